Background: an optimization exercise with open tools, aiming at small area and a short achievable clock period. Do not read the settings as production practice. Where RTL was checked, it was by simulation tests only, not by an equivalence proof against the original. Order is by start time. A run may have started before the one above it ended, and the first run may already hold edits. The series may have gaps, and a smaller design here may also do less where the tests do not look. Function not checked in runs 2 to 16, 29, 30, 41 to 44, 55 to 57, 60, 61, 67 to 73, 75, 77, 80 to 83, 86 to 89, 93, 94, 102, 103 and 108 to 111: the RTL went through the layout flow alone. The clock port is modelled as an ideal driver; clocking choices that lean on that would not hold on a real chip.

[flow/design.v]
module prng (
    input logic [31:0] seed,
    output logic [31:0] rand_num,
    input logic clk,
    input logic rst
);
    logic [31:0] state;
    parameter int unsigned A = 1103515245;
    parameter int unsigned C = 12345;
    parameter int unsigned M = 2 ** 31;
    always_ff @(posedge clk) begin
        if (rst) begin
            state <= seed;
        end else begin
            state <= (A * state + C) % M;
        end
        rand_num <= state;
    end
endmodule
[flow/config.mk]
export PLATFORM = sky130hd
export DESIGN_NAME = prng
export DESIGN_NICKNAME = prng
export VERILOG_FILES = /design/flow/design.v
export SDC_FILE = /design/flow/constraint.sdc
export NUM_CORES = 4
export LEC_CHECK = 0
export CAP_MARGIN = 20
export CORE_MARGIN = 2
export CORE_UTILIZATION = 40
export SLEW_MARGIN = 20
[flow/run.sh]
#!/bin/bash
# synth_recipe.tcl (not shown) runs the flow's synth.tcl, then flattens the netlist and writes it again
# the make line also repeats each setting of config.mk as NAME=value (left out here)
make -C /OpenROAD-flow-scripts/flow DESIGN_CONFIG=/design/flow/config.mk WORK_HOME=/design/flow/orfs CLKGATE_MAP_FILE= SYNTH_SCRIPT=/design/flow/synth_recipe.tcl finish
[flow/constraint.sdc]
create_clock -name core_clock -period 7.0 [get_ports {clk}]
set_input_delay 1.4000 -clock core_clock [delete_from_list [all_inputs] [get_ports {clk}]]
set_output_delay 1.4000 -clock core_clock [all_outputs]
set_load 0.01 [all_outputs]
==> results of run 1 <==
[through the flow]
step                utilization (%)  instance area, um2  std cells
CTS                            46.9               11900       1492
detailed placement             45.6               11500       1476
global placement               45.6               11500       1476
global route                   47.0               11900       1492
finish                         47.0               11900       1492
floorplan                         -               10300       1065
[worst max-delay path, stage by stage, from the launching register on]
cell and delay [ns]:
dfxtp_1 0.48, ha_1 0.31, xor2_1 0.19, ha_1 0.20, a21oi_1 0.28, fa_1 0.47
fa_1 0.49, inv_1 0.05, fa_1 0.49, inv_1 0.06, fa_1 0.54, inv_1 0.05
fa_1 0.47, inv_1 0.05, fa_1 0.47, inv_1 0.06, ha_1 0.36, nand4_1 0.18
nor2_1 0.21, nand3_1 0.11, a211o_1 0.27, a211oi_2 0.33, o31ai_2 0.13, xnor2_1 0.13
mux2_4 0.25
[synthesized netlist by cell type (2+ instances only)]
library cell    n
a21o_1          7
nand4_1         3
o21bai_1        2
a21oi_2         2
inv_1         386
o21ai_1         2
nor2_1         14
nand2b_1        5
o211ai_2        2
nand2_1        38
or3_1           2
o21a_1          3
o21ai_0        34
a21oi_1        16
a211o_1         2
nor3_1          2
xor2_1         18
clkbuf_1        6
nor3b_1         2
ha_1          195
a211oi_1        4
a31oi_1         2
nand3_1         3
a21boi_0        2
and3_1          2
fa_1          178
dfxtp_1        64
xnor2_1        39
nor4b_1         2
mux2_2          4
and2_1          5
[layout make-up]
class | count | area [um2] | share of cell area, %
Sequential cell | 64 | 1280 | 10.8
Timing Repair Buffer | 87 | 811 | 6.84
Tap cell | 330 | 413 | 3.48
Clock buffer | 14 | 274 | 2.31
Multi-Input combinational cell | 609 | 7570 | 63.8
Inverter | 386 | 1450 | 12.2
Clock inverter | 2 | 60.1 | 0.506
[final timing paths]
check / start / to / slack (ns)
min: state[31] / rand_num[31] / 0.33
min reg2reg: state[31] / rand_num[31] / 0.33
max reg2reg: state[6] / state[29] / 0.23
max: state[6] / state[29] / 0.23
[what timing repair did]
item,CTS,global route
endpoints found under the setup margin,0,2
hold buffers,0,0
resized for setup,0,1
[sequential cells by signal (all words and copies together) (netlist names)]
signal    cells
rand_num     32
state        32
[cell families after synthesis]
group | after synthesis | share of synthesized area [%]
buffers and inverters | 392 | 14.3
and+or+nand+nor | 84 | 3.92
AOI/OAI and AO/OA | 90 | 5.82
adders and majority gates | 373 | 58.2
muxes | 5 | 0.582
xor gates and xnor gates | 57 | 4.84
DFF | 64 | 12.4
[metal layers]
| layer | up-vias | wire (um) | global-route usage [%] |
|---|---|---|---|
| li1 | 3339 | - | - |
| met1 | 3392 | 12000 | 29.6 |
| met2 | 159 | 12100 | 33.8 |
| met3 | 40 | 1380 | 3.82 |
| met4 | 0 | 864 | 7.55 |
| met5 | - | 0 | 0 |
==> run_results.csv, run 1 <==
group,metric,value,unit
setup_path,crit_required,7.23,ns
clock_tree,insertion_delay,0.35,ns
routing,drc_errors,0,
die,pin_count,66,
timing,fin_crit_sh,96.6,%
routing,vias,6930,
hold_path,hold_path_class,"flip-flop to flip-flop",
setup_path,rr_worst_depth,24,
routing,drtIter0Drc,416,
die,fp.dieW,165,um
clock_tree,clk_pin_slew,0.06,ns
synthesis,postSynthAreaPerCell,9.69,um2
synthesis,yosysWarnings,1,
timing,hold_violations,0,
final_layout,antenna_cells,0,
synthesis,ys_types,50,
global_route,gr-usage-all-layers,21.4,%
routing,wl,26400,um
run,cap_violations,0,
timing,whs,0.332,ns
setup_path,start_kind,"flip-flop",
clock_tree,root_buffer,"clkbuf_16",
final_layout,final_cell_mix,"inv_1 (386), ha_1 (195), fa_1 (178)",
clock_tree,cts_max_path_buffers,2,
run_status,status,"timing/DRC/antenna clean",
synthesis,yosys.area.top_type,"fa_1",
setup_path,path_class,"flip-flop to flip-flop",
setup_path,crit_path_end_kind,"flip-flop",
synthesis,syn_inst,1065,
routing,wl_per_cell,17.7,um
placed_design,gp_congestion,0.961,
die,die_h,165,um
timing,slew_viol_final,0,
global_route,antenna_found_initial,0,
global_route,grt_pass1_wl,42200,um
final_layout,final_net_count,1564,
final_layout,drive_gt1_share,4.82,%
placed_design,post-place-ws,0.191,ns
die,dieArea,27100,um2
placed_design,dp.final_hpwl,23800,um
final_layout,fillers,2449,
synthesis,synth_top_area_share,34.5,%
timing,maxSlewHeadroom,49.2,%
setup_path,crit_fanout,7,
timing,fin_crit,6.77,ns
global_route,gr-total-overflow,0,
clock_tree,htreeDepth,3,
clock_tree,cts_tree,"done",
die,start_util,40.9,%
global_route,grt_pass1_vias,7645,
synthesis,async_flop_share,0,%
hold_path,min_path_cells,0,
routing,ant_nets,0,
final_layout,areaGrowthSynthToFinish,14.9,%
timing,clock_skew,0.0112,ns
clock_tree,cts_sinks,64,
timing,worst_pin_slew,0.754,ns
synthesis,yosys-top-cells-area,"fa_1 (35%), ha_1 (24%), inv_1 (14%)",
final_layout,layout_commonest_cell,"inv_1",
die,rows,58,
timing,setup_tns,0,ns
synthesis,netlist_area,10300,um2
die,core-area,25300,um2
synthesis,seq_area_frac_synth,12.4,%
timing,finalSetupViolCount,0,
timing,max_freq,0.148,GHz
clock_tree,cts_setup_buffers,0,
synthesis,synthFlopType,"dfxtp_1",
routing,avgViaCountPerCell,4.64,
synthesis,synth_edf_count,0,
global_route,grt_max_degree,33,
timing,worst_slack,0.235,ns
routing,first_pass_iters,4,
synthesis,syn_nets,1472,
clock_tree,cts_buffers,9,
synthesis,ys_ff_latch,64,
setup_path,arrival,7.00,ns
placed_design,io_buffers,65,
Power of run 1 is left out: the tool's default activity adds up to more than one toggle a clock period on the data nets, which glitch-free logic cannot reach.
--- run 2: outline of the changes from run 1 ---
flow/design.v: 19 -> 683 lines; modules unchanged: 0
  prng: edited, 19 -> 683 lines, shown in part
==> module prng, changes in run 2, first 101 of 683 lines <==
@@ -5,14 +5,678 @@
     input logic rst
 );
     logic [31:0] state;
-    parameter int unsigned A = 1103515245;
-    parameter int unsigned C = 12345;
-    parameter int unsigned M = 2 ** 31;
+    wire [30:0] x = state[30:0];
+    wire [30:0] xn = ~state[30:0];
+    wire [30:0] nxt;
+    wire s1;
+    wire c2;
+    wire s3;
+    wire c4;
+    wire s5;
+    wire c6;
+    wire s7;
+    wire c8;
+    wire s9;
+    wire c10;
+    wire s11;
+    wire c12;
+    wire s13;
+    wire c14;
+    wire s15;
+    wire c16;
+    wire s17;
+    wire c18;
+    wire s19;
+    wire c20;
+    wire s21;
+    wire c22;
+    wire s23;
+    wire c24;
+    wire s25;
+    wire c26;
+    wire s27;
+    wire c28;
+    wire s29;
+    wire c30;
+    wire s31;
+    wire c32;
+    wire s33;
+    wire c34;
+    wire s35;
+    wire c36;
+    wire s37;
+    wire c38;
+    wire s39;
+    wire c40;
+    wire s41;
+    wire c42;
+    wire s43;
+    wire c44;
+    wire s45;
+    wire c46;
+    wire s47;
+    wire c48;
+    wire s49;
+    wire c50;
+    wire s51;
+    wire c52;
+    wire s53;
+    wire c54;
+    wire s55;
+    wire c56;
+    wire s57;
+    wire c58;
+    wire s59;
+    wire c60;
+    wire s61;
+    wire c62;
+    wire s63;
+    wire c64;
+    wire s65;
+    wire c66;
+    wire s67;
+    wire c68;
+    wire s69;
+    wire c70;
+    wire s71;
+    wire c72;
+    wire s73;
+    wire c74;
+    wire s75;
+    wire c76;
+    wire s77;
+    wire c78;
+    wire s79;
+    wire c80;
+    wire s81;
+    wire c82;
+    wire s83;
+    wire c84;
+    wire s85;
+    wire c86;
+    wire s87;
+    wire c88;
+    wire s89;
+    wire c90;
+    wire s91;
==> run 2 against run 1 <==
Compared with the run above:
- fmax is 9.6% higher
- count of clock-buffer cells in the layout is 5 lower
- via count is 31% lower
- flip-flop and latch count stayed put
- die area is 34% lower
- critical endpoint is now state[30]
==> run_results.csv, run 2 <==
group,metric,value,unit
routing,wl,18400,um
setup_path,rrSetupSlack,0.83,ns
synthesis,ys_types,60,
global_route,gr-total-overflow,0,
routing,drc_errors,0,
hold_path,min_path_cells,0,
placed_design,io_buffers,65,
routing,wl_per_cell,19.3,um
die,core-area,16500,um2
synthesis,synth_edf_count,0,
final_layout,buf_share,8.89,%
setup_path,r2r_end,"state[30]",
final_layout,multi_input_area,4810,um2
synthesis,netlist_area,6720,um2
clock_tree,cts_setup_buffers,0,
die,rows,47,
die,pin_count,66,
hold_path,min_to,"rand_num[31]",
synthesis,syn_nets,859,
timing,finalSetupViolCount,0,
final_layout,clock_buffers,9,
synthesis,yosys.area.top_type,"fa_1",
timing,setup_tns,0,ns
run_status,status,"timing/DRC/antenna clean",
timing,clock_skew,0.00783,ns
global_route,grt_pass1_wl,29600,um
routing,vias,4788,
final_layout,fillers,1530,
global_route,grt_max_degree,60,
final_layout,largestRegisters,"rand_num: 32 flops, state: 32 flops",
setup_path,cp_common_cell,"fa_1",
final_layout,antenna_cells,0,
final_layout,fin_cells,952,
die,dieArea,17900,um2
-- run 2: changes by cell type after synthesis, moves of 8 or more --
| cell | change |
|---|---|
| fa_1 | -42 |
| ha_1 | -160 |
| inv_1 | -231 |
| nor2_1 | +8 |
| xnor2_1 | -11 |
-- run 2: worst reg2reg max path, stage by stage, from the launching register on --
cell     delay [ns]
dfxtp_1        0.68
inv_1          0.29
fa_1           0.45
fa_1           0.42
fa_1           0.43
fa_1           0.40
fa_1           0.39
fa_1           0.39
fa_1           0.37
inv_1          0.07
fa_1           0.42
ha_1           0.39
a21o_1         0.19
a311o_1        0.34
o221a_2        0.28
a31oi_1        0.21
xnor2_1        0.08
mux2_2         0.26
-- run 2: worst max path at each step --
stage,start,endpoint,slack [ns],cells past startpoint
3_5_place_dp,state[4],state[30],0.80,17
4_1_cts,state[4],state[30],0.80,17
5_1_grt,state[4],state[30],0.53,17
6_report,state[4],state[30],0.83,17
2_1_floorplan,state[9],state[30],1.27,17
3_3_place_gp,state[4],state[30],0.92,17
Power of run 2 is left out for the same reason.
--- run 3: outline of the changes from run 2 ---
flow/design.v: 683 -> 556 lines; modules unchanged: 0
  prng: edited, 683 -> 546 lines, not shown
  fa: new, 10 lines
==> module fa as of run 3 <==
module fa (
    input  logic a,
    input  logic b,
    input  logic c,
    output logic s,
    output logic co
);
    assign s = a ^ b ^ c;
    assign co = (a & b) | (a & c) | (b & c);
endmodule
--- a/flow/config.mk
+++ b/flow/config.mk
@@ -9,3 +9,4 @@
 export CORE_MARGIN = 2
 export CORE_UTILIZATION = 40
 export SLEW_MARGIN = 20
+export SYNTH_HIERARCHICAL = 1
==> run 3 against run 2 <==
Compared with the run above:
- hold slack lost 0.0035 ns
- fmax grew 0.60%
- register-to-register slack gained 0.04 ns
- global-route usage down 2.2 points
- count of clock-buffer cells in the layout unchanged
- core utilization grew 0.70 points
- highest routed layer unchanged
==> run_results.csv, run 3 <==
group,metric,value,unit
run_status,status,"timing/DRC/antenna clean",
synthesis,synthAdderAreaFrac,51.3,%
synthesis,ys_types,50,
die,pin_count,66,
final_layout,multi_input_gates,398,
setup_path,arrival,6.35,ns
hold_path,min_to,"rand_num[31]",
placed_design,dp_cells,771,
setup_path,critical-path-top-delay-family,"adder cells",
timing,whs,0.324,ns
global_route,grt_pass1_wl,24400,um
final_layout,antenna_cells,0,
final_layout,final_util,48.7,%
setup_path,max_stage_delay,0.87,ns
clock_tree,cts_hold_buf,0,
synthesis,yosys-top-cells-area,"fa_1 (45%), dfxtp_1 (21%), ha_1 (6.5%)",
placed_design,post-place-ws,0.865,ns
timing,max_freq,0.163,GHz
timing,clock_skew,0.00840,ns
timing,finalSetupViolCount,0,
clock_tree,cts_tree,"done",
synthesis,syn_nets,719,
die,fp.dieW,128,um
clock_tree,cts_buffers,9,
setup_path,cp_common_cell,"fa_1",
synthesis,synth_mux_area_share,0.551,%
timing,fin_crit,6.14,ns
run,cap_violations,0,
routing,vias,4162,
final_layout,clkCellAreaFrac,4.03,%
final_layout,areaGrowthSynthToFinish,19.9,%
die,rows,45,
synthesis,yosysWarnings,7,
synthesis,synthFlopType,"dfxtp_1",
## run 3: cell count changes in the layout (fill, tap and decap cells not counted), moves of 4 or more
cell / before / now
inv_1: 155 / 46
nor2_1: 22 / 13
nand4_1: 0 / 4
o21ai_0: 35 / 31
o21ai_1: 2 / 10
nand3_1: 10 / 3
xnor2_1: 28 / 36
a31oi_1: 9 / 1
## run 3: per-layer routing
metal  vias to the layer above  wire length [um]  part of all wire (%)  track usage [%]
met5                         -                 0                     0                0
met4                         0               374                   2.4             6.92
met3                        27               701                   4.6             4.09
met2                       103              7970                    52             35.3
met1                      2171              6310                    41             25.5
li1                       1861                 -                     -                -
## run 3: worst max-delay path by stage
stage                     startpoint   endpoint  cells after the start
final                       state[8]  state[29]                     17
after global routing        state[8]  state[29]                     17
after CTS                  state[13]  state[30]                     17
after detailed placement   state[13]  state[30]                     17
after global placement     state[14]  state[30]                     16
after floorplan             state[0]  state[30]                     17
Power of run 3 is left out for the same reason.
==> run 4: too many edits to list; what changed since run 3 <==
flow/design.v: 556 -> 556 lines; modules unchanged: 1
  prng: edited, 546 -> 546 lines, shown in part
==> module prng as of run 4, first 111 of 546 lines <==
module prng (
    input logic [31:0] seed,
    output logic [31:0] rand_num,
    input logic clk,
    input logic rst
);
    logic [31:0] state;
    wire [30:0] x = state[30:0];
    wire [30:0] xn = ~state[30:0];
    wire [30:0] nxt;
    wire s1;
    wire c2;
    wire s3;
    wire c4;
    wire s5;
    wire c6;
    wire s7;
    wire c8;
    wire s9;
    wire c10;
    wire s11;
    wire c12;
    wire s13;
    wire c14;
    wire s15;
    wire c16;
    wire s17;
    wire c18;
    wire s19;
    wire c20;
    wire s21;
    wire c22;
    wire s23;
    wire c24;
    wire s25;
    wire c26;
    wire s27;
    wire c28;
    wire s29;
    wire c30;
    wire s31;
    wire c32;
    wire s33;
    wire c34;
    wire s35;
    wire c36;
    wire s37;
    wire c38;
    wire s39;
    wire c40;
    wire s41;
    wire c42;
    wire s43;
    wire c44;
    wire s45;
    wire c46;
    wire s47;
    wire c48;
    wire s49;
    wire c50;
    wire s51;
    wire c52;
    wire s53;
    wire c54;
    wire s55;
    wire c56;
    wire s57;
    wire c58;
    wire s59;
    wire c60;
    wire s61;
    wire c62;
    wire s63;
    wire c64;
    wire s65;
    wire c66;
    wire s67;
    wire c68;
    wire s69;
    wire c70;
    wire s71;
    wire c72;
    wire s73;
    wire c74;
    wire s75;
    wire c76;
    wire s77;
    wire c78;
    wire s79;
    wire c80;
    wire s81;
    wire c82;
    wire s83;
    wire c84;
    wire s85;
    wire c86;
    wire s87;
    wire c88;
    wire s89;
    wire c90;
    wire s91;
    wire c92;
    wire s93;
    wire c94;
    wire s95;
    wire c96;
    wire s97;
    wire c98;
    wire s99;
    wire c100;
    wire s101;
==> run 4 against run 3 <==
Compared with the run above:
- global-route usage barely moved
- setup slack gained 0.79 ns
- still clean on timing, DRC and antenna
- cell count increased by 5.5%
- highest routed layer unchanged
- critical path type unchanged
- register-to-register slack better by 0.79 ns
- non-clock buffer count is 9 lower
- core utilization fell by 0.19 points
- design area rose by 0.36%
- first-iteration DRC count grew 44%
- area after synthesis is 1.8% higher
- count of clock-buffer cells in the layout up 4
==> run_results.csv, run 4 <==
group,metric,value,unit
clock_tree,cts_buffers,9,
global_route,met1_usage,27.6,%
setup_path,worst_path_max_delay_cell,"dfxtp_1",
routing,first_pass_iters,4,
synthesis,postSynthAreaPerCell,11.0,um2
global_route,gr-usage-all-layers,20.4,%
global_route,grt_max_degree,66,
die,core-area,15200,um2
setup_path,crit_path_end_kind,"flip-flop",
final_layout,fin_cells,830,
clock_tree,cts_sinks,64,
clock_tree,insertion_delay,0.34,ns
synthesis,synth_xor_area_share,6.03,%
routing,avgViaCountPerCell,4.99,
final_layout,final_area,7380,um2
run,cap_violations,0,
clock_tree,cts_setup_buffers,0,
timing,maxSlewHeadroom,49.6,%
placed_design,post-place-ws,1.70,ns
final_layout,largestRegisters,"rand_num: 32 flops, state: 32 flops",
final_layout,multi_input_area,4530,um2
final_layout,antenna_cells,0,
die,rows,45,
synthesis,yosys-top-cells-count,"fa_1 (137), inv_1 (108), dfxtp_1 (64), nand2_1 (37), ha_1 (32)",
run_status,status,"timing/DRC/antenna clean",
routing,wl_per_cell,18.6,um
clock_tree,cts_max_path_buffers,2,
final_layout,areaGrowthSynthToFinish,18.2,%
setup_path,path_class,"flip-flop to flip-flop",
final_layout,seq_area,1280,um2
synthesis,async_flop_share,0,%
global_route,use_met3,4.74,%
global_route,grt_pass1_wl,24800,um
die,fp.dieW,129,um
==> run 4: cell types whose count changed after synthesis, moves of 6 or more <==
cell     before  now
o21ai_1      10    1
a21o_1       10    4
inv_1        46  108
nand3_1       3    9
xnor2_1      36   29
==> run 4: path summary, 6_finish.rpt <==
path | start | to | slack (ns) | cells after the start
hold / removal | state[31] | rand_num[31] | 0.33 | 0
setup reg to reg | state[5] | state[30] | 1.65 | 15
hold reg to reg | state[31] | rand_num[31] | 0.33 | 0
setup / recovery | state[5] | state[30] | 1.65 | 15
==> run 4: layout make-up <==
cell class                 count  share of cell area [%]
tap                          188                    3.19
sequential                    64                    17.4
timing repair buffer          66                    8.85
inverter                     108                    5.49
clock inverter                 2                   0.203
clock buffer                  13                    3.53
multi-input combinational    389                    61.4
==> run 4: Yosys stat by module (local to each module, per instance) <==
| module | flip-flops and latches | area, um2 | cells | copies in the design |
|---|---|---|---|---|
| fa | 0 | 20.0 | 1 | 137 |
| prng | 64 | 3500 | 431 | 1 |
Power of run 4 is left out for the same reason.
==> run 5, diff against run 4 <==
--- a/flow/config.mk
+++ b/flow/config.mk
@@ -8,5 +8,6 @@
 export CAP_MARGIN = 20
 export CORE_MARGIN = 2
 export CORE_UTILIZATION = 40
+export SETUP_SLACK_MARGIN = 2.5
 export SLEW_MARGIN = 20
 export SYNTH_HIERARCHICAL = 1
==> run 5 against run 4 <==
Compared with the run above:
- count of clock-buffer cells in the layout shrank 2
- core utilization grew 4.4 points
- cell count grew 5.3%
- global-route usage grew 1.3 points
- register-to-register slack gained 0.79 ns
- critical path type unchanged
- first-iteration DRC count shrank 17%
- clock skew grew 0.0016 ns
- setup slack gained 0.79 ns
- design area grew 9.1%
- die area is the same
- hold slack gained 0.00063 ns
- critical path depth grew 1
==> run_results.csv, run 5 <==
group,metric,value,unit
timing,maxSlewHeadroom,58.5,%
routing,first_pass_iters,4,
synthesis,synth_xor_area_share,6.03,%
clock_tree,cts_hold_buf,0,
synthesis,ys_types,48,
setup_path,arrival,4.77,ns
setup_path,regToRegStartpoint,"state[10]",
clock_tree,cts_buffers,9,
setup_path,cp_common_cell,"fa_1",
final_layout,clock_buffers,11,
run_status,status,"timing/DRC/antenna clean",
final_layout,fin_cells,874,
timing,clock_skew,0.00674,ns
synthesis,synth_mux_area_share,0.701,%
timing,finalSetupViolCount,0,
placed_design,dp.final_hpwl,12800,um
setup_path,crit_fanout,4,
die,start_util,41.1,%
setup_path,path_depth,16,
final_layout,inverters_excl_clock,108,
timing,hold_violations,0,
final_layout,largestRegisters,"rand_num: 32 flops, state: 32 flops",
synthesis,async_flop_share,0,%
timing,fin_crit,4.56,ns
die,core-area,15200,um2
setup_path,worst_path_max_delay_cell,"fa_1",
placed_design,post-place-ws,1.69,ns
placed_design,placedInstanceArea,7110,um2
final_layout,seq_area,1360,um2
synthesis,synth.most_common_cell,"fa_1",
final_layout,nNonClkBuffers,109,
synthesis,netlist_area,6240,um2
setup_path,crit_required,7.21,ns
routing,wl_per_cell,19.1,um
## run 5: cell counts after synthesis
No cell type changed its count.
## run 5: what timing repair did
item	CTS	global route
buffers inserted	18	25
resized for setup	52	43
pin swaps	7	15
endpoints found under the setup margin	11	7
## run 5: metal layers
metal  routed length (um)  GRT usage [%]  share of wire, %  vias up
li1                     -              -                 -     2017
met1                 7490           29.9                45     2191
met2                 7890           34.5                47      116
met3                  758           3.83               4.5       36
met4                  531           7.99               3.2        0
met5                    0              0                 0        -
## run 5: final timing paths
path	end	slack (ns)
min reg2reg	rand_num[31]	0.33
max reg2reg	state[30]	2.44
max	state[30]	2.44
min	rand_num[31]	0.33
## run 5: cell families after synthesis
group,Yosys count
muxes,4
buffers and inverters,115
and+or+nand+nor,91
xor gates and xnor gates,43
DFF,64
AOI/OAI and AO/OA,82
adders and majority gates,169
## run 5: modules after synthesis (local to each module, per instance)
module  flip-flops and latches  times used  cells inside  cell area, um2
prng                        64           1           431            3500
fa                           0         137             1            20.0
Power of run 5 is left out for the same reason.
--- run 6: outline of the changes from run 5 ---
flow/design.v: 556 -> 806 lines; modules unchanged: 1
  prng: edited, 546 -> 796 lines, shown in part
==> module prng, changes in run 6, first 45 of 259 lines <==
@@ -534,7 +534,257 @@
     assign rb[29] = s289;
     assign ra[30] = s300;
     assign rb[30] = 1'b0;
-    assign nxt = ra + rb;
+    wire [30:0] g0 = ra & rb;
+    wire [30:0] p0 = ra ^ rb;
+    wire gg1 = g0[1] | (p0[1] & g0[0]);
+    wire gg2 = g0[2] | (p0[2] & g0[1]);
+    wire pp2 = p0[2] & p0[1];
+    wire gg3 = g0[3] | (p0[3] & g0[2]);
+    wire pp3 = p0[3] & p0[2];
+    wire gg4 = g0[4] | (p0[4] & g0[3]);
+    wire pp4 = p0[4] & p0[3];
+    wire gg5 = g0[5] | (p0[5] & g0[4]);
+    wire pp5 = p0[5] & p0[4];
+    wire gg6 = g0[6] | (p0[6] & g0[5]);
+    wire pp6 = p0[6] & p0[5];
+    wire gg7 = g0[7] | (p0[7] & g0[6]);
+    wire pp7 = p0[7] & p0[6];
+    wire gg8 = g0[8] | (p0[8] & g0[7]);
+    wire pp8 = p0[8] & p0[7];
+    wire gg9 = g0[9] | (p0[9] & g0[8]);
+    wire pp9 = p0[9] & p0[8];
+    wire gg10 = g0[10] | (p0[10] & g0[9]);
+    wire pp10 = p0[10] & p0[9];
+    wire gg11 = g0[11] | (p0[11] & g0[10]);
+    wire pp11 = p0[11] & p0[10];
+    wire gg12 = g0[12] | (p0[12] & g0[11]);
+    wire pp12 = p0[12] & p0[11];
+    wire gg13 = g0[13] | (p0[13] & g0[12]);
+    wire pp13 = p0[13] & p0[12];
+    wire gg14 = g0[14] | (p0[14] & g0[13]);
+    wire pp14 = p0[14] & p0[13];
+    wire gg15 = g0[15] | (p0[15] & g0[14]);
+    wire pp15 = p0[15] & p0[14];
+    wire gg16 = g0[16] | (p0[16] & g0[15]);
+    wire pp16 = p0[16] & p0[15];
+    wire gg17 = g0[17] | (p0[17] & g0[16]);
+    wire pp17 = p0[17] & p0[16];
+    wire gg18 = g0[18] | (p0[18] & g0[17]);
+    wire pp18 = p0[18] & p0[17];
+    wire gg19 = g0[19] | (p0[19] & g0[18]);
+    wire pp19 = p0[19] & p0[18];
+    wire gg20 = g0[20] | (p0[20] & g0[19]);
==> run 6 against run 5 <==
Compared with the run above:
- synthesized cell count increased by 0.53%
- clock skew about the same
- wire length increased by 9.1%
- critical path depth decreased by 2
- fmax increased by 3.4%
- largest cell class unchanged
==> run_results.csv, run 6 <==
group,metric,value,unit
final_layout,seq_area,1380,um2
synthesis,async_flop_share,0,%
synthesis,netlist_area,6310,um2
routing,drtIter0Drc,287,
synthesis,seq_area_frac_synth,20.3,%
final_layout,seq_share,16.7,%
timing,max_freq,0.227,GHz
synthesis,syn_inst,571,
clock_tree,root_buffer,"clkbuf_16",
timing,setup_tns,0,ns
final_layout,clkCellAreaFrac,3.61,%
final_layout,dominant_cells,"multi-input gates",
clock_tree,cts_setup_buffers,31,
routing,first_pass_iters,5,
run_status,status,"timing/DRC/antenna clean",
global_route,grt_pass1_wl,28200,um
routing,wl_per_cell,20.2,um
clock_tree,cts_tree,"done",
placed_design,dp.final_hpwl,13700,um
setup_path,r2r_end,"state[30]",
final_layout,layout_commonest_cell,"fa_1",
die,start_util,41.2,%
synthesis,postSynthAreaPerCell,11.0,um2
run,cap_violations,0,
synthesis,synth.most_common_cell,"fa_1",
clock_tree,cts_buffers,9,
die,n_tap_cell,211,
final_layout,inverters_excl_clock,110,
final_layout,multi_input_gates,388,
final_layout,multi_input_area_share,58.7,%
setup_path,critical-path-top-delay-family,"adder cells",
clock_tree,htreeDepth,3,
global_route,met1_usage,31.3,%
synthesis,ys_ff_latch,64,
[run 6: changes by cell type in the layout (fill, tap and decap cells not counted), moves of 5 or more]
cell and delta:
fa_1 -22, fa_2 +22, a21o_1 +6, xor2_1 -6
dfxtp_1 -5, nand3_1 -5, o21ai_0 -5
[run 6: metal layers]
layer | wire length (um) | share of wire [%]
met5 | 0 | 0
met3 | 1010 | 5.6
met1 | 8010 | 44
met4 | 601 | 3.3
met2 | 8560 | 47
[run 6: kinds of logic (layout without fill, tap and decap cells)]
logic type	after synthesis	after routing	synth area share, %
adders and majority gates	169	169	49.8
DFF	64	64	20.3
buffers and inverters	119	237	7.10
muxes	4	4	0.714
xor gates and xnor gates	40	40	5.56
and+or+nand+nor	86	86	6.75
AOI/OAI and AO/OA	89	89	9.72
[run 6: metrics by stage]
stage	instances	setup slack [ns]	utilization, %
floorplan	571	2.55	-
global placement	839	1.60	47.0
detailed placement	839	1.58	47.0
CTS	886	2.47	51.9
global route	900	2.41	53.7
finish	900	2.59	53.7
Power of run 6 is left out for the same reason.
## Run 7: large edit since run 6, in outline
flow/design.v: 806 -> 708 lines; modules unchanged: 1
  prng: edited, 796 -> 698 lines, not shown
==> run 7 against run 6 <==
Compared with the run above:
- synthesized cell count down 6.5%
- design area down 1.8%
- largest cell class unchanged
- sequential share of layout area up 0.33 points
- critical path depth down 1
- still clean on timing, DRC and antenna
- hold slack better by 0.0056 ns
==> run_results.csv, run 7 <==
group,metric,value,unit
timing,finalSetupViolCount,0,
hold_path,min_to,"rand_num[31]",
setup_path,arrival,4.82,ns
routing,first_pass_iters,4,
run_status,status,"timing/DRC/antenna clean",
setup_path,crit_required,7.27,ns
synthesis,synth_top_area_share,45.5,%
timing,hold_violations,0,
synthesis,netlist_area,6150,um2
setup_path,max_stage_delay,0.62,ns
global_route,top_usage_layer,"met2",
timing,max_freq,0.220,GHz
synthesis,synth.most_common_cell,"fa_1",
die,core-area,15100,um2
global_route,gr-usage-all-layers,21.8,%
routing,drtIter0Drc,177,
placed_design,placedInstanceArea,7100,um2
timing,setup_tns,0,ns
setup_path,crit_path_end_kind,"flip-flop",
die,fp.dieW,128,um
placed_design,dp.final_hpwl,12600,um
die,start_util,40.6,%
placed_design,io_buffers,65,
synthesis,async_flop_share,0,%
clock_tree,htreeDepth,3,
routing,wl_per_cell,19.2,um
timing,maxSlewHeadroom,60.7,%
global_route,use_met3,5.30,%
setup_path,rr_worst_depth,13,
final_layout,final_area,8080,um2
synthesis,synth_mux_area_share,1.28,%
synthesis,synth_xor_area_share,4.98,%
synthesis,synth_compound_area_share,7.64,%
final_layout,largestRegisters,"rand_num: 32 flops, state: 32 flops",
run 7: final cells by class:
class / instances / area [um2]
flip-flops and latches: 64 / 1380
clock buffers: 9 / 225
multi-input cells: 356 / 4670
inverters: 107 / 433
well taps: 188 / 235
clock inverters: 7 / 46.3
fillers: 1280 / 7070
repair buffers: 119 / 1090
run 7: per-stage QoR:
| step | setup WS [ns] | hold WS, ns |
|---|---|---|
| after detailed placement | 1.94 | 0.315 |
| after global routing | 2.36 | 0.343 |
| after floorplan | 2.50 | 0.310 |
| after CTS | 2.42 | 0.334 |
| after global placement | 2.01 | 0.316 |
| final | 2.45 | 0.331 |
run 7: repair_timing:
action,in CTS,in global routing
setup buffers,37,16
endpoints found under the hold margin,0,0
pin swaps,19,12
resized for setup,59,32
endpoints found under the setup margin,14,16
run 7: worst max path at each step:
stage,start,endpoint,slack [ns]
floorplan,state[12],state[30],2.50
global placement,state[0],state[30],2.01
detailed placement,state[0],state[30],1.94
CTS,state[20],state[30],2.42
global route,state[20],state[30],2.36
finish,state[21],state[30],2.45
Power of run 7 is left out for the same reason.
--- run 8: outline of the changes from run 7 ---
flow/design.v: 708 -> 662 lines; modules unchanged: 1
  prng: edited, 698 -> 652 lines, shown in part
==> module prng, changes in run 8, first 46 of 202 lines <==
@@ -565,128 +565,82 @@
     wire pp14 = p0[27] & p0[26];
     wire gg15 = g0[29] | (p0[29] & g0[28]);
     wire pp15 = p0[29] & p0[28];
-    wire gg16 = g0[2] | (p0[2] & gg1);
-    wire gg17 = gg2 | (pp2 & gg1);
-    wire gg18 = g0[6] | (p0[6] & gg3);
-    wire pp18 = p0[6] & pp3;
-    wire gg19 = gg4 | (pp4 & gg3);
-    wire pp19 = pp4 & pp3;
-    wire gg20 = g0[10] | (p0[10] & gg5);
-    wire pp20 = p0[10] & pp5;
-    wire gg21 = gg6 | (pp6 & gg5);
-    wire pp21 = pp6 & pp5;
-    wire gg22 = g0[14] | (p0[14] & gg7);
-    wire pp22 = p0[14] & pp7;
-    wire gg23 = gg8 | (pp8 & gg7);
-    wire pp23 = pp8 & pp7;
-    wire gg24 = g0[18] | (p0[18] & gg9);
-    wire pp24 = p0[18] & pp9;
-    wire gg25 = gg10 | (pp10 & gg9);
-    wire pp25 = pp10 & pp9;
-    wire gg26 = g0[22] | (p0[22] & gg11);
-    wire pp26 = p0[22] & pp11;
-    wire gg27 = gg12 | (pp12 & gg11);
-    wire pp27 = pp12 & pp11;
-    wire gg28 = g0[26] | (p0[26] & gg13);
-    wire pp28 = p0[26] & pp13;
-    wire gg29 = gg14 | (pp14 & gg13);
-    wire pp29 = pp14 & pp13;
-    wire gg30 = g0[30] | (p0[30] & gg15);
-    wire pp30 = p0[30] & pp15;
-    wire gg31 = g0[4] | (p0[4] & gg17);
-    wire gg32 = gg3 | (pp3 & gg17);
-    wire gg33 = gg18 | (pp18 & gg17);
-    wire gg34 = gg19 | (pp19 & gg17);
-    wire gg35 = g0[12] | (p0[12] & gg21);
-    wire pp35 = p0[12] & pp21;
-    wire gg36 = gg7 | (pp7 & gg21);
-    wire pp36 = pp7 & pp21;
-    wire gg37 = gg22 | (pp22 & gg21);
-    wire pp37 = pp22 & pp21;
-    wire gg38 = gg23 | (pp23 & gg21);
-    wire pp38 = pp23 & pp21;
-    wire gg39 = g0[20] | (p0[20] & gg25);
-    wire pp39 = p0[20] & pp25;
==> run 8 against run 7 <==
Compared with the run above:
- still clean
- critical path depth up 1
- first-iteration DRC count down 19%
- non-clock buffer count up 1
- die area down 0.17%
==> run_results.csv, run 8 <==
group,metric,value,unit
final_layout,multi_input_gates,327,
synthesis,synthFlopType,"dfxtp_1",
synthesis,synth_mux_area_share,2.02,%
routing,vias,4066,
clock_tree,htreeDepth,3,
global_route,gr-usage-all-layers,22.5,%
run,cap_violations,0,
hold_path,hold_path_class,"flip-flop to flip-flop",
synthesis,yosys-top-cells-count,"fa_1 (149), inv_1 (109), dfxtp_1 (64), ha_1 (34)",
clock_tree,cts_hold_buf,0,
timing,setup_tns,0,ns
synthesis,syn_nets,723,
global_route,grt_pass1_vias,4656,
routing,drtIter0Drc,144,
setup_path,critical-path-top-delay-family,"adder cells",
global_route,use_met3,6.09,%
timing,worst_pin_slew,0.950,ns
die,core-area,15100,um2
timing,fin_crit,4.73,ns
clock_tree,insertion_delay,0.34,ns
clock_tree,cts_sinks,64,
synthesis,synth.most_common_cell,"fa_1",
routing,wl,16600,um
setup_path,crit_fanout,4,
setup_path,path_cells,"buf_6, fa_2, fa_2, fa_2, fa_1, fa_2, fa_2, nand2_2, or3_1, o221ai_2, nand2b_4, a31o_4, fa_1, mux2_2",
die,start_util,40.7,%
global_route,gr-total-overflow,0,
global_route,grt_pass1_wl,26400,um
timing,finalSetupViolCount,0,
clock_tree,cts_buffers,9,
run_status,status,"timing/DRC/antenna clean",
routing,ant_nets,0,
synthesis,syn_inst,506,
final_layout,fin_cells,824,
final_layout,drive_gt1_share,29.1,%
global_route,top_usage_layer,"met2",
synthesis,yosys.area.top_type,"fa_1",
setup_path,arrival,4.96,ns
synthesis,synth_edf_count,0,
setup_path,crit_path_end_kind,"flip-flop",
routing,avgViaCountPerCell,4.93,
die,fp.dieW,128,um
clock_tree,root_buffer,"clkbuf_16",
placed_design,post-place-ws,1.90,ns
final_layout,inverters_excl_clock,109,
synthesis,async_flop_share,0,%
routing,wl_met2,7880,um
die,die_h,128,um
global_route,grt.met2_usage,36.0,%
[run 8: cell types whose count changed after synthesis, sizes merged, moves of 3 or more]
| cell | change |
|---|---|
| xnor2 | -3 |
| o21ai | +3 |
| nor3b | -3 |
| fa | +9 |
| nor2 | -3 |
| nand2 | -7 |
| a211oi | -4 |
| a21boi | -3 |
| mux2 | +4 |
| nand3 | -3 |
| o31ai | -4 |
| nor3 | -5 |
[run 8: stage by stage]
step           hold WS [ns]  instance area (um2)
2_1_floorplan         0.310                 6220
4_1_cts               0.328                 7920
3_5_place_dp          0.315                 7070
3_3_place_gp          0.314                 7070
5_1_grt               0.343                 8200
6_report              0.325                 8200
[run 8: final timing paths]
kind | startpoint | to | slack [ns] | depth (start not counted)
setup / recovery | state[7] | state[28] | 2.27 | 14
hold / removal | state[31] | rand_num[31] | 0.32 | 0
setup reg to reg | state[7] | state[28] | 2.27 | 14
hold reg to reg | state[31] | rand_num[31] | 0.32 | 0
Power of run 8 is left out for the same reason.
==> run 9, diff against run 8 <==
==> flow/design.v: back to that of run 4 <==
--- a/flow/config.mk
+++ b/flow/config.mk
@@ -5,6 +5,7 @@
 export SDC_FILE = /design/flow/constraint.sdc
 export NUM_CORES = 4
 export LEC_CHECK = 0
+export ABC_CLOCK_PERIOD_IN_PS = 2000
 export CAP_MARGIN = 20
 export CORE_MARGIN = 2
 export CORE_UTILIZATION = 40
==> run 9 against run 8 <==
Compared with the run above:
- die area increased by 1.6%
- critical path depth increased by 2
- via count increased by 7.2%
- setup slack improved by 0.17 ns
- flip-flop and latch count unchanged
- clock skew increased by 0.00097 ns
- critical path type unchanged
- area after synthesis increased by 1.6%
- still clean on timing, DRC and antenna
- synthesized cell count increased by 12%
- design area decreased by 1.8%
- hold slack improved by 0.0016 ns
- core utilization decreased by 1.4 points
==> run_results.csv, run 9 <==
group,metric,value,unit
synthesis,synth_top_area_share,43.9,%
setup_path,crit_start,"state[10]",
synthesis,yosys-top-cells-area,"fa_1 (44%), dfxtp_1 (21%), inv_1 (6.5%)",
placed_design,placedInstanceArea,7110,um2
die,die_h,129,um
placed_design,dp.final_hpwl,12800,um
synthesis,synthFlopType,"dfxtp_1",
setup_path,crit_end,"state[30]",
global_route,grt_pass1_vias,4732,
setup_path,path_cells,"clkinvlp_4, buf_4, fa_1, fa_1, fa_1, inv_1, fa_2, ha_4, or2_4, o22a_4, o311a_4, a211oi_4, a21oi_2, a311oi_2, xnor2_1, o21ai_1",
setup_path,r2r_end,"state[30]",
final_layout,final_area,8050,um2
final_layout,seq_area,1360,um2
routing,vias,4360,
synthesis,netlist_area,6240,um2
setup_path,max_stage_delay,0.47,ns
routing,first_pass_iters,4,
global_route,gr-usage-all-layers,21.7,%
routing,ant_nets,0,
run_status,status,"timing/DRC/antenna clean",
die,n_tap_cell,188,
setup_path,rr_worst_depth,16,
global_route,gr-total-overflow,0,
synthesis,postSynthAreaPerCell,11.0,um2
final_layout,nNonClkBuffers,109,
setup_path,regToRegStartpoint,"state[10]",
final_layout,multi_input_gates,389,
timing,fin_crit_sh,65.2,%
synthesis,seq_area_frac_synth,20.5,%
timing,max_freq,0.219,GHz
routing,avgViaCountPerCell,4.99,
clock_tree,htreeDepth,3,
hold_path,holdCritStartpoint,"state[31]",
routing,top_layer_used,"met4",
-- run 9: cell types whose count changed after synthesis, sizes merged, moves of 4 or more --
| cell | before | now |
|---|---|---|
| a21oi | 8 | 17 |
| fa | 149 | 137 |
| mux2 | 11 | 3 |
| nand2 | 24 | 37 |
| nand3 | 3 | 9 |
| nor2 | 2 | 13 |
| nor3 | 1 | 7 |
| o21ai | 22 | 32 |
| xnor2 | 25 | 29 |
| xor2 | 7 | 14 |
-- run 9: kinds of logic (layout without fill, tap and decap cells) --
logic type | Yosys count | count (layout) | share of synthesized area (%)
adders and majority gates | 169 | 169 | 50.3
xor gates and xnor gates | 43 | 43 | 6.03
DFF | 64 | 64 | 20.5
AOI/OAI and AO/OA | 82 | 82 | 8.32
and+or+nand+nor | 91 | 91 | 7.17
muxes | 4 | 4 | 0.701
buffers and inverters | 115 | 233 | 6.91
-- run 9: what timing repair did --
action	4_1_cts	5_1_grt
buffers inserted	18	25
setup endpoints to repair	11	7
pin swaps	7	15
gates resized for setup	52	43
Power of run 9 is left out for the same reason.
==> run 10, diff against run 9 <==
==> flow/design.v: back to that of run 6 <==
==> flow/config.mk (replaced) <==
export PLATFORM = sky130hd
export DESIGN_NAME = prng
export DESIGN_NICKNAME = prng
export VERILOG_FILES = /design/flow/design.v
export SDC_FILE = /design/flow/constraint.sdc
export NUM_CORES = 4
export LEC_CHECK = 0
export CAP_MARGIN = 20
export CORE_MARGIN = 2
export CORE_UTILIZATION = 60
export SETUP_SLACK_MARGIN = 2.5
export SLEW_MARGIN = 20
export SYNTH_HIERARCHICAL = 1
==> run 10 against run 9 <==
Compared with the run above:
- still clean
- non-clock buffer count up 1
- count of clock-buffer cells in the layout up 2
- setup slack better by 0.070 ns
- wire length up 3.1%
- flip-flop and latch count unchanged
- design area down 0.73%
- core utilization up 25 points
- sequential share of layout area up 0.30 points
- clock skew up 0.0041 ns
- critical path type unchanged
- critical endpoint unchanged
- highest routed layer unchanged
==> run_results.csv, run 10 <==
group,metric,value,unit
run_status,status,"timing/DRC/antenna clean",
setup_path,r2r_end,"state[30]",
setup_path,arrival,4.73,ns
setup_path,crit_path_end_kind,"flip-flop",
routing,wl,17200,um
placed_design,post-place-ws,1.68,ns
routing,vias,4560,
synthesis,yosys-top-cells-count,"fa_1 (137), inv_1 (110), dfxtp_1 (64), nand2_1 (36)",
hold_path,holdCritStartpoint,"state[31]",
clock_tree,cts_setup_buffers,26,
global_route,grt_pass1_vias,4886,
synthesis,postSynthAreaPerCell,11.0,um2
global_route,met1_usage,43.1,%
hold_path,min_to,"rand_num[31]",
die,core-area,10300,um2
synthesis,synth_top_family_by_area,"adder cells",
timing,finalSetupViolCount,0,
timing,hold_violations,0,
placed_design,placedInstanceArea,7090,um2
global_route,grt_pass1_wl,26600,um
global_route,gr-total-overflow,0,
placed_design,io_buffers,65,
clock_tree,clk_pin_slew,0.07,ns
timing,max_freq,0.223,GHz
timing,clock_skew,0.0109,ns
synthesis,synthSimpleGateAreaFrac,6.75,%
placed_design,gp_congestion,1.03,
routing,avgViaCountPerCell,5.54,
synthesis,ys_types,51,
setup_path,worst_path_max_delay_cell,"fa_2",
die,die_h,107,um
synthesis,synth_top_area_share,43.5,%
routing,top_layer_used,"met4",
synthesis,synth.most_common_cell,"fa_1",
==> run 10: changes by cell type after synthesis, moves of 3 or more <==
cell	delta
nor2_1	-3
nand3_1	-3
xnor2_1	+3
and3_1	-3
xor2_1	-6
a21o_1	+6
a211oi_1	+3
a21o_2	+3
and2_1	+4
o21ai_0	-6
==> run 10: final cells by class <==
class / instances / area [um2] / share of cell area (%)
tap: 136 / 170 / 2.13
inverter: 110 / 443 / 5.54
clock inverter: 2 / 12.5 / 0.157
timing repair buffer: 110 / 996 / 12.5
multi-input combinational: 388 / 4820 / 60.3
sequential: 64 / 1380 / 17.2
clock buffer: 13 / 179 / 2.24
==> run 10: worst max-delay path: cells and delay by family, from the launching register on <==
kind | cells | cell delay, ns
adder cells (fa/ha/maj) | 6 | 2.57
flip-flops | 1 | 0.37
buffers and inverters | 2 | 0.13
AO/OA/AOI/OAI | 6 | 1.11
XOR/XNOR | 1 | 0.17
Power of run 10 is left out for the same reason.
==> run 11, diff against run 10 <==
--- a/flow/config.mk
+++ b/flow/config.mk
@@ -8,6 +8,6 @@
 export CAP_MARGIN = 20
 export CORE_MARGIN = 2
 export CORE_UTILIZATION = 60
-export SETUP_SLACK_MARGIN = 2.5
+export SETUP_SLACK_MARGIN = 3.5
 export SLEW_MARGIN = 20
 export SYNTH_HIERARCHICAL = 1
==> run 11 against run 10 <==
Compared with the run above:
- non-clock buffer count increased by 37
- design area rose by 9.1%
- setup slack better by 0.19 ns
- flip-flop and latch count unchanged
- sequential share of layout area is 1.4 points lower
- critical endpoint is now state[26]
- critical path depth down 1
- register-to-register slack better by 0.19 ns
- core utilization increased by 7.1 points
- global-route usage grew 2.1 points
- wire length increased by 15%
==> run_results.csv, run 11 <==
group,metric,value,unit
final_layout,final_net_count,923,
die,dieArea,11300,um2
setup_path,start_kind,"flip-flop",
synthesis,yosys-top-cells-count,"fa_1 (137), inv_1 (110), dfxtp_1 (64), nand2_1 (36)",
global_route,grt_max_degree,56,
die,die_h,107,um
clock_tree,cts_sinks,64,
synthesis,synthFlopType,"dfxtp_1",
synthesis,synth_top_area_share,43.5,%
clock_tree,cts_buffers,9,
timing,maxSlewHeadroom,41.3,%
final_layout,final_cell_mix,"inv_1 (90), fa_1 (90), buf_4 (65)",
routing,avgViaCountPerCell,5.83,
placed_design,post-place-ws,2.44,ns
global_route,use_met3,13.3,%
routing,first_pass_iters,5,
synthesis,synth_mux_area_share,0.714,%
timing,worst_pin_slew,0.880,ns
clock_tree,cts_hold_buf,0,
clock_tree,clk_pin_slew,0.08,ns
timing,finalSetupViolCount,0,
synthesis,yosysWarnings,7,
synthesis,synth_top_family_by_area,"adder cells",
clock_tree,root_buffer,"clkbuf_8",
placed_design,placedInstanceArea,7380,um2
timing,clock_skew,0.0124,ns
synthesis,synth_xor_area_share,5.56,%
run_status,status,"timing/DRC/antenna clean",
setup_path,arrival,4.54,ns
final_layout,final_area,8720,um2
synthesis,synthAdderAreaFrac,49.8,%
timing,fin_crit_sh,61.4,%
global_route,grt_pass1_vias,5112,
routing,wl,19800,um
-- run 11: cell counts after synthesis --
Identical to the previous run, type by type.
-- run 11: path summary, 6_finish.rpt --
kind	to	startpoint	cells past startpoint
max	state[26]	state[13]	14
min	rand_num[31]	state[31]	0
max reg2reg	state[26]	state[13]	14
min reg2reg	rand_num[31]	state[31]	0
-- run 11: per-module statistics from Yosys, one instance, submodules excluded --
module / copies in the design / flip-flops and latches / cell area (um2) / cells
prng: 1 / 64 / 3560 / 434
fa: 137 / 0 / 20.0 / 1
-- run 11: area by class of cell --
type                            instances  area [um2]  area share [%]
Sequential cell                        64        1380            15.8
Multi-Input combinational cell        388        5110            58.6
Clock buffer                           10         128            1.46
Clock inverter                          6        83.8           0.961
Inverter                              110         437            5.01
Tap cell                              136         170            1.95
Timing Repair Buffer                  147        1410            16.2
-- run 11: layer usage --
layer	vias up	part of all wire, %
li1	2104	-
met5	-	0
met1	2514	37
met4	0	3.4
met3	63	12
met2	335	47
Power of run 11 is left out for the same reason.
==> run 12, diff against run 11 <==
--- a/flow/config.mk
+++ b/flow/config.mk
@@ -7,7 +7,7 @@
 export LEC_CHECK = 0
 export CAP_MARGIN = 20
 export CORE_MARGIN = 2
-export CORE_UTILIZATION = 60
-export SETUP_SLACK_MARGIN = 3.5
+export CORE_UTILIZATION = 40
+export SETUP_SLACK_MARGIN = 1.5
 export SLEW_MARGIN = 20
 export SYNTH_HIERARCHICAL = 1
==> run 12 against run 11 <==
Compared with the run above:
- still clean on timing, DRC and antenna
- setup slack lost 0.96 ns
- design area shrank 14%
- wire length shrank 15%
- clock skew shrank 0.0047 ns
- non-clock buffer count shrank 80
- sequential share of layout area grew 1.2 points
- synthesized cell count is the same
- die area grew 48%
- critical endpoint unchanged
- largest cell class unchanged
==> run_results.csv, run 12 <==
group,metric,value,unit
run_status,status,"timing/DRC/antenna clean",
final_layout,fillers,1412,
timing,fin_crit_sh,75.0,%
routing,ant_nets,0,
die,dieArea,16800,um2
placed_design,dp.final_hpwl,13600,um
clock_tree,cts_tree,"done",
clock_tree,root_buffer,"clkbuf_16",
final_layout,final_area,7520,um2
die,die_h,130,um
timing,fin_crit,5.25,ns
setup_path,crit_start,"state[11]",
synthesis,synth_compound_area_share,9.72,%
timing,worst_pin_slew,0.755,ns
setup_path,max_stage_delay,0.73,ns
run,cap_violations,0,
synthesis,ys_types,51,
placed_design,post-place-ws,1.74,ns
routing,wl_per_cell,19.7,um
die,core-area,15300,um2
routing,vias,4263,
setup_path,critical-path-top-delay-family,"adder cells",
clock_tree,cts_buffers,9,
global_route,gr-total-overflow,0,
clock_tree,post_cts_resized,0,
global_route,met1_usage,30.5,%
clock_tree,cts_setup_buffers,0,
synthesis,synth_mux_area_share,0.714,%
setup_path,crit_path_end_kind,"flip-flop",
synthesis,yosys.area.top_type,"fa_1",
routing,first_pass_iters,4,
setup_path,crit_required,7.24,ns
die,start_util,41.2,%
global_route,top_usage_layer,"met2",
run 12: cell counts after synthesis:
No cell type changed its count.
run 12: final cells by class:
type                       instances  area share (%)
multi-input combinational        388            60.9
sequential                        64            17.1
timing repair buffer              67            8.79
inverter                         110            5.49
tap                              211            3.51
clock buffer                       9            3.00
clock inverter                     7            1.26
run 12: path summary, 6_finish.rpt:
path	end	slack, ns	cells past startpoint
min	rand_num[31]	0.33	0
max reg2reg	state[26]	1.75	14
max	state[26]	1.75	14
min reg2reg	rand_num[31]	0.33	0
run 12: per-stage QoR:
step | utilization, % | hold slack [ns] | instances
2_1_floorplan | - | 0.310 | 571
3_3_place_gp | 47.0 | 0.314 | 840
3_5_place_dp | 47.0 | 0.312 | 840
4_1_cts | 49.1 | 0.326 | 856
5_1_grt | 49.1 | 0.335 | 856
6_report | 49.1 | 0.326 | 856
run 12: modules after synthesis, one instance, submodules excluded:
module / flops+latches / area [um2] / times used
fa: 0 / 20.0 / 137
prng: 64 / 3560 / 1
Power of run 12 is left out for the same reason.
==> run 13, diff against run 12 <==
==> flow/flow/run.sh (new file) <==
#!/bin/bash
# Standard layout, but with the smallest buffer on each port.
cp standard.sh standard_copy.txt
export BUFFER_PORTS_ARGS="-buffer_cell sky130_fd_sc_hd__buf_1"
bash standard.sh > standard.log 2>&1
==> flow/standard.sh (new file) <==
#!/bin/bash
# synth_recipe.tcl (not shown) runs the flow's synth.tcl, then flattens the netlist and writes it again
# the make line also repeats each setting of config.mk as NAME=value (left out here)
make -C /OpenROAD-flow-scripts/flow DESIGN_CONFIG=/design/flow/config.mk WORK_HOME=/design/flow/orfs CLKGATE_MAP_FILE= SYNTH_SCRIPT=/design/flow/synth_recipe.tcl "${@:-finish}"
--- a/flow/config.mk
+++ b/flow/config.mk
@@ -7,7 +7,7 @@
 export LEC_CHECK = 0
 export CAP_MARGIN = 20
 export CORE_MARGIN = 2
-export CORE_UTILIZATION = 40
-export SETUP_SLACK_MARGIN = 1.5
+export CORE_UTILIZATION = 60
+export SETUP_SLACK_MARGIN = 2.5
 export SLEW_MARGIN = 20
 export SYNTH_HIERARCHICAL = 1
removed: flow/run.sh
==> run 13 against run 12 <==
Compared with the run above:
- fmax grew 18%
- first-iteration DRC count increased by 18%
- critical path type unchanged
- clock skew is 0.0047 ns higher
- synthesized cell count stayed put
- non-clock buffer count rose by 47
- design area increased by 2.5%
- hold slack gained 0.012 ns
- core utilization grew 26 points
==> run_results.csv, run 13 <==
group,metric,value,unit
hold_path,hold_path_class,"flip-flop to flip-flop",
timing,max_freq,0.225,GHz
placed_design,io_buffers,65,
placed_design,dp_cells,763,
clock_tree,root_buffer,"clkbuf_8",
setup_path,crit_end,"state[30]",
timing,worst_slack,2.55,ns
routing,ant_nets,0,
timing,setup_tns,0,ns
synthesis,netlist_area,6310,um2
placed_design,post-place-ws,1.70,ns
synthesis,synth_xor_area_share,5.56,%
die,core-area,10300,um2
final_layout,final_area,7700,um2
placed_design,gp_congestion,0.939,
timing,whs,0.338,ns
setup_path,crit_required,7.23,ns
die,rows,37,
final_layout,layout_commonest_cell,"fa_1",
global_route,antenna_found_initial,0,
synthesis,synthAdderAreaFrac,49.8,%
final_layout,fin_cells,826,
synthesis,yosys-top-cells-area,"fa_1 (43%), dfxtp_1 (20%), inv_1 (6.5%)",
clock_tree,cts_buffers,9,
clock_tree,cts_max_path_buffers,2,
hold_path,min_to,"rand_num[31]",
routing,wl_per_cell,21.1,um
synthesis,ys_types,51,
global_route,use_met3,7.54,%
routing,wl,17400,um
run_status,status,"timing/DRC/antenna clean",
hold_path,min_path_cells,0,
final_layout,final_net_count,890,
synthesis,synth_compound_area_share,9.72,%
==> run 13: cell types whose count changed in the layout (fill, tap and decap cells not counted), moves of 10 or more <==
cell	previous run	this run
dfxtp_1	62	37
clkdlybuf4s50_1	64	0
buf_4	2	45
fa_2	0	23
dfxtp_4	0	25
clkbuf_8	0	12
buf_1	0	64
ha_1	32	22
inv_1	110	97
fa_1	137	114
==> run 13: critical path: stages, from the launching register on <==
cell and delay (ns):
dfxtp_4 0.37, clkinvlp_4 0.12, fa_1 0.46, fa_2 0.40
fa_2 0.34, fa_1 0.47, fa_1 0.41, fa_2 0.37
ha_4 0.19, a21o_1 0.21, a21oi_2 0.21, and2_1 0.17
o31ai_2 0.07, a31oi_2 0.28, xnor2_1 0.16, o21ai_1 0.07
==> run 13: final cells by class <==
class	instances	area, um2
clock buffers	14	173
flip-flops and latches	64	1380
fillers	727	2570
inverters	110	445
repair buffers	114	646
multi-input cells	388	4890
well taps	136	170
Power of run 13 is left out for the same reason.
--- run 14: outline of the changes from run 13 ---
flow/design.v: 806 -> 806 lines; modules unchanged: 1
  prng: edited, 796 -> 796 lines, shown in part
==> module prng, changes in run 14, first 25 of 106 lines <==
@@ -368,15 +368,15 @@
     fa u_s101 (.a(x[11]), .b(~x[9]), .c(x[6]), .s(s101), .co(c102));
     fa u_s103 (.a(~x[4]), .b(x[1]), .c(c88), .s(s103), .co(c104));
     fa u_s105 (.a(c90), .b(~c92), .c(s99), .s(s105), .co(c106));
-    fa u_s107 (.a(~s101), .b(c94), .c(s103), .s(s107), .co(c108));
+    fa u_s107 (.a(~s101), .b(s103), .c(c94), .s(s107), .co(c108));
     fa u_s109 (.a(s105), .b(~c96), .c(s107), .s(s109), .co(c110));
     fa u_s111 (.a(~x[19]), .b(x[17]), .c(x[15]), .s(s111), .co(c112));
     fa u_s113 (.a(x[12]), .b(~x[10]), .c(x[7]), .s(s113), .co(c114));
     fa u_s115 (.a(x[5]), .b(~x[2]), .c(x[0]), .s(s115), .co(c116));
     fa u_s117 (.a(c100), .b(~c102), .c(s111), .s(s117), .co(c118));
     fa u_s119 (.a(s113), .b(s115), .c(~c104), .s(s119), .co(c120));
-    fa u_s121 (.a(c106), .b(s117), .c(c108), .s(s121), .co(c122));
-    fa u_s123 (.a(~s119), .b(c110), .c(s121), .s(s123), .co(c124));
+    fa u_s121 (.a(c106), .b(s117), .c(~s119), .s(s121), .co(c122));
+    fa u_s123 (.a(c108), .b(s121), .c(c110), .s(s123), .co(c124));
     fa u_s125 (.a(~x[20]), .b(x[18]), .c(x[16]), .s(s125), .co(c126));
     fa u_s127 (.a(x[13]), .b(~x[11]), .c(x[8]), .s(s127), .co(c128));
     fa u_s129 (.a(x[6]), .b(~x[3]), .c(x[1]), .s(s129), .co(c130));
@@ -390,7 +390,7 @@
     fa u_s145 (.a(~c126), .b(c128), .c(c130), .s(s145), .co(c146));
     fa u_s147 (.a(~s139), .b(s141), .c(s143), .s(s147), .co(c148));
     fa u_s149 (.a(c132), .b(c134), .c(s145), .s(s149), .co(c150));
-    fa u_s151 (.a(s147), .b(c136), .c(s149), .s(s151), .co(c152));
+    fa u_s151 (.a(s147), .b(s149), .c(c136), .s(s151), .co(c152));
==> run 14 against run 13 <==
Compared with the run above:
- core utilization fell by 3.3 points
- cell count rose by 4.2%
- setup slack got worse by 0.033 ns
- critical path type unchanged
- via count rose by 6.1%
- non-clock buffer count fell by 6
- flip-flop and latch count did not move
==> run_results.csv, run 14 <==
group,metric,value,unit
routing,wl,18800,um
synthesis,synthFlopType,"dfxtp_1",
clock_tree,cts_setup_buffers,23,
setup_path,path_class,"flip-flop to flip-flop",
die,dieArea,11700,um2
global_route,top_usage_layer,"met2",
routing,dr_wl_met3,1860,um
setup_path,arrival,4.71,ns
synthesis,yosys-top-cells-area,"fa_1 (42%), dfxtp_1 (20%), inv_1 (6.3%)",
clock_tree,cts_buffers,9,
synthesis,synth_top_area_share,42.1,%
final_layout,nNonClkBuffers,108,
clock_tree,cts_sinks,64,
timing,setup_tns,0,ns
synthesis,synth_edf_count,0,
global_route,grt_pass1_wl,28500,um
final_layout,clkCellAreaFrac,2.46,%
global_route,grt_max_degree,61,
global_route,gr-usage-all-layers,34.8,%
setup_path,start_kind,"flip-flop",
synthesis,synth_top_family_by_area,"adder cells",
final_layout,buf_share,7.41,%
setup_path,path_cells,"inv_2, fa_2, fa_1, fa_2, fa_1, inv_1, fa_2, fa_2, ha_4, o21a_1, o21a_1, o21ai_2, nor2_1, a211o_2, xnor2_2, o21ai_0",
clock_tree,cts_tree,"done",
routing,top_layer_used,"met4",
clock_tree,htreeDepth,3,
die,die_h,108,um
run_status,status,"timing/DRC/antenna clean",
clock_tree,insertion_delay,0.37,ns
synthesis,synthSimpleGateAreaFrac,8.13,%
die,rows,38,
setup_path,crit_required,7.22,ns
routing,wl_per_cell,21.8,um
global_route,met1_usage,47.1,%
## run 14: cell count changes in the layout (fill, tap and decap cells not counted), moves of 7 or more
cell	before	now
xor2_1	8	15
fa_2	23	11
nor2_1	10	21
fa_1	114	126
a21oi_1	11	18
## run 14: final timing paths
check	startpoint	endpoint	slack, ns	cells past startpoint
setup / recovery	state[15]	state[30]	2.51	16
hold reg to reg	state[31]	rand_num[31]	0.33	0
setup reg to reg	state[15]	state[30]	2.51	16
hold / removal	state[31]	rand_num[31]	0.33	0
## run 14: through the flow
step | utilization [%] | hold WS, ns | cell area [um2] | worst slack, ns | std cells
2_1_floorplan | - | 0.310 | 6520 | 2.51 | 605
4_1_cts | 69.3 | 0.331 | 7420 | 2.49 | 841
3_5_place_dp | 64.6 | 0.315 | 6910 | 1.75 | 802
5_1_grt | 71.6 | 0.347 | 7660 | 2.36 | 860
3_3_place_gp | 64.6 | 0.316 | 6910 | 1.81 | 802
6_report | 71.6 | 0.329 | 7660 | 2.51 | 861
Power of run 14 is left out for the same reason.
## Run 15: large edit since run 14, in outline
flow/design.v: 806 -> 806 lines; modules unchanged: 1
  prng: edited, 796 -> 796 lines, not shown
==> run 15 against run 14 <==
Compared with the run above:
- fmax rose by 0.37%
- global-route usage hardly changed
- wire length is 0.98% higher
- still clean on timing, DRC and antenna
- design area is 1.3% higher
- flip-flop and latch count unchanged
- highest routed layer unchanged
==> run_results.csv, run 15 <==
group,metric,value,unit
die,rows,38,
die,dieArea,11800,um2
die,fp.dieW,109,um
final_layout,final_util,72.3,%
clock_tree,insertion_delay,0.37,ns
setup_path,critPathBufInv,2,
setup_path,crit_fanout,4,
placed_design,post-place-ws,1.88,ns
synthesis,async_flop_share,0,%
run_status,status,"timing/DRC/antenna clean",
setup_path,critical-path-top-delay-family,"adder cells",
synthesis,postSynthAreaPerCell,10.5,um2
final_layout,seq_area,1360,um2
synthesis,yosysWarnings,7,
clock_tree,cts_buffers,9,
global_route,antenna_found_initial,0,
final_layout,fillers,756,
synthesis,ys_types,54,
synthesis,seq_area_frac_synth,19.5,%
timing,maxSlewHeadroom,59.2,%
timing,worst_slack,2.53,ns
synthesis,synth_xor_area_share,4.54,%
clock_tree,cts_max_path_buffers,2,
placed_design,dp_cells,814,
timing,clock_skew,0.00980,ns
timing,fin_crit,4.47,ns
setup_path,crit_required,7.28,ns
hold_path,hold_path_class,"flip-flop to flip-flop",
final_layout,final_cell_mix,"fa_1 (121), inv_1 (95), buf_1 (64)",
timing,fin_crit_sh,63.9,%
routing,wl_met2,8520,um
setup_path,path_cells,"buf_4, fa_1, fa_1, fa_2, inv_1, fa_1, fa_2, ha_4, a21oi_4, nor2_1, a21oi_2, o221ai_2, nor2b_1, o31a_1, o31ai_1",
final_layout,layout_commonest_cell,"fa_1",
final_layout,areaGrowthSynthToFinish,18.5,%
-- run 15: area by class of cell --
type / instances / area share (%)
Multi-Input combinational cell: 439 / 64.3
Sequential cell: 64 / 17.5
Timing Repair Buffer: 106 / 7.60
Inverter: 105 / 5.46
Tap cell: 140 / 2.26
Clock buffer: 9 / 1.59
Clock inverter: 7 / 1.32
-- run 15: worst paths after layout --
check                           cells after the start      endpoint  slack (ns)       from
worst max register to register                     15     state[27]        2.53  state[16]
worst max-delay path                               15     state[27]        2.53  state[16]
worst min register to register                      0  rand_num[31]        0.33  state[31]
worst min-delay path                                0  rand_num[31]        0.33  state[31]
-- run 15: kinds of logic (layout without fill, tap and decap cells) --
family | after synthesis | count (layout)
adder cells (fa/ha/maj) | 169 | 169
AND/OR/NAND/NOR | 127 | 127
buffers and inverters | 119 | 227
AO/OA/AOI/OAI | 107 | 107
flip-flops | 64 | 64
XOR/XNOR | 34 | 34
multiplexers | 2 | 2
Power of run 15 is left out for the same reason.
==> run 16: too many edits to list; what changed since run 15 <==
flow/design.v: 806 -> 661 lines; modules unchanged: 1
  prng: edited, 796 -> 651 lines, shown in part
==> module prng as of run 16, first 44 of 651 lines <==
module prng (
    input logic [31:0] seed,
    output logic [31:0] rand_num,
    input logic clk,
    input logic rst
);
    logic [31:0] state;
    wire [30:0] x = state[30:0];
    wire [30:0] xn = ~state[30:0];
    wire [30:0] nxt;
    wire s0; wire c0;
    assign s0 = 1'b1 ^ x[2] ^ xn[0];
    assign c0 = (1'b1 & x[2]) | (1'b1 & xn[0]) | (x[2] & xn[0]);
    wire s1; wire c1;
    assign s1 = 1'b1 ^ x[3] ^ xn[1];
    assign c1 = (1'b1 & x[3]) | (1'b1 & xn[1]) | (x[3] & xn[1]);
    wire s2; wire c2;
    fa u2 (.a(x[4]), .b(xn[2]), .c(xn[0]), .s(s2), .co(c2));
    wire s3; wire c3;
    fa u3 (.a(x[5]), .b(xn[3]), .c(xn[1]), .s(s3), .co(c3));
    wire s4; wire c4;
    assign s4 = 1'b1 ^ x[6] ^ xn[4];
    assign c4 = (1'b1 & x[6]) | (1'b1 & xn[4]) | (x[6] & xn[4]);
    wire s5; wire c5;
    fa u5 (.a(xn[2]), .b(c3), .c(s4), .s(s5), .co(c5));
    wire s6; wire c6;
    fa u6 (.a(x[7]), .b(xn[5]), .c(xn[3]), .s(s6), .co(c6));
    wire s7; wire c7;
    fa u7 (.a(x[0]), .b(c4), .c(s6), .s(s7), .co(c7));
    wire s8; wire c8;
    fa u8 (.a(x[8]), .b(xn[6]), .c(xn[4]), .s(s8), .co(c8));
    wire s9; wire c9;
    fa u9 (.a(x[1]), .b(c6), .c(s8), .s(s9), .co(c9));
    wire s10; wire c10;
    assign s10 = 1'b1 ^ x[9] ^ xn[7];
    assign c10 = (1'b1 & x[9]) | (1'b1 & xn[7]) | (x[9] & xn[7]);
    wire s11; wire c11;
    fa u11 (.a(xn[5]), .b(x[2]), .c(xn[0]), .s(s11), .co(c11));
    wire s12; wire c12;
    fa u12 (.a(c8), .b(s10), .c(s11), .s(s12), .co(c12));
    wire s13; wire c13;
    fa u13 (.a(x[10]), .b(xn[8]), .c(xn[6]), .s(s13), .co(c13));
    wire s14; wire c14;
    fa u14 (.a(x[3]), .b(xn[1]), .c(c10), .s(s14), .co(c14));
==> run 16 against run 15 <==
Compared with the run above:
- core utilization up 1.9 points
- first-iteration DRC count fell by 20%
- non-clock buffer count rose by 25
- flip-flop and latch count is the same
- critical path depth down 2
- global-route usage shrank 1.8 points
- register-to-register slack got worse by 0.03 ns
- critical endpoint is now state[29]
==> run_results.csv, run 16 <==
group,metric,value,unit
run_status,status,"timing/DRC/antenna clean",
placed_design,post-place-ws,1.82,ns
synthesis,synthAdderAreaFrac,50.7,%
setup_path,path_cells,"clkinvlp_4, fa_2, fa_1, fa_2, fa_1, fa_1, fa_1, ha_4, nand2_2, nor3b_2, a31oi_1, or4_1, nand3_1",
setup_path,start_kind,"flip-flop",
placed_design,dp.final_hpwl,13600,um
final_layout,layout_commonest_cell,"fa_1",
global_route,gr-usage-all-layers,33.0,%
clock_tree,htreeDepth,3,
timing,worst_pin_slew,0.593,ns
die,start_util,60.9,%
final_layout,fin_cells,803,
synthesis,synthSimpleGateAreaFrac,8.31,%
die,n_tap_cell,136,
die,pin_count,66,
setup_path,path_depth,13,
timing,whs,0.342,ns
final_layout,multi_input_area_share,64.0,%
timing,setup_tns,0,ns
setup_path,crit_fanout,5,
setup_path,worst_path_max_delay_cell,"or4_1",
global_route,grt_pass1_wl,26000,um
hold_path,min_path_cells,0,
synthesis,netlist_area,6200,um2
timing,max_freq,0.222,GHz
synthesis,yosys-top-cells-area,"fa_1 (44%), dfxtp_1 (21%), ha_1 (6.5%)",
clock_tree,cts_tree,"done",
global_route,grt_max_degree,65,
final_layout,buf_share,9.81,%
timing,finalSetupViolCount,0,
timing,fin_crit,4.50,ns
synthesis,async_flop_share,0,%
setup_path,arrival,4.79,ns
hold_path,min_to,"rand_num[31]",
## run 16: changes by cell type after synthesis, moves of 8 or more
| cell | delta |
|---|---|
| nor2_1 | -9 |
| a21oi_1 | -10 |
| o21a_1 | -8 |
| inv_1 | -56 |
| clkbuf_1 | -9 |
| nor3_1 | -8 |
## run 16: routing by layer
| layer | GRT usage, % | routed length (um) | share of wire [%] |
|---|---|---|---|
| met3 | 9.59 | 1520 | 8.7 |
| met1 | 48.2 | 7450 | 43 |
| met5 | 0 | 0 | 0 |
| met4 | 10.8 | 468 | 2.7 |
| met2 | 48.0 | 8010 | 46 |
## run 16: what timing repair did
action / in CTS / in global routing
pin swaps: 1 / 5
buffers inserted: 24 / 41
gates resized for setup: 55 / 34
endpoints found under the setup margin: 14 / 9
## run 16: modules after synthesis (local to each module, per instance)
| module | flip-flops and latches | cells inside | times used | cell area (um2) |
|---|---|---|---|---|
| prng | 64 | 392 | 1 | 3460 |
| fa | 0 | 1 | 137 | 20.0 |
Power of run 16 is left out for the same reason.
## Run 17: large edit since run 16, in outline
flow/design.v: 661 -> 563 lines; modules unchanged: 1
  prng: edited, 651 -> 553 lines, not shown
==> run 17 against run 16 <==
Compared with the run above:
- still clean
- non-clock buffer count shrank 10
- cell count shrank 6.1%
- sequential share of layout area grew 0.36 points
- first-iteration DRC count shrank 9.4%
- area after synthesis shrank 2.2%
- clock skew is essentially flat
- wire length shrank 5.6%
- setup slack gained 0.086 ns
- register-to-register slack gained 0.09 ns
==> run_results.csv, run 17 <==
group,metric,value,unit
timing,clock_skew,0.0186,ns
synthesis,seq_area_frac_synth,21.1,%
die,core-area,9820,um2
final_layout,largestRegisters,"rand_num: 32 flops, state: 32 flops",
final_layout,layout_commonest_cell,"fa_1",
final_layout,antenna_cells,0,
global_route,antenna_found_initial,0,
run_status,status,"timing/DRC/antenna clean",
setup_path,path_class,"flip-flop to flip-flop",
clock_tree,root_buffer,"clkbuf_8",
synthesis,yosys.area.top_type,"fa_1",
die,pin_count,66,
setup_path,crit_required,7.26,ns
setup_path,crit_start,"state[11]",
setup_path,crit_path_end_kind,"flip-flop",
timing,setup_tns,0,ns
placed_design,io_buffers,65,
setup_path,crit_fanout,7,
synthesis,ys_ff_latch,64,
global_route,grt_pass1_vias,4479,
timing,fin_crit_sh,63.1,%
routing,vias,4319,
setup_path,rrSetupSlack,2.59,ns
timing,maxSlewHeadroom,54.6,%
setup_path,r2r_end,"state[25]",
synthesis,postSynthAreaPerCell,12.3,um2
die,fp.dieW,105,um
placed_design,dp.final_hpwl,12500,um
setup_path,cp_common_cell,"fa_1",
clock_tree,cts_max_path_buffers,2,
synthesis,syn_nets,700,
global_route,gr-total-overflow,0,
final_layout,final_area,7480,um2
final_layout,fillers,681,
-- run 17: final cells by class --
| class | instances | area [um2] | share of cell area [%] |
|---|---|---|---|
| timing repair buffer | 121 | 691 | 9.24 |
| sequential | 64 | 1370 | 18.3 |
| clock inverter | 7 | 72.6 | 0.970 |
| clock buffer | 9 | 124 | 1.66 |
| multi-input combinational | 359 | 4780 | 64.0 |
| tap | 133 | 166 | 2.23 |
| inverter | 61 | 275 | 3.68 |
-- run 17: metal layers --
| metal | vias up | global-route usage [%] | routed length (um) |
|---|---|---|---|
| met5 | - | 0 | 0 |
| met4 | 0 | 7.71 | 376 |
| met3 | 30 | 10.3 | 1710 |
| met2 | 225 | 47.4 | 7530 |
| met1 | 2187 | 46.8 | 6860 |
| li1 | 1877 | - | - |
-- run 17: timing repair --
item                       CTS  global route
setup endpoints to repair   12            10
buffers inserted            27            28
pin swaps                    3            24
hold buffers                 0             0
gates resized for setup     64            51
Power of run 17 is left out for the same reason.
--- run 18: outline of the changes from run 17 ---
flow/design.v: 563 -> 559 lines; modules unchanged: 1
  prng: edited, 553 -> 549 lines, not shown
==> run 18 against run 17 <==
Compared with the run above:
- hold slack lost 0.0033 ns
- largest cell class unchanged
- clock skew shrank 0.012 ns
- fmax shrank 0.50%
- global-route usage shrank 1.6 points
- critical endpoint is now state[29]
- wire length shrank 3.2%
- register-to-register slack lost 0.02 ns
- via count shrank 1.9%
- critical path type unchanged
- cell count grew 0.53%
- critical path depth is the same
==> run_results.csv, run 18 <==
group,metric,value,unit
die,dieArea,10600,um2
synthesis,ys_ff_latch,64,
setup_path,start_kind,"flip-flop",
global_route,use_met3,8.88,%
timing,clock_skew,0.00661,ns
setup_path,rr_worst_depth,12,
clock_tree,cts_buffers,9,
run_status,status,"timing/DRC/antenna clean",
placed_design,post-place-ws,1.94,ns
synthesis,synthFlopType,"dfxtp_1",
clock_tree,insertion_delay,0.36,ns
final_layout,drive_gt1_share,28.3,%
setup_path,crit_path_end_kind,"flip-flop",
hold_path,min_to,"rand_num[31]",
final_layout,final_util,76.8,%
clock_tree,root_buffer,"clkbuf_8",
placed_design,gp_congestion,0.966,
synthesis,synth_compound_area_share,9.33,%
die,fp.dieW,103,um
clock_tree,clk_pin_slew,0.07,ns
timing,whs,0.332,ns
routing,met1Wirelength,6480,um
final_layout,final_area,7400,um2
die,pin_count,66,
setup_path,cp_common_cell,"fa_1",
final_layout,layout_commonest_cell,"fa_1",
synthesis,synth_edf_count,0,
synthesis,synth.most_common_cell,"fa_1",
setup_path,path_cells,"clkinvlp_4, buf_4, fa_1, fa_1, fa_1, fa_1, fa_1, ha_1, and3_1, o211a_1, o21a_1, o31ai_1",
global_route,grt_pass1_wl,22500,um
timing,hold_violations,0,
global_route,met1_usage,44.0,%
synthesis,synth_top_family_by_area,"adder cells",
clock_tree,cts_max_path_buffers,2,
run 18: changes by cell type in the layout (fill, tap and decap cells not counted), moves of 7 or more:
cell	previous run	this run
nor3_1	1	8
inv_1	42	28
nor2_1	9	2
fa_2	31	3
buf_4	54	85
fa_1	109	134
run 18: layout make-up:
class | instances | area, um2
Inverter | 48 | 248
Timing Repair Buffer | 150 | 883
Fill cell | 629 | 2240
Clock buffer | 14 | 173
Sequential cell | 64 | 1360
Multi-Input combinational cell | 347 | 4510
Tap cell | 133 | 166
Clock inverter | 2 | 60.1
run 18: worst max path at each step:
stage,slack (ns),startpoint,end,cells past startpoint
floorplan,2.72,state[11],state[30],13
global placement,1.97,state[0],state[18],17
detailed placement,1.94,state[0],state[18],17
CTS,2.47,state[6],state[18],17
global route,2.46,state[7],state[29],12
finish,2.56,state[7],state[29],12
run 18: modules after synthesis (local to each module, per instance):
module	times used	cell area, um2	cells
fa	137	20.0	1
prng	1	3130	329
Power of run 18 is left out for the same reason.
==> run 19, diff against run 18 <==
--- a/flow/config.mk
+++ b/flow/config.mk
@@ -8,6 +8,6 @@
 export CAP_MARGIN = 20
 export CORE_MARGIN = 2
 export CORE_UTILIZATION = 60
-export SETUP_SLACK_MARGIN = 2.5
+export SETUP_SLACK_MARGIN = 3.0
 export SLEW_MARGIN = 20
 export SYNTH_HIERARCHICAL = 1
==> run 19 against run 18 <==
Compared with the run above:
- still clean
- setup slack improved by 0.20 ns
- register-to-register slack improved by 0.20 ns
- flip-flop and latch count did not move
- wire length fell by 1.3%
- cell count decreased by 4.2%
- via count fell by 4.2%
- synthesized cell count unchanged
- count of clock-buffer cells in the layout is 1 lower
- critical endpoint is now state[28]
==> run_results.csv, run 19 <==
group,metric,value,unit
die,start_util,60.9,%
routing,drc_errors,0,
global_route,use_met3,11.2,%
clock_tree,root_buffer,"clkbuf_8",
setup_path,max_stage_delay,0.54,ns
synthesis,yosys-top-cells-area,"fa_1 (47%), dfxtp_1 (22%), ha_1 (7.5%)",
final_layout,fillers,654,
timing,worst_pin_slew,0.551,ns
die,die_h,103,um
clock_tree,cts_hold_buf,0,
die,rows,36,
setup_path,path_cells,"clkinvlp_4, ha_4, inv_1, fa_2, fa_1, fa_2, ha_4, nand2_2, nor3_2, o211ai_1, buf_4, a211oi_2, buf_4, o2111ai_1, nor3b_1, o31ai_1",
global_route,gr-total-overflow,0,
timing,finalSetupViolCount,0,
setup_path,crit_required,7.26,ns
clock_tree,cts_sinks,64,
timing,max_freq,0.236,GHz
routing,wl,15700,um
synthesis,yosys-top-cells-count,"fa_1 (137), dfxtp_1 (64), inv_1 (48), ha_1 (35), nand2_1 (29)",
global_route,grt.met2_usage,49.2,%
global_route,grt_max_degree,62,
run_status,status,"timing/DRC/antenna clean",
synthesis,postSynthAreaPerCell,12.6,um2
synthesis,synth_edf_count,0,
clock_tree,cts_tree,"done",
timing,maxSlewHeadroom,63.3,%
die,fp.dieW,103,um
synthesis,synthAdderAreaFrac,54.1,%
synthesis,seq_area_frac_synth,21.8,%
clock_tree,insertion_delay,0.36,ns
setup_path,crit_path_end_kind,"flip-flop",
synthesis,synth_top_family_by_area,"adder cells",
run,cap_violations,0,
timing,setup_tns,0,ns
run 19: area by class of cell:
class                   count  area (um2)  area share (%)
clock buffers              13         159            2.17
clock inverters             1        5.00          0.0682
inverters                  48         210            2.86
multi-input cells         347        4730            64.5
flip-flops and latches     64        1370            18.7
well taps                 133         166            2.27
repair buffers            120         694            9.46
run 19: per-stage QoR:
| step | instances | instance area, um2 |
|---|---|---|
| 2_1_floorplan | 466 | 5910 |
| 3_3_place_gp | 658 | 6300 |
| 3_5_place_dp | 658 | 6300 |
| 4_1_cts | 717 | 7160 |
| 5_1_grt | 726 | 7340 |
| 6_report | 726 | 7340 |
run 19: final timing paths:
path                   from           end  cells past startpoint
setup / recovery  state[10]     state[28]                     16
hold reg to reg   state[31]  rand_num[31]                      0
setup reg to reg  state[10]     state[28]                     16
hold / removal    state[31]  rand_num[31]                      0
run 19: repair_timing:
item | in CTS | in global routing
setup endpoints to repair | 16 | 13
setup buffers | 45 | 9
pin swaps | 22 | 15
gates resized for setup | 91 | 18
Power of run 19 is left out for the same reason.
==> run 20, diff against run 19 <==
--- a/flow/config.mk
+++ b/flow/config.mk
@@ -8,6 +8,6 @@
 export CAP_MARGIN = 20
 export CORE_MARGIN = 2
 export CORE_UTILIZATION = 60
-export SETUP_SLACK_MARGIN = 3.0
+export SETUP_SLACK_MARGIN = 2.0
 export SLEW_MARGIN = 20
 export SYNTH_HIERARCHICAL = 1
==> run 20 against run 19 <==
Compared with the run above:
- still clean on timing, DRC and antenna
- hold slack got worse by 0.016 ns
- first-iteration DRC count rose by 6.3%
- register-to-register slack got worse by 0.50 ns
- design area is 11% lower
- fmax down 10%
==> run_results.csv, run 20 <==
group,metric,value,unit
run_status,status,"timing/DRC/antenna clean",
timing,hold_violations,0,
routing,met1Wirelength,5940,um
clock_tree,htreeDepth,3,
routing,drc_errors,0,
routing,vias,3745,
synthesis,yosys-top-cells-count,"fa_1 (137), dfxtp_1 (64), inv_1 (48), ha_1 (35), nand2_1 (29)",
routing,dr_wl_met3,1340,um
setup_path,critPathBufInv,1,
synthesis,synth.most_common_cell,"fa_1",
synthesis,ys_ff_latch,64,
global_route,antenna_found_initial,0,
setup_path,path_class,"flip-flop to flip-flop",
routing,wl_per_cell,20.5,um
setup_path,crit_fanout,11,
synthesis,synthAdderAreaFrac,54.1,%
global_route,top_usage_layer,"met1",
hold_path,min_to,"rand_num[31]",
final_layout,largestRegisters,"rand_num: 32 flops, state: 32 flops",
setup_path,r2r_end,"state[18]",
synthesis,syn_nets,672,
clock_tree,cts_hold_buf,0,
setup_path,cp_common_cell,"fa_1",
die,fp.dieW,103,um
final_layout,antenna_cells,0,
final_layout,final_net_count,741,
final_layout,dominant_cells,"multi-input gates",
routing,wl_met2,6000,um
die,n_tap_cell,133,
timing,max_freq,0.211,GHz
timing,maxSlewHeadroom,31.5,%
synthesis,postSynthAreaPerCell,12.6,um2
setup_path,path_depth,17,
final_layout,layout_commonest_cell,"fa_1",
setup_path,critical-path-top-delay-family,"adder cells",
final_layout,final_cell_mix,"fa_1 (137), buf_1 (64), dfxtp_1 (49)",
placed_design,gp_congestion,0.966,
final_layout,multi_input_area,4380,um2
clock_tree,cts_tree,"done",
synthesis,synthSimpleGateAreaFrac,4.90,%
global_route,grt_pass1_vias,3889,
synthesis,synth_xor_area_share,5.47,%
final_layout,seq_cell_count,64,
die,pin_count,66,
synthesis,synth_compound_area_share,9.33,%
clock_tree,cts_setup_buffers,0,
setup_path,crit_required,7.21,ns
die,start_util,60.9,%
placed_design,dp.final_hpwl,11400,um
-- run 20: cell counts after synthesis --
No cell type changed its count.
-- run 20: per-module statistics from Yosys, one instance, submodules excluded --
module | area [um2] | copies in the design | flops+latches | cells inside
prng | 3130 | 1 | 64 | 329
fa | 20.0 | 137 | 0 | 1
-- run 20: how the worst max path moves through the flow --
stage          slack [ns]       from   endpoint
5_1_grt              2.01  state[14]  state[23]
6_report             2.26   state[0]  state[18]
3_5_place_dp         1.94   state[0]  state[18]
2_1_floorplan        2.72  state[11]  state[30]
3_3_place_gp         1.97   state[0]  state[18]
4_1_cts              2.07   state[5]  state[23]
-- run 20: stage by stage --
step                setup slack, ns  hold WS [ns]  cell area [um2]  instances
floorplan                      2.72         0.310             5870        466
global placement               1.97         0.317             6260        657
detailed placement             1.94         0.318             6260        657
CTS                            2.07         0.334             6490        673
global route                   2.01         0.338             6510        673
finish                         2.26         0.332             6510        673
Power of run 20 is left out for the same reason.
==> run 21, diff against run 20 <==
--- a/flow/config.mk
+++ b/flow/config.mk
@@ -8,6 +8,7 @@
 export CAP_MARGIN = 20
 export CORE_MARGIN = 2
 export CORE_UTILIZATION = 60
-export SETUP_SLACK_MARGIN = 2.0
+export PLACE_DENSITY = 0.8
+export SETUP_SLACK_MARGIN = 2.5
 export SLEW_MARGIN = 20
 export SYNTH_HIERARCHICAL = 1
==> run 21 against run 20 <==
Compared with the run above:
- design area rose by 14%
- register-to-register slack improved by 0.25 ns
- non-clock buffer count rose by 82
- count of clock-buffer cells in the layout fell by 5
- largest cell class unchanged
- clock skew rose by 0.0060 ns
- hold slack improved by 0.0045 ns
- cell count rose by 12%
- critical path type unchanged
- wire length rose by 27%
- die area did not move
==> run_results.csv, run 21 <==
group,metric,value,unit
routing,wl,17600,um
setup_path,critPathBufInv,4,
hold_path,min_path_cells,0,
global_route,use_met3,8.68,%
routing,wl_met2,8430,um
synthesis,synthFlopType,"dfxtp_1",
final_layout,drive_gt1_share,28.5,%
timing,hold_violations,0,
global_route,met1_usage,44.4,%
synthesis,syn_inst,466,
clock_tree,cts_sinks,64,
final_layout,fillers,607,
final_layout,layout_commonest_cell,"fa_1",
timing,finalSetupViolCount,0,
timing,fin_crit,4.49,ns
synthesis,seq_area_frac_synth,21.8,%
die,die_h,103,um
setup_path,crit_start,"state[7]",
routing,met1Wirelength,6400,um
clock_tree,clk_pin_slew,0.09,ns
run,cap_violations,0,
setup_path,r2r_end,"state[30]",
run_status,status,"timing/DRC/antenna clean",
clock_tree,cts_buffers,9,
final_layout,final_cell_mix,"fa_1 (130), buf_4 (82), buf_1 (64)",
setup_path,arrival,4.75,ns
setup_path,rrSetupSlack,2.51,ns
clock_tree,post_cts_resized,46,
global_route,gr-usage-all-layers,31.7,%
setup_path,start_kind,"flip-flop",
routing,top_layer_used,"met4",
final_layout,multi_input_area_share,61.4,%
synthesis,yosysWarnings,7,
placed_design,gp_congestion,0.965,
## run 21: changes by cell type in the layout (fill, tap and decap cells not counted), sizes merged
cell,previous run,this run
clkinv,0,2
buf,65,146
inv,48,34
clkinvlp,0,17
clkbuf,14,10
## run 21: logic make-up after synthesis
| logic type | share of synthesized area, % |
|---|---|
| adder cells (fa/ha/maj) | 54.1 |
| AO/OA/AOI/OAI | 9.33 |
| AND/OR/NAND/NOR | 4.90 |
| buffers and inverters | 3.58 |
| XOR/XNOR | 5.47 |
| multiplexers | 0.767 |
| flip-flops | 21.8 |
## run 21: metrics by stage
| stage | cells | hold WS, ns | instance area, um2 | worst slack [ns] |
|---|---|---|---|---|
| floorplan | 466 | 0.310 | 5870 | 2.72 |
| global placement | 658 | 0.311 | 6260 | 1.92 |
| detailed placement | 658 | 0.319 | 6260 | 1.89 |
| CTS | 695 | 0.340 | 6760 | 2.51 |
| global route | 755 | 0.351 | 7390 | 2.38 |
| finish | 755 | 0.337 | 7390 | 2.51 |
Power of run 21 is left out for the same reason.
==> run 22, diff against run 21 <==
--- a/flow/config.mk
+++ b/flow/config.mk
@@ -7,8 +7,7 @@
 export LEC_CHECK = 0
 export CAP_MARGIN = 20
 export CORE_MARGIN = 2
-export CORE_UTILIZATION = 60
-export PLACE_DENSITY = 0.8
+export CORE_UTILIZATION = 70
 export SETUP_SLACK_MARGIN = 2.5
 export SLEW_MARGIN = 20
 export SYNTH_HIERARCHICAL = 1
==> run 22 against run 21 <==
Compared with the run above:
- still clean
- fmax shrank 4.6%
- global-route usage grew 6.1 points
- hold slack worse by 0.0068 ns
- core utilization is 12 points higher
- synthesized cell count did not move
- register-to-register slack got worse by 0.21 ns
- wire length grew 8.0%
- non-clock buffer count decreased by 11
- cell count decreased by 5.3%
- first-iteration DRC count grew 30%
- flip-flop and latch count is the same
- critical path type unchanged
- largest cell class unchanged
- highest routed layer unchanged
==> run_results.csv, run 22 <==
group,metric,value,unit
global_route,grt_max_degree,62,
setup_path,cp_common_cell,"ha_1",
final_layout,drive_gt1_share,26.6,%
routing,met1Wirelength,6190,um
synthesis,ys_types,45,
setup_path,start_kind,"flip-flop",
routing,first_pass_iters,5,
die,dieArea,9140,um2
global_route,grt_pass1_vias,4260,
timing,finalSetupViolCount,0,
final_layout,final_cell_mix,"fa_1 (132), buf_4 (71), buf_1 (64)",
setup_path,crit_end,"state[18]",
synthesis,yosys.area.top_type,"fa_1",
run_status,status,"timing/DRC/antenna clean",
setup_path,regToRegStartpoint,"state[5]",
synthesis,postSynthAreaPerCell,12.6,um2
synthesis,async_flop_share,0,%
synthesis,seq_area_frac_synth,21.8,%
routing,dr_wl_met3,2470,um
synthesis,yosys-top-cells-count,"fa_1 (137), dfxtp_1 (64), inv_1 (48), ha_1 (35), nand2_1 (29)",
final_layout,fin_cells,715,
routing,avgViaCountPerCell,6.54,
setup_path,path_depth,18,
clock_tree,root_buffer,"clkbuf_8",
hold_path,holdCritStartpoint,"state[31]",
run,cap_violations,0,
timing,slew_viol_final,0,
setup_path,r2r_end,"state[18]",
global_route,gr-usage-all-layers,37.8,%
synthesis,syn_nets,672,
clock_tree,htreeDepth,3,
setup_path,worst_path_max_delay_cell,"dfxtp_4",
timing,max_freq,0.213,GHz
setup_path,rrSetupSlack,2.30,ns
-- run 22: layout make-up --
type	instances	area [um2]	area share (%)
clock buffers	12	155	2.13
clock inverters	3	65.1	0.893
inverters	48	248	3.40
multi-input cells	347	4540	62.4
flip-flops and latches	64	1360	18.7
well taps	105	131	1.80
repair buffers	136	778	10.7
-- run 22: per-module statistics from Yosys (local to each module, per instance) --
module  area [um2]  cells
prng          3130    329
fa            20.0      1
-- run 22: cells by family (layout without fill, tap and decap cells) --
logic type | Yosys count | count (layout) | share of synthesized area, %
compound gates | 81 | 81 | 9.33
buf+inv | 55 | 199 | 3.58
xor+xnor | 33 | 33 | 5.47
flops | 64 | 64 | 21.8
mux | 4 | 4 | 0.767
fa+ha+maj | 172 | 172 | 54.1
simple gates | 57 | 57 | 4.90
-- run 22: timing repair --
action,in CTS,in global routing
setup buffers,18,52
pin swaps,3,12
endpoints found under the setup margin,12,9
resized for setup,52,35
Power of run 22 is left out for the same reason.
==> run 23, diff against run 22 <==
--- a/flow/config.mk
+++ b/flow/config.mk
@@ -7,7 +7,7 @@
 export LEC_CHECK = 0
 export CAP_MARGIN = 20
 export CORE_MARGIN = 2
-export CORE_UTILIZATION = 70
-export SETUP_SLACK_MARGIN = 2.5
+export CORE_UTILIZATION = 60
+export SETUP_SLACK_MARGIN = 1.5
 export SLEW_MARGIN = 20
 export SYNTH_HIERARCHICAL = 1
==> run 23 against run 22 <==
Compared with the run above:
- still clean on timing, DRC and antenna
- die area increased by 16%
- critical path depth shrank 1
- register-to-register slack worse by 0.41 ns
- flip-flop and latch count did not move
- non-clock buffer count fell by 71
- core utilization down 22 points
- setup slack got worse by 0.41 ns
- design area fell by 11%
- count of clock-buffer cells in the layout grew 2
- first-iteration DRC count decreased by 51%
- via count is 20% lower
- hold slack gained 0.0024 ns
- highest routed layer unchanged
==> run_results.csv, run 23 <==
group,metric,value,unit
run_status,status,"timing/DRC/antenna clean",
final_layout,dominant_cells,"multi-input gates",
setup_path,r2r_end,"state[18]",
synthesis,ys_ff_latch,64,
setup_path,rr_worst_depth,17,
routing,first_pass_iters,5,
timing,maxSlewHeadroom,34.8,%
timing,fin_crit,5.11,ns
setup_path,critical-path-top-delay-family,"adder cells",
final_layout,areaGrowthSynthToFinish,10.5,%
clock_tree,clk_pin_slew,0.07,ns
global_route,gr-total-overflow,0,
die,fp.dieW,103,um
setup_path,worst_path_max_delay_cell,"dfxtp_1",
placed_design,placedInstanceArea,6260,um2
routing,wl_per_cell,20.4,um
routing,met1Wirelength,5840,um
global_route,grt_max_degree,62,
synthesis,synth.most_common_cell,"fa_1",
timing,finalSetupViolCount,0,
final_layout,seq_area,1280,um2
setup_path,path_cells,"inv_1, fa_1, fa_1, fa_1, ha_1, nand3_1, nor2b_1, a2bb2oi_2, nand2_1, ha_1, a21o_1, a21o_1, a21oi_1, nor2b_1, nor2_1, xor2_1, o21ai_0",
final_layout,buf_share,3.78,%
placed_design,io_buffers,65,
global_route,met1_usage,43.6,%
final_layout,layout_commonest_cell,"fa_1",
global_route,gr-usage-all-layers,30.0,%
synthesis,async_flop_share,0,%
synthesis,synth_edf_count,0,
routing,drc_errors,0,
die,rows,36,
timing,slew_viol_final,0,
final_layout,multi_input_gates,347,
timing,hold_violations,0,
[run 23: cell counts after synthesis]
No cell type changed its count.
[run 23: worst max path at each step]
stage	to	cells past startpoint	startpoint	slack, ns
global placement	state[18]	17	state[0]	1.97
global route	state[18]	17	state[0]	1.66
finish	state[18]	17	state[0]	1.89
floorplan	state[30]	13	state[11]	2.72
detailed placement	state[18]	17	state[0]	1.94
CTS	state[18]	17	state[0]	1.92
[run 23: cell families (layout without fill, tap and decap cells)]
logic type                 Yosys count  count (layout)  share of synthesized area [%]
DFF                                 64              64                           21.8
and+or+nand+nor                     57              57                           4.90
buffers and inverters               55             129                           3.58
adders and majority gates          172             172                           54.1
xor gates and xnor gates            33              33                           5.47
muxes                                4               4                          0.767
AOI/OAI and AO/OA                   81              81                           9.33
[run 23: modules after synthesis, one instance, submodules excluded]
module  copies in the design  cells  flops+latches
fa                       137      1              0
prng                       1    329             64
Power of run 23 is left out for the same reason.
==> run 24, diff against run 23 <==
--- a/flow/config.mk
+++ b/flow/config.mk
@@ -8,6 +8,5 @@
 export CAP_MARGIN = 20
 export CORE_MARGIN = 2
 export CORE_UTILIZATION = 60
-export SETUP_SLACK_MARGIN = 1.5
 export SLEW_MARGIN = 20
 export SYNTH_HIERARCHICAL = 1
==> run 24 against run 23 <==
Compared with the run above:
- count of clock-buffer cells in the layout did not move
- critical path depth did not move
- cell count unchanged
- non-clock buffer count is the same
- synthesized cell count unchanged
- wire length unchanged
- register-to-register slack hardly changed
- sequential share of layout area is the same
==> run_results.csv, run 24 <==
group,metric,value,unit
placed_design,gp_congestion,0.966,
die,core-area,9640,um2
timing,maxSlewHeadroom,34.8,%
synthesis,seq_area_frac_synth,21.8,%
synthesis,yosysWarnings,7,
synthesis,synth_mux_area_share,0.767,%
run,cap_violations,0,
final_layout,seq_area,1280,um2
timing,hold_violations,0,
setup_path,crit_required,7.21,ns
timing,clock_skew,0.00783,ns
clock_tree,htreeDepth,3,
routing,first_pass_iters,5,
routing,wl,13700,um
run_status,status,"timing/DRC/antenna clean",
timing,setup_tns,0,ns
placed_design,post-place-ws,1.94,ns
clock_tree,clk_pin_slew,0.07,ns
hold_path,min_path_cells,0,
setup_path,start_kind,"flip-flop",
timing,whs,0.332,ns
die,pin_count,66,
timing,slew_viol_final,0,
final_layout,fin_cells,673,
synthesis,syn_nets,672,
global_route,use_met3,8.75,%
routing,ant_nets,0,
synthesis,synth_top_area_share,46.7,%
final_layout,final_area,6490,um2
global_route,top_usage_layer,"met1",
final_layout,final_util,67.3,%
synthesis,synthSimpleGateAreaFrac,4.90,%
global_route,antenna_found_initial,0,
timing,fin_crit_sh,73.1,%
[run 24: cell counts after synthesis]
Identical to the previous run, type by type.
[run 24: path summary, 6_finish.rpt]
check,from,end,slack (ns)
setup / recovery,state[0],state[18],1.89
hold / removal,state[31],rand_num[31],0.33
setup reg to reg,state[0],state[18],1.89
hold reg to reg,state[31],rand_num[31],0.33
[run 24: cell type report]
| class | instances | share of cell area [%] |
|---|---|---|
| sequential | 64 | 19.7 |
| timing repair buffer | 65 | 3.78 |
| inverter | 48 | 2.78 |
| clock inverter | 2 | 0.926 |
| multi-input combinational | 347 | 67.5 |
| tap | 133 | 2.56 |
| clock buffer | 14 | 2.66 |
[run 24: routing by layer]
metal | vias to the layer above | share of wire, %
li1 | 1670 | -
met1 | 1854 | 43
met2 | 185 | 44
met3 | 33 | 9.8
met4 | 0 | 3.2
met5 | - | 0
[run 24: per-module statistics from Yosys, one instance, submodules excluded]
module | cells | copies in the design | cell area, um2 | flops+latches
fa | 1 | 137 | 20.0 | 0
prng | 329 | 1 | 3130 | 64
Power of run 24 is left out for the same reason.
==> run 25, diff against run 24 <==
--- a/flow/config.mk
+++ b/flow/config.mk
@@ -8,5 +8,6 @@
 export CAP_MARGIN = 20
 export CORE_MARGIN = 2
 export CORE_UTILIZATION = 60
+export SETUP_SLACK_MARGIN = 2.8
 export SLEW_MARGIN = 20
 export SYNTH_HIERARCHICAL = 1
==> run 25 against run 24 <==
Compared with the run above:
- non-clock buffer count rose by 76
- cell count rose by 11%
- critical path depth rose by 1
- count of clock-buffer cells in the layout fell by 5
- fmax rose by 16%
- core utilization rose by 11 points
- setup slack improved by 0.71 ns
- critical path type unchanged
==> run_results.csv, run 25 <==
group,metric,value,unit
final_layout,buf_share,11.1,%
setup_path,cp_common_cell,"fa_1",
setup_path,rr_worst_depth,18,
timing,worst_pin_slew,0.576,ns
setup_path,crit_required,7.21,ns
die,rows,36,
final_layout,seq_share,18.1,%
global_route,grt_pass1_wl,24500,um
placed_design,dp.final_hpwl,11500,um
final_layout,multi_input_area,4740,um2
synthesis,ys_types,45,
run_status,status,"timing/DRC/antenna clean",
clock_tree,cts_setup_buffers,59,
clock_tree,cts_sinks,64,
die,n_tap_cell,133,
global_route,antenna_found_initial,0,
timing,fin_crit_sh,62.9,%
clock_tree,cts_buffers,9,
clock_tree,insertion_delay,0.37,ns
setup_path,max_stage_delay,0.54,ns
final_layout,largestRegisters,"rand_num: 32 flops, state: 32 flops",
setup_path,arrival,4.62,ns
die,pin_count,66,
routing,drc_errors,0,
clock_tree,cts_hold_buf,0,
synthesis,syn_inst,466,
final_layout,final_cell_mix,"fa_1 (108), buf_4 (72), buf_1 (64)",
setup_path,regToRegStartpoint,"state[7]",
placed_design,gp_congestion,0.976,
synthesis,synth_edf_count,0,
timing,clock_skew,0.00726,ns
global_route,gr-usage-all-layers,33.6,%
synthesis,yosysWarnings,7,
timing,hold_violations,0,
synthesis,ys_ff_latch,64,
final_layout,layout_commonest_cell,"fa_1",
final_layout,antenna_cells,0,
routing,first_pass_iters,4,
synthesis,synth_mux_area_share,0.767,%
hold_path,hold_path_class,"flip-flop to flip-flop",
final_layout,fillers,611,
die,start_util,60.9,%
setup_path,path_class,"flip-flop to flip-flop",
die,dieArea,10600,um2
timing,setup_tns,0,ns
setup_path,path_depth,18,
timing,finalSetupViolCount,0,
setup_path,rrSetupSlack,2.59,ns
final_layout,nNonClkBuffers,141,
run 25: cell counts after synthesis:
No cell type changed its count.
run 25: layer usage:
| layer | vias up | GRT usage [%] | wire [um] |
|---|---|---|---|
| met1 | 2107 | 43.7 | 6550 |
| met3 | 61 | 10.8 | 1540 |
| met2 | 217 | 51.5 | 8020 |
| met5 | - | 0 | 0 |
| met4 | 0 | 15.8 | 803 |
| li1 | 1827 | - | - |
run 25: path summary, 6_finish.rpt:
kind	end
max	state[18]
min	rand_num[31]
max reg2reg	state[18]
min reg2reg	rand_num[31]
run 25: modules after synthesis, one instance, submodules excluded:
module,copies in the design,flops+latches
fa,137,0
prng,1,64
run 25: per-stage QoR:
step / utilization, % / instance area (um2) / setup WS, ns
final: 78.5 / 7560 / 2.59
after global routing: 78.5 / 7560 / 2.47
after CTS: 75.9 / 7320 / 2.77
after detailed placement: 65.0 / 6270 / 1.86
after global placement: 65.0 / 6270 / 1.87
after floorplan: - / 5880 / 2.80
Power of run 25 is left out for the same reason.
==> run 26, diff against run 25 <==
--- a/flow/config.mk
+++ b/flow/config.mk
@@ -8,6 +8,6 @@
 export CAP_MARGIN = 20
 export CORE_MARGIN = 2
 export CORE_UTILIZATION = 60
-export SETUP_SLACK_MARGIN = 2.8
+export SETUP_SLACK_MARGIN = 2.2
 export SLEW_MARGIN = 20
 export SYNTH_HIERARCHICAL = 1
==> run 26 against run 25 <==
Compared with the run above:
- design area down 12%
- register-to-register slack got worse by 0.21 ns
- critical path type unchanged
- cell count decreased by 8.4%
- clock skew increased by 0.0016 ns
- core utilization shrank 9.4 points
- die area unchanged
==> run_results.csv, run 26 <==
group,metric,value,unit
synthesis,yosysWarnings,7,
clock_tree,clk_pin_slew,0.08,ns
synthesis,synthAdderAreaFrac,54.1,%
final_layout,dominant_cells,"multi-input gates",
final_layout,final_util,69.1,%
placed_design,dp_cells,657,
clock_tree,cts_sinks,64,
final_layout,layout_commonest_cell,"fa_1",
synthesis,yosys.area.top_type,"fa_1",
timing,clock_skew,0.00887,ns
synthesis,synthFlopType,"dfxtp_1",
die,dieArea,10600,um2
global_route,grt_max_degree,62,
timing,worst_pin_slew,0.983,ns
timing,slew_viol_final,0,
final_layout,fin_cells,686,
clock_tree,root_buffer,"clkbuf_8",
final_layout,multi_input_area,4390,um2
routing,met1Wirelength,5880,um
final_layout,final_net_count,754,
die,start_util,60.9,%
setup_path,arrival,4.82,ns
hold_path,hold_path_class,"flip-flop to flip-flop",
routing,wl,14000,um
synthesis,seq_area_frac_synth,21.8,%
synthesis,synth_top_area_share,46.7,%
setup_path,crit_fanout,6,
global_route,gr-total-overflow,0,
synthesis,synth_xor_area_share,5.47,%
die,fp.dieW,103,um
final_layout,seq_share,19.8,%
run_status,status,"timing/DRC/antenna clean",
setup_path,crit_required,7.21,ns
routing,avgViaCountPerCell,5.50,
global_route,gr-usage-all-layers,29.9,%
placed_design,dp.final_hpwl,11400,um
global_route,grt.met2_usage,42.4,%
die,n_tap_cell,133,
synthesis,synth_top_family_by_area,"adder cells",
timing,fin_crit_sh,65.9,%
setup_path,regToRegStartpoint,"state[6]",
global_route,grt_pass1_wl,22100,um
routing,first_pass_iters,4,
global_route,met1_usage,43.6,%
global_route,top_usage_layer,"met1",
setup_path,path_class,"flip-flop to flip-flop",
die,pin_count,66,
routing,dr_wl_met3,1330,um
final_layout,buf_share,5.15,%
==> run 26: critical path: stages, from the launching register on <==
cell and delay [ns]:
dfxtp_2 0.47, inv_1 0.29, fa_1 0.49, fa_1 0.51, fa_1 0.41, ha_1 0.32
a21o_1 0.19, a21oi_1 0.42, nand2_1 0.13, ha_1 0.23, a21o_1 0.18, a21o_1 0.16
a21oi_1 0.21, nor2b_1 0.08, nor2_1 0.11, xor2_1 0.17, o21ai_0 0.08
==> run 26: repair_timing <==
action	in CTS	in global routing
gates resized for setup	8	23
setup buffers	0	13
hold endpoints to repair	0	0
setup endpoints to repair	8	9
==> run 26: Yosys stat by module (local to each module, per instance) <==
module	copies in the design	cells
prng	1	329
fa	137	1
==> run 26: how the worst min path moves through the flow <==
stage,startpoint,depth (start not counted),to
after floorplan,state[31],0,rand_num[31]
after global placement,state[31],0,rand_num[31]
after detailed placement,state[31],0,rand_num[31]
after CTS,state[31],0,rand_num[31]
after global routing,state[31],0,rand_num[31]
final,state[31],0,rand_num[31]
Power of run 26 is left out for the same reason.
==> run 27, diff against run 26 <==
--- a/flow/config.mk
+++ b/flow/config.mk
@@ -7,7 +7,7 @@
 export LEC_CHECK = 0
 export CAP_MARGIN = 20
 export CORE_MARGIN = 2
-export CORE_UTILIZATION = 60
-export SETUP_SLACK_MARGIN = 2.2
+export CORE_UTILIZATION = 50
+export SETUP_SLACK_MARGIN = 2.0
 export SLEW_MARGIN = 20
 export SYNTH_HIERARCHICAL = 1
==> run 27 against run 26 <==
Compared with the run above:
- critical path type unchanged
- cell count rose by 0.44%
- fmax is 4.6% lower
- largest cell class unchanged
- hold slack got worse by 0.00078 ns
==> run_results.csv, run 27 <==
group,metric,value,unit
run_status,status,"timing/DRC/antenna clean",
clock_tree,cts_hold_buf,0,
final_layout,final_net_count,747,
clock_tree,cts_buffers,9,
setup_path,start_kind,"flip-flop",
routing,avgViaCountPerCell,5.32,
routing,drtIter0Drc,206,
placed_design,gp_congestion,0.905,
die,fp.dieW,112,um
synthesis,synth_top_area_share,46.7,%
setup_path,crit_required,7.27,ns
clock_tree,cts_sinks,64,
routing,dr_wl_met3,1060,um
final_layout,fillers,994,
routing,drc_errors,0,
run,cap_violations,0,
synthesis,synth_xor_area_share,5.47,%
global_route,grt_pass1_wl,23200,um
synthesis,yosysWarnings,7,
hold_path,min_path_cells,0,
global_route,gr-total-overflow,0,
synthesis,synthFlopType,"dfxtp_1",
timing,hold_violations,0,
global_route,gr-usage-all-layers,25.0,%
placed_design,io_buffers,65,
hold_path,holdCritStartpoint,"state[31]",
clock_tree,clk_pin_slew,0.06,ns
setup_path,critPathBufInv,1,
clock_tree,cts_tree,"done",
clock_tree,cts_max_path_buffers,2,
die,die_h,112,um
synthesis,synth_compound_area_share,9.33,%
setup_path,critical-path-top-delay-family,"adder cells",
final_layout,drive_gt1_share,9.89,%
[run 27: repair_timing]
| item | CTS | global route |
|---|---|---|
| resized for setup | 3 | 17 |
| endpoints found under the setup margin | 6 | 10 |
| setup buffers | 0 | 5 |
[run 27: area by class of cell]
| type | count | area (um2) | share of cell area [%] |
|---|---|---|---|
| repair buffers | 71 | 290 | 4.35 |
| well taps | 143 | 179 | 2.68 |
| flip-flops and latches | 64 | 1310 | 19.6 |
| clock buffers | 9 | 225 | 3.38 |
| clock inverters | 7 | 96.3 | 1.45 |
| multi-input cells | 347 | 4380 | 65.7 |
| inverters | 48 | 188 | 2.82 |
[run 27: per-stage QoR]
step	area [um2]	hold WS, ns	instances	worst slack, ns	utilization (%)
2_1_floorplan	5870	0.310	466	2.72	-
3_3_place_gp	6280	0.318	668	1.80	55.0
3_5_place_dp	6280	0.313	668	1.81	55.0
4_1_cts	6600	0.332	684	2.04	57.8
5_1_grt	6670	0.340	689	1.98	58.4
6_report	6670	0.331	689	2.17	58.4
Power of run 27 is left out for the same reason.
==> run 28, diff against run 27 <==
--- a/flow/config.mk
+++ b/flow/config.mk
@@ -7,7 +7,7 @@
 export LEC_CHECK = 0
 export CAP_MARGIN = 20
 export CORE_MARGIN = 2
-export CORE_UTILIZATION = 50
-export SETUP_SLACK_MARGIN = 2.0
+export CORE_UTILIZATION = 60
+export SETUP_SLACK_MARGIN = 3.2
 export SLEW_MARGIN = 20
 export SYNTH_HIERARCHICAL = 1
==> run 28 against run 27 <==
Compared with the run above:
- register-to-register slack better by 0.53 ns
- hold slack improved by 0.0023 ns
- global-route usage rose by 7.7 points
- critical endpoint is now state[23]
- fmax grew 12%
- via count grew 12%
- first-iteration DRC count is 5.8% lower
==> run_results.csv, run 28 <==
group,metric,value,unit
final_layout,fin_cells,735,
synthesis,seq_area_frac_synth,21.8,%
routing,vias,4115,
setup_path,start_kind,"flip-flop",
die,rows,36,
synthesis,ys_types,45,
synthesis,synth.most_common_cell,"fa_1",
timing,finalSetupViolCount,0,
timing,setup_tns,0,ns
setup_path,path_class,"flip-flop to flip-flop",
setup_path,critPathBufInv,2,
synthesis,syn_inst,466,
hold_path,holdCritStartpoint,"state[31]",
synthesis,netlist_area,5870,um2
timing,max_freq,0.233,GHz
setup_path,crit_fanout,5,
synthesis,synthFlopType,"dfxtp_1",
global_route,gr-usage-all-layers,32.7,%
clock_tree,cts_tree,"done",
synthesis,postSynthAreaPerCell,12.6,um2
run_status,status,"timing/DRC/antenna clean",
setup_path,crit_required,7.27,ns
routing,drtIter0Drc,194,
setup_path,worst_path_max_delay_cell,"fa_2",
clock_tree,clk_pin_slew,0.08,ns
routing,drc_errors,0,
synthesis,synth_xor_area_share,5.47,%
timing,worst_slack,2.70,ns
setup_path,critical-path-top-delay-family,"adder cells",
routing,wl_per_cell,21.6,um
synthesis,synth_top_area_share,46.7,%
die,pin_count,66,
global_route,antenna_found_initial,0,
final_layout,final_util,78.6,%
die,die_h,103,um
setup_path,crit_start,"state[8]",
global_route,gr-total-overflow,0,
clock_tree,htreeDepth,3,
timing,whs,0.334,ns
die,dieArea,10600,um2
hold_path,hold_path_class,"flip-flop to flip-flop",
synthesis,syn_nets,672,
timing,maxSlewHeadroom,64.2,%
routing,ant_nets,0,
die,core-area,9640,um2
routing,first_pass_iters,4,
synthesis,synth_mux_area_share,0.767,%
final_layout,layout_commonest_cell,"fa_1",
synthesis,synth_compound_area_share,9.33,%
[run 28: cell counts after synthesis]
Identical to the previous run, type by type.
[run 28: timing repair]
item	CTS	global route
gates resized for setup	51	19
hold buffers	0	0
endpoints found under the setup margin	16	14
pin swaps	33	37
buffers inserted	49	12
[run 28: layout make-up]
class                   instances  area, um2  share of cell area, %
clock buffers                  10        149                   1.96
clock inverters                 6        111                   1.47
inverters                      48        218                   2.87
multi-input cells             347       4850                   63.9
flip-flops and latches         64       1370                   18.0
well taps                     133        166                   2.20
repair buffers                127        723                   9.54
[run 28: routing by layer]
layer	global-route usage, %	routed length (um)
met1	44.4	6490
met2	50.2	7700
met3	11.3	1340
met4	10.6	362
met5	0	0
[run 28: path summary, 6_finish.rpt]
path / to / slack [ns] / depth (start not counted)
min reg2reg: rand_num[31] / 0.33 / 0
max reg2reg: state[23] / 2.70 / 14
min: rand_num[31] / 0.33 / 0
max: state[23] / 2.70 / 14
Power of run 28 is left out for the same reason.
## Run 29: large edit since run 28, in outline
flow/design.v: 559 -> 563 lines; modules unchanged: 1
  prng: edited, 549 -> 553 lines, not shown
--- a/flow/config.mk
+++ b/flow/config.mk
@@ -8,6 +8,6 @@
 export CAP_MARGIN = 20
 export CORE_MARGIN = 2
 export CORE_UTILIZATION = 60
-export SETUP_SLACK_MARGIN = 3.2
+export SETUP_SLACK_MARGIN = 2.0
 export SLEW_MARGIN = 20
 export SYNTH_HIERARCHICAL = 1
==> run 29 against run 28 <==
Compared with the run above:
- still clean on timing, DRC and antenna
- register-to-register slack got worse by 0.62 ns
- die area increased by 1.7%
- fmax decreased by 13%
- non-clock buffer count decreased by 34
- cell count decreased by 1.9%
- global-route usage decreased by 2.8 points
- count of clock-buffer cells in the layout increased by 1
- synthesized cell count increased by 4.3%
- setup slack got worse by 0.62 ns
- hold slack got worse by 0.0028 ns
- first-iteration DRC count increased by 12%
- clock skew increased by 0.0025 ns
- critical path type unchanged
- critical endpoint is now state[27]
- largest cell class unchanged
==> run_results.csv, run 29 <==
group,metric,value,unit
clock_tree,cts_tree,"done",
routing,top_layer_used,"met4",
setup_path,path_class,"flip-flop to flip-flop",
clock_tree,htreeDepth,3,
synthesis,synth_mux_area_share,0.754,%
final_layout,drive_gt1_share,15.8,%
global_route,met1_usage,40.8,%
routing,first_pass_iters,4,
run_status,status,"timing/DRC/antenna clean",
placed_design,dp_cells,678,
synthesis,yosys-top-cells-count,"fa_1 (140), dfxtp_1 (64), inv_1 (59), ha_1 (33), xnor2_1 (29)",
synthesis,synth.most_common_cell,"fa_1",
final_layout,areaGrowthSynthToFinish,15.9,%
setup_path,path_cells,"clkinvlp_4, fa_1, fa_1, fa_1, fa_1, fa_1, ha_1, nand3_2, or3_1, o31ai_4, a21oi_2, and4b_1, or3_1",
synthesis,synthFlopType,"dfxtp_1",
setup_path,r2r_end,"state[27]",
final_layout,fin_cells,721,
final_layout,antenna_cells,0,
routing,ant_nets,0,
global_route,use_met3,7.99,%
global_route,top_usage_layer,"met2",
setup_path,critical-path-top-delay-family,"adder cells",
synthesis,syn_nets,693,
final_layout,final_area,6930,um2
global_route,grt.met2_usage,47.8,%
synthesis,synth_edf_count,0,
clock_tree,cts_sinks,64,
global_route,grt_pass1_wl,23600,um
final_layout,final_cell_mix,"fa_1 (140), buf_1 (64), inv_1 (49)",
timing,maxSlewHeadroom,53.7,%
synthesis,syn_inst,486,
clock_tree,root_buffer,"clkbuf_8",
synthesis,synth_xor_area_share,5.28,%
setup_path,crit_fanout,8,
==> run 29: cell families after synthesis <==
| family | after synthesis |
|---|---|
| xor gates and xnor gates | 36 |
| adders and majority gates | 173 |
| and+or+nand+nor | 71 |
| DFF | 64 |
| AOI/OAI and AO/OA | 72 |
| muxes | 4 |
| buffers and inverters | 66 |
==> run 29: worst max path at each step <==
stage                    from        end  slack (ns)  depth (start not counted)
floorplan            state[8]  state[30]        2.25                         14
global placement     state[7]  state[30]        1.64                         14
detailed placement   state[7]  state[30]        1.61                         14
CTS                 state[11]  state[27]        2.01                         13
global route         state[8]  state[27]        1.95                         13
finish               state[8]  state[27]        2.08                         13
==> run 29: layout make-up <==
class	instances	area (um2)	share of cell area, %
inverter	59	259	3.74
clock inverter	5	86.3	1.25
tap	133	166	2.40
clock buffer	11	151	2.18
sequential	64	1340	19.3
multi-input combinational	356	4470	64.6
timing repair buffer	93	455	6.57
Power of run 29 is left out for the same reason.
==> run 30, diff against run 29 <==
--- a/flow/config.mk
+++ b/flow/config.mk
@@ -8,6 +8,6 @@
 export CAP_MARGIN = 20
 export CORE_MARGIN = 2
 export CORE_UTILIZATION = 60
-export SETUP_SLACK_MARGIN = 2.0
+export SETUP_SLACK_MARGIN = 2.2
 export SLEW_MARGIN = 20
 export SYNTH_HIERARCHICAL = 1
==> run 30 against run 29 <==
Compared with the run above:
- hold slack hardly changed
- still clean on timing, DRC and antenna
- synthesized cell count unchanged
- die area unchanged
- area after synthesis unchanged
- first-iteration DRC count fell by 2.3%
- via count is 2.7% higher
- critical path depth unchanged
- setup slack improved by 0.25 ns
- clock skew grew 0.0010 ns
- flip-flop and latch count stayed put
==> run_results.csv, run 30 <==
group,metric,value,unit
setup_path,path_cells,"clkinvlp_4, buf_4, fa_1, fa_1, fa_1, fa_1, fa_2, ha_4, a31o_2, a21o_1, a2111o_1, and3_1, o31ai_2",
placed_design,dp.final_hpwl,12000,um
clock_tree,cts_sinks,64,
routing,ant_nets,0,
setup_path,cp_common_cell,"fa_1",
global_route,grt_pass1_wl,24500,um
run_status,status,"timing/DRC/antenna clean",
final_layout,areaGrowthSynthToFinish,20.8,%
clock_tree,cts_tree,"done",
synthesis,yosys-top-cells-count,"fa_1 (140), dfxtp_1 (64), inv_1 (59), ha_1 (33), xnor2_1 (29)",
final_layout,final_cell_mix,"fa_1 (135), buf_1 (64), buf_4 (48)",
routing,dr_wl_met3,1460,um
die,n_tap_cell,133,
synthesis,yosysWarnings,7,
die,pin_count,66,
synthesis,synth_xor_area_share,5.28,%
die,dieArea,10800,um2
final_layout,multi_input_gates,356,
routing,vias,4116,
global_route,grt.met2_usage,50.3,%
timing,finalSetupViolCount,0,
hold_path,holdCritStartpoint,"state[31]",
routing,drtIter0Drc,212,
clock_tree,root_buffer,"clkbuf_8",
synthesis,syn_nets,693,
synthesis,synthSimpleGateAreaFrac,6.41,%
global_route,grt_max_degree,37,
final_layout,multi_input_area,4540,um2
synthesis,synthFlopType,"dfxtp_1",
final_layout,largestRegisters,"rand_num: 32 flops, state: 32 flops",
clock_tree,insertion_delay,0.36,ns
synthesis,synthAdderAreaFrac,53.8,%
routing,top_layer_used,"met4",
final_layout,dominant_cells,"multi-input gates",
[run 30: through the flow]
| stage | worst slack, ns | hold WS (ns) | area, um2 | utilization, % | std cells |
|---|---|---|---|---|---|
| 2_1_floorplan | 2.25 | 0.310 | 5980 | - | 486 |
| 3_3_place_gp | 1.64 | 0.312 | 6370 | 65.5 | 678 |
| 3_5_place_dp | 1.61 | 0.314 | 6370 | 65.5 | 678 |
| 4_1_cts | 2.15 | 0.332 | 7010 | 72.0 | 726 |
| 5_1_grt | 2.21 | 0.349 | 7220 | 74.2 | 743 |
| 6_report | 2.33 | 0.331 | 7220 | 74.2 | 743 |
[run 30: worst max-delay path by stage]
stage          startpoint         to  slack, ns  cells after the start
3_5_place_dp     state[7]  state[30]       1.61                     14
4_1_cts          state[4]  state[28]       2.15                     13
5_1_grt         state[13]  state[27]       2.21                     13
3_3_place_gp     state[7]  state[30]       1.64                     14
6_report         state[5]  state[30]       2.33                     13
2_1_floorplan    state[8]  state[30]       2.25                     14
Power of run 30 is left out for the same reason.
--- run 31: outline of the changes from run 30 ---
new, not shown: flow/flow/skew.py
new, not shown: flow/flow/skew.tcl
==> flow/design.v: back to that of run 18 <==
==> flow/flow/run.sh (replaced) <==
#!/bin/bash
# Standard layout with two changes: the smallest buffer on each port, and
# useful clock skew between registers after clock tree synthesis (skew.tcl).
export BUFFER_PORTS_ARGS="-buffer_cell sky130_fd_sc_hd__buf_1"
export POST_CTS_TCL="$PWD/flow/skew.tcl"
bash standard.sh > standard.log 2>&1
--- a/flow/config.mk
+++ b/flow/config.mk
@@ -8,6 +8,6 @@
 export CAP_MARGIN = 20
 export CORE_MARGIN = 2
 export CORE_UTILIZATION = 60
-export SETUP_SLACK_MARGIN = 2.2
+export SETUP_SLACK_MARGIN = 2.0
 export SLEW_MARGIN = 20
 export SYNTH_HIERARCHICAL = 1
==> run 31 against run 30 <==
Compared with the run above:
- the flow now stops in 4_1_cts
- synthesized cell count fell by 4.1%
- area after synthesis fell by 1.7%
==> run_results.csv, run 31 <==
group,metric,value,unit
synthesis,ys_ff_latch,64,
die,fp.dieW,103,um
synthesis,yosys.area.top_type,"fa_1",
synthesis,yosys-top-cells-area,"fa_1 (47%), dfxtp_1 (22%), ha_1 (7.5%)",
synthesis,netlist_area,5870,um2
synthesis,async_flop_share,0,%
synthesis,ys_types,45,
die,rows,36,
synthesis,synthFlopType,"dfxtp_1",
die,pin_count,66,
synthesis,yosys-top-cells-count,"fa_1 (137), dfxtp_1 (64), inv_1 (48), ha_1 (35), nand2_1 (29)",
placed_design,gp_congestion,0.966,
die,start_util,60.9,%
placed_design,dp.final_hpwl,11400,um
synthesis,synth_top_area_share,46.7,%
run_status,error_line,"Error: cts.tcl, 90 couldn't open \"skew_paths.txt\": read-only file system",
die,die_h,103,um
clock_tree,cts_sinks,64,
synthesis,syn_nets,672,
synthesis,yosysWarnings,7,
synthesis,postSynthAreaPerCell,12.6,um2
run_status,status,"did not finish",
synthesis,seq_area_frac_synth,21.8,%
placed_design,io_buffers,65,
synthesis,syn_inst,466,
synthesis,synth_edf_count,0,
run_status,lastStage,"4_1_cts",
synthesis,synth.most_common_cell,"fa_1",
-- run 31: logic make-up after synthesis --
| kind of cell | after synthesis | share of synthesized area [%] |
|---|---|---|
| fa+ha+maj | 172 | 54.1 |
| compound gates | 81 | 9.33 |
| flops | 64 | 21.8 |
| simple gates | 57 | 4.90 |
| buf+inv | 55 | 3.58 |
| xor+xnor | 33 | 5.47 |
| mux | 4 | 0.767 |
-- run 31: modules after synthesis, one instance, submodules excluded --
module  cells inside  cell area (um2)  flops+latches  times used
fa                 1             20.0              0         137
prng             329             3130             64           1
-- run 31: worst max-delay path by stage --
stage	depth (start not counted)	slack [ns]	endpoint	from
after floorplan	13	2.72	state[30]	state[11]
after global placement	17	1.97	state[18]	state[0]
after detailed placement	17	1.94	state[18]	state[0]
-- run 31: through the flow --
step	area (um2)	utilization (%)	setup slack (ns)	cells
detailed placement	6260	64.9	1.94	657
floorplan	5870	-	2.72	466
global placement	6260	64.9	1.97	657
==> run 32, diff against run 31 <==
--- a/flow/flow/skew.tcl
+++ b/flow/flow/skew.tcl
@@ -8,7 +8,8 @@
 # the skew. The delays are made by clock buffers put in front of the
 # registers' clock pins.
 
-set skew_dir [file dirname [info script]]
+set skew_dir [file dirname [file normalize [info script]]]
+set work_dir [file dirname $skew_dir]
 set_propagated_clock [all_clocks]
 estimate_parasitics -placement
 
@@ -24,7 +25,7 @@
   }
 }
 
-set f [open skew_paths.txt w]
+set f [open $work_dir/skew_paths.txt w]
 foreach r $regs {
   set n [get_full_name $r]
   set cp [dict get $clkpin $n]
@@ -53,13 +54,13 @@
 close $f
 
 set period [get_property [lindex [all_clocks] 0] period]
-exec python3 $skew_dir/skew.py skew_paths.txt $period > skew_plan.txt
+exec python3 $skew_dir/skew.py $work_dir/skew_paths.txt $period > $work_dir/skew_plan.txt
 puts "skew plan:"
-puts [exec cat skew_plan.txt]
+puts [exec cat $work_dir/skew_plan.txt]
 
 set block [ord::get_db_block]
 set nbuf 0
-foreach line [split [exec cat skew_plan.txt] "\n"] {
+foreach line [split [exec cat $work_dir/skew_plan.txt] "\n"] {
   if { [llength $line] < 3 || [lindex $line 0] != "delay" } { continue }
   set n [lindex $line 1]
   set cells [lrange $line 3 end]
==> run 32 against run 31 <==
Compared with the run above:
- the run again fails in 4_1_cts
- synthesized cell count unchanged
- area after synthesis unchanged
==> run_results.csv, run 32 <==
group,metric,value,unit
synthesis,yosysWarnings,7,
placed_design,dp.final_hpwl,11400,um
die,rows,36,
synthesis,synth.most_common_cell,"fa_1",
placed_design,post-place-ws,1.94,ns
synthesis,syn_inst,466,
synthesis,yosys-top-cells-area,"fa_1 (47%), dfxtp_1 (22%), ha_1 (7.5%)",
run_status,lastStage,"4_1_cts",
clock_tree,cts_sinks,64,
die,start_util,60.9,%
synthesis,seq_area_frac_synth,21.8,%
die,pin_count,66,
synthesis,synthFlopType,"dfxtp_1",
synthesis,yosys-top-cells-count,"fa_1 (137), dfxtp_1 (64), inv_1 (48), ha_1 (35), nand2_1 (29)",
synthesis,yosys.area.top_type,"fa_1",
synthesis,ys_types,45,
die,fp.dieW,103,um
synthesis,netlist_area,5870,um2
synthesis,syn_nets,672,
placed_design,gp_congestion,0.966,
synthesis,synth_top_area_share,46.7,%
die,die_h,103,um
synthesis,async_flop_share,0,%
synthesis,postSynthAreaPerCell,12.6,um2
synthesis,synth_edf_count,0,
synthesis,ys_ff_latch,64,
run_status,error_line,"Error: cts.tcl, 90 invalid command name \"NULL\"",
placed_design,io_buffers,65,
run_status,status,"did not finish",
run 32: cell families after synthesis:
| family | count (synthesis) | synth area share [%] |
|---|---|---|
| AOI/OAI and AO/OA | 81 | 9.33 |
| xor gates and xnor gates | 33 | 5.47 |
| adders and majority gates | 172 | 54.1 |
| buffers and inverters | 55 | 3.58 |
| DFF | 64 | 21.8 |
| muxes | 4 | 0.767 |
| and+or+nand+nor | 57 | 4.90 |
run 32: stage by stage:
step	utilization, %	area (um2)	cells
2_1_floorplan	-	5870	466
3_3_place_gp	64.9	6260	657
3_5_place_dp	64.9	6260	657
run 32: worst max path at each step:
| stage | slack [ns] | depth (start not counted) | start | end |
|---|---|---|---|---|
| 2_1_floorplan | 2.72 | 13 | state[11] | state[30] |
| 3_3_place_gp | 1.97 | 17 | state[0] | state[18] |
| 3_5_place_dp | 1.94 | 17 | state[0] | state[18] |
run 32: per-module statistics from Yosys, one instance, submodules excluded:
module  times used  area [um2]  flops+latches  cells
fa             137        20.0              0      1
prng             1        3130             64    329
==> run 33, diff against run 32 <==
--- a/flow/flow/skew.tcl
+++ b/flow/flow/skew.tcl
@@ -16,8 +16,10 @@
 set regs [all_registers -cells]
 set clkpin [dict create]
 set dpin [dict create]
+set cellof [dict create]
 foreach r $regs {
   set n [get_full_name $r]
+  dict set cellof $n $r
   foreach p [get_pins -of_objects $r] {
     set pn [get_property $p lib_pin_name]
     if { $pn == "CLK" } { dict set clkpin $n $p }
@@ -64,7 +66,7 @@
   if { [llength $line] < 3 || [lindex $line 0] != "delay" } { continue }
   set n [lindex $line 1]
   set cells [lrange $line 3 end]
-  set inst [$block findInst $n]
+  set inst [sta::sta_to_db_inst [dict get $cellof $n]]
   set loc [$inst getLocation]
   foreach cell $cells {
     set p [dict get $clkpin $n]
@@ -74,7 +76,7 @@
         [ord::dbu_to_microns [lindex $loc 1]]] \
       -buffer_name skewbuf_$nbuf -net_name skewnet_$nbuf
     set bnet [$block findNet skewnet_$nbuf]
-    if { $bnet != "NULL" } { $bnet setSigType CLOCK }
+    if { $bnet ne "NULL" && $bnet ne "" } { $bnet setSigType CLOCK }
     incr nbuf
   }
 }
==> run 33 against run 32 <==
Compared with the run above:
- the run now finishes clean
- area after synthesis is the same
- synthesized cell count is the same
==> run_results.csv, run 33 <==
group,metric,value,unit
timing,maxSlewHeadroom,34.8,%
final_layout,fillers,737,
routing,vias,3814,
setup_path,max_stage_delay,0.71,ns
run_status,status,"timing/DRC/antenna clean",
setup_path,path_depth,17,
run,cap_violations,0,
timing,setup_tns,0,ns
synthesis,postSynthAreaPerCell,12.6,um2
synthesis,seq_area_frac_synth,21.8,%
global_route,grt.met2_usage,43.3,%
setup_path,rr_worst_depth,17,
setup_path,arrival,5.16,ns
clock_tree,cts_tree,"done",
routing,drc_errors,0,
placed_design,dp.final_hpwl,11400,um
global_route,use_met3,9.02,%
synthesis,ys_types,45,
final_layout,areaGrowthSynthToFinish,14.3,%
routing,avgViaCountPerCell,5.42,
timing,max_freq,0.227,GHz
clock_tree,insertion_delay,1.42,ns
timing,fin_crit_sh,62.9,%
placed_design,placedInstanceArea,6260,um2
setup_path,critical-path-top-delay-family,"adder cells",
synthesis,syn_inst,466,
timing,hold_violations,0,
final_layout,final_cell_mix,"fa_1 (137), buf_1 (64), dfxtp_1 (63)",
setup_path,crit_required,7.76,ns
synthesis,synth.most_common_cell,"fa_1",
timing,fin_crit,4.40,ns
setup_path,cp_common_cell,"fa_1",
die,rows,36,
clock_tree,clk_pin_slew,0.07,ns
global_route,grt_max_degree,62,
setup_path,r2r_end,"state[18]",
hold_path,min_to,"state[29]",
final_layout,final_net_count,772,
routing,dr_wl_met3,1610,um
placed_design,io_buffers,65,
synthesis,syn_nets,672,
setup_path,crit_end,"state[18]",
final_layout,largestRegisters,"rand_num: 32 flops, state: 32 flops",
routing,top_layer_used,"met4",
synthesis,async_flop_share,0,%
placed_design,gp_congestion,0.966,
routing,wl_met2,6320,um
final_layout,layout_commonest_cell,"fa_1",
timing,slew_viol_final,0,
run 33: Yosys stat by module, one instance, submodules excluded:
| module | flops+latches | times used | cell area, um2 |
|---|---|---|---|
| fa | 0 | 137 | 20.0 |
| prng | 64 | 1 | 3130 |
run 33: tightest hold or removal path, delay by kind of cell:
kind,cells,cell delay (ns)
and+or+nand+nor,1,0.04
buffers and inverters,1,0.06
AOI/OAI and AO/OA,1,0.05
run 33: metrics by stage:
stage / setup WS [ns] / instances
after global routing: 2.37 / 704
final: 2.60 / 704
after detailed placement: 1.94 / 657
after floorplan: 2.72 / 466
after global placement: 1.97 / 657
run 33: cell type report, clock buffers not listed:
type / count / area (um2) / share of cell area [%]
multi-input combinational: 347 / 4380 / 65.3
inverter: 48 / 180 / 2.68
tap: 133 / 166 / 2.48
sequential: 64 / 1280 / 19.1
timing repair buffer: 65 / 245 / 3.65
clock inverter: 2 / 60.1 / 0.895
Power of run 33 is left out for the same reason.
==> run 34, diff against run 33 <==
--- a/flow/config.mk
+++ b/flow/config.mk
@@ -8,6 +8,6 @@
 export CAP_MARGIN = 20
 export CORE_MARGIN = 2
 export CORE_UTILIZATION = 60
-export SETUP_SLACK_MARGIN = 2.0
+export SETUP_SLACK_MARGIN = 2.6
 export SLEW_MARGIN = 20
 export SYNTH_HIERARCHICAL = 1
==> run 34 against run 33 <==
Compared with the run above:
- global-route usage increased by 1.5 points
- critical endpoint is now state[17]
- core utilization increased by 3.8 points
- sequential share of layout area increased by 0.079 points
- flip-flop and latch count unchanged
- hold slack got worse by 0.060 ns
- cell count increased by 3.7%
- highest routed layer unchanged
- wire length increased by 5.2%
- synthesized cell count unchanged
- area after synthesis unchanged
- setup slack improved by 0.33 ns
- design area increased by 5.5%
- still clean
- via count increased by 4.5%
==> run_results.csv, run 34 <==
group,metric,value,unit
placed_design,io_buffers,65,
die,dieArea,10600,um2
timing,hold_violations,0,
synthesis,syn_nets,672,
global_route,top_usage_layer,"met2",
timing,slew_viol_final,0,
clock_tree,cts_tree,"done",
setup_path,rrSetupSlack,2.93,ns
global_route,grt.met2_usage,45.9,%
placed_design,placedInstanceArea,6260,um2
run_status,status,"timing/DRC/antenna clean",
timing,finalSetupViolCount,0,
setup_path,max_stage_delay,0.51,ns
setup_path,worst_path_max_delay_cell,"fa_1",
synthesis,postSynthAreaPerCell,12.6,um2
synthesis,synth_compound_area_share,9.33,%
run,cap_violations,0,
setup_path,r2r_end,"state[17]",
synthesis,synth_top_family_by_area,"adder cells",
global_route,grt_pass1_wl,23600,um
timing,worst_slack,2.93,ns
routing,wl,14700,um
clock_tree,clk_pin_slew,0.07,ns
timing,fin_crit_sh,58.1,%
routing,wl_met2,6670,um
setup_path,rr_worst_depth,15,
synthesis,synth_top_area_share,46.7,%
timing,maxSlewHeadroom,33.5,%
final_layout,antenna_cells,0,
routing,vias,3987,
routing,first_pass_iters,4,
die,pin_count,66,
routing,met1Wirelength,6020,um
timing,whs,0.127,ns
[run 34: changes by cell type in the layout (fill, tap and decap cells not counted), moves of 7 or more]
| cell | delta |
|---|---|
| dfxtp_1 | -25 |
| clkinvlp_4 | +12 |
| dfxtp_2 | +7 |
| inv_1 | -14 |
| buf_4 | +29 |
| dfxtp_4 | +18 |
[run 34: cell families (layout without fill, tap and decap cells)]
| family | Yosys count | count (layout) |
|---|---|---|
| mux | 4 | 4 |
| flops | 64 | 64 |
| xor+xnor | 33 | 33 |
| buf+inv | 55 | 186 |
| fa+ha+maj | 172 | 172 |
| simple gates | 57 | 57 |
| compound gates | 81 | 81 |
[run 34: area by class of cell, clock buffers not listed]
type | count | area [um2] | share of cell area (%)
flip-flops and latches | 64 | 1360 | 19.2
clock inverters | 2 | 60.1 | 0.848
multi-input cells | 347 | 4440 | 62.7
inverters | 48 | 225 | 3.18
repair buffers | 94 | 463 | 6.53
well taps | 133 | 166 | 2.35
Power of run 34 is left out for the same reason.
==> run 35, diff against run 34 <==
--- a/flow/config.mk
+++ b/flow/config.mk
@@ -8,6 +8,6 @@
 export CAP_MARGIN = 20
 export CORE_MARGIN = 2
 export CORE_UTILIZATION = 60
-export SETUP_SLACK_MARGIN = 2.6
+export SETUP_SLACK_MARGIN = 2.3
 export SLEW_MARGIN = 20
 export SYNTH_HIERARCHICAL = 1
==> run 35 against run 34 <==
Compared with the run above:
- area after synthesis unchanged
- synthesized cell count unchanged
- largest cell class unchanged
- flip-flop and latch count unchanged
- design area decreased by 4.8%
- critical path depth unchanged
- clock skew about the same
- hold slack improved by 0.025 ns
- register-to-register slack got worse by 0.098 ns
- core utilization decreased by 3.5 points
- still clean on timing, DRC and antenna
- wire length decreased by 4.3%
- cell count decreased by 3.2%
==> run_results.csv, run 35 <==
group,metric,value,unit
run_status,status,"timing/DRC/antenna clean",
placed_design,io_buffers,65,
routing,met1Wirelength,5910,um
placed_design,dp.final_hpwl,11400,um
timing,max_freq,0.240,GHz
routing,drc_errors,0,
synthesis,synthAdderAreaFrac,54.1,%
final_layout,fin_cells,707,
final_layout,fillers,734,
run,cap_violations,0,
synthesis,seq_area_frac_synth,21.8,%
final_layout,antenna_cells,0,
final_layout,seq_area,1300,um2
timing,whs,0.152,ns
final_layout,final_util,70.0,%
placed_design,post-place-ws,1.94,ns
synthesis,synth_top_area_share,46.7,%
die,fp.dieW,103,um
timing,clock_skew,1.20,ns
synthesis,postSynthAreaPerCell,12.6,um2
final_layout,layout_commonest_cell,"fa_1",
synthesis,async_flop_share,0,%
final_layout,areaGrowthSynthToFinish,14.8,%
placed_design,placedInstanceArea,6260,um2
setup_path,crit_end,"state[17]",
routing,wl,14100,um
synthesis,netlist_area,5870,um2
global_route,gr-usage-all-layers,30.6,%
timing,slew_viol_final,0,
timing,finalSetupViolCount,0,
final_layout,drive_gt1_share,7.32,%
global_route,top_usage_layer,"met2",
synthesis,yosys.area.top_type,"fa_1",
routing,top_layer_used,"met4",
[run 35: cell counts after synthesis]
Identical to the previous run, type by type.
[run 35: worst max-delay path, cell delays in order (launching register included)]
cell	delay [ns]
dfxtp_2	0.64
inv_1	0.30
fa_1	0.51
fa_1	0.39
fa_1	0.46
ha_1	0.34
nand3_1	0.15
nor2b_1	0.07
a2bb2oi_2	0.34
nand2_1	0.12
ha_1	0.23
a21o_1	0.18
a21o_1	0.16
a21oi_1	0.22
xor2_1	0.17
o21ai_0	0.08
[run 35: cell type report, clock buffers not listed]
| class | count | area share (%) |
|---|---|---|
| Sequential cell | 64 | 19.3 |
| Multi-Input combinational cell | 347 | 65.0 |
| Timing Repair Buffer | 65 | 3.64 |
| Tap cell | 133 | 2.47 |
| Clock inverter | 2 | 0.890 |
| Inverter | 48 | 2.67 |
[run 35: per-module statistics from Yosys, one instance, submodules excluded]
| module | cell area (um2) | copies in the design | cells inside |
|---|---|---|---|
| fa | 20.0 | 137 | 1 |
| prng | 3130 | 1 | 329 |
Power of run 35 is left out for the same reason.
==> run 36, diff against run 35 <==
--- a/flow/config.mk
+++ b/flow/config.mk
@@ -8,6 +8,5 @@
 export CAP_MARGIN = 20
 export CORE_MARGIN = 2
 export CORE_UTILIZATION = 60
-export SETUP_SLACK_MARGIN = 2.3
 export SLEW_MARGIN = 20
 export SYNTH_HIERARCHICAL = 1
==> run 36 against run 35 <==
Compared with the run above:
- global-route usage fell by 0.17 points
- synthesized cell count did not move
- via count rose by 0.65%
- fmax fell by 6.9%
- first-iteration DRC count rose by 15%
- wire length fell by 0.53%
- critical path type unchanged
- critical endpoint is now state[23]
- highest routed layer unchanged
==> run_results.csv, run 36 <==
group,metric,value,unit
routing,avgViaCountPerCell,5.50,
clock_tree,insertion_delay,1.42,ns
hold_path,hold_path_class,"input port to flip-flop",
setup_path,crit_fanout,5,
synthesis,synth_mux_area_share,0.767,%
final_layout,drive_gt1_share,4.75,%
routing,wl,14000,um
setup_path,crit_path_end_kind,"flip-flop",
global_route,gr-usage-all-layers,30.5,%
global_route,met1_usage,43.5,%
final_layout,seq_area,1280,um2
timing,fin_crit_sh,63.9,%
synthesis,ys_types,45,
routing,drc_errors,0,
die,dieArea,10600,um2
synthesis,seq_area_frac_synth,21.8,%
setup_path,start_kind,"flip-flop",
global_route,use_met3,9.02,%
placed_design,dp.final_hpwl,11400,um
final_layout,multi_input_area_share,65.4,%
final_layout,final_cell_mix,"fa_1 (137), buf_1 (64), dfxtp_1 (64)",
synthesis,yosys-top-cells-area,"fa_1 (47%), dfxtp_1 (22%), ha_1 (7.5%)",
run_status,status,"timing/DRC/antenna clean",
final_layout,layout_commonest_cell,"fa_1",
global_route,antenna_found_initial,0,
setup_path,path_class,"flip-flop to flip-flop",
placed_design,io_buffers,65,
timing,clock_skew,1.07,ns
synthesis,yosys.area.top_type,"fa_1",
synthesis,synth_top_area_share,46.7,%
global_route,grt_pass1_wl,22600,um
synthesis,synth_edf_count,0,
routing,top_layer_used,"met4",
synthesis,postSynthAreaPerCell,12.6,um2
==> run 36: cell counts after synthesis <==
Identical to the previous run, type by type.
==> run 36: worst paths after layout <==
path / start / to / slack, ns / cells past startpoint
worst max-delay path: state[18] / state[23] / 2.53 / 11
worst min-delay path: seed[29] / state[29] / 0.18 / 3
worst max register to register: state[18] / state[23] / 2.53 / 11
worst min register to register: state[31] / rand_num[31] / 0.33 / 0
==> run 36: stage by stage <==
stage | setup slack (ns) | hold WS (ns)
floorplan | 2.72 | 0.310
global placement | 1.97 | 0.317
detailed placement | 1.94 | 0.318
global route | 2.32 | 0.171
finish | 2.53 | 0.184
==> run 36: worst max-delay path, cell delays in order (launching register included) <==
cell	delay (ns)
dfxtp_1	0.62
inv_1	0.25
fa_1	0.61
fa_1	0.45
fa_1	0.56
fa_1	0.44
ha_1	0.32
o211ai_1	0.15
a21oi_1	0.11
o31a_1	0.31
o21a_1	0.19
o31ai_1	0.30
Power of run 36 is left out for the same reason.
==> run 37, diff against run 36 <==
--- a/flow/config.mk
+++ b/flow/config.mk
@@ -8,5 +8,6 @@
 export CAP_MARGIN = 20
 export CORE_MARGIN = 2
 export CORE_UTILIZATION = 60
+export SETUP_SLACK_MARGIN = 3.3
 export SLEW_MARGIN = 20
 export SYNTH_HIERARCHICAL = 1
==> run 37 against run 36 <==
Compared with the run above:
- still clean
- clock skew is 0.086 ns higher
- via count is 14% higher
- synthesized cell count stayed put
- largest cell class unchanged
==> run_results.csv, run 37 <==
group,metric,value,unit
run_status,status,"timing/DRC/antenna clean",
synthesis,ys_types,45,
placed_design,io_buffers,65,
global_route,gr-usage-all-layers,34.9,%
setup_path,crit_path_end_kind,"flip-flop",
global_route,top_usage_layer,"met2",
hold_path,hold_path_class,"input port to flip-flop",
synthesis,synth_top_family_by_area,"adder cells",
synthesis,synth_edf_count,0,
final_layout,fin_cells,781,
clock_tree,clk_pin_slew,0.06,ns
final_layout,final_net_count,849,
global_route,grt_max_degree,59,
die,start_util,60.9,%
routing,drc_errors,0,
synthesis,synthSimpleGateAreaFrac,4.90,%
synthesis,yosys.area.top_type,"fa_1",
die,rows,36,
global_route,grt_pass1_wl,25700,um
synthesis,async_flop_share,0,%
final_layout,largestRegisters,"rand_num: 32 flops, state: 32 flops",
clock_tree,insertion_delay,1.51,ns
synthesis,seq_area_frac_synth,21.8,%
final_layout,multi_input_area_share,61.3,%
synthesis,syn_inst,466,
timing,clock_skew,1.16,ns
setup_path,crit_fanout,5,
timing,slew_viol_final,0,
final_layout,seq_area,1380,um2
setup_path,arrival,4.83,ns
global_route,met1_usage,45.2,%
synthesis,synthAdderAreaFrac,54.1,%
synthesis,synth.most_common_cell,"fa_1",
final_layout,multi_input_gates,347,
timing,worst_pin_slew,0.575,ns
final_layout,fillers,582,
timing,hold_violations,0,
routing,first_pass_iters,5,
synthesis,netlist_area,5870,um2
synthesis,yosys-top-cells-area,"fa_1 (47%), dfxtp_1 (22%), ha_1 (7.5%)",
clock_tree,cts_tree,"done",
synthesis,synthFlopType,"dfxtp_1",
placed_design,post-place-ws,2.34,ns
final_layout,inverters_excl_clock,48,
timing,max_freq,0.260,GHz
routing,avgViaCountPerCell,5.65,
final_layout,layout_commonest_cell,"fa_1",
final_layout,final_util,82.2,%
synthesis,ys_ff_latch,64,
-- run 37: path summary, 6_finish.rpt --
check	startpoint	end	slack, ns	depth (start not counted)
setup / recovery	state[21]	state[26]	3.15	13
hold / removal	seed[29]	state[29]	0.19	3
setup reg to reg	state[21]	state[26]	3.15	13
hold reg to reg	state[31]	rand_num[31]	0.34	0
-- run 37: worst max-delay path, cell delays in order (launching register included) --
cell      delay [ns]
dfxtp_4         0.42
inv_2           0.08
fa_1            0.58
fa_2            0.48
fa_1            0.60
fa_1            0.47
ha_4            0.30
nand4_1         0.15
a211oi_2        0.24
buf_4           0.17
buf_4           0.11
o21a_1          0.16
xnor2_1         0.12
o21ai_1         0.08
-- run 37: per-layer routing --
| metal | vias up | wire length [um] |
|---|---|---|
| li1 | 1892 | - |
| met2 | 256 | 8370 |
| met3 | 51 | 1570 |
| met5 | - | 0 |
| met1 | 2215 | 6720 |
| met4 | 0 | 628 |
Power of run 37 is left out for the same reason.
==> run 38, diff against run 37 <==
--- a/flow/config.mk
+++ b/flow/config.mk
@@ -8,6 +8,6 @@
 export CAP_MARGIN = 20
 export CORE_MARGIN = 2
 export CORE_UTILIZATION = 60
-export SETUP_SLACK_MARGIN = 3.3
+export SETUP_SLACK_MARGIN = 3.6
 export SLEW_MARGIN = 20
 export SYNTH_HIERARCHICAL = 1
==> run 38 against run 37 <==
Compared with the run above:
- via count is 4.8% lower
- die area unchanged
- wire length down 6.0%
- global-route usage shrank 2.0 points
- setup slack improved by 0.078 ns
- hold slack got worse by 0.020 ns
- synthesized cell count is the same
- cell count down 2.4%
==> run_results.csv, run 38 <==
group,metric,value,unit
timing,worst_slack,3.23,ns
global_route,top_usage_layer,"met2",
timing,whs,0.172,ns
synthesis,ys_ff_latch,64,
synthesis,postSynthAreaPerCell,12.6,um2
synthesis,ys_types,45,
synthesis,synth_top_family_by_area,"adder cells",
global_route,gr-usage-all-layers,32.9,%
timing,finalSetupViolCount,0,
placed_design,dp_cells,658,
final_layout,dominant_cells,"multi-input gates",
final_layout,layout_commonest_cell,"fa_1",
run_status,status,"timing/DRC/antenna clean",
final_layout,largestRegisters,"rand_num: 32 flops, state: 32 flops",
timing,setup_tns,0,ns
routing,drtIter0Drc,251,
synthesis,synth_compound_area_share,9.33,%
synthesis,yosys-top-cells-count,"fa_1 (137), dfxtp_1 (64), inv_1 (48), ha_1 (35), nand2_1 (29)",
final_layout,final_area,7720,um2
timing,maxSlewHeadroom,61.7,%
final_layout,fin_cells,762,
synthesis,synth_edf_count,0,
setup_path,path_class,"flip-flop to flip-flop",
routing,wl_met2,7780,um
global_route,antenna_found_initial,1,
routing,ant_nets,0,
timing,max_freq,0.265,GHz
placed_design,dp.final_hpwl,12300,um
hold_path,min_path_cells,3,
die,core-area,9640,um2
setup_path,crit_fanout,4,
final_layout,final_util,80.0,%
final_layout,seq_cell_count,64,
timing,clock_skew,1.16,ns
timing,slew_viol_final,0,
synthesis,synth_top_area_share,46.7,%
routing,vias,4202,
final_layout,multi_input_area_share,62.2,%
global_route,gr-total-overflow,0,
hold_path,hold_path_class,"input port to flip-flop",
routing,wl_per_cell,21.3,um
routing,wl,16300,um
synthesis,yosysWarnings,7,
setup_path,r2r_end,"state[18]",
hold_path,min_to,"state[29]",
hold_path,holdCritStartpoint,"seed[29]",
timing,hold_violations,0,
synthesis,seq_area_frac_synth,21.8,%
die,fp.dieW,103,um
run 38: how the worst max path moves through the flow:
stage          startpoint        end  slack, ns
3_5_place_dp    state[13]  state[30]       2.73
2_1_floorplan   state[23]  state[30]       3.12
3_3_place_gp     state[3]  state[29]       2.69
5_1_grt          state[7]  state[18]       3.05
6_report         state[7]  state[18]       3.23
run 38: critical path: stages, from the launching register on:
cell and delay [ns]:
dfxtp_4 0.40, inv_8 0.05, fa_2 0.38, fa_1 0.50
fa_1 0.62, ha_4 0.25, buf_4 0.14, a21oi_4 0.21
nand2_2 0.11, ha_4 0.17, a21o_1 0.15, a21o_1 0.16
a21oi_2 0.15, nor2b_1 0.06, nor2_1 0.13, xor2_1 0.18
o21ai_1 0.07
run 38: kinds of logic (layout without fill, tap and decap cells):
logic type      Yosys count  count (layout)
buf+inv                  55             217
mux                       4               4
simple gates             57              57
flops                    64              64
other cells               0               1
xor+xnor                 33              33
compound gates           81              81
fa+ha+maj               172             172
Power of run 38 is left out for the same reason.
==> run 39, diff against run 38 <==
--- a/flow/flow/skew.py
+++ b/flow/flow/skew.py
@@ -15,7 +15,7 @@
 """
 import sys
 
-DMAX = 1.2
+DMAX = 1.8
 HOLD_MARGIN = 0.2
 # cells and the delay each adds in front of one register's clock pin (ns)
 CELLS = [
--- a/flow/config.mk
+++ b/flow/config.mk
@@ -8,6 +8,6 @@
 export CAP_MARGIN = 20
 export CORE_MARGIN = 2
 export CORE_UTILIZATION = 60
-export SETUP_SLACK_MARGIN = 3.6
+export SETUP_SLACK_MARGIN = 2.3
 export SLEW_MARGIN = 20
 export SYNTH_HIERARCHICAL = 1
==> run 39 against run 38 <==
Compared with the run above:
- clock skew rose by 0.033 ns
- cell count fell by 7.2%
- global-route usage decreased by 2.2 points
- wire length fell by 14%
- hold slack worse by 0.020 ns
- register-to-register slack worse by 0.39 ns
- core utilization is 10 points lower
- fmax decreased by 9.4%
- first-iteration DRC count is 27% lower
- largest cell class unchanged
==> run_results.csv, run 39 <==
group,metric,value,unit
timing,worst_slack,2.83,ns
final_layout,multi_input_area_share,65.0,%
die,fp.dieW,103,um
routing,drc_errors,0,
timing,finalSetupViolCount,0,
clock_tree,cts_tree,"done",
setup_path,rr_worst_depth,15,
synthesis,ys_ff_latch,64,
timing,fin_crit,4.17,ns
timing,maxSlewHeadroom,34.3,%
placed_design,dp.final_hpwl,11400,um
placed_design,gp_congestion,0.966,
clock_tree,cts_sinks,64,
final_layout,antenna_cells,0,
timing,slew_viol_final,0,
setup_path,path_cells,"inv_1, fa_1, fa_1, fa_1, ha_1, nand3_1, nor2b_1, a2bb2oi_2, nand2_1, ha_1, a21o_1, a21o_1, a21oi_1, xor2_1, o21ai_0",
setup_path,cp_common_cell,"fa_1",
global_route,gr-total-overflow,0,
synthesis,seq_area_frac_synth,21.8,%
run_status,status,"timing/DRC/antenna clean",
placed_design,io_buffers,65,
die,core-area,9640,um2
setup_path,rrSetupSlack,2.83,ns
routing,ant_nets,0,
final_layout,layout_commonest_cell,"fa_1",
final_layout,fin_cells,707,
final_layout,seq_share,19.3,%
global_route,grt_pass1_vias,4194,
synthesis,yosys-top-cells-area,"fa_1 (47%), dfxtp_1 (22%), ha_1 (7.5%)",
synthesis,synth.most_common_cell,"fa_1",
die,n_tap_cell,133,
final_layout,final_util,70.0,%
final_layout,dominant_cells,"multi-input gates",
hold_path,min_path_cells,7,
run 39: critical path: cells and delay by family, from the launching register on:
family / cells / cell delay [ns]
AO/OA/AOI/OAI: 5 / 0.98
adder cells (fa/ha/maj): 5 / 1.93
AND/OR/NAND/NOR: 3 / 0.34
buffers and inverters: 1 / 0.30
flip-flops: 1 / 0.64
XOR/XNOR: 1 / 0.17
run 39: logic make-up (layout without fill, tap and decap cells):
kind of cell,Yosys count,after routing,share of synthesized area (%)
AND/OR/NAND/NOR,57,57,4.90
AO/OA/AOI/OAI,81,81,9.33
flip-flops,64,64,21.8
buffers and inverters,55,163,3.58
XOR/XNOR,33,33,5.47
adder cells (fa/ha/maj),172,172,54.1
multiplexers,4,4,0.767
run 39: layer usage:
metal | vias to the layer above | GRT usage, % | wire (um)
met3 | 33 | 11.0 | 1430
met2 | 182 | 43.2 | 6350
met4 | 0 | 13.5 | 369
met1 | 1881 | 43.1 | 5910
li1 | 1738 | - | -
met5 | - | 0 | 0
Power of run 39 is left out for the same reason.
==> run 40, diff against run 39 <==
--- a/flow/config.mk
+++ b/flow/config.mk
@@ -8,6 +8,6 @@
 export CAP_MARGIN = 20
 export CORE_MARGIN = 2
 export CORE_UTILIZATION = 60
-export SETUP_SLACK_MARGIN = 2.3
+export SETUP_SLACK_MARGIN = 3.0
 export SLEW_MARGIN = 20
 export SYNTH_HIERARCHICAL = 1
==> run 40 against run 39 <==
Compared with the run above:
- fmax grew 9.5%
- flip-flop and latch count did not move
- die area is the same
- design area up 9.2%
- critical path depth fell by 1
- hold slack improved by 0.017 ns
- area after synthesis is the same
- global-route usage grew 3.1 points
- register-to-register slack improved by 0.36 ns
- via count grew 6.5%
- largest cell class unchanged
==> run_results.csv, run 40 <==
group,metric,value,unit
setup_path,path_cells,"inv_2, ha_4, inv_1, fa_1, fa_1, fa_2, ha_4, nand2_2, o21ai_2, buf_4, o21ai_0, a21oi_1, xnor2_1, o21ai_0",
synthesis,synth_top_area_share,46.7,%
clock_tree,clk_pin_slew,0.06,ns
final_layout,fillers,656,
setup_path,rrSetupSlack,3.19,ns
synthesis,syn_inst,466,
timing,worst_pin_slew,0.546,ns
placed_design,gp_congestion,0.960,
routing,avgViaCountPerCell,5.45,
timing,setup_tns,0,ns
timing,max_freq,0.263,GHz
routing,wl_per_cell,20.8,um
timing,hold_violations,0,
timing,slew_viol_final,0,
setup_path,worst_path_max_delay_cell,"fa_1",
routing,dr_wl_met3,1530,um
placed_design,io_buffers,65,
setup_path,crit_start,"state[17]",
setup_path,critical-path-top-delay-family,"adder cells",
synthesis,yosys-top-cells-count,"fa_1 (137), dfxtp_1 (64), inv_1 (48), ha_1 (35), nand2_1 (29)",
routing,drtIter0Drc,164,
global_route,grt.met2_usage,49.8,%
clock_tree,cts_tree,"done",
global_route,grt_pass1_vias,4497,
final_layout,layout_commonest_cell,"fa_1",
routing,vias,4084,
die,die_h,103,um
routing,top_layer_used,"met5",
final_layout,drive_gt1_share,26.3,%
run_status,status,"timing/DRC/antenna clean",
final_layout,final_area,7370,um2
routing,ant_nets,0,
hold_path,min_path_cells,3,
global_route,grt_max_degree,62,
## run 40: metrics by stage
stage | cells | hold slack [ns] | utilization [%]
final | 750 | 0.169 | 76.5
after global routing | 750 | 0.149 | 76.5
after detailed placement | 658 | 0.348 | 65.4
after global placement | 658 | 0.316 | 65.4
after floorplan | 466 | 0.310 | -
## run 40: area by class of cell, clock buffers not listed
| class | count | area (um2) | share of cell area (%) |
|---|---|---|---|
| clock inverters | 1 | 5.00 | 0.0679 |
| inverters | 48 | 210 | 2.85 |
| flip-flops and latches | 64 | 1370 | 18.6 |
| repair buffers | 111 | 619 | 8.40 |
| well taps | 133 | 166 | 2.26 |
| multi-input cells | 347 | 4640 | 62.9 |
## run 40: tightest hold or removal path, cell delays in order
cell and delay, ns:
buf_1 0.08, o211ai_2 0.08, nor3_2 0.09
## run 40: modules after synthesis, one instance, submodules excluded
module,cells inside,times used,flops+latches
fa,1,137,0
prng,329,1,64
Power of run 40 is left out for the same reason.
==> run 41, diff against run 40 <==
--- a/flow/design.v
+++ b/flow/design.v
@@ -5,8 +5,9 @@
     input logic rst
 );
     logic [31:0] state;
+    logic [30:0] state_n;
     wire [30:0] x = state[30:0];
-    wire [30:0] xn = ~state[30:0];
+    wire [30:0] xn = state_n;
     wire [30:0] nxt;
     wire s0; wire c0;
     assign s0 = 1'b1 ^ x[2] ^ xn[0];
@@ -309,7 +310,7 @@
     wire s145;
     assign s145 = x[30] ^ x[23] ^ x[18];
     wire s146;
-    assign s146 = x[28] ^ x[26] ^ x[21];
+    assign s146 = xn[28] ^ xn[26] ^ xn[21];
     wire s147;
     assign s147 = x[16] ^ x[11] ^ x[5];
     wire s148;
@@ -317,7 +318,7 @@
     wire s149;
     assign s149 = c136 ^ c137 ^ c138;
     wire s150;
-    assign s150 = s145 ^ ~s146 ^ s147;
+    assign s150 = s145 ^ s146 ^ s147;
     wire s151;
     assign s151 = s148 ^ c139 ^ c140;
     wire s152;
@@ -541,8 +542,10 @@
     always_ff @(posedge clk) begin
         if (rst) begin
             state <= seed;
+            state_n <= ~seed[30:0];
         end else begin
             state <= {1'b0, nxt};
+            state_n <= ~nxt[30:0];
         end
         rand_num <= state;
     end
--- a/flow/flow/skew.py
+++ b/flow/flow/skew.py
@@ -15,7 +15,7 @@
 """
 import sys
 
-DMAX = 1.8
+DMAX = 1.2
 HOLD_MARGIN = 0.2
 # cells and the delay each adds in front of one register's clock pin (ns)
 CELLS = [
--- a/flow/config.mk
+++ b/flow/config.mk
@@ -8,6 +8,6 @@
 export CAP_MARGIN = 20
 export CORE_MARGIN = 2
 export CORE_UTILIZATION = 60
-export SETUP_SLACK_MARGIN = 3.0
+export SETUP_SLACK_MARGIN = 2.3
 export SLEW_MARGIN = 20
 export SYNTH_HIERARCHICAL = 1
==> run 41 against run 40 <==
Compared with the run above:
- still clean on timing, DRC and antenna
- area after synthesis is 13% higher
- core utilization down 4.5 points
- wire length rose by 9.6%
- synthesized cell count is 11% higher
- sequential share of layout area rose by 5.8 points
- fmax shrank 9.5%
- global-route usage fell by 0.77 points
- via count is 4.1% higher
- hold slack worse by 0.031 ns
==> run_results.csv, run 41 <==
group,metric,value,unit
run_status,status,"timing/DRC/antenna clean",
synthesis,yosysWarnings,7,
synthesis,synth_edf_count,0,
setup_path,regToRegStartpoint,"state_n[4]",
timing,hold_violations,0,
synthesis,yosys-top-cells-count,"fa_1 (137), dfxtp_1 (93), inv_1 (53), ha_1 (35), xnor2_1 (32)",
clock_tree,insertion_delay,1.45,ns
placed_design,io_buffers,65,
clock_tree,clk_pin_slew,0.10,ns
setup_path,crit_path_end_kind,"flip-flop",
global_route,gr-total-overflow,0,
setup_path,worst_path_max_delay_cell,"dfxtp_1",
setup_path,crit_end,"state[17]",
setup_path,path_depth,17,
setup_path,max_stage_delay,0.62,ns
setup_path,rrSetupSlack,2.79,ns
global_route,gr-usage-all-layers,33.0,%
setup_path,critPathBufInv,1,
synthesis,yosys.area.top_type,"fa_1",
final_layout,drive_gt1_share,8.97,%
routing,wl_per_cell,21.4,um
routing,drc_errors,0,
synthesis,syn_nets,721,
synthesis,postSynthAreaPerCell,12.8,um2
final_layout,inverters_excl_clock,54,
final_layout,seq_share,24.4,%
timing,worst_pin_slew,0.867,ns
timing,max_freq,0.238,GHz
final_layout,fillers,800,
clock_tree,cts_tree,"done",
clock_tree,cts_sinks,93,
synthesis,synthAdderAreaFrac,48.1,%
die,fp.dieW,109,um
timing,fin_crit,4.21,ns
run 41: changes by cell type after synthesis, sizes merged, moves of 4 or more:
cell    before  now
o21ai       20    7
mux2i        0   12
xnor2       25   32
o211ai       4    0
a21oi       16   20
clkbuf       6    2
dfxtp       64   93
o31ai       10    2
nor2         2   13
inv         48   53
nor3        11    7
run 41: worst register-to-register path: stages, from the launching register on:
cell	delay (ns)
dfxtp_1	0.62
fa_1	0.51
fa_1	0.48
ha_1	0.37
a21o_1	0.19
a21oi_1	0.32
a21boi_0	0.29
nand3_1	0.16
nand2_1	0.07
ha_1	0.21
nand2_1	0.10
nand2_1	0.06
a21o_1	0.18
a21oi_1	0.24
xor2_1	0.27
nor2_1	0.07
a21oi_1	0.18
inv_1	0.05
run 41: routing by layer:
layer | up-vias | global-route usage [%] | wire length (um)
met4 | 0 | 15.0 | 509
met3 | 35 | 10.9 | 1310
met5 | - | 0 | 0
li1 | 1939 | - | -
met2 | 150 | 49.3 | 8070
met1 | 2127 | 43.8 | 7180
Power of run 41 is left out for the same reason.
==> run 42, diff against run 41 <==
--- a/flow/config.mk
+++ b/flow/config.mk
@@ -8,6 +8,6 @@
 export CAP_MARGIN = 20
 export CORE_MARGIN = 2
 export CORE_UTILIZATION = 60
-export SETUP_SLACK_MARGIN = 2.3
+export SETUP_SLACK_MARGIN = 3.0
 export SLEW_MARGIN = 20
 export SYNTH_HIERARCHICAL = 1
==> run 42 against run 41 <==
Compared with the run above:
- still clean on timing, DRC and antenna
- design area grew 5.1%
- wire length is 2.9% higher
- register-to-register slack improved by 0.25 ns
- setup slack better by 0.25 ns
- via count grew 3.9%
- first-iteration DRC count is 40% higher
- synthesized cell count unchanged
- cell count rose by 1.9%
==> run_results.csv, run 42 <==
group,metric,value,unit
timing,max_freq,0.253,GHz
synthesis,syn_nets,721,
timing,clock_skew,1.06,ns
setup_path,max_stage_delay,0.58,ns
synthesis,seq_area_frac_synth,28.1,%
synthesis,postSynthAreaPerCell,12.8,um2
setup_path,r2r_end,"state_n[18]",
setup_path,crit_start,"state_n[3]",
setup_path,worst_path_max_delay_cell,"fa_1",
timing,worst_pin_slew,0.907,ns
synthesis,synth.most_common_cell,"fa_1",
synthesis,synth_edf_count,0,
placed_design,gp_congestion,0.874,
global_route,grt.met2_usage,52.7,%
final_layout,final_net_count,874,
routing,drc_errors,0,
setup_path,crit_fanout,3,
timing,fin_crit_sh,56.5,%
hold_path,min_to,"state[30]",
final_layout,seq_area,1930,um2
hold_path,hold_path_class,"input port to flip-flop",
hold_path,min_path_cells,3,
die,dieArea,11900,um2
global_route,use_met3,9.50,%
timing,slew_viol_final,0,
die,fp.dieW,109,um
routing,dr_wl_met3,1510,um
hold_path,holdCritStartpoint,"seed[30]",
routing,first_pass_iters,4,
run_status,status,"timing/DRC/antenna clean",
routing,ant_nets,0,
routing,wl,17600,um
timing,maxSlewHeadroom,39.2,%
final_layout,drive_gt1_share,22.7,%
final_layout,areaGrowthSynthToFinish,23.4,%
die,core-area,10800,um2
clock_tree,insertion_delay,1.45,ns
die,rows,38,
final_layout,final_cell_mix,"fa_1 (119), buf_1 (64), dfxtp_1 (60)",
routing,wl_met2,8870,um
timing,finalSetupViolCount,0,
synthesis,ys_types,44,
die,n_tap_cell,140,
routing,avgViaCountPerCell,5.43,
global_route,grt_pass1_vias,4966,
setup_path,critical-path-top-delay-family,"adder cells",
timing,hold_violations,0,
final_layout,layout_commonest_cell,"fa_1",
setup_path,start_kind,"flip-flop",
[run 42: through the flow]
step | instance area [um2] | setup slack (ns) | utilization [%] | hold WS (ns) | instances
after floorplan | 6700 | 2.66 | - | 0.310 | 515
after global placement | 7110 | 2.34 | 65.9 | 0.314 | 715
after detailed placement | 7110 | 2.28 | 65.9 | 0.327 | 715
after global routing | 8160 | 2.93 | 75.6 | 0.135 | 813
final | 8160 | 3.04 | 75.6 | 0.150 | 813
[run 42: worst max path at each step]
stage,slack [ns],cells past startpoint,end
after floorplan,2.66,14,state[28]
after global routing,2.93,20,state_n[18]
after global placement,2.34,13,state[28]
after detailed placement,2.28,13,state[28]
final,3.04,20,state_n[18]
[run 42: cell families after synthesis]
group	Yosys count	synth area share [%]
muxes	16	2.50
and+or+nand+nor	71	5.33
adders and majority gates	172	48.1
DFF	93	28.1
buffers and inverters	60	3.40
xor gates and xnor gates	40	5.30
AOI/OAI and AO/OA	63	7.24
Power of run 42 is left out for the same reason.
==> run 43, diff against run 42 <==
--- a/flow/design.v
+++ b/flow/design.v
@@ -5,9 +5,9 @@
     input logic rst
 );
     logic [31:0] state;
-    logic [30:0] state_n;
+    logic [15:0] state_n;
     wire [30:0] x = state[30:0];
-    wire [30:0] xn = state_n;
+    wire [30:0] xn = {~state[30:16], state_n};
     wire [30:0] nxt;
     wire s0; wire c0;
     assign s0 = 1'b1 ^ x[2] ^ xn[0];
@@ -542,10 +542,10 @@
     always_ff @(posedge clk) begin
         if (rst) begin
             state <= seed;
-            state_n <= ~seed[30:0];
+            state_n <= ~seed[15:0];
         end else begin
             state <= {1'b0, nxt};
-            state_n <= ~nxt[30:0];
+            state_n <= ~nxt[15:0];
         end
         rand_num <= state;
     end
--- a/flow/config.mk
+++ b/flow/config.mk
@@ -8,6 +8,6 @@
 export CAP_MARGIN = 20
 export CORE_MARGIN = 2
 export CORE_UTILIZATION = 60
-export SETUP_SLACK_MARGIN = 3.0
+export SETUP_SLACK_MARGIN = 2.3
 export SLEW_MARGIN = 20
 export SYNTH_HIERARCHICAL = 1
==> run 43 against run 42 <==
Compared with the run above:
- synthesized cell count down 1.6%
- core utilization down 6.2 points
- flip-flop and latch count down 13
- clock skew up 0.20 ns
- critical path type unchanged
- cell count down 8.2%
- critical path depth down 5
==> run_results.csv, run 43 <==
group,metric,value,unit
run_status,status,"timing/DRC/antenna clean",
final_layout,final_util,69.4,%
routing,dr_wl_met3,1350,um
global_route,gr-usage-all-layers,31.4,%
synthesis,syn_nets,713,
setup_path,start_kind,"flip-flop",
timing,hold_violations,0,
die,dieArea,11500,um2
placed_design,dp_cells,702,
placed_design,placedInstanceArea,6770,um2
run,cap_violations,0,
synthesis,netlist_area,6370,um2
setup_path,crit_fanout,5,
final_layout,multi_input_area_share,63.2,%
synthesis,synth_top_family_by_area,"adder cells",
global_route,gr-total-overflow,0,
setup_path,path_cells,"fa_1, fa_1, fa_1, ha_1, a21o_1, a21oi_1, o21ai_0, ha_1, a21oi_1, o21bai_1, a21oi_1, nor2b_1, nor2_1, xor2_1, o21ai_0",
global_route,antenna_found_initial,0,
global_route,grt_max_degree,38,
die,core-area,10300,um2
final_layout,layout_commonest_cell,"fa_1",
final_layout,final_cell_mix,"fa_1 (137), buf_1 (64), inv_1 (62), dfxtp_1 (62), ha_1 (34)",
clock_tree,cts_tree,"done",
final_layout,dominant_cells,"multi-input gates",
timing,slew_viol_final,0,
synthesis,ys_types,50,
synthesis,postSynthAreaPerCell,12.6,um2
synthesis,syn_inst,507,
setup_path,critical-path-top-delay-family,"adder cells",
final_layout,areaGrowthSynthToFinish,12.5,%
final_layout,final_area,7170,um2
die,die_h,107,um
synthesis,synthFlopType,"dfxtp_1",
final_layout,fin_cells,746,
[run 43: changes by cell type in the layout (fill, tap and decap cells not counted), moves of 6 or more]
cell,previous run,this run
fa_1,119,137
a21oi_2,6,0
buf_4,25,1
ha_1,23,34
dfxtp_4,11,1
nand3_1,2,9
buf_6,6,0
a21oi_1,14,20
inv_1,52,62
fa_2,18,0
ha_4,10,1
clkbuf_1,35,16
[run 43: path summary, 6_finish.rpt]
kind,start,end,cells past startpoint
max,state_n[5],state[18],15
min,state[16],state[30],5
max reg2reg,state_n[5],state[18],15
min reg2reg,state[16],state[30],5
[run 43: worst register-to-register path, delay by kind of cell, from the launching register on]
kind                       cells  cell delay [ns]
AOI/OAI and AO/OA              7             1.20
DFF                            1             0.67
xor gates and xnor gates       1             0.17
and+or+nand+nor                2             0.21
adders and majority gates      5             1.91
[run 43: routing by layer]
metal  vias up  global-route usage [%]
met5         -                       0
met4         0                    11.3
met3        32                    10.0
met2       154                    47.1
met1      2066                    43.4
li1       1850                       -
Power of run 43 is left out for the same reason.
==> run 44, diff against run 43 <==
--- a/flow/config.mk
+++ b/flow/config.mk
@@ -8,6 +8,6 @@
 export CAP_MARGIN = 20
 export CORE_MARGIN = 2
 export CORE_UTILIZATION = 60
-export SETUP_SLACK_MARGIN = 2.3
+export SETUP_SLACK_MARGIN = 3.0
 export SLEW_MARGIN = 20
 export SYNTH_HIERARCHICAL = 1
==> run 44 against run 43 <==
Compared with the run above:
- area after synthesis unchanged
- setup slack improved by 0.10 ns
- still clean on timing, DRC and antenna
- critical path depth unchanged
- via count increased by 2.0%
- hold slack improved by 0.093 ns
- synthesized cell count unchanged
- critical path type unchanged
- clock skew decreased by 0.12 ns
- cell count increased by 1.5%
- fmax increased by 2.6%
==> run_results.csv, run 44 <==
group,metric,value,unit
final_layout,final_area,7520,um2
setup_path,r2r_end,"state[26]",
timing,max_freq,0.251,GHz
placed_design,dp_cells,702,
die,fp.dieW,107,um
synthesis,ys_ff_latch,80,
global_route,gr-total-overflow,0,
die,rows,37,
run,cap_violations,0,
final_layout,antenna_cells,0,
synthesis,yosysWarnings,7,
setup_path,start_kind,"flip-flop",
die,core-area,10300,um2
synthesis,synth_top_family_by_area,"adder cells",
placed_design,gp_congestion,0.924,
synthesis,synth.most_common_cell,"fa_1",
timing,worst_slack,3.02,ns
synthesis,seq_area_frac_synth,25.1,%
die,start_util,61.7,%
die,dieArea,11500,um2
run_status,status,"timing/DRC/antenna clean",
hold_path,min_to,"state[30]",
global_route,grt_pass1_vias,4561,
setup_path,critical-path-top-delay-family,"adder cells",
synthesis,syn_nets,713,
final_layout,largestRegisters,"rand_num: 32 flops, state: 32 flops, state_n: 16 flops",
final_layout,areaGrowthSynthToFinish,18.0,%
hold_path,holdCritStartpoint,"state_n[8]",
setup_path,cp_common_cell,"fa_1",
synthesis,synthAdderAreaFrac,49.9,%
setup_path,regToRegStartpoint,"state[5]",
global_route,gr-usage-all-layers,31.4,%
setup_path,crit_path_end_kind,"flip-flop",
setup_path,max_stage_delay,0.56,ns
-- run 44: layer usage --
layer	part of all wire (%)	global-route usage, %	vias up
li1	-	-	1878
met1	43	45.1	2110
met2	47	48.0	165
met3	7.3	6.57	29
met4	2.3	10.8	0
met5	0	0	-
-- run 44: kinds of logic after synthesis --
logic type,Yosys count
buf+inv,69
xor+xnor,33
mux,10
fa+ha+maj,172
flops,80
compound gates,72
simple gates,71
-- run 44: area by class of cell, clock buffers not listed --
| cell class | count | area [um2] | share of cell area (%) |
|---|---|---|---|
| inverters | 62 | 238 | 3.16 |
| multi-input cells | 358 | 4680 | 62.3 |
| clock inverters | 7 | 58.8 | 0.782 |
| well taps | 136 | 170 | 2.26 |
| repair buffers | 83 | 404 | 5.38 |
| flip-flops and latches | 80 | 1690 | 22.5 |
-- run 44: modules after synthesis (local to each module, per instance) --
module	flops+latches	area (um2)	cells inside	times used
fa	0	20.0	1	137
prng	80	3630	370	1
Power of run 44 is left out for the same reason.
==> run 45, diff against run 44 <==
--- a/flow/design.v
+++ b/flow/design.v
@@ -5,9 +5,8 @@
     input logic rst
 );
     logic [31:0] state;
-    logic [15:0] state_n;
     wire [30:0] x = state[30:0];
-    wire [30:0] xn = {~state[30:16], state_n};
+    wire [30:0] xn = ~state[30:0];
     wire [30:0] nxt;
     wire s0; wire c0;
     assign s0 = 1'b1 ^ x[2] ^ xn[0];
@@ -310,7 +309,7 @@
     wire s145;
     assign s145 = x[30] ^ x[23] ^ x[18];
     wire s146;
-    assign s146 = xn[28] ^ xn[26] ^ xn[21];
+    assign s146 = x[28] ^ x[26] ^ x[21];
     wire s147;
     assign s147 = x[16] ^ x[11] ^ x[5];
     wire s148;
@@ -318,7 +317,7 @@
     wire s149;
     assign s149 = c136 ^ c137 ^ c138;
     wire s150;
-    assign s150 = s145 ^ s146 ^ s147;
+    assign s150 = s145 ^ ~s146 ^ s147;
     wire s151;
     assign s151 = s148 ^ c139 ^ c140;
     wire s152;
@@ -542,10 +541,8 @@
     always_ff @(posedge clk) begin
         if (rst) begin
             state <= seed;
-            state_n <= ~seed[15:0];
         end else begin
             state <= {1'b0, nxt};
-            state_n <= ~nxt[15:0];
         end
         rand_num <= state;
     end
==> run 45 against run 44 <==
Compared with the run above:
- critical endpoint is now state[20]
- fmax increased by 4.7%
- flip-flop and latch count decreased by 16
- design area decreased by 2.0%
- largest cell class unchanged
==> run_results.csv, run 45 <==
group,metric,value,unit
timing,worst_slack,3.19,ns
global_route,met1_usage,45.6,%
setup_path,critical-path-top-delay-family,"adder cells",
clock_tree,insertion_delay,1.52,ns
timing,fin_crit,3.81,ns
clock_tree,cts_tree,"done",
setup_path,r2r_end,"state[20]",
final_layout,dominant_cells,"multi-input gates",
timing,worst_pin_slew,0.546,ns
global_route,gr-total-overflow,0,
setup_path,crit_required,7.30,ns
final_layout,antenna_cells,0,
final_layout,final_area,7370,um2
final_layout,areaGrowthSynthToFinish,25.5,%
global_route,use_met3,11.9,%
routing,wl_met2,7220,um
synthesis,yosysWarnings,7,
die,core-area,9640,um2
routing,top_layer_used,"met5",
final_layout,final_net_count,820,
global_route,antenna_found_initial,0,
final_layout,seq_share,18.6,%
final_layout,drive_gt1_share,26.3,%
setup_path,crit_path_end_kind,"flip-flop",
routing,met1Wirelength,6310,um
synthesis,synth_top_area_share,46.7,%
synthesis,async_flop_share,0,%
die,dieArea,10600,um2
synthesis,synthFlopType,"dfxtp_1",
hold_path,min_to,"state[30]",
run_status,status,"timing/DRC/antenna clean",
timing,setup_tns,0,ns
global_route,gr-usage-all-layers,33.7,%
final_layout,seq_cell_count,64,
synthesis,yosys.area.top_type,"fa_1",
final_layout,seq_area,1370,um2
routing,ant_nets,0,
placed_design,post-place-ws,2.30,ns
synthesis,syn_nets,672,
final_layout,multi_input_gates,347,
final_layout,multi_input_area_share,62.9,%
final_layout,multi_input_area,4640,um2
placed_design,dp.final_hpwl,11800,um
clock_tree,clk_pin_slew,0.06,ns
placed_design,gp_congestion,0.960,
run,cap_violations,0,
hold_path,holdCritStartpoint,"seed[30]",
routing,drc_errors,0,
placed_design,dp_cells,658,
## run 45: cell types whose count changed after synthesis, sizes merged, moves of 4 or more
cell,before,now
a21oi,20,16
nand2,23,29
mux2i,8,0
o21ai,6,20
inv,62,48
nand3,9,2
nor2,15,2
nor3,5,11
dfxtp,80,64
## run 45: worst max path at each step
stage / startpoint / slack, ns / end
final: state[17] / 3.19 / state[20]
after global routing: state[17] / 3.01 / state[20]
after detailed placement: state[9] / 2.30 / state[17]
after global placement: state[9] / 2.31 / state[17]
after floorplan: state[6] / 2.97 / state[30]
## run 45: cells by family (layout without fill, tap and decap cells)
group | count (synthesis) | count (layout) | share of synthesized area, %
fa+ha+maj | 172 | 172 | 54.1
compound gates | 81 | 81 | 9.33
flops | 64 | 64 | 21.8
simple gates | 57 | 57 | 4.90
buf+inv | 55 | 206 | 3.58
xor+xnor | 33 | 33 | 5.47
mux | 4 | 4 | 0.767
Power of run 45 is left out for the same reason.
==> run 46, diff against run 45 <==
--- a/flow/flow/run.sh
+++ b/flow/flow/run.sh
@@ -3,4 +3,5 @@
 # useful clock skew between registers after clock tree synthesis (skew.tcl).
 export BUFFER_PORTS_ARGS="-buffer_cell sky130_fd_sc_hd__buf_1"
 export POST_CTS_TCL="$PWD/flow/skew.tcl"
+export RECOVER_POWER=100
 bash standard.sh > standard.log 2>&1
==> run 46 against run 45 <==
Compared with the run above:
- now fails the layout checks on capacitance limit, slew limit
- hold slack got worse by 0.0072 ns
- wire length increased by 0.32%
- register-to-register slack got worse by 1.1 ns
- synthesized cell count unchanged
- largest cell class unchanged
==> run_results.csv, run 46 <==
group,metric,value,unit
run_status,status,"finished with violations",
run_status,so.violations,"capacitance limit, slew limit",
timing,worst_slack,2.06,ns
final_layout,largestRegisters,"rand_num: 32 flops, state: 32 flops",
synthesis,synth_compound_area_share,9.33,%
synthesis,postSynthAreaPerCell,12.6,um2
synthesis,yosysWarnings,7,
synthesis,syn_inst,466,
setup_path,worst_path_max_delay_cell,"fa_1",
setup_path,crit_path_end_kind,"flip-flop",
synthesis,netlist_area,5870,um2
timing,finalSetupViolCount,0,
routing,drc_errors,0,
final_layout,final_net_count,820,
final_layout,final_area,7210,um2
synthesis,syn_nets,672,
timing,maxSlewHeadroom,-55.8,%
global_route,gr-usage-all-layers,33.7,%
hold_path,hold_path_class,"input port to flip-flop",
synthesis,yosys-top-cells-area,"fa_1 (47%), dfxtp_1 (22%), ha_1 (7.5%)",
placed_design,gp_congestion,0.960,
synthesis,synthFlopType,"dfxtp_1",
routing,first_pass_iters,4,
die,start_util,60.9,%
synthesis,seq_area_frac_synth,21.8,%
timing,slew_viol_final,62,
synthesis,async_flop_share,0,%
synthesis,synthSimpleGateAreaFrac,4.90,%
run,cap_violations,1,
global_route,grt_pass1_wl,24600,um
die,pin_count,66,
placed_design,io_buffers,65,
routing,avgViaCountPerCell,5.39,
global_route,grt_max_degree,62,
[run 46: worst paths after layout]
check	end	slack, ns	cells after the start	start
max	state[17]	2.06	15	state[6]
min	state[30]	0.16	3	seed[30]
max reg2reg	state[17]	2.06	15	state[6]
min reg2reg	state[30]	0.34	7	state[0]
[run 46: per-layer routing]
layer	up-vias	share of wire, %	routed length (um)	global-route usage, %
met4	0	2.7	419	14.4
met5	-	0	0	2.40
li1	1838	-	-	-
met3	32	11	1730	11.9
met1	1972	40	6200	45.6
met2	203	46	7260	49.8
[run 46: area by class of cell, clock buffers not listed]
type | count | area [um2] | share of cell area [%]
repair buffers | 111 | 578 | 8.01
flip-flops and latches | 64 | 1300 | 18.1
multi-input cells | 347 | 4590 | 63.6
clock inverters | 1 | 5.00 | 0.0694
well taps | 133 | 166 | 2.31
inverters | 48 | 209 | 2.90
[run 46: modules after synthesis (local to each module, per instance)]
module  area [um2]  cells inside  times used  flip-flops and latches
prng          3130           329           1                      64
fa            20.0             1         137                       0
Power of run 46 is left out for the same reason.
--- run 47: outline of the changes from run 46 ---
new, not shown: flow/flow/skew_core.tcl
removed: flow/flow/skew.tcl
==> flow/flow/run.sh (replaced) <==
#!/bin/bash
# Standard layout with two changes: the smallest buffer on each port, and
# useful clock skew between registers, planned and inserted after clock tree
# synthesis and again after global routing's timing repair (skew_*.tcl).
export BUFFER_PORTS_ARGS="-buffer_cell sky130_fd_sc_hd__buf_1"
export POST_CTS_TCL="$PWD/flow/skew_cts.tcl"
export POST_GLOBAL_ROUTE_TCL="$PWD/flow/skew_grt.tcl"
bash standard.sh > standard.log 2>&1
==> flow/flow/skew_cts.tcl (new file) <==
# After clock tree synthesis: plan and insert useful skew (see skew_core.tcl).
set skew_dir [file dirname [file normalize [info script]]]
set work_dir [file dirname $skew_dir]
set skew_para -placement
set skew_tag cts
source $skew_dir/skew_core.tcl
==> flow/flow/skew_grt.tcl (new file) <==
# After global routing and its timing repair: plan and insert more useful
# skew on the repaired design, then route the changed nets again.
set skew_dir [file dirname [file normalize [info script]]]
set work_dir [file dirname $skew_dir]
set skew_para -global_routing
set skew_tag grt
global_route -start_incremental
source $skew_dir/skew_core.tcl
global_route -end_incremental
estimate_parasitics -global_routing
report_worst_slack -max
report_worst_slack -min
==> run 47 against run 46 <==
Compared with the run above:
- the run now finishes clean
- die area is the same
- area after synthesis is the same
- hold slack gained 0.0072 ns
- cell count is the same
- largest cell class unchanged
==> run_results.csv, run 47 <==
group,metric,value,unit
run_status,status,"timing/DRC/antenna clean",
die,start_util,60.9,%
clock_tree,cts_tree,"done",
routing,top_layer_used,"met5",
synthesis,yosys-top-cells-area,"fa_1 (47%), dfxtp_1 (22%), ha_1 (7.5%)",
synthesis,synthAdderAreaFrac,54.1,%
timing,maxSlewHeadroom,63.6,%
timing,hold_violations,0,
final_layout,layout_commonest_cell,"fa_1",
clock_tree,clk_pin_slew,0.06,ns
final_layout,multi_input_area_share,62.9,%
synthesis,seq_area_frac_synth,21.8,%
final_layout,seq_cell_count,64,
global_route,gr-total-overflow,0,
clock_tree,cts_sinks,64,
synthesis,synth_edf_count,0,
routing,drc_errors,0,
timing,finalSetupViolCount,0,
global_route,antenna_found_initial,0,
synthesis,syn_nets,672,
die,pin_count,66,
die,fp.dieW,103,um
global_route,top_usage_layer,"met2",
die,rows,36,
timing,setup_tns,0,ns
synthesis,ys_types,45,
setup_path,crit_path_end_kind,"flip-flop",
die,die_h,103,um
final_layout,multi_input_gates,347,
synthesis,ys_ff_latch,64,
synthesis,synthSimpleGateAreaFrac,4.90,%
routing,ant_nets,0,
placed_design,dp.final_hpwl,11800,um
routing,vias,4084,
timing,worst_pin_slew,0.546,ns
placed_design,io_buffers,65,
timing,clock_skew,1.17,ns
setup_path,crit_required,7.30,ns
final_layout,fin_cells,750,
routing,first_pass_iters,5,
placed_design,post-place-ws,2.30,ns
placed_design,dp_cells,658,
final_layout,drive_gt1_share,26.3,%
die,n_tap_cell,133,
synthesis,synthFlopType,"dfxtp_1",
global_route,met1_usage,45.6,%
routing,wl_met2,7220,um
run,cap_violations,0,
final_layout,final_util,76.5,%
-- run 47: cell types whose count changed in the layout (fill, tap and decap cells not counted), moves of 2 or more --
cell and change:
clkbuf_1 -11, o21ai_1 +2, buf_4 +13, dfxtp_1 -18, o21ai_0 -3, dfxtp_4 +17
a21oi_1 -2, clkbuf_4 -2, a21oi_2 +2
-- run 47: critical path, cell delays in order, from the launching register on --
cell and delay [ns]:
dfxtp_4 0.36, inv_2 0.14, ha_4 0.15, inv_1 0.05, fa_1 0.48, fa_1 0.56
fa_2 0.47, ha_4 0.30, nand2_2 0.07, o21ai_2 0.24, buf_4 0.17, o21ai_0 0.09
a21oi_1 0.22, xnor2_1 0.15, o21ai_0 0.08
-- run 47: final timing paths --
path                            slack, ns         to  cells after the start       from
worst max-delay path                 3.19  state[20]                     14  state[17]
worst min-delay path                 0.17  state[30]                      3   seed[30]
worst max register to register       3.19  state[20]                     14  state[17]
worst min register to register       0.28  state[30]                      7   state[0]
Power of run 47 is left out for the same reason.
==> run 48, diff against run 47 <==
--- a/flow/config.mk
+++ b/flow/config.mk
@@ -8,6 +8,6 @@
 export CAP_MARGIN = 20
 export CORE_MARGIN = 2
 export CORE_UTILIZATION = 60
-export SETUP_SLACK_MARGIN = 3.0
+export SETUP_SLACK_MARGIN = 2.3
 export SLEW_MARGIN = 20
 export SYNTH_HIERARCHICAL = 1
==> run 48 against run 47 <==
Compared with the run above:
- flip-flop and latch count unchanged
- clock skew up 0.025 ns
- core utilization down 6.5 points
- area after synthesis unchanged
- sequential share of layout area up 0.70 points
- setup slack worse by 0.36 ns
- critical path depth up 1
==> run_results.csv, run 48 <==
group,metric,value,unit
synthesis,async_flop_share,0,%
final_layout,final_area,6750,um2
setup_path,rrSetupSlack,2.83,ns
setup_path,start_kind,"flip-flop",
routing,ant_nets,0,
setup_path,crit_required,7.54,ns
routing,drtIter0Drc,184,
setup_path,path_class,"flip-flop to flip-flop",
timing,maxSlewHeadroom,34.3,%
global_route,grt_max_degree,62,
synthesis,yosys-top-cells-area,"fa_1 (47%), dfxtp_1 (22%), ha_1 (7.5%)",
synthesis,synth.most_common_cell,"fa_1",
timing,max_freq,0.240,GHz
placed_design,gp_congestion,0.966,
routing,drc_errors,0,
setup_path,regToRegStartpoint,"state[0]",
hold_path,min_path_cells,7,
global_route,grt_pass1_vias,4194,
synthesis,syn_inst,466,
setup_path,path_cells,"inv_1, fa_1, fa_1, fa_1, ha_1, nand3_1, nor2b_1, a2bb2oi_2, nand2_1, ha_1, a21o_1, a21o_1, a21oi_1, xor2_1, o21ai_0",
synthesis,yosysWarnings,7,
timing,fin_crit,4.17,ns
routing,vias,3834,
die,core-area,9640,um2
setup_path,critical-path-top-delay-family,"adder cells",
setup_path,cp_common_cell,"fa_1",
synthesis,ys_types,45,
synthesis,seq_area_frac_synth,21.8,%
global_route,met1_usage,43.1,%
timing,worst_slack,2.83,ns
global_route,gr-total-overflow,0,
final_layout,drive_gt1_share,7.32,%
run_status,status,"timing/DRC/antenna clean",
placed_design,dp_cells,657,
run 48: cell counts after synthesis:
No cell type changed its count.
run 48: final cells by class, clock buffers not listed:
type / instances / share of cell area [%]
Tap cell: 133 / 2.47
Timing Repair Buffer: 65 / 3.64
Inverter: 48 / 2.67
Multi-Input combinational cell: 347 / 65.0
Clock inverter: 2 / 0.890
Sequential cell: 64 / 19.3
run 48: final timing paths:
path,end
max,state[17]
max reg2reg,state[17]
min,state[30]
min reg2reg,state[30]
run 48: cells by family (layout without fill, tap and decap cells):
group | count (synthesis) | in the layout | share of synthesized area (%)
xor gates and xnor gates | 33 | 33 | 5.47
AOI/OAI and AO/OA | 81 | 81 | 9.33
DFF | 64 | 64 | 21.8
adders and majority gates | 172 | 172 | 54.1
and+or+nand+nor | 57 | 57 | 4.90
buffers and inverters | 55 | 163 | 3.58
muxes | 4 | 4 | 0.767
run 48: per-layer routing:
metal	vias to the layer above	part of all wire, %
met4	0	2.6
met3	33	10
met2	182	45
li1	1738	-
met5	-	0
met1	1881	42
Power of run 48 is left out for the same reason.
==> run 49, diff against run 48 <==
--- a/flow/flow/skew.py
+++ b/flow/flow/skew.py
@@ -57,7 +57,7 @@
     for r in regs:
         ub = DMAX
         if r in inhold:
-            ub = min(ub, inhold[r] - HOLD_MARGIN)
+            ub = min(ub, max(0.0, inhold[r] - HOLD_MARGIN))
         if r in outp:
             ub = min(ub, T - (period - outp[r]))
         if ub < 0:
@@ -75,7 +75,7 @@
         if s == e:
             continue
         # D[e] - D[s] <= sl - margin
-        edges.append((idx[e], idx[s], -(sl - HOLD_MARGIN)))
+        edges.append((idx[e], idx[s], -max(0.0, sl - HOLD_MARGIN)))
     for e, sl in inp.items():
         if period - sl > T:
             return None
@@ -94,7 +94,8 @@
     return None
 
 
-t0 = max(period - sl for sl in setup.values())
+t0 = max([period - sl for sl in setup.values()] + [period - sl for sl in inp.values()]
+         + [period - sl for sl in outp.values()])
 lo, hi = 0.0, t0
 if solve(hi) is None:
     print(f'# no skew plan (T0 {t0:.3f})')
--- a/flow/config.mk
+++ b/flow/config.mk
@@ -8,6 +8,6 @@
 export CAP_MARGIN = 20
 export CORE_MARGIN = 2
 export CORE_UTILIZATION = 60
-export SETUP_SLACK_MARGIN = 2.3
+export SETUP_SLACK_MARGIN = 3.0
 export SLEW_MARGIN = 20
 export SYNTH_HIERARCHICAL = 1
==> run 49 against run 48 <==
Compared with the run above:
- design area rose by 9.2%
- synthesized cell count is the same
- setup slack better by 0.36 ns
- core utilization rose by 6.5 points
- sequential share of layout area shrank 0.70 points
- via count rose by 6.5%
- critical endpoint is now state[20]
- wire length is 11% higher
- area after synthesis did not move
- first-iteration DRC count shrank 11%
- clock skew down 0.025 ns
- critical path type unchanged
- global-route usage is 3.1 points higher
==> run_results.csv, run 49 <==
group,metric,value,unit
routing,wl,15600,um
synthesis,synth_mux_area_share,0.767,%
routing,avgViaCountPerCell,5.45,
synthesis,yosysWarnings,7,
global_route,grt_pass1_wl,24600,um
synthesis,postSynthAreaPerCell,12.6,um2
setup_path,start_kind,"flip-flop",
global_route,grt.met2_usage,49.8,%
routing,dr_wl_met3,1530,um
routing,drc_errors,0,
setup_path,crit_path_end_kind,"flip-flop",
global_route,gr-usage-all-layers,33.7,%
timing,finalSetupViolCount,0,
hold_path,min_path_cells,3,
final_layout,largestRegisters,"rand_num: 32 flops, state: 32 flops",
synthesis,seq_area_frac_synth,21.8,%
setup_path,path_depth,14,
timing,clock_skew,1.17,ns
synthesis,synth_top_family_by_area,"adder cells",
run_status,status,"timing/DRC/antenna clean",
clock_tree,insertion_delay,1.52,ns
global_route,met1_usage,45.6,%
synthesis,syn_nets,672,
synthesis,yosys-top-cells-area,"fa_1 (47%), dfxtp_1 (22%), ha_1 (7.5%)",
setup_path,path_cells,"inv_2, ha_4, inv_1, fa_1, fa_1, fa_2, ha_4, nand2_2, o21ai_2, buf_4, o21ai_0, a21oi_1, xnor2_1, o21ai_0",
clock_tree,cts_tree,"done",
setup_path,crit_start,"state[17]",
setup_path,crit_required,7.30,ns
synthesis,syn_inst,466,
routing,ant_nets,0,
setup_path,critPathBufInv,3,
timing,setup_tns,0,ns
routing,first_pass_iters,5,
placed_design,dp.final_hpwl,11800,um
run 49: changes by cell type in the layout (fill, tap and decap cells not counted), moves of 11 or more:
cell / change
buf_4: +43
dfxtp_2: -14
dfxtp_4: +23
fa_1: -23
fa_2: +23
ha_1: -11
inv_1: -19
run 49: per-module statistics from Yosys (local to each module, per instance):
module / times used / flops+latches / area, um2 / cells
fa: 137 / 0 / 20.0 / 1
prng: 1 / 64 / 3130 / 329
run 49: stage by stage:
step	hold slack [ns]	worst slack (ns)	instances	cell area, um2
after global placement	0.316	2.31	658	6300
after floorplan	0.310	2.97	466	5910
final	0.169	3.19	750	7370
after detailed placement	0.348	2.30	658	6300
run 49: layout make-up, clock buffers not listed:
class	count	share of cell area, %
Multi-Input combinational cell	347	62.9
Sequential cell	64	18.6
Timing Repair Buffer	111	8.40
Inverter	48	2.85
Tap cell	133	2.26
Clock inverter	1	0.0679
Power of run 49 is left out for the same reason.
==> run 50, diff against run 49 <==
--- a/flow/config.mk
+++ b/flow/config.mk
@@ -8,6 +8,6 @@
 export CAP_MARGIN = 20
 export CORE_MARGIN = 2
 export CORE_UTILIZATION = 60
-export SETUP_SLACK_MARGIN = 3.0
+export SETUP_SLACK_MARGIN = 2.6
 export SLEW_MARGIN = 20
 export SYNTH_HIERARCHICAL = 1
==> run 50 against run 49 <==
Compared with the run above:
- flip-flop and latch count unchanged
- register-to-register slack worse by 0.28 ns
- via count is 1.9% lower
- still clean
- design area decreased by 3.5%
- critical path depth shrank 1
- synthesized cell count did not move
- clock skew grew 0.027 ns
- critical path type unchanged
- wire length down 5.7%
- fmax is 6.9% lower
- core utilization is 2.6 points lower
==> run_results.csv, run 50 <==
group,metric,value,unit
run_status,status,"timing/DRC/antenna clean",
synthesis,synth_top_area_share,46.7,%
global_route,grt.met2_usage,45.9,%
routing,vias,4007,
routing,wl_per_cell,19.9,um
final_layout,layout_commonest_cell,"fa_1",
routing,met1Wirelength,5900,um
setup_path,crit_end,"state[26]",
die,fp.dieW,103,um
placed_design,post-place-ws,1.94,ns
global_route,grt_max_degree,62,
die,core-area,9640,um2
placed_design,placedInstanceArea,6260,um2
setup_path,regToRegStartpoint,"state[18]",
timing,clock_skew,1.20,ns
synthesis,ys_types,45,
setup_path,rr_worst_depth,13,
die,dieArea,10600,um2
routing,drc_errors,0,
setup_path,path_cells,"clkinvlp_4, fa_1, fa_1, fa_1, fa_1, fa_1, ha_4, nand4_1, a211oi_4, buf_4, o21a_1, xnor2_1, o21ai_1",
placed_design,gp_congestion,0.966,
final_layout,areaGrowthSynthToFinish,21.1,%
global_route,grt_pass1_vias,4304,
routing,avgViaCountPerCell,5.43,
final_layout,drive_gt1_share,16.9,%
timing,whs,0.121,ns
clock_tree,cts_sinks,64,
timing,worst_pin_slew,0.984,ns
die,start_util,60.9,%
synthesis,yosysWarnings,7,
routing,dr_wl_met3,1490,um
synthesis,yosys.area.top_type,"fa_1",
final_layout,final_util,73.8,%
synthesis,yosys-top-cells-count,"fa_1 (137), dfxtp_1 (64), inv_1 (48), ha_1 (35), nand2_1 (29)",
run 50: changes by cell type in the layout (fill, tap and decap cells not counted), moves of 6 or more:
cell,previous run,this run
inv_2,9,2
fa_1,114,137
fa_2,23,0
dfxtp_2,1,8
ha_4,9,2
ha_1,24,33
clkinvlp_4,4,12
buf_4,43,29
inv_4,6,0
run 50: worst min path at each step:
stage / to / startpoint / slack (ns)
3_3_place_gp: rand_num[31] / state[31] / 0.32
3_5_place_dp: rand_num[31] / state[31] / 0.32
6_report: state[30] / state[0] / 0.12
2_1_floorplan: rand_num[31] / state[31] / 0.31
run 50: cell type report, clock buffers not listed:
cell class / instances / area, um2
clock inverter: 2 / 60.1
fill: 688 / 2520
inverter: 48 / 225
multi-input combinational: 347 / 4440
sequential: 64 / 1360
tap: 133 / 166
timing repair buffer: 94 / 463
run 50: Yosys stat by module, one instance, submodules excluded:
module | cells inside | flip-flops and latches | copies in the design | area (um2)
fa | 1 | 0 | 137 | 20.0
prng | 329 | 64 | 1 | 3130
Power of run 50 is left out for the same reason.
==> run 51, diff against run 50 <==
==> flow/flow/run.sh (replaced) <==
#!/bin/bash
# Standard layout with two changes: the smallest buffer on each port, and
# useful clock skew between registers after clock tree synthesis (skew.tcl).
export BUFFER_PORTS_ARGS="-buffer_cell sky130_fd_sc_hd__buf_1"
export POST_CTS_TCL="$PWD/flow/skew.tcl"
export SKIP_CTS_REPAIR_TIMING=1
bash standard.sh > standard.log 2>&1
==> flow/flow/skew.tcl: back to that of run 33 <==
removed: flow/flow/skew_core.tcl
removed: flow/flow/skew_cts.tcl
removed: flow/flow/skew_grt.tcl
==> run 51 against run 50 <==
Compared with the run above:
- flip-flop and latch count unchanged
- setup slack got worse by 0.15 ns
- register-to-register slack got worse by 0.15 ns
- cell count decreased by 4.7%
- wire length decreased by 4.8%
- die area is the same
- hold slack gained 0.069 ns
- first-iteration DRC count increased by 9.5%
- largest cell class unchanged
==> run_results.csv, run 51 <==
group,metric,value,unit
run_status,status,"timing/DRC/antenna clean",
synthesis,ys_types,45,
timing,hold_violations,0,
timing,whs,0.190,ns
routing,wl_met2,6220,um
routing,avgViaCountPerCell,5.47,
final_layout,antenna_cells,0,
synthesis,syn_nets,672,
final_layout,final_util,69.9,%
timing,setup_tns,0,ns
routing,dr_wl_met3,1220,um
synthesis,yosys-top-cells-count,"fa_1 (137), dfxtp_1 (64), inv_1 (48), ha_1 (35), nand2_1 (29)",
synthesis,netlist_area,5870,um2
timing,finalSetupViolCount,0,
setup_path,rrSetupSlack,2.76,ns
global_route,met1_usage,43.5,%
synthesis,synth_edf_count,0,
routing,wl_per_cell,19.9,um
synthesis,syn_inst,466,
timing,clock_skew,1.07,ns
synthesis,postSynthAreaPerCell,12.6,um2
synthesis,synth_top_area_share,46.7,%
setup_path,rr_worst_depth,12,
global_route,grt_pass1_wl,22600,um
synthesis,ys_ff_latch,64,
final_layout,layout_commonest_cell,"fa_1",
setup_path,start_kind,"flip-flop",
timing,maxSlewHeadroom,34.8,%
routing,met1Wirelength,6080,um
timing,worst_slack,2.76,ns
global_route,grt.met2_usage,43.2,%
final_layout,fin_cells,703,
die,rows,36,
synthesis,yosysWarnings,7,
synthesis,synthAdderAreaFrac,54.1,%
clock_tree,insertion_delay,1.41,ns
placed_design,gp_congestion,0.966,
placed_design,dp.final_hpwl,11400,um
setup_path,arrival,5.54,ns
die,dieArea,10600,um2
setup_path,crit_start,"state[27]",
hold_path,holdCritStartpoint,"seed[29]",
placed_design,io_buffers,65,
global_route,use_met3,9.02,%
global_route,gr-usage-all-layers,30.5,%
routing,drtIter0Drc,184,
global_route,gr-total-overflow,0,
synthesis,seq_area_frac_synth,21.8,%
setup_path,crit_path_end_kind,"flip-flop",
-- run 51: cell counts after synthesis --
No cell type changed its count.
-- run 51: layout make-up, clock buffers not listed --
cell class | instances | area share, %
multi-input combinational | 347 | 65.1
sequential | 64 | 19.3
timing repair buffer | 66 | 3.75
inverter | 48 | 2.68
tap | 133 | 2.47
clock inverter | 2 | 0.892
-- run 51: critical path: stages (launching register included) --
cell and delay, ns:
dfxtp_1 0.35, fa_1 0.57, fa_1 0.43, fa_1 0.40, fa_1 0.42, fa_1 0.41
xor2_1 0.16, xnor2_1 0.20, xnor2_1 0.15, xnor3_2 0.47, or4_1 0.43, o211ai_2 0.08
nor3_2 0.04
-- run 51: worst max path at each step --
stage | to | slack [ns] | depth (start not counted)
after floorplan | state[30] | 2.72 | 13
after global placement | state[18] | 1.97 | 17
after detailed placement | state[18] | 1.94 | 17
after global routing | state[20] | 2.57 | 12
final | state[30] | 2.76 | 12
Power of run 51 is left out for the same reason.
==> run 52, diff against run 51 <==
--- a/flow/config.mk
+++ b/flow/config.mk
@@ -8,6 +8,6 @@
 export CAP_MARGIN = 20
 export CORE_MARGIN = 2
 export CORE_UTILIZATION = 60
-export SETUP_SLACK_MARGIN = 2.6
+export SETUP_SLACK_MARGIN = 3.0
 export SLEW_MARGIN = 20
 export SYNTH_HIERARCHICAL = 1
==> run 52 against run 51 <==
Compared with the run above:
- global-route usage up 0.10 points
- cell count is 2.7% higher
- synthesized cell count unchanged
- fmax increased by 5.8%
- critical path depth stayed put
- wire length rose by 4.0%
- register-to-register slack better by 0.23 ns
- critical endpoint is now state[25]
==> run_results.csv, run 52 <==
group,metric,value,unit
setup_path,worst_path_max_delay_cell,"fa_1",
timing,max_freq,0.249,GHz
setup_path,crit_fanout,5,
clock_tree,clk_pin_slew,0.06,ns
synthesis,ys_types,45,
hold_path,hold_path_class,"input port to flip-flop",
synthesis,synthAdderAreaFrac,54.1,%
synthesis,yosys-top-cells-area,"fa_1 (47%), dfxtp_1 (22%), ha_1 (7.5%)",
final_layout,antenna_cells,0,
routing,top_layer_used,"met4",
global_route,gr-usage-all-layers,30.6,%
global_route,grt.met2_usage,43.9,%
synthesis,yosys.area.top_type,"fa_1",
run_status,status,"timing/DRC/antenna clean",
synthesis,synth_xor_area_share,5.47,%
run,cap_violations,0,
global_route,antenna_found_initial,0,
clock_tree,insertion_delay,1.49,ns
global_route,gr-total-overflow,0,
final_layout,dominant_cells,"multi-input gates",
die,fp.dieW,103,um
routing,ant_nets,0,
synthesis,synthFlopType,"dfxtp_1",
timing,slew_viol_final,0,
setup_path,crit_required,8.00,ns
global_route,grt_pass1_wl,22500,um
clock_tree,cts_sinks,64,
setup_path,path_cells,"clkinvlp_4, fa_2, fa_2, fa_2, fa_1, fa_1, ha_4, nand4_1, a211oi_4, buf_4, nor3_1, o31ai_1",
die,pin_count,66,
routing,vias,3923,
final_layout,final_cell_mix,"fa_1 (131), buf_1 (64), dfxtp_1 (40)",
routing,first_pass_iters,5,
global_route,top_usage_layer,"met2",
final_layout,largestRegisters,"rand_num: 32 flops, state: 32 flops",
## run 52: changes by cell type in the layout (fill, tap and decap cells not counted), moves of 5 or more
| cell | change |
|---|---|
| fa_2 | +6 |
| dfxtp_4 | +7 |
| fa_1 | -6 |
| inv_1 | -15 |
| clkbuf_1 | +5 |
| buf_4 | +13 |
| inv_2 | +13 |
| dfxtp_1 | -10 |
## run 52: stage by stage
stage | std cells | hold slack (ns) | cell area [um2] | utilization, %
2_1_floorplan | 466 | 0.310 | 5910 | -
3_3_place_gp | 658 | 0.316 | 6300 | 65.4
3_5_place_dp | 658 | 0.348 | 6300 | 65.4
5_1_grt | 722 | 0.166 | 6980 | 72.4
6_report | 722 | 0.180 | 6980 | 72.4
## run 52: worst min-delay path: cells and delay by family
| family | cells | cell delay (ns) |
|---|---|---|
| buf+inv | 1 | 0.06 |
| simple gates | 1 | 0.06 |
| compound gates | 1 | 0.06 |
Power of run 52 is left out for the same reason.
==> run 53, diff against run 52 <==
--- a/flow/config.mk
+++ b/flow/config.mk
@@ -8,6 +8,6 @@
 export CAP_MARGIN = 20
 export CORE_MARGIN = 2
 export CORE_UTILIZATION = 60
-export SETUP_SLACK_MARGIN = 3.0
+export SETUP_SLACK_MARGIN = 3.4
 export SLEW_MARGIN = 20
 export SYNTH_HIERARCHICAL = 1
==> run 53 against run 52 <==
Compared with the run above:
- die area unchanged
- register-to-register slack gained 0.24 ns
- clock skew up 0.018 ns
- core utilization rose by 6.2 points
- flip-flop and latch count stayed put
- wire length is 8.6% higher
- fmax grew 6.4%
- area after synthesis stayed put
- critical path depth stayed put
- cell count is 4.8% higher
==> run_results.csv, run 53 <==
group,metric,value,unit
final_layout,fin_cells,757,
global_route,met1_usage,43.0,%
final_layout,drive_gt1_share,30.8,%
placed_design,dp_cells,658,
synthesis,synthFlopType,"dfxtp_1",
synthesis,syn_inst,466,
run_status,status,"timing/DRC/antenna clean",
synthesis,yosys-top-cells-count,"fa_1 (137), dfxtp_1 (64), inv_1 (48), ha_1 (35), nand2_1 (29)",
routing,ant_nets,0,
setup_path,crit_fanout,4,
timing,clock_skew,1.16,ns
routing,met1Wirelength,6270,um
timing,worst_slack,3.23,ns
global_route,gr-total-overflow,0,
timing,fin_crit,3.77,ns
die,die_h,103,um
timing,hold_violations,0,
placed_design,dp.final_hpwl,12400,um
timing,maxSlewHeadroom,63.7,%
setup_path,crit_path_end_kind,"flip-flop",
final_layout,layout_commonest_cell,"fa_1",
synthesis,seq_area_frac_synth,21.8,%
final_layout,final_cell_mix,"fa_1 (111), buf_1 (64), buf_4 (54)",
die,fp.dieW,103,um
die,rows,36,
routing,wl_per_cell,20.9,um
synthesis,async_flop_share,0,%
hold_path,hold_path_class,"input port to flip-flop",
routing,avgViaCountPerCell,5.47,
synthesis,postSynthAreaPerCell,12.6,um2
global_route,antenna_found_initial,0,
synthesis,synth_mux_area_share,0.767,%
global_route,top_usage_layer,"met2",
final_layout,areaGrowthSynthToFinish,29.0,%
run 53: cell counts after synthesis:
No cell type changed its count.
run 53: worst paths after layout:
path | cells after the start | from | to | slack (ns)
setup / recovery | 12 | state[15] | state[22] | 3.23
hold / removal | 3 | seed[30] | state[30] | 0.17
setup reg to reg | 12 | state[15] | state[22] | 3.23
hold reg to reg | 7 | state[0] | state[30] | 0.26
run 53: critical path, stage by stage, from the launching register on:
cell,delay (ns)
dfxtp_4,0.42
inv_6,0.06
fa_2,0.39
fa_1,0.55
fa_2,0.46
fa_2,0.58
ha_4,0.22
a21oi_4,0.16
o21ai_4,0.10
nor3b_4,0.31
a21oi_2,0.13
o31a_1,0.30
o31ai_1,0.26
run 53: final cells by class, clock buffers not listed:
| cell class | count | area, um2 |
|---|---|---|
| Timing Repair Buffer | 120 | 671 |
| Tap cell | 133 | 166 |
| Sequential cell | 64 | 1370 |
| Multi-Input combinational cell | 347 | 4760 |
| Clock inverter | 6 | 66.3 |
| Fill cell | 623 | 2060 |
| Inverter | 48 | 220 |
Power of run 53 is left out for the same reason.
==> run 54, diff against run 53 <==
--- a/flow/config.mk
+++ b/flow/config.mk
@@ -8,6 +8,6 @@
 export CAP_MARGIN = 20
 export CORE_MARGIN = 2
 export CORE_UTILIZATION = 60
-export SETUP_SLACK_MARGIN = 3.4
+export SETUP_SLACK_MARGIN = 3.8
 export SLEW_MARGIN = 20
 export SYNTH_HIERARCHICAL = 1
==> run 54 against run 53 <==
Compared with the run above:
- via count increased by 0.75%
- sequential share of layout area shrank 0.13 points
- highest routed layer unchanged
- cell count increased by 0.13%
- wire length is 4.0% higher
- critical path depth fell by 2
- synthesized cell count is the same
- setup slack worse by 0.014 ns
- critical path type unchanged
- first-iteration DRC count down 34%
- clock skew down 0.0067 ns
==> run_results.csv, run 54 <==
group,metric,value,unit
die,rows,36,
setup_path,path_depth,10,
setup_path,rr_worst_depth,10,
final_layout,final_cell_mix,"fa_1 (107), buf_1 (64), buf_4 (48)",
routing,drtIter0Drc,168,
synthesis,synth_top_area_share,46.7,%
timing,whs,0.185,ns
routing,vias,4173,
final_layout,areaGrowthSynthToFinish,29.7,%
global_route,gr-usage-all-layers,32.7,%
global_route,grt_pass1_vias,4356,
placed_design,gp_congestion,0.994,
placed_design,post-place-ws,2.71,ns
synthesis,ys_types,45,
die,die_h,103,um
die,core-area,9640,um2
timing,fin_crit_sh,54.1,%
timing,slew_viol_final,0,
routing,drc_errors,0,
setup_path,critPathBufInv,0,
setup_path,critical-path-top-delay-family,"adder cells",
synthesis,syn_nets,672,
timing,setup_tns,0,ns
global_route,grt_max_degree,62,
clock_tree,insertion_delay,1.52,ns
final_layout,fin_cells,758,
setup_path,cp_common_cell,"fa_1",
die,dieArea,10600,um2
final_layout,multi_input_area,4790,um2
final_layout,multi_input_area_share,62.9,%
final_layout,final_util,79.0,%
final_layout,final_area,7620,um2
die,fp.dieW,103,um
synthesis,synth.most_common_cell,"fa_1",
synthesis,yosys.area.top_type,"fa_1",
timing,hold_violations,0,
clock_tree,cts_tree,"done",
final_layout,layout_commonest_cell,"fa_1",
synthesis,yosysWarnings,7,
final_layout,fillers,593,
die,start_util,60.9,%
hold_path,min_path_cells,3,
final_layout,largestRegisters,"rand_num: 32 flops, state: 32 flops",
routing,ant_nets,0,
run_status,status,"timing/DRC/antenna clean",
final_layout,seq_cell_count,64,
setup_path,worst_path_max_delay_cell,"fa_1",
final_layout,seq_share,17.9,%
routing,wl,16400,um
[run 54: cell count changes in the layout (fill, tap and decap cells not counted), sizes merged]
cell / change
inv: -2
buf: -7
dlygate4sd1: +5
bufinv: -1
clkinv: -1
clkinvlp: -1
clkdlybuf4s50: +1
clkbuf: +7
[run 54: path summary, 6_finish.rpt]
check | start | to | slack, ns
setup / recovery | state[23] | state[26] | 3.22
hold / removal | seed[29] | state[29] | 0.18
hold reg to reg | state[13] | state[30] | 0.19
setup reg to reg | state[23] | state[26] | 3.22
[run 54: logic make-up after synthesis]
family | synth area share (%)
and+or+nand+nor | 4.90
buffers and inverters | 3.58
AOI/OAI and AO/OA | 9.33
DFF | 21.8
adders and majority gates | 54.1
xor gates and xnor gates | 5.47
muxes | 0.767
[run 54: per-layer routing]
metal  global-route usage, %  up-vias  part of all wire [%]
met4                    13.3        0                   3.0
met2                    49.6      177                    49
met1                    42.1     2120                    39
met5                       0        -                     0
li1                        -     1845                     -
met3                    13.6       31                   8.3
Power of run 54 is left out for the same reason.
==> run 55: too many edits to list; what changed since run 54 <==
flow/design.v: 559 -> 517 lines; modules unchanged: 1
  prng: edited, 549 -> 507 lines, not shown
--- a/flow/config.mk
+++ b/flow/config.mk
@@ -8,6 +8,6 @@
 export CAP_MARGIN = 20
 export CORE_MARGIN = 2
 export CORE_UTILIZATION = 60
-export SETUP_SLACK_MARGIN = 3.8
+export SETUP_SLACK_MARGIN = 3.0
 export SLEW_MARGIN = 20
 export SYNTH_HIERARCHICAL = 1
==> run 55 against run 54 <==
Compared with the run above:
- clock skew shrank 0.088 ns
- critical endpoint is now state[30]
- flip-flop and latch count stayed put
- wire length down 9.9%
- highest routed layer unchanged
- fmax fell by 7.1%
- via count fell by 4.0%
- first-iteration DRC count up 17%
- design area shrank 1.3%
- setup slack worse by 0.29 ns
==> run_results.csv, run 55 <==
group,metric,value,unit
placed_design,io_buffers,65,
setup_path,rr_worst_depth,11,
final_layout,seq_area,1360,um2
hold_path,min_path_cells,2,
synthesis,seq_area_frac_synth,21.6,%
final_layout,multi_input_area_share,62.2,%
placed_design,post-place-ws,2.09,ns
setup_path,path_class,"flip-flop to flip-flop",
routing,avgViaCountPerCell,5.30,
die,rows,36,
timing,hold_violations,0,
placed_design,placedInstanceArea,6540,um2
synthesis,yosys.area.top_type,"fa_1",
synthesis,synth_edf_count,0,
routing,ant_nets,0,
setup_path,crit_required,8.15,ns
setup_path,path_depth,11,
timing,worst_slack,2.92,ns
synthesis,syn_nets,677,
global_route,gr-total-overflow,0,
hold_path,holdCritStartpoint,"seed[28]",
timing,clock_skew,1.07,ns
setup_path,arrival,5.23,ns
synthesis,ys_ff_latch,64,
routing,first_pass_iters,5,
setup_path,regToRegStartpoint,"state[28]",
timing,fin_crit_sh,58.2,%
timing,setup_tns,0,ns
die,start_util,61.2,%
final_layout,final_area,7520,um2
timing,maxSlewHeadroom,62.4,%
global_route,gr-usage-all-layers,30.7,%
run_status,status,"timing/DRC/antenna clean",
synthesis,syn_inst,460,
-- run 55: cell count changes in the layout (fill, tap and decap cells not counted), moves of 4 or more --
cell / change
a21oi_1: -5
a21oi_2: -4
buf_4: +8
clkdlybuf4s50_1: -4
fa_1: +10
ha_1: +7
ha_4: -7
inv_1: +12
inv_4: -5
mux2_2: +4
nor3_1: -7
o21a_1: -6
o21ai_0: +7
o31ai_1: -9
-- run 55: cell families after synthesis --
group	Yosys count	synth area share, %
AOI/OAI and AO/OA	55	5.97
xor gates and xnor gates	33	5.11
adders and majority gates	183	57.5
buffers and inverters	65	4.11
DFF	64	21.6
muxes	9	1.71
and+or+nand+nor	51	4.01
-- run 55: per-layer routing --
metal / wire length (um) / GRT usage (%) / vias up
met5: 0 / 0 / -
met4: 327 / 9.62 / 0
met3: 1080 / 8.40 / 23
met2: 7310 / 47.7 / 150
met1: 6060 / 42.7 / 2049
li1: - / - / 1783
Power of run 55 is left out for the same reason.
--- run 56: outline of the changes from run 55 ---
flow/design.v: 517 -> 661 lines; modules unchanged: 1
  prng: edited, 507 -> 651 lines, shown in part
==> module prng, changes in run 56, first 45 of 356 lines <==
@@ -392,110 +392,254 @@
     wire [30:0] g0 = ra & rb;
     wire [30:0] p0 = ra ^ rb;
     wire gg1 = g0[1] | (p0[1] & g0[0]);
-    wire gg2 = g0[3] | (p0[3] & g0[2]);
-    wire pp2 = p0[3] & p0[2];
-    wire gg3 = g0[5] | (p0[5] & g0[4]);
-    wire pp3 = p0[5] & p0[4];
-    wire gg4 = g0[7] | (p0[7] & g0[6]);
-    wire pp4 = p0[7] & p0[6];
-    wire gg5 = g0[9] | (p0[9] & g0[8]);
-    wire pp5 = p0[9] & p0[8];
-    wire gg6 = g0[11] | (p0[11] & g0[10]);
-    wire pp6 = p0[11] & p0[10];
-    wire gg7 = g0[13] | (p0[13] & g0[12]);
-    wire pp7 = p0[13] & p0[12];
-    wire gg8 = g0[15] | (p0[15] & g0[14]);
-    wire pp8 = p0[15] & p0[14];
-    wire gg9 = g0[17] | (p0[17] & g0[16]);
-    wire pp9 = p0[17] & p0[16];
-    wire gg10 = g0[19] | (p0[19] & g0[18]);
-    wire pp10 = p0[19] & p0[18];
-    wire gg11 = g0[21] | (p0[21] & g0[20]);
-    wire pp11 = p0[21] & p0[20];
-    wire gg12 = g0[23] | (p0[23] & g0[22]);
-    wire pp12 = p0[23] & p0[22];
-    wire gg13 = g0[25] | (p0[25] & g0[24]);
-    wire pp13 = p0[25] & p0[24];
-    wire gg14 = g0[27] | (p0[27] & g0[26]);
-    wire pp14 = p0[27] & p0[26];
-    wire gg15 = g0[29] | (p0[29] & g0[28]);
-    wire pp15 = p0[29] & p0[28];
-    wire gg16 = gg2 | (pp2 & gg1);
-    wire gg17 = gg4 | (pp4 & gg3);
-    wire pp17 = pp4 & pp3;
-    wire gg18 = gg6 | (pp6 & gg5);
-    wire pp18 = pp6 & pp5;
-    wire gg19 = gg8 | (pp8 & gg7);
-    wire pp19 = pp8 & pp7;
-    wire gg20 = gg10 | (pp10 & gg9);
-    wire pp20 = pp10 & pp9;
-    wire gg21 = gg12 | (pp12 & gg11);
-    wire pp21 = pp12 & pp11;
-    wire gg22 = gg14 | (pp14 & gg13);
-    wire pp22 = pp14 & pp13;
==> run 56 against run 55 <==
Compared with the run above:
- still clean
- first-iteration DRC count rose by 84%
- clock skew up 0.14 ns
- register-to-register slack improved by 0.16 ns
- setup slack better by 0.16 ns
- largest cell class unchanged
- highest routed layer unchanged
==> run_results.csv, run 56 <==
group,metric,value,unit
run_status,status,"timing/DRC/antenna clean",
timing,maxSlewHeadroom,53.3,%
setup_path,path_class,"flip-flop to flip-flop",
final_layout,final_net_count,834,
setup_path,worst_path_max_delay_cell,"fa_1",
timing,fin_crit_sh,55.9,%
setup_path,crit_required,8.40,ns
hold_path,holdCritStartpoint,"seed[29]",
routing,met1Wirelength,7160,um
timing,clock_skew,1.21,ns
synthesis,netlist_area,6200,um2
final_layout,final_area,7270,um2
synthesis,synth_edf_count,0,
die,start_util,60.9,%
die,die_h,106,um
setup_path,path_depth,11,
hold_path,min_path_cells,3,
die,fp.dieW,106,um
global_route,grt.met2_usage,48.6,%
synthesis,yosys-top-cells-area,"fa_1 (44%), dfxtp_1 (21%), ha_1 (6.5%)",
clock_tree,clk_pin_slew,0.06,ns
die,dieArea,11200,um2
setup_path,rr_worst_depth,11,
run,cap_violations,0,
hold_path,hold_path_class,"input port to flip-flop",
routing,first_pass_iters,5,
placed_design,gp_congestion,1.00,
global_route,top_usage_layer,"met2",
synthesis,syn_nets,732,
routing,wl_per_cell,21.6,um
setup_path,rrSetupSlack,3.09,ns
setup_path,cp_common_cell,"fa_1",
final_layout,largestRegisters,"rand_num: 32 flops, state: 32 flops",
clock_tree,insertion_delay,1.56,ns
[run 56: final cells by class, clock buffers not listed]
class,count,area share (%)
inverters,49,2.68
clock inverters,6,0.998
multi-input cells,407,66.0
repair buffers,70,3.89
well taps,136,2.34
flip-flops and latches,64,18.6
[run 56: through the flow]
stage / utilization (%) / worst slack [ns] / hold slack [ns] / std cells
global route: 71.4 / 2.97 / 0.117 / 772
floorplan: - / 2.79 / 0.310 / 529
finish: 71.4 / 3.09 / 0.0964 / 772
detailed placement: 65.8 / 2.32 / 0.316 / 722
global placement: 65.8 / 2.29 / 0.313 / 722
[run 56: kinds of logic after synthesis]
group	count (synthesis)	share of synthesized area, %
XOR/XNOR	42	5.93
adder cells (fa/ha/maj)	169	50.7
buffers and inverters	58	4.07
AND/OR/NAND/NOR	100	8.31
flip-flops	64	20.7
multiplexers	3	0.545
AO/OA/AOI/OAI	93	9.82
[run 56: modules after synthesis, one instance, submodules excluded]
module | cell area, um2 | times used | cells | flops+latches
fa | 20.0 | 137 | 1 | 0
prng | 3460 | 1 | 392 | 64
Power of run 56 is left out for the same reason.
==> run 57, diff against run 56 <==
==> flow/design.v: back to that of run 55 <==
==> flow/flow/run.sh (replaced) <==
#!/bin/bash
# Standard layout with two changes: the smallest buffer on each port, and
# useful clock skew between registers after clock tree synthesis (skew.tcl).
export BUFFER_PORTS_ARGS="-buffer_cell sky130_fd_sc_hd__buf_1"
export POST_CTS_TCL="$PWD/flow/skew.tcl"
bash standard.sh > standard.log 2>&1
==> run 57 against run 56 <==
Compared with the run above:
- still clean
- register-to-register slack worse by 0.11 ns
- hold slack better by 0.083 ns
- die area shrank 4.3%
- flip-flop and latch count did not move
- via count decreased by 5.9%
- design area is 6.2% higher
- setup slack got worse by 0.11 ns
==> run_results.csv, run 57 <==
group,metric,value,unit
run_status,status,"timing/DRC/antenna clean",
timing,fin_crit,4.02,ns
synthesis,synthFlopType,"dfxtp_1",
global_route,grt_pass1_wl,24000,um
timing,slew_viol_final,0,
setup_path,rr_worst_depth,16,
synthesis,synth_edf_count,0,
die,fp.dieW,103,um
timing,worst_slack,2.98,ns
clock_tree,insertion_delay,1.44,ns
routing,wl,15700,um
global_route,met1_usage,43.5,%
synthesis,syn_inst,460,
timing,finalSetupViolCount,0,
setup_path,worst_path_max_delay_cell,"fa_2",
synthesis,netlist_area,5930,um2
setup_path,crit_required,7.74,ns
routing,drtIter0Drc,225,
setup_path,arrival,4.76,ns
setup_path,max_stage_delay,0.53,ns
synthesis,ys_ff_latch,64,
timing,maxSlewHeadroom,62.4,%
global_route,grt_max_degree,33,
global_route,use_met3,10.0,%
synthesis,async_flop_share,0,%
timing,clock_skew,1.07,ns
routing,drc_errors,0,
clock_tree,clk_pin_slew,0.06,ns
setup_path,regToRegStartpoint,"state[22]",
final_layout,largestRegisters,"rand_num: 32 flops, state: 32 flops",
routing,first_pass_iters,4,
clock_tree,cts_sinks,64,
hold_path,min_to,"state[28]",
routing,ant_nets,0,
synthesis,yosys-top-cells-area,"fa_1 (50%), dfxtp_1 (22%), ha_1 (7.2%)",
die,rows,36,
setup_path,critical-path-top-delay-family,"adder cells",
routing,avgViaCountPerCell,5.41,
die,pin_count,66,
die,die_h,103,um
hold_path,min_path_cells,2,
timing,setup_tns,0,ns
placed_design,placedInstanceArea,6540,um2
hold_path,hold_path_class,"input port to flip-flop",
final_layout,drive_gt1_share,34.2,%
global_route,gr-usage-all-layers,32.7,%
global_route,top_usage_layer,"met2",
die,core-area,9680,um2
placed_design,dp_cells,653,
run 57: changes by cell type in the layout (fill, tap and decap cells not counted), moves of 11 or more:
cell | before | now
a21oi_1 | 14 | 2
buf_4 | 5 | 60
fa_1 | 125 | 102
nor2_1 | 13 | 2
fa_2 | 12 | 47
nand2_1 | 43 | 24
run 57: logic make-up (layout without fill, tap and decap cells):
logic type                 after synthesis  in the layout  share of synthesized area (%)
adders and majority gates              183            183                           57.5
buffers and inverters                   65            236                           4.11
DFF                                     64             64                           21.6
AOI/OAI and AO/OA                       55             55                           5.97
and+or+nand+nor                         51             51                           4.01
xor gates and xnor gates                33             33                           5.11
muxes                                    9              9                           1.71
run 57: per-layer routing:
metal  routed length [um]  vias up
li1                     -     1797
met2                 7720      186
met4                  496        0
met1                 6010     2112
met3                 1490       41
met5                    0        -
run 57: final cells by class, clock buffers not listed:
class                   instances  area, um2
fillers                       621       1960
multi-input cells             331       4740
flip-flops and latches         64       1380
well taps                     133        166
inverters                      59        260
repair buffers                130        787
clock inverters                 7       62.6
Power of run 57 is left out for the same reason.
==> run 58, diff against run 57 <==
==> flow/design.v: back to that of run 18 <==
--- a/flow/flow/run.sh
+++ b/flow/flow/run.sh
@@ -3,4 +3,5 @@
 # useful clock skew between registers after clock tree synthesis (skew.tcl).
 export BUFFER_PORTS_ARGS="-buffer_cell sky130_fd_sc_hd__buf_1"
 export POST_CTS_TCL="$PWD/flow/skew.tcl"
+export SKIP_CTS_REPAIR_TIMING=1
 bash standard.sh > standard.log 2>&1
--- a/flow/config.mk
+++ b/flow/config.mk
@@ -7,7 +7,7 @@
 export LEC_CHECK = 0
 export CAP_MARGIN = 20
 export CORE_MARGIN = 2
-export CORE_UTILIZATION = 60
+export CORE_UTILIZATION = 50
 export SETUP_SLACK_MARGIN = 3.0
 export SLEW_MARGIN = 20
 export SYNTH_HIERARCHICAL = 1
==> run 58 against run 57 <==
Compared with the run above:
- design area shrank 8.5%
- fmax up 2.1%
- critical path depth fell by 6
- core utilization down 18 points
- clock skew rose by 0.087 ns
- hold slack got worse by 0.053 ns
- flip-flop and latch count did not move
- setup slack better by 0.084 ns
- register-to-register slack improved by 0.08 ns
- first-iteration DRC count decreased by 14%
==> run_results.csv, run 58 <==
group,metric,value,unit
timing,finalSetupViolCount,0,
synthesis,ys_types,45,
placed_design,dp.final_hpwl,11500,um
final_layout,final_cell_mix,"fa_1 (130), buf_1 (64), dfxtp_1 (39)",
timing,max_freq,0.254,GHz
routing,top_layer_used,"met4",
clock_tree,insertion_delay,1.50,ns
die,rows,39,
routing,wl,14600,um
clock_tree,cts_sinks,64,
setup_path,rr_worst_depth,10,
hold_path,min_to,"state[30]",
die,start_util,51.4,%
global_route,grt_pass1_wl,23400,um
global_route,grt.met2_usage,38.0,%
run_status,status,"timing/DRC/antenna clean",
routing,first_pass_iters,4,
global_route,gr-total-overflow,0,
die,core-area,11400,um2
final_layout,layout_commonest_cell,"fa_1",
final_layout,seq_area,1340,um2
setup_path,arrival,5.21,ns
setup_path,r2r_end,"state[29]",
placed_design,gp_congestion,0.936,
global_route,use_met3,6.05,%
final_layout,largestRegisters,"rand_num: 32 flops, state: 32 flops",
synthesis,syn_nets,672,
synthesis,synth_top_area_share,46.7,%
setup_path,crit_path_end_kind,"flip-flop",
setup_path,path_class,"flip-flop to flip-flop",
final_layout,seq_cell_count,64,
synthesis,ys_ff_latch,64,
synthesis,netlist_area,5870,um2
routing,vias,3830,
==> run 58: how the worst max path moves through the flow <==
stage / end / depth (start not counted)
6_report: state[29] / 10
5_1_grt: state[21] / 11
3_5_place_dp: state[18] / 17
3_3_place_gp: state[18] / 17
2_1_floorplan: state[30] / 13
==> run 58: cells by family after synthesis <==
| kind of cell | synth area share [%] |
|---|---|
| fa+ha+maj | 54.1 |
| compound gates | 9.33 |
| simple gates | 4.90 |
| flops | 21.8 |
| xor+xnor | 5.47 |
| mux | 0.767 |
| buf+inv | 3.58 |
==> run 58: per-module statistics from Yosys, one instance, submodules excluded <==
module  flops+latches  times used  cells
prng               64           1    329
fa                  0         137      1
==> run 58: metrics by stage <==
stage	area (um2)	utilization, %	worst slack [ns]	hold WS [ns]
3_3_place_gp	6310	55.3	2.23	0.313
2_1_floorplan	5910	-	2.97	0.310
5_1_grt	7070	61.9	2.93	0.149
3_5_place_dp	6310	55.3	2.19	0.315
6_report	7070	61.9	3.06	0.126
Power of run 58 is left out for the same reason.
==> run 59, diff against run 58 <==
--- a/flow/config.mk
+++ b/flow/config.mk
@@ -7,7 +7,7 @@
 export LEC_CHECK = 0
 export CAP_MARGIN = 20
 export CORE_MARGIN = 2
-export CORE_UTILIZATION = 50
+export CORE_UTILIZATION = 70
 export SETUP_SLACK_MARGIN = 3.0
 export SLEW_MARGIN = 20
 export SYNTH_HIERARCHICAL = 1
==> run 59 against run 58 <==
Compared with the run above:
- first-iteration DRC count up 93%
- synthesized cell count unchanged
- cell count down 4.0%
- wire length up 28%
- setup slack worse by 0.31 ns
- via count up 19%
- area after synthesis unchanged
- core utilization up 26 points
- critical path type unchanged
==> run_results.csv, run 59 <==
group,metric,value,unit
timing,clock_skew,1.17,ns
synthesis,yosys-top-cells-area,"fa_1 (47%), dfxtp_1 (22%), ha_1 (7.5%)",
placed_design,gp_congestion,0.993,
routing,met1Wirelength,6250,um
synthesis,synthFlopType,"dfxtp_1",
routing,ant_nets,0,
timing,slew_viol_final,0,
synthesis,ys_types,45,
setup_path,crit_start,"state[18]",
setup_path,crit_fanout,4,
setup_path,start_kind,"flip-flop",
synthesis,synth_top_area_share,46.7,%
global_route,grt_pass1_vias,4650,
timing,setup_tns,0,ns
timing,fin_crit,4.25,ns
timing,worst_pin_slew,0.531,ns
die,dieArea,9140,um2
setup_path,critical-path-top-delay-family,"adder cells",
run_status,status,"timing/DRC/antenna clean",
placed_design,io_buffers,65,
routing,dr_wl_met3,2490,um
setup_path,path_depth,15,
global_route,grt_pass1_wl,25400,um
setup_path,crit_required,8.35,ns
final_layout,drive_gt1_share,19.9,%
routing,wl_met2,8800,um
global_route,grt.met2_usage,61.2,%
clock_tree,clk_pin_slew,0.08,ns
timing,finalSetupViolCount,0,
final_layout,largestRegisters,"rand_num: 32 flops, state: 32 flops",
synthesis,syn_nets,672,
setup_path,cp_common_cell,"buf_4",
final_layout,fillers,366,
timing,max_freq,0.235,GHz
-- run 59: cell counts after synthesis --
No cell type changed its count.
-- run 59: layout make-up, clock buffers not listed --
cell class                      count  area (um2)  area share [%]
Multi-Input combinational cell    347        4610            64.4
Sequential cell                    64        1340            18.7
Timing Repair Buffer               83         397            5.55
Inverter                           48         188            2.63
Tap cell                          105         131            1.84
Clock inverter                      3        40.0           0.560
-- run 59: kinds of logic after synthesis --
kind of cell / share of synthesized area, %
AOI/OAI and AO/OA: 9.33
xor gates and xnor gates: 5.47
adders and majority gates: 54.1
buffers and inverters: 3.58
DFF: 21.8
muxes: 0.767
and+or+nand+nor: 4.90
-- run 59: metrics by stage --
stage / instances / cell area (um2) / worst slack, ns / hold slack [ns]
2_1_floorplan: 466 / 5910 / 2.97 / 0.310
3_3_place_gp: 630 / 6270 / 2.16 / 0.317
3_5_place_dp: 630 / 6270 / 2.10 / 0.325
5_1_grt: 702 / 7150 / 2.70 / 0.187
6_report: 702 / 7150 / 2.75 / 0.182
Power of run 59 is left out for the same reason.
==> run 60: too many edits to list; what changed since run 59 <==
flow/design.v: 559 -> 571 lines; modules unchanged: 1
  prng: edited, 549 -> 561 lines, shown in part
==> module prng, changes in run 60, first 37 of 308 lines <==
@@ -392,152 +392,164 @@
     wire [30:0] g0 = ra & rb;
     wire [30:0] p0 = ra ^ rb;
     wire gg1 = g0[1] | (p0[1] & g0[0]);
-    wire gg2 = g0[2] | (p0[2] & gg1);
-    wire gg3 = g0[3] | (p0[3] & g0[2]);
-    wire pp3 = p0[3] & p0[2];
-    wire gg4 = gg3 | (pp3 & gg1);
-    wire gg5 = g0[4] | (p0[4] & g0[3]);
-    wire pp5 = p0[4] & p0[3];
-    wire gg6 = gg5 | (pp5 & gg2);
-    wire gg7 = g0[5] | (p0[5] & g0[4]);
-    wire pp7 = p0[5] & p0[4];
-    wire gg8 = gg7 | (pp7 & g0[3]);
-    wire pp8 = pp7 & p0[3];
-    wire gg9 = gg8 | (pp8 & gg2);
-    wire gg10 = g0[6] | (p0[6] & gg9);
-    wire gg11 = g0[7] | (p0[7] & g0[6]);
-    wire pp11 = p0[7] & p0[6];
-    wire gg12 = gg11 | (pp11 & gg9);
-    wire gg13 = g0[8] | (p0[8] & g0[7]);
-    wire pp13 = p0[8] & p0[7];
-    wire gg14 = gg13 | (pp13 & gg10);
-    wire gg15 = g0[9] | (p0[9] & g0[8]);
-    wire pp15 = p0[9] & p0[8];
-    wire gg16 = gg15 | (pp15 & gg11);
-    wire pp16 = pp15 & pp11;
-    wire gg17 = gg16 | (pp16 & gg9);
-    wire gg18 = g0[10] | (p0[10] & gg15);
-    wire pp18 = p0[10] & pp15;
-    wire gg19 = gg18 | (pp18 & gg12);
-    wire gg20 = g0[11] | (p0[11] & g0[10]);
-    wire pp20 = p0[11] & p0[10];
-    wire gg21 = gg20 | (pp20 & gg17);
-    wire gg22 = g0[12] | (p0[12] & gg20);
-    wire pp22 = p0[12] & pp20;
-    wire gg23 = gg22 | (pp22 & gg17);
--- a/flow/config.mk
+++ b/flow/config.mk
@@ -7,7 +7,7 @@
 export LEC_CHECK = 0
 export CAP_MARGIN = 20
 export CORE_MARGIN = 2
-export CORE_UTILIZATION = 70
+export CORE_UTILIZATION = 50
 export SETUP_SLACK_MARGIN = 3.0
 export SLEW_MARGIN = 20
 export SYNTH_HIERARCHICAL = 1
==> run 60 against run 59 <==
Compared with the run above:
- register-to-register slack improved by 0.34 ns
- core utilization fell by 24 points
- wire length fell by 12%
- critical path depth fell by 3
- clock skew fell by 0.034 ns
- hold slack got worse by 0.048 ns
- largest cell class unchanged
==> run_results.csv, run 60 <==
group,metric,value,unit
global_route,grt_max_degree,62,
synthesis,synth_edf_count,0,
placed_design,placedInstanceArea,6380,um2
timing,clock_skew,1.14,ns
die,dieArea,12600,um2
synthesis,ys_types,44,
setup_path,critical-path-top-delay-family,"adder cells",
hold_path,min_path_cells,6,
clock_tree,clk_pin_slew,0.07,ns
final_layout,final_net_count,813,
routing,met1Wirelength,7420,um
hold_path,holdCritStartpoint,"state[13]",
run_status,status,"timing/DRC/antenna clean",
global_route,gr-usage-all-layers,28.3,%
routing,wl_per_cell,21.8,um
global_route,top_usage_layer,"met1",
global_route,grt.met2_usage,39.4,%
synthesis,synthFlopType,"dfxtp_1",
setup_path,arrival,5.00,ns
global_route,met1_usage,41.1,%
placed_design,io_buffers,65,
timing,fin_crit,3.91,ns
synthesis,syn_inst,476,
routing,top_layer_used,"met4",
final_layout,seq_area,1350,um2
synthesis,postSynthAreaPerCell,12.3,um2
global_route,antenna_found_initial,0,
placed_design,post-place-ws,2.38,ns
synthesis,synth_top_area_share,46.9,%
final_layout,drive_gt1_share,22.3,%
timing,slew_viol_final,0,
clock_tree,cts_tree,"done",
clock_tree,cts_sinks,64,
timing,maxSlewHeadroom,60.4,%
[run 60: cell count changes in the layout (fill, tap and decap cells not counted), moves of 7 or more]
| cell | before | now |
|---|---|---|
| clkbuf_16 | 0 | 9 |
| buf_4 | 16 | 30 |
| clkbuf_8 | 12 | 0 |
| dfxtp_4 | 10 | 17 |
| o21ai_1 | 5 | 12 |
| dfxtp_2 | 15 | 6 |
| nand2_1 | 28 | 37 |
[run 60: cell families after synthesis]
family	Yosys count	synth area share, %
adder cells (fa/ha/maj)	169	53.8
AND/OR/NAND/NOR	79	6.40
AO/OA/AOI/OAI	73	8.71
flip-flops	64	21.9
buffers and inverters	53	3.40
XOR/XNOR	36	5.40
multiplexers	2	0.385
[run 60: area by class of cell, clock buffers not listed]
type,count,share of cell area [%]
multi-input cells,359,62.6
flip-flops and latches,64,18.6
repair buffers,95,6.46
inverters,46,2.63
well taps,143,2.46
clock inverters,7,0.979
[run 60: Yosys stat by module, one instance, submodules excluded]
module  cell area [um2]  cells inside  flops+latches
fa                 20.0             1              0
prng               3100           339             64
Power of run 60 is left out for the same reason.
==> run 61, diff against run 60 <==
==> flow/flow/run.sh (replaced) <==
#!/bin/bash
# Standard layout with two changes: the smallest buffer on each port, and
# useful clock skew between registers after clock tree synthesis (skew.tcl).
export BUFFER_PORTS_ARGS="-buffer_cell sky130_fd_sc_hd__buf_1"
export POST_CTS_TCL="$PWD/flow/skew.tcl"
bash standard.sh > standard.log 2>&1
==> run 61 against run 60 <==
Compared with the run above:
- still clean on timing, DRC and antenna
- design area increased by 2.5%
- sequential share of layout area decreased by 0.30 points
- clock skew decreased by 0.0021 ns
- flip-flop and latch count unchanged
- die area unchanged
- critical path depth increased by 3
- highest routed layer unchanged
- global-route usage increased by 1.7 points
==> run_results.csv, run 61 <==
group,metric,value,unit
setup_path,crit_required,7.47,ns
routing,vias,4128,
setup_path,crit_fanout,3,
synthesis,syn_nets,679,
global_route,grt_pass1_wl,27000,um
final_layout,dominant_cells,"multi-input gates",
synthesis,synth_edf_count,0,
global_route,grt_pass1_vias,4600,
setup_path,worst_path_max_delay_cell,"fa_2",
clock_tree,insertion_delay,1.47,ns
final_layout,final_util,65.4,%
run_status,status,"timing/DRC/antenna clean",
clock_tree,clk_pin_slew,0.06,ns
synthesis,ys_types,44,
timing,maxSlewHeadroom,60.9,%
global_route,gr-total-overflow,0,
timing,fin_crit,3.91,ns
timing,whs,0.161,ns
routing,wl_met2,7570,um
final_layout,fillers,905,
setup_path,regToRegStartpoint,"state[11]",
timing,fin_crit_sh,55.8,%
die,core-area,11400,um2
setup_path,path_cells,"inv_6, buf_12, fa_2, fa_2, fa_2, fa_1, ha_4, nand4_4, or2_4, o22ai_4, o41a_1, o21a_1, nor2_1, xor2_1, o21ai_2",
routing,dr_wl_met3,1730,um
die,rows,39,
setup_path,path_depth,15,
final_layout,seq_cell_count,64,
clock_tree,cts_sinks,64,
placed_design,post-place-ws,2.38,ns
synthesis,yosys.area.top_type,"fa_1",
die,n_tap_cell,143,
synthesis,syn_inst,476,
final_layout,final_area,7470,um2
run 61: cell counts after synthesis:
Identical to the previous run, type by type.
run 61: kinds of logic after synthesis:
family                     count (synthesis)  share of synthesized area [%]
xor gates and xnor gates                  36                           5.40
and+or+nand+nor                           79                           6.40
buffers and inverters                     53                           3.40
adders and majority gates                169                           53.8
AOI/OAI and AO/OA                         73                           8.71
DFF                                       64                           21.9
muxes                                      2                          0.385
run 61: per-module statistics from Yosys, one instance, submodules excluded:
module | times used | cells inside | flops+latches
fa | 137 | 1 | 0
prng | 1 | 339 | 64
run 61: worst min path at each step:
stage / start / endpoint / slack (ns)
floorplan: state[31] / rand_num[31] / 0.31
global route: seed[30] / state[30] / 0.11
finish: seed[30] / state[30] / 0.16
detailed placement: state[31] / rand_num[31] / 0.31
global placement: state[31] / rand_num[31] / 0.31
run 61: metal layers:
layer / up-vias / track usage [%]
met4: 0 / 11.1
met2: 182 / 42.4
met3: 29 / 11.7
li1: 1847 / -
met5: - / 0
met1: 2070 / 42.4
Power of run 61 is left out for the same reason.
==> run 62, diff against run 61 <==
==> flow/design.v: back to that of run 18 <==
--- a/flow/flow/run.sh
+++ b/flow/flow/run.sh
@@ -3,4 +3,5 @@
 # useful clock skew between registers after clock tree synthesis (skew.tcl).
 export BUFFER_PORTS_ARGS="-buffer_cell sky130_fd_sc_hd__buf_1"
 export POST_CTS_TCL="$PWD/flow/skew.tcl"
+export SKIP_CTS_REPAIR_TIMING=1
 bash standard.sh > standard.log 2>&1
--- a/flow/config.mk
+++ b/flow/config.mk
@@ -8,6 +8,7 @@
 export CAP_MARGIN = 20
 export CORE_MARGIN = 2
 export CORE_UTILIZATION = 50
+export CTS_BUF_LIST = sky130_fd_sc_hd__clkbuf_2 sky130_fd_sc_hd__clkbuf_4
 export SETUP_SLACK_MARGIN = 3.0
 export SLEW_MARGIN = 20
 export SYNTH_HIERARCHICAL = 1
==> run 62 against run 61 <==
Compared with the run above:
- design area fell by 7.0%
- register-to-register slack worse by 0.08 ns
- cell count decreased by 5.1%
- die area up 0.49%
- clock skew shrank 0.14 ns
- area after synthesis grew 0.51%
- via count is 6.4% lower
- synthesized cell count down 2.1%
- fmax shrank 2.0%
- global-route usage fell by 4.8 points
- core utilization decreased by 4.6 points
- highest routed layer unchanged
==> run_results.csv, run 62 <==
group,metric,value,unit
run_status,status,"timing/DRC/antenna clean",
die,rows,39,
routing,wl_per_cell,20.1,um
setup_path,path_depth,12,
setup_path,path_class,"flip-flop to flip-flop",
final_layout,final_net_count,786,
die,start_util,51.4,%
routing,dr_wl_met3,945,um
routing,drtIter0Drc,180,
timing,setup_tns,0,ns
hold_path,min_path_cells,3,
synthesis,netlist_area,5870,um2
die,dieArea,12600,um2
placed_design,io_buffers,65,
timing,worst_slack,3.01,ns
setup_path,crit_end,"state[30]",
routing,wl_met2,6990,um
synthesis,synth_top_area_share,46.7,%
global_route,gr-total-overflow,0,
synthesis,seq_area_frac_synth,21.8,%
synthesis,synth_mux_area_share,0.767,%
global_route,met1_usage,35.6,%
timing,max_freq,0.251,GHz
die,core-area,11400,um2
routing,vias,3865,
synthesis,synthAdderAreaFrac,54.1,%
final_layout,largestRegisters,"rand_num: 32 flops, state: 32 flops",
placed_design,dp_cells,668,
final_layout,final_area,6950,um2
die,die_h,112,um
placed_design,dp.final_hpwl,11500,um
setup_path,crit_path_end_kind,"flip-flop",
hold_path,hold_path_class,"input port to flip-flop",
placed_design,placedInstanceArea,6310,um2
## run 62: changes by cell type after synthesis, sizes merged, moves of 3 or more
cell and delta:
nand2 -10, or2 -3, a31oi -3, nand3 -5
o21ai -5, xnor2 -3, nor2 -6, o211ai +4
a21oi +6, a21o +5, ha +3, o21a +3
## run 62: per-module statistics from Yosys (local to each module, per instance)
module	cell area [um2]	copies in the design	cells	flip-flops and latches
prng	3130	1	329	64
fa	20.0	137	1	0
## run 62: layout make-up, clock buffers not listed
cell class	instances	share of cell area, %
Multi-Input combinational cell	347	65.3
Clock inverter	7	0.684
Timing Repair Buffer	80	5.15
Sequential cell	64	19.3
Inverter	48	2.68
Tap cell	143	2.57
## run 62: how the worst min path moves through the flow
stage                     startpoint            to  slack, ns
final                       seed[29]     state[29]       0.15
after floorplan            state[31]  rand_num[31]       0.31
after global placement     state[31]  rand_num[31]       0.31
after detailed placement   state[31]  rand_num[31]       0.31
after global routing        seed[29]     state[29]       0.13
Power of run 62 is left out for the same reason.
==> run 63, diff against run 62 <==
--- a/flow/config.mk
+++ b/flow/config.mk
@@ -8,7 +8,7 @@
 export CAP_MARGIN = 20
 export CORE_MARGIN = 2
 export CORE_UTILIZATION = 50
-export CTS_BUF_LIST = sky130_fd_sc_hd__clkbuf_2 sky130_fd_sc_hd__clkbuf_4
+export CTS_BUF_LIST = sky130_fd_sc_hd__clkbuf_4 sky130_fd_sc_hd__clkbuf_8
 export SETUP_SLACK_MARGIN = 3.0
 export SLEW_MARGIN = 20
 export SYNTH_HIERARCHICAL = 1
==> run 63 against run 62 <==
Compared with the run above:
- sequential share of layout area is 0.20 points lower
- design area is 0.76% higher
- cell count is 0.14% higher
- die area stayed put
- still clean on timing, DRC and antenna
- critical path depth stayed put
- flip-flop and latch count stayed put
- wire length is 0.31% lower
- clock skew is 0.16 ns higher
- highest routed layer unchanged
- area after synthesis stayed put
==> run_results.csv, run 63 <==
group,metric,value,unit
routing,wl,14600,um
timing,clock_skew,1.15,ns
routing,vias,3814,
hold_path,holdCritStartpoint,"state[0]",
clock_tree,clk_pin_slew,0.08,ns
synthesis,synth_xor_area_share,5.47,%
synthesis,yosys-top-cells-count,"fa_1 (137), dfxtp_1 (64), inv_1 (48), ha_1 (35), nand2_1 (29)",
final_layout,final_net_count,787,
routing,top_layer_used,"met4",
setup_path,path_class,"flip-flop to flip-flop",
setup_path,crit_end,"state[25]",
placed_design,io_buffers,65,
setup_path,crit_path_end_kind,"flip-flop",
setup_path,start_kind,"flip-flop",
setup_path,crit_start,"state[18]",
run_status,status,"timing/DRC/antenna clean",
global_route,grt_max_degree,62,
setup_path,rr_worst_depth,12,
setup_path,crit_required,7.99,ns
synthesis,synth_top_family_by_area,"adder cells",
synthesis,ys_types,45,
setup_path,regToRegStartpoint,"state[18]",
die,die_h,112,um
synthesis,synthFlopType,"dfxtp_1",
routing,avgViaCountPerCell,5.23,
clock_tree,cts_sinks,64,
routing,first_pass_iters,4,
setup_path,arrival,4.90,ns
timing,maxSlewHeadroom,61.0,%
placed_design,gp_congestion,0.936,
synthesis,yosys.area.top_type,"fa_1",
synthesis,synth_edf_count,0,
clock_tree,cts_tree,"done",
die,rows,39,
==> run 63: cell count changes in the layout (fill, tap and decap cells not counted), moves of 2 or more <==
cell and delta:
clkbuf_8 +10, dfxtp_2 +3, clkdlybuf4s50_1 +3, a21oi_2 -3, dfxtp_4 -2, clkbuf_1 +3, o31ai_2 +2, clkbuf_4 -9
a21oi_1 +3, buf_4 -5, o31ai_1 -2
==> run 63: final cells by class, clock buffers not listed <==
type | count | area [um2] | share of cell area (%)
sequential | 64 | 1340 | 19.1
multi-input combinational | 347 | 4520 | 64.5
inverter | 48 | 186 | 2.66
clock inverter | 6 | 43.8 | 0.625
tap | 143 | 179 | 2.56
timing repair buffer | 76 | 332 | 4.74
==> run 63: metrics by stage <==
step                worst slack (ns)  utilization (%)  instance area, um2  cells  hold slack [ns]
detailed placement              2.19             55.3                6310    668            0.315
finish                          3.09             61.3                7000    729            0.145
floorplan                       2.97                -                5910    466            0.310
global placement                2.23             55.3                6310    668            0.313
global route                    2.95             61.3                7000    729            0.142
Power of run 63 is left out for the same reason.
--- run 64: outline of the changes from run 63 ---
changed, not shown: flow/flow/skew.tcl
==> flow/flow/run.sh (replaced) <==
#!/bin/bash
# Standard layout with two changes: the smallest buffer on each port, and
# useful clock skew between registers after clock tree synthesis (skew.tcl).
export BUFFER_PORTS_ARGS="-buffer_cell sky130_fd_sc_hd__buf_1"
export POST_CTS_TCL="$PWD/flow/skew.tcl"
bash standard.sh > standard.log 2>&1
--- a/flow/flow/skew.py
+++ b/flow/flow/skew.py
@@ -17,6 +17,7 @@
 
 DMAX = 1.2
 HOLD_MARGIN = 0.2
+LEVEL_COST = 0.15
 # cells and the delay each adds in front of one register's clock pin (ns)
 CELLS = [
     ('sky130_fd_sc_hd__clkbuf_1', 0.09, 3.75),
@@ -111,6 +112,9 @@
 print(f'# period without skew {t0:.3f}, with skew {T:.3f}')
 
 
+CELL_D = {c[0]: c[1] for c in CELLS}
+
+
 def chain(delta):
     # fewest-area chain of cells whose delay is closest to delta
     best = None
@@ -131,8 +135,44 @@
     return out
 
 
-for r in regs:
-    d = D[r]
-    if d < 0.06:
-        continue
-    print('delay', r, f'{d:.3f}', ' '.join(chain(d)))
+# Shared delays: the registers are put on a few levels; level k is reached
+# through a cascade of delay stages, each stage driving the registers of its
+# level and the next stage.
+need = sorted((D[r], r) for r in regs if D[r] >= 0.06)
+if not need:
+    sys.exit(0)
+vals = [v for v, _ in need]
+
+
+def levels_for(k):
+    # 1-D k-means on the wanted delays
+    cent = [vals[int((i + 0.5) * len(vals) / k)] for i in range(k)]
+    for _ in range(50):
+        groups = [[] for _ in cent]
+        for v in vals:
+            groups[min(range(k), key=lambda i: abs(v - cent[i]))].append(v)
+        cent = [sum(g) / len(g) if g else c for g, c in zip(groups, cent)]
+    err = sum(min(abs(v - c) for c in cent) for v in vals)
+    return sorted(cent), err
+
+
+best = None
+for k in range(1, 7):
+    cent, err = levels_for(k)
+    cost = err + LEVEL_COST * k
+    if best is None or cost < best[0]:
+        best = (cost, cent)
+cent = best[1]
+prev = 0.0
+real = 0.0
+DRIVER = ('sky130_fd_sc_hd__clkbuf_4', 0.12)
+for k, c in enumerate(cent, 1):
+    # each stage ends in a stronger buffer that drives its registers
+    rest = c - real - DRIVER[1]
+    cells = chain(rest) if rest > 0.05 else []
+    cells.append(DRIVER[0])
+    real += sum(CELL_D.get(x, DRIVER[1]) for x in cells)
+    print('stage', k, f'{c:.3f}', ' '.join(cells))
+for v, r in need:
+    k = min(range(len(cent)), key=lambda i: abs(v - cent[i])) + 1
+    print('level', r, k, f'{v:.3f}')
==> run 64 against run 63 <==
Compared with the run above:
- die area unchanged
- critical endpoint is now state[21]
- critical path type unchanged
- clock skew up 0.12 ns
- synthesized cell count did not move
- largest cell class unchanged
- fmax up 1.9%
- core utilization up 2.8 points
- hold slack improved by 0.12 ns
- wire length is 5.4% higher
- flip-flop and latch count stayed put
- setup slack improved by 0.073 ns
==> run_results.csv, run 64 <==
group,metric,value,unit
run_status,status,"timing/DRC/antenna clean",
setup_path,start_kind,"flip-flop",
die,core-area,11400,um2
timing,fin_crit_sh,54.8,%
timing,worst_slack,3.16,ns
die,fp.dieW,112,um
global_route,gr-usage-all-layers,27.0,%
timing,hold_violations,0,
routing,wl,15400,um
synthesis,syn_nets,672,
final_layout,dominant_cells,"multi-input gates",
placed_design,post-place-ws,2.19,ns
global_route,gr-total-overflow,0,
final_layout,fin_cells,742,
routing,wl_per_cell,20.8,um
placed_design,dp.final_hpwl,11500,um
routing,drtIter0Drc,199,
final_layout,drive_gt1_share,29.2,%
clock_tree,clk_pin_slew,0.08,ns
routing,dr_wl_met3,1130,um
hold_path,hold_path_class,"flip-flop to flip-flop",
global_route,grt_max_degree,62,
run,cap_violations,0,
timing,clock_skew,1.27,ns
synthesis,async_flop_share,0,%
setup_path,max_stage_delay,0.60,ns
final_layout,seq_share,18.8,%
setup_path,path_cells,"buf_4, fa_1, fa_2, fa_2, ha_4, a21oi_4, o21ai_4, nor3b_4, a21oi_2, buf_4, o21a_1, o31ai_2",
synthesis,seq_area_frac_synth,21.8,%
die,n_tap_cell,143,
setup_path,crit_fanout,4,
global_route,grt.met2_usage,40.4,%
final_layout,antenna_cells,0,
routing,wl_met2,7280,um
## run 64: cell counts after synthesis
No cell type changed its count.
## run 64: final timing paths
| check | slack (ns) | cells past startpoint | start | endpoint |
|---|---|---|---|---|
| setup reg to reg | 3.16 | 12 | state[18] | state[21] |
| setup / recovery | 3.16 | 12 | state[18] | state[21] |
| hold reg to reg | 0.27 | 8 | state[8] | state[30] |
| hold / removal | 0.27 | 8 | state[8] | state[30] |
## run 64: stage by stage
| stage | util, % | hold WS [ns] |
|---|---|---|
| floorplan | - | 0.310 |
| global placement | 55.3 | 0.313 |
| detailed placement | 55.3 | 0.315 |
| global route | 64.1 | 0.230 |
| finish | 64.1 | 0.270 |
## run 64: logic make-up (layout without fill, tap and decap cells)
kind of cell	Yosys count	in the layout	share of synthesized area, %
AND/OR/NAND/NOR	57	57	4.90
multiplexers	4	4	0.767
flip-flops	64	64	21.8
adder cells (fa/ha/maj)	172	172	54.1
buffers and inverters	55	188	3.58
AO/OA/AOI/OAI	81	81	9.33
XOR/XNOR	33	33	5.47
Power of run 64 is left out for the same reason.
==> run 65, diff against run 64 <==
--- a/flow/flow/run.sh
+++ b/flow/flow/run.sh
@@ -3,4 +3,5 @@
 # useful clock skew between registers after clock tree synthesis (skew.tcl).
 export BUFFER_PORTS_ARGS="-buffer_cell sky130_fd_sc_hd__buf_1"
 export POST_CTS_TCL="$PWD/flow/skew.tcl"
+export SKIP_CTS_REPAIR_TIMING=1
 bash standard.sh > standard.log 2>&1
==> run 65 against run 64 <==
Compared with the run above:
- critical path depth is the same
- fmax is 3.1% lower
- setup slack got worse by 0.12 ns
- via count decreased by 5.2%
- cell count fell by 5.3%
- flip-flop and latch count unchanged
==> run_results.csv, run 65 <==
group,metric,value,unit
setup_path,max_stage_delay,0.50,ns
timing,maxSlewHeadroom,61.3,%
final_layout,largestRegisters,"rand_num: 32 flops, state: 32 flops",
routing,wl_per_cell,20.7,um
final_layout,final_area,6840,um2
global_route,met1_usage,36.6,%
final_layout,inverters_excl_clock,48,
die,core-area,11400,um2
die,start_util,51.4,%
global_route,use_met3,6.05,%
synthesis,ys_ff_latch,64,
timing,max_freq,0.252,GHz
routing,vias,3781,
final_layout,final_cell_mix,"fa_1 (123), buf_1 (64), dfxtp_1 (37)",
synthesis,synth_top_area_share,46.7,%
routing,met1Wirelength,6370,um
global_route,grt_pass1_vias,4116,
global_route,grt_max_degree,62,
global_route,antenna_found_initial,0,
synthesis,syn_inst,466,
routing,drtIter0Drc,205,
clock_tree,cts_tree,"done",
die,pin_count,66,
routing,ant_nets,0,
die,rows,39,
routing,dr_wl_met3,1050,um
final_layout,multi_input_area,4550,um2
die,n_tap_cell,143,
placed_design,placedInstanceArea,6310,um2
routing,top_layer_used,"met4",
setup_path,critPathBufInv,0,
final_layout,fin_cells,703,
placed_design,io_buffers,65,
run_status,status,"timing/DRC/antenna clean",
-- run 65: cell families (layout without fill, tap and decap cells) --
logic type | Yosys count | in the layout | synth area share, %
adder cells (fa/ha/maj) | 172 | 172 | 54.1
AO/OA/AOI/OAI | 81 | 81 | 9.33
multiplexers | 4 | 4 | 0.767
buffers and inverters | 55 | 149 | 3.58
AND/OR/NAND/NOR | 57 | 57 | 4.90
XOR/XNOR | 33 | 33 | 5.47
flip-flops | 64 | 64 | 21.8
-- run 65: per-module statistics from Yosys, one instance, submodules excluded --
module | times used | area (um2)
prng | 1 | 3130
fa | 137 | 20.0
-- run 65: worst paths after layout --
kind / start / endpoint / slack [ns] / cells after the start
setup / recovery: state[28] / state[30] / 3.04 / 12
hold / removal: seed[28] / state[28] / 0.11 / 3
setup reg to reg: state[28] / state[30] / 3.04 / 12
hold reg to reg: state[0] / state[30] / 0.19 / 6
Power of run 65 is left out for the same reason.
==> run 66, diff against run 65 <==
--- a/flow/config.mk
+++ b/flow/config.mk
@@ -9,6 +9,6 @@
 export CORE_MARGIN = 2
 export CORE_UTILIZATION = 50
 export CTS_BUF_LIST = sky130_fd_sc_hd__clkbuf_4 sky130_fd_sc_hd__clkbuf_8
-export SETUP_SLACK_MARGIN = 3.0
+export SETUP_SLACK_MARGIN = 3.4
 export SLEW_MARGIN = 20
 export SYNTH_HIERARCHICAL = 1
==> run 66 against run 65 <==
Compared with the run above:
- first-iteration DRC count is 38% higher
- critical path depth is 2 lower
- area after synthesis stayed put
- largest cell class unchanged
- register-to-register slack better by 0.08 ns
- global-route usage is 2.5 points higher
- core utilization is 5.2 points higher
- highest routed layer unchanged
- sequential share of layout area is 1.2 points lower
- via count is 5.4% higher
- hold slack worse by 0.051 ns
==> run_results.csv, run 66 <==
group,metric,value,unit
global_route,antenna_found_initial,1,
setup_path,path_class,"flip-flop to flip-flop",
synthesis,ys_types,45,
run,cap_violations,0,
setup_path,worst_path_max_delay_cell,"fa_1",
routing,wl_met2,7620,um
global_route,gr-total-overflow,0,
synthesis,synth.most_common_cell,"fa_1",
timing,hold_violations,0,
synthesis,synth_top_area_share,46.7,%
routing,vias,3987,
timing,maxSlewHeadroom,57.5,%
synthesis,postSynthAreaPerCell,12.6,um2
routing,top_layer_used,"met4",
setup_path,crit_start,"state[18]",
synthesis,synthAdderAreaFrac,54.1,%
die,fp.dieW,112,um
setup_path,path_depth,10,
timing,clock_skew,1.29,ns
setup_path,r2r_end,"state[21]",
synthesis,synth_compound_area_share,9.33,%
synthesis,synthSimpleGateAreaFrac,4.90,%
setup_path,critPathBufInv,1,
setup_path,arrival,4.10,ns
synthesis,synth_top_family_by_area,"adder cells",
synthesis,synth_xor_area_share,5.47,%
setup_path,max_stage_delay,0.54,ns
die,start_util,51.4,%
placed_design,io_buffers,65,
setup_path,start_kind,"flip-flop",
global_route,grt_max_degree,62,
run_status,status,"timing/DRC/antenna clean",
setup_path,cp_common_cell,"fa_1",
routing,first_pass_iters,4,
## run 66: cell count changes in the layout (fill, tap and decap cells not counted), moves of 3 or more
cell | before | now
buf_4 | 13 | 54
fa_1 | 123 | 108
fa_2 | 14 | 29
dfxtp_2 | 15 | 5
dfxtp_4 | 12 | 22
inv_4 | 0 | 10
ha_1 | 29 | 21
ha_4 | 5 | 12
inv_1 | 33 | 26
a21oi_1 | 14 | 8
a21oi_2 | 2 | 5
a21oi_4 | 0 | 3
inv_2 | 13 | 10
## run 66: routing by layer
| metal | up-vias | global-route usage [%] |
|---|---|---|
| met5 | - | 0 |
| met4 | 0 | 7.48 |
| met3 | 27 | 7.78 |
| met2 | 136 | 41.5 |
| met1 | 2017 | 39.8 |
| li1 | 1807 | - |
## run 66: area by class of cell, clock buffers not listed
class	count	area [um2]	share of cell area, %
Multi-Input combinational cell	347	4750	63.8
Sequential cell	64	1370	18.4
Timing Repair Buffer	120	661	8.89
Inverter	48	215	2.89
Tap cell	143	179	2.41
Clock inverter	6	68.8	0.926
Power of run 66 is left out for the same reason.
## Run 67: large edit since run 66, in outline
flow/design.v: 559 -> 555 lines; modules unchanged: 1
  prng: edited, 549 -> 545 lines, shown in part
==> module prng, changes in run 67, first 28 of 411 lines <==
@@ -91,46 +91,46 @@
     wire s37; wire c37;
     fa u37 (.a(s35), .b(c31), .c(s36), .s(s37), .co(c37));
     wire s38; wire c38;
-    fa u38 (.a(x[16]), .b(x[9]), .c(x[4]), .s(s38), .co(c38));
+    fa u38 (.a(xn[14]), .b(xn[12]), .c(xn[7]), .s(s38), .co(c38));
     wire s39; wire c39;
-    fa u39 (.a(xn[14]), .b(xn[12]), .c(xn[7]), .s(s39), .co(c39));
+    fa u39 (.a(x[9]), .b(x[4]), .c(x[2]), .s(s39), .co(c39));
     wire s40; wire c40;
-    fa u40 (.a(x[2]), .b(c33), .c(c34), .s(s40), .co(c40));
+    fa u40 (.a(x[16]), .b(c33), .c(c34), .s(s40), .co(c40));
     wire s41; wire c41;
     fa u41 (.a(s38), .b(s39), .c(c35), .s(s41), .co(c41));
     wire s42; wire c42;
     fa u42 (.a(s40), .b(c36), .c(s41), .s(s42), .co(c42));
     wire s43; wire c43;
-    assign s43 = 1'b1 ^ x[17] ^ x[10];
-    assign c43 = (1'b1 & x[17]) | (1'b1 & x[10]) | (x[17] & x[10]);
+    assign s43 = 1'b0 ^ x[15] ^ x[13];
+    assign c43 = (1'b0 & x[15]) | (1'b0 & x[13]) | (x[15] & x[13]);
     wire s44; wire c44;
-    fa u44 (.a(xn[15]), .b(xn[13]), .c(xn[8]), .s(s44), .co(c44));
+    fa u44 (.a(x[10]), .b(x[5]), .c(x[3]), .s(s44), .co(c44));
     wire s45; wire c45;
-    fa u45 (.a(x[5]), .b(x[3]), .c(xn[0]), .s(s45), .co(c45));
+    fa u45 (.a(xn[8]), .b(xn[0]), .c(x[17]), .s(s45), .co(c45));
     wire s46; wire c46;
--- a/flow/config.mk
+++ b/flow/config.mk
@@ -9,6 +9,6 @@
 export CORE_MARGIN = 2
 export CORE_UTILIZATION = 50
 export CTS_BUF_LIST = sky130_fd_sc_hd__clkbuf_4 sky130_fd_sc_hd__clkbuf_8
-export SETUP_SLACK_MARGIN = 3.4
+export SETUP_SLACK_MARGIN = 3.0
 export SLEW_MARGIN = 20
 export SYNTH_HIERARCHICAL = 1
==> run 67 against run 66 <==
Compared with the run above:
- wire length down 11%
- critical path depth rose by 2
- flip-flop and latch count stayed put
- via count decreased by 3.9%
- sequential share of layout area grew 1.5 points
- design area shrank 9.8%
- critical path type unchanged
- critical endpoint is now state[19]
==> run_results.csv, run 67 <==
group,metric,value,unit
setup_path,arrival,4.33,ns
routing,first_pass_iters,5,
final_layout,final_util,58.5,%
global_route,met1_usage,35.7,%
hold_path,hold_path_class,"flip-flop to flip-flop",
placed_design,io_buffers,65,
placed_design,placedInstanceArea,6380,um2
setup_path,start_kind,"flip-flop",
clock_tree,cts_tree,"done",
global_route,grt_pass1_vias,4291,
die,die_h,113,um
global_route,antenna_found_initial,0,
setup_path,crit_path_end_kind,"flip-flop",
setup_path,worst_path_max_delay_cell,"fa_1",
setup_path,rr_worst_depth,12,
placed_design,dp_cells,674,
synthesis,yosys-top-cells-area,"fa_1 (47%), dfxtp_1 (22%), ha_1 (7.4%)",
final_layout,layout_commonest_cell,"fa_1",
placed_design,dp.final_hpwl,11600,um
final_layout,fin_cells,705,
final_layout,antenna_cells,0,
routing,drc_errors,0,
synthesis,netlist_area,5890,um2
synthesis,synthFlopType,"dfxtp_1",
final_layout,areaGrowthSynthToFinish,13.9,%
routing,wl_per_cell,20.4,um
global_route,grt.met2_usage,38.5,%
routing,wl,14400,um
global_route,top_usage_layer,"met2",
global_route,use_met3,5.56,%
setup_path,critical-path-top-delay-family,"adder cells",
global_route,grt_max_degree,65,
die,dieArea,12700,um2
run_status,status,"timing/DRC/antenna clean",
run 67: area by class of cell, clock buffers not listed:
class	instances	area, um2
fillers	968	4760
multi-input cells	352	4430
flip-flops and latches	64	1330
repair buffers	71	303
inverters	49	196
well taps	143	179
clock inverters	2	37.5
run 67: Yosys stat by module (local to each module, per instance):
module,times used,cell area (um2),flops+latches,cells
fa,137,20.0,0,1
prng,1,3150,64,335
run 67: how the worst max path moves through the flow:
stage | slack (ns) | end | cells past startpoint | startpoint
after floorplan | 2.99 | state[30] | 10 | state[9]
after global placement | 2.55 | state[30] | 13 | state[1]
after detailed placement | 2.41 | state[30] | 13 | state[1]
after global routing | 3.03 | state[17] | 14 | state[6]
final | 3.15 | state[19] | 12 | state[10]
run 67: cells by family after synthesis:
group	after synthesis	share of synthesized area (%)
adders and majority gates	172	54.0
AOI/OAI and AO/OA	74	8.50
and+or+nand+nor	65	5.38
DFF	64	21.8
buffers and inverters	56	3.87
xor gates and xnor gates	37	5.74
muxes	4	0.765
Power of run 67 is left out for the same reason.
==> run 68: too many edits to list; what changed since run 67 <==
flow/design.v: 555 -> 547 lines; modules unchanged: 1
  prng: edited, 545 -> 537 lines, shown in part
==> module prng, changes in run 68, first 35 of 358 lines <==
@@ -130,13 +130,13 @@
     wire s56; wire c56;
     fa u56 (.a(x[12]), .b(x[7]), .c(x[5]), .s(s56), .co(c56));
     wire s57; wire c57;
-    fa u57 (.a(x[0]), .b(xn[17]), .c(x[19]), .s(s57), .co(c57));
+    fa u57 (.a(x[0]), .b(c49), .c(c50), .s(s57), .co(c57));
     wire s58; wire c58;
-    fa u58 (.a(c49), .b(c50), .c(s55), .s(s58), .co(c58));
+    fa u58 (.a(xn[17]), .b(s55), .c(s56), .s(s58), .co(c58));
     wire s59; wire c59;
-    fa u59 (.a(s56), .b(s57), .c(c51), .s(s59), .co(c59));
+    fa u59 (.a(x[19]), .b(c51), .c(c52), .s(s59), .co(c59));
     wire s60; wire c60;
-    fa u60 (.a(c52), .b(s58), .c(c53), .s(s60), .co(c60));
+    fa u60 (.a(s57), .b(s58), .c(c53), .s(s60), .co(c60));
     wire s61; wire c61;
     fa u61 (.a(s59), .b(c54), .c(s60), .s(s61), .co(c61));
     wire s62; wire c62;
@@ -144,27 +144,27 @@
     wire s63; wire c63;
     fa u63 (.a(xn[11]), .b(xn[3]), .c(x[1]), .s(s63), .co(c63));
     wire s64; wire c64;
-    fa u64 (.a(xn[16]), .b(xn[18]), .c(x[20]), .s(s64), .co(c64));
+    fa u64 (.a(xn[16]), .b(xn[18]), .c(c55), .s(s64), .co(c64));
     wire s65; wire c65;
-    fa u65 (.a(c55), .b(c56), .c(s62), .s(s65), .co(c65));
+    fa u65 (.a(c56), .b(s62), .c(s63), .s(s65), .co(c65));
     wire s66; wire c66;
-    fa u66 (.a(s63), .b(c57), .c(s64), .s(s66), .co(c66));
+    fa u66 (.a(x[20]), .b(c57), .c(c58), .s(s66), .co(c66));
     wire s67; wire c67;
-    fa u67 (.a(c58), .b(s65), .c(s66), .s(s67), .co(c67));
+    fa u67 (.a(s64), .b(s65), .c(c59), .s(s67), .co(c67));
     wire s68; wire c68;
-    fa u68 (.a(c59), .b(s67), .c(c60), .s(s68), .co(c68));
==> run 68 against run 67 <==
Compared with the run above:
- register-to-register slack lost 0.09 ns
- core utilization up 4.5 points
- global-route usage fell by 0.23 points
- cell count is 4.8% higher
- hold slack gained 0.058 ns
- die area down 0.31%
- setup slack got worse by 0.090 ns
- first-iteration DRC count decreased by 36%
- sequential share of layout area decreased by 1.1 points
- synthesized cell count decreased by 1.7%
- largest cell class unchanged
==> run_results.csv, run 68 <==
group,metric,value,unit
final_layout,final_util,63.0,%
routing,avgViaCountPerCell,5.26,
hold_path,min_path_cells,3,
routing,wl_per_cell,19.5,um
synthesis,synthFlopType,"dfxtp_1",
routing,vias,3886,
timing,max_freq,0.254,GHz
die,start_util,51.4,%
setup_path,crit_fanout,7,
global_route,grt_max_degree,62,
run,cap_violations,0,
synthesis,synth_mux_area_share,0.767,%
synthesis,synth_xor_area_share,5.97,%
timing,fin_crit_sh,56.3,%
hold_path,hold_path_class,"input port to flip-flop",
clock_tree,insertion_delay,1.47,ns
setup_path,max_stage_delay,0.54,ns
global_route,antenna_found_initial,0,
routing,ant_nets,0,
synthesis,seq_area_frac_synth,21.8,%
synthesis,synth_top_family_by_area,"adder cells",
final_layout,largestRegisters,"rand_num: 32 flops, state: 32 flops",
final_layout,areaGrowthSynthToFinish,22.5,%
routing,wl,14400,um
timing,finalSetupViolCount,0,
run_status,status,"timing/DRC/antenna clean",
synthesis,synthSimpleGateAreaFrac,5.46,%
setup_path,critical-path-top-delay-family,"adder cells",
setup_path,worst_path_max_delay_cell,"fa_1",
routing,drtIter0Drc,184,
timing,worst_slack,3.06,ns
setup_path,crit_path_end_kind,"flip-flop",
setup_path,path_cells,"buf_4, fa_1, fa_2, fa_1, fa_1, fa_1, ha_4, and4_2, a221o_2, a21oi_4, xor2_1, o21ai_0",
die,rows,39,
run 68: changes by cell type in the layout (fill, tap and decap cells not counted), moves of 6 or more:
cell	change
ha_1	-6
ha_4	+6
fa_1	-13
nor2_1	-7
buf_4	+47
fa_2	+13
run 68: cell type report, clock buffers not listed:
type / instances / area, um2
Clock inverter: 7 / 103
Fill cell: 942 / 4230
Inverter: 48 / 211
Multi-Input combinational cell: 346 / 4570
Sequential cell: 64 / 1350
Tap cell: 143 / 179
Timing Repair Buffer: 113 / 606
run 68: metal layers:
layer	share of wire, %	routed length, um	global-route usage [%]	vias up
met4	1.5	218	7.15	0
met3	7.2	1050	7.40	17
met5	0	0	0	-
met2	45	6550	34.1	120
li1	-	-	-	1788
met1	46	6610	38.2	1961
run 68: path summary, 6_finish.rpt:
check	startpoint	end	slack [ns]
max	state[8]	state[23]	3.06
min reg2reg	state[21]	state[30]	0.22
max reg2reg	state[8]	state[23]	3.06
min	seed[29]	state[29]	0.14
Power of run 68 is left out for the same reason.
==> run 69, diff against run 68 <==
==> flow/design.v: back to that of run 67 <==
--- a/flow/flow/skew.py
+++ b/flow/flow/skew.py
@@ -165,14 +165,16 @@
 cent = best[1]
 prev = 0.0
 real = 0.0
-DRIVER = ('sky130_fd_sc_hd__clkbuf_4', 0.12)
+lev_of = {r: min(range(len(cent)), key=lambda i: abs(v - cent[i])) + 1 for v, r in need}
 for k, c in enumerate(cent, 1):
-    # each stage ends in a stronger buffer that drives its registers
-    rest = c - real - DRIVER[1]
+    # each stage ends in a stronger buffer that drives its registers and the
+    # next stage
+    nload = sum(1 for r in lev_of if lev_of[r] == k) + (1 if k < len(cent) else 0)
+    driver = ('sky130_fd_sc_hd__clkbuf_8', 0.12) if nload > 3 else ('sky130_fd_sc_hd__clkbuf_4', 0.12)
+    rest = c - real - driver[1]
     cells = chain(rest) if rest > 0.05 else []
-    cells.append(DRIVER[0])
-    real += sum(CELL_D.get(x, DRIVER[1]) for x in cells)
+    cells.append(driver[0])
+    real += sum(CELL_D.get(x, driver[1]) for x in cells)
     print('stage', k, f'{c:.3f}', ' '.join(cells))
 for v, r in need:
-    k = min(range(len(cent)), key=lambda i: abs(v - cent[i])) + 1
-    print('level', r, k, f'{v:.3f}')
+    print('level', r, lev_of[r], f'{v:.3f}')
==> run 69 against run 68 <==
Compared with the run above:
- still clean
- sequential share of layout area up 1.1 points
- critical path depth unchanged
- core utilization shrank 4.4 points
- clock skew increased by 0.16 ns
- die area up 0.31%
- area after synthesis increased by 0.32%
- flip-flop and latch count is the same
- via count down 1.9%
- fmax up 2.0%
- first-iteration DRC count grew 44%
- setup slack improved by 0.077 ns
- synthesized cell count is 1.7% higher
- largest cell class unchanged
==> run_results.csv, run 69 <==
group,metric,value,unit
final_layout,final_net_count,761,
timing,finalSetupViolCount,0,
global_route,use_met3,5.56,%
synthesis,synth_edf_count,0,
timing,max_freq,0.259,GHz
synthesis,postSynthAreaPerCell,12.5,um2
clock_tree,insertion_delay,1.63,ns
final_layout,multi_input_area_share,65.9,%
routing,first_pass_iters,4,
routing,drc_errors,0,
synthesis,ys_ff_latch,64,
clock_tree,clk_pin_slew,0.07,ns
synthesis,synth_top_area_share,46.6,%
final_layout,layout_commonest_cell,"fa_1",
die,rows,39,
final_layout,final_area,6710,um2
die,fp.dieW,113,um
hold_path,hold_path_class,"flip-flop to flip-flop",
die,pin_count,66,
global_route,grt_pass1_wl,23400,um
clock_tree,cts_tree,"done",
final_layout,fillers,960,
timing,maxSlewHeadroom,59.1,%
final_layout,final_cell_mix,"fa_1 (135), buf_1 (64), dfxtp_1 (48)",
final_layout,areaGrowthSynthToFinish,14.0,%
synthesis,netlist_area,5890,um2
routing,ant_nets,0,
setup_path,start_kind,"flip-flop",
routing,vias,3812,
placed_design,placedInstanceArea,6380,um2
run,cap_violations,0,
routing,wl,14300,um
synthesis,synthSimpleGateAreaFrac,5.37,%
run_status,status,"timing/DRC/antenna clean",
-- run 69: worst max-delay path, cell delays in order, from the launching register on --
cell     delay [ns]
dfxtp_4        0.45
inv_2          0.12
fa_1           0.41
fa_1           0.39
fa_1           0.55
fa_1           0.43
ha_1           0.35
nand2_1        0.11
or4_4          0.43
o221a_2        0.29
o21ai_1        0.20
xnor2_1        0.14
o21ai_0        0.09
-- run 69: worst paths after layout --
check,end,startpoint,slack (ns),cells after the start
max,state[19],state[8],3.13,12
min,state[30],state[13],0.05,6
max reg2reg,state[19],state[8],3.13,12
min reg2reg,state[30],state[13],0.05,6
-- run 69: logic make-up after synthesis --
group,count (synthesis)
AO/OA/AOI/OAI,74
XOR/XNOR,37
adder cells (fa/ha/maj),172
buffers and inverters,56
flip-flops,64
multiplexers,4
AND/OR/NAND/NOR,65
-- run 69: routing by layer --
metal	wire length, um	vias up
li1	-	1707
met1	6440	1930
met2	6670	152
met3	932	23
met4	272	0
met5	0	-
Power of run 69 is left out for the same reason.
--- run 70: outline of the changes from run 69 ---
flow/design.v: 555 -> 557 lines; modules unchanged: 1
  prng: edited, 545 -> 547 lines, shown in part
==> module prng, changes in run 70, first 34 of 314 lines <==
@@ -144,27 +144,27 @@
     wire s63; wire c63;
     fa u63 (.a(xn[11]), .b(xn[3]), .c(x[1]), .s(s63), .co(c63));
     wire s64; wire c64;
-    fa u64 (.a(xn[16]), .b(xn[18]), .c(x[20]), .s(s64), .co(c64));
+    fa u64 (.a(xn[16]), .b(xn[18]), .c(c55), .s(s64), .co(c64));
     wire s65; wire c65;
-    fa u65 (.a(c55), .b(c56), .c(s62), .s(s65), .co(c65));
+    fa u65 (.a(c56), .b(x[20]), .c(s62), .s(s65), .co(c65));
     wire s66; wire c66;
-    fa u66 (.a(s63), .b(c57), .c(s64), .s(s66), .co(c66));
+    fa u66 (.a(s63), .b(c57), .c(c58), .s(s66), .co(c66));
     wire s67; wire c67;
-    fa u67 (.a(c58), .b(s65), .c(s66), .s(s67), .co(c67));
+    fa u67 (.a(s64), .b(s65), .c(c59), .s(s67), .co(c67));
     wire s68; wire c68;
-    fa u68 (.a(c59), .b(s67), .c(c60), .s(s68), .co(c68));
+    fa u68 (.a(s66), .b(s67), .c(c60), .s(s68), .co(c68));
     wire s69; wire c69;
     fa u69 (.a(x[14]), .b(x[9]), .c(x[7]), .s(s69), .co(c69));
     wire s70; wire c70;
     fa u70 (.a(xn[12]), .b(xn[4]), .c(x[2]), .s(s70), .co(c70));
     wire s71; wire c71;
-    fa u71 (.a(xn[17]), .b(xn[19]), .c(x[21]), .s(s71), .co(c71));
+    fa u71 (.a(xn[17]), .b(xn[19]), .c(c62), .s(s71), .co(c71));
     wire s72; wire c72;
-    fa u72 (.a(c62), .b(c63), .c(s69), .s(s72), .co(c72));
+    fa u72 (.a(c63), .b(s69), .c(s70), .s(s72), .co(c72));
     wire s73; wire c73;
-    fa u73 (.a(s70), .b(c64), .c(s71), .s(s73), .co(c73));
+    fa u73 (.a(x[21]), .b(c64), .c(c65), .s(s73), .co(c73));
     wire s74; wire c74;
-    fa u74 (.a(c65), .b(s72), .c(c66), .s(s74), .co(c74));
+    fa u74 (.a(s71), .b(s72), .c(c66), .s(s74), .co(c74));
==> run 70 against run 69 <==
Compared with the run above:
- first-iteration DRC count grew 13%
- clock skew shrank 0.024 ns
- flip-flop and latch count is the same
- largest cell class unchanged
==> run_results.csv, run 70 <==
group,metric,value,unit
setup_path,max_stage_delay,0.52,ns
synthesis,syn_inst,493,
final_layout,inverters_excl_clock,56,
global_route,use_met3,11.3,%
final_layout,multi_input_gates,366,
synthesis,synthSimpleGateAreaFrac,6.09,%
routing,wl,16900,um
global_route,grt_pass1_wl,26000,um
timing,whs,0.0135,ns
synthesis,ys_ff_latch,64,
final_layout,layout_commonest_cell,"fa_1",
die,pin_count,66,
clock_tree,cts_tree,"done",
setup_path,path_class,"flip-flop to flip-flop",
die,fp.dieW,114,um
routing,met1Wirelength,7330,um
setup_path,path_cells,"inv_2, fa_1, fa_1, fa_1, fa_1, ha_1, a21oi_2, o211ai_1, nor2_1, or4_1, a31oi_1",
synthesis,netlist_area,6040,um2
clock_tree,insertion_delay,1.60,ns
final_layout,final_net_count,787,
final_layout,fin_cells,733,
timing,worst_pin_slew,0.668,ns
routing,top_layer_used,"met4",
routing,dr_wl_met3,1750,um
final_layout,multi_input_area,4680,um2
synthesis,postSynthAreaPerCell,12.2,um2
run_status,status,"timing/DRC/antenna clean",
placed_design,io_buffers,65,
hold_path,hold_path_class,"flip-flop to flip-flop",
routing,avgViaCountPerCell,5.71,
global_route,gr-usage-all-layers,28.4,%
synthesis,synth_compound_area_share,9.74,%
routing,drc_errors,0,
final_layout,final_area,7080,um2
final_layout,seq_cell_count,64,
synthesis,synthAdderAreaFrac,52.7,%
final_layout,dominant_cells,"multi-input gates",
global_route,antenna_found_initial,0,
routing,ant_nets,0,
final_layout,areaGrowthSynthToFinish,17.3,%
die,dieArea,13000,um2
global_route,met1_usage,41.3,%
synthesis,synth_xor_area_share,5.14,%
die,start_util,50.7,%
global_route,gr-total-overflow,0,
routing,drtIter0Drc,299,
final_layout,drive_gt1_share,17.6,%
die,rows,40,
setup_path,cp_common_cell,"fa_1",
==> run 70: cell count changes after synthesis, moves of 3 or more <==
| cell | previous run | this run |
|---|---|---|
| o21ai_0 | 21 | 18 |
| nor3b_1 | 3 | 0 |
| a2111oi_0 | 0 | 3 |
| xnor2_1 | 26 | 18 |
| a2111o_1 | 0 | 3 |
| a211oi_1 | 0 | 7 |
| and4_1 | 0 | 3 |
| inv_1 | 49 | 56 |
| nand3_1 | 4 | 9 |
| xor2_1 | 10 | 7 |
| o21a_1 | 5 | 2 |
| a21oi_1 | 13 | 17 |
==> run 70: worst paths after layout <==
path,start,slack [ns],depth (start not counted),end
hold reg to reg,state[13],0.01,5,state[30]
hold / removal,state[13],0.01,5,state[30]
setup reg to reg,state[4],3.15,11,state[20]
setup / recovery,state[4],3.15,11,state[20]
==> run 70: Yosys stat by module, one instance, submodules excluded <==
module | area, um2 | cells | flops+latches
fa | 20.0 | 1 | 0
prng | 3290 | 356 | 64
Power of run 70 is left out for the same reason.
--- run 71: outline of the changes from run 70 ---
flow/design.v: 557 -> 555 lines; modules unchanged: 1
  prng: edited, 547 -> 545 lines, shown in part
==> module prng, changes in run 71, first 36 of 330 lines <==
@@ -120,9 +120,9 @@
     wire s51; wire c51;
     fa u51 (.a(xn[16]), .b(~c43), .c(c44), .s(s51), .co(c51));
     wire s52; wire c52;
-    fa u52 (.a(x[18]), .b(s49), .c(s50), .s(s52), .co(c52));
+    fa u52 (.a(x[18]), .b(c45), .c(s49), .s(s52), .co(c52));
     wire s53; wire c53;
-    fa u53 (.a(c45), .b(c46), .c(s51), .s(s53), .co(c53));
+    fa u53 (.a(s50), .b(c46), .c(s51), .s(s53), .co(c53));
     wire s54; wire c54;
     fa u54 (.a(s52), .b(c47), .c(s53), .s(s54), .co(c54));
     wire s55; wire c55;
@@ -144,27 +144,27 @@
     wire s63; wire c63;
     fa u63 (.a(xn[11]), .b(xn[3]), .c(x[1]), .s(s63), .co(c63));
     wire s64; wire c64;
-    fa u64 (.a(xn[16]), .b(xn[18]), .c(c55), .s(s64), .co(c64));
+    fa u64 (.a(xn[16]), .b(xn[18]), .c(x[20]), .s(s64), .co(c64));
     wire s65; wire c65;
-    fa u65 (.a(c56), .b(x[20]), .c(s62), .s(s65), .co(c65));
+    fa u65 (.a(c55), .b(c56), .c(s62), .s(s65), .co(c65));
     wire s66; wire c66;
-    fa u66 (.a(s63), .b(c57), .c(c58), .s(s66), .co(c66));
+    fa u66 (.a(s63), .b(c57), .c(s64), .s(s66), .co(c66));
     wire s67; wire c67;
-    fa u67 (.a(s64), .b(s65), .c(c59), .s(s67), .co(c67));
+    fa u67 (.a(c58), .b(s65), .c(s66), .s(s67), .co(c67));
     wire s68; wire c68;
-    fa u68 (.a(s66), .b(s67), .c(c60), .s(s68), .co(c68));
+    fa u68 (.a(c59), .b(s67), .c(c60), .s(s68), .co(c68));
     wire s69; wire c69;
     fa u69 (.a(x[14]), .b(x[9]), .c(x[7]), .s(s69), .co(c69));
     wire s70; wire c70;
     fa u70 (.a(xn[12]), .b(xn[4]), .c(x[2]), .s(s70), .co(c70));
     wire s71; wire c71;
-    fa u71 (.a(xn[17]), .b(xn[19]), .c(c62), .s(s71), .co(c71));
==> run 71 against run 70 <==
Compared with the run above:
- the layout now fails its checks (hold timing)
- cell count shrank 1.6%
- flip-flop and latch count unchanged
- die area down 2.6%
- clock skew fell by 0.14 ns
- register-to-register slack lost 0.04 ns
- core utilization increased by 1.3 points
- global-route usage fell by 3.2 points
- first-iteration DRC count shrank 40%
- area after synthesis shrank 2.7%
- design area shrank 2.0%
- critical path depth increased by 1
- fmax down 1.0%
==> run_results.csv, run 71 <==
group,metric,value,unit
run_status,status,"finished with violations",
run_status,so.violations,"hold timing",
timing,fin_crit,3.89,ns
setup_path,critPathBufInv,1,
routing,drc_errors,0,
die,fp.dieW,112,um
setup_path,start_kind,"flip-flop",
timing,slew_viol_final,0,
die,die_h,112,um
clock_tree,cts_sinks,64,
timing,hold_violations,1,
synthesis,synthAdderAreaFrac,54.2,%
setup_path,worst_path_max_delay_cell,"fa_1",
routing,wl_per_cell,20.2,um
die,pin_count,66,
global_route,grt_pass1_vias,4201,
final_layout,areaGrowthSynthToFinish,18.2,%
final_layout,drive_gt1_share,22.7,%
global_route,grt.met2_usage,40.9,%
placed_design,io_buffers,65,
routing,vias,3812,
synthesis,syn_inst,471,
timing,clock_skew,1.10,ns
synthesis,synth_top_family_by_area,"adder cells",
timing,whs,-0.100,ns
final_layout,final_util,60.8,%
timing,finalSetupViolCount,0,
synthesis,synth_edf_count,0,
synthesis,ys_types,45,
setup_path,crit_path_end_kind,"flip-flop",
global_route,top_usage_layer,"met2",
setup_path,path_cells,"clkinvlp_4, fa_1, fa_1, fa_1, fa_1, ha_4, nor4_4, nand2b_1, nor3_4, a21oi_1, xnor2_1, o21ai_0",
global_route,gr-usage-all-layers,25.1,%
routing,wl_met2,7360,um
[run 71: cell types whose count changed in the layout (fill, tap and decap cells not counted), moves of 7 or more]
cell / previous run / this run
buf_4: 11 / 24
inv_1: 40 / 33
nand2_1: 28 / 36
nor2_1: 12 / 4
o21ai_0: 15 / 23
xnor2_1: 18 / 26
xor2_1: 7 / 14
[run 71: area by class of cell, clock buffers not listed]
cell class | count | area share, %
Inverter | 50 | 2.90
Multi-Input combinational cell | 351 | 65.6
Sequential cell | 64 | 19.3
Clock inverter | 4 | 0.433
Tap cell | 143 | 2.58
Timing Repair Buffer | 89 | 6.13
[run 71: worst paths after layout]
path	from	end	slack, ns	cells after the start
hold / removal	state[0]	state[30]	-0.10	4
setup / recovery	state[18]	state[24]	3.11	12
hold reg to reg	state[0]	state[30]	-0.10	4
setup reg to reg	state[18]	state[24]	3.11	12
[run 71: metrics by stage]
stage                     setup slack (ns)  cells
final                                 3.11    721
after global routing                  2.95    721
after detailed placement              2.25    674
after global placement                2.29    674
after floorplan                       2.98    471
Power of run 71 is left out for the same reason.
## Run 72: large edit since run 71, in outline
flow/design.v: 555 -> 557 lines; modules unchanged: 1
  prng: edited, 545 -> 547 lines, shown in part
==> module prng, changes in run 72, first 34 of 434 lines <==
@@ -60,40 +60,40 @@
     wire s22; wire c22;
     fa u22 (.a(s20), .b(c17), .c(s21), .s(s22), .co(c22));
     wire s23; wire c23;
-    assign s23 = 1'b1 ^ x[13] ^ x[6];
-    assign c23 = (1'b1 & x[13]) | (1'b1 & x[6]) | (x[13] & x[6]);
+    assign s23 = 1'b0 ^ x[11] ^ x[9];
+    assign c23 = (1'b0 & x[11]) | (1'b0 & x[9]) | (x[11] & x[9]);
     wire s24; wire c24;
-    fa u24 (.a(xn[11]), .b(xn[9]), .c(xn[4]), .s(s24), .co(c24));
+    fa u24 (.a(x[6]), .b(xn[4]), .c(x[1]), .s(s24), .co(c24));
     wire s25; wire c25;
-    fa u25 (.a(x[1]), .b(c19), .c(c20), .s(s25), .co(c25));
+    fa u25 (.a(x[13]), .b(c19), .c(c20), .s(s25), .co(c25));
     wire s26; wire c26;
-    fa u26 (.a(s23), .b(s24), .c(c21), .s(s26), .co(c26));
+    fa u26 (.a(~s23), .b(s24), .c(c21), .s(s26), .co(c26));
     wire s27; wire c27;
     fa u27 (.a(s25), .b(c22), .c(s26), .s(s27), .co(c27));
     wire s28; wire c28;
-    fa u28 (.a(x[14]), .b(x[7]), .c(x[2]), .s(s28), .co(c28));
+    fa u28 (.a(xn[12]), .b(xn[10]), .c(xn[5]), .s(s28), .co(c28));
     wire s29; wire c29;
-    fa u29 (.a(xn[12]), .b(xn[10]), .c(xn[5]), .s(s29), .co(c29));
+    fa u29 (.a(x[7]), .b(x[2]), .c(x[0]), .s(s29), .co(c29));
     wire s30; wire c30;
-    fa u30 (.a(x[0]), .b(c23), .c(c24), .s(s30), .co(c30));
+    fa u30 (.a(x[14]), .b(~c23), .c(c24), .s(s30), .co(c30));
     wire s31; wire c31;
     fa u31 (.a(s28), .b(s29), .c(c25), .s(s31), .co(c31));
     wire s32; wire c32;
     fa u32 (.a(s30), .b(c26), .c(s31), .s(s32), .co(c32));
     wire s33; wire c33;
-    fa u33 (.a(x[15]), .b(x[8]), .c(x[3]), .s(s33), .co(c33));
==> run 72 against run 71 <==
Compared with the run above:
- the run now finishes clean
- sequential share of layout area up 0.50 points
- clock skew up 0.080 ns
- core utilization down 2.0 points
- hold slack better by 0.19 ns
- fmax up 1.5%
- register-to-register slack better by 0.06 ns
- critical path depth unchanged
- wire length down 4.1%
- first-iteration DRC count down 11%
- area after synthesis down 0.49%
- die area down 0.47%
- global-route usage down 0.57 points
- critical endpoint is now state[30]
==> run_results.csv, run 72 <==
group,metric,value,unit
setup_path,crit_fanout,4,
run,cap_violations,0,
die,rows,39,
final_layout,areaGrowthSynthToFinish,14.9,%
setup_path,path_cells,"inv_1, fa_1, fa_1, fa_1, fa_1, fa_1, ha_4, a31oi_1, a21boi_4, o211ai_2, xnor2_1, mux2_2",
die,start_util,51.2,%
routing,wl,13900,um
routing,avgViaCountPerCell,5.16,
synthesis,async_flop_share,0,%
routing,drtIter0Drc,160,
synthesis,synth_top_family_by_area,"adder cells",
setup_path,rrSetupSlack,3.17,ns
synthesis,ys_types,37,
hold_path,hold_path_class,"input port to flip-flop",
timing,hold_violations,0,
global_route,grt_max_degree,58,
final_layout,final_cell_mix,"fa_1 (126), buf_1 (64), dfxtp_1 (48)",
run_status,status,"timing/DRC/antenna clean",
global_route,antenna_found_initial,0,
synthesis,syn_nets,676,
placed_design,post-place-ws,2.38,ns
synthesis,seq_area_frac_synth,21.9,%
synthesis,synth_compound_area_share,7.86,%
timing,fin_crit_sh,54.7,%
timing,fin_crit,3.83,ns
synthesis,synth_top_area_share,46.9,%
synthesis,synthSimpleGateAreaFrac,4.24,%
setup_path,crit_required,8.42,ns
setup_path,crit_path_end_kind,"flip-flop",
die,fp.dieW,112,um
synthesis,synth.most_common_cell,"fa_1",
timing,setup_tns,0,ns
routing,first_pass_iters,4,
setup_path,max_stage_delay,0.49,ns
==> run 72: layer usage <==
metal	share of wire (%)	GRT usage (%)	vias to the layer above
li1	-	-	1675
met2	46	37.2	120
met3	7.7	5.67	18
met1	45	35.6	1785
met4	1.7	7.72	0
met5	0	0	-
==> run 72: how the worst max path moves through the flow <==
stage,endpoint,slack [ns],cells after the start
5_1_grt,state[17],2.95,14
6_report,state[30],3.17,12
3_3_place_gp,state[30],2.32,14
3_5_place_dp,state[30],2.38,14
2_1_floorplan,state[30],2.75,14
==> run 72: area by class of cell, clock buffers not listed <==
cell class,instances,area [um2]
sequential,64,1330
fill,975,4700
timing repair buffer,66,253
clock inverter,6,83.8
inverter,53,211
multi-input combinational,347,4460
tap,143,179
==> run 72: worst max-delay path, delay by kind of cell (launching register included) <==
kind,cells,cell delay (ns)
adder cells (fa/ha/maj),6,2.43
AO/OA/AOI/OAI,3,0.54
flip-flops,1,0.49
multiplexers,1,0.25
buffers and inverters,1,0.22
XOR/XNOR,1,0.14
Power of run 72 is left out for the same reason.
==> run 73: too many edits to list; what changed since run 72 <==
flow/design.v: 557 -> 557 lines; modules unchanged: 1
  prng: edited, 547 -> 547 lines, shown in part
==> module prng, changes in run 73, first 34 of 442 lines <==
@@ -60,124 +60,124 @@
     wire s22; wire c22;
     fa u22 (.a(s20), .b(c17), .c(s21), .s(s22), .co(c22));
     wire s23; wire c23;
-    assign s23 = 1'b0 ^ x[11] ^ x[9];
-    assign c23 = (1'b0 & x[11]) | (1'b0 & x[9]) | (x[11] & x[9]);
+    assign s23 = 1'b1 ^ x[13] ^ x[6];
+    assign c23 = (1'b1 & x[13]) | (1'b1 & x[6]) | (x[13] & x[6]);
     wire s24; wire c24;
-    fa u24 (.a(x[6]), .b(xn[4]), .c(x[1]), .s(s24), .co(c24));
+    fa u24 (.a(xn[11]), .b(xn[9]), .c(xn[4]), .s(s24), .co(c24));
     wire s25; wire c25;
-    fa u25 (.a(x[13]), .b(c19), .c(c20), .s(s25), .co(c25));
+    fa u25 (.a(x[1]), .b(c19), .c(c20), .s(s25), .co(c25));
     wire s26; wire c26;
-    fa u26 (.a(~s23), .b(s24), .c(c21), .s(s26), .co(c26));
+    fa u26 (.a(s23), .b(s24), .c(c21), .s(s26), .co(c26));
     wire s27; wire c27;
     fa u27 (.a(s25), .b(c22), .c(s26), .s(s27), .co(c27));
     wire s28; wire c28;
-    fa u28 (.a(xn[12]), .b(xn[10]), .c(xn[5]), .s(s28), .co(c28));
+    fa u28 (.a(x[14]), .b(x[7]), .c(x[2]), .s(s28), .co(c28));
     wire s29; wire c29;
-    fa u29 (.a(x[7]), .b(x[2]), .c(x[0]), .s(s29), .co(c29));
+    fa u29 (.a(xn[12]), .b(xn[10]), .c(xn[5]), .s(s29), .co(c29));
     wire s30; wire c30;
-    fa u30 (.a(x[14]), .b(~c23), .c(c24), .s(s30), .co(c30));
+    fa u30 (.a(x[0]), .b(c23), .c(c24), .s(s30), .co(c30));
     wire s31; wire c31;
     fa u31 (.a(s28), .b(s29), .c(c25), .s(s31), .co(c31));
     wire s32; wire c32;
     fa u32 (.a(s30), .b(c26), .c(s31), .s(s32), .co(c32));
     wire s33; wire c33;
-    fa u33 (.a(x[8]), .b(x[3]), .c(x[1]), .s(s33), .co(c33));
==> run 73 against run 72 <==
Compared with the run above:
- still clean on timing, DRC and antenna
- first-iteration DRC count increased by 38%
- hold slack got worse by 0.023 ns
- die area increased by 0.62%
- flip-flop and latch count unchanged
- global-route usage increased by 0.80 points
- via count increased by 2.1%
- area after synthesis increased by 0.64%
- fmax decreased by 1.7%
- sequential share of layout area decreased by 0.43 points
- design area increased by 2.5%
- critical path depth increased by 1
- highest routed layer unchanged
==> run_results.csv, run 73 <==
group,metric,value,unit
clock_tree,cts_tree,"done",
routing,ant_nets,0,
global_route,top_usage_layer,"met2",
synthesis,postSynthAreaPerCell,12.7,um2
die,rows,39,
run_status,status,"timing/DRC/antenna clean",
setup_path,worst_path_max_delay_cell,"fa_1",
setup_path,rrSetupSlack,3.11,ns
placed_design,io_buffers,65,
synthesis,ys_ff_latch,64,
global_route,met1_usage,36.1,%
synthesis,synth_top_family_by_area,"adder cells",
setup_path,crit_path_end_kind,"flip-flop",
clock_tree,cts_sinks,64,
clock_tree,clk_pin_slew,0.07,ns
setup_path,r2r_end,"state[23]",
synthesis,synth_compound_area_share,8.83,%
global_route,gr-usage-all-layers,25.4,%
run,cap_violations,0,
final_layout,fillers,941,
final_layout,drive_gt1_share,20.3,%
synthesis,ys_types,46,
setup_path,crit_end,"state[23]",
setup_path,crit_required,7.92,ns
synthesis,seq_area_frac_synth,21.8,%
final_layout,final_util,60.0,%
timing,worst_pin_slew,0.551,ns
routing,dr_wl_met3,1160,um
placed_design,gp_congestion,0.908,
synthesis,synth_top_area_share,46.6,%
setup_path,rr_worst_depth,13,
routing,wl_met2,6750,um
placed_design,dp.final_hpwl,11400,um
final_layout,seq_area,1340,um2
run 73: logic make-up after synthesis:
kind of cell | count (synthesis)
muxes | 6
AOI/OAI and AO/OA | 73
and+or+nand+nor | 49
DFF | 64
xor gates and xnor gates | 43
buffers and inverters | 55
adders and majority gates | 172
run 73: layout make-up, clock buffers not listed:
cell class | instances | share of cell area [%]
Timing Repair Buffer | 75 | 4.76
Clock inverter | 5 | 1.18
Tap cell | 143 | 2.60
Antenna cell | 1 | 0.0364
Multi-Input combinational cell | 343 | 66.0
Inverter | 49 | 2.82
Sequential cell | 64 | 19.4
run 73: how the worst min path moves through the flow:
stage,endpoint,depth (start not counted),start,slack [ns]
after floorplan,rand_num[31],0,state[31],0.31
after global placement,rand_num[31],0,state[31],0.31
after detailed placement,rand_num[31],0,state[31],0.31
after global routing,state[30],7,state[11],0.06
final,state[30],7,state[11],0.07
run 73: modules after synthesis (local to each module, per instance):
module,times used,cells inside
prng,1,325
fa,137,1
Power of run 73 is left out for the same reason.
==> run 74: too many edits to list; what changed since run 73 <==
flow/design.v: 557 -> 555 lines; modules unchanged: 1
  prng: edited, 547 -> 545 lines, shown in part
==> module prng, changes in run 74, first 23 of 371 lines <==
@@ -91,46 +91,46 @@
     wire s37; wire c37;
     fa u37 (.a(s35), .b(c31), .c(s36), .s(s37), .co(c37));
     wire s38; wire c38;
-    fa u38 (.a(x[16]), .b(x[9]), .c(x[4]), .s(s38), .co(c38));
+    fa u38 (.a(xn[14]), .b(xn[12]), .c(xn[7]), .s(s38), .co(c38));
     wire s39; wire c39;
-    fa u39 (.a(xn[14]), .b(xn[12]), .c(xn[7]), .s(s39), .co(c39));
+    fa u39 (.a(x[9]), .b(x[4]), .c(x[2]), .s(s39), .co(c39));
     wire s40; wire c40;
-    fa u40 (.a(x[2]), .b(c33), .c(c34), .s(s40), .co(c40));
+    fa u40 (.a(x[16]), .b(c33), .c(c34), .s(s40), .co(c40));
     wire s41; wire c41;
     fa u41 (.a(s38), .b(s39), .c(c35), .s(s41), .co(c41));
     wire s42; wire c42;
     fa u42 (.a(s40), .b(c36), .c(s41), .s(s42), .co(c42));
     wire s43; wire c43;
-    assign s43 = 1'b1 ^ x[17] ^ x[10];
-    assign c43 = (1'b1 & x[17]) | (1'b1 & x[10]) | (x[17] & x[10]);
+    assign s43 = 1'b0 ^ x[15] ^ x[13];
+    assign c43 = (1'b0 & x[15]) | (1'b0 & x[13]) | (x[15] & x[13]);
     wire s44; wire c44;
-    fa u44 (.a(xn[15]), .b(xn[13]), .c(xn[8]), .s(s44), .co(c44));
--- a/flow/flow/skew.py
+++ b/flow/flow/skew.py
@@ -16,7 +16,7 @@
 import sys
 
 DMAX = 1.2
-HOLD_MARGIN = 0.2
+HOLD_MARGIN = 0.3
 LEVEL_COST = 0.15
 # cells and the delay each adds in front of one register's clock pin (ns)
 CELLS = [
--- a/flow/config.mk
+++ b/flow/config.mk
@@ -9,6 +9,7 @@
 export CORE_MARGIN = 2
 export CORE_UTILIZATION = 50
 export CTS_BUF_LIST = sky130_fd_sc_hd__clkbuf_4 sky130_fd_sc_hd__clkbuf_8
+export HOLD_SLACK_MARGIN = 0.15
 export SETUP_SLACK_MARGIN = 3.0
 export SLEW_MARGIN = 20
 export SYNTH_HIERARCHICAL = 1
==> run 74 against run 73 <==
Compared with the run above:
- still clean on timing, DRC and antenna
- flip-flop and latch count unchanged
- fmax increased by 3.3%
- via count grew 0.82%
- hold slack improved by 0.19 ns
- first-iteration DRC count down 3.6%
- clock skew is 0.22 ns lower
- setup slack improved by 0.12 ns
- core utilization is 0.80 points lower
- register-to-register slack improved by 0.12 ns
- global-route usage is essentially flat
- area after synthesis down 0.55%
- critical path depth is the same
- critical path type unchanged
==> run_results.csv, run 74 <==
group,metric,value,unit
run_status,status,"timing/DRC/antenna clean",
final_layout,final_cell_mix,"fa_1 (125), buf_1 (64), dfxtp_1 (45)",
global_route,grt_pass1_vias,4270,
setup_path,crit_fanout,6,
timing,whs,0.258,ns
routing,met1Wirelength,6600,um
synthesis,synth.most_common_cell,"fa_1",
final_layout,final_util,59.2,%
routing,ant_nets,0,
setup_path,critPathBufInv,1,
final_layout,multi_input_area,4460,um2
hold_path,holdCritStartpoint,"seed[30]",
timing,hold_violations,0,
setup_path,rrSetupSlack,3.23,ns
routing,drc_errors,0,
final_layout,final_net_count,760,
routing,wl_per_cell,20.3,um
die,start_util,51.2,%
synthesis,syn_inst,470,
global_route,grt_max_degree,61,
synthesis,synth_xor_area_share,5.84,%
setup_path,path_depth,13,
synthesis,postSynthAreaPerCell,12.4,um2
global_route,gr-usage-all-layers,25.4,%
global_route,grt_pass1_wl,23500,um
die,pin_count,66,
hold_path,hold_path_class,"input port to flip-flop",
setup_path,crit_path_end_kind,"flip-flop",
synthesis,synth_top_family_by_area,"adder cells",
global_route,grt.met2_usage,39.3,%
synthesis,seq_area_frac_synth,21.9,%
timing,fin_crit,3.77,ns
synthesis,synthAdderAreaFrac,54.4,%
global_route,use_met3,5.94,%
## run 74: changes by cell type after synthesis, moves of 3 or more
cell | before | now
nand2_1 | 30 | 33
a21o_1 | 6 | 3
o211ai_1 | 0 | 4
inv_1 | 49 | 53
nor3_1 | 1 | 4
xnor2_1 | 31 | 26
## run 74: cell type report, clock buffers not listed
class / count / share of cell area, %
clock inverters: 6 / 1.20
inverters: 53 / 3.16
multi-input cells: 347 / 65.9
flip-flops and latches: 64 / 19.8
well taps: 143 / 2.65
repair buffers: 70 / 4.25
## run 74: kinds of logic (layout without fill, tap and decap cells)
logic type	Yosys count	in the layout
buffers and inverters	59	148
xor gates and xnor gates	39	39
and+or+nand+nor	60	60
AOI/OAI and AO/OA	72	72
DFF	64	64
muxes	4	4
adders and majority gates	172	172
## run 74: modules after synthesis, one instance, submodules excluded
module / area, um2 / copies in the design / flip-flops and latches
fa: 20.0 / 137 / 0
prng: 3110 / 1 / 64
Power of run 74 is left out for the same reason.
==> run 75, diff against run 74 <==
==> flow/design.v: back to that of run 72 <==
==> run 75 against run 74 <==
Compared with the run above:
- via count is 1.9% lower
- area after synthesis hardly changed
- critical endpoint is now state[24]
- critical path depth stayed put
- largest cell class unchanged
- fmax down 2.4%
- die area hardly changed
- first-iteration DRC count is 9.4% higher
- still clean
- design area fell by 0.15%
==> run_results.csv, run 75 <==
group,metric,value,unit
final_layout,antenna_cells,0,
die,start_util,51.2,%
global_route,grt_pass1_vias,4068,
clock_tree,clk_pin_slew,0.07,ns
timing,slew_viol_final,0,
setup_path,critPathBufInv,0,
synthesis,async_flop_share,0,%
routing,vias,3632,
synthesis,yosys-top-cells-count,"fa_1 (137), dfxtp_1 (64), inv_1 (53), ha_1 (35), nand2_1 (34)",
placed_design,gp_congestion,0.916,
global_route,antenna_found_initial,0,
final_layout,final_area,6750,um2
setup_path,path_class,"flip-flop to flip-flop",
setup_path,worst_path_max_delay_cell,"fa_1",
synthesis,synth_edf_count,0,
final_layout,final_util,59.1,%
final_layout,fillers,973,
clock_tree,cts_sinks,64,
die,rows,39,
die,fp.dieW,112,um
die,die_h,112,um
routing,avgViaCountPerCell,5.18,
setup_path,crit_required,8.07,ns
placed_design,io_buffers,65,
final_layout,layout_commonest_cell,"fa_1",
final_layout,multi_input_area,4460,um2
run_status,status,"timing/DRC/antenna clean",
synthesis,synth_top_area_share,46.9,%
final_layout,final_net_count,759,
die,n_tap_cell,143,
timing,fin_crit,3.86,ns
final_layout,areaGrowthSynthToFinish,15.6,%
timing,setup_tns,0,ns
timing,finalSetupViolCount,0,
[run 75: changes by cell type after synthesis, sizes merged, moves of 3 or more]
cell	change
xnor2	+5
nor3	-4
o31ai	-4
a21o	+3
nand3	+3
o21a	-3
[run 75: logic make-up (layout without fill, tap and decap cells)]
group	Yosys count	after routing	share of synthesized area, %
mux	7	7	1.33
buf+inv	59	147	3.79
simple gates	55	55	4.24
compound gates	70	70	7.86
fa+ha+maj	172	172	54.4
xor+xnor	43	43	6.44
flops	64	64	21.9
[run 75: metal layers]
layer  vias to the layer above  GRT usage (%)  part of all wire [%]
li1                       1684              -                     -
met1                      1830           35.8                    46
met2                       102           37.6                    47
met3                        16           5.78                   6.0
met4                         0           7.48                   1.5
met5                         -              0                     0
[run 75: path summary, 6_finish.rpt]
kind,from,end,slack [ns],depth (start not counted)
worst min-delay path,seed[28],state[28],0.16,3
worst max register to register,state[19],state[24],3.14,13
worst min register to register,state[8],state[30],0.24,7
worst max-delay path,state[19],state[24],3.14,13
Power of run 75 is left out for the same reason.
==> run 76, diff against run 75 <==
==> flow/design.v: back to that of run 74 <==
--- a/flow/flow/skew.py
+++ b/flow/flow/skew.py
@@ -16,7 +16,7 @@
 import sys
 
 DMAX = 1.2
-HOLD_MARGIN = 0.3
+HOLD_MARGIN = 0.2
 LEVEL_COST = 0.15
 # cells and the delay each adds in front of one register's clock pin (ns)
 CELLS = [
--- a/flow/config.mk
+++ b/flow/config.mk
@@ -9,7 +9,6 @@
 export CORE_MARGIN = 2
 export CORE_UTILIZATION = 50
 export CTS_BUF_LIST = sky130_fd_sc_hd__clkbuf_4 sky130_fd_sc_hd__clkbuf_8
-export HOLD_SLACK_MARGIN = 0.15
 export SETUP_SLACK_MARGIN = 3.0
 export SLEW_MARGIN = 20
 export SYNTH_HIERARCHICAL = 1
==> run 76 against run 75 <==
Compared with the run above:
- still clean on timing, DRC and antenna
- clock skew grew 0.059 ns
- design area decreased by 0.17%
- core utilization decreased by 0.099 points
- sequential share of layout area increased by 0.18 points
- hold slack lost 0.086 ns
- flip-flop and latch count unchanged
- cell count decreased by 0.14%
- fmax grew 3.3%
- die area about the same
- first-iteration DRC count shrank 4.7%
- synthesized cell count unchanged
- critical path depth unchanged
==> run_results.csv, run 76 <==
group,metric,value,unit
routing,vias,3675,
final_layout,layout_commonest_cell,"fa_1",
timing,maxSlewHeadroom,61.8,%
die,pin_count,66,
setup_path,crit_fanout,7,
setup_path,path_class,"flip-flop to flip-flop",
clock_tree,cts_sinks,64,
synthesis,synth_top_family_by_area,"adder cells",
global_route,use_met3,5.99,%
synthesis,yosys.area.top_type,"fa_1",
run_status,status,"timing/DRC/antenna clean",
setup_path,crit_path_end_kind,"flip-flop",
hold_path,hold_path_class,"flip-flop to flip-flop",
synthesis,postSynthAreaPerCell,12.4,um2
timing,setup_tns,0,ns
die,start_util,51.2,%
synthesis,seq_area_frac_synth,21.9,%
placed_design,gp_congestion,0.881,
synthesis,async_flop_share,0,%
final_layout,largestRegisters,"rand_num: 32 flops, state: 32 flops",
routing,wl_met2,6600,um
synthesis,ys_ff_latch,64,
synthesis,synth.most_common_cell,"fa_1",
die,rows,39,
die,dieArea,12600,um2
timing,worst_pin_slew,0.573,ns
final_layout,drive_gt1_share,16.2,%
timing,fin_crit_sh,53.4,%
timing,clock_skew,1.19,ns
die,die_h,112,um
routing,wl,14200,um
synthesis,netlist_area,5850,um2
synthesis,syn_inst,470,
setup_path,critical-path-top-delay-family,"adder cells",
## run 76: per-module statistics from Yosys, one instance, submodules excluded
module / flops+latches / area (um2)
fa: 0 / 20.0
prng: 64 / 3110
## run 76: worst paths after layout
check              end  depth (start not counted)
max reg2reg  state[19]                         13
min          state[30]                          6
max          state[19]                         13
min reg2reg  state[30]                          6
## run 76: final cells by class, clock buffers not listed
type | count | area, um2 | area share, %
clock inverters | 6 | 81.3 | 1.21
inverters | 53 | 214 | 3.17
multi-input cells | 347 | 4460 | 66.1
flip-flops and latches | 64 | 1340 | 19.9
well taps | 143 | 179 | 2.65
repair buffers | 67 | 263 | 3.90
## run 76: through the flow
step	hold slack, ns	instances	util (%)	instance area (um2)	setup WS (ns)
2_1_floorplan	0.310	470	-	6030	2.86
5_1_grt	0.0184	700	59.1	6740	3.03
3_5_place_dp	0.329	673	56.4	6440	2.38
3_3_place_gp	0.312	673	56.4	6440	2.50
6_report	0.0699	700	59.1	6740	3.26
Power of run 76 is left out for the same reason.
==> run 77: too many edits to list; what changed since run 76 <==
flow/design.v: 555 -> 557 lines; modules unchanged: 1
  prng: edited, 545 -> 547 lines, shown in part
==> module prng, changes in run 77, first 33 of 278 lines <==
@@ -91,11 +91,11 @@
     wire s37; wire c37;
     fa u37 (.a(s35), .b(c31), .c(s36), .s(s37), .co(c37));
     wire s38; wire c38;
-    fa u38 (.a(xn[14]), .b(xn[12]), .c(xn[7]), .s(s38), .co(c38));
+    fa u38 (.a(x[16]), .b(x[9]), .c(x[4]), .s(s38), .co(c38));
     wire s39; wire c39;
-    fa u39 (.a(x[9]), .b(x[4]), .c(x[2]), .s(s39), .co(c39));
+    fa u39 (.a(xn[14]), .b(xn[12]), .c(xn[7]), .s(s39), .co(c39));
     wire s40; wire c40;
-    fa u40 (.a(x[16]), .b(c33), .c(c34), .s(s40), .co(c40));
+    fa u40 (.a(x[2]), .b(c33), .c(c34), .s(s40), .co(c40));
     wire s41; wire c41;
     fa u41 (.a(s38), .b(s39), .c(c35), .s(s41), .co(c41));
     wire s42; wire c42;
@@ -114,11 +114,11 @@
     wire s48; wire c48;
     fa u48 (.a(s46), .b(c41), .c(s47), .s(s48), .co(c48));
     wire s49; wire c49;
-    fa u49 (.a(xn[14]), .b(xn[9]), .c(xn[1]), .s(s49), .co(c49));
+    fa u49 (.a(xn[16]), .b(xn[14]), .c(xn[9]), .s(s49), .co(c49));
     wire s50; wire c50;
     fa u50 (.a(x[11]), .b(x[6]), .c(x[4]), .s(s50), .co(c50));
     wire s51; wire c51;
-    fa u51 (.a(xn[16]), .b(~c43), .c(c44), .s(s51), .co(c51));
+    fa u51 (.a(xn[1]), .b(~c43), .c(c44), .s(s51), .co(c51));
     wire s52; wire c52;
     fa u52 (.a(x[18]), .b(s49), .c(s50), .s(s52), .co(c52));
     wire s53; wire c53;
@@ -140,11 +140,11 @@
     wire s61; wire c61;
     fa u61 (.a(s59), .b(c54), .c(s60), .s(s61), .co(c61));
     wire s62; wire c62;
--- a/flow/flow/skew.py
+++ b/flow/flow/skew.py
@@ -16,7 +16,7 @@
 import sys
 
 DMAX = 1.2
-HOLD_MARGIN = 0.2
+HOLD_MARGIN = 0.3
 LEVEL_COST = 0.15
 # cells and the delay each adds in front of one register's clock pin (ns)
 CELLS = [
==> run 77 against run 76 <==
Compared with the run above:
- setup slack lost 0.14 ns
- synthesized cell count is the same
- sequential share of layout area shrank 0.11 points
- first-iteration DRC count shrank 3.2%
- wire length is essentially flat
- fmax shrank 3.7%
- critical path type unchanged
==> run_results.csv, run 77 <==
group,metric,value,unit
run_status,status,"timing/DRC/antenna clean",
routing,dr_wl_met3,814,um
final_layout,largestRegisters,"rand_num: 32 flops, state: 32 flops",
routing,met1Wirelength,6610,um
global_route,gr-total-overflow,0,
placed_design,placedInstanceArea,6450,um2
synthesis,netlist_area,5840,um2
die,start_util,51.2,%
synthesis,postSynthAreaPerCell,12.4,um2
setup_path,path_cells,"inv_2, fa_1, fa_1, fa_1, fa_1, ha_1, and2_1, a221o_2, o31ai_2",
synthesis,yosys-top-cells-count,"fa_1 (137), dfxtp_1 (64), inv_1 (53), ha_1 (35), nand2_1 (34)",
placed_design,dp_cells,672,
synthesis,syn_inst,470,
synthesis,synthFlopType,"dfxtp_1",
die,fp.dieW,112,um
global_route,gr-usage-all-layers,25.5,%
clock_tree,clk_pin_slew,0.07,ns
setup_path,crit_start,"state[18]",
clock_tree,cts_sinks,64,
setup_path,crit_fanout,5,
timing,worst_slack,3.12,ns
routing,wl,14200,um
die,core-area,11400,um2
synthesis,ys_ff_latch,64,
final_layout,antenna_cells,0,
placed_design,gp_congestion,0.876,
global_route,use_met3,4.97,%
setup_path,worst_path_max_delay_cell,"fa_1",
final_layout,drive_gt1_share,18.8,%
global_route,grt.met2_usage,38.7,%
timing,maxSlewHeadroom,34.4,%
synthesis,synth_edf_count,0,
synthesis,yosys-top-cells-area,"fa_1 (47%), dfxtp_1 (22%), ha_1 (7.5%)",
setup_path,cp_common_cell,"fa_1",
## run 77: path summary, 6_finish.rpt
check | to | depth (start not counted)
setup reg to reg | state[21] | 9
hold reg to reg | state[30] | 5
hold / removal | state[30] | 5
setup / recovery | state[21] | 9
## run 77: cell type report, clock buffers not listed
class	count	area, um2
clock inverter	5	103
timing repair buffer	69	275
multi-input combinational	347	4490
tap	143	179
sequential	64	1350
fill	970	4590
inverter	53	211
## run 77: cells by family after synthesis
logic type,Yosys count,synth area share [%]
and+or+nand+nor,55,4.24
AOI/OAI and AO/OA,70,7.86
muxes,7,1.33
buffers and inverters,59,3.79
adders and majority gates,172,54.4
DFF,64,21.9
xor gates and xnor gates,43,6.44
## run 77: worst max-delay path: cells and delay by family, from the launching register on
family / cells / cell delay, ns
AOI/OAI and AO/OA: 2 / 0.61
buffers and inverters: 1 / 0.13
adders and majority gates: 5 / 2.15
DFF: 1 / 0.38
and+or+nand+nor: 1 / 0.16
Power of run 77 is left out for the same reason.
==> run 78, diff against run 77 <==
==> flow/design.v: back to that of run 74 <==
--- a/flow/config.mk
+++ b/flow/config.mk
@@ -8,7 +8,7 @@
 export CAP_MARGIN = 20
 export CORE_MARGIN = 2
 export CORE_UTILIZATION = 50
-export CTS_BUF_LIST = sky130_fd_sc_hd__clkbuf_4 sky130_fd_sc_hd__clkbuf_8
+export CTS_BUF_LIST = sky130_fd_sc_hd__clkbuf_2 sky130_fd_sc_hd__clkbuf_4 sky130_fd_sc_hd__clkbuf_8
 export SETUP_SLACK_MARGIN = 3.0
 export SLEW_MARGIN = 20
 export SYNTH_HIERARCHICAL = 1
==> run 78 against run 77 <==
Compared with the run above:
- critical path depth grew 4
- setup slack gained 0.11 ns
- hold slack gained 0.083 ns
- sequential share of layout area grew 0.11 points
- core utilization shrank 0.77 points
- cell count shrank 0.14%
- global-route usage shrank 0.17 points
- critical path type unchanged
- fmax grew 2.9%
- area after synthesis is essentially flat
==> run_results.csv, run 78 <==
group,metric,value,unit
global_route,grt.met2_usage,39.3,%
setup_path,crit_path_end_kind,"flip-flop",
synthesis,synth_edf_count,0,
die,start_util,51.2,%
setup_path,crit_fanout,6,
global_route,gr-total-overflow,0,
placed_design,io_buffers,65,
synthesis,synth_xor_area_share,5.84,%
routing,wl_per_cell,20.4,um
setup_path,crit_required,7.50,ns
timing,maxSlewHeadroom,61.4,%
synthesis,synth_compound_area_share,8.53,%
routing,vias,3677,
synthesis,netlist_area,5850,um2
synthesis,syn_nets,676,
final_layout,fillers,976,
timing,clock_skew,1.10,ns
run_status,status,"timing/DRC/antenna clean",
final_layout,fin_cells,700,
setup_path,cp_common_cell,"fa_1",
placed_design,gp_congestion,0.881,
setup_path,critical-path-top-delay-family,"adder cells",
placed_design,dp.final_hpwl,11400,um
routing,top_layer_used,"met4",
timing,fin_crit_sh,53.9,%
routing,wl,14300,um
clock_tree,cts_tree,"done",
final_layout,final_util,59.1,%
final_layout,drive_gt1_share,16.5,%
routing,ant_nets,0,
setup_path,critPathBufInv,1,
setup_path,rrSetupSlack,3.23,ns
routing,avgViaCountPerCell,5.25,
die,pin_count,66,
## run 78: changes by cell type after synthesis, moves of 3 or more
cell     delta
o31ai_1     +3
o21a_1      +3
a21oi_1     -3
xnor2_1     -5
## run 78: how the worst max path moves through the flow
stage / start / end / slack [ns] / depth (start not counted)
after floorplan: state[14] / state[30] / 2.86 / 13
after global placement: state[6] / state[30] / 2.50 / 14
after detailed placement: state[6] / state[30] / 2.38 / 14
after global routing: state[7] / state[17] / 3.00 / 14
final: state[6] / state[19] / 3.23 / 13
## run 78: final cells by class, clock buffers not listed
cell class	count	share of cell area, %
multi-input combinational	347	66.1
sequential	64	19.9
timing repair buffer	68	3.97
inverter	53	3.17
tap	143	2.65
clock inverter	6	1.21
## run 78: per-module statistics from Yosys, one instance, submodules excluded
| module | flops+latches | copies in the design | cells | area [um2] |
|---|---|---|---|---|
| fa | 0 | 137 | 1 | 20.0 |
| prng | 64 | 1 | 333 | 3110 |
## run 78: worst min-delay path, cell delays in order
cell	delay, ns
buf_1	0.06
nand2_1	0.06
o31ai_2	0.05
Power of run 78 is left out for the same reason.
==> run 79, diff against run 78 <==
--- a/flow/config.mk
+++ b/flow/config.mk
@@ -8,7 +8,9 @@
 export CAP_MARGIN = 20
 export CORE_MARGIN = 2
 export CORE_UTILIZATION = 50
-export CTS_BUF_LIST = sky130_fd_sc_hd__clkbuf_2 sky130_fd_sc_hd__clkbuf_4 sky130_fd_sc_hd__clkbuf_8
+export CTS_BUF_LIST = sky130_fd_sc_hd__clkbuf_4 sky130_fd_sc_hd__clkbuf_8
+export CTS_CLUSTER_DIAMETER = 80
+export CTS_CLUSTER_SIZE = 30
 export SETUP_SLACK_MARGIN = 3.0
 export SLEW_MARGIN = 20
 export SYNTH_HIERARCHICAL = 1
==> run 79 against run 78 <==
Compared with the run above:
- still clean on timing, DRC and antenna
- core utilization did not move
- sequential share of layout area unchanged
- critical path depth stayed put
- clock skew stayed put
- critical path type unchanged
- largest cell class unchanged
==> run_results.csv, run 79 <==
group,metric,value,unit
synthesis,synth_mux_area_share,0.770,%
clock_tree,clk_pin_slew,0.08,ns
synthesis,syn_nets,676,
setup_path,start_kind,"flip-flop",
timing,hold_violations,0,
routing,wl,14300,um
die,pin_count,66,
setup_path,path_depth,13,
setup_path,path_cells,"inv_2, fa_1, fa_1, fa_1, fa_1, ha_1, nand4_1, a211oi_1, nor3_1, o31ai_1, nand2_1, o31ai_1, o21ai_0",
setup_path,arrival,4.27,ns
routing,vias,3677,
setup_path,crit_required,7.50,ns
synthesis,yosys-top-cells-area,"fa_1 (47%), dfxtp_1 (22%), ha_1 (7.5%)",
timing,fin_crit,3.77,ns
run,cap_violations,0,
routing,dr_wl_met3,742,um
routing,drtIter0Drc,218,
timing,worst_pin_slew,0.579,ns
hold_path,holdCritStartpoint,"seed[29]",
setup_path,max_stage_delay,0.52,ns
synthesis,synth.most_common_cell,"fa_1",
final_layout,final_area,6740,um2
synthesis,yosys-top-cells-count,"fa_1 (137), dfxtp_1 (64), inv_1 (53), ha_1 (35), nand2_1 (33)",
placed_design,dp_cells,673,
setup_path,rr_worst_depth,13,
placed_design,post-place-ws,2.38,ns
timing,clock_skew,1.10,ns
routing,top_layer_used,"met4",
routing,met1Wirelength,6690,um
placed_design,placedInstanceArea,6440,um2
synthesis,synthFlopType,"dfxtp_1",
run_status,status,"timing/DRC/antenna clean",
global_route,grt_pass1_vias,4270,
timing,fin_crit_sh,53.9,%
run 79: layout make-up, clock buffers not listed:
type,count,area share (%)
well taps,143,2.65
inverters,53,3.17
flip-flops and latches,64,19.9
multi-input cells,347,66.1
repair buffers,68,3.97
clock inverters,6,1.21
run 79: kinds of logic after synthesis:
| kind of cell | Yosys count |
|---|---|
| multiplexers | 4 |
| AND/OR/NAND/NOR | 60 |
| adder cells (fa/ha/maj) | 172 |
| buffers and inverters | 59 |
| AO/OA/AOI/OAI | 72 |
| flip-flops | 64 |
| XOR/XNOR | 39 |
run 79: per-module statistics from Yosys, one instance, submodules excluded:
| module | cells | copies in the design | cell area (um2) | flops+latches |
|---|---|---|---|---|
| prng | 333 | 1 | 3110 | 64 |
| fa | 1 | 137 | 20.0 | 0 |
run 79: worst register-to-register path, delay by kind of cell, from the launching register on:
family	cells	cell delay, ns
compound gates	4	0.54
fa+ha+maj	5	2.10
buf+inv	1	0.15
flops	1	0.44
simple gates	3	0.67
Power of run 79 is left out for the same reason.
--- run 80: outline of the changes from run 79 ---
flow/design.v: 555 -> 553 lines; modules unchanged: 1
  prng: edited, 545 -> 543 lines, shown in part
==> module prng, changes in run 80, first 29 of 188 lines <==
@@ -134,7 +134,7 @@
     wire s58; wire c58;
     fa u58 (.a(c49), .b(c50), .c(s55), .s(s58), .co(c58));
     wire s59; wire c59;
-    fa u59 (.a(s56), .b(s57), .c(c51), .s(s59), .co(c59));
+    fa u59 (.a(s56), .b(c51), .c(s57), .s(s59), .co(c59));
     wire s60; wire c60;
     fa u60 (.a(c52), .b(s58), .c(c53), .s(s60), .co(c60));
     wire s61; wire c61;
@@ -152,19 +152,19 @@
     wire s67; wire c67;
     fa u67 (.a(c58), .b(s65), .c(c59), .s(s67), .co(c67));
     wire s68; wire c68;
-    fa u68 (.a(s66), .b(s67), .c(c60), .s(s68), .co(c68));
+    fa u68 (.a(s66), .b(c60), .c(s67), .s(s68), .co(c68));
     wire s69; wire c69;
     fa u69 (.a(x[14]), .b(x[9]), .c(x[7]), .s(s69), .co(c69));
     wire s70; wire c70;
     fa u70 (.a(xn[12]), .b(xn[4]), .c(x[2]), .s(s70), .co(c70));
     wire s71; wire c71;
-    fa u71 (.a(xn[17]), .b(xn[19]), .c(x[21]), .s(s71), .co(c71));
+    fa u71 (.a(xn[17]), .b(xn[19]), .c(c62), .s(s71), .co(c71));
     wire s72; wire c72;
-    fa u72 (.a(c62), .b(c63), .c(s69), .s(s72), .co(c72));
+    fa u72 (.a(c63), .b(x[21]), .c(s69), .s(s72), .co(c72));
     wire s73; wire c73;
-    fa u73 (.a(s70), .b(c64), .c(s71), .s(s73), .co(c73));
+    fa u73 (.a(s70), .b(c64), .c(c65), .s(s73), .co(c73));
     wire s74; wire c74;
--- a/flow/config.mk
+++ b/flow/config.mk
@@ -9,8 +9,6 @@
 export CORE_MARGIN = 2
 export CORE_UTILIZATION = 50
 export CTS_BUF_LIST = sky130_fd_sc_hd__clkbuf_4 sky130_fd_sc_hd__clkbuf_8
-export CTS_CLUSTER_DIAMETER = 80
-export CTS_CLUSTER_SIZE = 30
 export SETUP_SLACK_MARGIN = 3.0
 export SLEW_MARGIN = 20
 export SYNTH_HIERARCHICAL = 1
==> run 80 against run 79 <==
Compared with the run above:
- still clean
- fmax is 1.7% lower
- design area is 1.1% higher
- area after synthesis is 0.49% higher
- synthesized cell count is 1.7% higher
- hold slack worse by 0.023 ns
- setup slack worse by 0.065 ns
- register-to-register slack worse by 0.06 ns
- critical path depth is 1 lower
- die area is 0.47% higher
- sequential share of layout area is 0.20 points lower
- flip-flop and latch count stayed put
- global-route usage is 1.7 points higher
==> run_results.csv, run 80 <==
group,metric,value,unit
run_status,status,"timing/DRC/antenna clean",
final_layout,final_area,6820,um2
timing,whs,0.131,ns
final_layout,fillers,960,
synthesis,synth_edf_count,0,
setup_path,crit_path_end_kind,"flip-flop",
placed_design,gp_congestion,0.912,
die,rows,39,
final_layout,multi_input_area,4530,um2
final_layout,final_net_count,764,
final_layout,areaGrowthSynthToFinish,16.0,%
synthesis,netlist_area,5880,um2
setup_path,rrSetupSlack,3.16,ns
clock_tree,insertion_delay,1.47,ns
clock_tree,clk_pin_slew,0.07,ns
routing,vias,3823,
setup_path,worst_path_max_delay_cell,"fa_1",
run,cap_violations,0,
setup_path,path_class,"flip-flop to flip-flop",
synthesis,syn_inst,478,
setup_path,path_depth,12,
timing,hold_violations,0,
final_layout,antenna_cells,0,
hold_path,min_to,"state[29]",
timing,worst_slack,3.16,ns
hold_path,min_path_cells,3,
synthesis,async_flop_share,0,%
timing,max_freq,0.261,GHz
synthesis,syn_nets,684,
synthesis,synthFlopType,"dfxtp_1",
clock_tree,cts_sinks,64,
synthesis,synth.most_common_cell,"fa_1",
final_layout,final_cell_mix,"fa_1 (104), buf_1 (64), dfxtp_1 (46)",
timing,maxSlewHeadroom,59.7,%
-- run 80: layout make-up, clock buffers not listed --
class / count / area share [%]
Timing Repair Buffer: 67 / 3.82
Clock inverter: 7 / 1.41
Multi-Input combinational cell: 354 / 66.4
Sequential cell: 64 / 19.7
Inverter: 54 / 3.28
Tap cell: 143 / 2.62
-- run 80: cells by family (layout without fill, tap and decap cells) --
| family | after synthesis | in the layout | synth area share (%) |
|---|---|---|---|
| xor gates and xnor gates | 35 | 35 | 5.45 |
| adders and majority gates | 172 | 172 | 54.1 |
| DFF | 64 | 64 | 21.8 |
| muxes | 4 | 4 | 0.766 |
| AOI/OAI and AO/OA | 77 | 77 | 8.75 |
| and+or+nand+nor | 66 | 66 | 5.24 |
| buffers and inverters | 60 | 145 | 3.90 |
-- run 80: per-layer routing --
metal / global-route usage, % / vias to the layer above / routed length, um
met2: 40.5 / 113 / 6860
met1: 38.5 / 1948 / 6860
met3: 6.37 / 31 / 894
li1: - / 1731 / -
met5: 0 / - / 0
met4: 11.5 / 0 / 509
Power of run 80 is left out for the same reason.
## Run 81: large edit since run 80, in outline
flow/design.v: 553 -> 545 lines; modules unchanged: 1
  prng: edited, 543 -> 535 lines, shown in part
==> module prng, changes in run 81, first 37 of 432 lines <==
@@ -134,11 +134,11 @@
     wire s58; wire c58;
     fa u58 (.a(c49), .b(c50), .c(s55), .s(s58), .co(c58));
     wire s59; wire c59;
-    fa u59 (.a(s56), .b(c51), .c(s57), .s(s59), .co(c59));
+    fa u59 (.a(s56), .b(s57), .c(c51), .s(s59), .co(c59));
     wire s60; wire c60;
     fa u60 (.a(c52), .b(s58), .c(c53), .s(s60), .co(c60));
     wire s61; wire c61;
-    fa u61 (.a(s59), .b(c54), .c(s60), .s(s61), .co(c61));
+    fa u61 (.a(s59), .b(s60), .c(c54), .s(s61), .co(c61));
     wire s62; wire c62;
     fa u62 (.a(x[13]), .b(x[8]), .c(x[6]), .s(s62), .co(c62));
     wire s63; wire c63;
@@ -150,21 +150,21 @@
     wire s66; wire c66;
     fa u66 (.a(s63), .b(c57), .c(s64), .s(s66), .co(c66));
     wire s67; wire c67;
-    fa u67 (.a(c58), .b(s65), .c(c59), .s(s67), .co(c67));
+    fa u67 (.a(c58), .b(s65), .c(s66), .s(s67), .co(c67));
     wire s68; wire c68;
-    fa u68 (.a(s66), .b(c60), .c(s67), .s(s68), .co(c68));
+    fa u68 (.a(c59), .b(s67), .c(c60), .s(s68), .co(c68));
     wire s69; wire c69;
     fa u69 (.a(x[14]), .b(x[9]), .c(x[7]), .s(s69), .co(c69));
     wire s70; wire c70;
     fa u70 (.a(xn[12]), .b(xn[4]), .c(x[2]), .s(s70), .co(c70));
     wire s71; wire c71;
-    fa u71 (.a(xn[17]), .b(xn[19]), .c(c62), .s(s71), .co(c71));
+    fa u71 (.a(xn[17]), .b(xn[19]), .c(x[21]), .s(s71), .co(c71));
     wire s72; wire c72;
-    fa u72 (.a(c63), .b(x[21]), .c(s69), .s(s72), .co(c72));
+    fa u72 (.a(c62), .b(c63), .c(s69), .s(s72), .co(c72));
     wire s73; wire c73;
-    fa u73 (.a(s70), .b(c64), .c(c65), .s(s73), .co(c73));
+    fa u73 (.a(s70), .b(c64), .c(s71), .s(s73), .co(c73));
     wire s74; wire c74;
==> run 81 against run 80 <==
Compared with the run above:
- still clean on timing, DRC and antenna
- cell count up 4.1%
- global-route usage fell by 2.7 points
- setup slack worse by 0.25 ns
- sequential share of layout area is 0.91 points lower
- fmax shrank 6.0%
- flip-flop and latch count did not move
- via count is essentially flat
- critical endpoint is now state[29]
- highest routed layer is now met5
==> run_results.csv, run 81 <==
group,metric,value,unit
synthesis,synth.most_common_cell,"fa_1",
setup_path,arrival,5.09,ns
die,rows,39,
global_route,gr-total-overflow,0,
final_layout,seq_share,18.8,%
final_layout,fin_cells,735,
setup_path,critPathBufInv,1,
final_layout,final_util,63.2,%
routing,drc_errors,0,
run_status,status,"timing/DRC/antenna clean",
synthesis,yosys.area.top_type,"fa_1",
global_route,grt_pass1_vias,4036,
synthesis,synth_edf_count,0,
clock_tree,clk_pin_slew,0.07,ns
final_layout,multi_input_area,4540,um2
placed_design,dp_cells,659,
final_layout,seq_cell_count,64,
timing,fin_crit,4.08,ns
timing,setup_tns,0,ns
global_route,antenna_found_initial,1,
final_layout,inverters_excl_clock,50,
setup_path,cp_common_cell,"a21o_1",
setup_path,path_class,"flip-flop to flip-flop",
setup_path,path_cells,"inv_8, fa_1, fa_1, ha_4, a21o_1, a31o_4, a21o_1, fa_2, a211oi_4, nor3_4, o21a_1, o21a_1, a41o_1, ha_2, a21o_1, a21o_1, a21oi_2, xnor2_1, o21ai_1",
placed_design,placedInstanceArea,6360,um2
timing,clock_skew,1.08,ns
run,cap_violations,0,
clock_tree,insertion_delay,1.44,ns
placed_design,io_buffers,65,
final_layout,dominant_cells,"multi-input gates",
timing,slew_viol_final,0,
final_layout,final_area,7190,um2
synthesis,seq_area_frac_synth,22.1,%
synthesis,async_flop_share,0,%
[run 81: cell types whose count changed in the layout (fill, tap and decap cells not counted), moves of 4 or more]
cell,previous run,this run
o21ai_1,4,9
ha_4,4,8
fa_2,33,9
nor2_1,8,3
mux2_2,4,8
inv_4,7,1
nand3_1,8,1
a21oi_1,11,7
fa_1,104,129
ha_1,30,26
o21ai_0,24,14
nand2_1,33,27
a21oi_2,1,7
buf_4,2,50
[run 81: path summary, 6_finish.rpt]
path	startpoint	end	slack (ns)	cells after the start
max	state[5]	state[29]	2.92	19
min	state[0]	state[30]	0.13	6
max reg2reg	state[5]	state[29]	2.92	19
min reg2reg	state[0]	state[30]	0.13	6
[run 81: layer usage]
| metal | GRT usage [%] | wire length [um] |
|---|---|---|
| met5 | 0 | 9 |
| met4 | 9.79 | 305 |
| met3 | 5.39 | 705 |
| met2 | 37.2 | 6610 |
| met1 | 34.3 | 6320 |
Power of run 81 is left out for the same reason.
## Run 82: large edit since run 81, in outline
flow/design.v: 545 -> 569 lines; modules unchanged: 1
  prng: edited, 535 -> 559 lines, shown in part
==> module prng, changes in run 82, first 39 of 389 lines <==
@@ -138,7 +138,7 @@
     wire s60; wire c60;
     fa u60 (.a(c52), .b(s58), .c(c53), .s(s60), .co(c60));
     wire s61; wire c61;
-    fa u61 (.a(s59), .b(s60), .c(c54), .s(s61), .co(c61));
+    fa u61 (.a(s59), .b(c54), .c(s60), .s(s61), .co(c61));
     wire s62; wire c62;
     fa u62 (.a(x[13]), .b(x[8]), .c(x[6]), .s(s62), .co(c62));
     wire s63; wire c63;
@@ -150,9 +150,9 @@
     wire s66; wire c66;
     fa u66 (.a(s63), .b(c57), .c(s64), .s(s66), .co(c66));
     wire s67; wire c67;
-    fa u67 (.a(c58), .b(s65), .c(s66), .s(s67), .co(c67));
+    fa u67 (.a(c58), .b(s65), .c(c59), .s(s67), .co(c67));
     wire s68; wire c68;
-    fa u68 (.a(c59), .b(s67), .c(c60), .s(s68), .co(c68));
+    fa u68 (.a(s66), .b(s67), .c(c60), .s(s68), .co(c68));
     wire s69; wire c69;
     fa u69 (.a(x[14]), .b(x[9]), .c(x[7]), .s(s69), .co(c69));
     wire s70; wire c70;
@@ -195,7 +195,7 @@
     wire s88; wire c88;
     fa u88 (.a(s85), .b(x[23]), .c(c78), .s(s88), .co(c88));
     wire s89; wire c89;
-    fa u89 (.a(s86), .b(c79), .c(c80), .s(s89), .co(c89));
+    fa u89 (.a(c79), .b(s86), .c(c80), .s(s89), .co(c89));
     wire s90; wire c90;
     fa u90 (.a(s87), .b(s88), .c(c81), .s(s90), .co(c90));
     wire s91; wire c91;
@@ -205,13 +205,13 @@
     wire s93; wire c93;
     fa u93 (.a(x[12]), .b(x[10]), .c(x[5]), .s(s93), .co(c93));
     wire s94; wire c94;
-    fa u94 (.a(x[17]), .b(xn[20]), .c(xn[22]), .s(s94), .co(c94));
+    fa u94 (.a(x[17]), .b(c84), .c(c85), .s(s94), .co(c94));
     wire s95; wire c95;
-    fa u95 (.a(c84), .b(c85), .c(s92), .s(s95), .co(c95));
+    fa u95 (.a(xn[20]), .b(xn[22]), .c(s92), .s(s95), .co(c95));
==> run 82 against run 81 <==
Compared with the run above:
- synthesized cell count up 7.0%
- core utilization shrank 3.7 points
- critical path depth down 8
- hold slack improved by 0.056 ns
- cell count shrank 2.6%
- setup slack better by 0.18 ns
- fmax is 4.6% higher
- via count rose by 1.2%
- wire length increased by 8.4%
- area after synthesis increased by 3.1%
- register-to-register slack better by 0.18 ns
==> run_results.csv, run 82 <==
group,metric,value,unit
die,core-area,11600,um2
global_route,met1_usage,39.0,%
setup_path,crit_start,"state[17]",
placed_design,post-place-ws,2.43,ns
setup_path,rr_worst_depth,11,
hold_path,holdCritStartpoint,"state[0]",
die,fp.dieW,113,um
clock_tree,cts_tree,"done",
synthesis,netlist_area,5980,um2
synthesis,synth.most_common_cell,"fa_1",
timing,clock_skew,1.08,ns
global_route,grt_pass1_wl,25100,um
final_layout,final_util,59.5,%
setup_path,crit_path_end_kind,"flip-flop",
routing,drtIter0Drc,216,
global_route,gr-total-overflow,0,
global_route,antenna_found_initial,0,
hold_path,hold_path_class,"flip-flop to flip-flop",
setup_path,max_stage_delay,0.50,ns
clock_tree,clk_pin_slew,0.09,ns
timing,worst_slack,3.09,ns
timing,hold_violations,0,
final_layout,largestRegisters,"rand_num: 32 flops, state: 32 flops",
synthesis,yosys-top-cells-count,"fa_1 (137), dfxtp_1 (64), inv_1 (55), nand2_1 (38), ha_1 (33)",
global_route,grt.met2_usage,40.2,%
final_layout,drive_gt1_share,17.6,%
synthesis,syn_inst,488,
final_layout,final_net_count,772,
routing,wl,15100,um
global_route,top_usage_layer,"met2",
run_status,status,"timing/DRC/antenna clean",
global_route,grt_pass1_vias,4372,
placed_design,dp_cells,689,
synthesis,synthFlopType,"dfxtp_1",
## run 82: changes by cell type after synthesis, moves of 3 or more
cell / before / now
a211oi_1: 0 / 4
a211oi_4: 0 / 3
a21o_1: 12 / 1
a21oi_2: 0 / 4
ha_1: 37 / 33
inv_1: 50 / 55
mux2_2: 8 / 2
nand2_1: 29 / 38
nand3_1: 2 / 6
nand4_1: 0 / 4
nor3b_1: 2 / 6
o21ai_1: 1 / 4
or4_1: 0 / 3
## run 82: area by class of cell, clock buffers not listed
type,instances,area [um2]
fillers,985,4690
multi-input cells,361,4570
flip-flops and latches,64,1340
repair buffers,69,275
inverters,55,220
well taps,143,179
clock inverters,7,119
## run 82: kinds of logic (layout without fill, tap and decap cells)
group                    count (synthesis)  after routing  synth area share, %
AND/OR/NAND/NOR                         73             73                 6.23
XOR/XNOR                                38             38                 5.56
buffers and inverters                   63            148                 3.97
AO/OA/AOI/OAI                           78             78                 9.68
flip-flops                              64             64                 21.4
multiplexers                             2              2                0.376
adder cells (fa/ha/maj)                170            170                 52.8
Power of run 82 is left out for the same reason.
--- run 83: outline of the changes from run 82 ---
flow/design.v: 569 -> 535 lines; modules unchanged: 1
  prng: edited, 559 -> 525 lines, shown in part
==> module prng, changes in run 83, first 44 of 253 lines <==
@@ -404,119 +404,85 @@
     wire gg8 = gg7 | (pp7 & g0[3]);
     wire pp8 = pp7 & p0[3];
     wire gg9 = gg8 | (pp8 & gg2);
-    wire gg10 = g0[6] | (p0[6] & gg7);
-    wire pp10 = p0[6] & pp7;
-    wire gg11 = gg10 | (pp10 & gg4);
-    wire gg12 = g0[7] | (p0[7] & g0[6]);
-    wire pp12 = p0[7] & p0[6];
-    wire gg13 = gg12 | (pp12 & gg9);
-    wire gg14 = g0[8] | (p0[8] & g0[7]);
-    wire pp14 = p0[8] & p0[7];
-    wire gg15 = gg14 | (pp14 & gg10);
-    wire pp15 = pp14 & pp10;
-    wire gg16 = gg15 | (pp15 & gg4);
-    wire gg17 = g0[9] | (p0[9] & g0[8]);
-    wire pp17 = p0[9] & p0[8];
-    wire gg18 = gg17 | (pp17 & gg12);
-    wire pp18 = pp17 & pp12;
-    wire gg19 = gg18 | (pp18 & gg9);
-    wire gg20 = g0[10] | (p0[10] & gg17);
-    wire pp20 = p0[10] & pp17;
-    wire gg21 = gg20 | (pp20 & gg13);
-    wire gg22 = g0[11] | (p0[11] & g0[10]);
-    wire pp22 = p0[11] & p0[10];
-    wire gg23 = gg22 | (pp22 & gg19);
-    wire gg24 = g0[12] | (p0[12] & gg22);
-    wire pp24 = p0[12] & pp22;
-    wire gg25 = gg24 | (pp24 & gg19);
-    wire gg26 = g0[12] | (p0[12] & g0[11]);
-    wire pp26 = p0[12] & p0[11];
-    wire gg27 = g0[13] | (p0[13] & gg26);
-    wire pp27 = p0[13] & pp26;
-    wire gg28 = gg27 | (pp27 & gg21);
-    wire gg29 = g0[14] | (p0[14] & g0[13]);
-    wire pp29 = p0[14] & p0[13];
-    wire gg30 = gg29 | (pp29 & gg25);
-    wire gg31 = g0[15] | (p0[15] & g0[14]);
-    wire pp31 = p0[15] & p0[14];
-    wire gg32 = gg31 | (pp31 & g0[13]);
-    wire pp32 = pp31 & p0[13];
-    wire gg33 = gg32 | (pp32 & gg25);
-    wire gg34 = g0[16] | (p0[16] & g0[15]);
-    wire pp34 = p0[16] & p0[15];
==> run 83 against run 82 <==
Compared with the run above:
- still clean on timing, DRC and antenna
- area after synthesis shrank 2.9%
- hold slack gained 0.11 ns
- design area grew 1.4%
- sequential share of layout area shrank 0.26 points
- critical path depth grew 5
- largest cell class unchanged
==> run_results.csv, run 83 <==
group,metric,value,unit
synthesis,synth.most_common_cell,"fa_1",
routing,top_layer_used,"met4",
timing,slew_viol_final,0,
run_status,status,"timing/DRC/antenna clean",
synthesis,yosys.area.top_type,"fa_1",
final_layout,areaGrowthSynthToFinish,20.2,%
timing,setup_tns,0,ns
routing,wl_per_cell,19.8,um
setup_path,crit_path_end_kind,"flip-flop",
timing,maxSlewHeadroom,62.1,%
die,die_h,112,um
synthesis,ys_ff_latch,64,
placed_design,gp_congestion,0.950,
final_layout,multi_input_area_share,64.6,%
setup_path,crit_required,7.97,ns
timing,fin_crit,4.35,ns
final_layout,multi_input_gates,331,
routing,drc_errors,0,
final_layout,inverters_excl_clock,49,
setup_path,critPathBufInv,1,
routing,drtIter0Drc,139,
setup_path,worst_path_max_delay_cell,"fa_1",
final_layout,final_cell_mix,"fa_1 (131), buf_1 (64), dfxtp_1 (47)",
timing,hold_violations,0,
clock_tree,cts_tree,"done",
setup_path,max_stage_delay,0.56,ns
routing,met1Wirelength,6670,um
routing,dr_wl_met3,581,um
timing,max_freq,0.230,GHz
synthesis,yosys-top-cells-count,"fa_1 (138), dfxtp_1 (64), inv_1 (49), ha_1 (37), xnor2_1 (28)",
final_layout,seq_area,1340,um2
global_route,gr-usage-all-layers,24.7,%
synthesis,syn_nets,659,
timing,worst_pin_slew,0.568,ns
-- run 83: path summary, 6_finish.rpt --
| check | start | end | slack [ns] |
|---|---|---|---|
| hold reg to reg | state[0] | state[30] | 0.30 |
| hold / removal | state[0] | state[30] | 0.30 |
| setup reg to reg | state[8] | state[28] | 2.65 |
| setup / recovery | state[8] | state[28] | 2.65 |
-- run 83: logic make-up (layout without fill, tap and decap cells) --
kind of cell | count (synthesis) | after routing | synth area share, %
simple gates | 44 | 44 | 3.66
flops | 64 | 64 | 22.1
compound gates | 67 | 67 | 7.61
buf+inv | 55 | 169 | 3.73
mux | 8 | 8 | 1.55
xor+xnor | 37 | 37 | 5.82
fa+ha+maj | 175 | 175 | 55.6
-- run 83: per-stage QoR --
step	area [um2]	utilization (%)	setup WS (ns)	instances
3_3_place_gp	6380	56.1	1.70	653
5_1_grt	6980	61.4	2.51	707
6_report	6980	61.4	2.65	707
3_5_place_dp	6380	56.1	1.71	653
2_1_floorplan	5980	-	2.16	450
Power of run 83 is left out for the same reason.
==> run 84, diff against run 83 <==
==> flow/design.v: back to that of run 74 <==
--- a/flow/config.mk
+++ b/flow/config.mk
@@ -9,6 +9,6 @@
 export CORE_MARGIN = 2
 export CORE_UTILIZATION = 50
 export CTS_BUF_LIST = sky130_fd_sc_hd__clkbuf_4 sky130_fd_sc_hd__clkbuf_8
-export SETUP_SLACK_MARGIN = 3.0
+export SETUP_SLACK_MARGIN = 3.2
 export SLEW_MARGIN = 20
 export SYNTH_HIERARCHICAL = 1
==> run 84 against run 83 <==
Compared with the run above:
- via count rose by 3.1%
- wire length is 2.3% higher
- clock skew grew 0.23 ns
- largest cell class unchanged
==> run_results.csv, run 84 <==
group,metric,value,unit
run_status,status,"timing/DRC/antenna clean",
placed_design,dp.final_hpwl,11300,um
synthesis,yosysWarnings,7,
final_layout,seq_area,1350,um2
final_layout,dominant_cells,"multi-input gates",
setup_path,start_kind,"flip-flop",
setup_path,crit_path_end_kind,"flip-flop",
synthesis,async_flop_share,0,%
final_layout,final_net_count,778,
final_layout,final_area,6950,um2
routing,drc_errors,0,
synthesis,synth_compound_area_share,8.53,%
global_route,gr-usage-all-layers,25.0,%
routing,top_layer_used,"met4",
final_layout,multi_input_area_share,64.6,%
setup_path,worst_path_max_delay_cell,"fa_1",
synthesis,yosys-top-cells-area,"fa_1 (47%), dfxtp_1 (22%), ha_1 (7.5%)",
die,fp.dieW,112,um
global_route,use_met3,5.94,%
final_layout,seq_cell_count,64,
setup_path,rrSetupSlack,3.32,ns
global_route,grt.met2_usage,37.8,%
routing,drtIter0Drc,213,
routing,met1Wirelength,6700,um
placed_design,gp_congestion,0.955,
final_layout,areaGrowthSynthToFinish,18.7,%
setup_path,crit_required,7.40,ns
synthesis,synthAdderAreaFrac,54.4,%
synthesis,synth_mux_area_share,0.770,%
setup_path,path_class,"flip-flop to flip-flop",
final_layout,seq_share,19.4,%
global_route,gr-total-overflow,0,
global_route,grt_max_degree,61,
clock_tree,cts_tree,"done",
final_layout,multi_input_area,4490,um2
timing,finalSetupViolCount,0,
die,core-area,11400,um2
placed_design,placedInstanceArea,6440,um2
setup_path,critPathBufInv,1,
die,die_h,112,um
final_layout,antenna_cells,0,
final_layout,largestRegisters,"rand_num: 32 flops, state: 32 flops",
synthesis,synth_edf_count,0,
timing,slew_viol_final,0,
synthesis,syn_nets,676,
timing,max_freq,0.272,GHz
final_layout,fillers,972,
final_layout,drive_gt1_share,20.6,%
final_layout,final_cell_mix,"fa_1 (125), buf_1 (64), dfxtp_1 (43)",
-- run 84: cell types whose count changed after synthesis, moves of 3 or more --
| cell | delta |
|---|---|
| o21ai_0 | +4 |
| o31ai_1 | +3 |
| xor2_1 | +5 |
| nand2_1 | +9 |
| o21bai_1 | -4 |
| a21o_1 | -6 |
| mux2_2 | -4 |
| o211ai_1 | +4 |
| inv_1 | +4 |
-- run 84: modules after synthesis (local to each module, per instance) --
module / flip-flops and latches / times used
fa: 0 / 137
prng: 64 / 1
-- run 84: kinds of logic (layout without fill, tap and decap cells) --
logic type / Yosys count / count (layout)
AOI/OAI and AO/OA: 72 / 72
xor gates and xnor gates: 39 / 39
buffers and inverters: 59 / 166
DFF: 64 / 64
muxes: 4 / 4
adders and majority gates: 172 / 172
and+or+nand+nor: 60 / 60
-- run 84: path summary, 6_finish.rpt --
check,cells past startpoint,start,end
max,10,state[17],state[20]
min,3,seed[29],state[29]
max reg2reg,10,state[17],state[20]
min reg2reg,7,state[0],state[30]
Power of run 84 is left out for the same reason.
==> run 85, diff against run 84 <==
--- a/flow/config.mk
+++ b/flow/config.mk
@@ -9,6 +9,6 @@
 export CORE_MARGIN = 2
 export CORE_UTILIZATION = 50
 export CTS_BUF_LIST = sky130_fd_sc_hd__clkbuf_4 sky130_fd_sc_hd__clkbuf_8
-export SETUP_SLACK_MARGIN = 3.2
+export SETUP_SLACK_MARGIN = 2.8
 export SLEW_MARGIN = 20
 export SYNTH_HIERARCHICAL = 1
==> run 85 against run 84 <==
Compared with the run above:
- wire length down 2.1%
- first-iteration DRC count up 17%
- global-route usage down 0.53 points
- clock skew down 0.15 ns
- hold slack better by 0.16 ns
- register-to-register slack worse by 0.25 ns
- fmax down 6.3%
- still clean
- via count down 0.79%
- largest cell class unchanged
==> run_results.csv, run 85 <==
group,metric,value,unit
run_status,status,"timing/DRC/antenna clean",
die,start_util,51.2,%
synthesis,synth_mux_area_share,0.770,%
setup_path,critical-path-top-delay-family,"adder cells",
global_route,grt_max_degree,61,
timing,whs,0.259,ns
placed_design,post-place-ws,2.34,ns
die,fp.dieW,112,um
synthesis,syn_inst,470,
routing,wl,14000,um
final_layout,drive_gt1_share,13.2,%
synthesis,syn_nets,676,
synthesis,synthAdderAreaFrac,54.4,%
die,core-area,11400,um2
global_route,gr-usage-all-layers,24.5,%
setup_path,arrival,4.79,ns
routing,vias,3746,
setup_path,path_class,"flip-flop to flip-flop",
synthesis,synthFlopType,"dfxtp_1",
synthesis,yosys.area.top_type,"fa_1",
final_layout,final_area,6610,um2
setup_path,start_kind,"flip-flop",
routing,drtIter0Drc,250,
synthesis,synth_top_area_share,46.9,%
synthesis,postSynthAreaPerCell,12.4,um2
global_route,grt_pass1_wl,22500,um
timing,slew_viol_final,0,
global_route,gr-total-overflow,0,
clock_tree,clk_pin_slew,0.07,ns
synthesis,yosysWarnings,7,
synthesis,netlist_area,5850,um2
final_layout,largestRegisters,"rand_num: 32 flops, state: 32 flops",
routing,drc_errors,0,
timing,setup_tns,0,ns
setup_path,crit_start,"state[18]",
hold_path,holdCritStartpoint,"seed[28]",
timing,worst_pin_slew,0.556,ns
synthesis,synth_xor_area_share,5.84,%
synthesis,yosys-top-cells-count,"fa_1 (137), dfxtp_1 (64), inv_1 (53), ha_1 (35), nand2_1 (33)",
timing,worst_slack,3.07,ns
routing,first_pass_iters,4,
setup_path,worst_path_max_delay_cell,"dfxtp_1",
die,die_h,112,um
final_layout,fillers,993,
clock_tree,cts_tree,"done",
synthesis,async_flop_share,0,%
global_route,grt_pass1_vias,4109,
placed_design,dp_cells,673,
die,pin_count,66,
## run 85: cell counts after synthesis
No cell type changed its count.
## run 85: routing by layer
metal  track usage [%]  part of all wire, %  wire (um)
met1              34.9                   46       6380
met5                 0                    0          0
met3              5.13                  6.0        838
met4              7.97                  1.9        261
met2              38.2                   47       6510
## run 85: final cells by class, clock buffers not listed
| cell class | instances | area [um2] | share of cell area (%) |
|---|---|---|---|
| Multi-Input combinational cell | 347 | 4400 | 66.6 |
| Sequential cell | 64 | 1330 | 20.1 |
| Timing Repair Buffer | 66 | 253 | 3.82 |
| Inverter | 53 | 201 | 3.05 |
| Tap cell | 143 | 179 | 2.71 |
| Clock inverter | 4 | 45.0 | 0.682 |
## run 85: final timing paths
kind | end | slack (ns) | depth (start not counted)
worst min register to register | state[30] | 0.30 | 6
worst max register to register | state[27] | 3.07 | 12
worst min-delay path | state[28] | 0.26 | 3
worst max-delay path | state[27] | 3.07 | 12
Power of run 85 is left out for the same reason.
--- run 86: outline of the changes from run 85 ---
flow/design.v: 555 -> 537 lines; modules unchanged: 1
  prng: edited, 545 -> 527 lines, not shown
--- a/flow/config.mk
+++ b/flow/config.mk
@@ -9,6 +9,6 @@
 export CORE_MARGIN = 2
 export CORE_UTILIZATION = 50
 export CTS_BUF_LIST = sky130_fd_sc_hd__clkbuf_4 sky130_fd_sc_hd__clkbuf_8
-export SETUP_SLACK_MARGIN = 2.8
+export SETUP_SLACK_MARGIN = 3.0
 export SLEW_MARGIN = 20
 export SYNTH_HIERARCHICAL = 1
==> run 86 against run 85 <==
Compared with the run above:
- fmax rose by 0.33%
- first-iteration DRC count fell by 23%
- sequential share of layout area fell by 0.39 points
- register-to-register slack barely moved
- setup slack improved by 0.013 ns
- flip-flop and latch count did not move
- clock skew rose by 0.12 ns
- core utilization rose by 2.5 points
- wire length rose by 5.2%
- via count fell by 0.85%
- largest cell class unchanged
==> run_results.csv, run 86 <==
group,metric,value,unit
run_status,status,"timing/DRC/antenna clean",
setup_path,crit_path_end_kind,"flip-flop",
synthesis,yosys-top-cells-count,"fa_1 (129), dfxtp_1 (64), inv_1 (62), ha_1 (35), nand2_1 (28)",
setup_path,rrSetupSlack,3.08,ns
hold_path,hold_path_class,"input port to flip-flop",
routing,wl_met2,6870,um
placed_design,io_buffers,65,
synthesis,synth_compound_area_share,9.21,%
clock_tree,cts_sinks,64,
timing,max_freq,0.255,GHz
synthesis,synthAdderAreaFrac,52.8,%
hold_path,min_to,"state[30]",
die,pin_count,66,
placed_design,dp_cells,666,
global_route,top_usage_layer,"met2",
placed_design,placedInstanceArea,6320,um2
die,fp.dieW,111,um
final_layout,final_cell_mix,"fa_1 (117), buf_1 (64), inv_1 (51)",
clock_tree,insertion_delay,1.47,ns
routing,drc_errors,0,
synthesis,synthFlopType,"dfxtp_1",
synthesis,async_flop_share,0,%
setup_path,regToRegStartpoint,"state[17]",
timing,fin_crit_sh,55.9,%
routing,ant_nets,0,
synthesis,syn_nets,662,
hold_path,holdCritStartpoint,"seed[30]",
die,start_util,50.7,%
timing,whs,0.134,ns
setup_path,start_kind,"flip-flop",
routing,drtIter0Drc,192,
die,core-area,11300,um2
setup_path,max_stage_delay,0.54,ns
synthesis,seq_area_frac_synth,22.4,%
[run 86: changes by cell type in the layout (fill, tap and decap cells not counted), sizes merged, moves of 4 or more]
cell / delta
fa: -8
a21oi: +6
nand2: -5
o31ai: -4
nor3: -5
inv: +7
a21o: +6
o211ai: -4
buf: +25
nor3b: +4
[run 86: layout make-up, clock buffers not listed]
type	count	area share (%)
Multi-Input combinational cell	330	63.9
Clock inverter	5	0.736
Tap cell	143	2.63
Timing Repair Buffer	91	6.47
Sequential cell	64	19.7
Inverter	63	3.66
[run 86: worst max path at each step]
stage,slack (ns),end,start
2_1_floorplan,2.82,state[30],state[12]
3_3_place_gp,2.46,state[28],state[0]
3_5_place_dp,2.41,state[29],state[0]
5_1_grt,2.92,state[17],state[5]
6_report,3.08,state[23],state[17]
[run 86: worst min-delay path: stages]
cell and delay [ns]:
buf_1 0.07, nand2_1 0.06, o211ai_2 0.05
Power of run 86 is left out for the same reason.
--- run 87: outline of the changes from run 86 ---
flow/design.v: 537 -> 537 lines; modules unchanged: 1
  prng: edited, 527 -> 527 lines, shown in part
==> module prng, changes in run 87, first 39 of 185 lines <==
@@ -11,7 +11,7 @@
     wire s0; wire c0;
     fa u0 (.a(xn[5]), .b(x[3]), .c(xn[0]), .s(s0), .co(c0));
     wire s1; wire c1;
-    fa u1 (.a(x[6]), .b(xn[4]), .c(x[1]), .s(s1), .co(c1));
+    fa u1 (.a(xn[6]), .b(x[4]), .c(xn[1]), .s(s1), .co(c1));
     wire s2; wire c2;
     fa u2 (.a(x[7]), .b(xn[5]), .c(x[2]), .s(s2), .co(c2));
     wire s3; wire c3;
@@ -101,23 +101,23 @@
     wire s42; wire c42;
     fa u42 (.a(xn[13]), .b(c0), .c(c38), .s(s42), .co(c42));
     wire s43; wire c43;
-    fa u43 (.a(s1), .b(~s41), .c(c39), .s(s43), .co(c43));
+    fa u43 (.a(~s1), .b(~s41), .c(c39), .s(s43), .co(c43));
     wire s44; wire c44;
     fa u44 (.a(~s42), .b(c40), .c(s43), .s(s44), .co(c44));
     wire s45; wire c45;
     fa u45 (.a(x[14]), .b(xn[12]), .c(xn[10]), .s(s45), .co(c45));
     wire s46; wire c46;
-    fa u46 (.a(x[0]), .b(c1), .c(~c41), .s(s46), .co(c46));
+    fa u46 (.a(xn[0]), .b(c1), .c(c41), .s(s46), .co(c46));
     wire s47; wire c47;
     fa u47 (.a(s2), .b(s45), .c(~c42), .s(s47), .co(c47));
     wire s48; wire c48;
-    fa u48 (.a(s46), .b(c43), .c(s47), .s(s48), .co(c48));
+    fa u48 (.a(~s46), .b(c43), .c(s47), .s(s48), .co(c48));
     wire s49; wire c49;
     fa u49 (.a(x[15]), .b(xn[13]), .c(xn[11]), .s(s49), .co(c49));
     wire s50; wire c50;
     fa u50 (.a(x[1]), .b(c2), .c(c45), .s(s50), .co(c50));
     wire s51; wire c51;
-    fa u51 (.a(s3), .b(s49), .c(c46), .s(s51), .co(c51));
+    fa u51 (.a(s3), .b(s49), .c(~c46), .s(s51), .co(c51));
     wire s52; wire c52;
     fa u52 (.a(s50), .b(c47), .c(s51), .s(s52), .co(c52));
     wire s53; wire c53;
@@ -170,9 +170,9 @@
     wire s76; wire c76;
==> run 87 against run 86 <==
Compared with the run above:
- flip-flop and latch count stayed put
- synthesized cell count down 0.22%
- critical path depth shrank 1
- fmax is 1.4% lower
- critical path type unchanged
- critical endpoint is now state[21]
- largest cell class unchanged
- highest routed layer unchanged
==> run_results.csv, run 87 <==
group,metric,value,unit
run_status,status,"timing/DRC/antenna clean",
routing,wl_per_cell,19.8,um
placed_design,dp_cells,665,
global_route,gr-total-overflow,0,
clock_tree,cts_tree,"done",
timing,whs,0.186,ns
global_route,grt_pass1_wl,22700,um
final_layout,fin_cells,706,
routing,met1Wirelength,6270,um
die,pin_count,66,
synthesis,synth_top_family_by_area,"adder cells",
final_layout,final_area,6750,um2
die,die_h,111,um
global_route,grt_max_degree,64,
routing,wl_met2,6240,um
routing,drc_errors,0,
synthesis,seq_area_frac_synth,22.4,%
placed_design,io_buffers,65,
routing,vias,3684,
clock_tree,insertion_delay,1.44,ns
placed_design,gp_congestion,0.987,
final_layout,multi_input_area,4310,um2
placed_design,placedInstanceArea,6250,um2
timing,fin_crit_sh,56.7,%
final_layout,fillers,952,
routing,avgViaCountPerCell,5.22,
synthesis,yosys-top-cells-count,"fa_1 (129), dfxtp_1 (64), inv_1 (63), ha_1 (35), nand2_1 (27)",
setup_path,path_class,"flip-flop to flip-flop",
final_layout,final_net_count,757,
synthesis,yosys.area.top_type,"fa_1",
setup_path,crit_required,7.47,ns
final_layout,multi_input_area_share,63.9,%
die,dieArea,12300,um2
setup_path,crit_start,"state[18]",
==> run 87: worst paths after layout <==
path / depth (start not counted) / slack (ns) / endpoint
max: 10 / 3.03 / state[21]
min: 3 / 0.19 / state[30]
max reg2reg: 10 / 3.03 / state[21]
min reg2reg: 0 / 0.34 / rand_num[31]
==> run 87: Yosys stat by module (local to each module, per instance) <==
module / copies in the design / flops+latches / cells
fa: 129 / 0 / 1
prng: 1 / 64 / 334
==> run 87: worst max-delay path: stages (launching register included) <==
cell and delay, ns:
dfxtp_4 0.40, inv_2 0.07, fa_1 0.56, fa_1 0.43, fa_1 0.52, fa_1 0.47, ha_4 0.31, inv_1 0.06
o31ai_4 0.24, xnor2_1 0.15, o21ai_0 0.09
==> run 87: logic make-up after synthesis <==
| logic type | after synthesis |
|---|---|
| buffers and inverters | 70 |
| adders and majority gates | 164 |
| muxes | 4 |
| xor gates and xnor gates | 39 |
| and+or+nand+nor | 49 |
| DFF | 64 |
| AOI/OAI and AO/OA | 73 |
Power of run 87 is left out for the same reason.
## Run 88: large edit since run 87, in outline
flow/design.v: 537 -> 585 lines; modules unchanged: 1
  prng: edited, 527 -> 575 lines, not shown
==> run 88 against run 87 <==
Compared with the run above:
- synthesized cell count increased by 5.4%
- via count increased by 12%
- register-to-register slack about the same
- highest routed layer unchanged
==> run_results.csv, run 88 <==
group,metric,value,unit
hold_path,holdCritStartpoint,"seed[29]",
timing,slew_viol_final,0,
timing,max_freq,0.253,GHz
setup_path,crit_end,"state[23]",
final_layout,layout_commonest_cell,"fa_1",
routing,vias,4122,
routing,wl,16300,um
setup_path,crit_required,7.39,ns
global_route,grt_pass1_wl,25900,um
routing,first_pass_iters,4,
routing,drc_errors,0,
final_layout,final_cell_mix,"fa_1 (113), buf_1 (64), buf_4 (54)",
final_layout,drive_gt1_share,29.1,%
placed_design,post-place-ws,2.07,ns
final_layout,final_util,64.8,%
setup_path,cp_common_cell,"fa_2",
setup_path,rrSetupSlack,3.04,ns
timing,clock_skew,1.02,ns
die,die_h,113,um
setup_path,crit_fanout,7,
setup_path,crit_start,"state[7]",
setup_path,r2r_end,"state[23]",
die,pin_count,66,
global_route,gr-usage-all-layers,27.9,%
synthesis,synth_edf_count,0,
hold_path,hold_path_class,"input port to flip-flop",
timing,maxSlewHeadroom,58.5,%
synthesis,ys_ff_latch,64,
final_layout,largestRegisters,"rand_num: 32 flops, state: 32 flops",
run_status,status,"timing/DRC/antenna clean",
timing,worst_slack,3.04,ns
global_route,use_met3,9.19,%
setup_path,crit_path_end_kind,"flip-flop",
clock_tree,cts_tree,"done",
[run 88: through the flow]
stage,cells,hold WS (ns)
after floorplan,488,0.310
after global placement,689,0.310
after detailed placement,689,0.325
after global routing,766,0.249
final,766,0.263
[run 88: logic make-up (layout without fill, tap and decap cells)]
family / Yosys count / in the layout
buf+inv: 59 / 194
flops: 64 / 64
mux: 2 / 2
simple gates: 73 / 73
fa+ha+maj: 170 / 170
compound gates: 83 / 83
xor+xnor: 37 / 37
[run 88: cell type report, clock buffers not listed]
| type | count | area [um2] | area share [%] |
|---|---|---|---|
| multi-input combinational | 365 | 4780 | 63.8 |
| sequential | 64 | 1350 | 18.0 |
| timing repair buffer | 121 | 691 | 9.21 |
| inverter | 51 | 213 | 2.84 |
| tap | 143 | 179 | 2.39 |
| clock inverter | 7 | 96.3 | 1.29 |
[run 88: Yosys stat by module (local to each module, per instance)]
module / cells inside / copies in the design / cell area, um2
fa: 1 / 137 / 20.0
prng: 351 / 1 / 3250
Power of run 88 is left out for the same reason.
--- run 89: outline of the changes from run 88 ---
flow/design.v: 585 -> 569 lines; modules unchanged: 1
  prng: edited, 575 -> 559 lines, not shown
==> run 89 against run 88 <==
Compared with the run above:
- still clean
- synthesized cell count decreased by 0.61%
- sequential share of layout area is 1.9 points higher
- die area shrank 0.83%
- via count shrank 8.2%
- largest cell class unchanged
==> run_results.csv, run 89 <==
group,metric,value,unit
synthesis,yosys.area.top_type,"fa_1",
clock_tree,insertion_delay,1.38,ns
synthesis,postSynthAreaPerCell,12.3,um2
setup_path,start_kind,"flip-flop",
final_layout,layout_commonest_cell,"fa_1",
global_route,grt_pass1_vias,4152,
final_layout,seq_area,1350,um2
die,die_h,113,um
timing,setup_tns,0,ns
routing,drc_errors,0,
die,start_util,51.6,%
run,cap_violations,0,
timing,fin_crit_sh,55.0,%
setup_path,path_cells,"inv_2, fa_1, fa_1, fa_1, fa_1, fa_1, ha_4, nand4_1, or3_1, o22ai_2, o211ai_4, nor3b_2, o31ai_1",
routing,wl,14000,um
run_status,status,"timing/DRC/antenna clean",
synthesis,async_flop_share,0,%
global_route,gr-total-overflow,0,
placed_design,post-place-ws,2.12,ns
final_layout,multi_input_area,4500,um2
timing,slew_viol_final,0,
die,pin_count,66,
hold_path,hold_path_class,"input port to flip-flop",
global_route,grt_max_degree,63,
setup_path,critPathBufInv,1,
die,core-area,11500,um2
placed_design,io_buffers,65,
clock_tree,cts_tree,"done",
setup_path,path_class,"flip-flop to flip-flop",
routing,top_layer_used,"met4",
synthesis,synth_top_area_share,46.1,%
setup_path,crit_required,8.06,ns
timing,fin_crit,3.85,ns
clock_tree,clk_pin_slew,0.07,ns
==> run 89: cell types whose count changed in the layout (fill, tap and decap cells not counted), sizes merged, moves of 3 or more <==
cell and delta:
buf -55, inv +9, a21oi -6, clkbuf +5, o211ai +4, a31o -3
and3 -3, nor2 +3
==> run 89: worst paths after layout <==
check | to | slack (ns)
hold / removal | state[28] | 0.26
setup / recovery | state[27] | 3.15
setup reg to reg | state[27] | 3.15
hold reg to reg | rand_num[31] | 0.33
==> run 89: logic make-up after synthesis <==
| logic type | after synthesis | synth area share (%) |
|---|---|---|
| fa+ha+maj | 170 | 53.1 |
| compound gates | 78 | 9.39 |
| simple gates | 69 | 5.49 |
| buf+inv | 66 | 4.51 |
| flops | 64 | 21.6 |
| xor+xnor | 35 | 5.39 |
| mux | 3 | 0.568 |
==> run 89: per-module statistics from Yosys, one instance, submodules excluded <==
module,area (um2),cells inside,copies in the design,flops+latches
fa,20.0,1,137,0
prng,3200,348,1,64
Power of run 89 is left out for the same reason.
==> run 90, diff against run 89 <==
==> flow/design.v: back to that of run 74 <==
--- a/flow/flow/skew.py
+++ b/flow/flow/skew.py
@@ -15,8 +15,8 @@
 """
 import sys
 
-DMAX = 1.2
-HOLD_MARGIN = 0.3
+DMAX = 1.5
+HOLD_MARGIN = 0.0
 LEVEL_COST = 0.15
 # cells and the delay each adds in front of one register's clock pin (ns)
 CELLS = [
--- a/flow/config.mk
+++ b/flow/config.mk
@@ -9,6 +9,7 @@
 export CORE_MARGIN = 2
 export CORE_UTILIZATION = 50
 export CTS_BUF_LIST = sky130_fd_sc_hd__clkbuf_4 sky130_fd_sc_hd__clkbuf_8
+export HOLD_SLACK_MARGIN = 0.1
 export SETUP_SLACK_MARGIN = 3.0
 export SLEW_MARGIN = 20
 export SYNTH_HIERARCHICAL = 1
==> run 90 against run 89 <==
Compared with the run above:
- fmax rose by 2.5%
- synthesized cell count fell by 3.1%
- via count is 1.7% lower
- flip-flop and latch count did not move
- register-to-register slack better by 0.095 ns
- first-iteration DRC count down 18%
- critical path depth unchanged
- highest routed layer unchanged
- cell count fell by 1.3%
- core utilization is 0.57 points higher
- critical endpoint is now state[21]
- hold slack worse by 0.10 ns
- area after synthesis decreased by 1.6%
==> run_results.csv, run 90 <==
group,metric,value,unit
run_status,status,"timing/DRC/antenna clean",
placed_design,io_buffers,65,
synthesis,yosys.area.top_type,"fa_1",
final_layout,areaGrowthSynthToFinish,15.8,%
placed_design,dp_cells,673,
synthesis,syn_nets,676,
die,rows,39,
synthesis,async_flop_share,0,%
die,start_util,51.2,%
setup_path,crit_fanout,7,
setup_path,path_cells,"inv_2, fa_1, fa_1, fa_1, fa_1, ha_1, nand4_1, a211oi_1, nor3_1, o311a_4, nor2_1, xnor2_1, o21ai_0",
global_route,grt.met2_usage,39.0,%
die,core-area,11400,um2
routing,dr_wl_met3,749,um
routing,wl_met2,6610,um
routing,top_layer_used,"met4",
synthesis,ys_ff_latch,64,
global_route,grt_pass1_vias,4289,
setup_path,arrival,4.50,ns
setup_path,crit_required,7.74,ns
final_layout,seq_area,1340,um2
final_layout,final_net_count,760,
synthesis,yosys-top-cells-count,"fa_1 (137), dfxtp_1 (64), inv_1 (53), ha_1 (35), nand2_1 (33)",
clock_tree,cts_tree,"done",
clock_tree,cts_sinks,64,
synthesis,yosys-top-cells-area,"fa_1 (47%), dfxtp_1 (22%), ha_1 (7.5%)",
final_layout,drive_gt1_share,15.9,%
global_route,antenna_found_initial,0,
synthesis,seq_area_frac_synth,21.9,%
hold_path,hold_path_class,"flip-flop to flip-flop",
synthesis,synth_mux_area_share,0.770,%
timing,clock_skew,1.30,ns
timing,fin_crit_sh,53.6,%
synthesis,synth_edf_count,0,
-- run 90: final timing paths --
| check | cells after the start | slack [ns] | to | from |
|---|---|---|---|---|
| setup / recovery | 13 | 3.25 | state[21] | state[13] |
| hold / removal | 8 | 0.16 | state[30] | state[11] |
| setup reg to reg | 13 | 3.25 | state[21] | state[13] |
| hold reg to reg | 8 | 0.16 | state[30] | state[11] |
-- run 90: kinds of logic (layout without fill, tap and decap cells) --
family | after synthesis | after routing
flip-flops | 64 | 64
adder cells (fa/ha/maj) | 172 | 172
buffers and inverters | 59 | 148
AND/OR/NAND/NOR | 60 | 60
AO/OA/AOI/OAI | 72 | 72
multiplexers | 4 | 4
XOR/XNOR | 39 | 39
-- run 90: cell type report, clock buffers not listed --
type / count / share of cell area (%)
multi-input cells: 347 / 65.8
well taps: 143 / 2.64
repair buffers: 70 / 4.32
inverters: 53 / 3.16
flip-flops and latches: 64 / 19.8
clock inverters: 6 / 1.20
Power of run 90 is left out for the same reason.
==> run 91, diff against run 90 <==
--- a/flow/config.mk
+++ b/flow/config.mk
@@ -10,6 +10,6 @@
 export CORE_UTILIZATION = 50
 export CTS_BUF_LIST = sky130_fd_sc_hd__clkbuf_4 sky130_fd_sc_hd__clkbuf_8
 export HOLD_SLACK_MARGIN = 0.1
-export SETUP_SLACK_MARGIN = 3.0
+export SETUP_SLACK_MARGIN = 3.6
 export SLEW_MARGIN = 20
 export SYNTH_HIERARCHICAL = 1
==> run 91 against run 90 <==
Compared with the run above:
- synthesized cell count did not move
- wire length is 7.5% higher
- die area unchanged
- design area rose by 9.3%
- register-to-register slack better by 0.29 ns
==> run_results.csv, run 91 <==
group,metric,value,unit
synthesis,synth_top_area_share,46.9,%
timing,max_freq,0.288,GHz
global_route,grt.met2_usage,39.6,%
routing,wl_per_cell,20.0,um
global_route,grt_pass1_wl,23100,um
final_layout,largestRegisters,"rand_num: 32 flops, state: 32 flops",
final_layout,fillers,920,
routing,avgViaCountPerCell,5.21,
clock_tree,cts_tree,"done",
hold_path,hold_path_class,"flip-flop to flip-flop",
routing,wl,15300,um
placed_design,placedInstanceArea,6470,um2
routing,ant_nets,0,
final_layout,final_cell_mix,"fa_1 (116), buf_1 (64), buf_4 (59)",
global_route,met1_usage,35.9,%
placed_design,io_buffers,65,
synthesis,async_flop_share,0,%
routing,vias,3985,
routing,first_pass_iters,4,
setup_path,crit_start,"state[7]",
run,cap_violations,0,
global_route,use_met3,4.70,%
die,n_tap_cell,143,
timing,maxSlewHeadroom,61.2,%
timing,worst_pin_slew,0.581,ns
die,start_util,51.2,%
global_route,gr-usage-all-layers,25.3,%
synthesis,seq_area_frac_synth,21.9,%
timing,hold_violations,0,
routing,drtIter0Drc,255,
final_layout,multi_input_gates,347,
hold_path,min_path_cells,7,
routing,dr_wl_met3,887,um
timing,worst_slack,3.53,ns
final_layout,seq_cell_count,64,
setup_path,arrival,3.88,ns
setup_path,rr_worst_depth,14,
placed_design,dp.final_hpwl,11600,um
synthesis,syn_nets,676,
synthesis,yosysWarnings,7,
final_layout,multi_input_area,4570,um2
placed_design,post-place-ws,2.40,ns
clock_tree,clk_pin_slew,0.08,ns
placed_design,gp_congestion,0.935,
synthesis,netlist_area,5850,um2
timing,fin_crit_sh,49.5,%
timing,clock_skew,1.36,ns
run_status,status,"timing/DRC/antenna clean",
timing,whs,0.108,ns
## run 91: cell counts after synthesis
Identical to the previous run, type by type.
## run 91: worst max path at each step
stage | endpoint | cells after the start
global route | state[17] | 14
detailed placement | state[30] | 14
global placement | state[30] | 14
finish | state[17] | 14
floorplan | state[30] | 13
## run 91: critical path: stages (launching register included)
cell and delay [ns]:
dfxtp_4 0.41, inv_8 0.05, fa_1 0.47, fa_2 0.36
fa_1 0.49, ha_4 0.32, nand3_2 0.07, o31a_4 0.31
o211ai_1 0.24, ha_2 0.24, a21oi_1 0.07, o21bai_1 0.13
a21oi_1 0.11, xor2_1 0.15, o21ai_1 0.08
## run 91: cell families after synthesis
| group | Yosys count | share of synthesized area, % |
|---|---|---|
| buffers and inverters | 59 | 3.79 |
| adders and majority gates | 172 | 54.4 |
| AOI/OAI and AO/OA | 72 | 8.53 |
| muxes | 4 | 0.770 |
| DFF | 64 | 21.9 |
| and+or+nand+nor | 60 | 4.79 |
| xor gates and xnor gates | 39 | 5.84 |
Power of run 91 is left out for the same reason.
==> run 92, diff against run 91 <==
--- a/flow/config.mk
+++ b/flow/config.mk
@@ -10,6 +10,6 @@
 export CORE_UTILIZATION = 50
 export CTS_BUF_LIST = sky130_fd_sc_hd__clkbuf_4 sky130_fd_sc_hd__clkbuf_8
 export HOLD_SLACK_MARGIN = 0.1
-export SETUP_SLACK_MARGIN = 3.6
+export SETUP_SLACK_MARGIN = 3.3
 export SLEW_MARGIN = 20
 export SYNTH_HIERARCHICAL = 1
==> run 92 against run 91 <==
Compared with the run above:
- cell count is 6.1% lower
- die area stayed put
- clock skew is 0.033 ns lower
- wire length is 6.6% lower
- register-to-register slack worse by 0.10 ns
- flip-flop and latch count stayed put
- largest cell class unchanged
==> run_results.csv, run 92 <==
group,metric,value,unit
run_status,status,"timing/DRC/antenna clean",
setup_path,worst_path_max_delay_cell,"fa_1",
setup_path,path_cells,"inv_4, fa_1, fa_1, fa_1, ha_4, nand3_1, o31a_4, o211ai_1, ha_2, mux2_2",
final_layout,largestRegisters,"rand_num: 32 flops, state: 32 flops",
synthesis,synthFlopType,"dfxtp_1",
final_layout,final_area,6980,um2
setup_path,cp_common_cell,"fa_1",
routing,dr_wl_met3,788,um
setup_path,start_kind,"flip-flop",
routing,avgViaCountPerCell,5.29,
die,core-area,11400,um2
placed_design,io_buffers,65,
synthesis,synth_edf_count,0,
final_layout,final_cell_mix,"fa_1 (125), buf_1 (64), dfxtp_1 (41)",
routing,ant_nets,0,
final_layout,drive_gt1_share,20.0,%
global_route,met1_usage,36.9,%
timing,maxSlewHeadroom,62.5,%
final_layout,final_net_count,776,
setup_path,crit_fanout,5,
timing,worst_pin_slew,0.563,ns
global_route,grt_pass1_vias,4251,
global_route,top_usage_layer,"met2",
global_route,gr-total-overflow,0,
global_route,antenna_found_initial,0,
die,pin_count,66,
global_route,grt_pass1_wl,23300,um
synthesis,yosys-top-cells-area,"fa_1 (47%), dfxtp_1 (22%), ha_1 (7.5%)",
synthesis,syn_inst,470,
die,dieArea,12600,um2
routing,vias,3801,
setup_path,rrSetupSlack,3.43,ns
placed_design,dp.final_hpwl,11300,um
global_route,gr-usage-all-layers,25.3,%
[run 92: worst max-delay path by stage]
stage | endpoint | slack [ns] | cells past startpoint | from
2_1_floorplan | state[30] | 2.86 | 13 | state[14]
6_report | state[13] | 3.43 | 10 | state[7]
5_1_grt | state[21] | 3.30 | 13 | state[12]
3_5_place_dp | state[30] | 2.35 | 14 | state[11]
3_3_place_gp | state[30] | 2.48 | 14 | state[11]
[run 92: logic make-up after synthesis]
kind of cell	Yosys count	synth area share (%)
adders and majority gates	172	54.4
AOI/OAI and AO/OA	72	8.53
DFF	64	21.9
and+or+nand+nor	60	4.79
buffers and inverters	59	3.79
xor gates and xnor gates	39	5.84
muxes	4	0.770
[run 92: cell type report, clock buffers not listed]
class                           instances  area (um2)  area share, %
Tap cell                              143         179           2.56
Clock inverter                          5         101           1.45
Multi-Input combinational cell        347        4490           64.4
Sequential cell                        64        1350           19.4
Timing Repair Buffer                   86         413           5.92
Inverter                               53         219           3.14
Power of run 92 is left out for the same reason.
==> run 93, diff against run 92 <==
==> flow/design.v: back to that of run 67 <==
==> run 93 against run 92 <==
Compared with the run above:
- still clean on timing, DRC and antenna
- first-iteration DRC count shrank 2.7%
- clock skew is 0.062 ns higher
- sequential share of layout area fell by 0.53 points
- wire length is 5.7% higher
- cell count grew 0.70%
- critical path depth is the same
- setup slack improved by 0.017 ns
- core utilization grew 0.98 points
- flip-flop and latch count is the same
- largest cell class unchanged
==> run_results.csv, run 93 <==
group,metric,value,unit
synthesis,async_flop_share,0,%
setup_path,r2r_end,"state[13]",
die,fp.dieW,113,um
die,rows,39,
final_layout,largestRegisters,"rand_num: 32 flops, state: 32 flops",
setup_path,path_class,"flip-flop to flip-flop",
final_layout,fin_cells,723,
routing,drc_errors,0,
routing,avgViaCountPerCell,5.40,
die,dieArea,12700,um2
timing,hold_violations,0,
timing,fin_crit,3.55,ns
setup_path,crit_path_end_kind,"flip-flop",
routing,wl,15100,um
final_layout,final_net_count,781,
timing,maxSlewHeadroom,57.8,%
global_route,antenna_found_initial,0,
routing,vias,3905,
final_layout,final_area,7120,um2
placed_design,io_buffers,65,
global_route,grt_max_degree,65,
placed_design,placedInstanceArea,6630,um2
placed_design,dp.final_hpwl,11900,um
global_route,grt_pass1_wl,24000,um
setup_path,regToRegStartpoint,"state[9]",
final_layout,drive_gt1_share,23.4,%
timing,whs,0.122,ns
setup_path,arrival,3.81,ns
hold_path,min_path_cells,6,
final_layout,final_cell_mix,"fa_1 (114), buf_1 (64), dfxtp_1 (45)",
hold_path,min_to,"state[30]",
placed_design,post-place-ws,2.63,ns
run_status,status,"timing/DRC/antenna clean",
die,core-area,11500,um2
[run 93: layer usage]
| layer | part of all wire (%) | track usage, % |
|---|---|---|
| met2 | 47 | 41.0 |
| met3 | 3.9 | 4.81 |
| met1 | 47 | 38.0 |
| met5 | 0 | 0 |
| met4 | 1.4 | 6.99 |
[run 93: kinds of logic (layout without fill, tap and decap cells)]
kind of cell	Yosys count	after routing	synth area share (%)
multiplexers	4	4	0.765
XOR/XNOR	37	37	5.74
AND/OR/NAND/NOR	65	65	5.38
AO/OA/AOI/OAI	74	74	8.50
adder cells (fa/ha/maj)	172	172	54.0
buffers and inverters	56	164	3.87
flip-flops	64	64	21.8
[run 93: area by class of cell, clock buffers not listed]
cell class	instances	area, um2
clock inverters	4	47.5
flip-flops and latches	64	1340
inverters	49	219
multi-input cells	352	4650
well taps	143	179
fillers	952	4350
repair buffers	89	448
[run 93: modules after synthesis (local to each module, per instance)]
| module | area, um2 | times used |
|---|---|---|
| fa | 20.0 | 137 |
| prng | 3150 | 1 |
Power of run 93 is left out for the same reason.
==> run 94: too many edits to list; what changed since run 93 <==
flow/design.v: 555 -> 557 lines; modules unchanged: 1
  prng: edited, 545 -> 547 lines, shown in part
==> module prng, changes in run 94, first 37 of 276 lines <==
@@ -150,21 +150,21 @@
     wire s66; wire c66;
     fa u66 (.a(s63), .b(c57), .c(s64), .s(s66), .co(c66));
     wire s67; wire c67;
-    fa u67 (.a(c58), .b(s65), .c(s66), .s(s67), .co(c67));
+    fa u67 (.a(c58), .b(s65), .c(c59), .s(s67), .co(c67));
     wire s68; wire c68;
-    fa u68 (.a(c59), .b(s67), .c(c60), .s(s68), .co(c68));
+    fa u68 (.a(s66), .b(s67), .c(c60), .s(s68), .co(c68));
     wire s69; wire c69;
     fa u69 (.a(x[14]), .b(x[9]), .c(x[7]), .s(s69), .co(c69));
     wire s70; wire c70;
     fa u70 (.a(xn[12]), .b(xn[4]), .c(x[2]), .s(s70), .co(c70));
     wire s71; wire c71;
-    fa u71 (.a(xn[17]), .b(xn[19]), .c(x[21]), .s(s71), .co(c71));
+    fa u71 (.a(xn[17]), .b(xn[19]), .c(c62), .s(s71), .co(c71));
     wire s72; wire c72;
-    fa u72 (.a(c62), .b(c63), .c(s69), .s(s72), .co(c72));
+    fa u72 (.a(c63), .b(x[21]), .c(s69), .s(s72), .co(c72));
     wire s73; wire c73;
-    fa u73 (.a(s70), .b(c64), .c(s71), .s(s73), .co(c73));
+    fa u73 (.a(s70), .b(c64), .c(c65), .s(s73), .co(c73));
     wire s74; wire c74;
-    fa u74 (.a(c65), .b(s72), .c(c66), .s(s74), .co(c74));
+    fa u74 (.a(s71), .b(s72), .c(c66), .s(s74), .co(c74));
     wire s75; wire c75;
     fa u75 (.a(s73), .b(c67), .c(s74), .s(s75), .co(c75));
     wire s76; wire c76;
@@ -177,7 +177,7 @@
     wire s79; wire c79;
     fa u79 (.a(xn[20]), .b(c69), .c(c70), .s(s79), .co(c79));
     wire s80; wire c80;
-    fa u80 (.a(x[22]), .b(s76), .c(s77), .s(s80), .co(c80));
+    fa u80 (.a(s76), .b(s77), .c(x[22]), .s(s80), .co(c80));
     wire s81; wire c81;
     fa u81 (.a(s78), .b(c71), .c(c72), .s(s81), .co(c81));
     wire s82; wire c82;
==> run 94 against run 93 <==
Compared with the run above:
- highest routed layer unchanged
- setup slack got worse by 0.011 ns
- fmax fell by 0.31%
- flip-flop and latch count did not move
- synthesized cell count fell by 0.42%
- critical endpoint is now state[15]
- core utilization fell by 0.12 points
- still clean
- wire length fell by 3.8%
- largest cell class unchanged
- register-to-register slack barely moved
- hold slack improved by 0.14 ns
==> run_results.csv, run 94 <==
group,metric,value,unit
routing,top_layer_used,"met4",
final_layout,layout_commonest_cell,"fa_1",
clock_tree,insertion_delay,1.65,ns
synthesis,syn_inst,470,
die,fp.dieW,112,um
timing,whs,0.261,ns
die,start_util,51.2,%
setup_path,critPathBufInv,2,
final_layout,fin_cells,730,
synthesis,synth_top_area_share,46.9,%
synthesis,seq_area_frac_synth,21.9,%
routing,first_pass_iters,4,
setup_path,rr_worst_depth,12,
clock_tree,cts_tree,"done",
synthesis,ys_ff_latch,64,
routing,dr_wl_met3,659,um
die,rows,39,
timing,setup_tns,0,ns
setup_path,max_stage_delay,0.51,ns
synthesis,syn_nets,676,
synthesis,yosysWarnings,7,
placed_design,dp.final_hpwl,11500,um
global_route,use_met3,5.99,%
final_layout,largestRegisters,"rand_num: 32 flops, state: 32 flops",
synthesis,yosys.area.top_type,"fa_1",
run_status,status,"timing/DRC/antenna clean",
synthesis,yosys-top-cells-count,"fa_1 (137), dfxtp_1 (64), inv_1 (53), ha_1 (35), nand2_1 (34)",
setup_path,crit_fanout,5,
final_layout,final_cell_mix,"fa_1 (117), buf_1 (64), dfxtp_1 (42)",
die,core-area,11400,um2
routing,wl_met2,6750,um
placed_design,placedInstanceArea,6530,um2
setup_path,arrival,3.79,ns
synthesis,ys_types,37,
-- run 94: changes by cell type after synthesis, sizes merged, moves of 4 or more --
cell / delta
inv: +4
xnor2: +5
o21ai: +4
nand2: +4
nor2: -4
o21a: -4
-- run 94: logic make-up (layout without fill, tap and decap cells) --
| kind of cell | after synthesis | in the layout | synth area share (%) |
|---|---|---|---|
| fa+ha+maj | 172 | 172 | 54.4 |
| mux | 7 | 7 | 1.33 |
| simple gates | 55 | 55 | 4.24 |
| flops | 64 | 64 | 21.9 |
| compound gates | 70 | 70 | 7.86 |
| buf+inv | 59 | 176 | 3.79 |
| xor+xnor | 43 | 43 | 6.44 |
-- run 94: final cells by class, clock buffers not listed --
class	count	area (um2)
fillers	981	4340
well taps	143	179
flip-flops and latches	64	1350
inverters	53	223
repair buffers	98	508
multi-input cells	347	4540
clock inverters	6	68.8
-- run 94: modules after synthesis, one instance, submodules excluded --
module / cells / flops+latches / copies in the design
prng: 333 / 64 / 1
fa: 1 / 0 / 137
Power of run 94 is left out for the same reason.
==> run 95, diff against run 94 <==
==> flow/design.v: back to that of run 74 <==
==> flow/flow/run.sh (replaced) <==
#!/bin/bash
# Standard layout with two changes: the smallest buffer on each port, and
# useful clock skew between registers after clock tree synthesis (skew.tcl).
# Clock tree synthesis adds no dummy loads.
export BUFFER_PORTS_ARGS="-buffer_cell sky130_fd_sc_hd__buf_1"
export POST_CTS_TCL="$PWD/flow/skew.tcl"
export SKIP_CTS_REPAIR_TIMING=1
# clock tree: no dummy loads for balancing (the skew step sets the arrivals)
export CTS_ARGS="-sink_clustering_enable -repair_clock_nets -dont_use_dummy_load -buf_list {sky130_fd_sc_hd__clkbuf_4 sky130_fd_sc_hd__clkbuf_8}"
bash standard.sh > standard.log 2>&1
--- a/flow/config.mk
+++ b/flow/config.mk
@@ -10,6 +10,6 @@
 export CORE_UTILIZATION = 50
 export CTS_BUF_LIST = sky130_fd_sc_hd__clkbuf_4 sky130_fd_sc_hd__clkbuf_8
 export HOLD_SLACK_MARGIN = 0.1
-export SETUP_SLACK_MARGIN = 3.3
+export SETUP_SLACK_MARGIN = 3.0
 export SLEW_MARGIN = 20
 export SYNTH_HIERARCHICAL = 1
==> run 95 against run 94 <==
Compared with the run above:
- via count shrank 2.8%
- first-iteration DRC count grew 11%
- global-route usage grew 0.19 points
- critical endpoint is now state[19]
- highest routed layer unchanged
==> run_results.csv, run 95 <==
group,metric,value,unit
placed_design,dp_cells,673,
setup_path,crit_path_end_kind,"flip-flop",
final_layout,seq_cell_count,64,
global_route,gr-usage-all-layers,25.3,%
timing,max_freq,0.262,GHz
final_layout,drive_gt1_share,14.8,%
final_layout,fillers,976,
timing,setup_tns,0,ns
final_layout,inverters_excl_clock,53,
synthesis,synthFlopType,"dfxtp_1",
final_layout,dominant_cells,"multi-input gates",
final_layout,final_util,58.5,%
global_route,grt_max_degree,61,
setup_path,regToRegStartpoint,"state[17]",
setup_path,path_class,"flip-flop to flip-flop",
setup_path,path_depth,11,
routing,drtIter0Drc,195,
routing,ant_nets,0,
timing,worst_slack,3.18,ns
timing,whs,0.115,ns
setup_path,rr_worst_depth,11,
final_layout,antenna_cells,0,
synthesis,synth.most_common_cell,"fa_1",
synthesis,syn_inst,470,
timing,slew_viol_final,0,
synthesis,ys_types,42,
global_route,grt_pass1_wl,23400,um
timing,maxSlewHeadroom,61.4,%
synthesis,synthAdderAreaFrac,54.4,%
setup_path,crit_start,"state[17]",
routing,vias,3675,
timing,hold_violations,0,
final_layout,layout_commonest_cell,"fa_1",
global_route,gr-total-overflow,0,
run_status,status,"timing/DRC/antenna clean",
final_layout,final_net_count,761,
die,n_tap_cell,143,
synthesis,synth_top_area_share,46.9,%
setup_path,arrival,4.58,ns
placed_design,io_buffers,65,
run,cap_violations,0,
setup_path,path_cells,"fa_1, fa_1, fa_1, ha_1, nand4_1, a211oi_1, nor3_1, o31ai_1, nand2_1, o31ai_1, o21ai_0",
timing,worst_pin_slew,0.579,ns
final_layout,seq_area,1340,um2
synthesis,yosys-top-cells-area,"fa_1 (47%), dfxtp_1 (22%), ha_1 (7.5%)",
timing,clock_skew,1.34,ns
placed_design,gp_congestion,0.881,
clock_tree,clk_pin_slew,0.07,ns
synthesis,syn_nets,676,
-- run 95: cell types whose count changed after synthesis, moves of 3 or more --
cell | previous run | this run
xnor2_1 | 31 | 26
a21oi_1 | 15 | 12
o21a_1 | 1 | 4
o31ai_1 | 2 | 5
-- run 95: layer usage --
layer	wire length [um]	GRT usage (%)
met5	0	0
met4	233	7.80
met3	785	5.94
met2	6560	38.4
met1	6510	36.6
-- run 95: per-module statistics from Yosys, one instance, submodules excluded --
module / cell area (um2) / copies in the design / flip-flops and latches / cells inside
fa: 20.0 / 137 / 0 / 1
prng: 3110 / 1 / 64 / 333
-- run 95: worst reg2reg max path: stages (launching register included) --
cell and delay, ns:
dfxtp_1 0.58, fa_1 0.56, fa_1 0.55, fa_1 0.42, ha_1 0.35, nand4_1 0.21
a211oi_1 0.09, nor3_1 0.36, o31ai_1 0.16, nand2_1 0.15, o31ai_1 0.09, o21ai_0 0.22
Power of run 95 is left out for the same reason.
==> run 96, diff against run 95 <==
--- a/flow/config.mk
+++ b/flow/config.mk
@@ -10,6 +10,6 @@
 export CORE_UTILIZATION = 50
 export CTS_BUF_LIST = sky130_fd_sc_hd__clkbuf_4 sky130_fd_sc_hd__clkbuf_8
 export HOLD_SLACK_MARGIN = 0.1
-export SETUP_SLACK_MARGIN = 3.0
+export SETUP_SLACK_MARGIN = 3.3
 export SLEW_MARGIN = 20
 export SYNTH_HIERARCHICAL = 1
==> run 96 against run 95 <==
Compared with the run above:
- critical path type unchanged
- design area is 2.5% higher
- wire length down 0.13%
- fmax increased by 7.4%
- global-route usage is 0.37 points lower
- core utilization is 1.5 points higher
- sequential share of layout area is 0.27 points lower
- flip-flop and latch count did not move
- still clean
- largest cell class unchanged
- first-iteration DRC count grew 9.7%
==> run_results.csv, run 96 <==
group,metric,value,unit
routing,vias,3768,
final_layout,final_net_count,776,
die,fp.dieW,112,um
die,start_util,51.2,%
setup_path,critPathBufInv,1,
routing,wl_per_cell,19.8,um
setup_path,crit_end,"state[13]",
setup_path,rr_worst_depth,10,
routing,avgViaCountPerCell,5.30,
synthesis,seq_area_frac_synth,21.9,%
final_layout,largestRegisters,"rand_num: 32 flops, state: 32 flops",
die,core-area,11400,um2
final_layout,final_cell_mix,"fa_1 (125), buf_1 (64), dfxtp_1 (41)",
setup_path,regToRegStartpoint,"state[7]",
global_route,met1_usage,36.5,%
synthesis,postSynthAreaPerCell,12.4,um2
global_route,grt.met2_usage,37.9,%
routing,met1Wirelength,6440,um
run_status,status,"timing/DRC/antenna clean",
timing,worst_pin_slew,0.560,ns
synthesis,synth_top_area_share,46.9,%
hold_path,min_path_cells,8,
hold_path,holdCritStartpoint,"state[13]",
placed_design,gp_congestion,0.868,
routing,drc_errors,0,
clock_tree,cts_sinks,64,
synthesis,netlist_area,5850,um2
placed_design,io_buffers,65,
global_route,antenna_found_initial,0,
synthesis,syn_nets,676,
routing,drtIter0Drc,214,
setup_path,crit_start,"state[7]",
timing,slew_viol_final,0,
synthesis,yosys.area.top_type,"fa_1",
run 96: changes by cell type in the layout (fill, tap and decap cells not counted), moves of 2 or more:
cell and delta:
buf_4 +16, clkbuf_4 -2, dfxtp_1 -6, dfxtp_2 +3, dfxtp_4 +3, ha_1 -2
inv_2 -2, inv_4 +2, nor3_1 -2, nor3_2 +2
run 96: cells by family after synthesis:
logic type,after synthesis,share of synthesized area (%)
adder cells (fa/ha/maj),172,54.4
AO/OA/AOI/OAI,72,8.53
flip-flops,64,21.9
AND/OR/NAND/NOR,60,4.79
buffers and inverters,59,3.79
XOR/XNOR,39,5.84
multiplexers,4,0.770
run 96: layout make-up, clock buffers not listed:
type	count	area (um2)	share of cell area (%)
repair buffers	86	413	6.03
flip-flops and latches	64	1350	19.7
multi-input cells	347	4490	65.6
inverters	53	219	3.20
well taps	143	179	2.61
run 96: Yosys stat by module, one instance, submodules excluded:
| module | flip-flops and latches | area (um2) |
|---|---|---|
| fa | 0 | 20.0 |
| prng | 64 | 3110 |
Power of run 96 is left out for the same reason.
==> run 97, diff against run 96 <==
--- a/flow/flow/run.sh
+++ b/flow/flow/run.sh
@@ -6,5 +6,5 @@
 export POST_CTS_TCL="$PWD/flow/skew.tcl"
 export SKIP_CTS_REPAIR_TIMING=1
 # clock tree: no dummy loads for balancing (the skew step sets the arrivals)
-export CTS_ARGS="-sink_clustering_enable -repair_clock_nets -dont_use_dummy_load -buf_list {sky130_fd_sc_hd__clkbuf_4 sky130_fd_sc_hd__clkbuf_8}"
+export CTS_ARGS="-sink_clustering_enable -repair_clock_nets -dont_use_dummy_load -sink_clustering_size 24 -sink_clustering_max_diameter 120 -buf_list {sky130_fd_sc_hd__clkbuf_4 sky130_fd_sc_hd__clkbuf_8}"
 bash standard.sh > standard.log 2>&1
==> run 97 against run 96 <==
Compared with the run above:
- design area stayed put
- setup slack stayed put
- global-route usage stayed put
- still clean on timing, DRC and antenna
- via count stayed put
- sequential share of layout area stayed put
- highest routed layer unchanged
- critical endpoint unchanged
- flip-flop and latch count stayed put
- core utilization stayed put
- area after synthesis stayed put
- first-iteration DRC count stayed put
- register-to-register slack hardly changed
==> run_results.csv, run 97 <==
group,metric,value,unit
timing,setup_tns,0,ns
global_route,grt_pass1_wl,23000,um
setup_path,path_cells,"inv_4, fa_1, fa_1, fa_1, ha_4, nand3_1, o31a_4, o211ai_1, ha_2, mux2_2",
timing,finalSetupViolCount,0,
synthesis,postSynthAreaPerCell,12.4,um2
global_route,use_met3,4.75,%
setup_path,path_class,"flip-flop to flip-flop",
run_status,status,"timing/DRC/antenna clean",
synthesis,yosys.area.top_type,"fa_1",
clock_tree,cts_sinks,64,
synthesis,async_flop_share,0,%
routing,top_layer_used,"met4",
setup_path,start_kind,"flip-flop",
setup_path,cp_common_cell,"fa_1",
timing,hold_violations,0,
placed_design,dp_cells,673,
setup_path,regToRegStartpoint,"state[7]",
timing,clock_skew,1.32,ns
routing,ant_nets,0,
synthesis,synth_top_area_share,46.9,%
final_layout,antenna_cells,0,
setup_path,worst_path_max_delay_cell,"fa_1",
synthesis,ys_ff_latch,64,
setup_path,arrival,3.80,ns
timing,worst_slack,3.44,ns
synthesis,yosysWarnings,7,
setup_path,crit_path_end_kind,"flip-flop",
routing,drtIter0Drc,214,
hold_path,min_to,"state[30]",
clock_tree,insertion_delay,1.67,ns
run,cap_violations,0,
setup_path,crit_start,"state[7]",
synthesis,ys_types,42,
timing,whs,0.117,ns
-- run 97: cell counts after synthesis --
No cell type changed its count.
-- run 97: cell families (layout without fill, tap and decap cells) --
| logic type | after synthesis | count (layout) | synth area share (%) |
|---|---|---|---|
| AO/OA/AOI/OAI | 72 | 72 | 8.53 |
| adder cells (fa/ha/maj) | 172 | 172 | 54.4 |
| XOR/XNOR | 39 | 39 | 5.84 |
| multiplexers | 4 | 4 | 0.770 |
| flip-flops | 64 | 64 | 21.9 |
| AND/OR/NAND/NOR | 60 | 60 | 4.79 |
| buffers and inverters | 59 | 157 | 3.79 |
-- run 97: cell type report, clock buffers not listed --
class / count / area share (%)
multi-input combinational: 347 / 65.6
timing repair buffer: 86 / 6.03
inverter: 53 / 3.20
tap: 143 / 2.61
sequential: 64 / 19.7
-- run 97: modules after synthesis, one instance, submodules excluded --
module | cells | cell area [um2] | times used | flops+latches
prng | 333 | 3110 | 1 | 64
fa | 1 | 20.0 | 137 | 0
Power of run 97 is left out for the same reason.
==> run 98, diff against run 97 <==
==> flow/flow/run.sh (replaced) <==
#!/bin/bash
# Standard layout with two changes: the smallest buffer on each port, and
# useful clock skew between registers after clock tree synthesis (skew.tcl).
# Clock tree synthesis adds no dummy loads.
export BUFFER_PORTS_ARGS="-buffer_cell sky130_fd_sc_hd__buf_1"
export POST_CTS_TCL="$PWD/flow/skew.tcl"
export SKIP_CTS_REPAIR_TIMING=1
# clock tree: no dummy loads for balancing (the skew step sets the arrivals)
export CTS_ARGS="-sink_clustering_enable -repair_clock_nets -dont_use_dummy_load -buf_list {sky130_fd_sc_hd__clkbuf_4} -root_buf sky130_fd_sc_hd__clkbuf_8"
bash standard.sh > standard.log 2>&1
==> run 98 against run 97 <==
Compared with the run above:
- still clean on timing, DRC and antenna
- area after synthesis unchanged
- synthesized cell count stayed put
- design area did not move
- wire length unchanged
- die area unchanged
- clock skew did not move
- hold slack unchanged
- fmax is the same
- setup slack is the same
==> run_results.csv, run 98 <==
group,metric,value,unit
final_layout,layout_commonest_cell,"fa_1",
placed_design,dp.final_hpwl,11300,um
final_layout,largestRegisters,"rand_num: 32 flops, state: 32 flops",
synthesis,synth_edf_count,0,
run_status,status,"timing/DRC/antenna clean",
synthesis,synth_mux_area_share,0.770,%
clock_tree,cts_sinks,64,
hold_path,holdCritStartpoint,"state[13]",
global_route,use_met3,4.75,%
timing,max_freq,0.281,GHz
setup_path,crit_path_end_kind,"flip-flop",
timing,setup_tns,0,ns
final_layout,antenna_cells,0,
final_layout,fillers,1006,
routing,first_pass_iters,4,
global_route,gr-total-overflow,0,
synthesis,syn_inst,470,
synthesis,synthSimpleGateAreaFrac,4.79,%
clock_tree,clk_pin_slew,0.06,ns
setup_path,crit_start,"state[7]",
placed_design,io_buffers,65,
die,die_h,112,um
timing,slew_viol_final,0,
clock_tree,cts_tree,"done",
hold_path,min_path_cells,8,
global_route,grt.met2_usage,37.9,%
synthesis,ys_ff_latch,64,
synthesis,synth_compound_area_share,8.53,%
timing,worst_pin_slew,0.560,ns
synthesis,synthFlopType,"dfxtp_1",
global_route,grt_pass1_wl,23000,um
timing,fin_crit_sh,50.9,%
hold_path,min_to,"state[30]",
synthesis,async_flop_share,0,%
setup_path,crit_required,7.24,ns
routing,wl_per_cell,19.8,um
clock_tree,insertion_delay,1.67,ns
final_layout,areaGrowthSynthToFinish,17.1,%
placed_design,placedInstanceArea,6440,um2
synthesis,ys_types,42,
synthesis,netlist_area,5850,um2
final_layout,final_net_count,776,
global_route,antenna_found_initial,0,
final_layout,final_cell_mix,"fa_1 (125), buf_1 (64), dfxtp_1 (41)",
timing,hold_violations,0,
timing,whs,0.117,ns
timing,clock_skew,1.32,ns
setup_path,arrival,3.80,ns
timing,finalSetupViolCount,0,
## run 98: cell counts after synthesis
Identical to the previous run, type by type.
## run 98: cell type report, clock buffers not listed
class	count	area, um2	area share (%)
inverters	53	219	3.20
multi-input cells	347	4490	65.6
flip-flops and latches	64	1350	19.7
well taps	143	179	2.61
repair buffers	86	413	6.03
## run 98: modules after synthesis, one instance, submodules excluded
module,cell area (um2),times used
prng,3110,1
fa,20.0,137
## run 98: stage by stage
step | worst slack (ns) | std cells
after floorplan | 2.86 | 470
after detailed placement | 2.35 | 673
after global placement | 2.48 | 673
after global routing | 3.30 | 711
final | 3.44 | 711
## run 98: cell families after synthesis
group / count (synthesis)
AOI/OAI and AO/OA: 72
xor gates and xnor gates: 39
adders and majority gates: 172
buffers and inverters: 59
DFF: 64
muxes: 4
and+or+nand+nor: 60
## run 98: routing by layer
metal	up-vias	part of all wire, %
met2	105	47
met5	-	0
met4	0	1.6
met1	1921	46
li1	1725	-
met3	17	5.7
Power of run 98 is left out for the same reason.
==> run 99, diff against run 98 <==
--- a/flow/flow/run.sh
+++ b/flow/flow/run.sh
@@ -6,5 +6,5 @@
 export POST_CTS_TCL="$PWD/flow/skew.tcl"
 export SKIP_CTS_REPAIR_TIMING=1
 # clock tree: no dummy loads for balancing (the skew step sets the arrivals)
-export CTS_ARGS="-sink_clustering_enable -repair_clock_nets -dont_use_dummy_load -buf_list {sky130_fd_sc_hd__clkbuf_4} -root_buf sky130_fd_sc_hd__clkbuf_8"
+export CTS_ARGS="-sink_clustering_enable -repair_clock_nets -dont_use_dummy_load -buf_list {sky130_fd_sc_hd__clkbuf_2 sky130_fd_sc_hd__clkbuf_4} -root_buf sky130_fd_sc_hd__clkbuf_8"
 bash standard.sh > standard.log 2>&1
==> run 99 against run 98 <==
Compared with the run above:
- design area unchanged
- flip-flop and latch count unchanged
- still clean on timing, DRC and antenna
- via count unchanged
- highest routed layer unchanged
- fmax did not move
- global-route usage unchanged
==> run_results.csv, run 99 <==
group,metric,value,unit
final_layout,fillers,1006,
clock_tree,cts_tree,"done",
hold_path,min_path_cells,8,
setup_path,start_kind,"flip-flop",
clock_tree,clk_pin_slew,0.06,ns
synthesis,synth.most_common_cell,"fa_1",
placed_design,gp_congestion,0.868,
clock_tree,cts_sinks,64,
synthesis,syn_nets,676,
routing,avgViaCountPerCell,5.30,
final_layout,seq_cell_count,64,
synthesis,seq_area_frac_synth,21.9,%
global_route,antenna_found_initial,0,
final_layout,multi_input_gates,347,
die,start_util,51.2,%
timing,max_freq,0.281,GHz
routing,wl,14100,um
setup_path,crit_path_end_kind,"flip-flop",
global_route,use_met3,4.75,%
setup_path,crit_start,"state[7]",
hold_path,holdCritStartpoint,"state[13]",
routing,ant_nets,0,
routing,wl_met2,6600,um
routing,first_pass_iters,4,
final_layout,seq_area,1350,um2
synthesis,yosys-top-cells-area,"fa_1 (47%), dfxtp_1 (22%), ha_1 (7.5%)",
global_route,grt_pass1_vias,4231,
routing,dr_wl_met3,804,um
timing,finalSetupViolCount,0,
final_layout,drive_gt1_share,19.0,%
timing,setup_tns,0,ns
routing,met1Wirelength,6440,um
global_route,gr-usage-all-layers,24.9,%
synthesis,netlist_area,5850,um2
synthesis,yosys.area.top_type,"fa_1",
synthesis,syn_inst,470,
clock_tree,insertion_delay,1.67,ns
run_status,status,"timing/DRC/antenna clean",
routing,vias,3768,
setup_path,crit_end,"state[13]",
timing,slew_viol_final,0,
synthesis,ys_ff_latch,64,
final_layout,final_net_count,776,
die,fp.dieW,112,um
timing,fin_crit,3.56,ns
routing,drtIter0Drc,214,
synthesis,synth_edf_count,0,
setup_path,crit_required,7.24,ns
placed_design,dp.final_hpwl,11300,um
## run 99: logic make-up after synthesis
logic type	Yosys count	share of synthesized area, %
and+or+nand+nor	60	4.79
xor gates and xnor gates	39	5.84
adders and majority gates	172	54.4
muxes	4	0.770
buffers and inverters	59	3.79
DFF	64	21.9
AOI/OAI and AO/OA	72	8.53
## run 99: critical path, stage by stage (launching register included)
cell	delay [ns]
dfxtp_4	0.39
inv_4	0.08
fa_1	0.49
fa_1	0.41
fa_1	0.50
ha_4	0.31
nand3_1	0.07
o31a_4	0.37
o211ai_1	0.23
ha_2	0.33
mux2_2	0.26
## run 99: through the flow
step / instances / setup WS [ns] / area [um2] / utilization, % / hold slack, ns
after global routing: 711 / 3.30 / 6850 / 60.0 / 0.158
after global placement: 673 / 2.48 / 6440 / 56.4 / 0.312
after detailed placement: 673 / 2.35 / 6440 / 56.4 / 0.324
final: 711 / 3.44 / 6850 / 60.0 / 0.117
after floorplan: 470 / 2.86 / 6030 / - / 0.310
Power of run 99 is left out for the same reason.
==> run 100, diff against run 99 <==
--- a/flow/flow/run.sh
+++ b/flow/flow/run.sh
@@ -6,5 +6,5 @@
 export POST_CTS_TCL="$PWD/flow/skew.tcl"
 export SKIP_CTS_REPAIR_TIMING=1
 # clock tree: no dummy loads for balancing (the skew step sets the arrivals)
-export CTS_ARGS="-sink_clustering_enable -repair_clock_nets -dont_use_dummy_load -buf_list {sky130_fd_sc_hd__clkbuf_2 sky130_fd_sc_hd__clkbuf_4} -root_buf sky130_fd_sc_hd__clkbuf_8"
+export CTS_ARGS="-sink_clustering_enable -repair_clock_nets -dont_use_dummy_load -buf_list {sky130_fd_sc_hd__clkbuf_4 sky130_fd_sc_hd__clkbuf_8}"
 bash standard.sh > standard.log 2>&1
--- a/flow/config.mk
+++ b/flow/config.mk
@@ -10,6 +10,6 @@
 export CORE_UTILIZATION = 50
 export CTS_BUF_LIST = sky130_fd_sc_hd__clkbuf_4 sky130_fd_sc_hd__clkbuf_8
 export HOLD_SLACK_MARGIN = 0.1
-export SETUP_SLACK_MARGIN = 3.3
+export SETUP_SLACK_MARGIN = 3.2
 export SLEW_MARGIN = 20
 export SYNTH_HIERARCHICAL = 1
==> run 100 against run 99 <==
Compared with the run above:
- still clean
- synthesized cell count unchanged
- area after synthesis unchanged
- die area unchanged
- clock skew up 0.18 ns
- core utilization down 0.31 points
- cell count down 0.42%
- critical path depth unchanged
- global-route usage up 0.18 points
- flip-flop and latch count unchanged
==> run_results.csv, run 100 <==
group,metric,value,unit
final_layout,fin_cells,708,
setup_path,crit_start,"state[17]",
setup_path,start_kind,"flip-flop",
setup_path,rr_worst_depth,10,
run,cap_violations,0,
final_layout,final_cell_mix,"fa_1 (125), buf_1 (64), dfxtp_1 (43)",
setup_path,critical-path-top-delay-family,"adder cells",
synthesis,yosys-top-cells-count,"fa_1 (137), dfxtp_1 (64), inv_1 (53), ha_1 (35), nand2_1 (33)",
global_route,grt.met2_usage,37.5,%
routing,ant_nets,0,
synthesis,postSynthAreaPerCell,12.4,um2
timing,worst_pin_slew,0.582,ns
final_layout,final_util,59.7,%
setup_path,regToRegStartpoint,"state[17]",
die,rows,39,
timing,setup_tns,0,ns
timing,hold_violations,0,
clock_tree,cts_tree,"done",
global_route,grt_pass1_wl,23200,um
synthesis,synth_edf_count,0,
timing,max_freq,0.273,GHz
run_status,status,"timing/DRC/antenna clean",
timing,clock_skew,1.50,ns
synthesis,netlist_area,5850,um2
global_route,top_usage_layer,"met2",
setup_path,arrival,4.40,ns
routing,wl,14200,um
final_layout,drive_gt1_share,15.9,%
clock_tree,cts_sinks,64,
final_layout,dominant_cells,"multi-input gates",
final_layout,multi_input_gates,347,
setup_path,path_depth,10,
routing,drtIter0Drc,249,
final_layout,inverters_excl_clock,53,
==> run 100: changes by cell type in the layout (fill, tap and decap cells not counted), sizes merged <==
cell | before | now
buf | 81 | 67
dlygate4sd3 | 4 | 13
dlygate4sd1 | 2 | 1
clkbuf | 17 | 20
==> run 100: metal layers <==
layer  vias to the layer above  routed length [um]
li1                       1718                   -
met1                      1889                6500
met2                       112                6490
met3                        21                 940
met4                         0                 301
met5                         -                   0
==> run 100: stage by stage <==
| step | hold slack, ns | setup slack [ns] |
|---|---|---|
| 2_1_floorplan | 0.310 | 2.86 |
| 3_3_place_gp | 0.312 | 2.55 |
| 3_5_place_dp | 0.312 | 2.51 |
| 5_1_grt | 0.139 | 3.11 |
| 6_report | 0.107 | 3.34 |
==> run 100: cells by family after synthesis <==
group,after synthesis,synth area share (%)
multiplexers,4,0.770
AND/OR/NAND/NOR,60,4.79
buffers and inverters,59,3.79
adder cells (fa/ha/maj),172,54.4
XOR/XNOR,39,5.84
AO/OA/AOI/OAI,72,8.53
flip-flops,64,21.9
Power of run 100 is left out for the same reason.
==> run 101, diff against run 100 <==
--- a/flow/config.mk
+++ b/flow/config.mk
@@ -10,6 +10,6 @@
 export CORE_UTILIZATION = 50
 export CTS_BUF_LIST = sky130_fd_sc_hd__clkbuf_4 sky130_fd_sc_hd__clkbuf_8
 export HOLD_SLACK_MARGIN = 0.1
-export SETUP_SLACK_MARGIN = 3.2
+export SETUP_SLACK_MARGIN = 3.5
 export SLEW_MARGIN = 20
 export SYNTH_HIERARCHICAL = 1
==> run 101 against run 100 <==
Compared with the run above:
- largest cell class unchanged
- wire length is 4.7% higher
- critical path depth stayed put
- design area is 3.6% higher
- core utilization is 2.1 points higher
- fmax is 4.4% higher
- critical endpoint is now state[27]
- cell count is 2.5% higher
- via count is 2.9% higher
- clock skew is 0.084 ns lower
==> run_results.csv, run 101 <==
group,metric,value,unit
run_status,status,"timing/DRC/antenna clean",
setup_path,start_kind,"flip-flop",
hold_path,min_to,"state[30]",
timing,max_freq,0.286,GHz
setup_path,cp_common_cell,"fa_2",
die,fp.dieW,112,um
setup_path,crit_required,8.20,ns
synthesis,ys_types,42,
timing,hold_violations,0,
synthesis,seq_area_frac_synth,21.9,%
routing,vias,3848,
setup_path,crit_end,"state[27]",
setup_path,critPathBufInv,1,
final_layout,final_area,7060,um2
setup_path,crit_fanout,4,
timing,whs,0.157,ns
timing,clock_skew,1.41,ns
global_route,antenna_found_initial,0,
synthesis,synth_top_area_share,46.9,%
synthesis,synth_top_family_by_area,"adder cells",
placed_design,gp_congestion,0.947,
final_layout,layout_commonest_cell,"fa_1",
setup_path,crit_start,"state[22]",
global_route,grt_pass1_wl,23500,um
timing,setup_tns,0,ns
die,start_util,51.2,%
placed_design,placedInstanceArea,6470,um2
synthesis,synth_compound_area_share,8.53,%
setup_path,worst_path_max_delay_cell,"fa_1",
final_layout,drive_gt1_share,24.7,%
final_layout,fillers,947,
setup_path,max_stage_delay,0.55,ns
final_layout,inverters_excl_clock,53,
synthesis,synthFlopType,"dfxtp_1",
-- run 101: cell count changes in the layout (fill, tap and decap cells not counted), sizes merged --
cell,before,now
buf,67,94
inv,53,52
clkinvlp,0,1
clkbuf,20,18
dlygate4sd3,13,5
dlygate4sd1,1,2
-- run 101: routing by layer --
layer  track usage, %  share of wire, %  up-vias
met2             38.7                47      124
met1             37.9                45     1946
met4             8.62               2.4        0
met3             4.70               6.0       26
met5                0                 0        -
li1                 -                 -     1752
-- run 101: kinds of logic (layout without fill, tap and decap cells) --
| group | after synthesis | count (layout) |
|---|---|---|
| AO/OA/AOI/OAI | 72 | 72 |
| XOR/XNOR | 39 | 39 |
| adder cells (fa/ha/maj) | 172 | 172 |
| buffers and inverters | 59 | 172 |
| flip-flops | 64 | 64 |
| multiplexers | 4 | 4 |
| AND/OR/NAND/NOR | 60 | 60 |
-- run 101: modules after synthesis (local to each module, per instance) --
module / flops+latches / copies in the design
fa: 0 / 137
prng: 64 / 1
Power of run 101 is left out for the same reason.
==> run 102, diff against run 101 <==
==> flow/design.v: back to that of run 94 <==
--- a/flow/config.mk
+++ b/flow/config.mk
@@ -10,6 +10,6 @@
 export CORE_UTILIZATION = 50
 export CTS_BUF_LIST = sky130_fd_sc_hd__clkbuf_4 sky130_fd_sc_hd__clkbuf_8
 export HOLD_SLACK_MARGIN = 0.1
-export SETUP_SLACK_MARGIN = 3.5
+export SETUP_SLACK_MARGIN = 3.3
 export SLEW_MARGIN = 20
 export SYNTH_HIERARCHICAL = 1
==> run 102 against run 101 <==
Compared with the run above:
- critical path depth shrank 1
- cell count is 0.41% higher
- global-route usage decreased by 0.58 points
- design area hardly changed
- wire length shrank 2.4%
- fmax shrank 2.7%
- setup slack worse by 0.098 ns
- clock skew decreased by 0.12 ns
- synthesized cell count unchanged
==> run_results.csv, run 102 <==
group,metric,value,unit
synthesis,ys_types,37,
synthesis,yosys-top-cells-count,"fa_1 (137), dfxtp_1 (64), inv_1 (53), ha_1 (35), nand2_1 (34)",
final_layout,fillers,977,
placed_design,gp_congestion,0.898,
global_route,top_usage_layer,"met2",
placed_design,dp_cells,673,
routing,dr_wl_met3,572,um
run_status,status,"timing/DRC/antenna clean",
timing,whs,0.304,ns
placed_design,io_buffers,65,
routing,met1Wirelength,7020,um
clock_tree,cts_tree,"done",
setup_path,arrival,4.42,ns
synthesis,syn_nets,676,
routing,drtIter0Drc,187,
timing,max_freq,0.278,GHz
clock_tree,cts_sinks,64,
setup_path,path_cells,"clkinvlp_4, fa_1, fa_1, fa_1, fa_1, ha_1, and2_1, a221o_2, o31ai_1",
final_layout,multi_input_area,4550,um2
timing,maxSlewHeadroom,62.2,%
timing,worst_pin_slew,0.567,ns
synthesis,synth_top_area_share,46.9,%
synthesis,synth_mux_area_share,1.33,%
setup_path,rrSetupSlack,3.40,ns
routing,wl_met2,6690,um
synthesis,yosys-top-cells-area,"fa_1 (47%), dfxtp_1 (22%), ha_1 (7.5%)",
placed_design,placedInstanceArea,6530,um2
global_route,met1_usage,37.2,%
synthesis,synth_compound_area_share,7.86,%
routing,top_layer_used,"met4",
global_route,use_met3,5.83,%
synthesis,synth.most_common_cell,"fa_1",
die,fp.dieW,112,um
synthesis,syn_inst,470,
-- run 102: Yosys stat by module (local to each module, per instance) --
module,cell area [um2],flip-flops and latches,cells inside
fa,20.0,0,1
prng,3100,64,333
-- run 102: path summary, 6_finish.rpt --
kind              from        end  cells after the start
max          state[18]  state[21]                      9
max reg2reg  state[18]  state[21]                      9
min          state[15]  state[30]                      8
min reg2reg  state[15]  state[30]                      8
-- run 102: critical path: cells and delay by family, from the launching register on --
kind                     cells  cell delay, ns
buffers and inverters        1            0.14
AND/OR/NAND/NOR              1            0.17
adder cells (fa/ha/maj)      5            2.13
flip-flops                   1            0.42
AO/OA/AOI/OAI                2            0.65
-- run 102: area by class of cell, clock buffers not listed --
cell class                      count  share of cell area, %
Sequential cell                    64                   19.1
Multi-Input combinational cell    347                   64.5
Inverter                           53                   3.15
Timing Repair Buffer              103                   7.94
Tap cell                          143                   2.53
-- run 102: logic make-up after synthesis --
kind of cell | after synthesis
xor+xnor | 43
mux | 7
fa+ha+maj | 172
simple gates | 55
compound gates | 70
buf+inv | 59
flops | 64
Power of run 102 is left out for the same reason.
==> run 103, diff against run 102 <==
==> flow/design.v: back to that of run 67 <==
==> run 103 against run 102 <==
Compared with the run above:
- still clean on timing, DRC and antenna
- cell count shrank 1.1%
- core utilization down 0.12 points
- area after synthesis rose by 0.77%
- global-route usage up 1.0 points
- hold slack worse by 0.21 ns
- first-iteration DRC count is 18% higher
- wire length up 4.3%
- fmax grew 0.41%
- via count rose by 3.7%
- critical endpoint is now state[16]
- highest routed layer unchanged
==> run_results.csv, run 103 <==
group,metric,value,unit
final_layout,largestRegisters,"rand_num: 32 flops, state: 32 flops",
synthesis,syn_inst,472,
setup_path,critPathBufInv,1,
synthesis,synth_top_family_by_area,"adder cells",
final_layout,areaGrowthSynthToFinish,20.2,%
timing,worst_pin_slew,0.641,ns
setup_path,path_cells,"inv_6, fa_2, fa_2, fa_1, fa_1, ha_4, nand2_4, or4_4, o221a_4, nor2b_1, nor2_1, xor2_1, o21ai_0",
placed_design,gp_congestion,0.941,
routing,drtIter0Drc,221,
synthesis,synthAdderAreaFrac,54.0,%
timing,hold_violations,0,
synthesis,seq_area_frac_synth,21.8,%
hold_path,holdCritStartpoint,"state[11]",
routing,dr_wl_met3,678,um
setup_path,rrSetupSlack,3.41,ns
run_status,status,"timing/DRC/antenna clean",
setup_path,crit_end,"state[16]",
global_route,gr-usage-all-layers,26.0,%
synthesis,synth_mux_area_share,0.765,%
die,dieArea,12700,um2
routing,wl_per_cell,21.0,um
setup_path,worst_path_max_delay_cell,"fa_1",
setup_path,path_class,"flip-flop to flip-flop",
setup_path,regToRegStartpoint,"state[10]",
hold_path,min_path_cells,6,
timing,fin_crit,3.59,ns
global_route,grt.met2_usage,40.4,%
global_route,use_met3,4.75,%
timing,maxSlewHeadroom,57.2,%
routing,vias,3908,
die,fp.dieW,113,um
routing,first_pass_iters,4,
timing,finalSetupViolCount,0,
synthesis,synth_xor_area_share,5.74,%
-- run 103: cell types whose count changed after synthesis, moves of 3 or more --
cell     before  now
nor2_1        6   10
inv_1        53   49
o21ai_0      26   21
o31ai_1       2    5
o21a_1        1    5
nor2b_1       0    3
xnor2_1      31   26
nand2_1      34   30
nor3b_1       0    3
-- run 103: final cells by class, clock buffers not listed --
class                      instances  area (um2)  area share [%]
inverter                          49         219            3.09
multi-input combinational        352        4640            65.6
sequential                        64        1340            19.0
tap                              143         179            2.53
timing repair buffer              94         480            6.79
-- run 103: stage by stage --
step	util, %	cells	hold WS, ns	setup WS, ns	cell area [um2]
final	61.7	721	0.0908	3.41	7080
after global routing	61.7	721	0.102	3.26	7080
after detailed placement	57.8	674	0.319	2.63	6630
after global placement	57.8	674	0.317	2.66	6630
after floorplan	-	472	0.310	3.03	6240
-- run 103: modules after synthesis, one instance, submodules excluded --
module	area, um2	times used	flops+latches	cells
prng	3150	1	64	335
fa	20.0	137	0	1
Power of run 103 is left out for the same reason.
==> run 104, diff against run 103 <==
==> flow/design.v: back to that of run 74 <==
--- a/flow/config.mk
+++ b/flow/config.mk
@@ -7,7 +7,7 @@
 export LEC_CHECK = 0
 export CAP_MARGIN = 20
 export CORE_MARGIN = 2
-export CORE_UTILIZATION = 50
+export CORE_UTILIZATION = 55
 export CTS_BUF_LIST = sky130_fd_sc_hd__clkbuf_4 sky130_fd_sc_hd__clkbuf_8
 export HOLD_SLACK_MARGIN = 0.1
 export SETUP_SLACK_MARGIN = 3.3
==> run 104 against run 103 <==
Compared with the run above:
- die area shrank 9.4%
- first-iteration DRC count down 26%
- critical endpoint is now state[18]
- still clean
- largest cell class unchanged
- core utilization up 4.6 points
- clock skew is 0.0023 ns lower
==> run_results.csv, run 104 <==
group,metric,value,unit
setup_path,max_stage_delay,0.53,ns
global_route,grt_pass1_wl,23300,um
hold_path,hold_path_class,"flip-flop to flip-flop",
synthesis,synthAdderAreaFrac,54.4,%
clock_tree,insertion_delay,1.72,ns
die,dieArea,11500,um2
die,pin_count,66,
routing,first_pass_iters,4,
routing,wl,14400,um
routing,ant_nets,0,
die,fp.dieW,107,um
run_status,status,"timing/DRC/antenna clean",
synthesis,synth_compound_area_share,8.53,%
timing,clock_skew,1.40,ns
setup_path,worst_path_max_delay_cell,"fa_1",
timing,worst_slack,3.42,ns
clock_tree,clk_pin_slew,0.07,ns
clock_tree,cts_sinks,64,
routing,vias,3832,
synthesis,async_flop_share,0,%
routing,wl_per_cell,20.5,um
synthesis,postSynthAreaPerCell,12.4,um2
timing,worst_pin_slew,0.570,ns
global_route,use_met3,5.71,%
timing,slew_viol_final,0,
routing,met1Wirelength,6460,um
timing,maxSlewHeadroom,62.0,%
synthesis,ys_types,42,
routing,wl_met2,6900,um
setup_path,path_class,"flip-flop to flip-flop",
synthesis,yosys-top-cells-area,"fa_1 (47%), dfxtp_1 (22%), ha_1 (7.5%)",
global_route,antenna_found_initial,0,
setup_path,arrival,4.47,ns
synthesis,netlist_area,5850,um2
[run 104: worst paths after layout]
kind / startpoint / endpoint / slack (ns)
worst min register to register: state[11] / state[30] / 0.10
worst max register to register: state[2] / state[18] / 3.42
worst max-delay path: state[2] / state[18] / 3.42
worst min-delay path: state[11] / state[30] / 0.10
[run 104: worst max-delay path: cells and delay by family (launching register included)]
kind | cells | cell delay (ns)
XOR/XNOR | 1 | 0.08
flip-flops | 1 | 0.49
adder cells (fa/ha/maj) | 5 | 1.95
buffers and inverters | 2 | 0.22
AO/OA/AOI/OAI | 7 | 1.36
[run 104: final cells by class, clock buffers not listed]
| class | instances | area (um2) |
|---|---|---|
| multi-input cells | 347 | 4510 |
| fillers | 814 | 3480 |
| flip-flops and latches | 64 | 1350 |
| repair buffers | 85 | 405 |
| inverters | 53 | 214 |
| well taps | 136 | 170 |
[run 104: Yosys stat by module (local to each module, per instance)]
| module | cells inside | copies in the design |
|---|---|---|
| fa | 1 | 137 |
| prng | 333 | 1 |
Power of run 104 is left out for the same reason.
==> run 105, diff against run 104 <==
--- a/flow/config.mk
+++ b/flow/config.mk
@@ -7,7 +7,7 @@
 export LEC_CHECK = 0
 export CAP_MARGIN = 20
 export CORE_MARGIN = 2
-export CORE_UTILIZATION = 55
+export CORE_UTILIZATION = 45
 export CTS_BUF_LIST = sky130_fd_sc_hd__clkbuf_4 sky130_fd_sc_hd__clkbuf_8
 export HOLD_SLACK_MARGIN = 0.1
 export SETUP_SLACK_MARGIN = 3.3
==> run 105 against run 104 <==
Compared with the run above:
- wire length is 2.4% higher
- area after synthesis stayed put
- critical endpoint is now state[20]
- highest routed layer unchanged
- critical path type unchanged
- global-route usage is 4.9 points lower
- clock skew is 0.077 ns lower
- cell count is 5.3% higher
- via count is 1.5% lower
- synthesized cell count stayed put
==> run_results.csv, run 105 <==
group,metric,value,unit
hold_path,min_to,"state[30]",
routing,drc_errors,0,
routing,drtIter0Drc,212,
final_layout,multi_input_area,4480,um2
timing,hold_violations,0,
die,dieArea,13900,um2
clock_tree,clk_pin_slew,0.07,ns
synthesis,synth.most_common_cell,"fa_1",
synthesis,yosys.area.top_type,"fa_1",
timing,worst_slack,3.35,ns
synthesis,yosys-top-cells-area,"fa_1 (47%), dfxtp_1 (22%), ha_1 (7.5%)",
hold_path,min_path_cells,8,
synthesis,yosysWarnings,7,
placed_design,io_buffers,65,
setup_path,path_depth,13,
routing,wl_per_cell,20.0,um
setup_path,crit_start,"state[12]",
setup_path,max_stage_delay,0.52,ns
placed_design,gp_congestion,0.930,
setup_path,rrSetupSlack,3.35,ns
routing,avgViaCountPerCell,5.10,
timing,slew_viol_final,0,
die,rows,41,
timing,maxSlewHeadroom,61.4,%
setup_path,path_class,"flip-flop to flip-flop",
setup_path,arrival,4.16,ns
placed_design,post-place-ws,2.50,ns
setup_path,rr_worst_depth,13,
final_layout,drive_gt1_share,18.3,%
clock_tree,cts_tree,"done",
run_status,status,"timing/DRC/antenna clean",
global_route,gr-usage-all-layers,23.4,%
final_layout,layout_commonest_cell,"fa_1",
setup_path,critPathBufInv,1,
-- run 105: cell counts after synthesis --
No cell type changed its count.
-- run 105: logic make-up (layout without fill, tap and decap cells) --
logic type	Yosys count	in the layout	synth area share, %
compound gates	72	72	8.53
xor+xnor	39	39	5.84
fa+ha+maj	172	172	54.4
buf+inv	59	157	3.79
flops	64	64	21.9
mux	4	4	0.770
simple gates	60	60	4.79
-- run 105: tightest hold or removal path, delay by kind of cell (launching register included) --
kind / cells / cell delay (ns)
AOI/OAI and AO/OA: 1 / 0.10
xor gates and xnor gates: 5 / 0.67
and+or+nand+nor: 2 / 0.20
DFF: 1 / 0.44
-- run 105: final cells by class, clock buffers not listed --
| class | count | share of cell area [%] |
|---|---|---|
| Multi-Input combinational cell | 347 | 65.3 |
| Sequential cell | 64 | 19.7 |
| Timing Repair Buffer | 85 | 5.90 |
| Inverter | 53 | 3.15 |
| Tap cell | 172 | 3.13 |
-- run 105: Yosys stat by module, one instance, submodules excluded --
module / cells inside / area, um2
prng: 333 / 3110
fa: 1 / 20.0
Power of run 105 is left out for the same reason.
==> run 106, diff against run 105 <==
--- a/flow/flow/skew.py
+++ b/flow/flow/skew.py
@@ -17,7 +17,7 @@
 
 DMAX = 1.5
 HOLD_MARGIN = 0.0
-LEVEL_COST = 0.15
+LEVEL_COST = 0.3
 # cells and the delay each adds in front of one register's clock pin (ns)
 CELLS = [
     ('sky130_fd_sc_hd__clkbuf_1', 0.09, 3.75),
--- a/flow/config.mk
+++ b/flow/config.mk
@@ -7,7 +7,7 @@
 export LEC_CHECK = 0
 export CAP_MARGIN = 20
 export CORE_MARGIN = 2
-export CORE_UTILIZATION = 45
+export CORE_UTILIZATION = 50
 export CTS_BUF_LIST = sky130_fd_sc_hd__clkbuf_4 sky130_fd_sc_hd__clkbuf_8
 export HOLD_SLACK_MARGIN = 0.1
 export SETUP_SLACK_MARGIN = 3.3
==> run 106 against run 105 <==
Compared with the run above:
- area after synthesis stayed put
- first-iteration DRC count is 0.94% higher
- via count is 0.16% lower
- highest routed layer unchanged
- cell count is 3.9% lower
- register-to-register slack better by 0.09 ns
- wire length is 4.8% lower
- setup slack better by 0.089 ns
- design area is 0.26% lower
- critical path type unchanged
- synthesized cell count stayed put
==> run_results.csv, run 106 <==
group,metric,value,unit
setup_path,crit_path_end_kind,"flip-flop",
setup_path,critical-path-top-delay-family,"adder cells",
clock_tree,cts_tree,"done",
clock_tree,clk_pin_slew,0.06,ns
placed_design,dp_cells,673,
setup_path,crit_required,7.24,ns
final_layout,drive_gt1_share,19.0,%
setup_path,cp_common_cell,"fa_1",
synthesis,async_flop_share,0,%
routing,ant_nets,0,
synthesis,seq_area_frac_synth,21.9,%
timing,worst_pin_slew,0.560,ns
run_status,status,"timing/DRC/antenna clean",
routing,first_pass_iters,4,
run,cap_violations,0,
placed_design,gp_congestion,0.868,
setup_path,regToRegStartpoint,"state[7]",
synthesis,netlist_area,5850,um2
synthesis,synth.most_common_cell,"fa_1",
synthesis,synth_top_area_share,46.9,%
die,fp.dieW,112,um
routing,drc_errors,0,
routing,drtIter0Drc,214,
synthesis,yosys.area.top_type,"fa_1",
synthesis,syn_nets,676,
synthesis,synth_xor_area_share,5.84,%
timing,whs,0.117,ns
synthesis,synth_compound_area_share,8.53,%
hold_path,min_to,"state[30]",
global_route,grt_pass1_wl,23000,um
timing,fin_crit,3.56,ns
timing,clock_skew,1.32,ns
setup_path,start_kind,"flip-flop",
synthesis,yosys-top-cells-count,"fa_1 (137), dfxtp_1 (64), inv_1 (53), ha_1 (35), nand2_1 (33)",
==> run 106: layer usage <==
| metal | global-route usage (%) | part of all wire, % | vias to the layer above | wire length [um] |
|---|---|---|---|---|
| met1 | 36.5 | 46 | 1921 | 6440 |
| met3 | 4.75 | 5.7 | 17 | 804 |
| met2 | 37.9 | 47 | 105 | 6600 |
| met5 | 0 | 0 | - | 0 |
| li1 | - | - | 1725 | - |
| met4 | 8.29 | 1.6 | 0 | 221 |
==> run 106: stage by stage <==
step / util, % / instance area, um2
finish: 60.0 / 6850
global route: 60.0 / 6850
detailed placement: 56.4 / 6440
global placement: 56.4 / 6440
floorplan: - / 6030
==> run 106: final cells by class, clock buffers not listed <==
cell class                      count  area [um2]
Sequential cell                    64        1350
Tap cell                          143         179
Multi-Input combinational cell    347        4490
Inverter                           53         219
Fill cell                        1006        4570
Timing Repair Buffer               86         413
==> run 106: modules after synthesis (local to each module, per instance) <==
module | flip-flops and latches | area (um2)
prng | 64 | 3110
fa | 0 | 20.0
Power of run 106 is left out for the same reason.
==> run 107, diff against run 106 <==
--- a/flow/flow/skew.py
+++ b/flow/flow/skew.py
@@ -17,7 +17,7 @@
 
 DMAX = 1.5
 HOLD_MARGIN = 0.0
-LEVEL_COST = 0.3
+LEVEL_COST = 0.07
 # cells and the delay each adds in front of one register's clock pin (ns)
 CELLS = [
     ('sky130_fd_sc_hd__clkbuf_1', 0.09, 3.75),
==> run 107 against run 106 <==
Compared with the run above:
- synthesized cell count unchanged
- sequential share of layout area decreased by 0.21 points
- via count increased by 1.2%
- flip-flop and latch count unchanged
- setup slack got worse by 0.053 ns
- largest cell class unchanged
- cell count increased by 1.1%
- fmax decreased by 1.5%
- die area unchanged
==> run_results.csv, run 107 <==
group,metric,value,unit
placed_design,post-place-ws,2.35,ns
setup_path,crit_required,7.24,ns
final_layout,areaGrowthSynthToFinish,17.8,%
placed_design,io_buffers,65,
setup_path,path_class,"flip-flop to flip-flop",
routing,drtIter0Drc,271,
final_layout,final_util,60.3,%
clock_tree,clk_pin_slew,0.06,ns
global_route,antenna_found_initial,0,
setup_path,critical-path-top-delay-family,"adder cells",
timing,fin_crit,3.61,ns
placed_design,dp.final_hpwl,11300,um
setup_path,arrival,3.86,ns
routing,wl_per_cell,19.7,um
synthesis,syn_nets,676,
clock_tree,insertion_delay,1.76,ns
synthesis,ys_ff_latch,64,
synthesis,ys_types,42,
run_status,status,"timing/DRC/antenna clean",
final_layout,final_cell_mix,"fa_1 (125), buf_1 (64), dfxtp_1 (44)",
timing,worst_pin_slew,0.570,ns
setup_path,crit_fanout,5,
synthesis,synth.most_common_cell,"fa_1",
setup_path,worst_path_max_delay_cell,"fa_1",
routing,avgViaCountPerCell,5.30,
global_route,gr-usage-all-layers,24.9,%
placed_design,dp_cells,673,
synthesis,async_flop_share,0,%
run,cap_violations,0,
setup_path,max_stage_delay,0.51,ns
final_layout,final_net_count,784,
die,pin_count,66,
routing,first_pass_iters,5,
global_route,grt_pass1_wl,23000,um
==> run 107: logic make-up after synthesis <==
kind of cell	count (synthesis)	share of synthesized area (%)
buf+inv	59	3.79
fa+ha+maj	172	54.4
compound gates	72	8.53
mux	4	0.770
simple gates	60	4.79
flops	64	21.9
xor+xnor	39	5.84
==> run 107: worst paths after layout <==
check / to / depth (start not counted) / slack (ns) / start
max: state[13] / 10 / 3.39 / state[7]
min: state[30] / 9 / 0.24 / state[15]
max reg2reg: state[13] / 10 / 3.39 / state[7]
min reg2reg: state[30] / 9 / 0.24 / state[15]
==> run 107: layout make-up, clock buffers not listed <==
cell class / count / area [um2]
fillers: 1015 / 4530
repair buffers: 91 / 458
well taps: 143 / 179
flip-flops and latches: 64 / 1350
multi-input cells: 347 / 4490
inverters: 53 / 216
==> run 107: metal layers <==
layer	global-route usage [%]	wire (um)	share of wire, %	up-vias
met2	37.8	6610	47	98
met3	4.75	710	5.0	19
met4	7.97	244	1.7	0
met1	36.8	6580	47	1951
met5	0	0	0	-
li1	-	-	-	1744
Power of run 107 is left out for the same reason.
==> run 108: too many edits to list; what changed since run 107 <==
flow/design.v: 555 -> 557 lines; modules unchanged: 1
  prng: edited, 545 -> 547 lines, shown in part
==> module prng, changes in run 108, first 29 of 412 lines <==
@@ -71,29 +71,29 @@
     wire s27; wire c27;
     fa u27 (.a(s25), .b(c22), .c(s26), .s(s27), .co(c27));
     wire s28; wire c28;
-    fa u28 (.a(x[14]), .b(x[7]), .c(x[2]), .s(s28), .co(c28));
+    fa u28 (.a(xn[12]), .b(xn[10]), .c(xn[5]), .s(s28), .co(c28));
     wire s29; wire c29;
-    fa u29 (.a(xn[12]), .b(xn[10]), .c(xn[5]), .s(s29), .co(c29));
+    fa u29 (.a(x[7]), .b(x[2]), .c(x[0]), .s(s29), .co(c29));
     wire s30; wire c30;
-    fa u30 (.a(x[0]), .b(c23), .c(c24), .s(s30), .co(c30));
+    fa u30 (.a(x[14]), .b(c23), .c(c24), .s(s30), .co(c30));
     wire s31; wire c31;
     fa u31 (.a(s28), .b(s29), .c(c25), .s(s31), .co(c31));
     wire s32; wire c32;
     fa u32 (.a(s30), .b(c26), .c(s31), .s(s32), .co(c32));
     wire s33; wire c33;
-    fa u33 (.a(x[15]), .b(x[8]), .c(x[3]), .s(s33), .co(c33));
+    fa u33 (.a(xn[13]), .b(xn[11]), .c(xn[6]), .s(s33), .co(c33));
     wire s34; wire c34;
-    fa u34 (.a(xn[13]), .b(xn[11]), .c(xn[6]), .s(s34), .co(c34));
+    fa u34 (.a(x[8]), .b(x[3]), .c(x[1]), .s(s34), .co(c34));
     wire s35; wire c35;
-    fa u35 (.a(x[1]), .b(c28), .c(c29), .s(s35), .co(c35));
+    fa u35 (.a(x[15]), .b(c28), .c(c29), .s(s35), .co(c35));
     wire s36; wire c36;
     fa u36 (.a(s33), .b(s34), .c(c30), .s(s36), .co(c36));
     wire s37; wire c37;
     fa u37 (.a(s35), .b(c31), .c(s36), .s(s37), .co(c37));
--- a/flow/flow/skew.py
+++ b/flow/flow/skew.py
@@ -17,7 +17,7 @@
 
 DMAX = 1.5
 HOLD_MARGIN = 0.0
-LEVEL_COST = 0.07
+LEVEL_COST = 0.15
 # cells and the delay each adds in front of one register's clock pin (ns)
 CELLS = [
     ('sky130_fd_sc_hd__clkbuf_1', 0.09, 3.75),
==> run 108 against run 107 <==
Compared with the run above:
- still clean on timing, DRC and antenna
- setup slack got worse by 0.10 ns
- die area increased by 0.44%
- fmax decreased by 2.7%
- critical path type unchanged
- highest routed layer is now met5
==> run_results.csv, run 108 <==
group,metric,value,unit
run_status,status,"timing/DRC/antenna clean",
synthesis,synthFlopType,"dfxtp_1",
timing,finalSetupViolCount,0,
final_layout,final_util,64.7,%
placed_design,placedInstanceArea,6470,um2
die,start_util,51.2,%
setup_path,path_depth,18,
final_layout,largestRegisters,"rand_num: 32 flops, state: 32 flops",
die,pin_count,66,
setup_path,path_cells,"inv_8, fa_1, fa_2, fa_1, ha_4, o21ai_2, nor2_2, a41o_1, a21oi_2, inv_2, ha_4, nand3_2, nand2_1, a21oi_2, nor2b_1, nor2_1, xor2_1, o21ai_1",
timing,whs,0.221,ns
setup_path,regToRegStartpoint,"state[7]",
setup_path,crit_end,"state[18]",
synthesis,async_flop_share,0,%
hold_path,min_path_cells,7,
timing,max_freq,0.269,GHz
global_route,gr-total-overflow,0,
placed_design,io_buffers,65,
setup_path,arrival,4.10,ns
timing,worst_slack,3.29,ns
routing,wl_per_cell,20.8,um
setup_path,start_kind,"flip-flop",
final_layout,layout_commonest_cell,"fa_1",
run,cap_violations,0,
hold_path,hold_path_class,"flip-flop to flip-flop",
hold_path,min_to,"state[30]",
routing,wl,15800,um
synthesis,ys_types,45,
setup_path,crit_path_end_kind,"flip-flop",
die,core-area,11500,um2
final_layout,fin_cells,758,
final_layout,final_net_count,823,
placed_design,dp.final_hpwl,11800,um
synthesis,synth.most_common_cell,"fa_1",
[run 108: kinds of logic (layout without fill, tap and decap cells)]
kind of cell / Yosys count / count (layout) / synth area share, %
AND/OR/NAND/NOR: 70 / 70 / 5.66
buffers and inverters: 52 / 193 / 3.45
XOR/XNOR: 38 / 38 / 6.03
adder cells (fa/ha/maj): 172 / 172 / 54.1
AO/OA/AOI/OAI: 73 / 73 / 7.96
multiplexers: 5 / 5 / 0.958
flip-flops: 64 / 64 / 21.8
[run 108: cell type report, clock buffers not listed]
| type | count | area (um2) |
|---|---|---|
| tap | 143 | 179 |
| fill | 890 | 4050 |
| timing repair buffer | 127 | 726 |
| sequential | 64 | 1350 |
| inverter | 46 | 205 |
| multi-input combinational | 358 | 4740 |
[run 108: per-layer routing]
layer | vias up | global-route usage (%) | routed length (um)
met4 | 2 | 9.19 | 435
li1 | 1838 | - | -
met1 | 2056 | 37.4 | 6810
met2 | 158 | 39.0 | 7430
met3 | 26 | 7.29 | 1090
met5 | - | 2.35 | 34
Power of run 108 is left out for the same reason.
--- run 109: outline of the changes from run 108 ---
flow/design.v: 557 -> 555 lines; modules unchanged: 1
  prng: edited, 547 -> 545 lines, shown in part
==> module prng, changes in run 109, first 37 of 348 lines <==
@@ -71,11 +71,11 @@
     wire s27; wire c27;
     fa u27 (.a(s25), .b(c22), .c(s26), .s(s27), .co(c27));
     wire s28; wire c28;
-    fa u28 (.a(xn[12]), .b(xn[10]), .c(xn[5]), .s(s28), .co(c28));
+    fa u28 (.a(x[14]), .b(x[7]), .c(x[2]), .s(s28), .co(c28));
     wire s29; wire c29;
-    fa u29 (.a(x[7]), .b(x[2]), .c(x[0]), .s(s29), .co(c29));
+    fa u29 (.a(xn[12]), .b(xn[10]), .c(xn[5]), .s(s29), .co(c29));
     wire s30; wire c30;
-    fa u30 (.a(x[14]), .b(c23), .c(c24), .s(s30), .co(c30));
+    fa u30 (.a(x[0]), .b(c23), .c(c24), .s(s30), .co(c30));
     wire s31; wire c31;
     fa u31 (.a(s28), .b(s29), .c(c25), .s(s31), .co(c31));
     wire s32; wire c32;
@@ -91,9 +91,9 @@
     wire s37; wire c37;
     fa u37 (.a(s35), .b(c31), .c(s36), .s(s37), .co(c37));
     wire s38; wire c38;
-    fa u38 (.a(x[9]), .b(x[4]), .c(x[2]), .s(s38), .co(c38));
+    fa u38 (.a(xn[14]), .b(xn[12]), .c(xn[7]), .s(s38), .co(c38));
     wire s39; wire c39;
-    fa u39 (.a(xn[12]), .b(xn[7]), .c(xn[14]), .s(s39), .co(c39));
+    fa u39 (.a(x[9]), .b(x[4]), .c(x[2]), .s(s39), .co(c39));
     wire s40; wire c40;
     fa u40 (.a(x[16]), .b(c33), .c(c34), .s(s40), .co(c40));
     wire s41; wire c41;
@@ -114,9 +114,9 @@
     wire s48; wire c48;
     fa u48 (.a(s46), .b(c41), .c(s47), .s(s48), .co(c48));
     wire s49; wire c49;
-    fa u49 (.a(x[11]), .b(x[6]), .c(x[4]), .s(s49), .co(c49));
+    fa u49 (.a(xn[14]), .b(xn[9]), .c(xn[1]), .s(s49), .co(c49));
     wire s50; wire c50;
-    fa u50 (.a(xn[9]), .b(xn[1]), .c(xn[14]), .s(s50), .co(c50));
+    fa u50 (.a(x[11]), .b(x[6]), .c(x[4]), .s(s50), .co(c50));
     wire s51; wire c51;
==> run 109 against run 108 <==
Compared with the run above:
- setup slack better by 0.12 ns
- fmax is 3.2% higher
- global-route usage is 0.44 points lower
- synthesized cell count is 0.42% lower
- largest cell class unchanged
- flip-flop and latch count stayed put
- register-to-register slack better by 0.12 ns
- core utilization is 4.4 points lower
- die area is 0.72% lower
- wire length is 7.1% lower
- clock skew is 0.050 ns lower
- still clean on timing, DRC and antenna
- area after synthesis is 0.75% lower
==> run_results.csv, run 109 <==
group,metric,value,unit
run_status,status,"timing/DRC/antenna clean",
final_layout,antenna_cells,0,
routing,vias,3776,
setup_path,path_depth,13,
final_layout,dominant_cells,"multi-input gates",
die,n_tap_cell,143,
final_layout,seq_area,1350,um2
die,core-area,11400,um2
synthesis,yosys-top-cells-count,"fa_1 (137), dfxtp_1 (64), inv_1 (52), ha_1 (35), nand2_1 (35)",
setup_path,critical-path-top-delay-family,"adder cells",
synthesis,async_flop_share,0,%
synthesis,synth_xor_area_share,5.71,%
final_layout,multi_input_area_share,65.2,%
global_route,antenna_found_initial,0,
setup_path,crit_path_end_kind,"flip-flop",
final_layout,fillers,982,
die,start_util,51.1,%
clock_tree,cts_tree,"done",
timing,worst_pin_slew,0.551,ns
routing,drc_errors,0,
final_layout,layout_commonest_cell,"fa_1",
timing,finalSetupViolCount,0,
final_layout,largestRegisters,"rand_num: 32 flops, state: 32 flops",
hold_path,hold_path_class,"flip-flop to flip-flop",
setup_path,max_stage_delay,0.54,ns
synthesis,synth_compound_area_share,8.24,%
global_route,gr-usage-all-layers,25.8,%
timing,setup_tns,0,ns
timing,max_freq,0.278,GHz
synthesis,synthAdderAreaFrac,54.5,%
hold_path,min_path_cells,6,
timing,fin_crit,3.60,ns
final_layout,seq_cell_count,64,
final_layout,seq_share,19.6,%
==> run 109: modules after synthesis (local to each module, per instance) <==
module  cells  cell area, um2
prng      335            3090
fa          1            20.0
==> run 109: worst paths after layout <==
| path | startpoint | end | slack, ns |
|---|---|---|---|
| worst min-delay path | state[16] | state[30] | 0.14 |
| worst max-delay path | state[13] | state[21] | 3.40 |
| worst min register to register | state[16] | state[30] | 0.14 |
| worst max register to register | state[13] | state[21] | 3.40 |
==> run 109: per-layer routing <==
| layer | wire length (um) | vias to the layer above | GRT usage [%] | part of all wire, % |
|---|---|---|---|---|
| met4 | 305 | 0 | 7.15 | 2.1 |
| met3 | 1030 | 20 | 8.17 | 7.0 |
| met5 | 0 | - | 0 | 0 |
| li1 | - | 1738 | - | - |
| met1 | 6600 | 1905 | 36.5 | 45 |
| met2 | 6740 | 113 | 39.0 | 46 |
==> run 109: metrics by stage <==
step	area, um2	hold WS (ns)
floorplan	6000	0.310
global placement	6410	0.310
detailed placement	6410	0.315
global route	6890	0.182
finish	6890	0.144
Power of run 109 is left out for the same reason.
## Run 110: large edit since run 109, in outline
flow/design.v: 555 -> 567 lines; modules unchanged: 1
  prng: edited, 545 -> 557 lines, shown in part
==> module prng, changes in run 110, first 29 of 476 lines <==
@@ -81,11 +81,11 @@
     wire s32; wire c32;
     fa u32 (.a(s30), .b(c26), .c(s31), .s(s32), .co(c32));
     wire s33; wire c33;
-    fa u33 (.a(xn[13]), .b(xn[11]), .c(xn[6]), .s(s33), .co(c33));
+    fa u33 (.a(x[15]), .b(x[8]), .c(x[3]), .s(s33), .co(c33));
     wire s34; wire c34;
-    fa u34 (.a(x[8]), .b(x[3]), .c(x[1]), .s(s34), .co(c34));
+    fa u34 (.a(xn[13]), .b(xn[11]), .c(xn[6]), .s(s34), .co(c34));
     wire s35; wire c35;
-    fa u35 (.a(x[15]), .b(c28), .c(c29), .s(s35), .co(c35));
+    fa u35 (.a(x[1]), .b(c28), .c(c29), .s(s35), .co(c35));
     wire s36; wire c36;
     fa u36 (.a(s33), .b(s34), .c(c30), .s(s36), .co(c36));
     wire s37; wire c37;
@@ -101,12 +101,12 @@
     wire s42; wire c42;
     fa u42 (.a(s40), .b(c36), .c(s41), .s(s42), .co(c42));
     wire s43; wire c43;
-    assign s43 = 1'b0 ^ x[13] ^ x[8];
-    assign c43 = (1'b0 & x[13]) | (1'b0 & x[8]) | (x[13] & x[8]);
+    assign s43 = 1'b0 ^ x[15] ^ x[13];
+    assign c43 = (1'b0 & x[15]) | (1'b0 & x[13]) | (x[15] & x[13]);
     wire s44; wire c44;
     fa u44 (.a(x[10]), .b(x[5]), .c(x[3]), .s(s44), .co(c44));
     wire s45; wire c45;
-    fa u45 (.a(xn[0]), .b(xn[15]), .c(x[17]), .s(s45), .co(c45));
+    fa u45 (.a(xn[8]), .b(xn[0]), .c(x[17]), .s(s45), .co(c45));
     wire s46; wire c46;
--- a/flow/config.mk
+++ b/flow/config.mk
@@ -10,6 +10,6 @@
 export CORE_UTILIZATION = 50
 export CTS_BUF_LIST = sky130_fd_sc_hd__clkbuf_4 sky130_fd_sc_hd__clkbuf_8
 export HOLD_SLACK_MARGIN = 0.1
-export SETUP_SLACK_MARGIN = 3.3
+export SETUP_SLACK_MARGIN = 3.5
 export SLEW_MARGIN = 20
 export SYNTH_HIERARCHICAL = 1
==> run 110 against run 109 <==
Compared with the run above:
- cell count rose by 6.4%
- via count is 6.6% higher
- core utilization grew 4.3 points
- flip-flop and latch count unchanged
==> run_results.csv, run 110 <==
group,metric,value,unit
synthesis,yosysWarnings,7,
global_route,grt_pass1_wl,23700,um
timing,fin_crit_sh,50.6,%
synthesis,synthFlopType,"dfxtp_1",
die,pin_count,66,
clock_tree,cts_sinks,64,
routing,drtIter0Drc,146,
final_layout,final_area,7440,um2
routing,dr_wl_met3,836,um
die,fp.dieW,113,um
die,core-area,11500,um2
setup_path,r2r_end,"state[16]",
run_status,status,"timing/DRC/antenna clean",
global_route,grt_max_degree,67,
synthesis,yosys.area.top_type,"fa_1",
routing,ant_nets,0,
clock_tree,clk_pin_slew,0.07,ns
synthesis,synth.most_common_cell,"fa_1",
final_layout,final_net_count,828,
synthesis,ys_types,54,
routing,drc_errors,0,
setup_path,arrival,4.08,ns
final_layout,fin_cells,766,
setup_path,crit_path_end_kind,"flip-flop",
synthesis,postSynthAreaPerCell,12.3,um2
synthesis,netlist_area,5940,um2
hold_path,min_path_cells,8,
setup_path,crit_required,7.54,ns
setup_path,path_cells,"inv_8, fa_2, fa_2, fa_1, fa_1, ha_4, nand4_1, a2111o_1, a21boi_4, nor2_1, xor2_1, o21ai_0",
routing,first_pass_iters,15,
placed_design,post-place-ws,2.49,ns
global_route,antenna_found_initial,0,
setup_path,worst_path_max_delay_cell,"fa_1",
synthesis,syn_nets,687,
timing,whs,0.125,ns
setup_path,path_class,"flip-flop to flip-flop",
timing,worst_slack,3.46,ns
final_layout,largestRegisters,"rand_num: 32 flops, state: 32 flops",
clock_tree,cts_tree,"done",
timing,max_freq,0.282,GHz
timing,maxSlewHeadroom,58.0,%
timing,worst_pin_slew,0.630,ns
timing,setup_tns,0,ns
placed_design,io_buffers,65,
setup_path,regToRegStartpoint,"state[8]",
global_route,top_usage_layer,"met2",
routing,top_layer_used,"met4",
routing,wl,15300,um
die,rows,39,
==> run 110: layout make-up, clock buffers not listed <==
type / instances / area (um2)
Sequential cell: 64 / 1360
Inverter: 48 / 216
Timing Repair Buffer: 126 / 736
Tap cell: 143 / 179
Fill cell: 947 / 4080
Multi-Input combinational cell: 365 / 4740
==> run 110: kinds of logic after synthesis <==
logic type	after synthesis	share of synthesized area (%)
fa+ha+maj	169	52.9
buf+inv	55	3.50
mux	1	0.190
compound gates	77	9.67
xor+xnor	34	5.01
flops	64	21.6
simple gates	84	7.12
==> run 110: how the worst min path moves through the flow <==
stage | endpoint | startpoint | slack (ns)
6_report | state[30] | state[7] | 0.12
5_1_grt | state[30] | state[16] | 0.11
3_5_place_dp | rand_num[31] | state[31] | 0.31
3_3_place_gp | rand_num[31] | state[31] | 0.32
2_1_floorplan | rand_num[31] | state[31] | 0.31
==> run 110: Yosys stat by module, one instance, submodules excluded <==
module	flops+latches	cells	cell area (um2)	times used
fa	0	1	20.0	137
prng	64	347	3200	1
Power of run 110 is left out for the same reason.
==> run 111, diff against run 110 <==
--- a/flow/config.mk
+++ b/flow/config.mk
@@ -10,6 +10,6 @@
 export CORE_UTILIZATION = 50
 export CTS_BUF_LIST = sky130_fd_sc_hd__clkbuf_4 sky130_fd_sc_hd__clkbuf_8
 export HOLD_SLACK_MARGIN = 0.1
-export SETUP_SLACK_MARGIN = 3.5
+export SETUP_SLACK_MARGIN = 3.3
 export SLEW_MARGIN = 20
 export SYNTH_HIERARCHICAL = 1
==> run 111 against run 110 <==
Compared with the run above:
- critical path depth grew 2
- hold slack lost 0.0052 ns
- die area is the same
- flip-flop and latch count unchanged
- via count up 0.55%
- cell count down 1.3%
- still clean
==> run_results.csv, run 111 <==
group,metric,value,unit
final_layout,final_cell_mix,"fa_1 (119), buf_1 (64), dfxtp_1 (42)",
setup_path,crit_path_end_kind,"flip-flop",
timing,clock_skew,1.50,ns
timing,finalSetupViolCount,0,
setup_path,regToRegStartpoint,"state[17]",
die,die_h,113,um
hold_path,hold_path_class,"flip-flop to flip-flop",
timing,worst_slack,3.41,ns
clock_tree,clk_pin_slew,0.09,ns
routing,first_pass_iters,15,
timing,hold_violations,0,
synthesis,synth_top_area_share,46.2,%
setup_path,path_cells,"inv_2, fa_1, fa_2, fa_1, fa_1, ha_4, a41oi_1, o21ai_1, and2_1, or2_4, buf_4, a311oi_4, nor4b_1, a211o_1",
timing,slew_viol_final,0,
timing,whs,0.119,ns
routing,avgViaCountPerCell,5.36,
timing,max_freq,0.278,GHz
die,core-area,11500,um2
global_route,grt_max_degree,67,
setup_path,r2r_end,"state[29]",
global_route,gr-usage-all-layers,27.4,%
setup_path,rrSetupSlack,3.41,ns
run,cap_violations,0,
timing,maxSlewHeadroom,58.0,%
synthesis,ys_ff_latch,64,
run_status,status,"timing/DRC/antenna clean",
placed_design,post-place-ws,2.45,ns
routing,wl_per_cell,20.8,um
clock_tree,insertion_delay,1.86,ns
setup_path,rr_worst_depth,14,
final_layout,final_area,7220,um2
placed_design,dp_cells,686,
routing,vias,4049,
global_route,top_usage_layer,"met2",
run 111: cell counts after synthesis:
No cell type changed its count.
run 111: critical path: cells and delay by family (launching register included):
| family | cells | cell delay (ns) |
|---|---|---|
| compound gates | 4 | 0.83 |
| buf+inv | 2 | 0.24 |
| fa+ha+maj | 5 | 2.15 |
| simple gates | 3 | 0.50 |
| flops | 1 | 0.38 |
run 111: cell type report, clock buffers not listed:
cell class,count,area (um2)
fill,965,4300
timing repair buffer,115,653
multi-input combinational,365,4620
tap,143,179
sequential,64,1360
inverter,48,195
run 111: cells by family (layout without fill, tap and decap cells):
logic type	after synthesis	after routing	synth area share [%]
adders and majority gates	169	169	52.9
and+or+nand+nor	84	84	7.12
AOI/OAI and AO/OA	77	77	9.67
DFF	64	64	21.6
buffers and inverters	55	184	3.50
xor gates and xnor gates	34	34	5.01
muxes	1	1	0.190
run 111: modules after synthesis, one instance, submodules excluded:
module  cells inside  cell area [um2]  flops+latches  copies in the design
fa                 1             20.0              0                   137
prng             347             3200             64                     1
Power of run 111 is left out for the same reason.

-- re-timing with driven ports --
No port has a modelled driver above. Below, the same layouts with a new extraction and two added sets of constraints. Step 1 (the two cells are an assumption about what drives the block):
set clk [get_ports {clk}]
set_driving_cell -lib_cell sky130_fd_sc_hd__clkbuf_16 $clk
set_driving_cell -lib_cell sky130_fd_sc_hd__buf_2 [delete_from_list [all_inputs] $clk]
Step 2, shift: input delay + t, output delay - t, t = (earliest + latest rising clock arrival at the registers) / 2. This alone moves slack from input paths to output paths. Slacks: no drivers / after step 1 / after step 2; pairs: no drivers / after step 1.
| run | t, ns | setup slack, ns | hold slack, ns | worst setup path at the end | clock arrival spread, ns |
|---|---|---|---|---|---|
| run 1 | 0.386 | 0.235 / 0.235 / 0.235 | 0.332 / 0.332 / 0.332 | register to register | 0.011 / 0.012 |
| run 2 | 0.387 | 0.826 / 0.826 / 0.826 | 0.328 / 0.328 / 0.328 | register to register | 0.009 / 0.008 |
| run 3 | 0.380 | 0.863 / 0.863 / 0.863 | 0.324 / 0.324 / 0.324 | register to register | 0.008 / 0.009 |
| run 4 | 0.380 | 1.648 / 1.648 / 1.648 | 0.326 / 0.326 / 0.326 | register to register | 0.005 / 0.005 |
| run 5 | 0.388 | 2.439 / 2.439 / 2.439 | 0.326 / 0.326 / 0.326 | register to register | 0.007 / 0.007 |
| run 6 | 0.387 | 2.587 / 2.587 / 2.587 | 0.325 / 0.325 / 0.325 | register to register | 0.008 / 0.008 |
| run 7 | 0.382 | 2.451 / 2.451 / 2.451 | 0.331 / 0.331 / 0.331 | register to register | 0.006 / 0.006 |
| run 8 | 0.386 | 2.273 / 2.273 / 2.273 | 0.325 / 0.325 / 0.325 | register to register | 0.007 / 0.006 |
| run 9 | 0.388 | 2.439 / 2.439 / 2.439 | 0.326 / 0.326 / 0.326 | register to register | 0.007 / 0.007 |
| run 10 | 0.419 | 2.509 / 2.509 / 2.509 | 0.340 / 0.340 / 0.340 | register to register | 0.011 / 0.011 |
| run 11 | 0.391 | 2.704 / 2.704 / 2.704 | 0.352 / 0.352 / 0.352 | register to register | 0.013 / 0.013 |
| run 12 | 0.389 | 1.747 / 1.747 / 1.747 | 0.326 / 0.326 / 0.326 | register to register | 0.008 / 0.008 |
| run 13 | 0.407 | 2.547 / 2.547 / 2.547 | 0.338 / 0.338 / 0.338 | register to register | 0.012 / 0.013 |
| run 14 | 0.392 | 2.513 / 2.513 / 2.513 | 0.329 / 0.329 / 0.329 | register to register | 0.017 / 0.018 |
| run 15 | 0.403 | 2.530 / 2.530 / 2.530 | 0.333 / 0.333 / 0.333 | register to register | 0.010 / 0.011 |
| run 16 | 0.386 | 2.500 / 2.500 / 2.500 | 0.342 / 0.342 / 0.342 | register to register | 0.019 / 0.019 |
| run 17 | 0.388 | 2.586 / 2.586 / 2.586 | 0.335 / 0.335 / 0.335 | register to register | 0.019 / 0.019 |
| run 18 | 0.399 | 2.564 / 2.564 / 2.564 | 0.332 / 0.332 / 0.332 | register to register | 0.007 / 0.007 |
| run 19 | 0.391 | 2.760 / 2.760 / 2.760 | 0.348 / 0.348 / 0.348 | register to register | 0.008 / 0.009 |
| run 20 | 0.391 | 2.263 / 2.263 / 2.263 | 0.332 / 0.332 / 0.332 | register to register | 0.007 / 0.006 |
| run 21 | 0.400 | 2.511 / 2.511 / 2.511 | 0.337 / 0.337 / 0.337 | register to register | 0.012 / 0.013 |
| run 22 | 0.395 | 2.296 / 2.296 / 2.296 | 0.330 / 0.330 / 0.330 | register to register | 0.016 / 0.016 |
| run 23 | 0.393 | 1.886 / 1.886 / 1.886 | 0.332 / 0.332 / 0.332 | register to register | 0.008 / 0.007 |
| run 24 | 0.393 | 1.886 / 1.886 / 1.886 | 0.332 / 0.332 / 0.332 | register to register | 0.008 / 0.007 |
| run 25 | 0.402 | 2.595 / 2.595 / 2.595 | 0.331 / 0.331 / 0.331 | register to register | 0.007 / 0.007 |
| run 26 | 0.393 | 2.386 / 2.386 / 2.386 | 0.332 / 0.332 / 0.332 | register to register | 0.009 / 0.009 |
| run 27 | 0.378 | 2.165 / 2.165 / 2.165 | 0.331 / 0.331 / 0.331 | register to register | 0.008 / 0.007 |
| run 28 | 0.409 | 2.700 / 2.700 / 2.700 | 0.334 / 0.334 / 0.334 | register to register | 0.010 / 0.010 |
| run 29 | 0.386 | 2.081 / 2.081 / 2.081 | 0.331 / 0.331 / 0.331 | register to register | 0.014 / 0.014 |
| run 30 | 0.385 | 2.332 / 2.332 / 2.332 | 0.331 / 0.331 / 0.331 | register to register | 0.014 / 0.014 |
| run 33 | 0.924 | 2.600 / 2.600 / 2.600 | 0.187 / 0.170 / 0.301 | register to register | 1.072 / 1.072 |
| run 34 | 0.986 | 2.932 / 2.931 / 2.931 | 0.127 / 0.127 / 0.127 | register to register | 1.196 / 1.196 |
| run 35 | 0.979 | 2.834 / 2.834 / 2.834 | 0.152 / 0.139 / 0.152 | register to register | 1.196 / 1.196 |
| run 36 | 0.924 | 2.526 / 2.526 / 2.526 | 0.184 / 0.167 / 0.330 | register to register | 1.072 / 1.072 |
| run 37 | 0.972 | 3.148 / 3.148 / 3.148 | 0.192 / 0.178 / 0.337 | register to register | 1.158 / 1.158 |
| run 38 | 0.978 | 3.226 / 3.226 / 3.226 | 0.172 / 0.164 / 0.334 | register to register | 1.163 / 1.163 |
| run 39 | 0.979 | 2.834 / 2.834 / 2.834 | 0.152 / 0.139 / 0.152 | register to register | 1.196 / 1.196 |
| run 40 | 0.968 | 3.194 / 3.194 / 3.194 | 0.169 / 0.157 / 0.283 | register to register | 1.173 / 1.173 |
| run 41 | 0.953 | 2.794 / 2.794 / 2.794 | 0.138 / 0.138 / 0.138 | register to register | 1.060 / 1.060 |
| run 42 | 0.953 | 3.044 / 3.044 / 2.900 | 0.150 / 0.135 / 0.211 | input to register | 1.061 / 1.061 |
| run 43 | 1.034 | 2.911 / 2.911 / 2.911 | 0.111 / 0.111 / 0.111 | register to register | 1.263 / 1.263 |
| run 44 | 0.974 | 3.015 / 3.015 / 3.015 | 0.204 / 0.204 / 0.204 | register to register | 1.147 / 1.147 |
| run 45 | 0.968 | 3.194 / 3.194 / 3.194 | 0.169 / 0.157 / 0.283 | register to register | 1.173 / 1.173 |
| run 46 | 0.974 | 2.059 / 2.059 / 2.059 | 0.162 / 0.149 / 0.344 | register to register | 1.177 / 1.177 |
| run 47 | 0.968 | 3.194 / 3.194 / 3.194 | 0.169 / 0.157 / 0.283 | register to register | 1.173 / 1.173 |
| run 48 | 0.979 | 2.834 / 2.834 / 2.834 | 0.152 / 0.139 / 0.152 | register to register | 1.196 / 1.196 |
| run 49 | 0.968 | 3.194 / 3.194 / 3.194 | 0.169 / 0.157 / 0.283 | register to register | 1.173 / 1.173 |
| run 50 | 0.987 | 2.912 / 2.912 / 2.912 | 0.121 / 0.121 / 0.121 | register to register | 1.199 / 1.199 |
| run 51 | 0.919 | 2.758 / 2.758 / 2.758 | 0.190 / 0.173 / 0.250 | register to register | 1.066 / 1.065 |
| run 52 | 0.952 | 2.989 / 2.989 / 2.989 | 0.180 / 0.168 / 0.259 | register to register | 1.149 / 1.149 |
| run 53 | 0.981 | 3.230 / 3.230 / 3.230 | 0.166 / 0.153 / 0.264 | register to register | 1.164 / 1.163 |
| run 54 | 0.970 | 3.216 / 3.216 / 3.216 | 0.185 / 0.174 / 0.189 | register to register | 1.157 / 1.157 |
| run 55 | 0.943 | 2.924 / 2.924 / 2.924 | 0.183 / 0.178 / 0.330 | register to register | 1.068 / 1.069 |
| run 56 | 0.992 | 3.085 / 3.085 / 3.085 | 0.096 / 0.081 / 0.315 | register to register | 1.215 / 1.215 |
| run 57 | 0.946 | 2.975 / 2.975 / 2.975 | 0.179 / 0.180 / 0.306 | register to register | 1.073 / 1.073 |
| run 58 | 0.957 | 3.059 / 3.059 / 3.059 | 0.126 / 0.126 / 0.126 | register to register | 1.162 / 1.163 |
| run 59 | 0.966 | 2.752 / 2.752 / 2.752 | 0.182 / 0.188 / 0.197 | register to register | 1.172 / 1.172 |
| run 60 | 0.952 | 3.095 / 3.095 / 3.095 | 0.135 / 0.135 / 0.135 | register to register | 1.139 / 1.139 |
| run 61 | 0.944 | 3.094 / 3.094 / 3.094 | 0.161 / 0.143 / 0.246 | register to register | 1.136 / 1.137 |
| run 62 | 0.984 | 3.013 / 3.013 / 3.013 | 0.147 / 0.139 / 0.343 | register to register | 0.997 / 0.998 |
| run 63 | 0.983 | 3.090 / 3.090 / 3.090 | 0.145 / 0.145 / 0.145 | register to register | 1.154 / 1.155 |
| run 64 | 1.014 | 3.162 / 3.162 / 3.162 | 0.270 / 0.270 / 0.270 | register to register | 1.273 / 1.272 |
| run 65 | 0.947 | 3.039 / 3.039 / 3.039 | 0.114 / 0.103 / 0.189 | register to register | 1.135 / 1.135 |
| run 66 | 1.028 | 3.124 / 3.124 / 3.124 | 0.063 / 0.048 / 0.114 | register to register | 1.310 / 1.309 |
| run 67 | 1.039 | 3.147 / 3.147 / 3.147 | 0.078 / 0.078 / 0.078 | register to register | 1.331 / 1.332 |
| run 68 | 0.952 | 3.057 / 3.057 / 3.057 | 0.136 / 0.124 / 0.220 | register to register | 1.111 / 1.111 |
| run 69 | 1.014 | 3.134 / 3.134 / 3.134 | 0.052 / 0.052 / 0.052 | register to register | 1.289 / 1.289 |
| run 70 | 1.013 | 3.153 / 3.153 / 3.153 | 0.013 / 0.013 / 0.013 | register to register | 1.252 / 1.252 |
| run 71 | 0.943 | 3.113 / 3.113 / 3.113 | -0.100 / -0.100 / -0.100 | register to register | 1.108 / 1.108 |
| run 72 | 0.973 | 3.171 / 3.171 / 3.171 | 0.094 / 0.079 / 0.181 | register to register | 1.186 / 1.186 |
| run 73 | 1.051 | 3.107 / 3.107 / 3.107 | 0.070 / 0.070 / 0.070 | register to register | 1.318 / 1.318 |
| run 74 | 0.935 | 3.231 / 3.231 / 3.231 | 0.258 / 0.247 / 0.340 | register to register | 1.102 / 1.101 |
| run 75 | 0.947 | 3.137 / 3.137 / 3.137 | 0.156 / 0.142 / 0.239 | register to register | 1.130 / 1.130 |
| run 76 | 0.976 | 3.260 / 3.260 / 3.260 | 0.070 / 0.070 / 0.070 | register to register | 1.189 / 1.189 |
| run 77 | 0.950 | 3.117 / 3.117 / 3.117 | 0.072 / 0.072 / 0.072 | register to register | 1.152 / 1.152 |
| run 78 | 0.932 | 3.228 / 3.228 / 3.228 | 0.155 / 0.146 / 0.158 | register to register | 1.099 / 1.099 |
| run 79 | 0.932 | 3.228 / 3.228 / 3.228 | 0.155 / 0.146 / 0.158 | register to register | 1.099 / 1.099 |
| run 80 | 0.943 | 3.163 / 3.163 / 3.163 | 0.131 / 0.120 / 0.289 | register to register | 1.116 / 1.116 |
| run 81 | 0.931 | 2.916 / 2.916 / 2.916 | 0.133 / 0.133 / 0.133 | register to register | 1.078 / 1.078 |
| run 82 | 0.925 | 3.095 / 3.095 / 3.095 | 0.189 / 0.188 / 0.189 | register to register | 1.083 / 1.083 |
| run 83 | 0.855 | 2.650 / 2.650 / 2.650 | 0.297 / 0.297 / 0.297 | register to register | 0.926 / 0.926 |
| run 84 | 0.958 | 3.317 / 3.317 / 3.317 | 0.100 / 0.089 / 0.193 | register to register | 1.158 / 1.158 |
| run 85 | 0.870 | 3.072 / 3.072 / 3.072 | 0.259 / 0.248 / 0.300 | register to register | 1.000 / 1.000 |
| run 86 | 0.944 | 3.085 / 3.085 / 3.085 | 0.134 / 0.124 / 0.259 | register to register | 1.117 / 1.117 |
| run 87 | 0.926 | 3.030 / 3.030 / 3.030 | 0.186 / 0.174 / 0.335 | register to register | 1.099 / 1.099 |
| run 88 | 0.885 | 3.042 / 3.042 / 3.042 | 0.263 / 0.255 / 0.338 | register to register | 1.022 / 1.022 |
| run 89 | 0.897 | 3.150 / 3.150 / 3.150 | 0.260 / 0.244 / 0.328 | register to register | 1.033 / 1.033 |
| run 90 | 1.030 | 3.246 / 3.246 / 3.246 | 0.160 / 0.160 / 0.160 | register to register | 1.302 / 1.301 |
| run 91 | 1.075 | 3.532 / 3.532 / 3.532 | 0.108 / 0.108 / 0.108 | register to register | 1.363 / 1.363 |
| run 92 | 1.059 | 3.430 / 3.430 / 3.430 | 0.114 / 0.114 / 0.114 | register to register | 1.333 / 1.332 |
| run 93 | 1.084 | 3.446 / 3.446 / 3.446 | 0.122 / 0.122 / 0.122 | register to register | 1.411 / 1.412 |
| run 94 | 1.035 | 3.435 / 3.435 / 3.435 | 0.261 / 0.247 / 0.302 | register to register | 1.312 / 1.312 |
| run 95 | 1.039 | 3.176 / 3.176 / 3.176 | 0.115 / 0.115 / 0.115 | register to register | 1.341 / 1.341 |
| run 96 | 1.043 | 3.438 / 3.438 / 3.438 | 0.117 / 0.117 / 0.117 | register to register | 1.324 / 1.325 |
| run 97 | 1.043 | 3.438 / 3.438 / 3.438 | 0.117 / 0.117 / 0.117 | register to register | 1.324 / 1.325 |
| run 98 | 1.043 | 3.438 / 3.438 / 3.438 | 0.117 / 0.117 / 0.117 | register to register | 1.324 / 1.325 |
| run 99 | 1.043 | 3.438 / 3.438 / 3.438 | 0.117 / 0.117 / 0.117 | register to register | 1.324 / 1.325 |
| run 100 | 1.123 | 3.343 / 3.343 / 3.343 | 0.107 / 0.107 / 0.107 | register to register | 1.507 / 1.508 |
| run 101 | 1.081 | 3.498 / 3.498 / 3.498 | 0.157 / 0.157 / 0.157 | register to register | 1.415 / 1.415 |
| run 102 | 1.020 | 3.400 / 3.400 / 3.400 | 0.304 / 0.304 / 0.304 | register to register | 1.300 / 1.300 |
| run 103 | 1.086 | 3.415 / 3.415 / 3.415 | 0.091 / 0.091 / 0.091 | register to register | 1.413 / 1.412 |
| run 104 | 1.056 | 3.424 / 3.424 / 3.424 | 0.104 / 0.104 / 0.104 | register to register | 1.400 / 1.400 |
| run 105 | 1.044 | 3.349 / 3.349 / 3.349 | 0.150 / 0.150 / 0.150 | register to register | 1.329 / 1.328 |
| run 106 | 1.043 | 3.438 / 3.438 / 3.438 | 0.117 / 0.117 / 0.117 | register to register | 1.324 / 1.325 |
| run 107 | 1.089 | 3.386 / 3.386 / 3.386 | 0.244 / 0.241 / 0.244 | register to register | 1.418 / 1.418 |
| run 108 | 1.101 | 3.286 / 3.286 / 3.286 | 0.221 / 0.212 / 0.221 | register to register | 1.444 / 1.443 |
| run 109 | 1.082 | 3.402 / 3.402 / 3.402 | 0.144 / 0.144 / 0.144 | register to register | 1.392 / 1.392 |
| run 110 | 1.111 | 3.459 / 3.459 / 3.459 | 0.125 / 0.125 / 0.125 | register to register | 1.517 / 1.517 |
| run 111 | 1.133 | 3.408 / 3.408 / 3.408 | 0.119 / 0.119 / 0.119 | register to register | 1.524 / 1.525 |
In 79 of these runs the clock reaches the registers at very different times; t lies between them, and the last value is a rough guide only. For run 42, which loses most, drivers alone change the setup slack by 0.000 ns; drivers and shift together by -0.144 ns.
